Context: an optimization exercise on an open-source flow, tuned for small area, a short achievable clock period and few clock cycles. The choices shown serve that exercise and are no tape-out recipe. Where RTL was checked, it was by simulation tests only, not by an equivalence proof against the original. Runs are listed by start time; runs that overlapped did not see each other's results, and the first one shown may already differ from the original design. The series may have gaps, and a smaller design here may also do less where the tests do not look. For runs 4, 5, 8 to 10, 16, 17, 29, 31 and 36, only the layout was checked, not whether the RTL still works.

$ cat run.sh
#!/bin/bash
# synth_recipe.tcl (not shown) runs the flow's synth.tcl, then flattens the netlist and writes it again
# the make line also repeats each setting of config.mk as NAME=value (left out here)
make -C /OpenROAD-flow-scripts/flow DESIGN_CONFIG=/design/flow/config.mk WORK_HOME=/design/flow/orfs CLKGATE_MAP_FILE= SYNTH_SCRIPT=/design/flow/synth_recipe.tcl finish
$ cat config.mk
export PLATFORM = sky130hd
export DESIGN_NAME = triangle
export DESIGN_NICKNAME = triangle
export VERILOG_FILES = /design/flow/design.v
export SDC_FILE = /design/flow/constraint.sdc
export NUM_CORES = 4
export LEC_CHECK = 0
export CAP_MARGIN = 20
export CORE_MARGIN = 2
export CORE_UTILIZATION = 40
export SLEW_MARGIN = 20
$ cat constraint.sdc
create_clock -name core_clock -period 6.0 [get_ports {clk}]
set_input_delay 1.2000 -clock core_clock [delete_from_list [all_inputs] [get_ports {clk}]]
set_output_delay 1.2000 -clock core_clock [all_outputs]
set_load 0.01 [all_outputs]
$ cat design.v
module triangle (clk, reset, nt, xi, yi, busy, po, xo, yo);
   input clk, reset, nt;
   input [2:0] xi, yi;
   output reg busy, po;
   output reg[2:0] xo, yo;
reg [2:0] IMEMX [0:2];		 
reg [2:0] IMEMY [0:2];		 
reg [2:0] i_counter;
wire x2_direction;		 
reg [5:0] f_counter;		 
wire [2:0] x, y;		 
reg flag1, flag2, flag3;	
reg signed [3:0] x_diff_12, y_diff_12, x_diff_1, y_diff_1;
reg signed [7:0] m11, m12, m13;
reg signed [7:0] a1;
reg signed [3:0] x_diff_23, y_diff_23, x_diff_3, y_diff_3;
reg signed [7:0] m21, m22, m23;
reg signed [7:0] b1;
reg busy_flag;
integer i;
always @(posedge clk or posedge reset)begin
	if(reset)begin
		for(i=0; i<3; i=i+1)begin
			IMEMX[i] <= 'd0;
			IMEMY[i] <= 'd0;	
		end
	end
	else if(i_counter < 'd3)begin	 
		IMEMX[i_counter] <= xi;
		IMEMY[i_counter] <= yi;
	end
end
always @(posedge clk or posedge reset)begin
	if(reset)begin
		i_counter <= 'd0;
	end
	else if(nt)begin			 
		i_counter <= 'd1;
	end
	else if(f_counter == 'd63)begin		 
		i_counter <= 'd0;
	end
	else if(i_counter == 'd3)begin		 
		i_counter <= i_counter;
	end
	else begin				 
		i_counter <= i_counter + 'd1;
	end
end
assign x2_direction = (IMEMX[1] > IMEMX[0]) ? 'd1 : 'd0;
always @(posedge clk or posedge reset)begin
	if(reset)begin
		f_counter <= 'd63;		 
	end
	else if(nt)begin
		f_counter <= 'd0;		 
	end
	else if(i_counter == 'd3)begin		 
		if(f_counter == 'd63)begin	 
			f_counter <= f_counter;
		end
		else begin
			f_counter <= f_counter + 'd1;
		end
	end
end
assign x = f_counter[2:0];
assign y = f_counter[5:3];
always @(*)begin
	if(x2_direction)begin
		if(x >= IMEMX[0])begin
			flag1 = 'd1;
		end
		else begin
			flag1 = 'd0;
		end
	end
	else begin
		if(x <= IMEMX[0])begin
			flag1 = 'd1;
		end
		else begin
			flag1 = 'd0;
		end
	end
end
always @(*)begin
	x_diff_12 = $signed({1'd0, IMEMX[1]}) - $signed({1'd0, IMEMX[0]});
	y_diff_12 = $signed({1'd0, IMEMY[1]}) - $signed({1'd0, IMEMY[0]});
	x_diff_1 = $signed({1'd0, x}) - $signed({1'd0, IMEMX[0]});
	y_diff_1 = $signed({1'd0, y}) - $signed({1'd0, IMEMY[0]});
	m11 = x_diff_1*y_diff_12;
	m12 = y_diff_1*x_diff_12;
	a1 = m11 - m12;
end
always @(*)begin
	if(x2_direction)begin
		if(a1[7] == 'd0)begin
			flag2 = 'd0;
		end
		else begin
			flag2 = 'd1;
		end
	end
	else begin
		if(a1[7] == 'd0)begin
			flag2 = 'd1;
		end
		else begin
			flag2 = 'd0;
		end
	end
end
always @(*)begin
	x_diff_23 = $signed({1'd0, IMEMX[1]}) - $signed({1'd0, IMEMX[2]});
	y_diff_23 = $signed({1'd0, IMEMY[1]}) - $signed({1'd0, IMEMY[2]});
	x_diff_3 = $signed({1'd0, x}) - $signed({1'd0, IMEMX[2]});
	y_diff_3 = $signed({1'd0, y}) - $signed({1'd0, IMEMY[2]});
	m21 = x_diff_3*y_diff_23;
	m22 = y_diff_3*x_diff_23;
	m23 = y_diff_3*y_diff_23;
	b1 = m21 - m22;
end
always @(*)begin
	if(x2_direction)begin
		if(b1[7] == 'd0)begin
			flag3 = 'd1;
		end
		else begin
			flag3 = 'd0;
		end
	end
	else begin
		if(b1[7] == 'd0)begin
			flag3 = 'd0;
		end
		else begin
			flag3 = 'd1;
		end
	end
end
always @(posedge clk or posedge reset)begin
	if(reset)begin
		po <= 'd0;
	end
	else if(i_counter != 'd3)begin		 
		po <= 'd0;
	end
	else if(flag1 && (flag2 || (a1 == 'd0)) && (flag3 || (b1 == 'd0)))begin
		po <= 'd1;
	end
	else begin
		po <= 'd0;
	end
end
always @(posedge clk or posedge reset)begin
	if(reset)begin
		xo <= 'd0;
		yo <= 'd0;
	end
	else begin
		xo <= x;
		yo <= y;
	end
end
always @(posedge clk or posedge reset)begin
	if(reset)begin
		busy <= 'd0;
		busy_flag <= 'd0;
	end
	else if(nt || busy_flag)begin
		if(f_counter == 'd63 && busy_flag)begin
			busy <= 'd0;
			busy_flag <= 'd0;
		end
		else begin
			busy <= 'd1;
			busy_flag <= 'd1;
		end
	end
	else begin
		busy <= 'd0;
		busy_flag <= 'd0;
	end
end
endmodule
==> summary.txt, run 1 <==
Run status
The flow ran to the end and the layout has no timing, DRC or antenna violations.

Worst setup path
In this design, the critical path's most frequently occurring cell is sky130_fd_sc_hd__fa_1. By startpoint and endpoint, the worst setup path is classified as register to register. The most critical setup path has its startpoint at f_counter[0]$_DFFE_PP1P_. Broken down by cell family, the worst path's largest delay share belongs to adder cells. The number of cells on the worst reg-to-reg path is 18. The worst setup path is captured at a register. Following the worst setup path forward leads to its endpoint at po$_DFF_PP0_. The register-to-register path setup slack is 440 ps. The endpoint identified for the worst register-to-register timing path is po$_DFF_PP0_. At the worst endpoint, the required time is 6190 ps. The data arrival time at the worst-slack endpoint is 5750 ps. The largest single stage delay on the critical path is 570 ps.

Along the worst path, the maximum fanout reaches 5. The type of element launching the critical path is a register. In this run the number of cells on the critical path is 18. The launching point of the worst reg2reg path is f_counter[0]$_DFFE_PP1P_. Among all stages on the critical path, the largest delay is contributed by sky130_fd_sc_hd__dfstp_2.

Traced cell by cell, the critical path runs through inv_1 -> ha_1 -> inv_1 -> fa_1 -> fa_1 -> or2_2 -> fa_1 -> inv_1 -> fa_1 -> fa_1 -> fa_1 -> ha_1 -> ha_1 -> a21oi_1 -> o21ai_0 -> xor2_1 -> o21a_1 -> o32ai_2. The number of buffers and inverters on the critical path is 3.

Route
The total wire length after detailed routing is 9.39 mm. The post-detailed-route wirelength per cell is 14.8 um. The number of DRC violations after detailed routing is 0.

The average vias per placed instance is 4.92. In this run, the number of DRC markers left after iteration 0 of detailed routing was 142. The count of nets left with antenna violations once routing finished came out at 0. The detailed router placed 3116 vias in this run. For this run, the detailed router's first-pass iteration total came to 4.

Clocking
Clock-pin slew was measured on the worst setup and hold paths at 60 ps. In this run, post-CTS repair resized a total of 0 instances. TritonCTS built the clock tree. After clock tree synthesis, the flow added hold-fix buffers numbering 0. CTS saw 35 sinks.

The tree is rooted in a sky130_fd_sc_hd__clkbuf_16. The clock passes through at most 2 buffers. The maximum level of the CTS H-tree is 2. Clock latency on the worst-skew pair, taken at its later pin, is 280 ps. The post-CTS setup buffer count is 0. In this run, CTS created clock tree buffers numbering 5.

Finish
The share of layout cells above drive strength 1 is 8.57%. Counting the fill cells in the layout gives 1089. 0 antenna diodes ended up in the layout. The net count of the finished layout is 632.

The finished layout holds 633 standard cells, fillers aside. Across the whole layout, storage elements account for 883 um2. The area added between synthesis and finish is 10.1%. Summing all multi-input logic gate instances after layout gives 3480 um2.

STA
Measured against its own limit, the worst slew margin works out to 64.7%. The post-route clock period utilization is 92.7%. At the pin with the least slew margin, the transition time is 529 ps. Setup repair after global routing left no endpoint under its margin.

Derived from the worst setup path, the maximum achievable clock frequency is 180 MHz. The count of final max-slew check failures was 0. The number of hold-slack violations in the final timing report is 0.

The worst path in the final design needs a cycle of 5560 ps, including I/O delays and setup. In the final timing run, aggregate negative setup slack is 0 ps. The final worst clock skew is 6.94 ps. The total setup violations reported at the end of the flow is 0.

Yosys
Of all cell types, the one taking the most synthesized area is sky130_fd_sc_hd__fa_1. The synthesized design contains 35 register bits. The total of warnings raised by yosys is 3. The synthesized cell area is 4740 um2. The post-synthesis sequential area ratio is 18.6%. Counting flops with a built-in enable in the synthesized netlist gives 0. After technology mapping, the gate count stands at 467. After synthesis, the cell types taking the most area are sky130_fd_sc_hd__fa_1, sky130_fd_sc_hd__ha_1, sky130_fd_sc_hd__dfrtp_1. After synthesis, the largest area contributor takes up 27.0% of total cell area. The top flip-flop cell by instance count after synthesis is sky130_fd_sc_hd__dfrtp_1.

The netlist uses 36 different library cells. The share of flip-flops with an asynchronous set or reset after synthesis is 100%. The mean area per synthesized cell is 10.1 um2. Synthesis produced a netlist with a net count of 610. Among all cell types in the netlist, the one instantiated most often is sky130_fd_sc_hd__inv_1. Sorting the synthesized cells by how often they occur yields sky130_fd_sc_hd__inv_1, sky130_fd_sc_hd__ha_1, sky130_fd_sc_hd__fa_1, sky130_fd_sc_hd__dfrtp_1, sky130_fd_sc_hd__nor2_1.

Global route
The via count of the first global-routing pass came to 3337. The total grt overflow is 0. For this run, the total global-route usage over all layers was measured as 16.1%. The first global-routing pass estimated 16.3 mm of wire. Entering global routing, the biggest net connects 36 pins. The initial antenna violation count is 0.

Placement
After detailed placement, the design holds a cell count of 625. Routability-driven placement finished with a final weighted congestion of 0.898. The count of input and output buffers is 16. The detailed placer's ending HPWL is 8.24 mm.

Die
The chip height is 113 um. The count of boundary I/O pins is 17. Measured along the x axis, the die boundary spans 113 um. The number of rows created at floorplan is 39.

The effective utilization at floorplan is 41.3%. The die covers 12700 um2. In this run the standard cell core region covers 11500 um2.

Worst hold path
The path class of the tightest hold or removal check is register to register.

Job
Across the run, the number of max-cap violations was 0.
==> stage by stage <==
step	setup WS, ps	instance area (um2)	hold slack [ps]	utilization (%)
after floorplan	717	4740	411	-
after global placement	562	5080	421	44.3
after detailed placement	405	5080	420	44.3
after CTS	403	5220	427	45.5
after global routing	91.7	5220	441	45.5
final	438	5220	429	45.5
==> metal layers <==
metal  share of wire (%)  vias to the layer above  GRT usage, %
li1                    -                     1509             -
met3                 4.5                        7          1.98
met1                  46                     1552          22.9
met4                0.69                        0          2.44
met2                  48                       48          27.1
met5                   0                        -             0
==> cell type report <==
class / count / share of cell area, %
Multi-Input combinational cell: 333 / 66.7
Sequential cell: 35 / 16.9
Inverter: 97 / 6.98
Tap cell: 143 / 3.43
Timing Repair Buffer: 17 / 3.21
Clock buffer: 6 / 2.47
Clock inverter: 2 / 0.264
==> flip-flops by register name, indices dropped and copies added (netlist names) <==
name       flops
busy_flag      1
po             1
yo             3
i_counter      3
xo             3
IMEMX          9
f_counter      6
IMEMY          9
==> logic make-up (layout without fill, tap and decap cells) <==
kind of cell	count (synthesis)	count (layout)	synth area share, %
XOR/XNOR	37	37	6.84
multiplexers	20	20	4.70
buffers and inverters	99	122	7.87
AO/OA/AOI/OAI	46	46	6.55
flip-flops	35	35	18.6
adder cells (fa/ha/maj)	134	134	45.5
AND/OR/NAND/NOR	96	96	9.88
==> cells in the final DEF, fill, tap and decap left out, drive strengths merged <==
cell type and count:
a211o 1, a211oi 2, a21o 16, a21oi 13, a31oi 2, a41oi 1, and2 7, and3 1
buf 1, clkbuf 6, clkdlybuf4s50 16, clkinv 2, dfrtp 29, dfstp 6, fa 64, ha 70
inv 97, mux2 18, mux2i 2, nand2 25, nand2b 8, nand3 4, nand4 2, nor2 28
nor2b 9, nor3 2, nor4 2, o2111ai 1, o21a 1, o21ai 5, o21bai 3, o32ai 1
or2 7, or3 1, xnor2 21, xor2 16
==> worst min-delay path by stage <==
stage                             start         endpoint  cells after the start
3_3_place_gp   f_counter[3]$_DFFE_PP1P_  yo[0]$_DFF_PP0_                      0
6_report       f_counter[0]$_DFFE_PP1P_  xo[0]$_DFF_PP0_                      0
5_1_grt        f_counter[3]$_DFFE_PP1P_  yo[0]$_DFF_PP0_                      0
3_5_place_dp   f_counter[3]$_DFFE_PP1P_  yo[0]$_DFF_PP0_                      0
2_1_floorplan  f_counter[3]$_DFFE_PP1P_  yo[0]$_DFF_PP0_                      0
4_1_cts        f_counter[3]$_DFFE_PP1P_  yo[0]$_DFF_PP0_                      0
==> worst reg2reg max path: stages, from the launching register on <==
cell                      delay, ps
sky130_fd_sc_hd__dfstp_2        570
sky130_fd_sc_hd__inv_1           70
sky130_fd_sc_hd__ha_1           190
sky130_fd_sc_hd__inv_1           80
sky130_fd_sc_hd__fa_1           200
sky130_fd_sc_hd__fa_1           470
sky130_fd_sc_hd__or2_2          340
sky130_fd_sc_hd__fa_1           480
sky130_fd_sc_hd__inv_1           50
sky130_fd_sc_hd__fa_1           460
sky130_fd_sc_hd__fa_1           510
sky130_fd_sc_hd__fa_1           500
sky130_fd_sc_hd__ha_1           310
sky130_fd_sc_hd__ha_1           350
sky130_fd_sc_hd__a21oi_1        200
sky130_fd_sc_hd__o21ai_0        130
sky130_fd_sc_hd__xor2_1         160
sky130_fd_sc_hd__o21a_1         180
sky130_fd_sc_hd__o32ai_2        230
Testbench counts, summed over its fixed seeds: cycles 32,160.
Power of run 1 is not shown: default switching activity piles up to over one toggle a cycle in this logic, so the estimate is an artifact.
==> run 2, diff against run 1 <==
==> design.v (replaced) <==
module triangle (clk, reset, nt, xi, yi, busy, po, xo, yo);
   input clk, reset, nt;
   input [2:0] xi, yi;
   output reg busy, po;
   output reg [2:0] xo, yo;
reg [1:0] ld;            
reg [2:0] X1, Y1, Y2, Y3;
reg [2:0] W;             
reg       rt;            
reg [2:0] xe;            
reg [2:0] Q12, R12, B12, Q23, R23, B23;    
reg [2:0] ax, ae, cx, ce;                  
function [5:0] sdiv;
   input neg;
   input [2:0] w, b;
   begin
      case ({neg, w, b})
      7'd1: sdiv = 6'd0;
      7'd2: sdiv = 6'd0;
      7'd3: sdiv = 6'd0;
      7'd4: sdiv = 6'd0;
      7'd5: sdiv = 6'd0;
      7'd6: sdiv = 6'd0;
      7'd7: sdiv = 6'd0;
      7'd9: sdiv = 6'd8;
      7'd10: sdiv = 6'd1;
      7'd11: sdiv = 6'd1;
      7'd12: sdiv = 6'd1;
      7'd13: sdiv = 6'd1;
      7'd14: sdiv = 6'd1;
      7'd15: sdiv = 6'd1;
      7'd17: sdiv = 6'd16;
      7'd18: sdiv = 6'd8;
      7'd19: sdiv = 6'd2;
      7'd20: sdiv = 6'd2;
      7'd21: sdiv = 6'd2;
      7'd22: sdiv = 6'd2;
      7'd23: sdiv = 6'd2;
      7'd25: sdiv = 6'd24;
      7'd26: sdiv = 6'd9;
      7'd27: sdiv = 6'd8;
      7'd28: sdiv = 6'd3;
      7'd29: sdiv = 6'd3;
      7'd30: sdiv = 6'd3;
      7'd31: sdiv = 6'd3;
      7'd33: sdiv = 6'd32;
      7'd34: sdiv = 6'd16;
      7'd35: sdiv = 6'd9;
      7'd36: sdiv = 6'd8;
      7'd37: sdiv = 6'd4;
      7'd38: sdiv = 6'd4;
      7'd39: sdiv = 6'd4;
      7'd41: sdiv = 6'd40;
      7'd42: sdiv = 6'd17;
      7'd43: sdiv = 6'd10;
      7'd44: sdiv = 6'd9;
      7'd45: sdiv = 6'd8;
      7'd46: sdiv = 6'd5;
      7'd47: sdiv = 6'd5;
      7'd49: sdiv = 6'd48;
      7'd50: sdiv = 6'd24;
      7'd51: sdiv = 6'd16;
      7'd52: sdiv = 6'd10;
      7'd53: sdiv = 6'd9;
      7'd54: sdiv = 6'd8;
      7'd55: sdiv = 6'd6;
      7'd57: sdiv = 6'd56;
      7'd58: sdiv = 6'd25;
      7'd59: sdiv = 6'd17;
      7'd60: sdiv = 6'd11;
      7'd61: sdiv = 6'd10;
      7'd62: sdiv = 6'd9;
      7'd63: sdiv = 6'd8;
      7'd65: sdiv = 6'd0;
      7'd66: sdiv = 6'd0;
      7'd67: sdiv = 6'd0;
      7'd68: sdiv = 6'd0;
      7'd69: sdiv = 6'd0;
      7'd70: sdiv = 6'd0;
      7'd71: sdiv = 6'd0;
      7'd73: sdiv = 6'd56;
      7'd74: sdiv = 6'd57;
      7'd75: sdiv = 6'd58;
      7'd76: sdiv = 6'd59;
      7'd77: sdiv = 6'd60;
      7'd78: sdiv = 6'd61;
      7'd79: sdiv = 6'd62;
      7'd81: sdiv = 6'd48;
      7'd82: sdiv = 6'd56;
      7'd83: sdiv = 6'd57;
      7'd84: sdiv = 6'd58;
      7'd85: sdiv = 6'd59;
      7'd86: sdiv = 6'd60;
      7'd87: sdiv = 6'd61;
      7'd89: sdiv = 6'd40;
      7'd90: sdiv = 6'd49;
      7'd91: sdiv = 6'd56;
      7'd92: sdiv = 6'd57;
      7'd93: sdiv = 6'd58;
      7'd94: sdiv = 6'd59;
      7'd95: sdiv = 6'd60;
      7'd97: sdiv = 6'd32;
      7'd98: sdiv = 6'd48;
      7'd99: sdiv = 6'd50;
      7'd100: sdiv = 6'd56;
      7'd101: sdiv = 6'd57;
      7'd102: sdiv = 6'd58;
      7'd103: sdiv = 6'd59;
      7'd105: sdiv = 6'd24;
      7'd106: sdiv = 6'd41;
      7'd107: sdiv = 6'd49;
      7'd108: sdiv = 6'd51;
      7'd109: sdiv = 6'd56;
      7'd110: sdiv = 6'd57;
      7'd111: sdiv = 6'd58;
      7'd113: sdiv = 6'd16;
      7'd114: sdiv = 6'd40;
      7'd115: sdiv = 6'd48;
      7'd116: sdiv = 6'd50;
      7'd117: sdiv = 6'd52;
      7'd118: sdiv = 6'd56;
      7'd119: sdiv = 6'd57;
      7'd121: sdiv = 6'd8;
      7'd122: sdiv = 6'd33;
      7'd123: sdiv = 6'd42;
      7'd124: sdiv = 6'd49;
      7'd125: sdiv = 6'd51;
      7'd126: sdiv = 6'd53;
      7'd127: sdiv = 6'd56;
      default: sdiv = 6'bxxxxxx;
      endcase
   end
endfunction
function [5:0] step;
   input [2:0] x, e, q, r, b;
   reg [3:0] s;
   reg c;
   begin
      s = {1'b0, e} + {1'b0, r};
      c = s >= {1'b0, b};
      step = {x + q + {2'b0, c}, c ? s[2:0] - b : s[2:0]};
   end
endfunction
wire       l1   = ld == 2'd1;
wire [2:0] yref = l1 ? Y1 : Y2;
wire       yup  = yi > yref;
wire [2:0] dy   = yup ? yi - yref : yref - yi;
wire       xr   = xi > X1;
wire [2:0] dxa  = xr ? xi - X1 : X1 - xi;
wire [5:0] qr   = sdiv(l1 ? (yup ? !xr : xr) : (yup ? rt : !rt), l1 ? dxa : W, dy);
wire [2:0] ymax = (Y2 > Y3) ? Y2 : Y3;
wire [2:0] yn   = yo + 3'd1;
wire [5:0] an = step(ax, ae, Q12, R12, B12);
wire [5:0] cn = step(cx, ce, Q23, R23, B23);
wire       cgo = (yn > Y2) || (yn > Y3);            
wire [5:0] cs  = cgo ? cn : {cx, ce};
wire [5:0] on  = (yn <= Y2) ? an : cs;
wire [5:0] inn = (yn < Y1) ? an : (yn > Y3) ? cs : {X1, 3'd0};
wire [2:0] ofl = on[5:3],  oce = on[5:3]  + {2'b0, on[2:0]  != 3'd0};
wire [2:0] ifl = inn[5:3], ice = inn[5:3] + {2'b0, inn[2:0] != 3'd0};
wire [2:0] nlo = rt ? ice : oce;
wire [2:0] nhi = rt ? ofl : ifl;
always @(posedge clk or posedge reset) begin
   if (reset) begin
      busy <= 1'b0; po <= 1'b0; ld <= 2'd0;
   end else if (nt) begin
      busy <= 1'b1; po <= 1'b0; ld <= 2'd1;
   end else if (ld == 2'd1) begin
      ld <= 2'd2; po <= 1'b1;
   end else if (ld != 2'd0) begin
      if (ld == 2'd2) ld <= 2'd3;
      if (ld == 2'd2 && Y2 < Y1) begin
         po <= 1'b0;                  
      end else if (xo != xe) begin
         po <= 1'b1;
         if (xo + 3'd1 == xe && yo == ymax) begin
            busy <= 1'b0; ld <= 2'd0;
         end
      end else begin
         po <= nlo <= nhi;
         if (nlo == nhi && yn == ymax) begin
            busy <= 1'b0; ld <= 2'd0;
         end
      end
   end else begin
      po <= 1'b0;
   end
end
always @(posedge clk) begin
   if (nt) begin
      X1 <= xi; Y1 <= yi;
   end else if (ld == 2'd1) begin
      W <= dxa; rt <= xr;
      Y2 <= yi; Y3 <= 3'd7;
      {Q12, R12} <= qr; B12 <= dy;
      ax <= (yi < Y1) ? xi : X1; ae <= 3'd0;
      cx <= xi; ce <= 3'd0;
      if (yi < Y1) begin
         xo <= xi; xe <= xi; yo <= yi;
      end else if (yi == Y1) begin
         xo <= xr ? X1 : xi; xe <= xr ? xi : X1; yo <= yi;
      end else begin
         xo <= X1; xe <= X1; yo <= Y1;
      end
   end else if (ld != 2'd0) begin
      if (ld == 2'd2) begin
         Y3 <= yi; {Q23, R23} <= qr; B23 <= dy;
         if (yi < Y2) cx <= X1;       
      end
      if (ld == 2'd2 && Y2 < Y1) begin
      end else if (xo != xe) begin
         xo <= xo + 3'd1;
      end else begin
         yo <= yn;
         {ax, ae} <= an;
         if (ld != 2'd2) {cx, ce} <= cs;
         xe <= nhi;
         xo <= (nlo <= nhi) ? nlo : nhi;
      end
   end
end
endmodule
==> run 2 against run 1 <==
Still clean on timing, DRC and antenna. Fmax shrank 1.7%. Area after synthesis grew 17%. Routed wire length grew 55%. Critical endpoint is now xo[1]$_DFFE_PP_. Highest routed layer unchanged.
==> summary.txt, run 2 <==
Run status
The flow ran to the end and the layout has no timing, DRC or antenna violations.

Clocking
The number of clock buffers inserted by TritonCTS is 9. The CTS tree is done. The clock transition at the register clock pins on the worst setup and hold paths after CTS is 60 ps. Clock tree synthesis selected as its root buffer the cell sky130_fd_sc_hd__clkbuf_16.

For the worst-skew pair, the clock arrives at the later sink with an insertion delay of 330 ps. The number of clock sinks seen by CTS is 59. After clock tree synthesis, the flow added hold-fix buffers numbering 0. The H-tree was split into 3 levels. The maximum number of buffers from clock root to sink is 2.

STA
The worst slew margin relative to its limit is 31.5%. Adding up every negative setup slack in the final design gives 0 ps. The highest attainable clock frequency is 177 MHz. Setup violations remaining at the end of the flow were counted as 0. Setup repair after global routing left no endpoint under its margin. The final hold slack is 553 ps.

The count of final max-slew check failures came to 0. The number of hold-slack violations in the final timing report is 0. For the pin with the worst max-slew slack, the measured transition is 1020 ps. The post-route clock period utilization is 94.4%. The final worst clock skew is 7.63 ps.

The worst path needs 5660 ps of the cycle, external delays included.

Global route
The first global-routing pass estimated 23.5 mm of wire. After global routing the overflow that remains totals 0. The layer flagged by global routing as most heavily used is met2.

The initial antenna violation count is 0. The global-route met1 utilization is 26.3%. The global routing met3 resource utilization is 2.67%.

The total routing usage reported by global routing is 20.3%. For this run, global-route usage on met2 was measured as 34.3%. The largest net degree at the start of global routing is 36. The via count of the first global-routing pass is 4552.

Route
The count of vias placed by the detailed router is 4612. In this run, the number of DRC markers left after iteration 0 of detailed routing was 411. The number of antenna-violating nets in the routed design is 0. The average vias per placed instance is 5.88. For this run, design rule violations remaining after detail routing come to 0. Summed over all layers, the routed wires come to 14.5 mm. Dividing the detail-routed wire length by the instance count gives 18.5 um. The first-pass detailed-route iteration total is 5.

Yosys
Synthesis inferred 59 register bits. The share of flip-flops with an asynchronous set or reset after synthesis is 6.78%. Sequential elements use 31.5% of the synthesized area.

Summed over its instances, the top area cell type makes up 29.7% of the synthesized netlist area. Among all flip-flop cells after synthesis, the most frequent one is sky130_fd_sc_hd__edfxtp_1. By area the synthesized netlist is led by sky130_fd_sc_hd__edfxtp_1, sky130_fd_sc_hd__ha_1, sky130_fd_sc_hd__inv_1. The top cell type by total area after synthesis is sky130_fd_sc_hd__edfxtp_1. The mean area per synthesized cell is 9.45 um2. The count of flip-flops with a built-in enable after synthesis is 55. Counting instances in the post-synthesis netlist gives the leading cell types as sky130_fd_sc_hd__inv_1, sky130_fd_sc_hd__ha_1, sky130_fd_sc_hd__edfxtp_1, sky130_fd_sc_hd__nor2_1. The number of different library cells in the post-synthesis netlist is 73. The library cell with the highest instance count after synthesis is sky130_fd_sc_hd__inv_1. For this run, the number of Yosys warnings is 1.

The synthesized cell area is 5560 um2. The cell count after synthesis is 588. The number of nets handed over by synthesis was 672.

Die
The die covers 14800 um2. The width of the die is 122 um. The number of rows created at floorplan is 43. In this run the vertical extent of the chip is 122 um.

The count of boundary I/O pins is 17. The floorplan core area is 13700 um2. For this configuration, the core starts out at a cell density of 40.5%.

Job
The count of maximum capacitance violations is 0.

Finish
The top cell types in the final layout, fill and taps aside, are sky130_fd_sc_hd__inv_1, sky130_fd_sc_hd__ha_1, sky130_fd_sc_hd__edfxtp_1. In the final layout, the share of cells above drive strength 1 is 6.95%. The leading cell type in the layout, fill and taps excluded is sky130_fd_sc_hd__inv_1.

Relative to the synthesized area, the layout overhead comes to 11.6%. The number of inserted diodes is 0. The net count reported at finish is 683.

Placement
The final weighted congestion of routability-driven global placement is 0.906. In this run the tool buffered the top-level ports with 16 buffer cells. The detailed placer's ending HPWL is 10.8 mm.

Worst setup path
The maximum fanout along the worst path is 6. In this run the register-to-register setup slack is 340 ps. The data arrival time at the worst-slack endpoint is 5740 ps. STA classifies the critical path startpoint as a register. For the worst setup path, the data required time is 6080 ps.

The critical path is of the register to register type. The capturing element type of the critical path is a register.

Worst hold path
The min-delay analysis places its worst path in the category register to register.
[run 2: cell types whose count changed in the layout (fill, tap and decap cells not counted), sizes merged, moves of 11 or more]
cell,previous run,this run
edfxtp,0,55
xnor2,21,7
nand2,25,38
a21oi,13,37
nor2,28,49
dfrtp,29,4
inv,97,67
o21a,1,13
fa,64,12
mux2,18,7
o21ai,5,28
o211ai,0,12
mux2i,2,20
[run 2: final cells by class]
cell class	count	area [um2]
Clock buffer	9	225
Clock inverter	7	92.6
Fill cell	1297	7520
Inverter	68	258
Multi-Input combinational cell	442	3470
Sequential cell	59	1750
Tap cell	180	225
Timing Repair Buffer	19	183
[run 2: logic make-up (layout without fill, tap and decap cells)]
kind of cell               Yosys count  count (layout)  share of synthesized area (%)
AOI/OAI and AO/OA                  168             168                           20.9
and+or+nand+nor                    146             146                           12.9
buffers and inverters               87             103                           6.19
adders and majority gates           76              76                           18.7
DFF                                 59              59                           31.5
muxes                               28              28                           5.49
xor gates and xnor gates            24              24                           4.28
[run 2: path summary, 6_finish.rpt]
| check | startpoint | end | depth (start not counted) |
|---|---|---|---|
| setup reg to reg | ce[0]$_SDFFCE_PP0P_ | xo[1]$_DFFE_PP_ | 20 |
| max in group asynchronous | reset | ld[0]$_DFFE_PP0P_ | 2 |
| hold reg to reg | busy$_DFFE_PP0P_ | busy$_DFFE_PP0P_ | 2 |
| hold / removal | busy$_DFFE_PP0P_ | busy$_DFFE_PP0P_ | 2 |
| setup / recovery | ce[0]$_SDFFCE_PP0P_ | xo[1]$_DFFE_PP_ | 20 |
| min in group asynchronous | reset | po$_DFF_PP0_ | 2 |
[run 2: timing repair]
item | CTS | global route
endpoints found under the setup margin | 0 | 3
gates resized for setup | 0 | 1
endpoints found under the hold margin | 0 | 0
setup buffers | 0 | 0
[run 2: per-stage QoR]
stage	instances	cell area [um2]	setup slack (ps)	util [%]
after CTS	784	6200	238	45.2
after floorplan	588	5560	544	-
after global placement	768	5880	559	42.8
after detailed placement	768	5880	373	42.9
after global routing	784	6200	16.4	45.2
final	784	6200	339	45.2
[run 2: worst max-delay path: stages (launching register included)]
cell                        delay, ps
sky130_fd_sc_hd__edfxtp_1         440
sky130_fd_sc_hd__ha_1             230
sky130_fd_sc_hd__fa_1             510
sky130_fd_sc_hd__fa_1             450
sky130_fd_sc_hd__a21oi_1          130
sky130_fd_sc_hd__nor2b_1           70
sky130_fd_sc_hd__a2111oi_2        470
sky130_fd_sc_hd__buf_4            230
sky130_fd_sc_hd__mux2i_1          220
sky130_fd_sc_hd__o21a_1           160
sky130_fd_sc_hd__o21a_1           150
sky130_fd_sc_hd__o22ai_1           80
sky130_fd_sc_hd__ha_1             230
sky130_fd_sc_hd__ha_1             190
sky130_fd_sc_hd__or4_1            520
sky130_fd_sc_hd__and3_1           190
sky130_fd_sc_hd__ha_1             320
sky130_fd_sc_hd__and3_1           200
sky130_fd_sc_hd__a21oi_2          230
sky130_fd_sc_hd__a21oi_1          110
sky130_fd_sc_hd__a311o_1          280
[run 2: routing by layer]
layer | vias to the layer above | wire, um
met1 | 2247 | 6530
met4 | 0 | 405
met3 | 30 | 670
li1 | 2195 | -
met2 | 140 | 6940
met5 | - | 0
Testbench counts for the RTL of run 2, summed over its fixed seeds: cycles 4,845.
Power of run 2 is left out for the same reason.
==> run 3, diff against run 2 <==
--- a/config.mk
+++ b/config.mk
@@ -5,6 +5,7 @@
 export SDC_FILE = /design/flow/constraint.sdc
 export NUM_CORES = 4
 export LEC_CHECK = 0
+export ABC_AREA = 1
 export CAP_MARGIN = 20
 export CORE_MARGIN = 2
 export CORE_UTILIZATION = 40
==> run 3 against run 2 <==
Count of clock-buffer cells in the layout did not move. Cell count rose by 15%. Area after synthesis fell by 1.7%. Utilization increased by 0.41 points. Via count rose by 4.3%. Fmax is 9.7% higher. Clock skew grew 2.5 ps. Synthesized cell count increased by 20%. Largest cell class unchanged. Highest routed layer unchanged.
==> summary.txt, run 3 <==
Placement
The count of input and output buffers is 16. The cell count after placement is 889. Once placement finished, the instance area stood at 5780 um2. The final weighted congestion of routability-driven global placement is 0.905. The detailed placer's ending HPWL is 11.2 mm.

STA
The number of hold-slack violations in the final timing report is 0. The highest attainable clock frequency is 194 MHz. The count of final max-slew check failures is 0.

The worst pin sits at a relative slew slack of 30.0%. Setup violations remaining at the end of the flow were counted as 0. The total negative slack is 0 ps. The final critical-path required period is 5160 ps. Clock skew on the completed layout was measured at 10.2 ps.

Setup repair after global routing left no endpoint under its margin. The final hold slack is 516 ps. The post-route clock period utilization is 86.0%. The pin slew with the least headroom to its limit is 1050 ps.

Yosys
The cell count after synthesis is 708. The total of warnings raised by yosys is 1. The post-synthesis sequential area ratio is 32.1%. The mean area per synthesized cell is 7.71 um2.

After synthesis, the share of flip-flops with an asynchronous set or reset is 6.78%. The top cell type by total area after synthesis is sky130_fd_sc_hd__edfxtp_1. The library cell with the highest instance count after synthesis is sky130_fd_sc_hd__nand2_1. The commonest cells after synthesis are sky130_fd_sc_hd__nand2_1, sky130_fd_sc_hd__inv_1, sky130_fd_sc_hd__nand3_1, sky130_fd_sc_hd__ha_1, sky130_fd_sc_hd__edfxtp_1.

The count of flip-flops with a built-in enable after synthesis is 55. The number of flip-flops and latches in the synthesized netlist is 59. The number of different library cells in the post-synthesis netlist is 38.

Of the post-synthesis cell area, the dominant cell type holds 30.2%. The synthesized cell area is 5460 um2. The net count of the mapped netlist is 792. After synthesis, the cell types taking the most area are sky130_fd_sc_hd__edfxtp_1, sky130_fd_sc_hd__ha_1, sky130_fd_sc_hd__nand2_1.

The most used flip-flop cell after synthesis is sky130_fd_sc_hd__edfxtp_1.

Clocking
In this run the post-CTS setup repair buffer count came out at 0. The number of clock sinks seen by CTS is 59. In this run, post-CTS repair resized a total of 0 instances.

The CTS tree is done. The number of buffers inserted by hold repair at cts is 0. The clock insertion delay at the later pin of the skew report is 330 ps. The maximum level of the CTS H-tree is 3. After clock tree synthesis, the clock-pin slew on the worst setup and hold paths is 60 ps. The number of clock buffers inserted by TritonCTS is 9. The maximum number of buffers from clock root to sink is 2.

The root buffer cell is sky130_fd_sc_hd__clkbuf_16.

Finish
The leading cell type in the layout, fill and taps excluded is sky130_fd_sc_hd__nand2_1. The top cell types in the final layout, fill and taps aside, are sky130_fd_sc_hd__nand2_1, sky130_fd_sc_hd__inv_1, sky130_fd_sc_hd__nand3_1. The number of inserted diodes is 0. Relative to the synthesized area, the layout overhead comes to 11.1%. Once layout is done, the placed cells without fillers occupy 6060 um2.

The net count reported at finish is 808. The layout has 1292 filler cells. The share of layout cells above drive strength 1 is 5.77%.

The non-filler instance count after layout is 904.

Route
The number of DRC violations after detailed routing is 0. The pre-antenna-repair detailed-routing pass consisted of 5 iterations. The initial detailed-routing violation count is 445. The final layout contains routed wiring with a total length of 14.2 mm. The post-detailed-route wirelength per cell is 15.7 um. The routed layout has 4811 vias. After detailed routing, the number of vias per cell comes to 5.32. Once detail routing completed, the nets flagged for antenna violations numbered 0.

Global route
The via count of the first global-routing pass came to 4567. The global-route met1 utilization is 28.1%. Summed over all layers, the global routing overflow is 0. For this run, global-route usage on met2 was measured as 32.2%. The first global-routing pass estimated 23.0 mm of wire. The total routing usage reported by global routing is 20.0%.

Global routing consumed, on the met3 layer, 3.16% of the routing resources. The initial antenna violation count is 0. After global routing, the most crowded layer is met2. The largest net degree at the start of global routing is 25.

Job
The count of maximum capacitance violations is 0.

Worst hold path
The worst hold path passes through 2 cells. The path class of the tightest hold or removal check is register to register.

Die
The floorplan core area is 13300 um2. The die covers 14600 um2. The chip height is 121 um. For this configuration, the core starts out at a cell density of 41.1%. The count of boundary I/O pins is 17.

The number of rows created at floorplan is 42. The floorplan step set the die width to 121 um.

Worst setup path
The critical path is of the register to register type. The data required time of the critical path is 6090 ps. The type of element launching the critical path is a register. The capturing element type of the critical path is a register. Data arrives at the worst endpoint at 5250 ps. The worst-case reg-to-reg path depth is 25.

Of all nets on the critical path, the largest fanout is 11.

Run status
The run finished with no timing, DRC or antenna violations.
[run 3: final timing paths]
| path | from | endpoint | slack, ps |
|---|---|---|---|
| hold reg to reg | busy$_DFFE_PP0P_ | busy$_DFFE_PP0P_ | 520 |
| setup / recovery | yo[0]$_DFFE_PP_ | xo[2]$_DFFE_PP_ | 840 |
| max in group asynchronous | reset | ld[0]$_DFFE_PP0P_ | 4790 |
| setup reg to reg | yo[0]$_DFFE_PP_ | xo[2]$_DFFE_PP_ | 840 |
| hold / removal | busy$_DFFE_PP0P_ | busy$_DFFE_PP0P_ | 520 |
| min in group asynchronous | reset | ld[1]$_DFFE_PP0P_ | 1060 |
[run 3: metal layers]
layer	vias to the layer above	part of all wire [%]
met5	-	0
met4	0	1.2
met3	15	7.4
met2	192	45
met1	2225	46
li1	2379	-
[run 3: critical path, cell delays in order, from the launching register on]
cell                       delay [ps]
sky130_fd_sc_hd__edfxtp_1         550
sky130_fd_sc_hd__ha_1             280
sky130_fd_sc_hd__xor2_1           420
sky130_fd_sc_hd__ha_1             340
sky130_fd_sc_hd__a21oi_1          150
sky130_fd_sc_hd__o21a_1           140
sky130_fd_sc_hd__nand2b_1         230
sky130_fd_sc_hd__nand2_1          260
sky130_fd_sc_hd__o21ai_0          300
sky130_fd_sc_hd__nand3_1          150
sky130_fd_sc_hd__o21a_1           200
sky130_fd_sc_hd__ha_1             190
sky130_fd_sc_hd__ha_1             180
sky130_fd_sc_hd__or2_2            290
sky130_fd_sc_hd__nand3_1          110
sky130_fd_sc_hd__nand2_1           70
sky130_fd_sc_hd__ha_1             310
sky130_fd_sc_hd__nand2_1           50
sky130_fd_sc_hd__nor2_1            90
sky130_fd_sc_hd__a211oi_1          50
sky130_fd_sc_hd__nor2_1           230
sky130_fd_sc_hd__nand3_1          120
sky130_fd_sc_hd__nand2_1           70
sky130_fd_sc_hd__inv_1             40
sky130_fd_sc_hd__nand2_1           50
sky130_fd_sc_hd__nand2_1           40
[run 3: area by class of cell]
| type | count | area, um2 | share of cell area [%] |
|---|---|---|---|
| inverter | 105 | 394 | 6.50 |
| clock buffer | 9 | 225 | 3.71 |
| multi-input combinational | 531 | 3240 | 53.4 |
| sequential | 59 | 1750 | 28.9 |
| tap | 176 | 220 | 3.63 |
| timing repair buffer | 18 | 175 | 2.89 |
| clock inverter | 6 | 57.6 | 0.949 |
[run 3: logic make-up (layout without fill, tap and decap cells)]
family	after synthesis	in the layout	synth area share [%]
buf+inv	118	138	8.62
flops	59	59	32.1
fa+ha+maj	75	75	18.8
simple gates	321	321	25.4
xor+xnor	17	17	2.73
compound gates	114	114	11.6
mux	4	4	0.733
[run 3: per-stage QoR]
stage | worst slack [ps] | util, %
2_1_floorplan | 1380 | -
3_5_place_dp | 878 | 43.5
3_3_place_gp | 1030 | 43.5
6_report | 840 | 45.6
5_1_grt | 328 | 45.6
4_1_cts | 874 | 45.6
Power of run 3 is left out for the same reason.
==> run 4, diff against run 3 <==
==> design.v (replaced) <==
module triangle (clk, reset, nt, xi, yi, busy, po, xo, yo);
   input clk, reset, nt;
   input [2:0] xi, yi;
   output reg busy, po;
   output reg [2:0] xo, yo;
reg [1:0] ld;            
reg [2:0] Y1, X2, Y2, Y3;
reg [2:0] W;             
reg       rt;            
reg [2:0] xe;            
function [2:0] fdiv;
   input [2:0] w, n, d;
   begin
      case ({w, n, d})
      9'd1: fdiv = 3'd0;
      9'd2: fdiv = 3'd0;
      9'd3: fdiv = 3'd0;
      9'd4: fdiv = 3'd0;
      9'd5: fdiv = 3'd0;
      9'd6: fdiv = 3'd0;
      9'd7: fdiv = 3'd0;
      9'd9: fdiv = 3'd0;
      9'd10: fdiv = 3'd0;
      9'd11: fdiv = 3'd0;
      9'd12: fdiv = 3'd0;
      9'd13: fdiv = 3'd0;
      9'd14: fdiv = 3'd0;
      9'd15: fdiv = 3'd0;
      9'd18: fdiv = 3'd0;
      9'd19: fdiv = 3'd0;
      9'd20: fdiv = 3'd0;
      9'd21: fdiv = 3'd0;
      9'd22: fdiv = 3'd0;
      9'd23: fdiv = 3'd0;
      9'd27: fdiv = 3'd0;
      9'd28: fdiv = 3'd0;
      9'd29: fdiv = 3'd0;
      9'd30: fdiv = 3'd0;
      9'd31: fdiv = 3'd0;
      9'd36: fdiv = 3'd0;
      9'd37: fdiv = 3'd0;
      9'd38: fdiv = 3'd0;
      9'd39: fdiv = 3'd0;
      9'd45: fdiv = 3'd0;
      9'd46: fdiv = 3'd0;
      9'd47: fdiv = 3'd0;
      9'd54: fdiv = 3'd0;
      9'd55: fdiv = 3'd0;
      9'd63: fdiv = 3'd0;
      9'd65: fdiv = 3'd0;
      9'd66: fdiv = 3'd0;
      9'd67: fdiv = 3'd0;
      9'd68: fdiv = 3'd0;
      9'd69: fdiv = 3'd0;
      9'd70: fdiv = 3'd0;
      9'd71: fdiv = 3'd0;
      9'd73: fdiv = 3'd1;
      9'd74: fdiv = 3'd0;
      9'd75: fdiv = 3'd0;
      9'd76: fdiv = 3'd0;
      9'd77: fdiv = 3'd0;
      9'd78: fdiv = 3'd0;
      9'd79: fdiv = 3'd0;
      9'd82: fdiv = 3'd1;
      9'd83: fdiv = 3'd0;
      9'd84: fdiv = 3'd0;
      9'd85: fdiv = 3'd0;
      9'd86: fdiv = 3'd0;
      9'd87: fdiv = 3'd0;
      9'd91: fdiv = 3'd1;
      9'd92: fdiv = 3'd0;
      9'd93: fdiv = 3'd0;
      9'd94: fdiv = 3'd0;
      9'd95: fdiv = 3'd0;
      9'd100: fdiv = 3'd1;
      9'd101: fdiv = 3'd0;
      9'd102: fdiv = 3'd0;
      9'd103: fdiv = 3'd0;
      9'd109: fdiv = 3'd1;
      9'd110: fdiv = 3'd0;
      9'd111: fdiv = 3'd0;
      9'd118: fdiv = 3'd1;
      9'd119: fdiv = 3'd0;
      9'd127: fdiv = 3'd1;
      9'd129: fdiv = 3'd0;
      9'd130: fdiv = 3'd0;
      9'd131: fdiv = 3'd0;
      9'd132: fdiv = 3'd0;
      9'd133: fdiv = 3'd0;
      9'd134: fdiv = 3'd0;
      9'd135: fdiv = 3'd0;
      9'd137: fdiv = 3'd2;
      9'd138: fdiv = 3'd1;
      9'd139: fdiv = 3'd0;
      9'd140: fdiv = 3'd0;
      9'd141: fdiv = 3'd0;
      9'd142: fdiv = 3'd0;
      9'd143: fdiv = 3'd0;
      9'd146: fdiv = 3'd2;
      9'd147: fdiv = 3'd1;
      9'd148: fdiv = 3'd1;
      9'd149: fdiv = 3'd0;
      9'd150: fdiv = 3'd0;
      9'd151: fdiv = 3'd0;
      9'd155: fdiv = 3'd2;
      9'd156: fdiv = 3'd1;
      9'd157: fdiv = 3'd1;
      9'd158: fdiv = 3'd1;
      9'd159: fdiv = 3'd0;
      9'd164: fdiv = 3'd2;
      9'd165: fdiv = 3'd1;
      9'd166: fdiv = 3'd1;
      9'd167: fdiv = 3'd1;
      9'd173: fdiv = 3'd2;
      9'd174: fdiv = 3'd1;
      9'd175: fdiv = 3'd1;
      9'd182: fdiv = 3'd2;
      9'd183: fdiv = 3'd1;
      9'd191: fdiv = 3'd2;
      9'd193: fdiv = 3'd0;
      9'd194: fdiv = 3'd0;
      9'd195: fdiv = 3'd0;
      9'd196: fdiv = 3'd0;
      9'd197: fdiv = 3'd0;
      9'd198: fdiv = 3'd0;
      9'd199: fdiv = 3'd0;
      9'd201: fdiv = 3'd3;
      9'd202: fdiv = 3'd1;
      9'd203: fdiv = 3'd1;
      9'd204: fdiv = 3'd0;
      9'd205: fdiv = 3'd0;
      9'd206: fdiv = 3'd0;
      9'd207: fdiv = 3'd0;
      9'd210: fdiv = 3'd3;
      9'd211: fdiv = 3'd2;
      9'd212: fdiv = 3'd1;
      9'd213: fdiv = 3'd1;
      9'd214: fdiv = 3'd1;
      9'd215: fdiv = 3'd0;
      9'd219: fdiv = 3'd3;
      9'd220: fdiv = 3'd2;
      9'd221: fdiv = 3'd1;
      9'd222: fdiv = 3'd1;
      9'd223: fdiv = 3'd1;
      9'd228: fdiv = 3'd3;
      9'd229: fdiv = 3'd2;
      9'd230: fdiv = 3'd2;
      9'd231: fdiv = 3'd1;
      9'd237: fdiv = 3'd3;
      9'd238: fdiv = 3'd2;
      9'd239: fdiv = 3'd2;
      9'd246: fdiv = 3'd3;
      9'd247: fdiv = 3'd2;
      9'd255: fdiv = 3'd3;
      9'd257: fdiv = 3'd0;
      9'd258: fdiv = 3'd0;
      9'd259: fdiv = 3'd0;
      9'd260: fdiv = 3'd0;
      9'd261: fdiv = 3'd0;
      9'd262: fdiv = 3'd0;
      9'd263: fdiv = 3'd0;
      9'd265: fdiv = 3'd4;
      9'd266: fdiv = 3'd2;
      9'd267: fdiv = 3'd1;
      9'd268: fdiv = 3'd1;
      9'd269: fdiv = 3'd0;
      9'd270: fdiv = 3'd0;
      9'd271: fdiv = 3'd0;
      9'd274: fdiv = 3'd4;
      9'd275: fdiv = 3'd2;
      9'd276: fdiv = 3'd2;
      9'd277: fdiv = 3'd1;
      9'd278: fdiv = 3'd1;
      9'd279: fdiv = 3'd1;
      9'd283: fdiv = 3'd4;
      9'd284: fdiv = 3'd3;
      9'd285: fdiv = 3'd2;
      9'd286: fdiv = 3'd2;
      9'd287: fdiv = 3'd1;
      9'd292: fdiv = 3'd4;
      9'd293: fdiv = 3'd3;
      9'd294: fdiv = 3'd2;
      9'd295: fdiv = 3'd2;
      9'd301: fdiv = 3'd4;
      9'd302: fdiv = 3'd3;
      9'd303: fdiv = 3'd2;
      9'd310: fdiv = 3'd4;
      9'd311: fdiv = 3'd3;
      9'd319: fdiv = 3'd4;
      9'd321: fdiv = 3'd0;
      9'd322: fdiv = 3'd0;
      9'd323: fdiv = 3'd0;
      9'd324: fdiv = 3'd0;
      9'd325: fdiv = 3'd0;
      9'd326: fdiv = 3'd0;
      9'd327: fdiv = 3'd0;
      9'd329: fdiv = 3'd5;
      9'd330: fdiv = 3'd2;
      9'd331: fdiv = 3'd1;
      9'd332: fdiv = 3'd1;
      9'd333: fdiv = 3'd1;
      9'd334: fdiv = 3'd0;
      9'd335: fdiv = 3'd0;
      9'd338: fdiv = 3'd5;
      9'd339: fdiv = 3'd3;
      9'd340: fdiv = 3'd2;
      9'd341: fdiv = 3'd2;
      9'd342: fdiv = 3'd1;
      9'd343: fdiv = 3'd1;
      9'd347: fdiv = 3'd5;
      9'd348: fdiv = 3'd3;
      9'd349: fdiv = 3'd3;
      9'd350: fdiv = 3'd2;
      9'd351: fdiv = 3'd2;
      9'd356: fdiv = 3'd5;
      9'd357: fdiv = 3'd4;
      9'd358: fdiv = 3'd3;
      9'd359: fdiv = 3'd2;
      9'd365: fdiv = 3'd5;
      9'd366: fdiv = 3'd4;
      9'd367: fdiv = 3'd3;
      9'd374: fdiv = 3'd5;
      9'd375: fdiv = 3'd4;
      9'd383: fdiv = 3'd5;
      9'd385: fdiv = 3'd0;
      9'd386: fdiv = 3'd0;
      9'd387: fdiv = 3'd0;
      9'd388: fdiv = 3'd0;
      9'd389: fdiv = 3'd0;
      9'd390: fdiv = 3'd0;
      9'd391: fdiv = 3'd0;
      9'd393: fdiv = 3'd6;
      9'd394: fdiv = 3'd3;
      9'd395: fdiv = 3'd2;
      9'd396: fdiv = 3'd1;
      9'd397: fdiv = 3'd1;
      9'd398: fdiv = 3'd1;
      9'd399: fdiv = 3'd0;
      9'd402: fdiv = 3'd6;
      9'd403: fdiv = 3'd4;
      9'd404: fdiv = 3'd3;
      9'd405: fdiv = 3'd2;
      9'd406: fdiv = 3'd2;
      9'd407: fdiv = 3'd1;
      9'd411: fdiv = 3'd6;
      9'd412: fdiv = 3'd4;
      9'd413: fdiv = 3'd3;
      9'd414: fdiv = 3'd3;
      9'd415: fdiv = 3'd2;
      9'd420: fdiv = 3'd6;
      9'd421: fdiv = 3'd4;
      9'd422: fdiv = 3'd4;
      9'd423: fdiv = 3'd3;
      9'd429: fdiv = 3'd6;
      9'd430: fdiv = 3'd5;
      9'd431: fdiv = 3'd4;
      9'd438: fdiv = 3'd6;
      9'd439: fdiv = 3'd5;
      9'd447: fdiv = 3'd6;
      9'd449: fdiv = 3'd0;
      9'd450: fdiv = 3'd0;
      9'd451: fdiv = 3'd0;
      9'd452: fdiv = 3'd0;
      9'd453: fdiv = 3'd0;
      9'd454: fdiv = 3'd0;
      9'd455: fdiv = 3'd0;
      9'd457: fdiv = 3'd7;
      9'd458: fdiv = 3'd3;
      9'd459: fdiv = 3'd2;
      9'd460: fdiv = 3'd1;
      9'd461: fdiv = 3'd1;
      9'd462: fdiv = 3'd1;
      9'd463: fdiv = 3'd1;
      9'd466: fdiv = 3'd7;
      9'd467: fdiv = 3'd4;
      9'd468: fdiv = 3'd3;
      9'd469: fdiv = 3'd2;
      9'd470: fdiv = 3'd2;
      9'd471: fdiv = 3'd2;
      9'd475: fdiv = 3'd7;
      9'd476: fdiv = 3'd5;
      9'd477: fdiv = 3'd4;
      9'd478: fdiv = 3'd3;
      9'd479: fdiv = 3'd3;
      9'd484: fdiv = 3'd7;
      9'd485: fdiv = 3'd5;
      9'd486: fdiv = 3'd4;
      9'd487: fdiv = 3'd4;
      9'd493: fdiv = 3'd7;
      9'd494: fdiv = 3'd5;
      9'd495: fdiv = 3'd5;
      9'd502: fdiv = 3'd7;
      9'd503: fdiv = 3'd6;
      9'd511: fdiv = 3'd7;
      default: fdiv = 3'bxxx;
      endcase
   end
endfunction
function [2:0] cdiv;
   input [2:0] w, n, d;
   begin
      case ({w, n, d})
      9'd1: cdiv = 3'd0;
      9'd2: cdiv = 3'd0;
      9'd3: cdiv = 3'd0;
      9'd4: cdiv = 3'd0;
      9'd5: cdiv = 3'd0;
      9'd6: cdiv = 3'd0;
      9'd7: cdiv = 3'd0;
      9'd9: cdiv = 3'd0;
      9'd10: cdiv = 3'd0;
      9'd11: cdiv = 3'd0;
      9'd12: cdiv = 3'd0;
      9'd13: cdiv = 3'd0;
      9'd14: cdiv = 3'd0;
      9'd15: cdiv = 3'd0;
      9'd18: cdiv = 3'd0;
      9'd19: cdiv = 3'd0;
      9'd20: cdiv = 3'd0;
      9'd21: cdiv = 3'd0;
      9'd22: cdiv = 3'd0;
      9'd23: cdiv = 3'd0;
      9'd27: cdiv = 3'd0;
      9'd28: cdiv = 3'd0;
      9'd29: cdiv = 3'd0;
      9'd30: cdiv = 3'd0;
      9'd31: cdiv = 3'd0;
      9'd36: cdiv = 3'd0;
      9'd37: cdiv = 3'd0;
      9'd38: cdiv = 3'd0;
      9'd39: cdiv = 3'd0;
      9'd45: cdiv = 3'd0;
      9'd46: cdiv = 3'd0;
      9'd47: cdiv = 3'd0;
      9'd54: cdiv = 3'd0;
      9'd55: cdiv = 3'd0;
      9'd63: cdiv = 3'd0;
      9'd65: cdiv = 3'd0;
      9'd66: cdiv = 3'd0;
      9'd67: cdiv = 3'd0;
      9'd68: cdiv = 3'd0;
      9'd69: cdiv = 3'd0;
      9'd70: cdiv = 3'd0;
      9'd71: cdiv = 3'd0;
      9'd73: cdiv = 3'd1;
      9'd74: cdiv = 3'd1;
      9'd75: cdiv = 3'd1;
      9'd76: cdiv = 3'd1;
      9'd77: cdiv = 3'd1;
      9'd78: cdiv = 3'd1;
      9'd79: cdiv = 3'd1;
      9'd82: cdiv = 3'd1;
      9'd83: cdiv = 3'd1;
      9'd84: cdiv = 3'd1;
      9'd85: cdiv = 3'd1;
      9'd86: cdiv = 3'd1;
      9'd87: cdiv = 3'd1;
      9'd91: cdiv = 3'd1;
      9'd92: cdiv = 3'd1;
      9'd93: cdiv = 3'd1;
      9'd94: cdiv = 3'd1;
      9'd95: cdiv = 3'd1;
      9'd100: cdiv = 3'd1;
      9'd101: cdiv = 3'd1;
      9'd102: cdiv = 3'd1;
      9'd103: cdiv = 3'd1;
      9'd109: cdiv = 3'd1;
      9'd110: cdiv = 3'd1;
      9'd111: cdiv = 3'd1;
      9'd118: cdiv = 3'd1;
      9'd119: cdiv = 3'd1;
      9'd127: cdiv = 3'd1;
      9'd129: cdiv = 3'd0;
      9'd130: cdiv = 3'd0;
      9'd131: cdiv = 3'd0;
      9'd132: cdiv = 3'd0;
      9'd133: cdiv = 3'd0;
      9'd134: cdiv = 3'd0;
      9'd135: cdiv = 3'd0;
      9'd137: cdiv = 3'd2;
      9'd138: cdiv = 3'd1;
      9'd139: cdiv = 3'd1;
      9'd140: cdiv = 3'd1;
      9'd141: cdiv = 3'd1;
      9'd142: cdiv = 3'd1;
      9'd143: cdiv = 3'd1;
      9'd146: cdiv = 3'd2;
      9'd147: cdiv = 3'd2;
      9'd148: cdiv = 3'd1;
      9'd149: cdiv = 3'd1;
      9'd150: cdiv = 3'd1;
      9'd151: cdiv = 3'd1;
      9'd155: cdiv = 3'd2;
      9'd156: cdiv = 3'd2;
      9'd157: cdiv = 3'd2;
      9'd158: cdiv = 3'd1;
      9'd159: cdiv = 3'd1;
      9'd164: cdiv = 3'd2;
      9'd165: cdiv = 3'd2;
      9'd166: cdiv = 3'd2;
      9'd167: cdiv = 3'd2;
      9'd173: cdiv = 3'd2;
      9'd174: cdiv = 3'd2;
      9'd175: cdiv = 3'd2;
      9'd182: cdiv = 3'd2;
      9'd183: cdiv = 3'd2;
      9'd191: cdiv = 3'd2;
      9'd193: cdiv = 3'd0;
      9'd194: cdiv = 3'd0;
      9'd195: cdiv = 3'd0;
      9'd196: cdiv = 3'd0;
      9'd197: cdiv = 3'd0;
      9'd198: cdiv = 3'd0;
      9'd199: cdiv = 3'd0;
      9'd201: cdiv = 3'd3;
      9'd202: cdiv = 3'd2;
      9'd203: cdiv = 3'd1;
      9'd204: cdiv = 3'd1;
      9'd205: cdiv = 3'd1;
      9'd206: cdiv = 3'd1;
      9'd207: cdiv = 3'd1;
      9'd210: cdiv = 3'd3;
      9'd211: cdiv = 3'd2;
      9'd212: cdiv = 3'd2;
      9'd213: cdiv = 3'd2;
      9'd214: cdiv = 3'd1;
      9'd215: cdiv = 3'd1;
      9'd219: cdiv = 3'd3;
      9'd220: cdiv = 3'd3;
      9'd221: cdiv = 3'd2;
      9'd222: cdiv = 3'd2;
      9'd223: cdiv = 3'd2;
      9'd228: cdiv = 3'd3;
      9'd229: cdiv = 3'd3;
      9'd230: cdiv = 3'd2;
      9'd231: cdiv = 3'd2;
      9'd237: cdiv = 3'd3;
      9'd238: cdiv = 3'd3;
      9'd239: cdiv = 3'd3;
      9'd246: cdiv = 3'd3;
      9'd247: cdiv = 3'd3;
      9'd255: cdiv = 3'd3;
      9'd257: cdiv = 3'd0;
      9'd258: cdiv = 3'd0;
      9'd259: cdiv = 3'd0;
      9'd260: cdiv = 3'd0;
      9'd261: cdiv = 3'd0;
      9'd262: cdiv = 3'd0;
      9'd263: cdiv = 3'd0;
      9'd265: cdiv = 3'd4;
      9'd266: cdiv = 3'd2;
      9'd267: cdiv = 3'd2;
      9'd268: cdiv = 3'd1;
      9'd269: cdiv = 3'd1;
      9'd270: cdiv = 3'd1;
      9'd271: cdiv = 3'd1;
      9'd274: cdiv = 3'd4;
      9'd275: cdiv = 3'd3;
      9'd276: cdiv = 3'd2;
      9'd277: cdiv = 3'd2;
      9'd278: cdiv = 3'd2;
      9'd279: cdiv = 3'd2;
      9'd283: cdiv = 3'd4;
      9'd284: cdiv = 3'd3;
      9'd285: cdiv = 3'd3;
      9'd286: cdiv = 3'd2;
      9'd287: cdiv = 3'd2;
      9'd292: cdiv = 3'd4;
      9'd293: cdiv = 3'd4;
      9'd294: cdiv = 3'd3;
      9'd295: cdiv = 3'd3;
      9'd301: cdiv = 3'd4;
      9'd302: cdiv = 3'd4;
      9'd303: cdiv = 3'd3;
      9'd310: cdiv = 3'd4;
      9'd311: cdiv = 3'd4;
      9'd319: cdiv = 3'd4;
      9'd321: cdiv = 3'd0;
      9'd322: cdiv = 3'd0;
      9'd323: cdiv = 3'd0;
      9'd324: cdiv = 3'd0;
      9'd325: cdiv = 3'd0;
      9'd326: cdiv = 3'd0;
      9'd327: cdiv = 3'd0;
      9'd329: cdiv = 3'd5;
      9'd330: cdiv = 3'd3;
      9'd331: cdiv = 3'd2;
      9'd332: cdiv = 3'd2;
      9'd333: cdiv = 3'd1;
      9'd334: cdiv = 3'd1;
      9'd335: cdiv = 3'd1;
      9'd338: cdiv = 3'd5;
      9'd339: cdiv = 3'd4;
      9'd340: cdiv = 3'd3;
      9'd341: cdiv = 3'd2;
      9'd342: cdiv = 3'd2;
      9'd343: cdiv = 3'd2;
      9'd347: cdiv = 3'd5;
      9'd348: cdiv = 3'd4;
      9'd349: cdiv = 3'd3;
      9'd350: cdiv = 3'd3;
      9'd351: cdiv = 3'd3;
      9'd356: cdiv = 3'd5;
      9'd357: cdiv = 3'd4;
      9'd358: cdiv = 3'd4;
      9'd359: cdiv = 3'd3;
      9'd365: cdiv = 3'd5;
      9'd366: cdiv = 3'd5;
      9'd367: cdiv = 3'd4;
      9'd374: cdiv = 3'd5;
      9'd375: cdiv = 3'd5;
      9'd383: cdiv = 3'd5;
      9'd385: cdiv = 3'd0;
      9'd386: cdiv = 3'd0;
      9'd387: cdiv = 3'd0;
      9'd388: cdiv = 3'd0;
      9'd389: cdiv = 3'd0;
      9'd390: cdiv = 3'd0;
      9'd391: cdiv = 3'd0;
      9'd393: cdiv = 3'd6;
      9'd394: cdiv = 3'd3;
      9'd395: cdiv = 3'd2;
      9'd396: cdiv = 3'd2;
      9'd397: cdiv = 3'd2;
      9'd398: cdiv = 3'd1;
      9'd399: cdiv = 3'd1;
      9'd402: cdiv = 3'd6;
      9'd403: cdiv = 3'd4;
      9'd404: cdiv = 3'd3;
      9'd405: cdiv = 3'd3;
      9'd406: cdiv = 3'd2;
      9'd407: cdiv = 3'd2;
      9'd411: cdiv = 3'd6;
      9'd412: cdiv = 3'd5;
      9'd413: cdiv = 3'd4;
      9'd414: cdiv = 3'd3;
      9'd415: cdiv = 3'd3;
      9'd420: cdiv = 3'd6;
      9'd421: cdiv = 3'd5;
      9'd422: cdiv = 3'd4;
      9'd423: cdiv = 3'd4;
      9'd429: cdiv = 3'd6;
      9'd430: cdiv = 3'd5;
      9'd431: cdiv = 3'd5;
      9'd438: cdiv = 3'd6;
      9'd439: cdiv = 3'd6;
      9'd447: cdiv = 3'd6;
      9'd449: cdiv = 3'd0;
      9'd450: cdiv = 3'd0;
      9'd451: cdiv = 3'd0;
      9'd452: cdiv = 3'd0;
      9'd453: cdiv = 3'd0;
      9'd454: cdiv = 3'd0;
      9'd455: cdiv = 3'd0;
      9'd457: cdiv = 3'd7;
      9'd458: cdiv = 3'd4;
      9'd459: cdiv = 3'd3;
      9'd460: cdiv = 3'd2;
      9'd461: cdiv = 3'd2;
      9'd462: cdiv = 3'd2;
      9'd463: cdiv = 3'd1;
      9'd466: cdiv = 3'd7;
      9'd467: cdiv = 3'd5;
      9'd468: cdiv = 3'd4;
      9'd469: cdiv = 3'd3;
      9'd470: cdiv = 3'd3;
      9'd471: cdiv = 3'd2;
      9'd475: cdiv = 3'd7;
      9'd476: cdiv = 3'd6;
      9'd477: cdiv = 3'd5;
      9'd478: cdiv = 3'd4;
      9'd479: cdiv = 3'd3;
      9'd484: cdiv = 3'd7;
      9'd485: cdiv = 3'd6;
      9'd486: cdiv = 3'd5;
      9'd487: cdiv = 3'd4;
      9'd493: cdiv = 3'd7;
      9'd494: cdiv = 3'd6;
      9'd495: cdiv = 3'd5;
      9'd502: cdiv = 3'd7;
      9'd503: cdiv = 3'd6;
      9'd511: cdiv = 3'd7;
      default: cdiv = 3'bxxx;
      endcase
   end
endfunction
wire [2:0] ymax = (Y2 > Y3) ? Y2 : Y3;
wire [2:0] yn   = yo + 3'd1;
wire       up   = yn > Y2;
wire [2:0] n    = up ? yn - Y2 : Y2 - yn;
wire [2:0] dou  = up ? Y3 - Y2 : Y2 - Y1;
wire [2:0] din  = up ? Y1 - Y2 : Y2 - Y3;
wire       tip  = (yn < Y1) || (yn > Y3);
wire [2:0] vlo  = cdiv(W, n, dou);
wire [2:0] vhi  = tip ? fdiv(W, n, din) : W;
wire       empty = vlo > vhi;
wire [2:0] nlo  = rt ? X2 - vhi : X2 + vlo;
wire [2:0] nhi  = rt ? X2 - vlo : X2 + vhi;
always @(posedge clk or posedge reset) begin
   if (reset) begin
      busy <= 1'b0; po <= 1'b0; ld <= 2'd0;
   end else if (nt) begin
      busy <= 1'b1; po <= 1'b0; ld <= 2'd1;
   end else if (ld == 2'd1) begin
      ld <= 2'd2; po <= 1'b1;
   end else if (ld != 2'd0) begin
      if (ld == 2'd2) ld <= 2'd3;
      if (ld == 2'd2 && Y2 < Y1) begin
         po <= 1'b0;                  
      end else if (xo != xe) begin
         po <= 1'b1;
         if (xo + 3'd1 == xe && yo == ymax) begin
            busy <= 1'b0; ld <= 2'd0;
         end
      end else begin
         po <= !empty;
         if (vlo == vhi && yn == ymax) begin
            busy <= 1'b0; ld <= 2'd0;
         end
      end
   end else begin
      po <= 1'b0;
   end
end
always @(posedge clk) begin
   if (nt) begin
      xo <= xi; Y1 <= yi;             
   end else if (ld == 2'd1) begin
      W  <= (xi > xo) ? xi - xo : xo - xi;
      rt <= xi > xo;
      X2 <= xi; Y2 <= yi; Y3 <= 3'd7;
      if (yi < Y1) begin
         xo <= xi; xe <= xi; yo <= yi;
      end else if (yi == Y1) begin
         xo <= (xi > xo) ? xo : xi; xe <= (xi > xo) ? xi : xo; yo <= yi;
      end else begin
         xe <= xo; yo <= Y1;
      end
   end else if (ld != 2'd0) begin
      if (ld == 2'd2) Y3 <= yi;
      if (ld == 2'd2 && Y2 < Y1) begin
      end else if (xo != xe) begin
         xo <= xo + 3'd1;
      end else begin
         yo <= yn;
         xe <= nhi;
         xo <= empty ? nhi : nlo;
      end
   end
end
endmodule
--- a/config.mk
+++ b/config.mk
@@ -5,7 +5,6 @@
 export SDC_FILE = /design/flow/constraint.sdc
 export NUM_CORES = 4
 export LEC_CHECK = 0
-export ABC_AREA = 1
 export CAP_MARGIN = 20
 export CORE_MARGIN = 2
 export CORE_UTILIZATION = 40
==> run 4 against run 3 <==
Register-to-register slack worse by 570 ps. Die area down 14%. Non-clock buffer count up 25. Critical path depth down 1. Global-route usage up 0.24 points. Worst hold slack better by 3.3 ps. Setup slack worse by 570 ps. Cell count down 19%. Largest cell class unchanged. Sequential share of layout area down 13 points. First-iteration DRC count down 6.5%.
==> summary.txt, run 4 <==
Die
Row generation in the floorplan step produced 39 rows. The count of boundary I/O pins is 17. The full die area is 12600 um2. The total area inside the core boundary comes to 11400 um2. The floorplan step set the die height to 112 um. In this run the horizontal extent of the chip is 112 um.

The initial utilization of the core area, before any placement, comes to 41.1%.

STA
The worst slew margin relative to its limit is 29.1%. Timing would allow up to 175 MHz. Clock skew on the completed layout was measured at 1.85 ps.

Setup total negative slack on the finished layout was measured at 0 ps. The number of hold-slack violations in the final timing report is 0. The post-route clock period utilization is 95.5%. Setup violations remaining at the end of the flow were counted as 0.

Setup repair after global routing could not meet its margin everywhere. The count of final max-slew check failures is 0. Hold is met by 519 ps.

After layout, the minimum clock period comes to 5730 ps. For the pin with the worst max-slew slack, the measured transition is 1050 ps. The worst setup slack after layout is 270 ps.

Worst setup path
The worst register-to-register path ends at xo[2]$_DFFE_PP_. The critical path in this run is classified as register to register. The register-to-register path setup slack is 270 ps. The worst setup path endpoint is xo[2]$_DFFE_PP_. The maximum fanout along the worst path is 9. Data on the critical path is required at its endpoint by 6020 ps.

The worst register-to-register path begins at yo[1]$_DFFE_PP_. The type of element launching the critical path is a register. At the worst endpoint, the arrival time is 5750 ps. The worst-case reg-to-reg path depth is 24. The worst setup path startpoint is yo[1]$_DFFE_PP_. The capturing element type of the critical path is a register.

Yosys
The number of different library cells in the post-synthesis netlist is 81. In the post-synthesis netlist, the biggest area contributors are sky130_fd_sc_hd__edfxtp_1, sky130_fd_sc_hd__ha_1, sky130_fd_sc_hd__mux2i_1. Yosys instantiated no cell more often than sky130_fd_sc_hd__ha_1. The post-synthesis sequential area ratio is 18.1%. For this run, the number of Yosys warnings is 1. For this run, the leading register cell type out of synthesis is sky130_fd_sc_hd__edfxtp_1. The number of flip-flops and latches in the synthesized netlist is 29.

The synthesized design contains 25 enable-type register cells. The share of flip-flops with an asynchronous set or reset after synthesis is 13.8%. The synthesized cell area is 4690 um2. Ranked by instance count, the synthesized netlist is headed by sky130_fd_sc_hd__ha_1, sky130_fd_sc_hd__inv_1, sky130_fd_sc_hd__nor2_1, sky130_fd_sc_hd__o21ai_0. The area share of the largest cell type after synthesis is 16.0%. The mean area per synthesized cell is 8.22 um2. Counting every net in the synthesized netlist gives 643. The cell count after synthesis came out at 571. The biggest area contributor in the post-synthesis netlist is sky130_fd_sc_hd__edfxtp_1.

Clocking
Clock-pin slew was measured on the worst setup and hold paths at 50 ps. The clock insertion delay at the later pin of the skew report is 270 ps. The maximum number of buffers from clock root to sink is 2. The number of clock sinks seen by CTS is 29. The maximum level of the CTS H-tree is 2. The number of clock buffers inserted by TritonCTS is 5. The number of buffers inserted by hold repair at cts is 0. The quantity of gates resized following cts is 0. The cell sitting at the root of the clock tree is a sky130_fd_sc_hd__clkbuf_16.

The CTS tree is done. The post-CTS setup buffer count is 0.

Global route
The met2 capacity usage during global routing is 33.3%. Entering global routing, the biggest net connects 49 pins. The initial antenna violation count is 0. The via count of the first global-routing pass is 4106. The wire length of the first global-routing pass is 21.1 mm. The global-route met1 utilization is 28.2%. The total grt overflow is 0.

The global routing met3 resource utilization is 2.27%. The total routing usage reported by global routing is 20.2%. In this run the most used layer during global routing was met2.

Route
The post-detailed-route wirelength per cell is 17.9 um. The number of antenna-violating nets in the routed design is 0. Before antenna repair, the detailed router went through 5 iterations. The initial detailed-routing violation count is 416. The total wire length after detailed routing is 13.1 mm. The number of DRC violations after detailed routing is 0. The count of vias placed by the detailed router is 4440. In the routed layout, each cell is associated on average with a via count of 6.07.

Placement
OpenSTA, run right after detailed placement, puts the worst setup slack at 209 ps. Routability-driven placement finished with a final weighted congestion of 0.968. The detailed placer's ending HPWL is 10.0 mm. Port buffering added 16 buffers.

Run status
The run finished with no timing, DRC or antenna violations.

Finish
The top cell types in the final layout, fill and taps aside, are sky130_fd_sc_hd__ha_1, sky130_fd_sc_hd__inv_1, sky130_fd_sc_hd__nor2_1. The share of layout cells above drive strength 1 is 12.6%. The number of inserted diodes is 0.

The net count reported at finish is 660. The leading cell type in the layout, fill and taps excluded is sky130_fd_sc_hd__ha_1. Compared with the post-synthesis result, the final layout area differs by 12.7%.

Worst hold path
The worst hold path belongs to the class register to register.

Job
The count of maximum capacitance violations is 0.
## run 4: per-layer routing
metal,routed length [um],vias to the layer above,share of wire (%)
met2,6130,175,47
met3,679,30,5.2
li1,-,2139,-
met4,312,0,2.4
met1,5960,2096,46
met5,0,-,0
## run 4: area by class of cell
type	count	area, um2
Tap cell	143	179
Clock inverter	1	30.0
Timing Repair Buffer	43	363
Multi-Input combinational cell	457	3530
Sequential cell	29	851
Clock buffer	7	143
Inverter	52	195
Fill cell	1141	6130
## run 4: logic make-up (layout without fill, tap and decap cells)
group | Yosys count | count (layout) | synth area share, %
AOI/OAI and AO/OA | 191 | 191 | 28.7
adders and majority gates | 63 | 63 | 18.4
and+or+nand+nor | 148 | 148 | 15.4
xor gates and xnor gates | 24 | 24 | 4.48
muxes | 31 | 31 | 6.91
buffers and inverters | 85 | 103 | 7.95
DFF | 29 | 29 | 18.1
## run 4: stage by stage
stage          cell area, um2  instances  util, %
6_report                 5290        732     46.3
5_1_grt                  5290        732     46.3
4_1_cts                  5230        732     45.8
3_5_place_dp             5060        724     44.3
3_3_place_gp             5060        724     44.3
2_1_floorplan            4690        571        -
## run 4: critical path, stage by stage (launching register included)
cell and delay (ps):
sky130_fd_sc_hd__edfxtp_1 430, sky130_fd_sc_hd__ha_1 400, sky130_fd_sc_hd__inv_1 80, sky130_fd_sc_hd__fa_1 680
sky130_fd_sc_hd__mux2_4 220, sky130_fd_sc_hd__o32ai_2 80, sky130_fd_sc_hd__a21o_2 250, sky130_fd_sc_hd__nor3_2 570
sky130_fd_sc_hd__o21ai_0 230, sky130_fd_sc_hd__o32ai_1 170, sky130_fd_sc_hd__nand2_1 80, sky130_fd_sc_hd__o211ai_1 130
sky130_fd_sc_hd__nand3b_1 100, sky130_fd_sc_hd__o211ai_1 170, sky130_fd_sc_hd__inv_1 80, sky130_fd_sc_hd__ha_1 270
sky130_fd_sc_hd__nor2_1 40, sky130_fd_sc_hd__a21o_1 170, sky130_fd_sc_hd__fa_1 420, sky130_fd_sc_hd__xor2_2 180
sky130_fd_sc_hd__xnor2_1 180, sky130_fd_sc_hd__xnor2_1 150, sky130_fd_sc_hd__nor3_1 70, sky130_fd_sc_hd__o31ai_1 250
sky130_fd_sc_hd__nand2_1 70
## run 4: worst min-delay path by stage
stage / start / to / slack, ps / cells after the start
finish: busy$_DFFE_PP0P_ / busy$_DFFE_PP0P_ / 520 / 2
global route: busy$_DFFE_PP0P_ / busy$_DFFE_PP0P_ / 560 / 2
CTS: busy$_DFFE_PP0P_ / busy$_DFFE_PP0P_ / 520 / 2
detailed placement: busy$_DFFE_PP0P_ / busy$_DFFE_PP0P_ / 500 / 2
global placement: busy$_DFFE_PP0P_ / busy$_DFFE_PP0P_ / 490 / 2
floorplan: ld[0]$_DFFE_PP0N_ / po$_DFF_PP0_ / 510 / 2
Power of run 4 is left out for the same reason.
==> run 5, diff against run 4 <==
--- a/config.mk
+++ b/config.mk
@@ -5,6 +5,7 @@
 export SDC_FILE = /design/flow/constraint.sdc
 export NUM_CORES = 4
 export LEC_CHECK = 0
+export ABC_AREA = 1
 export CAP_MARGIN = 20
 export CORE_MARGIN = 2
 export CORE_UTILIZATION = 40
==> run 5 against run 4 <==
Highest routed layer unchanged. Count of clock-buffer cells in the layout shrank 1. Via count shrank 3.3%. Flip-flop and latch count unchanged. Utilization decreased by 2.5 points. Routed wire length fell by 12%. Clock skew is 7.4 ps higher. Cell count increased by 6.7%. Still clean. Critical path type unchanged. Fmax increased by 4.5%.
==> summary.txt, run 5 <==
Yosys
The count of flip-flops with a built-in enable after synthesis is 25. The share of synthesized area in the top cell type comes to 17.2%. After synthesis, the cell types taking the most area are sky130_fd_sc_hd__edfxtp_1, sky130_fd_sc_hd__ha_1, sky130_fd_sc_hd__nand2_1. The top cell type by total area after synthesis is sky130_fd_sc_hd__edfxtp_1. The number of flip-flops and latches in the synthesized netlist is 29. Among all flip-flop cells after synthesis, the most frequent one is sky130_fd_sc_hd__edfxtp_1. In the synthesized netlist, the cells that appear most often are sky130_fd_sc_hd__nand2_1, sky130_fd_sc_hd__inv_1, sky130_fd_sc_hd__nand3_1, sky130_fd_sc_hd__ha_1, sky130_fd_sc_hd__o21ai_0. The mean area per synthesized cell is 6.88 um2. For this run, the number of Yosys warnings is 1. In this run, distinct cell masters in the synthesized netlist total 46. The library cell with the highest instance count after synthesis is sky130_fd_sc_hd__nand2_1. The cell count after synthesis is 634. The post-synthesis sequential area ratio is 19.5%. The synthesized cell area is 4360 um2. The share of flip-flops with an asynchronous set or reset after synthesis is 13.8%.

Counting every net in the synthesized netlist gives 706.

Clocking
CTS placed an instance of sky130_fd_sc_hd__clkbuf_8 at the clock tree root. The maximum level of the CTS H-tree is 2. Counting every sink on the clock net gives 29. The CTS tree is done. The number of buffers inserted by hold repair at cts is 0. The number of clock buffers inserted by TritonCTS is 5. Clock-pin slew was measured on the worst setup and hold paths at 60 ps. For the worst-skew pair, the clock arrives at the later sink with an insertion delay of 280 ps.

The maximum number of buffers from clock root to sink is 2.

Worst setup path
The register-to-register path setup slack is 520 ps. At the worst endpoint, the required time is 6030 ps. The worst setup path endpoint is xo[2]$_DFFE_PP_.

On the worst path, the slowest cell contributes a delay of 480 ps. The capturing element type of the critical path is a register. STA classifies the critical path startpoint as a register.

The startpoint identified for the worst register-to-register timing path is yo[0]$_DFFE_PP_. The cell with the largest stage delay on the worst path is sky130_fd_sc_hd__edfxtp_1. The worst register-to-register path ends at xo[2]$_DFFE_PP_. The worst-case reg-to-reg path depth is 29. The worst setup path startpoint is yo[0]$_DFFE_PP_. The data arrival time at the worst-slack endpoint is 5520 ps. Counting stages on the worst path, the most repeated cell is sky130_fd_sc_hd__nand2_1. The maximum fanout along the worst path is 14.

The start-to-end type of the worst setup path is register to register.

Placement
Port buffering added 16 buffers. At the end of routability-driven placement, the weighted congestion stood at 0.956. The detailed placer's ending HPWL is 8.91 mm.

Route
The routed layout has 4295 vias. The average vias per placed instance is 5.50. The post-detailed-route wirelength per cell is 14.7 um. For this block, the routed nets add up to 11.5 mm of wire. The number of DRC violations after detailed routing is 0. The number of antenna-violating nets in the routed design is 0.

The first-pass detailed-route iteration total is 5. The initial detailed-routing violation count is 336.

Finish
Summing all flip-flop and latch instances after layout gives 851 um2. In the final design database the tool counted 712 nets. The fill cell total of the finished layout is 1140. The area of combinational cells with multiple inputs is 3060 um2. The area added between synthesis and finish is 7.98%. The top cell types in the final layout, fill and taps aside, are sky130_fd_sc_hd__nand2_1, sky130_fd_sc_hd__inv_1, sky130_fd_sc_hd__nand3_1. The post-route netlist has 6.24% of its cells at a drive strength greater than 1. The number of inserted diodes is 0. Leaving out fill and tap cells, the most frequent cell in the layout is sky130_fd_sc_hd__nand2_1.

STA
The clock period could shrink to 5480 ps. The total setup violations reported at the end of the flow is 0. The count of final max-slew check failures is 0. The final worst clock skew is 9.21 ps. The highest attainable clock frequency is 182 MHz. The total negative slack is 0 ps. The worst slew margin relative to its limit is 30.7%. The post-route clock period utilization is 91.4%. The pin slew with the least headroom to its limit is 1040 ps. The number of hold-slack violations in the final timing report is 0. Setup repair after global routing left no endpoint under its margin.

Die
The total area inside the core boundary comes to 10700 um2. For this design the top-level I/O count stands at 17. The effective utilization at floorplan is 40.6%. The floorplan has 38 rows.

The width of the die is 108 um. The die covers 11800 um2. From bottom edge to top edge, the die measures 108 um.

Global route
The global routing met3 resource utilization is 2.29%. met2 is the most crowded layer. Global routing used 27.2% of the available met1 tracks. The wire length of the first global-routing pass is 19.6 mm. The met2 capacity usage during global routing is 34.4%. The via count of the first global-routing pass is 4122. Entering global routing, the biggest net connects 31 pins. The initial antenna violation count is 0.

The total routing usage reported by global routing is 20.3%. The total grt overflow is 0.

Worst hold path
The worst min-delay path class is register to register.

Run status
The flow ran to the end and the layout has no timing, DRC or antenna violations.

Job
Max-cap violations in this run came to 0.
## run 5: changes by cell type in the layout (fill, tap and decap cells not counted), moves of 11 or more
cell	previous run	this run
sky130_fd_sc_hd__nand2_1	37	146
sky130_fd_sc_hd__nand3_1	13	64
sky130_fd_sc_hd__inv_1	49	87
sky130_fd_sc_hd__mux2i_1	26	2
sky130_fd_sc_hd__buf_4	27	5
sky130_fd_sc_hd__nor2_1	43	32
## run 5: how the worst min path moves through the flow
| stage | from | slack, ps | cells past startpoint | to |
|---|---|---|---|---|
| 3_3_place_gp | busy$_DFFE_PP0P_ | 490 | 2 | busy$_DFFE_PP0P_ |
| 5_1_grt | busy$_DFFE_PP0P_ | 550 | 2 | busy$_DFFE_PP0P_ |
| 3_5_place_dp | busy$_DFFE_PP0P_ | 480 | 2 | busy$_DFFE_PP0P_ |
| 6_report | ld[1]$_DFFE_PP0N_ | 510 | 1 | po$_DFF_PP0_ |
| 2_1_floorplan | ld[1]$_DFFE_PP0N_ | 450 | 1 | po$_DFF_PP0_ |
| 4_1_cts | ld[1]$_DFFE_PP0N_ | 510 | 1 | po$_DFF_PP0_ |
## run 5: logic make-up after synthesis
| group | count (synthesis) | share of synthesized area, % |
|---|---|---|
| AO/OA/AOI/OAI | 129 | 16.8 |
| XOR/XNOR | 20 | 4.02 |
| adder cells (fa/ha/maj) | 63 | 19.8 |
| buffers and inverters | 114 | 10.5 |
| flip-flops | 29 | 19.5 |
| multiplexers | 2 | 0.459 |
| AND/OR/NAND/NOR | 277 | 28.9 |
## run 5: layer usage
| layer | share of wire, % | wire length, um |
|---|---|---|
| met5 | 0 | 0 |
| met4 | 1.8 | 212 |
| met3 | 6.1 | 703 |
| met2 | 46 | 5320 |
| met1 | 46 | 5260 |
## run 5: cell type report
type | count | share of cell area (%)
clock buffer | 6 | 1.54
sequential | 29 | 18.1
timing repair buffer | 21 | 4.20
multi-input combinational | 491 | 64.9
clock inverter | 2 | 0.213
tap | 140 | 3.72
inverter | 92 | 7.33
## run 5: per-stage QoR
stage	area [um2]	std cells	hold WS [ps]	setup slack, ps	util (%)
final	4710	781	509	517	43.8
after floorplan	4360	634	455	1230	-
after detailed placement	4600	770	485	414	42.8
after CTS	4680	778	506	404	43.6
after global routing	4710	781	550	56.1	43.8
after global placement	4600	770	492	514	42.8
## run 5: timing repair
item	4_1_cts	5_1_grt
gates resized for setup	0	2
setup buffers	0	3
setup endpoints to repair	0	3
## run 5: critical path, delay by kind of cell, from the launching register on
kind	cells	cell delay, ps
flops	1	480
simple gates	15	1740
compound gates	5	680
buf+inv	2	330
xor+xnor	2	380
fa+ha+maj	5	1630
Power of run 5 is left out for the same reason.
==> run 6, diff against run 5 <==
--- a/design.v
+++ b/design.v
@@ -8,6 +8,8 @@
 reg [2:0] W;             
 reg       rt;            
 reg [2:0] xe;            
+reg [2:0] svl, svh;      
+reg       fresh;         
 function [2:0] fdiv;
    input [2:0] w, n, d;
    begin
@@ -585,17 +587,19 @@
    end
 endfunction
 wire [2:0] ymax = (Y2 > Y3) ? Y2 : Y3;
-wire [2:0] yn   = yo + 3'd1;
-wire       up   = yn > Y2;
-wire [2:0] n    = up ? yn - Y2 : Y2 - yn;
+wire       run  = ld == 2'd3;
+wire       adv  = run && !fresh && xo == xe;    
+wire       sem  = svl > svh;                    
+wire [2:0] slo  = rt ? X2 - svh : X2 + svl;
+wire [2:0] shi  = rt ? X2 - svl : X2 + svh;
+wire [2:0] rq   = yo + (fresh ? 3'd1 : 3'd2);
+wire       up   = rq > Y2;
+wire [2:0] n    = up ? rq - Y2 : Y2 - rq;
 wire [2:0] dou  = up ? Y3 - Y2 : Y2 - Y1;
 wire [2:0] din  = up ? Y1 - Y2 : Y2 - Y3;
-wire       tip  = (yn < Y1) || (yn > Y3);
+wire       tip  = (rq < Y1) || (rq > Y3);
 wire [2:0] vlo  = cdiv(W, n, dou);
 wire [2:0] vhi  = tip ? fdiv(W, n, din) : W;
-wire       empty = vlo > vhi;
-wire [2:0] nlo  = rt ? X2 - vhi : X2 + vlo;
-wire [2:0] nhi  = rt ? X2 - vlo : X2 + vhi;
 always @(posedge clk or posedge reset) begin
    if (reset) begin
       busy <= 1'b0; po <= 1'b0; ld <= 2'd0;
@@ -603,18 +607,20 @@
       busy <= 1'b1; po <= 1'b0; ld <= 2'd1;
    end else if (ld == 2'd1) begin
       ld <= 2'd2; po <= 1'b1;
-   end else if (ld != 2'd0) begin
-      if (ld == 2'd2) ld <= 2'd3;
-      if (ld == 2'd2 && Y2 < Y1) begin
-         po <= 1'b0;                  
-      end else if (xo != xe) begin
+   end else if (ld == 2'd2) begin
+      ld <= 2'd3;
+      po <= Y2 == Y1;                 
+   end else if (ld == 2'd3) begin
+      if (xo != xe) begin
          po <= 1'b1;
          if (xo + 3'd1 == xe && yo == ymax) begin
             busy <= 1'b0; ld <= 2'd0;
          end
+      end else if (fresh) begin
+         po <= 1'b0;
       end else begin
-         po <= !empty;
-         if (vlo == vhi && yn == ymax) begin
+         po <= !sem;
+         if (!sem && svl == svh && yo + 3'd1 == ymax) begin
             busy <= 1'b0; ld <= 2'd0;
          end
       end
@@ -623,12 +629,16 @@
    end
 end
 always @(posedge clk) begin
+   if (fresh || adv) begin
+      svl <= vlo; svh <= vhi;
+   end
    if (nt) begin
       xo <= xi; Y1 <= yi;             
    end else if (ld == 2'd1) begin
       W  <= (xi > xo) ? xi - xo : xo - xi;
       rt <= xi > xo;
       X2 <= xi; Y2 <= yi; Y3 <= 3'd7;
+      fresh <= 1'b1;
       if (yi < Y1) begin
          xo <= xi; xe <= xi; yo <= yi;
       end else if (yi == Y1) begin
@@ -636,15 +646,18 @@
       end else begin
          xe <= xo; yo <= Y1;
       end
-   end else if (ld != 2'd0) begin
-      if (ld == 2'd2) Y3 <= yi;
-      if (ld == 2'd2 && Y2 < Y1) begin
-      end else if (xo != xe) begin
+   end else if (ld == 2'd2) begin
+      Y3 <= yi;
+      fresh <= Y2 <= Y1;
+      if (Y2 == Y1) xo <= xo + 3'd1;
+   end else if (ld == 2'd3) begin
+      fresh <= 1'b0;
+      if (xo != xe) begin
          xo <= xo + 3'd1;
-      end else begin
-         yo <= yn;
-         xe <= nhi;
-         xo <= empty ? nhi : nlo;
+      end else if (!fresh) begin
+         yo <= yo + 3'd1;
+         xe <= shi;
+         xo <= sem ? shi : slo;
       end
    end
 end
==> run 6 against run 5 <==
Cell count grew 1.3%. Critical path type unchanged. Routed wire length is 5.0% higher. Still clean. Flip-flop and latch count increased by 7. Area after synthesis grew 3.7%. Final area is 4.5% higher. Worst hold slack improved by 27 ps. Fmax grew 26%. First-iteration DRC count is 20% lower. Setup slack improved by 1100 ps. Critical endpoint is now svh[0]$_DFFE_PP_. Die area is 3.6% higher.
==> summary.txt, run 6 <==
Clocking
The post-CTS setup buffer count is 0. The maximum level of the CTS H-tree is 2. Post-CTS repair changed the size of 0 cells. The CTS tree is done. The number of clock buffers inserted by TritonCTS is 5. The clock transition at the register clock pins on the worst setup and hold paths after CTS is 60 ps. For the worst-skew pair, the clock arrives at the later sink with an insertion delay of 280 ps.

Clock tree synthesis found a total of 36 sinks. The number of buffers inserted by hold repair at cts is 0. The cell sitting at the root of the clock tree is a sky130_fd_sc_hd__clkbuf_16.

In this run the deepest clock path goes through 2 buffers.

STA
The final critical-path required period is 4340 ps. Setup repair after global routing left no endpoint under its margin. The number of hold-slack violations in the final timing report is 0.

Across the routed clock network, the largest skew measured is 9.85 ps. The pin slew with the least headroom to its limit is 1050 ps. The total setup violations reported at the end of the flow is 0. The post-route clock period utilization is 72.3%.

The total negative slack is 0 ps. The count of final max-slew check failures is 0. The worst pin sits at a relative slew slack of 29.9%. Timing would allow up to 231 MHz.

Route
The number of antenna-violating nets in the routed design is 0. For this run, design rule violations remaining after detail routing come to 0. The average vias per placed instance is 5.40.

The initial detailed-routing violation count is 270. Summing over every cut layer, the via total after detailed routing is 4270. The first-pass detailed-route iteration total is 5.

The post-detailed-route wirelength per cell is 15.3 um. The final layout contains routed wiring with a total length of 12.1 mm.

Worst hold path
The path class of the tightest hold or removal check is register to register.

Yosys
The number of flip-flops and latches in the synthesized netlist is 36. The top cell type by total area after synthesis is sky130_fd_sc_hd__edfxtp_1. By area the synthesized netlist is led by sky130_fd_sc_hd__edfxtp_1, sky130_fd_sc_hd__ha_1, sky130_fd_sc_hd__nand2_1. In the synthesized netlist the dominant register cell turns out to be sky130_fd_sc_hd__edfxtp_1. For this run, the number of Yosys warnings is 1. The area share of the largest cell type after synthesis is 21.2%.

The net count of the mapped netlist is 718. The mapped netlist covers 4520 um2. Dividing the synthesized area by the synthesized cell count gives 7.02 um2.

The count of flip-flops with a built-in enable after synthesis is 32. The post-synthesis sequential area ratio is 23.5%. The cell count after synthesis is 644.

The share of flip-flops with an asynchronous set or reset after synthesis is 11.1%. The number of different library cells in the post-synthesis netlist is 42. By count the netlist is led by sky130_fd_sc_hd__nand2_1, sky130_fd_sc_hd__inv_1, sky130_fd_sc_hd__nand3_1, sky130_fd_sc_hd__ha_1, sky130_fd_sc_hd__o21ai_0.

sky130_fd_sc_hd__nand2_1 is the most common cell in the netlist.

Die
The count of boundary I/O pins is 17. The chip height is 110 um. For this configuration, the core starts out at a cell density of 41.4%. The floorplan core area is 10900 um2. The number of rows created at floorplan is 38.

In this run the horizontal extent of the chip is 110 um. The full die area is 12200 um2.

Global route
Entering global routing, the biggest net connects 27 pins. The initial antenna violation count is 0. The via count of the first global-routing pass is 4234. The total routing usage reported by global routing is 21.2%. The wire length of the first global-routing pass is 20.3 mm.

Summed over all layers, the global routing overflow is 0.

Worst setup path
The cell with the largest stage delay on the worst path is sky130_fd_sc_hd__nand2_1. Of all nets on the critical path, the largest fanout is 21. The type of element launching the critical path is a register. The dominant delay contributor by cell family on the critical path is simple AND/OR/NAND/NOR gates. The delay of the slowest critical-path stage is 570 ps. The cell occurring most often along the worst timing path is sky130_fd_sc_hd__nand2_1.

Data on the critical path arrives at its endpoint at 4370 ps. The start-to-end type of the worst setup path is register to register. The data required time of the critical path is 6030 ps. The critical path contains buffers and inverters numbering 2 combined. The capturing element type of the critical path is a register.

Traced cell by cell, the critical path runs through ha_1 -> inv_1 -> fa_1 -> xnor2_1 -> ha_1 -> a21oi_1 -> nand2_2 -> nand2_2 -> nand2_1 -> nand2_1 -> nor2_1 -> nand2_1 -> nand3_1 -> nand2_1 -> nand2_1 -> nor2_1 -> nand2_1 -> nand3_1 -> nand3_1 -> nand2_1 -> inv_1.

Finish
After filler insertion, the fill cell instance count of the layout stands at 1130. The finished layout holds 791 standard cells, fillers aside. The leading cell type in the layout, fill and taps excluded is sky130_fd_sc_hd__nand2_1. The net count reported at finish is 724. From synthesis to final layout, the design area changed by 8.82%. The number of inserted diodes is 0.

The top cell types in the final layout, fill and taps aside, are sky130_fd_sc_hd__nand2_1, sky130_fd_sc_hd__inv_1, sky130_fd_sc_hd__nand3_1. Of the cells placed in the final design, the portion with a size suffix greater than 1 is 4.61%.

Placement
Counting tap cells, the placed design contains a total of 783 instances. The final weighted congestion of routability-driven global placement is 0.886. Detailed placement ended at an HPWL of 9.52 mm. During placement, the flow inserted port buffers numbering 16.

Run status
The run finished with no timing, DRC or antenna violations.

Job
The tool flagged a number of max-cap violations equal to 0.
run 6: cell count changes after synthesis, sizes merged, moves of 4 or more:
cell,before,now
nor2,35,47
nand2,157,166
edfxtp,25,32
a21oi,40,34
xnor2,7,13
nand3,69,65
nand4,7,3
run 6: layout make-up:
cell class,instances,area [um2],share of cell area [%]
Timing Repair Buffer,17,168,3.41
Clock inverter,1,7.51,0.153
Sequential cell,36,1060,21.6
Clock buffer,7,143,2.90
Multi-Input combinational cell,498,3020,61.4
Inverter,92,345,7.02
Tap cell,140,175,3.56
run 6: metal layers:
layer  part of all wire [%]  GRT usage [%]
met4                    2.3           6.70
met3                    4.9           2.41
met1                     44           27.2
met5                      0              0
met2                     49           37.2
run 6: final timing paths:
kind                              startpoint           endpoint  slack [ps]  cells past startpoint
max                          yo[0]$_DFFE_PP_   svh[0]$_DFFE_PP_        1660                     21
min                        ld[1]$_DFFE_PP0P_  ld[1]$_DFFE_PP0P_         540                      2
max reg2reg                  yo[0]$_DFFE_PP_   svh[0]$_DFFE_PP_        1660                     21
min reg2reg                ld[1]$_DFFE_PP0P_  ld[1]$_DFFE_PP0P_         540                      2
max in group asynchronous              reset       po$_DFF_PP0_        4760                      2
min in group asynchronous              reset   busy$_DFFE_PP0P_        1090                      2
run 6: worst register-to-register path: stages, from the launching register on:
cell	delay [ps]
sky130_fd_sc_hd__edfxtp_1	440
sky130_fd_sc_hd__ha_1	170
sky130_fd_sc_hd__inv_1	40
sky130_fd_sc_hd__fa_1	370
sky130_fd_sc_hd__xnor2_1	300
sky130_fd_sc_hd__ha_1	370
sky130_fd_sc_hd__a21oi_1	190
sky130_fd_sc_hd__nand2_2	130
sky130_fd_sc_hd__nand2_2	270
sky130_fd_sc_hd__nand2_1	80
sky130_fd_sc_hd__nand2_1	570
sky130_fd_sc_hd__nor2_1	360
sky130_fd_sc_hd__nand2_1	170
sky130_fd_sc_hd__nand3_1	100
sky130_fd_sc_hd__nand2_1	80
sky130_fd_sc_hd__nand2_1	50
sky130_fd_sc_hd__nor2_1	100
sky130_fd_sc_hd__nand2_1	60
sky130_fd_sc_hd__nand3_1	70
sky130_fd_sc_hd__nand3_1	80
sky130_fd_sc_hd__nand2_1	60
sky130_fd_sc_hd__inv_1	30
run 6: kinds of logic after synthesis:
group | after synthesis | share of synthesized area, %
adder cells (fa/ha/maj) | 65 | 19.8
buffers and inverters | 110 | 9.71
multiplexers | 2 | 0.443
AO/OA/AOI/OAI | 119 | 15.1
flip-flops | 36 | 23.5
AND/OR/NAND/NOR | 288 | 26.9
XOR/XNOR | 24 | 4.65
run 6: metrics by stage:
step	hold slack (ps)	setup WS, ps	area (um2)	util (%)
after detailed placement	525	1770	4770	43.6
after global placement	520	1800	4770	43.6
after CTS	538	1740	4920	45.0
after floorplan	490	2380	4520	-
after global routing	562	1270	4920	45.0
final	536	1660	4920	45.0
Testbench counts for the RTL of run 6, summed over its fixed seeds: cycles 5,273.
Power of run 6 is left out for the same reason.
==> run 7, diff against run 6 <==
--- a/config.mk
+++ b/config.mk
@@ -9,4 +9,5 @@
 export CAP_MARGIN = 20
 export CORE_MARGIN = 2
 export CORE_UTILIZATION = 40
+export SETUP_SLACK_MARGIN = 2.2
 export SLEW_MARGIN = 20
==> run 7 against run 6 <==
Fmax rose by 18%. Area after synthesis unchanged. Non-clock buffer count increased by 12. Via count increased by 2.1%. Synthesized cell count unchanged. Global-route usage is 0.18 points higher. Critical path depth shrank 1.
==> summary.txt, run 7 <==
Route
The initial detailed-routing violation count is 358. Summing over every cut layer, the via total after detailed routing is 4358. For this run, design rule violations remaining after detail routing come to 0. After detailed routing, the average wire length per cell comes to 15.6 um.

The number of antenna-violating nets in the routed design is 0. The average vias per placed instance is 5.43. The routed design has 12.5 mm of wire. For this run, the detailed router's first-pass iteration total came to 5.

STA
Hold is met by 536 ps. The worst setup slack after layout is 2330 ps. The pin slew with the least headroom to its limit is 1040 ps. The final critical-path required period is 3670 ps. The clock arrives with 10.2 ps of skew. The worst slew margin relative to its limit is 30.1%.

Setup violations remaining at the end of the flow were counted as 0. The number of hold-slack violations in the final timing report is 0. Setup total negative slack on the finished layout was measured at 0 ps. After layout, the worst path uses 61.2% of the clock period. The count of final max-slew check failures is 0. Setup repair after global routing could not meet its margin everywhere. Based on the critical path, the design can be clocked at up to 272 MHz.

Clocking
CTS placed an instance of sky130_fd_sc_hd__clkbuf_16 at the clock tree root. The CTS tree is done. The longest clock path from root to sink contains 2 buffers.

For the worst-skew pair, the clock arrives at the later sink with an insertion delay of 280 ps. The clock transition at the register clock pins on the worst setup and hold paths after CTS is 60 ps. In this run the number of H-tree levels came out at 2. The number of clock buffers added by TritonCTS is 5. For this design, the sink count on the clock tree is 36.

Yosys
The total of warnings raised by yosys is 1. The number of flip-flops and latches in the synthesized netlist is 36. In the synthesized netlist the async set-or-reset flop fraction comes to 11.1%. The average instance in the mapped netlist occupies 7.02 um2. The top cell type by total area after synthesis is sky130_fd_sc_hd__edfxtp_1.

After technology mapping, the gate count stands at 644. After synthesis the cells add up to 4520 um2. The number of nets handed over by synthesis was 718. Yosys mapped a number of flops with a built-in enable equal to 32.

The area share of the largest cell type after synthesis is 21.2%. The top flip-flop cell by instance count after synthesis is sky130_fd_sc_hd__edfxtp_1. The library cell with the highest instance count after synthesis is sky130_fd_sc_hd__nand2_1. The number of different library cells in the post-synthesis netlist is 42. Sorting the synthesized cells by area gives the leading types as sky130_fd_sc_hd__edfxtp_1, sky130_fd_sc_hd__ha_1, sky130_fd_sc_hd__nand2_1. The share of the Yosys chip area taken by registers is 23.5%. Ranked by instance count, the synthesized netlist is headed by sky130_fd_sc_hd__nand2_1, sky130_fd_sc_hd__inv_1, sky130_fd_sc_hd__nand3_1, sky130_fd_sc_hd__ha_1, sky130_fd_sc_hd__o21ai_0.

Worst setup path
The largest single stage delay on the critical path is 560 ps. The cell with the largest stage delay on the worst path is sky130_fd_sc_hd__fa_2. The count of buffer and inverter cells on the critical path is 5.

The dominant delay contributor by cell family on the critical path is adder cells. The start-to-end type of the worst setup path is register to register. The register-to-register path setup slack is 2330 ps.

The data arrival time at the worst-slack endpoint is 3700 ps. The type of element launching the critical path is a register. Of all nets on the critical path, the largest fanout is 8. The capturing element type of the critical path is a register. Walking the worst path, the cells encountered are ha_1 -> inv_1 -> fa_2 -> inv_2 -> ha_4 -> nand3_2 -> nand2_4 -> nand2_8 -> clkbuf_4 -> o21ai_4 -> ha_4 -> nor2_4 -> inv_1 -> o211ai_1 -> nor2_2 -> inv_1 -> nand3_1 -> nand3_1 -> nand3_1 -> nand2_1. For the worst setup path, the data required time is 6030 ps.

Finish
0 antenna diodes ended up in the layout. At the end of the flow, the number of nets in the layout was 736. The filler cells instantiated in the layout total 1116. Leaving out filler cells and counting taps, the final layout contains 803. In the layout the commonest cells are sky130_fd_sc_hd__nand2_1, sky130_fd_sc_hd__inv_1, sky130_fd_sc_hd__nand3_1. The area added between synthesis and finish is 14.4%.

The post-route netlist has 9.05% of its cells at a drive strength greater than 1. The library cell used most frequently in the layout, excluding fill and tap cells, is sky130_fd_sc_hd__nand2_1.

Die
The effective utilization at floorplan is 41.4%. The number of rows created at floorplan is 38. In this run the horizontal extent of the chip is 110 um. The core region is 10900 um2.

The die is 110 um tall. The count of boundary I/O pins is 17. The full die area is 12200 um2.

Global route
The total grt overflow is 0. Entering global routing, the biggest net connects 27 pins. The via count of the first global-routing pass came to 4257.

The first global-routing pass estimated 20.5 mm of wire. Global routing used 21.4% of the available tracks. The initial antenna violation count is 0.

Placement
The count of input and output buffers is 16. The final weighted congestion of routability-driven global placement is 0.886. The detailed placer's ending HPWL is 9.52 mm.

The number of placed instances, taps included, is 783. Prior to clock tree synthesis, the placed netlist has a worst setup slack of 1770 ps.

Job
The count of maximum capacitance violations is 0.

Worst hold path
The worst min-delay path class is register to register.

Run status
The run finished with no timing, DRC or antenna violations.
-- run 7: worst paths after layout --
path,end,from,depth (start not counted)
setup / recovery,svl[1]$_DFFE_PP_,fresh$_SDFFCE_PP1P_,20
hold / removal,ld[1]$_DFFE_PP0P_,ld[1]$_DFFE_PP0P_,2
setup reg to reg,svl[1]$_DFFE_PP_,fresh$_SDFFCE_PP1P_,20
hold reg to reg,ld[1]$_DFFE_PP0P_,ld[1]$_DFFE_PP0P_,2
max in group asynchronous,po$_DFF_PP0_,reset,2
min in group asynchronous,busy$_DFFE_PP0P_,reset,2
-- run 7: layout make-up --
cell class,instances,area (um2),area share (%)
flip-flops and latches,36,1060,20.5
clock buffers,7,143,2.76
well taps,140,175,3.39
repair buffers,29,262,5.05
multi-input cells,498,3180,61.4
inverters,92,350,6.77
clock inverters,1,7.51,0.145
-- run 7: worst register-to-register path, delay by kind of cell (launching register included) --
kind,cells,cell delay [ps]
AO/OA/AOI/OAI,2,430
adder cells (fa/ha/maj),4,1240
buffers and inverters,5,480
flip-flops,1,400
AND/OR/NAND/NOR,9,870
-- run 7: cells by family (layout without fill, tap and decap cells) --
| kind of cell | Yosys count | count (layout) | share of synthesized area [%] |
|---|---|---|---|
| adder cells (fa/ha/maj) | 65 | 65 | 19.8 |
| flip-flops | 36 | 36 | 23.5 |
| buffers and inverters | 110 | 129 | 9.71 |
| XOR/XNOR | 24 | 24 | 4.65 |
| multiplexers | 2 | 2 | 0.443 |
| AO/OA/AOI/OAI | 119 | 119 | 15.1 |
| AND/OR/NAND/NOR | 288 | 288 | 26.9 |
-- run 7: per-layer routing --
layer,part of all wire [%],vias up,track usage (%),wire [um]
met5,0,-,0,0
met4,2.5,0,6.79,309
met3,4.5,24,2.47,566
met2,50,127,37.6,6200
met1,43,2052,27.4,5440
li1,-,2155,-,-
-- run 7: metrics by stage --
stage	cell area [um2]	util (%)
after floorplan	4520	-
after global placement	4770	43.6
after detailed placement	4770	43.6
after CTS	4970	45.5
after global routing	5170	47.3
final	5170	47.3
-- run 7: what timing repair did --
item / CTS / global route
cloned: 0 / 0
hold buffers: 0 / 0
pin swaps: 1 / 8
setup endpoints to repair: 6 / 6
buffers inserted: 2 / 10
resized for setup: 7 / 29
Power of run 7 is left out for the same reason.
==> run 8, diff against run 7 <==
--- a/design.v
+++ b/design.v
@@ -4,12 +4,14 @@
    output reg busy, po;
    output reg [2:0] xo, yo;
 reg [1:0] ld;            
-reg [2:0] Y1, X2, Y2, Y3;
+reg [2:0] X2, Y2, Y3;
 reg [2:0] W;             
 reg       rt;            
 reg [2:0] xe;            
 reg [2:0] svl, svh;      
 reg       fresh;         
+reg [2:0] n, dou, din;
+reg       up;
 function [2:0] fdiv;
    input [2:0] w, n, d;
    begin
@@ -592,14 +594,12 @@
 wire       sem  = svl > svh;                    
 wire [2:0] slo  = rt ? X2 - svh : X2 + svl;
 wire [2:0] shi  = rt ? X2 - svl : X2 + svh;
-wire [2:0] rq   = yo + (fresh ? 3'd1 : 3'd2);
-wire       up   = rq > Y2;
-wire [2:0] n    = up ? rq - Y2 : Y2 - rq;
-wire [2:0] dou  = up ? Y3 - Y2 : Y2 - Y1;
-wire [2:0] din  = up ? Y1 - Y2 : Y2 - Y3;
-wire       tip  = (rq < Y1) || (rq > Y3);
+wire       tip  = n < din;                      
 wire [2:0] vlo  = cdiv(W, n, dou);
 wire [2:0] vhi  = tip ? fdiv(W, n, din) : W;
+wire       nz   = n == 3'd0;
+wire       eq12 = up && din == 3'd0;            
+wire       take = adv || (fresh && (run || (ld == 2'd2 && !up)));
 always @(posedge clk or posedge reset) begin
    if (reset) begin
       busy <= 1'b0; po <= 1'b0; ld <= 2'd0;
@@ -609,7 +609,7 @@
       ld <= 2'd2; po <= 1'b1;
    end else if (ld == 2'd2) begin
       ld <= 2'd3;
-      po <= Y2 == Y1;                 
+      po <= eq12;                     
    end else if (ld == 2'd3) begin
       if (xo != xe) begin
          po <= 1'b1;
@@ -632,24 +632,38 @@
    if (fresh || adv) begin
       svl <= vlo; svh <= vhi;
    end
+   if (take) begin
+      n  <= (up || nz) ? n + 3'd1 : n - 3'd1;
+      up <= up || nz;
+      if (!up && nz) begin            
+         dou <= ((ld == 2'd2) ? yi : Y3) - Y2; din <= 3'd0;
+      end
+   end
    if (nt) begin
-      xo <= xi; Y1 <= yi;             
+      xo <= xi; yo <= yi;             
    end else if (ld == 2'd1) begin
       W  <= (xi > xo) ? xi - xo : xo - xi;
       rt <= xi > xo;
       X2 <= xi; Y2 <= yi; Y3 <= 3'd7;
       fresh <= 1'b1;
-      if (yi < Y1) begin
+      if (yi > yo) begin              
+         up <= 1'b0; n <= yi - yo - 3'd1; dou <= yi - yo; din <= 3'd0;
+      end else begin                  
+         up <= 1'b1; n <= 3'd1; din <= yo - yi;
+      end
+      if (yi < yo) begin
          xo <= xi; xe <= xi; yo <= yi;
-      end else if (yi == Y1) begin
-         xo <= (xi > xo) ? xo : xi; xe <= (xi > xo) ? xi : xo; yo <= yi;
+      end else if (yi == yo) begin
+         xo <= (xi > xo) ? xo : xi; xe <= (xi > xo) ? xi : xo;
       end else begin
-         xe <= xo; yo <= Y1;
+         xe <= xo;
       end
    end else if (ld == 2'd2) begin
       Y3 <= yi;
-      fresh <= Y2 <= Y1;
-      if (Y2 == Y1) xo <= xo + 3'd1;
+      if (up) dou <= yi - Y2;
+      else din <= (Y2 > yi) ? Y2 - yi : 3'd0;
+      fresh <= up;
+      if (eq12) xo <= xo + 3'd1;
    end else if (ld == 2'd3) begin
       fresh <= 1'b0;
       if (xo != xe) begin
--- a/config.mk
+++ b/config.mk
@@ -9,5 +9,5 @@
 export CAP_MARGIN = 20
 export CORE_MARGIN = 2
 export CORE_UTILIZATION = 40
-export SETUP_SLACK_MARGIN = 2.2
+export SETUP_SLACK_MARGIN = 3.0
 export SLEW_MARGIN = 20
==> run 8 against run 7 <==
Routed wire length increased by 7.0%. Flip-flop and latch count increased by 7. Still clean. Utilization decreased by 1.6 points. Highest routed layer unchanged.
==> summary.txt, run 8 <==
Run status
The run finished with no timing, DRC or antenna violations.

Die
From bottom edge to top edge, the die measures 112 um. In this run the standard cell core region covers 11400 um2. The count of boundary I/O pins is 17. The floorplan has 39 rows. From left edge to right edge, the die measures 112 um.

The floorplan step defined a die boundary enclosing 12600 um2. Once the floorplan was initialized, standard cells occupied 41.1% of the core.

Worst setup path
The start-to-end type of the worst setup path is input port to register. The dominant delay contributor by cell family on the critical path is buffers and inverters. The worst setup path is launched from an input port.

The largest single stage delay on the critical path is 590 ps. The maximum fanout along the worst path is 5. Across all register-to-register paths, the minimum setup slack is 3250 ps. At the worst endpoint, the required time is 6210 ps. The cell with the largest stage delay on the worst path is sky130_fd_sc_hd__clkdlybuf4s50_1. The data arrival time at the worst-slack endpoint is 3150 ps. The endpoint identified for the worst register-to-register timing path is dou[2]$_DFF_P_.

STA classifies the critical path endpoint as a register. The critical path ends at din[1]$_DFF_P_. Tracing the worst setup path back leads to its startpoint at yi[2]. Counting stages on the worst path, the most repeated cell is sky130_fd_sc_hd__o21ai_0.

The count of buffer and inverter cells on the critical path is 2. The launching point of the worst reg2reg path is ld[0]$_DFFE_PP0P_. Traced cell by cell, the critical path runs through clkdlybuf4s50_1 -> inv_1 -> ha_4 -> nand2_1 -> o21ai_0 -> o21ai_0 -> nor4_1 -> o21ai_0 -> o211ai_1. The critical path crosses 9 cells after its start point. The worst-case reg-to-reg path depth is 13.

Clocking
The clock transition at the register clock pins on the worst setup and hold paths after CTS is 60 ps. The longest clock path from root to sink contains 2 buffers. The H-tree was split into 2 levels. The later pin in the worst-skew pair is clocked with a latency of 290 ps. The post-CTS setup buffer count is 0. The clock drives 43 sinks. The number of clock buffers inserted by TritonCTS is 5. The CTS tree is done. For this design, the CTS-stage hold fixing added 0 buffers. The tree is rooted in a sky130_fd_sc_hd__clkbuf_16.

Job
Max-cap violations in this run came to 0.

STA
Setup violations remaining at the end of the flow were counted as 0. At the pin with the least slew margin, the transition time is 720 ps. Setup repair after global routing could not meet its margin everywhere. The worst slew margin relative to its limit is 52.0%. The highest attainable clock frequency is 340 MHz. For the final database, setup skew stands at 6.40 ps. The routed design could run at a clock period as short as 2940 ps. The count of final max-slew check failures is 0. The worst path uses 49.0% of the clock period. The total negative slack is 0 ps. The number of hold-slack violations in the final timing report is 0.

Global route
The global routing met3 resource utilization is 2.21%. The largest net degree at the start of global routing is 22. In the global route stage, met2 resource usage came out at 35.4%. The first global-routing pass estimated 22.0 mm of wire. The global-route met1 utilization is 30.6%. The total routing usage reported by global routing is 21.5%.

The via count of the first global-routing pass is 4438. The initial antenna violation count is 0. The layer flagged by global routing as most heavily used is met2.

The total overflow left after global routing is 0.

Finish
The area growth from synthesis to layout is 11.3%. The number of inserted diodes is 0. In the layout the commonest cells are sky130_fd_sc_hd__nand2_1, sky130_fd_sc_hd__inv_1, sky130_fd_sc_hd__nand3_1. The leading cell type in the layout, fill and taps excluded is sky130_fd_sc_hd__nand2_1. The post-layout utilization of the core is 45.8%. The share of layout cells above drive strength 1 is 7.70%. After routing the design area is 5230 um2. After the flow finishes, the layout carries non-filler instances totaling 831.

After the last flow step, the layout net total stands at 752.

Placement
The count of input and output buffers is 16. The final weighted congestion of routability-driven global placement is 0.891. Detailed placement ended at an HPWL of 10.3 mm. After detailed placement, the design holds a cell count of 823. The placed instances occupy a cell area of 4950 um2.

Yosys
The net count of the mapped netlist is 746. The number of flip-flops and latches in the synthesized netlist is 43. The synthesized netlist occupies a cell area of 4690 um2.

After synthesis, the mean cell area works out to 6.89 um2. The total of warnings raised by yosys is 1. Ranked by total cell area, the synthesized netlist is headed by sky130_fd_sc_hd__edfxtp_1, sky130_fd_sc_hd__nand2_1, sky130_fd_sc_hd__ha_1. The library cell with the highest instance count after synthesis is sky130_fd_sc_hd__nand2_1. The share of flip-flops with an asynchronous set or reset after synthesis is 9.30%. The number of different library cells in the post-synthesis netlist is 48. The top flip-flop cell by instance count after synthesis is sky130_fd_sc_hd__edfxtp_1.

In this run the biggest area consumer among cell types represents 18.6% of the synthesized area. By count the netlist is led by sky130_fd_sc_hd__nand2_1, sky130_fd_sc_hd__inv_1, sky130_fd_sc_hd__nand3_1, sky130_fd_sc_hd__nor2_1, sky130_fd_sc_hd__o21ai_0. The count of flip-flops with a built-in enable after synthesis is 29. The biggest area contributor in the post-synthesis netlist is sky130_fd_sc_hd__edfxtp_1. The cell count after synthesis is 681. The post-synthesis sequential area ratio is 24.9%.

Route
The post-detailed-route wirelength per cell is 16.1 um. After the first detailed-routing iteration, the DRC count stood at 332. The average vias per placed instance is 5.54. For this block, the routed nets add up to 13.4 mm of wire. The number of antenna-violating nets in the routed design is 0. The number of DRC violations after detailed routing is 0.

The first detailed-routing pass took 5 iterations. The count of vias placed by the detailed router is 4603.

Worst hold path
The worst min-delay path class is register to register.
[run 8: changes by cell type in the layout (fill, tap and decap cells not counted), moves of 8 or more]
cell / delta
sky130_fd_sc_hd__buf_4: -8
sky130_fd_sc_hd__dfxtp_1: +10
sky130_fd_sc_hd__ha_1: -9
sky130_fd_sc_hd__nor2_1: +14
sky130_fd_sc_hd__o21ai_0: +9
[run 8: through the flow]
step | hold WS, ps | setup WS (ps)
4_1_cts | 482 | 3010
3_3_place_gp | 461 | 2240
2_1_floorplan | 490 | 3180
3_5_place_dp | 468 | 2160
5_1_grt | 512 | 2950
6_report | 474 | 3060
[run 8: worst min-delay path by stage]
stage	cells past startpoint	slack, ps	end	startpoint
2_1_floorplan	2	490	ld[1]$_DFFE_PP0P_	ld[1]$_DFFE_PP0P_
3_3_place_gp	2	460	busy$_DFFE_PP0P_	busy$_DFFE_PP0P_
3_5_place_dp	2	470	busy$_DFFE_PP0P_	busy$_DFFE_PP0P_
4_1_cts	2	480	busy$_DFFE_PP0P_	busy$_DFFE_PP0P_
5_1_grt	2	510	busy$_DFFE_PP0P_	busy$_DFFE_PP0P_
6_report	2	470	busy$_DFFE_PP0P_	busy$_DFFE_PP0P_
[run 8: cell type report]
| class | count | area [um2] |
|---|---|---|
| Inverter | 91 | 342 |
| Clock inverter | 2 | 60.1 |
| Sequential cell | 43 | 1170 |
| Clock buffer | 6 | 129 |
| Multi-Input combinational cell | 527 | 3160 |
| Fill cell | 1186 | 6190 |
| Tap cell | 143 | 179 |
| Timing Repair Buffer | 19 | 181 |
[run 8: logic make-up (layout without fill, tap and decap cells)]
family	count (synthesis)	in the layout	synth area share, %
simple gates	310	310	28.3
mux	1	1	0.213
flops	43	43	24.9
buf+inv	111	118	9.51
xor+xnor	18	18	3.36
fa+ha+maj	56	56	16.5
compound gates	142	142	17.2
[run 8: timing repair]
| action | CTS | global route |
|---|---|---|
| hold endpoints to repair | 0 | 0 |
| endpoints found under the setup margin | 23 | 14 |
| gates resized for setup | 17 | 14 |
| gates cloned | 0 | 0 |
| pin swaps | 2 | 4 |
[run 8: worst reg2reg max path: cells and delay by family (launching register included)]
family / cells / cell delay, ps
XOR/XNOR: 2 / 370
buffers and inverters: 2 / 150
adder cells (fa/ha/maj): 3 / 1000
AO/OA/AOI/OAI: 2 / 200
flip-flops: 1 / 440
AND/OR/NAND/NOR: 4 / 490
[run 8: routing by layer]
| layer | wire length, um | share of wire (%) |
|---|---|---|
| met1 | 6320 | 47 |
| met2 | 6160 | 46 |
| met3 | 778 | 5.8 |
| met4 | 129 | 0.96 |
| met5 | 0 | 0 |
Power of run 8 is not shown: the default activity estimate is doubtful for this run.
==> run 9, diff against run 8 <==
--- a/design.v
+++ b/design.v
@@ -588,13 +588,43 @@
       endcase
    end
 endfunction
-wire [2:0] ymax = (Y2 > Y3) ? Y2 : Y3;
+function [2:0] add3;
+   input [2:0] a, b;
+   begin
+      add3 = a + b;
+   end
+endfunction
+function [2:0] sub3;
+   input [2:0] a, b;
+   begin
+      sub3 = a - b;
+   end
+endfunction
+function gt3;
+   input [2:0] a, b;
+   begin
+      gt3 = (a[2] & ~b[2]) | (~(a[2] ^ b[2]) & ((a[1] & ~b[1]) | (~(a[1] ^ b[1]) & a[0] & ~b[0])));
+   end
+endfunction
+function [2:0] absd3;
+   input [2:0] a, b;
+   begin
+      absd3 = (a > b) ? a - b : b - a;
+   end
+endfunction
+function [2:0] subp3;
+   input [2:0] a, b;
+   begin
+      subp3 = (a > b) ? a - b : 3'd0;
+   end
+endfunction
+wire [2:0] ymax = gt3(Y2, Y3) ? Y2 : Y3;
 wire       run  = ld == 2'd3;
 wire       adv  = run && !fresh && xo == xe;    
-wire       sem  = svl > svh;                    
-wire [2:0] slo  = rt ? X2 - svh : X2 + svl;
-wire [2:0] shi  = rt ? X2 - svl : X2 + svh;
-wire       tip  = n < din;                      
+wire       sem  = gt3(svl, svh);                    
+wire [2:0] slo  = rt ? sub3(X2, svh) : add3(X2, svl);
+wire [2:0] shi  = rt ? sub3(X2, svl) : add3(X2, svh);
+wire       tip  = gt3(din, n);                      
 wire [2:0] vlo  = cdiv(W, n, dou);
 wire [2:0] vhi  = tip ? fdiv(W, n, din) : W;
 wire       nz   = n == 3'd0;
@@ -613,14 +643,14 @@
    end else if (ld == 2'd3) begin
       if (xo != xe) begin
          po <= 1'b1;
-         if (xo + 3'd1 == xe && yo == ymax) begin
+         if (add3(xo, 3'd1) == xe && yo == ymax) begin
             busy <= 1'b0; ld <= 2'd0;
          end
       end else if (fresh) begin
          po <= 1'b0;
       end else begin
          po <= !sem;
-         if (!sem && svl == svh && yo + 3'd1 == ymax) begin
+         if (!sem && svl == svh && add3(yo, 3'd1) == ymax) begin
             busy <= 1'b0; ld <= 2'd0;
          end
       end
@@ -633,43 +663,43 @@
       svl <= vlo; svh <= vhi;
    end
    if (take) begin
-      n  <= (up || nz) ? n + 3'd1 : n - 3'd1;
+      n  <= (up || nz) ? add3(n, 3'd1) : sub3(n, 3'd1);
       up <= up || nz;
       if (!up && nz) begin            
-         dou <= ((ld == 2'd2) ? yi : Y3) - Y2; din <= 3'd0;
+         dou <= sub3((ld == 2'd2) ? yi : Y3, Y2); din <= 3'd0;
       end
    end
    if (nt) begin
       xo <= xi; yo <= yi;             
    end else if (ld == 2'd1) begin
-      W  <= (xi > xo) ? xi - xo : xo - xi;
-      rt <= xi > xo;
+      W  <= absd3(xi, xo);
+      rt <= gt3(xi, xo);
       X2 <= xi; Y2 <= yi; Y3 <= 3'd7;
       fresh <= 1'b1;
-      if (yi > yo) begin              
-         up <= 1'b0; n <= yi - yo - 3'd1; dou <= yi - yo; din <= 3'd0;
+      if (gt3(yi, yo)) begin              
+         up <= 1'b0; n <= sub3(sub3(yi, yo), 3'd1); dou <= sub3(yi, yo); din <= 3'd0;
       end else begin                  
-         up <= 1'b1; n <= 3'd1; din <= yo - yi;
+         up <= 1'b1; n <= 3'd1; din <= sub3(yo, yi);
       end
-      if (yi < yo) begin
+      if (gt3(yo, yi)) begin
          xo <= xi; xe <= xi; yo <= yi;
       end else if (yi == yo) begin
-         xo <= (xi > xo) ? xo : xi; xe <= (xi > xo) ? xi : xo;
+         xo <= gt3(xi, xo) ? xo : xi; xe <= gt3(xi, xo) ? xi : xo;
       end else begin
          xe <= xo;
       end
    end else if (ld == 2'd2) begin
       Y3 <= yi;
-      if (up) dou <= yi - Y2;
-      else din <= (Y2 > yi) ? Y2 - yi : 3'd0;
+      if (up) dou <= sub3(yi, Y2);
+      else din <= subp3(Y2, yi);
       fresh <= up;
-      if (eq12) xo <= xo + 3'd1;
+      if (eq12) xo <= add3(xo, 3'd1);
    end else if (ld == 2'd3) begin
       fresh <= 1'b0;
       if (xo != xe) begin
-         xo <= xo + 3'd1;
+         xo <= add3(xo, 3'd1);
       end else if (!fresh) begin
-         yo <= yo + 3'd1;
+         yo <= add3(yo, 3'd1);
          xe <= shi;
          xo <= sem ? shi : slo;
       end
--- a/config.mk
+++ b/config.mk
@@ -9,5 +9,5 @@
 export CAP_MARGIN = 20
 export CORE_MARGIN = 2
 export CORE_UTILIZATION = 40
-export SETUP_SLACK_MARGIN = 3.0
+export SETUP_SLACK_MARGIN = 3.6
 export SLEW_MARGIN = 20
==> run 9 against run 8 <==
First-iteration DRC count up 49%. Count of clock-buffer cells in the layout down 1. Via count up 7.1%. Sequential share of layout area down 2.3 points. Cell count up 5.2%. Critical path depth up 5. Synthesized cell count up 0.73%. Final area up 11%. Critical endpoint is now dou[2]$_DFF_P_.
==> summary.txt, run 9 <==
Global route
The first global-routing pass estimated 23.2 mm of wire. The largest net degree at the start of global routing is 28. The via count of the first global-routing pass is 4733.

The initial antenna violation count came to 0. In the global route stage, overall resource usage came out at 22.1%. The total grt overflow is 0.

Finish
In the final layout, the share of cells above drive strength 1 is 18.5%. The number of inserted diodes is 0. Compared with the post-synthesis result, the final layout area differs by 21.6%. The leading cell type in the layout, fill and taps excluded is sky130_fd_sc_hd__nand2_1.

In the layout the commonest cells are sky130_fd_sc_hd__nand2_1, sky130_fd_sc_hd__inv_1, sky130_fd_sc_hd__nand3_1. The net count reported at finish is 797. The fill cell total of the finished layout is 1096.

Route
For this block, the via count after detailed routing is 4929. The final layout contains routed wiring with a total length of 14.2 mm. The number of DRC violations after detailed routing is 0. The post-detailed-route wirelength per cell is 16.2 um. Using the TritonRoute via totals, the vias-per-cell ratio works out to 5.64. The highest metal layer with signal wires is met4. The first-pass detailed-route iteration total is 6. The count of nets left with antenna violations once routing finished came out at 0. In the detailed route, the total length drawn on met2 is 6.85 mm.

The length of routed wiring on met1 is 6.36 mm. The routed design uses 775 um of met3 wire. The initial detailed-routing violation count is 494.

Job
Max-cap violations in this run came to 0.

Die
The die is 113 um wide. In this run the vertical extent of the chip is 113 um. The number of rows created at floorplan is 39. The core region is 11600 um2.

The effective utilization at floorplan is 41.4%. The floorplan step defined a die boundary enclosing 12900 um2. During I/O placement, the number of pins put on the boundary was 17.

STA
The worst setup slack after layout is 3370 ps. For the pin with the worst max-slew slack, the measured transition is 565 ps. Counting I/O delays and the setup requirement, the final critical path takes 2630 ps. The count of final max-slew check failures is 0. Setup violations remaining at the end of the flow were counted as 0.

Setup repair after global routing could not meet its margin everywhere. The number of hold-slack violations in the final timing report is 0. The total negative slack is 0 ps.

The final worst clock skew is 4.24 ps. The post-route clock period utilization is 43.8%. The highest attainable clock frequency is 381 MHz. The worst slew margin relative to its limit is 62.3%.

Yosys
In this run the cell area of the synthesized design comes to 4790 um2. The cell count after synthesis is 686. In the post-synthesis netlist, the cell with the most instances is sky130_fd_sc_hd__nand2_1. The area share of the largest cell type after synthesis is 18.2%. By area the synthesized netlist is led by sky130_fd_sc_hd__edfxtp_1, sky130_fd_sc_hd__ha_1, sky130_fd_sc_hd__nand2_1. The number of flip-flops and latches in the synthesized netlist is 43.

The number of different library cells in the post-synthesis netlist is 46. The post-synthesis sequential area ratio is 24.5%. The share of flip-flops with an asynchronous set or reset after synthesis is 9.30%. The top cell type by total area after synthesis is sky130_fd_sc_hd__edfxtp_1. Synthesis produced a netlist with a net count of 753. In the synthesized netlist, the cells that appear most often are sky130_fd_sc_hd__nand2_1, sky130_fd_sc_hd__inv_1, sky130_fd_sc_hd__nand3_1, sky130_fd_sc_hd__nor2_1, sky130_fd_sc_hd__ha_1. Each instance of the synthesized netlist takes up on average 6.98 um2.

The count of flip-flops with a built-in enable after synthesis is 29. The top flip-flop cell by instance count after synthesis is sky130_fd_sc_hd__edfxtp_1. For this run, the number of Yosys warnings is 1.

Clocking
The clock tree synthesis step divided the H-tree into 2 levels. The maximum number of buffers from clock root to sink is 2. The clock transition at the register clock pins on the worst setup and hold paths after CTS is 60 ps. In this run, CTS created clock tree buffers numbering 5. The tree is rooted in a sky130_fd_sc_hd__clkbuf_16. At the later pin of the worst-skew pair, clock insertion delay measures 290 ps.

TritonCTS built the clock tree. For this design, the CTS-stage hold fixing added 0 buffers. The clock drives 43 sinks.

Placement
The worst setup slack before clock tree synthesis is 2400 ps. The count of input and output buffers is 16. Routability-driven placement finished with a final weighted congestion of 0.947. The HPWL after detailed placement is 10.4 mm.

Worst setup path
For the worst setup path, the data required time is 6170 ps. STA classifies the critical path endpoint as a register. The maximum fanout along the worst path is 5.

The type of element launching the critical path is an input port. The setup path with the least slack is of type input port to register. The data arrival time at the worst-slack endpoint is 2800 ps.

Worst hold path
The path class of the tightest hold or removal check is register to register.

Run status
The flow ran to the end and the layout has no timing, DRC or antenna violations.
[run 9: worst paths after layout]
path,start,endpoint,slack [ps],depth (start not counted)
max,yi[0],dou[2]$_DFF_P_,3370,14
min,busy$_DFFE_PP0P_,busy$_DFFE_PP0P_,480,2
max reg2reg,ld[0]$_DFFE_PP0P_,dou[2]$_DFF_P_,3430,14
min reg2reg,busy$_DFFE_PP0P_,busy$_DFFE_PP0P_,480,2
max in group asynchronous,reset,ld[1]$_DFFE_PP0P_,4740,2
min in group asynchronous,reset,po$_DFF_PP0_,1100,2
[run 9: cell families after synthesis]
family                   share of synthesized area (%)
flip-flops                                        24.5
AND/OR/NAND/NOR                                   26.9
multiplexers                                     0.627
buffers and inverters                             9.69
adder cells (fa/ha/maj)                           16.7
AO/OA/AOI/OAI                                     17.3
XOR/XNOR                                          4.36
[run 9: metrics by stage]
step / hold WS [ps] / cells / utilization (%) / area [um2]
after floorplan: 495 / 686 / - / 4900
after global placement: 465 / 829 / 44.8 / 5180
after detailed placement: 468 / 829 / 44.8 / 5180
after CTS: 484 / 862 / 48.7 / 5630
after global routing: 534 / 874 / 50.4 / 5820
final: 476 / 874 / 50.4 / 5820
[run 9: repair_timing]
item | in CTS | in global routing
gates resized for setup | 57 | 43
endpoints found under the setup margin | 54 | 34
endpoints found under the hold margin | 0 | 0
cloned | 0 | 0
pin swaps | 19 | 20
buffers inserted | 25 | 12
[run 9: worst max-delay path, cell delays in order]
cell and delay [ps]:
sky130_fd_sc_hd__buf_12 110, sky130_fd_sc_hd__inv_16 50, sky130_fd_sc_hd__nand2_4 40, sky130_fd_sc_hd__o21ai_4 60, sky130_fd_sc_hd__ha_2 190, sky130_fd_sc_hd__inv_2 40, sky130_fd_sc_hd__fa_2 340, sky130_fd_sc_hd__xnor2_2 140
sky130_fd_sc_hd__xnor2_1 150, sky130_fd_sc_hd__o21ai_1 80, sky130_fd_sc_hd__nand2_1 80, sky130_fd_sc_hd__nand2_1 80, sky130_fd_sc_hd__o21ai_1 140, sky130_fd_sc_hd__nand3_1 80
[run 9: layer usage]
| metal | vias to the layer above | GRT usage (%) |
|---|---|---|
| met5 | - | 0 |
| met4 | 0 | 6.02 |
| met3 | 28 | 2.44 |
| met2 | 205 | 37.4 |
| met1 | 2307 | 30.2 |
| li1 | 2389 | - |
[run 9: cell type report]
class	count	area, um2	area share, %
Tap cell	143	179	3.07
Timing Repair Buffer	57	492	8.44
Inverter	99	410	7.05
Multi-Input combinational cell	524	3410	58.5
Clock buffer	5	125	2.15
Sequential cell	43	1170	20.1
Clock inverter	3	38.8	0.666
Power of run 9 is not shown: the default activity estimate is doubtful for this run.
==> run 10, diff against run 9 <==
--- a/config.mk
+++ b/config.mk
@@ -9,5 +9,5 @@
 export CAP_MARGIN = 20
 export CORE_MARGIN = 2
 export CORE_UTILIZATION = 40
-export SETUP_SLACK_MARGIN = 3.6
+export SETUP_SLACK_MARGIN = 4.0
 export SLEW_MARGIN = 20
==> run 10 against run 9 <==
Non-clock buffer count is 25 higher. Area after synthesis did not move. Global-route usage up 1.4 points. Die area did not move. Setup slack got worse by 25 ps. Final area increased by 11%. Routed wire length up 13%.
==> summary.txt, run 10 <==
STA
Clock skew on the completed layout was measured at 4.37 ps. The number of hold-slack violations in the final timing report is 0. The clock period could shrink to 2650 ps.

The count of final max-slew check failures is 0. The total setup violations reported at the end of the flow is 0. Setup repair after global routing could not meet its margin everywhere. The total negative slack is 0 ps. The pin slew with the least headroom to its limit is 617 ps.

The worst slew margin relative to its limit is 58.8%. Timing would allow up to 377 MHz. Of the available clock period, the critical path in the final layout requires 44.2%.

Worst setup path
For this run, the slowest stage of the critical path takes 510 ps. The cell with the largest stage delay on the worst path is sky130_fd_sc_hd__fa_1. The worst setup path is captured at a register.

The critical path goes through buf_12 -> inv_16 -> buf_4 -> buf_8 -> ha_4 -> fa_1 -> nand2_2 -> a21oi_2 -> nand2_1 -> o211ai_1 -> o211ai_1. The start-to-end type of the worst setup path is input port to register. The data arrival time at the worst-slack endpoint is 2790 ps. For the worst flop-to-flop path, the logic depth is 14. The worst setup path is launched from an input port. The maximum fanout along the worst path is 4. By instance count, the cell type seen most on the critical path is sky130_fd_sc_hd__o211ai_1. For flop-to-flop paths, the worst setup slack is 3460 ps. The data required time of the critical path is 6140 ps.

Clocking
The H-tree was split into 2 levels. The maximum number of buffers from clock root to sink is 2. Clock tree synthesis inserted a total of 5 buffers.

The later pin in the worst-skew pair is clocked with a latency of 290 ps. The clock transition at the register clock pins on the worst setup and hold paths after CTS is 70 ps. In this run the clock root is driven by a sky130_fd_sc_hd__clkbuf_16. The number of clock sinks seen by CTS is 43.

For this design, the CTS-stage hold fixing added 0 buffers. TritonCTS built the clock tree.

Yosys
The net count of the mapped netlist is 753. Summing the areas of all compound-gate instances in the mapped netlist gives 17.3% of the synthesized area. For this run, the number of Yosys warnings is 1. The largest family of logic cells by synthesized area is simple AND/OR/NAND/NOR gates. Yosys mapped a number of flops with a built-in enable equal to 29. Summing the areas of all xor and xnor instances in the mapped netlist gives 4.36% of the synthesized area. The multiplexer share of the synthesized area is 0.627%. Yosys attributes the largest share of cell area to sky130_fd_sc_hd__edfxtp_1, sky130_fd_sc_hd__ha_1, sky130_fd_sc_hd__nand2_1. The number of different library cells in the post-synthesis netlist is 46. The top cell type by area accounts for 18.2% of the synthesized area. The library cell with the highest instance count after synthesis is sky130_fd_sc_hd__nand2_1. The share of synthesized cell area in and, or, nand and nor gates is 26.9%. The top cell type by total area after synthesis is sky130_fd_sc_hd__edfxtp_1. Counting every instance in the synthesized netlist gives 686.

The post-synthesis sequential area ratio is 24.5%. For this run, asynchronously set or reset flops after synthesis account for 9.30%. After synthesis the netlist holds a flip-flop and latch count of 43. After synthesis the cells add up to 4790 um2. In this run the mean area of a mapped cell was 6.98 um2.

The top flip-flop cell by instance count after synthesis is sky130_fd_sc_hd__edfxtp_1. The synthesized netlist devotes 16.7% of its cell area to adder and majority cells. After synthesis, the most frequently instantiated cells are sky130_fd_sc_hd__nand2_1, sky130_fd_sc_hd__inv_1, sky130_fd_sc_hd__nand3_1, sky130_fd_sc_hd__nor2_1, sky130_fd_sc_hd__ha_1.

Placement
Detailed placement finished with a half-perimeter wire length of 10.6 mm. The final weighted congestion of routability-driven global placement is 0.916. The count of input and output buffers is 16.

The cell count after placement is 827.

Route
The average vias per placed instance is 5.73. In the routed design, unresolved DRC markers number 0. The total wire length after detailed routing is 16.0 mm. The first-pass detailed-route iteration total is 5.

The count of vias placed by the detailed router is 5149. After detailed routing, the average wire length per cell comes to 17.8 um. The initial detailed-routing violation count is 459. The detail route stage leaves a number of antenna-violating nets equal to 0.

Die
The effective utilization at floorplan is 41.4%. The full die area is 12900 um2. The chip height is 113 um. The floorplan core area is 11600 um2.

The count of boundary I/O pins is 17. The number of rows created at floorplan is 39. The die is 113 um wide.

Finish
Fill cells in the final layout number 1046. The number of inserted diodes is 0. Cells with a size suffix above 1 make up 30.8% of the layout. The finished layout holds 899 standard cells, fillers aside. The area growth from synthesis to layout is 35.0%. The leading cell type in the layout, fill and taps excluded is sky130_fd_sc_hd__nand2_1. In the layout the commonest cells are sky130_fd_sc_hd__nand2_1, sky130_fd_sc_hd__inv_1, sky130_fd_sc_hd__nand3_1.

The net count reported at finish is 822.

Global route
The via count of the first global-routing pass is 4892. The total grt overflow is 0. The largest net degree at the start of global routing is 28.

The wire length of the first global-routing pass is 24.3 mm. Global routing used 23.5% of the available tracks. The initial antenna violation count came to 0.

Worst hold path
Along the worst hold path, the cell count comes to 2. The worst min-delay path class is register to register.

Job
The tool flagged a number of max-cap violations equal to 0.

Run status
The run finished with no timing, DRC or antenna violations.
-- run 10: final cells by class --
class                   count  area, um2  share of cell area (%)
clock buffers               5        125                    1.93
clock inverters             3       43.8                   0.677
inverters                  99        452                    6.99
multi-input cells         524       3750                    58.0
flip-flops and latches     43       1190                    18.4
well taps                 143        179                    2.77
repair buffers             82        726                    11.2
-- run 10: path summary, 6_finish.rpt --
| kind | end | startpoint |
|---|---|---|
| setup / recovery | dou[1]$_DFF_P_ | yi[0] |
| hold / removal | busy$_DFFE_PP0P_ | busy$_DFFE_PP0P_ |
| setup reg to reg | dou[2]$_DFF_P_ | ld[0]$_DFFE_PP0P_ |
| hold reg to reg | busy$_DFFE_PP0P_ | busy$_DFFE_PP0P_ |
| max in group asynchronous | po$_DFF_PP0_ | reset |
| min in group asynchronous | ld[0]$_DFFE_PP0P_ | reset |
-- run 10: routing by layer --
metal	GRT usage (%)	part of all wire, %
met2	40.2	50
met4	8.21	3.0
met3	2.66	5.6
met5	0	0
met1	30.9	42
-- run 10: critical path, delay by kind of cell --
family / cells / cell delay (ps)
adder cells (fa/ha/maj): 2 / 660
buffers and inverters: 4 / 380
AO/OA/AOI/OAI: 3 / 380
AND/OR/NAND/NOR: 2 / 160
-- run 10: kinds of logic after synthesis --
logic type                 count (synthesis)
and+or+nand+nor                          297
AOI/OAI and AO/OA                        143
buffers and inverters                    119
adders and majority gates                 58
DFF                                       43
xor gates and xnor gates                  23
muxes                                      3
-- run 10: timing repair --
action	CTS	global route
cloned	0	1
pin swaps	26	40
buffers inserted	37	26
gates resized for setup	150	74
endpoints found under the setup margin	74	61
hold endpoints to repair	0	0
-- run 10: metrics by stage --
stage | hold WS [ps] | worst slack [ps] | utilization, % | area [um2]
after floorplan | 495 | 3350 | - | 5030
after global placement | 464 | 2460 | 45.5 | 5260
after detailed placement | 464 | 2380 | 45.5 | 5260
after CTS | 479 | 3410 | 51.3 | 5930
after global routing | 525 | 3260 | 55.9 | 6470
final | 480 | 3350 | 55.9 | 6470
Power of run 10 is not shown: the default activity estimate is doubtful for this run.
==> run 11, diff against run 10 <==
--- a/design.v
+++ b/design.v
@@ -4,7 +4,8 @@
    output reg busy, po;
    output reg [2:0] xo, yo;
 reg [1:0] ld;            
-reg [2:0] X2, Y2, Y3;
+reg [2:0] X2, Y2;
+reg [2:0] YM;            
 reg [2:0] W;             
 reg       rt;            
 reg [2:0] xe;            
@@ -618,44 +619,48 @@
       subp3 = (a > b) ? a - b : 3'd0;
    end
 endfunction
-wire [2:0] ymax = gt3(Y2, Y3) ? Y2 : Y3;
 wire       run  = ld == 2'd3;
 wire       adv  = run && !fresh && xo == xe;    
-wire       sem  = gt3(svl, svh);                    
+wire       sem  = gt3(svl, svh);                
 wire [2:0] slo  = rt ? sub3(X2, svh) : add3(X2, svl);
 wire [2:0] shi  = rt ? sub3(X2, svl) : add3(X2, svh);
-wire       tip  = gt3(din, n);                      
+wire       tip  = gt3(din, n);                  
 wire [2:0] vlo  = cdiv(W, n, dou);
 wire [2:0] vhi  = tip ? fdiv(W, n, din) : W;
 wire       nz   = n == 3'd0;
 wire       eq12 = up && din == 3'd0;            
 wire       take = adv || (fresh && (run || (ld == 2'd2 && !up)));
+wire [2:0] ybas = (ld == 2'd1) ? yo : Y2;
+wire [2:0] dyu  = sub3(yi, ybas);
+wire [2:0] dyd  = sub3(ybas, yi);
+wire       yigt = gt3(yi, ybas);
 always @(posedge clk or posedge reset) begin
    if (reset) begin
       busy <= 1'b0; po <= 1'b0; ld <= 2'd0;
-   end else if (nt) begin
-      busy <= 1'b1; po <= 1'b0; ld <= 2'd1;
+   end else if (ld == 2'd0) begin
+      po <= 1'b0;
+      if (nt) begin
+         busy <= 1'b1; ld <= 2'd1;
+      end
    end else if (ld == 2'd1) begin
       ld <= 2'd2; po <= 1'b1;
    end else if (ld == 2'd2) begin
       ld <= 2'd3;
       po <= eq12;                     
-   end else if (ld == 2'd3) begin
+   end else begin
       if (xo != xe) begin
          po <= 1'b1;
-         if (add3(xo, 3'd1) == xe && yo == ymax) begin
+         if (add3(xo, 3'd1) == xe && yo == YM) begin
             busy <= 1'b0; ld <= 2'd0;
          end
       end else if (fresh) begin
          po <= 1'b0;
       end else begin
          po <= !sem;
-         if (!sem && svl == svh && add3(yo, 3'd1) == ymax) begin
+         if (!sem && svl == svh && add3(yo, 3'd1) == YM) begin
             busy <= 1'b0; ld <= 2'd0;
          end
       end
-   end else begin
-      po <= 1'b0;
    end
 end
 always @(posedge clk) begin
@@ -665,21 +670,18 @@
    if (take) begin
       n  <= (up || nz) ? add3(n, 3'd1) : sub3(n, 3'd1);
       up <= up || nz;
-      if (!up && nz) begin            
-         dou <= sub3((ld == 2'd2) ? yi : Y3, Y2); din <= 3'd0;
-      end
    end
-   if (nt) begin
+   if (ld == 2'd0) begin
       xo <= xi; yo <= yi;             
    end else if (ld == 2'd1) begin
       W  <= absd3(xi, xo);
       rt <= gt3(xi, xo);
-      X2 <= xi; Y2 <= yi; Y3 <= 3'd7;
+      X2 <= xi; Y2 <= yi; YM <= 3'd7;
       fresh <= 1'b1;
-      if (gt3(yi, yo)) begin              
-         up <= 1'b0; n <= sub3(sub3(yi, yo), 3'd1); dou <= sub3(yi, yo); din <= 3'd0;
+      if (yigt) begin                 
+         up <= 1'b0; n <= add3(yi, ~yo); dou <= dyu; din <= 3'd0;
       end else begin                  
-         up <= 1'b1; n <= 3'd1; din <= sub3(yo, yi);
+         up <= 1'b1; n <= 3'd1; din <= dyd;
       end
       if (gt3(yo, yi)) begin
          xo <= xi; xe <= xi; yo <= yi;
@@ -689,12 +691,17 @@
          xe <= xo;
       end
    end else if (ld == 2'd2) begin
-      Y3 <= yi;
-      if (up) dou <= sub3(yi, Y2);
-      else din <= subp3(Y2, yi);
+      YM <= yigt ? yi : Y2;
+      if (up || nz) dou <= dyu;
+      if (up) begin
+      end else if (nz) din <= 3'd0;   
+      else din <= yigt ? 3'd0 : dyd;
       fresh <= up;
       if (eq12) xo <= add3(xo, 3'd1);
-   end else if (ld == 2'd3) begin
+   end else begin
+      if (take && !up && nz) begin    
+         dou <= sub3(YM, Y2); din <= 3'd0;
+      end
       fresh <= 1'b0;
       if (xo != xe) begin
          xo <= add3(xo, 3'd1);
--- a/config.mk
+++ b/config.mk
@@ -9,5 +9,5 @@
 export CAP_MARGIN = 20
 export CORE_MARGIN = 2
 export CORE_UTILIZATION = 40
-export SETUP_SLACK_MARGIN = 4.0
+export SETUP_SLACK_MARGIN = 3.0
 export SLEW_MARGIN = 20
==> run 11 against run 10 <==
Worst hold slack worse by 8.8 ps. Clock skew is 2.5 ps higher. Global-route usage down 3.2 points. Die area down 3.5%. Utilization down 11 points. Non-clock buffer count decreased by 63. Sequential share of layout area grew 6.0 points. Count of clock-buffer cells in the layout grew 1. Critical path depth decreased by 3. Cell count shrank 11%. Area after synthesis decreased by 3.7%. First-iteration DRC count down 6.8%.
==> summary.txt, run 11 <==
Worst setup path
The startpoint identified for the worst register-to-register timing path is ld[1]$_DFFE_PP0P_. The data arrival time at the worst-slack endpoint is 2870 ps. The maximum fanout along the worst path is 4. The register-to-register path setup slack is 3310 ps. The type of element launching the critical path is an input port. The start-to-end type of the worst setup path is input port to register. The worst-case reg-to-reg path depth is 12. In this run the worst setup path terminates at xe[0]$_DFFE_PP_. The worst setup path startpoint is yi[2]. The capture point of the worst reg-to-reg path is din[0]$_DFFE_PP_. STA classifies the critical path endpoint as a register. STA puts the critical path data required time at 6030 ps.

STA
Setup repair after global routing left no endpoint under its margin. For the finished layout, the period the worst path requires is 2840 ps. The total setup violations reported at the end of the flow is 0. Headroom to the max-slew limit came out at 48.5%. The number of hold-slack violations in the final timing report was 0.

The highest attainable clock frequency is 352 MHz. Between clock sinks in the finished design, the worst skew comes to 6.91 ps. The count of final max-slew check failures is 0.

The total negative slack is 0 ps. The pin slew with the least headroom to its limit is 772 ps. The post-route clock period utilization is 47.3%.

Finish
Relative to the synthesized area, the layout overhead comes to 9.49%. The final layout contains 719 nets. The number of inserted diodes is 0. The leading cell type in the layout, fill and taps excluded is sky130_fd_sc_hd__nand2_1. The share of layout cells above drive strength 1 is 5.63%.

The library cells used most frequently in the layout, excluding fill and tap cells, are sky130_fd_sc_hd__nand2_1, sky130_fd_sc_hd__inv_1, sky130_fd_sc_hd__nand3_1.

Yosys
When the netlist entered floorplanning its net count stood at 712. The library cell with the highest instance count after synthesis is sky130_fd_sc_hd__nand2_1. The cell count after synthesis came out at 649. The number of different library cells in the post-synthesis netlist is 41. The mean area per synthesized cell is 7.11 um2. The count of flip-flops with a built-in enable after synthesis is 35. For this run, the number of Yosys warnings is 1. Sorting the synthesized cells by how often they occur yields sky130_fd_sc_hd__nand2_1, sky130_fd_sc_hd__inv_1, sky130_fd_sc_hd__nand3_1, sky130_fd_sc_hd__o21ai_0, sky130_fd_sc_hd__ha_1. The number of flip-flops and latches in the synthesized netlist is 43. The area share of the largest cell type after synthesis is 22.8%.

Yosys attributes the largest share of cell area to sky130_fd_sc_hd__edfxtp_1, sky130_fd_sc_hd__nand2_1, sky130_fd_sc_hd__ha_1. The top cell type by total area after synthesis is sky130_fd_sc_hd__edfxtp_1. For this run, asynchronously set or reset flops after synthesis account for 9.30%. Of the synthesized area, sequential elements account for 26.7%. The top flip-flop cell by instance count after synthesis is sky130_fd_sc_hd__edfxtp_1. The synthesized netlist occupies a cell area of 4610 um2.

Route
The first routing iteration left 428 violations. The number of antenna-violating nets in the routed design is 0. The average vias per placed instance is 5.46. The number of DRC violations after detailed routing is 0. Dividing the detail-routed wire length by the instance count gives 15.4 um. The count of vias placed by the detailed router is 4369.

The total wire length after detailed routing is 12.3 mm. The first-pass detailed-route iteration total is 5.

Clocking
The number of clock buffers inserted by TritonCTS is 5. For this design, the CTS-stage hold fixing added 0 buffers. The clock insertion delay at the later pin of the skew report is 290 ps. No sink is reached through more buffers than the 2 on the longest clock path.

Clock-pin slew was measured on the worst setup and hold paths at 60 ps. The root buffer cell is sky130_fd_sc_hd__clkbuf_16. The tree built by TritonCTS fans out to 43 sinks. TritonCTS built the clock tree. The maximum level of the CTS H-tree is 2.

Die
The chip height is 111 um. The full die area is 12400 um2. The floorplan step set the die width to 111 um.

Once the floorplan was initialized, standard cells occupied 40.8% of the core. The number of rows created at floorplan is 39. For this design the top-level I/O count stands at 17. The floorplan core area is 11300 um2.

Global route
The total routing usage reported by global routing is 20.3%. The via count of the first global-routing pass is 4209. The largest net degree at the start of global routing is 24.

Global routing finished with a remaining overflow of 0. The first global-routing pass estimated 20.9 mm of wire. The initial antenna violation count is 0.

Job
The tool flagged a number of max-cap violations equal to 0.

Placement
The count of input and output buffers is 16. The final weighted congestion of routability-driven global placement is 0.913. Detailed placement finished with a half-perimeter wire length of 9.45 mm.

Run status
The run finished with no timing, DRC or antenna violations.

Worst hold path
The min-delay analysis places its worst path in the category register to register.
run 11: cell count changes in the layout (fill, tap and decap cells not counted), sizes merged, moves of 4 or more:
| cell | change |
|---|---|
| nand2 | +18 |
| buf | -78 |
| nor2 | -11 |
| dfxtp | -6 |
| o221ai | -5 |
| edfxtp | +6 |
| clkinvlp | -4 |
| clkdlybuf4s50 | +12 |
| o21ai | -14 |
run 11: critical path: stages:
cell and delay [ps]:
sky130_fd_sc_hd__clkdlybuf4s50_1 530, sky130_fd_sc_hd__inv_1 80, sky130_fd_sc_hd__ha_1 360, sky130_fd_sc_hd__nand3_1 200, sky130_fd_sc_hd__o21ai_2 260, sky130_fd_sc_hd__inv_1 90
sky130_fd_sc_hd__nand2_1 70, sky130_fd_sc_hd__a21oi_1 80
run 11: worst min-delay path by stage:
stage                      from  slack (ps)  cells after the start               end
3_5_place_dp   busy$_DFFE_PP0P_         460                      2  busy$_DFFE_PP0P_
3_3_place_gp   busy$_DFFE_PP0P_         450                      2  busy$_DFFE_PP0P_
6_report       busy$_DFFE_PP0P_         470                      2  busy$_DFFE_PP0P_
2_1_floorplan  busy$_DFFE_PP0P_         500                      2  busy$_DFFE_PP0P_
4_1_cts        busy$_DFFE_PP0P_         470                      2  busy$_DFFE_PP0P_
5_1_grt        busy$_DFFE_PP0P_         490                      2  busy$_DFFE_PP0P_
run 11: stage by stage:
stage	hold WS [ps]	util (%)	area, um2	setup slack (ps)	instances
after floorplan	504	-	4610	3390	649
after global placement	454	42.8	4850	2420	791
after detailed placement	459	42.8	4850	2350	791
after CTS	472	44.6	5050	3030	799
after global routing	491	44.6	5050	3000	800
final	471	44.6	5050	3160	800
run 11: area by class of cell:
cell class	instances	area, um2
Timing Repair Buffer	19	173
Tap cell	143	179
Multi-Input combinational cell	497	2960
Inverter	90	340
Sequential cell	43	1230
Clock inverter	2	35.0
Fill cell	1177	6270
Clock buffer	6	139
run 11: what timing repair did:
item / in CTS / in global routing
setup buffers: 0 / 1
gates resized for setup: 8 / 8
setup endpoints to repair: 16 / 22
pin swaps: 0 / 1
run 11: layer usage:
layer  up-vias  routed length [um]  GRT usage (%)
met4         0                 187           4.53
met1      2022                5470           27.8
met2       170                5840           33.5
li1       2158                   -              -
met3        19                 810           3.92
met5         -                   0              0
run 11: kinds of logic after synthesis:
| family | Yosys count | synth area share, % |
|---|---|---|
| buf+inv | 109 | 9.92 |
| mux | 4 | 0.868 |
| compound gates | 119 | 14.6 |
| fa+ha+maj | 54 | 16.1 |
| simple gates | 296 | 27.2 |
| flops | 43 | 26.7 |
| xor+xnor | 24 | 4.56 |
Testbench counts for the RTL of run 11, summed over its fixed seeds: cycles 5,273.
Power of run 11 is not shown: the default activity estimate is doubtful for this run.
==> run 12, diff against run 11 <==
--- a/config.mk
+++ b/config.mk
@@ -9,5 +9,5 @@
 export CAP_MARGIN = 20
 export CORE_MARGIN = 2
 export CORE_UTILIZATION = 40
-export SETUP_SLACK_MARGIN = 3.0
+export SETUP_SLACK_MARGIN = 3.4
 export SLEW_MARGIN = 20
==> run 12 against run 11 <==
Still clean. Area after synthesis stayed put. Final area increased by 2.9%. Synthesized cell count unchanged. Register-to-register slack gained 270 ps. Via count is 1.6% higher. Critical path depth down 7. Sequential share of layout area fell by 0.66 points. Critical path type is now register to output port.
==> summary.txt, run 12 <==
Run status
The flow ran to the end and the layout has no timing, DRC or antenna violations.

Yosys
In this run, synthesis inferred 35 flip-flops with an integrated enable. The net count of the mapped netlist is 712. The number of flip-flops and latches in the synthesized netlist is 43. The total of warnings raised by yosys is 1.

By area the synthesized netlist is led by sky130_fd_sc_hd__edfxtp_1, sky130_fd_sc_hd__nand2_1, sky130_fd_sc_hd__ha_1. The post-synthesis sequential area ratio is 26.7%. The share of flip-flops with an asynchronous set or reset after synthesis is 9.30%.

Yosys instantiated no cell more often than sky130_fd_sc_hd__nand2_1. The top flip-flop cell by instance count after synthesis is sky130_fd_sc_hd__edfxtp_1. The number of different library cells in the post-synthesis netlist is 41.

The synthesized cell area is 4610 um2. The mean area per synthesized cell is 7.11 um2. The area share of the largest cell type after synthesis is 22.8%. The commonest cells after synthesis are sky130_fd_sc_hd__nand2_1, sky130_fd_sc_hd__inv_1, sky130_fd_sc_hd__nand3_1, sky130_fd_sc_hd__o21ai_0, sky130_fd_sc_hd__ha_1. The cell count after synthesis is 649. Summed over all instances, the cell type with the most area after synthesis is sky130_fd_sc_hd__edfxtp_1.

Worst setup path
The endpoint identified for the worst register-to-register timing path is svh[0]$_DFFE_PP_. STA classifies the critical path endpoint as an output port. In this run the worst setup path terminates at yo[0]. The slowest stage of the critical path is the sky130_fd_sc_hd__clkdlybuf4s50_1 cell. The critical path depth in cells is 1. Data arrives at the worst endpoint at 1380 ps. The dominant delay contributor by cell family on the critical path is buffers and inverters.

The launching point of the worst reg2reg path is n[2]$_DFF_P_. STA classifies the critical path startpoint as a register. Counting both buffers and inverters, the worst setup path holds a total of 1. The most critical setup path has its startpoint at yo[0]$_DFFE_PP_. The data required time of the critical path is 4800 ps. The register-to-register path setup slack is 3580 ps. The delay of the slowest critical-path stage is 600 ps. For the worst flop-to-flop path, the logic depth is 10. Walking the worst path, the cells encountered are clkdlybuf4s50_1. The maximum fanout along the worst path is 6.

The start-to-end type of the worst setup path is register to output port.

STA
The pin slew with the least headroom to its limit is 760 ps. Based on the critical path, the design can be clocked at up to 388 MHz. The number of hold-slack violations in the final timing report came to 0. The final critical path takes up 43.0% of the cycle.

The routed design could run at a clock period as short as 2580 ps. The total negative slack is 0 ps. Setup repair after global routing left no endpoint under its margin. The count of final max-slew check failures is 0. In this run the tightest slew margin relative to its limit is 49.3%. The total setup violations reported at the end of the flow is 0. The final worst clock skew is 8.35 ps.

Global route
Global routing consumed, over all layers together, 20.4% of the routing resources. The via count of the first global-routing pass is 4362. The wire length of the first global-routing pass is 20.9 mm.

The initial antenna violation count is 0. Entering global routing, the biggest net connects 24 pins. The total grt overflow is 0.

Clocking
The clock transition at the register clock pins on the worst setup and hold paths after CTS is 60 ps. The root buffer cell is sky130_fd_sc_hd__clkbuf_16. The clock reaches the later pin of the worst-skew pair after 290 ps. The maximum number of buffers from clock root to sink is 2. Hold repair after CTS inserted 0 buffers.

The maximum level of the CTS H-tree is 2. In this run, CTS created clock tree buffers numbering 5. The tree built by TritonCTS fans out to 43 sinks. TritonCTS built the clock tree.

Die
The width of the die is 111 um. The core region is 11300 um2. In this run the vertical extent of the chip is 111 um. Once the floorplan was initialized, standard cells occupied 40.8% of the core. The full die area is 12400 um2. The initialized floorplan defines 39 standard-cell rows.

During I/O placement, the number of pins put on the boundary was 17.

Placement
The detailed placer's ending HPWL is 9.48 mm. The count of input and output buffers is 16. Routability-driven placement finished with a final weighted congestion of 0.926.

Worst hold path
The worst min-delay path class is register to register. In this run the most critical hold path is launched from busy$_DFFE_PP0P_.

Finish
The fill cell total of the finished layout is 1137. Summing all multi-input logic gate instances after layout gives 3040 um2. The repair_antennas step left the layout with diodes totalling 0. The net count reported at finish is 733. Summing all flip-flop and latch instances after layout gives 1230 um2. The area added between synthesis and finish is 12.6%. The leading cell type in the layout, fill and taps excluded is sky130_fd_sc_hd__nand2_1. The top cell types in the final layout, fill and taps aside, are sky130_fd_sc_hd__nand2_1, sky130_fd_sc_hd__inv_1, sky130_fd_sc_hd__nand3_1. The post-route netlist has 9.84% of its cells at a drive strength greater than 1.

Route
The detail route stage leaves a number of antenna-violating nets equal to 0. Wires add up to 12.8 mm. In the final routed layout, each cell accounts on average for 15.7 um. Using the TritonRoute via totals, the vias-per-cell ratio works out to 5.45. The first-pass detailed-route iteration total is 5. The number of DRC violations after detailed routing is 0.

The count of vias placed by the detailed router is 4439. The initial detailed-routing violation count is 404.

Job
Max-cap violations in this run came to 0.
-- run 12: worst min path at each step --
stage,to,slack (ps),cells after the start
2_1_floorplan,busy$_DFFE_PP0P_,500,2
5_1_grt,busy$_DFFE_PP0P_,520,2
3_3_place_gp,busy$_DFFE_PP0P_,460,2
3_5_place_dp,busy$_DFFE_PP0P_,470,2
6_report,busy$_DFFE_PP0P_,480,2
4_1_cts,busy$_DFFE_PP0P_,490,2
-- run 12: worst min-delay path, cell delays in order (launching register included) --
cell and delay [ps]:
sky130_fd_sc_hd__dfrtp_1 340, sky130_fd_sc_hd__nand2_1 50, sky130_fd_sc_hd__nand2_1 50
-- run 12: cell type report --
| type | instances | area share, % |
|---|---|---|
| inverters | 90 | 6.62 |
| multi-input cells | 497 | 58.4 |
| well taps | 143 | 3.44 |
| clock inverters | 2 | 0.144 |
| repair buffers | 33 | 5.20 |
| flip-flops and latches | 43 | 23.7 |
| clock buffers | 6 | 2.48 |
-- run 12: timing repair --
action | in CTS | in global routing
resized for setup | 32 | 17
setup endpoints to repair | 27 | 31
pin swaps | 3 | 3
gates cloned | 0 | 0
setup buffers | 3 | 12
-- run 12: kinds of logic (layout without fill, tap and decap cells) --
kind of cell	Yosys count	in the layout	synth area share, %
simple gates	296	296	27.2
mux	4	4	0.868
buf+inv	109	131	9.92
xor+xnor	24	24	4.56
flops	43	43	26.7
fa+ha+maj	54	54	16.1
compound gates	119	119	14.6
-- run 12: per-stage QoR --
step / hold slack (ps) / utilization (%) / std cells / setup slack [ps] / area (um2)
after global routing: 522 / 45.9 / 814 / 3390 / 5200
final: 482 / 45.9 / 814 / 3420 / 5200
after detailed placement: 474 / 42.9 / 791 / 2420 / 4860
after CTS: 489 / 44.8 / 802 / 3370 / 5070
after global placement: 455 / 42.9 / 791 / 2490 / 4860
after floorplan: 504 / - / 649 / 3410 / 4620
-- run 12: routing by layer --
metal  vias up  track usage [%]  share of wire [%]
met4         0             6.42                1.8
met3        31             2.34                6.4
met2       178             34.3                 48
met5         -                0                  0
li1       2188                -                  -
met1      2042             27.7                 44
Power of run 12 is not shown: the default activity estimate is doubtful for this run.
==> run 13, diff against run 12 <==
==> flow/run.sh (new file) <==
#!/bin/bash
# The standard layout (standard.sh), with one synthesis change: no adder cell
# mapping (ADDER_MAP_FILE empty), so yosys leaves adders and comparators as
# plain gates for abc to optimise. Registers are mapped exactly as standard.
set -euo pipefail
bash standard.sh ADDER_MAP_FILE= finish > standard_flow.log 2>&1
==> standard.sh (new file) <==
#!/bin/bash
# synth_recipe.tcl (not shown) runs the flow's synth.tcl, then flattens the netlist and writes it again
# the make line also repeats each setting of config.mk as NAME=value (left out here)
make -C /OpenROAD-flow-scripts/flow DESIGN_CONFIG=/design/flow/config.mk WORK_HOME=/design/flow/orfs CLKGATE_MAP_FILE= SYNTH_SCRIPT=/design/flow/synth_recipe.tcl "${@:-finish}"
removed: run.sh
==> run 13 against run 12 <==
Still clean on timing, DRC and antenna. Sequential share of layout area rose by 3.2 points. Critical path depth did not move. Count of clock-buffer cells in the layout shrank 1. Clock skew rose by 3.4 ps. Final area shrank 12%. Critical endpoint is now yo[1].
==> summary.txt, run 13 <==
Route
In this run, the number of DRC markers left after iteration 0 of detailed routing was 329. The average vias per placed instance is 5.36. The number of DRC violations after detailed routing is 0. The final layout contains routed wiring with a total length of 11.8 mm.

The post-detailed-route wirelength per cell is 14.4 um. In this run the remaining antenna-violating nets after routing total 0. The first-pass detailed-route iteration total is 5.

The count of vias placed by the detailed router is 4412.

Finish
The leading cell type in the layout, fill and taps excluded is sky130_fd_sc_hd__nand2_1. The net count of the finished layout is 695. Relative to the synthesized area, the layout overhead comes to 9.55%. The area of combinational cells with multiple inputs is 2550 um2. The final design area excluding fillers is 4580 um2.

The fill cell total of the finished layout is 1071. Leaving out fill and tap cells, the most frequent cells in the layout are sky130_fd_sc_hd__nand2_1, sky130_fd_sc_hd__inv_1, sky130_fd_sc_hd__nand3_1. The number of inserted diodes is 0. Cells with a size suffix above 1 make up 5.68% of the layout. The post-layout utilization of the core is 44.8%. The sequential cell area is 1230 um2.

STA
The smallest clock period supported by the final layout is computed as 2520 ps. The highest attainable clock frequency is 397 MHz. The count of final max-slew check failures was 0. The post-route clock period utilization is 42.0%.

In the final timing run, aggregate negative setup slack is 0 ps. The worst slew margin relative to its limit is 48.2%. The number of hold-slack violations in the final timing report came to 0. The total setup violations reported at the end of the flow is 0. The pin slew with the least headroom to its limit is 776 ps. On the final layout, the worst clock skew is 11.7 ps. Setup repair after global routing left no endpoint under its margin.

Worst setup path
The worst setup path startpoint is yo[1]$_DFFE_PP_. The worst setup path is of the register to output port kind. In this design, the stage delay of the slowest critical-path cell is 570 ps. Traced cell by cell, the critical path runs through clkdlybuf4s50_1. The register-to-register path setup slack is 3690 ps. The dominant delay contributor by cell family on the critical path is buffers and inverters. In this run the critical register-to-register path is captured at svh[0]$_DFFE_PP_. The worst-case reg-to-reg path depth is 9. STA classifies the critical path startpoint as a register. The capturing element type of the critical path is an output port.

The maximum fanout along the worst path is 6. Following the worst setup path forward leads to its endpoint at yo[1]. The data arrival time at the worst-slack endpoint is 1320 ps. The launching point of the worst reg2reg path is n[2]$_DFF_P_. For the worst setup path, the data required time is 4800 ps. The critical path depth in cells is 1. The count of buffer and inverter cells on the critical path is 1. The slowest stage of the critical path belongs to the cell sky130_fd_sc_hd__clkdlybuf4s50_1.

Clocking
The clock reaches the later pin of the worst-skew pair after 300 ps. The number of clock sinks seen by CTS is 43. The CTS tree is done. The maximum level of the CTS H-tree is 2. Clock-pin slew was measured on the worst setup and hold paths at 90 ps. The maximum number of buffers from clock root to sink is 2.

The number of clock buffers inserted by TritonCTS is 5. The root buffer cell is sky130_fd_sc_hd__clkbuf_8.

Yosys
Counting flops with an async set or reset pin after synthesis yields a share of 9.30%. The number of flip-flops and latches in the synthesized netlist is 43. The count of flip-flops with a built-in enable after synthesis is 35. The mapped netlist covers 4180 um2. In the synthesized netlist, the cells that appear most often are sky130_fd_sc_hd__nand2_1, sky130_fd_sc_hd__inv_1, sky130_fd_sc_hd__nand3_1, sky130_fd_sc_hd__nor2_1, sky130_fd_sc_hd__o21ai_0. The area share of the largest cell type after synthesis is 25.1%.

The cell count after synthesis is 681. The mean area per synthesized cell is 6.14 um2. The biggest area contributor in the post-synthesis netlist is sky130_fd_sc_hd__edfxtp_1.

After synthesis, the cell types taking the most area are sky130_fd_sc_hd__edfxtp_1, sky130_fd_sc_hd__nand2_1, sky130_fd_sc_hd__nand3_1. The post-synthesis sequential area ratio is 29.5%. The number of different library cells in the post-synthesis netlist is 40. By instance count, the leading cell after synthesis is sky130_fd_sc_hd__nand2_1. Counting every net in the synthesized netlist gives 690.

For this run, the number of Yosys warnings is 1. In the synthesized netlist the dominant register cell turns out to be sky130_fd_sc_hd__edfxtp_1.

Global route
The total routing usage reported by global routing is 21.3%. The first global-routing pass estimated 19.6 mm of wire. The via count of the first global-routing pass is 4167.

In the global route stage, met1 resource usage came out at 29.3%. Global routing finished with a remaining overflow of 0. In the global route stage, met2 resource usage came out at 35.9%. The global routing's busiest layer is met2. The initial antenna violation count is 0.

The global routing met3 resource utilization is 1.72%. Entering global routing, the biggest net connects 29 pins.

Die
The initial utilization of the core area, before any placement, comes to 40.9%. Row generation in the floorplan step produced 37 rows. In this run the horizontal extent of the chip is 106 um. The count of boundary I/O pins is 17. The die covers 11300 um2. The chip height is 106 um.

In this run the standard cell core region covers 10200 um2.

Placement
The detailed placer's ending HPWL is 9.01 mm. The instance area after placement is 4410 um2. The final weighted congestion of routability-driven global placement is 0.870.

Buffers placed on the I/O ports in this run total 16.

Worst hold path
The startpoint identified for the worst hold timing path is busy$_DFFE_PP0P_. The min-delay analysis places its worst path in the category register to register. The hold path depth is 2.

Run status
The flow ran to the end and the layout has no timing, DRC or antenna violations.

Job
The tool flagged a number of max-cap violations equal to 0.
run 13: repair_timing:
| item | CTS | global route |
|---|---|---|
| endpoints found under the setup margin | 17 | 8 |
| resized for setup | 13 | 3 |
| pin swaps | 2 | 1 |
| buffers inserted | 3 | 0 |
| hold buffers | 0 | 0 |
| cloned | 0 | 0 |
run 13: final cells by class:
cell class | count | share of cell area (%)
clock buffer | 5 | 1.50
clock inverter | 3 | 0.956
inverter | 82 | 6.89
multi-input combinational | 533 | 55.8
sequential | 43 | 26.9
tap | 136 | 3.72
timing repair buffer | 21 | 4.23
run 13: stage by stage:
| step | cells | setup WS (ps) | hold WS [ps] |
|---|---|---|---|
| global placement | 812 | 2780 | 480 |
| global route | 823 | 3400 | 531 |
| finish | 823 | 3480 | 510 |
| detailed placement | 812 | 2720 | 487 |
| CTS | 823 | 3460 | 513 |
| floorplan | 681 | 3530 | 518 |
run 13: cell families after synthesis:
kind of cell	share of synthesized area [%]
buf+inv	10.3
simple gates	40.0
compound gates	16.3
xor+xnor	3.95
flops	29.5
run 13: per-layer routing:
metal,up-vias,share of wire [%]
met5,-,0
met4,0,1.4
met3,14,4.0
met2,108,47
met1,2034,48
li1,2256,-
run 13: how the worst min path moves through the flow:
stage          slack, ps               end
2_1_floorplan        520  busy$_DFFE_PP0P_
3_3_place_gp         480  busy$_DFFE_PP0P_
3_5_place_dp         490  busy$_DFFE_PP0P_
4_1_cts              510  busy$_DFFE_PP0P_
5_1_grt              530  busy$_DFFE_PP0P_
6_report             510  busy$_DFFE_PP0P_
Power of run 13 is not shown: the default activity estimate is doubtful for this run.
==> run 14, diff against run 13 <==
--- a/config.mk
+++ b/config.mk
@@ -8,6 +8,6 @@
 export ABC_AREA = 1
 export CAP_MARGIN = 20
 export CORE_MARGIN = 2
-export CORE_UTILIZATION = 40
+export CORE_UTILIZATION = 65
 export SETUP_SLACK_MARGIN = 3.4
 export SLEW_MARGIN = 20
==> run 14 against run 13 <==
Clock skew shrank 5.9 ps. Synthesized cell count is the same. Cell count shrank 7.3%. Sequential share of layout area grew 0.71 points. Area after synthesis is the same. Via count grew 4.9%. Critical path depth is the same. Utilization grew 26 points. Critical path type unchanged.
==> summary.txt, run 14 <==
Yosys
The net count of the mapped netlist is 690. The synthesized cell area is 4180 um2. The cell count after synthesis is 681.

After synthesis the netlist holds a flip-flop and latch count of 43. The netlist uses 40 different library cells. In the synthesized netlist the dominant register cell turns out to be sky130_fd_sc_hd__edfxtp_1. By instance count, the leading cell after synthesis is sky130_fd_sc_hd__nand2_1. Of the post-synthesis cell area, the dominant cell type holds 25.1%. Counting instances in the post-synthesis netlist gives the leading cell types as sky130_fd_sc_hd__nand2_1, sky130_fd_sc_hd__inv_1, sky130_fd_sc_hd__nand3_1, sky130_fd_sc_hd__nor2_1, sky130_fd_sc_hd__o21ai_0. By area the synthesized netlist is led by sky130_fd_sc_hd__edfxtp_1, sky130_fd_sc_hd__nand2_1, sky130_fd_sc_hd__nand3_1.

Summing the sequential cell areas from Yosys gives 29.5% of the chip area. sky130_fd_sc_hd__edfxtp_1 takes more of the synthesized area than any other cell. The count of flip-flops with a built-in enable after synthesis is 35. The total of warnings raised by yosys is 1. The share of flip-flops with an asynchronous set or reset after synthesis is 9.30%. Each instance of the synthesized netlist takes up on average 6.14 um2.

Worst setup path
The register-to-register path setup slack is 3620 ps. The maximum fanout along the worst path is 5. The data arrival time at the worst-slack endpoint is 1350 ps. The capture point of the worst reg-to-reg path is svh[0]$_DFFE_PP_. The critical path goes through clkdlybuf4s50_1. The delay of the slowest critical-path stage is 580 ps. In this run the number of cells on the critical path is 1. The type of element launching the critical path is a register. The worst register-to-register path has a depth of 9. The count of buffer and inverter cells on the critical path is 1. In this run the critical register-to-register path is launched from n[2]$_DFF_P_. Tracing the worst setup path back leads to its startpoint at xo[1]$_DFFE_PP_. The most critical setup path has its endpoint at xo[1]. The dominant delay contributor by cell family on the critical path is buffers and inverters. The critical path is of the register to output port type. The slowest stage of the critical path belongs to the cell sky130_fd_sc_hd__clkdlybuf4s50_1. The capturing element type of the critical path is an output port. The data required time of the critical path is 4800 ps.

Global route
In the global route stage, overall resource usage came out at 34.4%. The global routing met3 resource utilization is 5.01%. The global routing's busiest layer is met2. The initial antenna violation count is 0. The wire length of the first global-routing pass is 20.1 mm. The via count of the first global-routing pass was 4365.

For met1 alone, demand over resource in global routing was 46.0%. The total grt overflow is 0. The largest net degree at the start of global routing is 29.

The met2 capacity usage during global routing is 58.1%.

Clocking
The clock insertion delay at the later pin of the skew report is 300 ps. No sink is reached through more buffers than the 2 on the longest clock path. The clock transition at the register clock pins on the worst setup and hold paths after CTS is 80 ps. The number of clock sinks seen by CTS is 43. The number of clock buffers inserted by TritonCTS is 5. In this run the clock root is driven by a sky130_fd_sc_hd__clkbuf_8. TritonCTS built the clock tree. The maximum level of the CTS H-tree is 2.

Route
For this block, the initial DRC count from the detailed router was 549. Dividing the detail-routed via count by the number of cells gives 6.07. The total wire length after detailed routing is 11.8 mm. In the routed design, unresolved DRC markers number 0.

The first TritonRoute pass finished after 6 iterations. The routed layout has 4628 vias. The detail route stage leaves a number of antenna-violating nets equal to 0. The post-detailed-route wirelength per cell is 15.5 um.

STA
Across all hold checks on the routed design, the worst slack comes to 509 ps. The total negative slack is 0 ps. Timing would allow up to 393 MHz.

In this run the tightest slew margin relative to its limit is 42.8%. Setup repair after global routing could not meet its margin everywhere. The number of hold-slack violations in the final timing report is 0.

Subtracting the final worst setup slack from the clock period gives 2550 ps. Dividing the final minimum period by the clock period gives 42.4%. For the final database, setup skew stands at 5.81 ps. The pin slew with the least headroom to its limit is 857 ps. The count of final max-slew check failures is 0. Setup violations remaining at the end of the flow were counted as 0.

Finish
The non-filler instance count after layout is 763. The share of layout cells above drive strength 1 is 5.54%. The area growth from synthesis to layout is 6.85%. In the layout the commonest cells are sky130_fd_sc_hd__nand2_1, sky130_fd_sc_hd__inv_1, sky130_fd_sc_hd__nand3_1. The leading cell type in the layout, fill and taps excluded is sky130_fd_sc_hd__nand2_1. The net count of the finished layout is 694.

The fill cell total of the finished layout is 556. 0 antenna diodes ended up in the layout.

Placement
The final weighted congestion of routability-driven global placement is 0.947. The detailed placer's ending HPWL is 8.68 mm. Counting tap cells, the placed design contains a total of 752 instances.

The count of input and output buffers is 16.

Die
The full die area is 7090 um2. The count of boundary I/O pins is 17. Measured along the y axis, the die boundary spans 84.2 um. The initial utilization of the core area, before any placement, comes to 66.6%.

The floorplan core area is 6280 um2. The width of the die is 84.2 um. The number of rows created at floorplan is 29.

Worst hold path
The tightest min-delay check is of the register to register type.

Job
Max-cap violations in this run came to 0.

Run status
The flow ran to the end and the layout has no timing, DRC or antenna violations.
## run 14: worst min path at each step
stage                     cells after the start             start               end  slack, ps
after CTS                                     2  busy$_DFFE_PP0P_  busy$_DFFE_PP0P_        520
after detailed placement                      2  busy$_DFFE_PP0P_  busy$_DFFE_PP0P_        490
after global routing                          2  busy$_DFFE_PP0P_  busy$_DFFE_PP0P_        550
after floorplan                               2  busy$_DFFE_PP0P_  busy$_DFFE_PP0P_        520
final                                         2  busy$_DFFE_PP0P_  busy$_DFFE_PP0P_        510
after global placement                        2  busy$_DFFE_PP0P_  busy$_DFFE_PP0P_        480
## run 14: cells by family (layout without fill, tap and decap cells)
| family | after synthesis | count (layout) | synth area share [%] |
|---|---|---|---|
| AND/OR/NAND/NOR | 396 | 396 | 40.0 |
| AO/OA/AOI/OAI | 119 | 119 | 16.3 |
| buffers and inverters | 105 | 110 | 10.3 |
| flip-flops | 43 | 43 | 29.5 |
| XOR/XNOR | 18 | 18 | 3.95 |
## run 14: layer usage
metal / routed length, um / vias up
met3: 1090 / 38
li1: - / 2256
met5: 0 / -
met4: 285 / 0
met2: 5660 / 275
met1: 4770 / 2059
## run 14: cell type report
| type | count | area (um2) | area share (%) |
|---|---|---|---|
| sequential | 43 | 1230 | 27.6 |
| inverter | 82 | 315 | 7.06 |
| multi-input combinational | 533 | 2550 | 57.0 |
| timing repair buffer | 20 | 189 | 4.23 |
| clock inverter | 2 | 12.5 | 0.280 |
| tap | 77 | 96.3 | 2.16 |
| clock buffer | 6 | 72.6 | 1.62 |
## run 14: metrics by stage
stage	instance area [um2]	utilization (%)	worst slack (ps)
after floorplan	4180	-	3530
after global placement	4330	69.0	2830
after detailed placement	4330	69.0	2760
after CTS	4440	70.8	3450
after global routing	4470	71.2	3360
final	4470	71.2	3450
## run 14: timing repair
action,4_1_cts,5_1_grt
pin swaps,3,1
gates resized for setup,10,8
cloned,0,0
endpoints found under the setup margin,16,12
hold buffers,0,0
setup buffers,3,0
Power of run 14 is not shown: the default activity estimate is doubtful for this run.
==> run 15, diff against run 14 <==
--- a/config.mk
+++ b/config.mk
@@ -8,6 +8,6 @@
 export ABC_AREA = 1
 export CAP_MARGIN = 20
 export CORE_MARGIN = 2
-export CORE_UTILIZATION = 65
+export CORE_UTILIZATION = 80
 export SETUP_SLACK_MARGIN = 3.4
 export SLEW_MARGIN = 20
==> run 15 against run 14 <==
Synthesized cell count unchanged. The run now fails in global placement (3_3_place_gp). Area after synthesis unchanged.
==> summary.txt, run 15 <==
Yosys
In this run the cell area of the synthesized design comes to 4180 um2. The count of flip-flops with a built-in enable after synthesis is 35. Of the post-synthesis cell area, the dominant cell type holds 25.1%. Synthesis produced a netlist with a net count of 690. In the synthesized netlist the dominant register cell turns out to be sky130_fd_sc_hd__edfxtp_1.

The library cell with the highest instance count after synthesis is sky130_fd_sc_hd__nand2_1. By area the synthesized netlist is led by sky130_fd_sc_hd__edfxtp_1, sky130_fd_sc_hd__nand2_1, sky130_fd_sc_hd__nand3_1. sky130_fd_sc_hd__edfxtp_1 takes more of the synthesized area than any other cell.

Synthesis inferred 43 register bits. The mean area per synthesized cell is 6.14 um2. After synthesis, flip-flops and latches occupy 29.5% of the total area.

After synthesis, the share of flip-flops with an asynchronous set or reset is 9.30%. Counting instances in the post-synthesis netlist gives the leading cell types as sky130_fd_sc_hd__nand2_1, sky130_fd_sc_hd__inv_1, sky130_fd_sc_hd__nand3_1, sky130_fd_sc_hd__nor2_1, sky130_fd_sc_hd__o21ai_0. The total of warnings raised by yosys is 1. The cell count after synthesis is 681. The number of different library cells in the post-synthesis netlist is 40.

Die
The count of boundary I/O pins is 17. The floorplan step set the die height to 76.3 um. After floorplanning, the core was divided into 26 placement rows. The floorplan step set the die width to 76.3 um. For this configuration, the core starts out at a cell density of 82.4%.

Placement
In this run the tool buffered the top-level ports with 16 buffer cells.

Run status
The run ended at global placement (3_3_place_gp). The flow did not finish. The first error in the log reads "[ERROR GPL-0301] Utilization 100.338 % exceeds 100%".
-- run 15: cell counts after synthesis --
No cell type changed its count.
-- run 15: cell families after synthesis --
| kind of cell | synth area share [%] |
|---|---|
| buf+inv | 10.3 |
| compound gates | 16.3 |
| xor+xnor | 3.95 |
| flops | 29.5 |
| simple gates | 40.0 |
==> run 16, diff against run 15 <==
--- a/design.v
+++ b/design.v
@@ -4,8 +4,10 @@
    output reg busy, po;
    output reg [2:0] xo, yo;
 reg [1:0] ld;            
-reg [2:0] X2, Y2;
+reg [2:0] Y2;
 reg [2:0] YM;            
+reg       lr;            
+reg [2:0] XB;            
 reg [2:0] W;             
 reg       rt;            
 reg [2:0] xe;            
@@ -622,8 +624,8 @@
 wire       run  = ld == 2'd3;
 wire       adv  = run && !fresh && xo == xe;    
 wire       sem  = gt3(svl, svh);                
-wire [2:0] slo  = rt ? sub3(X2, svh) : add3(X2, svl);
-wire [2:0] shi  = rt ? sub3(X2, svl) : add3(X2, svh);
+wire [2:0] slo  = add3(XB, rt ? svh : svl) ^ {3{rt}};
+wire [2:0] shi  = add3(XB, rt ? svl : svh) ^ {3{rt}};
 wire       tip  = gt3(din, n);                  
 wire [2:0] vlo  = cdiv(W, n, dou);
 wire [2:0] vhi  = tip ? fdiv(W, n, din) : W;
@@ -650,14 +652,14 @@
    end else begin
       if (xo != xe) begin
          po <= 1'b1;
-         if (add3(xo, 3'd1) == xe && yo == YM) begin
+         if (lr && add3(xo, 3'd1) == xe) begin
             busy <= 1'b0; ld <= 2'd0;
          end
       end else if (fresh) begin
          po <= 1'b0;
       end else begin
          po <= !sem;
-         if (!sem && svl == svh && add3(yo, 3'd1) == YM) begin
+         if (!sem && svl == svh && yo == YM) begin
             busy <= 1'b0; ld <= 2'd0;
          end
       end
@@ -676,7 +678,7 @@
    end else if (ld == 2'd1) begin
       W  <= absd3(xi, xo);
       rt <= gt3(xi, xo);
-      X2 <= xi; Y2 <= yi; YM <= 3'd7;
+      XB <= gt3(xi, xo) ? ~xi : xi; Y2 <= yi; YM <= 3'd7; lr <= 1'b0;
       fresh <= 1'b1;
       if (yigt) begin                 
          up <= 1'b0; n <= add3(yi, ~yo); dou <= dyu; din <= 3'd0;
@@ -691,7 +693,7 @@
          xe <= xo;
       end
    end else if (ld == 2'd2) begin
-      YM <= yigt ? yi : Y2;
+      YM <= sub3(yigt ? yi : Y2, 3'd1);
       if (up || nz) dou <= dyu;
       if (up) begin
       end else if (nz) din <= 3'd0;   
@@ -700,13 +702,14 @@
       if (eq12) xo <= add3(xo, 3'd1);
    end else begin
       if (take && !up && nz) begin    
-         dou <= sub3(YM, Y2); din <= 3'd0;
+         dou <= sub3(add3(YM, 3'd1), Y2); din <= 3'd0;
       end
       fresh <= 1'b0;
       if (xo != xe) begin
          xo <= add3(xo, 3'd1);
       end else if (!fresh) begin
          yo <= add3(yo, 3'd1);
+         lr <= yo == YM;
          xe <= shi;
          xo <= sem ? shi : slo;
       end
--- a/config.mk
+++ b/config.mk
@@ -8,6 +8,6 @@
 export ABC_AREA = 1
 export CAP_MARGIN = 20
 export CORE_MARGIN = 2
-export CORE_UTILIZATION = 80
+export CORE_UTILIZATION = 65
 export SETUP_SLACK_MARGIN = 3.4
 export SLEW_MARGIN = 20
==> run 16 against run 15 <==
Now clean on timing, DRC and antenna. Synthesized cell count shrank 0.29%. Area after synthesis shrank 0.39%.
==> summary.txt, run 16 <==
Finish
The area of combinational cells with multiple inputs is 2560 um2. In the final layout, the share of cells above drive strength 1 is 7.25%. Leaving out fill and tap cells, the most frequent cell in the layout is sky130_fd_sc_hd__nand2_1. In the layout the commonest cells are sky130_fd_sc_hd__nand2_1, sky130_fd_sc_hd__nand3_1, sky130_fd_sc_hd__nor2_1. The sequential cells in the finished layout cover a total of 1270 um2. The area added between synthesis and finish is 9.68%. The non-filler instance count after layout is 767. 0 antenna diodes ended up in the layout.

The fill cell total of the finished layout is 533. The finished cells cover 4570 um2. The net count reported at finish is 698.

Route
Once detail routing completed, the nets flagged for antenna violations numbered 0. For this run, the detailed router's first-pass iteration total came to 6. The initial detailed-routing violation count is 555.

The count of vias placed by the detailed router is 4630. The post-detailed-route wirelength per cell is 15.2 um. The number of DRC violations after detailed routing is 0. Dividing the detail-routed via count by the number of cells gives 6.04. Summed over all layers, the routed wires come to 11.7 mm.

Die
The initial utilization of the core area, before any placement, comes to 66.3%. The full die area is 7060 um2. The floorplan step defined a core boundary enclosing 6280 um2.

17 I/O pins were placed. The chip height is 84.0 um. In this run the core area contains 29 standard-cell rows. The floorplan step set the die width to 84.0 um.

Worst setup path
The worst setup path startpoint is yo[2]$_DFFE_PP_. Counting both buffers and inverters, the worst setup path holds a total of 1. The data arrival time at the worst-slack endpoint is 1360 ps. The start-to-end type of the worst setup path is register to output port. The cell with the largest stage delay on the worst path is sky130_fd_sc_hd__clkdlybuf4s50_1.

The cell family contributing the most delay on the critical path is buffers and inverters. The type of element launching the critical path is a register. The critical path depth in cells is 1.

STA classifies the critical path endpoint as an output port. The worst register-to-register path has a depth of 12. For flop-to-flop paths, the worst setup slack is 3640 ps. The data required time of the critical path is 4800 ps. The delay of the slowest critical-path stage is 580 ps.

In this run the critical register-to-register path is launched from ld[1]$_DFFE_PP0P_. The signal on the critical path passes through clkdlybuf4s50_1. The capture point of the worst reg-to-reg path is YM[2]$_SDFFCE_PP1P_. The maximum fanout along the worst path is 5. The worst setup path endpoint is yo[2].

STA
The post-route clock period utilization is 42.6%. The worst slew margin relative to its limit is 50.5%. At the pin with the least slew margin, the transition time is 735 ps. The number of hold-slack violations in the final timing report is 0. Setup violations remaining at the end of the flow were counted as 0. The highest attainable clock frequency is 391 MHz.

Final hold analysis gives a worst-case slack of 507 ps. The count of final max-slew check failures was 0. Setup repair after global routing left no endpoint under its margin. The final critical-path required period is 2560 ps.

The final worst clock skew is 9.62 ps. The total negative slack is 0 ps.

Global route
The met2 capacity usage during global routing is 56.7%. Global routing finished with a remaining overflow of 0. The via count of the first global-routing pass came to 4363. The wire length of the first global-routing pass is 19.7 mm. For met1 alone, demand over resource in global routing was 44.4%. The initial antenna violation count is 0. The global routing met3 resource utilization is 3.96%. The global routing's busiest layer is met2.

The largest net degree at the start of global routing is 26. Global routing used 33.7% of the available tracks across all layers.

Job
The count of maximum capacitance violations is 0.

Yosys
In the post-synthesis netlist, the biggest area contributors are sky130_fd_sc_hd__edfxtp_1, sky130_fd_sc_hd__nand2_1, sky130_fd_sc_hd__nand3_1. The cell count after synthesis is 679. Of the synthesized area, sequential elements account for 30.3%. Among all flip-flop cells after synthesis, the most frequent one is sky130_fd_sc_hd__edfxtp_1.

The share of synthesized area in the top cell type comes to 26.0%. In the synthesized netlist, the cells that appear most often are sky130_fd_sc_hd__nand2_1, sky130_fd_sc_hd__nand3_1, sky130_fd_sc_hd__nor2_1, sky130_fd_sc_hd__inv_1, sky130_fd_sc_hd__o21ai_0. The count of flip-flops with a built-in enable after synthesis is 36.

The total of warnings raised by yosys is 1. The mean area per synthesized cell is 6.13 um2. The library cell with the highest instance count after synthesis is sky130_fd_sc_hd__nand2_1. Counting every net in the synthesized netlist gives 688.

The number of flip-flops and latches in the synthesized netlist is 44. The top cell type by total area after synthesis is sky130_fd_sc_hd__edfxtp_1. The number of different library cells in the post-synthesis netlist is 42. The synthesized cell area is 4160 um2. The share of flip-flops with an asynchronous set or reset after synthesis is 9.09%.

Clocking
The H-tree was split into 2 levels. The clock reaches the later pin of the worst-skew pair after 310 ps. The number of clock buffers inserted by TritonCTS is 5.

The CTS tree is done. The maximum number of buffers from clock root to sink is 2. CTS placed an instance of sky130_fd_sc_hd__clkbuf_8 at the clock tree root. The clock transition at the register clock pins on the worst setup and hold paths after CTS is 90 ps.

The number of clock sinks seen by CTS is 44. The number of hold buffers added after CTS was 0.

Placement
The placed instances occupy a cell area of 4300 um2. Input and output buffers added on the ports amount to 16. Detailed placement ended at an HPWL of 8.32 mm. Routability-driven placement finished with a final weighted congestion of 1.00. Counting tap cells, the placed design contains a total of 748 instances.

Run status
The flow ran to the end and the layout has no timing, DRC or antenna violations.

Worst hold path
The worst min-delay path class is register to register.
==> run 16: area by class of cell <==
type,count,area share [%]
inverters,74,6.30
well taps,77,2.11
repair buffers,26,5.15
repair inverters,1,0.110
clock buffers,5,1.51
clock inverters,3,1.01
multi-input cells,537,56.1
flip-flops and latches,44,27.7
==> run 16: logic make-up (layout without fill, tap and decap cells) <==
kind of cell | after synthesis | count (layout) | synth area share (%)
flops | 44 | 44 | 30.3
compound gates | 101 | 101 | 13.5
buf+inv | 98 | 109 | 9.53
xor+xnor | 22 | 22 | 4.63
simple gates | 414 | 414 | 42.0
==> run 16: how the worst min path moves through the flow <==
stage | startpoint | endpoint | cells after the start
4_1_cts | busy$_DFFE_PP0P_ | busy$_DFFE_PP0P_ | 2
6_report | busy$_DFFE_PP0P_ | busy$_DFFE_PP0P_ | 2
2_1_floorplan | busy$_DFFE_PP0P_ | busy$_DFFE_PP0P_ | 2
3_5_place_dp | busy$_DFFE_PP0P_ | busy$_DFFE_PP0P_ | 2
5_1_grt | busy$_DFFE_PP0P_ | busy$_DFFE_PP0P_ | 2
3_3_place_gp | busy$_DFFE_PP0P_ | busy$_DFFE_PP0P_ | 2
==> run 16: metal layers <==
metal / wire length [um] / share of wire [%] / up-vias
li1: - / - / 2250
met1: 4780 / 41 / 2092
met2: 5630 / 48 / 246
met3: 886 / 7.6 / 42
met4: 389 / 3.3 / 0
met5: 0 / 0 / -
==> run 16: per-stage QoR <==
stage	utilization (%)	worst slack [ps]
after floorplan	-	3620
after global placement	68.6	2910
after detailed placement	68.6	2810
after CTS	71.3	3410
after global routing	72.8	3410
final	72.8	3440
==> run 16: repair_timing <==
item                                    in CTS  in global routing
setup buffers                                2                  8
cloned                                       1                  0
endpoints found under the setup margin      21                 20
pin swaps                                    3                  1
gates resized for setup                     14                 11
Power of run 16 is not shown: the default activity estimate is doubtful for this run.
==> run 17, diff against run 16 <==
--- a/config.mk
+++ b/config.mk
@@ -9,5 +9,5 @@
 export CAP_MARGIN = 20
 export CORE_MARGIN = 2
 export CORE_UTILIZATION = 65
-export SETUP_SLACK_MARGIN = 3.4
+export SETUP_SLACK_MARGIN = 3.7
 export SLEW_MARGIN = 20
==> run 17 against run 16 <==
Via count rose by 3.4%. Routed wire length is 9.1% higher. First-iteration DRC count up 8.8%. Sequential share of layout area fell by 0.98 points.
==> summary.txt, run 17 <==
Finish
The area added between synthesis and finish is 14.0%. The final layout contains 712 nets. The sequential cell area is 1270 um2. In the final layout, the share of cells above drive strength 1 is 12.8%.

The library cell used most frequently in the layout, excluding fill and tap cells, is sky130_fd_sc_hd__nand2_1. Excluding fillers, the count of instances in the completed layout stands at 781. The layout has 497 filler cells. The area of combinational cells with multiple inputs is 2660 um2. Leaving out fill and tap cells, the most frequent cells in the layout are sky130_fd_sc_hd__nand2_1, sky130_fd_sc_hd__nand3_1, sky130_fd_sc_hd__nor2_1. The number of inserted diodes is 0.

Yosys
The number of flip-flops and latches in the synthesized netlist is 44. The number of different library cells in the post-synthesis netlist is 42. The total of warnings raised by yosys is 1. The cell count after synthesis is 679. The share of flip-flops with an asynchronous set or reset after synthesis is 9.09%.

The number of nets in the synthesized netlist is 688. The most used flip-flop cell after synthesis is sky130_fd_sc_hd__edfxtp_1. By count the netlist is led by sky130_fd_sc_hd__nand2_1, sky130_fd_sc_hd__nand3_1, sky130_fd_sc_hd__nor2_1, sky130_fd_sc_hd__inv_1, sky130_fd_sc_hd__o21ai_0.

The share of the Yosys chip area taken by registers is 30.3%. The synthesized cell area is 4160 um2. Summed over all instances, the cell type with the most area after synthesis is sky130_fd_sc_hd__edfxtp_1.

The mean area per synthesized cell is 6.13 um2. By area the synthesized netlist is led by sky130_fd_sc_hd__edfxtp_1, sky130_fd_sc_hd__nand2_1, sky130_fd_sc_hd__nand3_1. Yosys instantiated no cell more often than sky130_fd_sc_hd__nand2_1. The area share of the largest cell type after synthesis is 26.0%.

The count of flip-flops with a built-in enable after synthesis is 36.

STA
The total negative slack is 0 ps. At the pin with the least slew margin, the transition time is 655 ps. The post-route clock period utilization is 37.8%. The number of hold-slack violations in the final timing report is 0. For this run, the top clock speed supported by timing is 441 MHz. In the post-route analysis, the smallest setup slack over all paths is 3730 ps.

Subtracting the final worst setup slack from the clock period gives 2270 ps. The clock arrives with 12.0 ps of skew. Setup repair after global routing could not meet its margin everywhere.

The worst slew margin relative to its limit is 55.9%. Setup violations remaining at the end of the flow were counted as 0. The count of final max-slew check failures was 0.

Worst setup path
The maximum fanout along the worst path is 5. Data on the critical path arrives at its endpoint at 2280 ps. The data required time of the critical path is 6010 ps. STA classifies the critical path startpoint as a register. The worst setup path is of the register to register kind.

The capturing element type of the critical path is a register.

Die
In this run the standard cell core region covers 6280 um2. In this run the core area contains 29 standard-cell rows. The count of boundary I/O pins is 17. The width of the die is 84.0 um.

For this configuration, the core starts out at a cell density of 66.3%. The die is 84.0 um tall. The floorplan step defined a die boundary enclosing 7060 um2.

Global route
Global routing used 34.5% of the available tracks. The via count of the first global-routing pass is 4352. The initial antenna violation count is 0. The first global-routing pass estimated 19.9 mm of wire. The total grt overflow is 0. The largest net degree at the start of global routing is 26.

Run status
The run finished with no timing, DRC or antenna violations.

Route
The average vias per placed instance is 6.13. The final layout contains routed wiring with a total length of 12.7 mm. The first-pass detailed-route iteration total is 6. Dividing the detail-routed wire length by the instance count gives 16.3 um. Summing over every cut layer, the via total after detailed routing is 4789. In the routed design, unresolved DRC markers number 0.

Once detail routing completed, the nets flagged for antenna violations numbered 0. In this run, the number of DRC markers left after iteration 0 of detailed routing was 604.

Clocking
The root buffer cell is sky130_fd_sc_hd__clkbuf_8. The CTS tree is done. The number of buffers inserted by hold repair at cts is 0. Buffers inserted during clock tree synthesis total 5. The maximum number of buffers from clock root to sink is 2. After clock tree synthesis, the clock-pin slew on the worst setup and hold paths is 100 ps. The clock net in this run drives a total of 44 sinks. The H-tree was split into 2 levels. For the worst-skew pair, the clock arrives at the later sink with an insertion delay of 310 ps.

Job
Across the run, the number of max-cap violations was 0.

Placement
The count of input and output buffers is 16. At the end of routability-driven placement, the weighted congestion stood at 0.994. The detailed placer's ending HPWL is 8.40 mm. Prior to clock tree synthesis, the placed netlist has a worst setup slack of 2860 ps. The number of placed instances, taps included, is 749.

Worst hold path
The worst hold path belongs to the class register to register.
==> run 17: cell types whose count changed in the layout (fill, tap and decap cells not counted), moves of 3 or more <==
| cell | previous run | this run |
|---|---|---|
| sky130_fd_sc_hd__nand2_2 | 6 | 15 |
| sky130_fd_sc_hd__buf_2 | 0 | 4 |
| sky130_fd_sc_hd__nor2_1 | 72 | 69 |
| sky130_fd_sc_hd__buf_4 | 10 | 23 |
| sky130_fd_sc_hd__dlygate4sd2_1 | 4 | 8 |
| sky130_fd_sc_hd__clkdlybuf4s50_1 | 10 | 2 |
| sky130_fd_sc_hd__nand2_1 | 226 | 216 |
==> run 17: cells by family (layout without fill, tap and decap cells) <==
family	Yosys count	in the layout	synth area share (%)
flip-flops	44	44	30.3
AND/OR/NAND/NOR	414	414	42.0
AO/OA/AOI/OAI	101	101	13.5
buffers and inverters	98	123	9.53
XOR/XNOR	22	22	4.63
==> run 17: per-layer routing <==
| metal | part of all wire (%) | global-route usage [%] |
|---|---|---|
| met2 | 48 | 59.8 |
| met5 | 0 | 0 |
| met4 | 4.7 | 13.8 |
| met1 | 39 | 43.9 |
| met3 | 8.0 | 3.76 |
==> run 17: what timing repair did <==
| item | CTS | global route |
|---|---|---|
| gates resized for setup | 52 | 26 |
| cloned | 1 | 0 |
| pin swaps | 6 | 10 |
| buffers inserted | 12 | 11 |
| endpoints found under the setup margin | 40 | 28 |
==> run 17: area by class of cell <==
| type | instances | area share (%) |
|---|---|---|
| Sequential cell | 44 | 26.7 |
| Tap cell | 77 | 2.03 |
| Timing Repair Buffer | 40 | 6.72 |
| Multi-Input combinational cell | 537 | 55.9 |
| Timing Repair inverter | 1 | 0.105 |
| Inverter | 74 | 6.06 |
| Clock buffer | 5 | 1.45 |
| Clock inverter | 3 | 0.975 |
==> run 17: metrics by stage <==
step,utilization [%],hold slack [ps],cell area (um2)
after global routing,75.6,559,4750
after global placement,68.8,477,4320
after CTS,73.3,534,4600
final,75.6,545,4750
after detailed placement,68.8,514,4320
after floorplan,-,515,4170
==> run 17: critical path: stages (launching register included) <==
cell and delay, ps:
sky130_fd_sc_hd__edfxtp_1 430, sky130_fd_sc_hd__buf_4 170, sky130_fd_sc_hd__xnor2_2 230, sky130_fd_sc_hd__nand3_1 170, sky130_fd_sc_hd__nor3_2 200, sky130_fd_sc_hd__nand2_1 200
sky130_fd_sc_hd__nand2_2 150, sky130_fd_sc_hd__nand3_1 80, sky130_fd_sc_hd__nand2_1 80, sky130_fd_sc_hd__inv_1 70, sky130_fd_sc_hd__nor2_2 180
==> run 17: final timing paths <==
kind,startpoint,endpoint,slack [ps],cells past startpoint
worst max-delay path,xo[1]$_DFFE_PP_,dou[0]$_DFFE_PP_,3730,10
worst min-delay path,busy$_DFFE_PP0P_,busy$_DFFE_PP0P_,540,2
worst max register to register,xo[1]$_DFFE_PP_,dou[0]$_DFFE_PP_,3730,10
worst min register to register,busy$_DFFE_PP0P_,busy$_DFFE_PP0P_,540,2
max in group asynchronous,reset,ld[1]$_DFFE_PP0P_,4780,2
min in group asynchronous,reset,ld[1]$_DFFE_PP0P_,1060,2
Power of run 17 is not shown: the default activity estimate is doubtful for this run.
==> run 18, diff against run 17 <==
--- a/design.v
+++ b/design.v
@@ -4,10 +4,8 @@
    output reg busy, po;
    output reg [2:0] xo, yo;
 reg [1:0] ld;            
-reg [2:0] Y2;
+reg [2:0] X2, Y2;
 reg [2:0] YM;            
-reg       lr;            
-reg [2:0] XB;            
 reg [2:0] W;             
 reg       rt;            
 reg [2:0] xe;            
@@ -624,8 +622,8 @@
 wire       run  = ld == 2'd3;
 wire       adv  = run && !fresh && xo == xe;    
 wire       sem  = gt3(svl, svh);                
-wire [2:0] slo  = add3(XB, rt ? svh : svl) ^ {3{rt}};
-wire [2:0] shi  = add3(XB, rt ? svl : svh) ^ {3{rt}};
+wire [2:0] slo  = rt ? sub3(X2, svh) : add3(X2, svl);
+wire [2:0] shi  = rt ? sub3(X2, svl) : add3(X2, svh);
 wire       tip  = gt3(din, n);                  
 wire [2:0] vlo  = cdiv(W, n, dou);
 wire [2:0] vhi  = tip ? fdiv(W, n, din) : W;
@@ -652,14 +650,14 @@
    end else begin
       if (xo != xe) begin
          po <= 1'b1;
-         if (lr && add3(xo, 3'd1) == xe) begin
+         if (add3(xo, 3'd1) == xe && yo == YM) begin
             busy <= 1'b0; ld <= 2'd0;
          end
       end else if (fresh) begin
          po <= 1'b0;
       end else begin
          po <= !sem;
-         if (!sem && svl == svh && yo == YM) begin
+         if (!sem && svl == svh && add3(yo, 3'd1) == YM) begin
             busy <= 1'b0; ld <= 2'd0;
          end
       end
@@ -678,7 +676,7 @@
    end else if (ld == 2'd1) begin
       W  <= absd3(xi, xo);
       rt <= gt3(xi, xo);
-      XB <= gt3(xi, xo) ? ~xi : xi; Y2 <= yi; YM <= 3'd7; lr <= 1'b0;
+      X2 <= xi; Y2 <= yi; YM <= 3'd7;
       fresh <= 1'b1;
       if (yigt) begin                 
          up <= 1'b0; n <= add3(yi, ~yo); dou <= dyu; din <= 3'd0;
@@ -693,7 +691,7 @@
          xe <= xo;
       end
    end else if (ld == 2'd2) begin
-      YM <= sub3(yigt ? yi : Y2, 3'd1);
+      YM <= yigt ? yi : Y2;
       if (up || nz) dou <= dyu;
       if (up) begin
       end else if (nz) din <= 3'd0;   
@@ -702,14 +700,13 @@
       if (eq12) xo <= add3(xo, 3'd1);
    end else begin
       if (take && !up && nz) begin    
-         dou <= sub3(add3(YM, 3'd1), Y2); din <= 3'd0;
+         dou <= sub3(YM, Y2); din <= 3'd0;
       end
       fresh <= 1'b0;
       if (xo != xe) begin
          xo <= add3(xo, 3'd1);
       end else if (!fresh) begin
          yo <= add3(yo, 3'd1);
-         lr <= yo == YM;
          xe <= shi;
          xo <= sem ? shi : slo;
       end
--- a/config.mk
+++ b/config.mk
@@ -9,5 +9,5 @@
 export CAP_MARGIN = 20
 export CORE_MARGIN = 2
 export CORE_UTILIZATION = 65
-export SETUP_SLACK_MARGIN = 3.7
+export SETUP_SLACK_MARGIN = 4.0
 export SLEW_MARGIN = 20
==> run 18 against run 17 <==
Still clean. Flip-flop and latch count shrank 1. Fmax shrank 0.69%. Final area grew 8.1%. Critical path depth grew 1. Worst hold slack lost 29 ps. Synthesized cell count grew 0.29%. Register-to-register slack gained 270 ps. Utilization grew 6.1 points. Count of clock-buffer cells in the layout is the same. Global-route usage grew 2.4 points. Via count grew 12%. Critical endpoint is now xe[1]$_DFFE_PP_.
==> summary.txt, run 18 <==
Yosys
The commonest cells after synthesis are sky130_fd_sc_hd__nand2_1, sky130_fd_sc_hd__inv_1, sky130_fd_sc_hd__nand3_1, sky130_fd_sc_hd__nor2_1, sky130_fd_sc_hd__o21ai_0. The cell count after synthesis is 681. Among all flip-flop cells after synthesis, the most frequent one is sky130_fd_sc_hd__edfxtp_1. The mean area per synthesized cell is 6.14 um2. The number of flip-flops and latches in the synthesized netlist is 43.

The total of warnings raised by yosys is 1. The net count of the mapped netlist is 690. The number of different library cells in the post-synthesis netlist is 40. After synthesis, the share of flip-flops with an asynchronous set or reset is 9.30%. The synthesized cell area is 4180 um2. The synthesized design contains 35 enable-type register cells. The post-synthesis sequential area ratio is 29.5%. Sorting the synthesized cells by area gives the leading types as sky130_fd_sc_hd__edfxtp_1, sky130_fd_sc_hd__nand2_1, sky130_fd_sc_hd__nand3_1. The area share of the largest cell type after synthesis is 25.1%. The most common cell in the synthesized netlist is sky130_fd_sc_hd__nand2_1. sky130_fd_sc_hd__edfxtp_1 takes more of the synthesized area than any other cell.

Placement
Counting tap cells, the placed design contains a total of 752 instances. Once placement finished, the instance area stood at 4410 um2. At the end of routability-driven placement, the weighted congestion stood at 0.977. The count of buffers added on input and output ports is 16. Detailed placement ended at an HPWL of 8.79 mm.

Job
The count of maximum capacitance violations is 0.

Die
For this design the top-level I/O count stands at 17. From bottom edge to top edge, the die measures 84.2 um. The floorplan step set the die width to 84.2 um.

The effective utilization at floorplan is 66.6%. The full die area is 7090 um2. The floorplan core area is 6280 um2. The number of rows created at floorplan is 29.

Global route
The initial antenna violation count is 0. The total grt overflow is 0. Entering global routing, the biggest net connects 29 pins. The total routing usage reported by global routing is 37.0%. The via count of the first global-routing pass came to 4607. The wire length of the first global-routing pass is 21.3 mm.

Clocking
The clock net in this run drives a total of 43 sinks. The number of clock buffers inserted by TritonCTS is 5. In this run the number of H-tree levels came out at 2. The number of buffers inserted by hold repair at cts is 0. The clock insertion delay at the later pin of the skew report is 320 ps. The clock transition at the register clock pins on the worst setup and hold paths after CTS is 90 ps. The CTS tree is done. No sink is reached through more buffers than the 2 on the longest clock path. CTS placed an instance of sky130_fd_sc_hd__clkbuf_8 at the clock tree root.

STA
For the pin with the worst max-slew slack, the measured transition is 714 ps. The highest attainable clock frequency is 438 MHz. The count of final max-slew check failures is 0. Measured against its own limit, the worst slew margin works out to 52.1%.

Setup repair after global routing could not meet its margin everywhere. The final critical path takes up 38.0% of the cycle. For the final database, setup skew stands at 12.2 ps. The number of hold-slack violations in the final timing report is 0. After routing, the total negative slack on setup checks comes to 0 ps. The final critical-path required period is 2280 ps. Setup violations remaining at the end of the flow were counted as 0.

Finish
The number of inserted diodes is 0. The final design area excluding fillers is 5130 um2. The area of combinational cells with multiple inputs is 2850 um2. The library cell used most frequently in the layout, excluding fill and tap cells, is sky130_fd_sc_hd__nand2_1. In the layout the commonest cells are sky130_fd_sc_hd__nand2_1, sky130_fd_sc_hd__nand3_1, sky130_fd_sc_hd__inv_1.

In the final layout, flip-flops and latches occupy 1240 um2. Leaving out filler cells and counting taps, the final layout contains 803. The net count reported at finish is 734. The share of layout cells above drive strength 1 is 20.7%. The area growth from synthesis to layout is 22.8%. The fill cell total of the finished layout is 395.

Worst setup path
The type of element launching the critical path is an input port. For the worst flop-to-flop path, the logic depth is 11. The maximum fanout along the worst path is 4. For flop-to-flop paths, the worst setup slack is 4000 ps. The cell occurring most often along the worst timing path is sky130_fd_sc_hd__nand2_2.

The delay of the slowest critical-path stage is 200 ps. The data arrival time at the worst-slack endpoint is 2340 ps. The critical path goes through buf_4 -> inv_2 -> nand2_2 -> nand2_2 -> o21ai_4 -> nand2_2 -> nand2_2 -> a21oi_4 -> a21oi_1 -> o21ai_1 -> nand2_1. The count of buffer and inverter cells on the critical path is 2.

STA puts the critical path data required time at 6060 ps. Among cell families on the critical path, the largest total delay comes from simple AND/OR/NAND/NOR gates. The cell with the largest stage delay on the worst path is sky130_fd_sc_hd__a21oi_4. The launching point of the worst reg2reg path is xo[1]$_DFFE_PP_. The critical path depth in cells is 11.

The capturing element type of the critical path is a register. The worst setup path is of the input port to register kind. The capture point of the worst reg-to-reg path is xe[1]$_DFFE_PP_.

Worst hold path
The worst hold path belongs to the class register to register. The startpoint identified for the worst hold timing path is busy$_DFFE_PP0P_. The worst hold path was traced through 2 stages.

The path with the worst hold slack has its endpoint at busy$_DFFE_PP0P_.

Route
The number of DRC violations after detailed routing is 0. The initial detailed-routing violation count is 920. In the routed layout, each cell is associated on average with a via count of 6.65. For this block, the via count after detailed routing is 5342.

The number of antenna-violating nets in the routed design is 0. The first-pass detailed-route iteration total is 7. In the final routed layout, each cell accounts on average for 19.6 um. The total wire length after detailed routing is 15.7 mm.

Run status
The run finished with no timing, DRC or antenna violations.
==> run 18: cell types whose count changed after synthesis, sizes merged, moves of 3 or more <==
cell    change
nand3      -13
inv        +10
nor2        -8
o211ai      +4
o21ai       +4
a22oi       +3
and2        -3
nor3        +3
==> run 18: metrics by stage <==
| stage | setup WS [ps] | hold WS, ps | util, % |
|---|---|---|---|
| 2_1_floorplan | 3680 | 518 | - |
| 5_1_grt | 3710 | 528 | 81.8 |
| 4_1_cts | 3840 | 501 | 75.1 |
| 3_5_place_dp | 2800 | 481 | 70.2 |
| 6_report | 3720 | 516 | 81.8 |
| 3_3_place_gp | 2890 | 486 | 70.2 |
==> run 18: what timing repair did <==
action                                 CTS  global route
resized for setup                      109            50
gates cloned                             0             1
setup endpoints to repair               46            42
pin swaps                               14            20
endpoints found under the hold margin    0             0
setup buffers                           13            29
==> run 18: worst max path at each step <==
stage	to	from
3_3_place_gp	xe[1]$_DFFE_PP_	yi[2]
3_5_place_dp	xe[1]$_DFFE_PP_	yi[2]
4_1_cts	xe[1]$_DFFE_PP_	xi[1]
2_1_floorplan	xo[0]$_DFFE_PP_	yi[2]
6_report	xe[1]$_DFFE_PP_	xi[1]
5_1_grt	xe[0]$_DFFE_PP_	xi[1]
==> run 18: logic make-up after synthesis <==
group | Yosys count | synth area share (%)
compound gates | 119 | 16.3
xor+xnor | 18 | 3.95
buf+inv | 105 | 10.3
flops | 43 | 29.5
simple gates | 396 | 40.0
==> run 18: layer usage <==
layer	wire length [um]	part of all wire, %	up-vias	global-route usage [%]
met2	7170	46	508	60.7
li1	-	-	2335	-
met5	0	0	-	0
met3	1800	11	136	6.19
met4	1110	7.0	0	17.2
met1	5630	36	2363	47.9
==> run 18: worst reg2reg max path: cells and delay by family, from the launching register on <==
| kind | cells | cell delay, ps |
|---|---|---|
| AO/OA/AOI/OAI | 4 | 470 |
| buffers and inverters | 2 | 330 |
| AND/OR/NAND/NOR | 5 | 510 |
| flip-flops | 1 | 430 |
==> run 18: area by class of cell <==
type	instances	share of cell area, %
clock buffer	5	1.34
clock inverter	3	0.853
inverter	82	6.78
multi-input combinational	534	55.6
sequential	43	24.1
tap	77	1.88
timing repair buffer	59	9.43
Testbench counts for the RTL of run 18, summed over its fixed seeds: cycles 5,273.
Power of run 18 is not shown: the default activity estimate is doubtful for this run.
==> run 19, diff against run 18 <==
--- a/config.mk
+++ b/config.mk
@@ -8,6 +8,6 @@
 export ABC_AREA = 1
 export CAP_MARGIN = 20
 export CORE_MARGIN = 2
-export CORE_UTILIZATION = 65
-export SETUP_SLACK_MARGIN = 4.0
+export CORE_UTILIZATION = 70
+export SETUP_SLACK_MARGIN = 3.7
 export SLEW_MARGIN = 20
==> run 19 against run 18 <==
Sequential share of layout area grew 2.7 points. Routed wire length shrank 17%. Flip-flop and latch count is the same. Critical path depth shrank 10. Clock skew grew 7.8 ps. First-iteration DRC count shrank 26%. Still clean. Setup slack lost 15 ps. Worst hold slack is essentially flat.
==> summary.txt, run 19 <==
Worst setup path
The dominant delay contributor by cell family on the critical path is flip-flops. STA puts the critical path data required time at 4800 ps. The count of buffer and inverter cells on the critical path is 1. The startpoint identified for the worst register-to-register timing path is ld[1]$_DFFE_PP0P_.

In this run the worst path has a maximum fanout of 2. The start-to-end type of the worst setup path is register to output port. The worst setup path is launched from a register. The capturing element type of the critical path is an output port. The worst-case reg-to-reg path depth is 11. The cell with the largest stage delay on the worst path is sky130_fd_sc_hd__edfxtp_1. Data on the critical path arrives at its endpoint at 1100 ps. The delay of the slowest critical-path stage is 460 ps. Across all register-to-register paths, the minimum setup slack is 3750 ps. The capture point of the worst reg-to-reg path is dou[2]$_DFFE_PP_. Traced cell by cell, the critical path runs through dlygate4sd2_1.

Finish
The layout has 408 filler cells. The sequential cell area is 1230 um2. Leaving out fill and tap cells, the most frequent cell in the layout is sky130_fd_sc_hd__nand2_1.

For this run, the post-layout net count is 700. The post-route netlist has 10.8% of its cells at a drive strength greater than 1. The number of inserted diodes is 0. The area added between synthesis and finish is 10.1%. The area of combinational cells with multiple inputs is 2620 um2. In the layout the commonest cells are sky130_fd_sc_hd__nand2_1, sky130_fd_sc_hd__inv_1, sky130_fd_sc_hd__nand3_1.

STA
The number of hold-slack violations in the final timing report is 0. Measured against its own limit, the worst slew margin works out to 62.4%. Setup violations remaining at the end of the flow were counted as 0. The clock period could shrink to 2300 ps.

The total negative slack is 0 ps. The count of final max-slew check failures is 0. The final worst clock skew is 20.0 ps. Static timing analysis puts the maximum clock frequency at 435 MHz. The pin slew with the least headroom to its limit is 562 ps. Setup repair after global routing could not meet its margin everywhere. The post-route clock period utilization is 38.3%.

Route
Dividing the detail-routed wire length by the instance count gives 17.0 um. The number of antenna-violating nets in the routed design is 0. The first-pass detailed-route iteration total is 5. The routed layout has 4867 vias. The routed design has 13.1 mm of wire.

The detailed router finished its first iteration with 682 violations. After detailed routing, the number of vias per cell comes to 6.35. The number of DRC violations after detailed routing is 0.

Clocking
The clock insertion delay at the later pin of the skew report is 320 ps. No sink is reached through more buffers than the 2 on the longest clock path. The number of clock buffers inserted by TritonCTS is 5.

The maximum level of the CTS H-tree is 2. The root buffer cell is sky130_fd_sc_hd__clkbuf_8. The clock transition at the register clock pins on the worst setup and hold paths after CTS is 100 ps. TritonCTS built the clock tree.

The clock net in this run drives a total of 43 sinks. The number of buffers inserted by hold repair at cts is 0.

Yosys
The synthesized cell area is 4180 um2. By area the synthesized netlist is led by sky130_fd_sc_hd__edfxtp_1, sky130_fd_sc_hd__nand2_1, sky130_fd_sc_hd__nand3_1. The synthesized design contains 35 enable-type register cells. The cell count after synthesis is 681. The library cell with the highest instance count after synthesis is sky130_fd_sc_hd__nand2_1. The top flip-flop cell by instance count after synthesis is sky130_fd_sc_hd__edfxtp_1. In the synthesized netlist the async set-or-reset flop fraction comes to 9.30%. Averaged over all synthesized cells, the footprint is 6.14 um2.

The number of nets in the synthesized netlist is 690. Summed over its instances, the top area cell type makes up 25.1% of the synthesized netlist area. In this run, synthesis produced a sequential element count of 43. The top cell type by total area after synthesis is sky130_fd_sc_hd__edfxtp_1. Sequential elements use 29.5% of the synthesized area.

Yosys mapped the design onto 40 distinct sky130hd cell types. By count the netlist is led by sky130_fd_sc_hd__nand2_1, sky130_fd_sc_hd__inv_1, sky130_fd_sc_hd__nand3_1, sky130_fd_sc_hd__nor2_1, sky130_fd_sc_hd__o21ai_0. For this run, the number of Yosys warnings is 1.

Worst hold path
The hold-critical path endpoint is busy$_DFFE_PP0P_. The origin of the worst min-delay path is busy$_DFFE_PP0P_. The min-delay analysis places its worst path in the category register to register. The hold path depth is 2.

Die
The die is 81.3 um wide. In this run the vertical extent of the chip is 81.3 um. The count of boundary I/O pins is 17. For this configuration, the core starts out at a cell density of 71.4%. The floorplan step defined a core boundary enclosing 5850 um2. The floorplan step defined a die boundary enclosing 6610 um2. The number of rows created at floorplan is 28.

Job
Max-cap violations in this run came to 0.

Placement
At the end of routability-driven placement, the weighted congestion stood at 0.988. The detailed placer's ending HPWL is 8.75 mm. Buffers placed on the I/O ports in this run total 16.

Global route
In this run the most used layer during global routing was met2. The largest net degree at the start of global routing is 29. The initial antenna violation count came to 0. The met2 capacity usage during global routing is 67.6%. The global-route met1 utilization is 47.8%.

Global routing consumed, on the met3 layer, 7.44% of the routing resources. The wire length of the first global-routing pass is 19.9 mm. The via count of the first global-routing pass was 4327. The total grt overflow is 0. The total routing usage reported by global routing is 39.2%.

Run status
The run finished with no timing, DRC or antenna violations.
[run 19: cell counts after synthesis]
Identical to the previous run, type by type.
[run 19: what timing repair did]
| action | 4_1_cts | 5_1_grt |
|---|---|---|
| setup buffers | 8 | 1 |
| gates resized for setup | 49 | 18 |
| setup endpoints to repair | 34 | 22 |
| pin swaps | 6 | 4 |
[run 19: logic make-up after synthesis]
group,synth area share [%]
AO/OA/AOI/OAI,16.3
XOR/XNOR,3.95
flip-flops,29.5
buffers and inverters,10.3
AND/OR/NAND/NOR,40.0
[run 19: worst max-delay path by stage]
stage	start	to	slack [ps]	cells past startpoint
floorplan	yi[2]	xo[0]$_DFFE_PP_	3680	6
global placement	yi[2]	xo[2]$_DFFE_PP_	2900	7
detailed placement	yi[2]	xo[2]$_DFFE_PP_	2770	7
CTS	yi[1]	xo[0]$_DFFE_PP_	3710	7
global route	xi[2]	xe[0]$_DFFE_PP_	3630	10
finish	yo[1]$_DFFE_PP_	yo[1]	3700	1
[run 19: through the flow]
stage,worst slack (ps),std cells,instance area (um2),hold WS [ps],util [%]
floorplan,3680,681,4210,518,-
global placement,2900,750,4350,487,74.4
detailed placement,2770,750,4350,487,74.4
CTS,3710,766,4580,508,78.3
global route,3630,767,4600,525,78.7
finish,3700,767,4600,516,78.7
[run 19: area by class of cell]
type	instances	share of cell area (%)
Multi-Input combinational cell	533	57.0
Inverter	82	7.12
Tap cell	75	2.04
Clock inverter	3	0.951
Clock buffer	5	1.49
Sequential cell	43	26.8
Timing Repair Buffer	26	4.59
[run 19: routing by layer]
| layer | vias to the layer above | part of all wire, % |
|---|---|---|
| met4 | 0 | 4.4 |
| met1 | 2199 | 39 |
| li1 | 2271 | - |
| met5 | - | 0 |
| met2 | 327 | 47 |
| met3 | 70 | 9.7 |
Power of run 19 is not shown: the default activity estimate is doubtful for this run.
==> run 20, diff against run 19 <==
--- a/config.mk
+++ b/config.mk
@@ -8,6 +8,6 @@
 export ABC_AREA = 1
 export CAP_MARGIN = 20
 export CORE_MARGIN = 2
-export CORE_UTILIZATION = 70
-export SETUP_SLACK_MARGIN = 3.7
+export CORE_UTILIZATION = 65
+export SETUP_SLACK_MARGIN = 3.55
 export SLEW_MARGIN = 20
==> run 20 against run 19 <==
Still clean on timing, DRC and antenna. Fmax is 4.9% lower. Global-route usage down 5.1 points. Synthesized cell count did not move. Count of clock-buffer cells in the layout increased by 1. Cell count unchanged. Clock skew down 14 ps. Via count decreased by 5.0%. Utilization shrank 6.9 points. Setup slack got worse by 120 ps. Die area increased by 7.3%. Critical path type unchanged.
==> summary.txt, run 20 <==
Route
After detailed routing, the number of remaining DRC violations is 0. The total wire length after detailed routing is 11.8 mm. The post-detailed-route wirelength per cell is 15.4 um. The first-pass detailed-route iteration total is 6. The number of antenna-violating nets in the routed design is 0. The average vias per placed instance is 6.03.

The initial detailed-routing violation count is 514. The count of vias placed by the detailed router is 4626.

Yosys
The post-synthesis sequential area ratio is 29.5%. The number of flip-flops and latches in the synthesized netlist is 43. The cell count after synthesis came out at 681. Counting distinct cell types in the post-synthesis netlist gives 40. By count the netlist is led by sky130_fd_sc_hd__nand2_1, sky130_fd_sc_hd__inv_1, sky130_fd_sc_hd__nand3_1, sky130_fd_sc_hd__nor2_1, sky130_fd_sc_hd__o21ai_0. The count of flip-flops with a built-in enable after synthesis is 35. In the synthesized netlist the dominant register cell turns out to be sky130_fd_sc_hd__edfxtp_1. The synthesized design devotes to its leading area cell type 25.1% of total area.

The library cell with the highest instance count after synthesis is sky130_fd_sc_hd__nand2_1. The top cell type by total area after synthesis is sky130_fd_sc_hd__edfxtp_1. For this run, the number of Yosys warnings is 1. The number of nets handed over by synthesis was 690. The mapped netlist covers 4180 um2. Dividing the synthesized area by the synthesized cell count gives 6.14 um2.

The share of flip-flops with an asynchronous set or reset after synthesis is 9.30%. Yosys attributes the largest share of cell area to sky130_fd_sc_hd__edfxtp_1, sky130_fd_sc_hd__nand2_1, sky130_fd_sc_hd__nand3_1.

Die
The width of the die is 84.2 um. The die covers 7090 um2. The count of boundary I/O pins is 17. The number of rows created at floorplan is 29.

The chip height is 84.2 um. The floorplan core area is 6280 um2. The effective utilization at floorplan is 66.6%.

Clocking
TritonCTS built the clock tree. The root buffer cell is sky130_fd_sc_hd__clkbuf_8. The clock transition at the register clock pins on the worst setup and hold paths after CTS is 80 ps. The clock insertion delay at the later pin of the skew report is 300 ps.

The maximum level of the CTS H-tree is 2. For this design, the sink count on the clock tree is 43. The clock passes through at most 2 buffers.

The number of clock buffers added by TritonCTS is 5.

STA
Setup repair after global routing could not meet its margin everywhere. Between clock sinks in the finished design, the worst skew comes to 6.40 ps. Subtracting the final worst setup slack from the clock period gives 2410 ps. Setup violations remaining at the end of the flow were counted as 0.

The total negative slack is 0 ps. The worst slew margin relative to its limit is 47.5%. The pin slew with the least headroom to its limit is 787 ps.

On the final layout, the worst hold slack is 518 ps. The highest attainable clock frequency is 414 MHz. The post-route clock period utilization is 40.2%.

The count of final max-slew check failures was 0. The number of hold-slack violations in the final timing report is 0.

Global route
The initial antenna violation count is 0. After global routing the overflow that remains totals 0. The via count of the first global-routing pass was 4306. The first global-routing pass estimated 19.8 mm of wire. Entering global routing, the biggest net connects 29 pins. In the global route stage, overall resource usage came out at 34.1%.

Placement
The count of input and output buffers is 16. The detailed placer's ending HPWL is 8.63 mm. The final weighted congestion of routability-driven global placement is 0.964.

Finish
The sequential cell area is 1230 um2. The fill cell total of the finished layout is 543. Cells fill 71.8% of the core in the end.

Leaving out fill and tap cells, the most frequent cell in the layout is sky130_fd_sc_hd__nand2_1. The number of inserted diodes is 0. The top cell types in the final layout, fill and taps aside, are sky130_fd_sc_hd__nand2_1, sky130_fd_sc_hd__inv_1, sky130_fd_sc_hd__nand3_1. In the final layout, the share of cells above drive strength 1 is 6.96%. The net count reported at finish is 698.

The area of combinational cells with multiple inputs is 2560 um2. From synthesis to final layout, the design area changed by 7.84%.

Run status
The run finished with no timing, DRC or antenna violations.

Worst setup path
Traced cell by cell, the critical path runs through clkdlybuf4s50_1. The data arrival time at the worst-slack endpoint is 1210 ps. The dominant delay contributor by cell family on the critical path is buffers and inverters. The capturing element type of the critical path is an output port. The data required time of the critical path is 4800 ps. The critical path in this run is classified as register to output port. The maximum fanout along the worst path is 2. The type of element launching the critical path is a register. The number of buffers and inverters on the critical path is 1.

On the critical path, the stage with the largest delay is an instance of sky130_fd_sc_hd__clkdlybuf4s50_1. In this design, the stage delay of the slowest critical-path cell is 550 ps.

Worst hold path
The min-delay analysis places its worst path in the category register to register.

Job
The count of maximum capacitance violations is 0.
-- run 20: cell types whose count changed in the layout (fill, tap and decap cells not counted), moves of 4 or more --
| cell | change |
|---|---|
| sky130_fd_sc_hd__nand2_1 | +10 |
| sky130_fd_sc_hd__nand2_2 | -10 |
| sky130_fd_sc_hd__dlygate4sd2_1 | -7 |
| sky130_fd_sc_hd__clkdlybuf4s50_1 | +4 |
| sky130_fd_sc_hd__dlymetal6s2s_1 | +4 |
| sky130_fd_sc_hd__nor2_1 | +4 |
| sky130_fd_sc_hd__nor2_2 | -4 |
-- run 20: layout make-up --
class | instances | area share, %
inverters | 82 | 6.99
flip-flops and latches | 43 | 27.4
clock buffers | 6 | 1.61
clock inverters | 2 | 0.278
multi-input cells | 533 | 56.8
repair buffers | 24 | 4.86
well taps | 77 | 2.14
-- run 20: timing repair --
| item | 4_1_cts | 5_1_grt |
|---|---|---|
| cloned | 0 | 0 |
| hold buffers | 0 | 0 |
| buffers inserted | 6 | 1 |
| gates resized for setup | 15 | 16 |
| pin swaps | 2 | 4 |
| hold endpoints to repair | 0 | 0 |
| setup endpoints to repair | 22 | 23 |
-- run 20: layer usage --
layer | vias up | track usage, % | wire length (um)
li1 | 2261 | - | -
met1 | 2101 | 43.8 | 4930
met2 | 230 | 57.3 | 5590
met3 | 34 | 5.90 | 928
met4 | 0 | 13.5 | 343
met5 | - | 0 | 0
-- run 20: logic make-up after synthesis --
family | share of synthesized area [%]
xor+xnor | 3.95
simple gates | 40.0
buf+inv | 10.3
compound gates | 16.3
flops | 29.5
-- run 20: final timing paths --
kind,from,endpoint,cells after the start,slack (ps)
worst max-delay path,yo[2]$_DFFE_PP_,yo[2],1,3590
worst min-delay path,busy$_DFFE_PP0P_,busy$_DFFE_PP0P_,2,520
worst max register to register,n[2]$_DFF_P_,svh[0]$_DFFE_PP_,9,3650
worst min register to register,busy$_DFFE_PP0P_,busy$_DFFE_PP0P_,2,520
max in group asynchronous,reset,ld[1]$_DFFE_PP0P_,2,4770
min in group asynchronous,reset,busy$_DFFE_PP0P_,2,1080
-- run 20: per-stage QoR --
step,cell area (um2),setup WS (ps),cells
CTS,4480,3550,766
detailed placement,4330,2900,752
floorplan,4190,3630,681
finish,4510,3590,767
global route,4510,3490,767
global placement,4330,2930,752
Power of run 20 is not shown: the default activity estimate is doubtful for this run.
==> run 21, diff against run 20 <==
--- a/config.mk
+++ b/config.mk
@@ -9,5 +9,5 @@
 export CAP_MARGIN = 20
 export CORE_MARGIN = 2
 export CORE_UTILIZATION = 65
-export SETUP_SLACK_MARGIN = 3.55
+export SETUP_SLACK_MARGIN = 3.7
 export SLEW_MARGIN = 20
==> run 21 against run 20 <==
Critical path depth up 9. Cell count stayed put. Register-to-register slack gained 160 ps. Fmax rose by 4.4%. Clock skew decreased by 0.62 ps. Setup slack improved by 100 ps. Utilization rose by 1.0 points. Non-clock buffer count did not move. Critical path type is now input port to register. Critical endpoint is now xe[1]$_DFFE_PP_.
==> summary.txt, run 21 <==
Run status
The flow ran to the end and the layout has no timing, DRC or antenna violations.

Finish
In the layout the commonest cells are sky130_fd_sc_hd__nand2_1, sky130_fd_sc_hd__inv_1, sky130_fd_sc_hd__nand3_1. The net count reported at finish is 698. The number of inserted diodes is 0. Relative to the synthesized area, the layout overhead comes to 9.37%. The non-filler instance count after layout is 767. Of the cells placed in the final design, the portion with a size suffix greater than 1 is 9.57%. The library cell used most frequently in the layout, excluding fill and tap cells, is sky130_fd_sc_hd__nand2_1.

Worst setup path
In this run the worst path has a maximum fanout of 5. The register-to-register path setup slack is 3810 ps. The type of element launching the critical path is an input port. The worst-case reg-to-reg path depth is 10. The capture point of the worst reg-to-reg path is din[0]$_DFFE_PP_. STA classifies the critical path endpoint as a register. STA puts the critical path data arrival time at 2380 ps. The startpoint identified for the worst register-to-register timing path is xo[2]$_DFFE_PP_. The setup path with the least slack is of type input port to register. For the worst setup path, the data required time is 6060 ps.

Job
The tool flagged a number of max-cap violations equal to 0.

STA
The worst path uses 38.5% of the clock period. Setup repair after global routing could not meet its margin everywhere. At the pin with the least slew margin, the transition time is 530 ps. The total negative slack is 0 ps. In this run the tightest slew margin relative to its limit is 64.5%.

Setup slack closes at 3690 ps. On the final layout, the worst clock skew is 5.78 ps. The number of hold-slack violations in the final timing report is 0.

Timing would allow up to 432 MHz. The count of final max-slew check failures is 0. Setup violations remaining at the end of the flow were counted as 0. The clock period could shrink to 2310 ps.

Placement
The worst setup slack before clock tree synthesis is 2820 ps. The final weighted congestion of routability-driven global placement is 1.01. In this run the tool buffered the top-level ports with 16 buffer cells. Detailed placement ended at an HPWL of 8.55 mm. The cell count after placement is 752.

Yosys
The area share of the largest cell type after synthesis is 25.1%. The number of different library cells in the post-synthesis netlist is 40. In the synthesized netlist, the number of instances is 681.

The mean area per synthesized cell is 6.14 um2. The library cell with the highest instance count after synthesis is sky130_fd_sc_hd__nand2_1. By area the synthesized netlist is led by sky130_fd_sc_hd__edfxtp_1, sky130_fd_sc_hd__nand2_1, sky130_fd_sc_hd__nand3_1. Summing every instance area after synthesis gives 4180 um2.

The net count of the mapped netlist is 690. The biggest area contributor in the post-synthesis netlist is sky130_fd_sc_hd__edfxtp_1. The post-synthesis sequential area ratio is 29.5%.

Counting flops with a built-in enable in the synthesized netlist gives 35. The number of flip-flops and latches in the synthesized netlist is 43. For this run, asynchronously set or reset flops after synthesis account for 9.30%. For this run, the number of Yosys warnings is 1. The commonest cells after synthesis are sky130_fd_sc_hd__nand2_1, sky130_fd_sc_hd__inv_1, sky130_fd_sc_hd__nand3_1, sky130_fd_sc_hd__nor2_1, sky130_fd_sc_hd__o21ai_0.

The top flip-flop cell by instance count after synthesis is sky130_fd_sc_hd__edfxtp_1.

Clocking
The tree built by TritonCTS fans out to 43 sinks. The clock insertion delay at the later pin of the skew report is 310 ps. In this run the deepest clock path goes through 2 buffers.

The root buffer cell is sky130_fd_sc_hd__clkbuf_8. The number of clock buffers inserted by TritonCTS is 5. TritonCTS built the clock tree. Clock-pin slew was measured on the worst setup and hold paths at 80 ps.

The maximum level of the CTS H-tree is 2. Hold repair after CTS inserted 0 buffers.

Die
The die is 84.2 um wide. In this run the count of I/O pins placed on the die edge is 17. The die covers 7090 um2. The number of rows created at floorplan is 29. The floorplan step defined a core boundary enclosing 6280 um2. The chip height is 84.2 um. The effective utilization at floorplan is 66.6%.

Global route
Entering global routing, the biggest net connects 29 pins. The initial antenna violation count is 0. After global routing the overflow that remains totals 0. Global routing used 33.9% of the available tracks across all layers. The via count of the first global-routing pass is 4261. The first global-routing pass estimated 19.6 mm of wire.

Worst hold path
The worst min-delay path class is register to register. The worst hold path begins at busy$_DFFE_PP0P_. The worst hold path terminates at busy$_DFFE_PP0P_. The hold path depth is 2.

Route
The count of vias placed by the detailed router is 4611. After detailed routing, the total wire length is 11.9 mm. For this run, design rule violations remaining after detail routing come to 0. The average vias per placed instance is 6.01. The detailed router finished its first iteration with 491 violations. In the final routed layout, each cell accounts on average for 15.6 um.

The pre-antenna-repair detailed-routing pass consisted of 6 iterations. The count of nets left with antenna violations once routing finished came out at 0.
[run 21: layout make-up]
class	instances	area, um2
fillers	517	1710
flip-flops and latches	43	1240
clock buffers	5	68.8
multi-input cells	533	2610
well taps	77	96.3
inverters	82	328
repair buffers	24	189
clock inverters	3	43.8
[run 21: routing by layer]
layer  vias to the layer above  GRT usage [%]  share of wire (%)  routed length [um]
met5                         -              0                  0                   0
met3                        39           4.42                8.5                1020
met2                       250           55.6                 47                5610
li1                       2256              -                  -                   -
met1                      2066           45.9                 42                4970
met4                         0           12.9                2.8                 337
[run 21: cells by family (layout without fill, tap and decap cells)]
group / Yosys count / after routing / synth area share, %
buf+inv: 105 / 114 / 10.3
simple gates: 396 / 396 / 40.0
flops: 43 / 43 / 29.5
xor+xnor: 18 / 18 / 3.95
compound gates: 119 / 119 / 16.3
[run 21: worst max path at each step]
stage	slack, ps	endpoint	start	cells past startpoint
global placement	2890	xo[2]$_DFFE_PP_	yi[2]	7
floorplan	3680	xo[0]$_DFFE_PP_	yi[2]	6
CTS	3690	xe[0]$_DFFE_PP_	xi[2]	10
finish	3690	xe[1]$_DFFE_PP_	yi[2]	10
global route	3650	xe[1]$_DFFE_PP_	yi[2]	10
detailed placement	2820	xe[0]$_DFFE_PP_	yi[2]	9
[run 21: repair_timing]
action,in CTS,in global routing
buffers inserted,6,1
gates resized for setup,41,23
endpoints found under the setup margin,34,21
pin swaps,3,5
[run 21: metrics by stage]
step                hold WS [ps]  utilization (%)  cell area (um2)
floorplan                    518                -             4210
global placement             488             69.4             4350
detailed placement           484             69.4             4350
CTS                          506             72.4             4550
global route                 548             72.8             4570
finish                       498             72.8             4570
[run 21: critical path, cell delays in order]
cell,delay [ps]
sky130_fd_sc_hd__buf_6,120
sky130_fd_sc_hd__inv_12,30
sky130_fd_sc_hd__or2_1,250
sky130_fd_sc_hd__nand2_2,100
sky130_fd_sc_hd__nor3_4,60
sky130_fd_sc_hd__buf_4,140
sky130_fd_sc_hd__a21oi_4,190
sky130_fd_sc_hd__a21oi_1,110
sky130_fd_sc_hd__o21ai_1,120
sky130_fd_sc_hd__nand2_1,70
Power of run 21 is not shown: the default activity estimate is doubtful for this run.
==> run 22, diff against run 21 <==
--- a/config.mk
+++ b/config.mk
@@ -9,5 +9,6 @@
 export CAP_MARGIN = 20
 export CORE_MARGIN = 2
 export CORE_UTILIZATION = 65
+export PLACE_DENSITY = 0.8
 export SETUP_SLACK_MARGIN = 3.7
 export SLEW_MARGIN = 20
==> run 22 against run 21 <==
Sequential share of layout area stayed put. Non-clock buffer count stayed put. Setup slack stayed put. Worst hold slack stayed put. Count of clock-buffer cells in the layout stayed put. Synthesized cell count stayed put. Global-route usage stayed put. Critical path depth stayed put. Cell count stayed put. Still clean on timing, DRC and antenna. Register-to-register slack hardly changed. Flip-flop and latch count stayed put. First-iteration DRC count stayed put.
==> summary.txt, run 22 <==
Global route
The total grt overflow is 0. The via count of the first global-routing pass is 4261. The wire length of the first global-routing pass is 19.6 mm. The total routing usage reported by global routing is 33.9%. The initial antenna violation count is 0. The largest net degree at the start of global routing is 29.

Worst setup path
Along the worst path, the maximum fanout reaches 5. At the worst endpoint, the required time is 6060 ps. The critical path is of the input port to register type.

The launching point of the worst reg2reg path is xo[2]$_DFFE_PP_. The worst setup path startpoint is yi[2]. The worst setup path is launched from an input port. The capturing element type of the critical path is a register.

The data arrival time at the worst-slack endpoint is 2380 ps.

STA
The post-route clock period utilization is 38.5%. The worst slew margin relative to its limit is 64.5%. Setup repair after global routing could not meet its margin everywhere. At the pin with the least slew margin, the transition time is 530 ps. Subtracting the final worst setup slack from the clock period gives 2310 ps. Static timing analysis puts the maximum clock frequency at 432 MHz. The number of hold-slack violations in the final timing report is 0. The total negative slack is 0 ps. The total setup violations reported at the end of the flow is 0. The count of final max-slew check failures is 0. The final worst clock skew is 5.78 ps.

Route
The count of vias placed by the detailed router is 4611. The number of antenna-violating nets in the routed design is 0. Dividing the detail-routed wire length by the instance count gives 15.6 um.

The first-pass detailed-route iteration total is 6. The average vias per placed instance is 6.01. The routed design has 11.9 mm of wire.

The number of DRC violations after detailed routing is 0. The initial detailed-routing violation count is 491.

Yosys
Synthesis produced a netlist with a net count of 690. Ranked by total cell area, the synthesized netlist is headed by sky130_fd_sc_hd__edfxtp_1, sky130_fd_sc_hd__nand2_1, sky130_fd_sc_hd__nand3_1. The area share of fa/ha/maj cells after synthesis is 0%.

After synthesis, the largest family of logic cells by area is simple AND/OR/NAND/NOR gates. Multiplexer cells account for 0% of the synthesized area. The post-synthesis sequential area ratio is 29.5%. Yosys mapped a number of flops with a built-in enable equal to 35. After synthesis the cells add up to 4180 um2. The cell count after synthesis is 681.

Counting instances in the post-synthesis netlist gives the leading cell types as sky130_fd_sc_hd__nand2_1, sky130_fd_sc_hd__inv_1, sky130_fd_sc_hd__nand3_1, sky130_fd_sc_hd__nor2_1, sky130_fd_sc_hd__o21ai_0. The area share of the largest cell type after synthesis is 25.1%. The synthesized-area fraction occupied by ao, oa, aoi and oai cells is 16.3%. The number of different library cells in the post-synthesis netlist is 40.

The synthesized netlist devotes 40.0% of its cell area to simple gates. The most used flip-flop cell after synthesis is sky130_fd_sc_hd__edfxtp_1. The library cell with the highest instance count after synthesis is sky130_fd_sc_hd__nand2_1. The share of flip-flops with an asynchronous set or reset after synthesis is 9.30%.

After Yosys synthesis, XOR and XNOR cells account for 3.95% of the synthesized area. Synthesis inferred 43 register bits. For this run, the number of Yosys warnings is 1. The top cell type by total area after synthesis is sky130_fd_sc_hd__edfxtp_1. A synthesized cell averages 6.14 um2.

Clocking
The H-tree was split into 2 levels. The clock insertion delay at the later pin of the skew report is 310 ps. The maximum number of buffers from clock root to sink is 2.

The root buffer cell is sky130_fd_sc_hd__clkbuf_8. After clock tree synthesis, the flow added hold-fix buffers numbering 0. TritonCTS built the clock tree. The clock transition at the register clock pins on the worst setup and hold paths after CTS is 80 ps. Clock tree synthesis inserted a total of 5 buffers. The number of clock sinks seen by CTS is 43.

Finish
The leading cell type in the layout, fill and taps excluded is sky130_fd_sc_hd__nand2_1. Once layout is complete, the utilization of the core stands at 72.8%. Of the cells placed in the final design, the portion with a size suffix greater than 1 is 9.57%. The net count reported at finish is 698.

The library cells used most frequently in the layout, excluding fill and tap cells, are sky130_fd_sc_hd__nand2_1, sky130_fd_sc_hd__inv_1, sky130_fd_sc_hd__nand3_1. The area growth from synthesis to layout is 9.37%. The repair_antennas step left the layout with diodes totalling 0.

Worst hold path
The worst hold path belongs to the class register to register. The origin of the worst min-delay path is busy$_DFFE_PP0P_.

Placement
The count of input and output buffers is 16. The final weighted congestion of routability-driven global placement is 1.01. Detailed placement ended at an HPWL of 8.55 mm.

Job
Across the run, the number of max-cap violations was 0.

Die
The floorplan core area is 6280 um2. The count of boundary I/O pins is 17. The die covers 7090 um2.

Row generation in the floorplan step produced 29 rows. In this run the vertical extent of the chip is 84.2 um. The die is 84.2 um wide. For this configuration, the core starts out at a cell density of 66.6%.

Run status
The flow ran to the end and the layout has no timing, DRC or antenna violations.
[run 22: cell counts after synthesis]
Identical to the previous run, type by type.
[run 22: final timing paths]
path	endpoint	slack [ps]	cells after the start
setup / recovery	xe[1]$_DFFE_PP_	3690	10
hold reg to reg	busy$_DFFE_PP0P_	500	2
hold / removal	busy$_DFFE_PP0P_	500	2
setup reg to reg	din[0]$_DFFE_PP_	3810	10
min in group asynchronous	po$_DFF_PP0_	1060	2
max in group asynchronous	ld[1]$_DFFE_PP0P_	4780	2
[run 22: per-stage QoR]
stage / setup slack (ps) / std cells / hold slack, ps / area, um2
after detailed placement: 2820 / 752 / 484 / 4350
after global routing: 3650 / 767 / 548 / 4570
after global placement: 2890 / 752 / 488 / 4350
final: 3690 / 767 / 498 / 4570
after CTS: 3690 / 766 / 506 / 4550
after floorplan: 3680 / 681 / 518 / 4210
[run 22: what timing repair did]
item,CTS,global route
gates cloned,0,0
setup endpoints to repair,34,21
resized for setup,41,23
endpoints found under the hold margin,0,0
pin swaps,3,5
setup buffers,6,1
[run 22: logic make-up (layout without fill, tap and decap cells)]
kind of cell,after synthesis,in the layout
AO/OA/AOI/OAI,119,119
XOR/XNOR,18,18
buffers and inverters,105,114
flip-flops,43,43
AND/OR/NAND/NOR,396,396
[run 22: area by class of cell]
type / instances / area [um2]
repair buffers: 24 / 189
flip-flops and latches: 43 / 1240
fillers: 517 / 1710
multi-input cells: 533 / 2610
clock inverters: 3 / 43.8
inverters: 82 / 328
well taps: 77 / 96.3
clock buffers: 5 / 68.8
[run 22: per-layer routing]
metal	vias up	global-route usage, %	routed length [um]
met5	-	0	0
li1	2256	-	-
met2	250	55.6	5610
met1	2066	45.9	4970
met3	39	4.42	1020
met4	0	12.9	337
[run 22: worst max-delay path, stage by stage]
cell and delay [ps]:
sky130_fd_sc_hd__buf_6 120, sky130_fd_sc_hd__inv_12 30, sky130_fd_sc_hd__or2_1 250, sky130_fd_sc_hd__nand2_2 100, sky130_fd_sc_hd__nor3_4 60, sky130_fd_sc_hd__buf_4 140
sky130_fd_sc_hd__a21oi_4 190, sky130_fd_sc_hd__a21oi_1 110, sky130_fd_sc_hd__o21ai_1 120, sky130_fd_sc_hd__nand2_1 70
Power of run 22 is not shown: the default activity estimate is doubtful for this run.
==> run 23, diff against run 22 <==
--- a/config.mk
+++ b/config.mk
@@ -6,9 +6,8 @@
 export NUM_CORES = 4
 export LEC_CHECK = 0
 export ABC_AREA = 1
-export CAP_MARGIN = 20
+export CAP_MARGIN = 0
 export CORE_MARGIN = 2
 export CORE_UTILIZATION = 65
-export PLACE_DENSITY = 0.8
 export SETUP_SLACK_MARGIN = 3.7
-export SLEW_MARGIN = 20
+export SLEW_MARGIN = 0
==> run 23 against run 22 <==
Still clean. Die area is the same. Synthesized cell count unchanged. Flip-flop and latch count unchanged. Clock skew unchanged. Critical path depth stayed put. Sequential share of layout area unchanged. Largest cell class unchanged. Highest routed layer unchanged.
==> summary.txt, run 23 <==
Job
The count of maximum capacitance violations is 0.

Worst setup path
For the worst setup path, the data arrival time is 2380 ps. The maximum fanout along the worst path is 5. The type of element launching the critical path is an input port. On the worst path, the slowest cell contributes a delay of 250 ps. The cell with the largest stage delay on the worst path is sky130_fd_sc_hd__or2_1. The start-to-end type of the worst setup path is input port to register. The data required time of the critical path is 6060 ps. The critical path contains buffers and inverters numbering 3 combined. The dominant delay contributor by cell family on the critical path is simple AND/OR/NAND/NOR gates.

The capturing element type of the critical path is a register. The critical path runs through a total of 10 cells. Walking the worst path, the cells encountered are buf_6 -> inv_12 -> or2_1 -> nand2_2 -> nor3_4 -> buf_4 -> a21oi_4 -> a21oi_1 -> o21ai_1 -> nand2_1. The worst-case reg-to-reg path depth is 10.

Placement
At the end of routability-driven placement, the weighted congestion stood at 1.01. During placement, the flow inserted port buffers numbering 16. After legalization and detailed placement, the total HPWL measured 8.55 mm.

Global route
The total grt overflow is 0. The initial antenna violation count is 0. The via count of the first global-routing pass came to 4261. The wire length of the first global-routing pass is 19.6 mm. The largest net degree at the start of global routing is 29. The total routing usage reported by global routing is 33.9%.

Finish
The fill cell total of the finished layout is 517. Summing all multi-input logic gate instances after layout gives 2610 um2. The sequential cell area is 1240 um2. The leading cell type in the layout, fill and taps excluded is sky130_fd_sc_hd__nand2_1. The number of inserted diodes is 0.

The library cells used most frequently in the layout, excluding fill and tap cells, are sky130_fd_sc_hd__nand2_1, sky130_fd_sc_hd__inv_1, sky130_fd_sc_hd__nand3_1. Compared with the post-synthesis result, the final layout area differs by 9.37%. In the final design database the tool counted 698 nets. The share of layout cells above drive strength 1 is 9.57%.

Route
The total wire length after detailed routing is 11.9 mm. The initial detailed-routing violation count is 491. Dividing the detail-routed via count by the number of cells gives 6.01. The number of DRC violations after detailed routing is 0.

The routed layout has 4611 vias. The number of antenna-violating nets in the routed design is 0. The first-pass detailed-route iteration total is 6. After detailed routing, the average wire length per cell comes to 15.6 um.

Yosys
Counting instances in the post-synthesis netlist gives the leading cell types as sky130_fd_sc_hd__nand2_1, sky130_fd_sc_hd__inv_1, sky130_fd_sc_hd__nand3_1, sky130_fd_sc_hd__nor2_1, sky130_fd_sc_hd__o21ai_0. The synthesized netlist occupies a cell area of 4180 um2. Synthesis handed over a netlist of 681 instances. In the synthesized netlist the async set-or-reset flop fraction comes to 9.30%. The synthesized design contains 35 enable-type register cells.

Of the synthesized area, sequential elements account for 29.5%. The top cell type by total area after synthesis is sky130_fd_sc_hd__edfxtp_1. Sorting the synthesized cells by area gives the leading types as sky130_fd_sc_hd__edfxtp_1, sky130_fd_sc_hd__nand2_1, sky130_fd_sc_hd__nand3_1. The net count of the mapped netlist is 690. The total of warnings raised by yosys is 1. After synthesis, the largest area contributor takes up 25.1% of total cell area.

In the synthesized netlist the dominant register cell turns out to be sky130_fd_sc_hd__edfxtp_1. In this run the mean area of a mapped cell was 6.14 um2. The synthesized design contains 43 register bits. After synthesis, the netlist uses 40 different library cells. By instance count, the leading cell after synthesis is sky130_fd_sc_hd__nand2_1.

Clocking
The maximum level of the CTS H-tree is 2. The number of clock buffers inserted by TritonCTS is 5. Clock tree synthesis found a total of 43 sinks.

The maximum number of buffers from clock root to sink is 2. The clock insertion delay at the later pin of the skew report is 310 ps. The clock transition at the register clock pins on the worst setup and hold paths after CTS is 80 ps. The root buffer cell is sky130_fd_sc_hd__clkbuf_8. The number of buffers inserted by hold repair at cts is 0.

The CTS tree is done.

Die
The count of boundary I/O pins is 17. The full die area is 7090 um2. The effective utilization at floorplan is 66.6%.

Measured along the y axis, the die boundary spans 84.2 um. After floorplanning, the core was divided into 29 placement rows. The width of the die is 84.2 um. The floorplan core area is 6280 um2.

STA
For the pin with the worst max-slew slack, the measured transition is 530 ps. Headroom to the max-slew limit came out at 64.5%. Summed over all failing endpoints, the final setup total negative slack is 0 ps. Counting I/O delays and the setup requirement, the final critical path takes 2310 ps. The count of final max-slew check failures is 0. In the finished design, the share of the clock period the worst path needs comes to 38.5%.

The final worst clock skew is 5.78 ps. Timing would allow up to 432 MHz. The number of hold-slack violations in the final timing report came to 0. The total setup violations reported at the end of the flow is 0. Setup repair after global routing could not meet its margin everywhere.

Run status
The flow ran to the end and the layout has no timing, DRC or antenna violations.

Worst hold path
The hold path depth is 2. The worst min-delay path class is register to register.
## run 23: cell counts after synthesis
No cell type changed its count.
## run 23: layout make-up
type	instances	share of cell area (%)
well taps	77	2.11
clock buffers	5	1.51
clock inverters	3	0.958
repair buffers	24	4.13
inverters	82	7.17
multi-input cells	533	57.1
flip-flops and latches	43	27.1
## run 23: cell families (layout without fill, tap and decap cells)
| family | count (synthesis) | count (layout) | synth area share, % |
|---|---|---|---|
| AND/OR/NAND/NOR | 396 | 396 | 40.0 |
| AO/OA/AOI/OAI | 119 | 119 | 16.3 |
| buffers and inverters | 105 | 114 | 10.3 |
| flip-flops | 43 | 43 | 29.5 |
| XOR/XNOR | 18 | 18 | 3.95 |
## run 23: repair_timing
action,4_1_cts,5_1_grt
endpoints found under the hold margin,0,0
buffers inserted,6,1
gates resized for setup,41,23
endpoints found under the setup margin,34,21
pin swaps,3,5
## run 23: metal layers
layer	routed length [um]	GRT usage [%]
met1	4970	45.9
met2	5610	55.6
met3	1020	4.42
met4	337	12.9
met5	0	0
## run 23: through the flow
stage               worst slack (ps)  std cells  util (%)  hold WS (ps)  cell area [um2]
floorplan                       3680        681         -           518             4210
global placement                2890        752      69.4           488             4350
detailed placement              2820        752      69.4           484             4350
CTS                             3690        766      72.4           506             4550
global route                    3650        767      72.8           548             4570
finish                          3690        767      72.8           498             4570
## run 23: worst reg2reg max path, delay by kind of cell (launching register included)
kind	cells	cell delay, ps
compound gates	1	320
xor+xnor	1	220
buf+inv	2	240
flops	1	390
simple gates	6	700
## run 23: final timing paths
kind | start | endpoint | slack (ps)
worst min register to register | busy$_DFFE_PP0P_ | busy$_DFFE_PP0P_ | 500
max in group asynchronous | reset | ld[1]$_DFFE_PP0P_ | 4780
worst max-delay path | yi[2] | xe[1]$_DFFE_PP_ | 3690
worst max register to register | xo[2]$_DFFE_PP_ | din[0]$_DFFE_PP_ | 3810
min in group asynchronous | reset | po$_DFF_PP0_ | 1060
worst min-delay path | busy$_DFFE_PP0P_ | busy$_DFFE_PP0P_ | 500
Power of run 23 is not shown: the default activity estimate is doubtful for this run.
==> run 24, diff against run 23 <==
--- a/config.mk
+++ b/config.mk
@@ -6,8 +6,9 @@
 export NUM_CORES = 4
 export LEC_CHECK = 0
 export ABC_AREA = 1
-export CAP_MARGIN = 0
+export CAP_MARGIN = 20
 export CORE_MARGIN = 2
 export CORE_UTILIZATION = 65
 export SETUP_SLACK_MARGIN = 3.7
-export SLEW_MARGIN = 0
+export SLEW_MARGIN = 20
+export TNS_END_PERCENT = 100
==> run 24 against run 23 <==
Still clean on timing, DRC and antenna. Critical path depth stayed put. Routed wire length stayed put. Synthesized cell count stayed put. Cell count stayed put. Clock skew stayed put. Fmax stayed put. Register-to-register slack hardly changed. First-iteration DRC count stayed put. Final area stayed put. Utilization stayed put. Critical path type unchanged. Critical endpoint unchanged. Highest routed layer unchanged.
==> summary.txt, run 24 <==
Yosys
Sorting the synthesized cells by how often they occur yields sky130_fd_sc_hd__nand2_1, sky130_fd_sc_hd__inv_1, sky130_fd_sc_hd__nand3_1, sky130_fd_sc_hd__nor2_1, sky130_fd_sc_hd__o21ai_0. For this run, the leading register cell type out of synthesis is sky130_fd_sc_hd__edfxtp_1. The cell count after synthesis is 681.

The number of flip-flops and latches in the synthesized netlist is 43. In the post-synthesis netlist, the cell with the most instances is sky130_fd_sc_hd__nand2_1. The share of flip-flops with an asynchronous set or reset after synthesis is 9.30%.

When the netlist entered floorplanning its net count stood at 690. The synthesized cell area is 4180 um2. After synthesis, flip-flops and latches occupy 29.5% of the total area. The area share of the largest cell type after synthesis is 25.1%. The synthesized design contains 35 enable-type register cells.

The mean area per synthesized cell is 6.14 um2. The top cell type by total area after synthesis is sky130_fd_sc_hd__edfxtp_1. The total of warnings raised by yosys is 1. The number of different library cells in the post-synthesis netlist is 40. Sorting the synthesized cells by area gives the leading types as sky130_fd_sc_hd__edfxtp_1, sky130_fd_sc_hd__nand2_1, sky130_fd_sc_hd__nand3_1.

Clocking
After clock tree synthesis, the clock-pin slew on the worst setup and hold paths is 80 ps. TritonCTS built the clock tree. The clock insertion delay at the later pin of the skew report is 310 ps.

The H-tree was split into 2 levels. The number of clock buffers inserted by TritonCTS is 5. Buffers inserted to repair hold after CTS numbered 0. CTS placed an instance of sky130_fd_sc_hd__clkbuf_8 at the clock tree root. Counting along the longest clock path gives a buffer depth of 2. The number of clock sinks seen by CTS is 43.

Global route
The total grt overflow is 0. Entering global routing, the biggest net connects 29 pins. The total routing usage reported by global routing is 33.9%. The wire length of the first global-routing pass is 19.6 mm. The via count of the first global-routing pass is 4261. The initial antenna violation count came to 0.

STA
The final critical-path required period is 2310 ps. The final worst clock skew is 5.78 ps. The post-route clock period utilization is 38.5%. Setup violations remaining at the end of the flow were counted as 0. The number of hold-slack violations in the final timing report is 0. The worst slew margin relative to its limit is 64.5%. The pin slew with the least headroom to its limit is 530 ps. The count of final max-slew check failures came to 0. The highest attainable clock frequency is 432 MHz. Setup repair after global routing could not meet its margin everywhere. The total negative slack is 0 ps.

Worst setup path
The type of element launching the critical path is an input port. The launching point of the worst reg2reg path is xo[2]$_DFFE_PP_. The worst setup path endpoint is xe[1]$_DFFE_PP_.

The worst setup path startpoint is yi[2]. The critical path is of the input port to register type. The data arrival time at the worst-slack endpoint is 2380 ps. The capture point of the worst reg-to-reg path is din[0]$_DFFE_PP_. The register-to-register path setup slack is 3810 ps. For the worst setup path, the data required time is 6060 ps. The worst register-to-register path has a depth of 10. STA classifies the critical path endpoint as a register. Along the worst path, the maximum fanout reaches 5.

Finish
For this run, the post-layout net count is 698. The number of inserted diodes is 0. The library cells used most frequently in the layout, excluding fill and tap cells, are sky130_fd_sc_hd__nand2_1, sky130_fd_sc_hd__inv_1, sky130_fd_sc_hd__nand3_1.

The leading cell type in the layout, fill and taps excluded is sky130_fd_sc_hd__nand2_1. The area added between synthesis and finish is 9.37%. The post-layout utilization of the core is 72.8%.

With fillers left out, the area of the finished cells amounts to 4570 um2. Of the cells placed in the final design, the portion with a size suffix greater than 1 is 9.57%.

Route
After detailed routing, the number of remaining DRC violations is 0. The pre-antenna-repair detailed-routing pass consisted of 6 iterations. The post-detailed-route wirelength per cell is 15.6 um. For this block, the initial DRC count from the detailed router was 491. After detailed routing, the number of vias per cell comes to 6.01.

For this block, the via count after detailed routing is 4611. The number of antenna-violating nets in the routed design is 0. The total wire length after detailed routing is 11.9 mm.

Die
The width of the die is 84.2 um. The floorplan step defined a die boundary enclosing 7090 um2. The floorplan core area is 6280 um2. The chip height is 84.2 um. For this configuration, the core starts out at a cell density of 66.6%.

During I/O placement, the number of pins put on the boundary was 17. The number of rows created at floorplan is 29.

Run status
The flow ran to the end and the layout has no timing, DRC or antenna violations.

Placement
The instance area after placement is 4350 um2. After legalization and detailed placement, the total HPWL measured 8.55 mm. At the end of routability-driven placement, the weighted congestion stood at 1.01.

The count of buffers added on input and output ports is 16.

Job
The tool flagged a number of max-cap violations equal to 0.

Worst hold path
The worst min-delay path class is register to register.
[run 24: cell counts after synthesis]
No cell type changed its count.
[run 24: critical path, cell delays in order]
cell                      delay (ps)
sky130_fd_sc_hd__buf_6           120
sky130_fd_sc_hd__inv_12           30
sky130_fd_sc_hd__or2_1           250
sky130_fd_sc_hd__nand2_2         100
sky130_fd_sc_hd__nor3_4           60
sky130_fd_sc_hd__buf_4           140
sky130_fd_sc_hd__a21oi_4         190
sky130_fd_sc_hd__a21oi_1         110
sky130_fd_sc_hd__o21ai_1         120
sky130_fd_sc_hd__nand2_1          70
[run 24: cells by family after synthesis]
| group | count (synthesis) | share of synthesized area [%] |
|---|---|---|
| simple gates | 396 | 40.0 |
| xor+xnor | 18 | 3.95 |
| buf+inv | 105 | 10.3 |
| compound gates | 119 | 16.3 |
| flops | 43 | 29.5 |
[run 24: cell type report]
class	instances	area, um2
Clock inverter	3	43.8
Inverter	82	328
Timing Repair Buffer	24	189
Clock buffer	5	68.8
Multi-Input combinational cell	533	2610
Tap cell	77	96.3
Fill cell	517	1710
Sequential cell	43	1240
[run 24: repair_timing]
action / 4_1_cts / 5_1_grt
endpoints found under the setup margin: 34 / 21
pin swaps: 3 / 5
setup buffers: 6 / 1
gates resized for setup: 41 / 23
endpoints found under the hold margin: 0 / 0
[run 24: worst min path at each step]
stage,endpoint,depth (start not counted),startpoint
3_3_place_gp,busy$_DFFE_PP0P_,2,busy$_DFFE_PP0P_
6_report,busy$_DFFE_PP0P_,2,busy$_DFFE_PP0P_
4_1_cts,busy$_DFFE_PP0P_,2,busy$_DFFE_PP0P_
2_1_floorplan,busy$_DFFE_PP0P_,2,busy$_DFFE_PP0P_
5_1_grt,busy$_DFFE_PP0P_,2,busy$_DFFE_PP0P_
3_5_place_dp,busy$_DFFE_PP0P_,2,busy$_DFFE_PP0P_
[run 24: metal layers]
layer	up-vias	global-route usage, %	share of wire [%]
li1	2256	-	-
met2	250	55.6	47
met5	-	0	0
met3	39	4.42	8.5
met1	2066	45.9	42
met4	0	12.9	2.8
[run 24: metrics by stage]
step	setup slack [ps]	std cells	hold slack [ps]
3_3_place_gp	2890	752	488
6_report	3690	767	498
2_1_floorplan	3680	681	518
5_1_grt	3650	767	548
4_1_cts	3690	766	506
3_5_place_dp	2820	752	484
Power of run 24 is not shown: the default activity estimate is doubtful for this run.
==> run 25, diff against run 24 <==
==> flow/run.sh (replaced) <==
#!/bin/bash
# The standard layout (standard.sh) with two synthesis changes, neither of
# which touches a register:
#  1. no adder cell mapping (ADDER_MAP_FILE empty);
#  2. after the standard synthesis, the combinational cells are mapped again by
#     abc with an area script (flow/resynth.tcl); every flip-flop instance is
#     kept as it is, with its name and cell type.
set -euo pipefail
B=$PWD/orfs/results/sky130hd/triangle/base
bash standard.sh ADDER_MAP_FILE= $B/1_2_yosys.v > standard_synth.log 2>&1
cp $B/1_2_yosys.v yosys_standard.v
DONT_USE="$(grep -o -- '-dont_use [^ ]*' orfs/logs/sky130hd/triangle/base/1_2_yosys.log | sort -u | tr '\n' ' ')" \
  IN=$PWD/yosys_standard.v OUT=$PWD/yosys_resynth.v \
  yosys -c flow/resynth.tcl > resynth.log 2>&1
cp yosys_resynth.v $B/1_2_yosys.v
touch $B/1_2_yosys.v
bash standard.sh ADDER_MAP_FILE= finish > standard_flow.log 2>&1
==> flow/resynth.tcl (new file) <==
# Map the combinational logic of the synthesized netlist again with abc.
# Flip-flops are black boxes here, so they keep their instance names and cells.
set lib $::env(FLOW_HOME)/platforms/sky130hd/lib/sky130_fd_sc_hd__tt_025C_1v80.lib
yosys read_liberty -ignore_miss_func $lib
yosys read_verilog $::env(IN)
yosys hierarchy -top triangle
foreach c [list dfrtp_1 dfxtp_1 edfxtp_1 dfstp_2 dfrtp_2 dfxtp_2 dfxtp_4 dfrtp_4 dfstp_1 dfstp_4 dfsbp_1 dfrbp_1 dfxbp_1 edfxbp_1] {
  yosys setattr -mod -set blackbox 1 sky130_fd_sc_hd__$c
}
yosys flatten
yosys opt_clean -purge
yosys delete t:\$scopeinfo
yosys abc -liberty $lib {*}$::env(DONT_USE) -script "+strash;dch -f;map -a;topo"
yosys opt_clean -purge
yosys stat -liberty $lib
yosys hierarchy -top triangle
yosys write_verilog -noattr -nohex -nodec $::env(OUT)
--- a/config.mk
+++ b/config.mk
@@ -11,4 +11,3 @@
 export CORE_UTILIZATION = 65
 export SETUP_SLACK_MARGIN = 3.7
 export SLEW_MARGIN = 20
-export TNS_END_PERCENT = 100
==> run 25 against run 24 <==
Count of clock-buffer cells in the layout up 1. Synthesized cell count down 20%. Cell count fell by 11%. Routed wire length increased by 22%. Sequential share of layout area fell by 0.61 points. Final area is 2.7% higher. Clock skew rose by 6.8 ps. Die area down 11%. Largest cell class unchanged. Critical path type unchanged.
==> summary.txt, run 25 <==
Finish
After the last flow step, the layout net total stands at 620. Cells with a size suffix above 1 make up 23.2% of the layout. The area added between synthesis and finish is 27.6%. The number of antenna diodes in the final layout is 0.

Counting the fill cells in the layout gives 323. Leaving out fill and tap cells, the most frequent cell in the layout is sky130_fd_sc_hd__nor2_1. In the layout the commonest cells are sky130_fd_sc_hd__nor2_1, sky130_fd_sc_hd__clkinv_1, sky130_fd_sc_hd__nand2_1, sky130_fd_sc_hd__o21ai_0, sky130_fd_sc_hd__a21oi_1.

Die
The core region is 5470 um2. In this run the core area contains 27 standard-cell rows. The chip height is 79.2 um.

The die covers 6280 um2. The initial utilization of the core area, before any placement, comes to 67.2%. The count of boundary I/O pins is 17. The floorplan step set the die width to 79.2 um.

Worst setup path
The worst setup path endpoint is xe[1]$_DFFE_PP_. The worst register-to-register path has a depth of 10. The launching point of the worst reg2reg path is xo[1]$_DFFE_PP_. The data required time of the critical path is 6120 ps. The capturing element type of the critical path is a register. STA classifies the critical path startpoint as an input port.

The setup check on the worst reg-to-reg path leaves a slack of 3580 ps. The worst setup path is of the input port to register kind. The capture point of the worst reg-to-reg path is n[2]$_DFF_P_. The worst setup path startpoint is xi[2].

Along the worst path, the maximum fanout reaches 4. STA puts the critical path data arrival time at 2710 ps.

Worst hold path
Along the worst hold path, the cell count comes to 2. The worst min-delay path class is register to register.

Clocking
TritonCTS built the clock tree. The root buffer cell is sky130_fd_sc_hd__clkbuf_8. The clock insertion delay at the later pin of the skew report is 320 ps. The number of clock sinks seen by CTS is 43. Counting the buffers created by CTS gives 5. The clock tree synthesis step divided the H-tree into 2 levels. The clock transition at the register clock pins on the worst setup and hold paths after CTS is 80 ps.

In this run the deepest clock path goes through 2 buffers. For this design, the CTS-stage hold fixing added 0 buffers.

Yosys
The synthesized cell area is 3680 um2. The number of nets handed over by synthesis was 553. For this run, the number of Yosys warnings is 1.

The mean area per synthesized cell is 6.76 um2. The cell count after synthesis came out at 544.

Route
The first-pass detailed-route iteration total is 22. The post-detailed-route wirelength per cell is 21.3 um. The total wire length after detailed routing is 14.6 mm.

The detail route stage leaves a number of antenna-violating nets equal to 0. The count of vias placed by the detailed router is 4949. After the first detailed-routing iteration, the DRC count stood at 1122. The number of DRC violations after detailed routing is 0. The average vias per placed instance is 7.24.

STA
Setup violations remaining at the end of the flow were counted as 0. The worst setup slack after layout is 3410 ps. The number of hold-slack violations in the final timing report is 0. The post-route clock period utilization is 43.1%.

The final critical-path required period is 2590 ps. Setup repair after global routing could not meet its margin everywhere. At the pin with the least slew margin, the transition time is 778 ps. The total negative slack is 0 ps.

The worst pin sits at a relative slew slack of 48.0%. The count of final max-slew check failures came to 0. The highest attainable clock frequency is 387 MHz. Across the routed clock network, the largest skew measured is 12.6 ps.

Global route
The largest net degree at the start of global routing is 23. The initial antenna violation count is 0. The wire length of the first global-routing pass is 20.1 mm. For this run, the total global-route usage over all layers was measured as 41.6%. The total grt overflow is 0.

The via count of the first global-routing pass was 4265.

Placement
Timing analysis after detailed placement gives a worst setup slack of 2760 ps. Routability-driven placement finished with a final weighted congestion of 1.04. Input and output buffers added on the ports amount to 16. The detailed placer's ending HPWL is 8.10 mm.

Run status
The run finished with no timing, DRC or antenna violations.

Job
The count of maximum capacitance violations is 0.
## run 25: cell types whose count changed in the layout (fill, tap and decap cells not counted), moves of 15 or more
cell	change
sky130_fd_sc_hd__clkinv_1	+64
sky130_fd_sc_hd__nand2_2	-16
sky130_fd_sc_hd__nor2_2	+15
sky130_fd_sc_hd__o21ai_0	+18
sky130_fd_sc_hd__a21oi_1	+16
sky130_fd_sc_hd__inv_1	-75
sky130_fd_sc_hd__nand2_1	-158
sky130_fd_sc_hd__buf_4	+36
sky130_fd_sc_hd__nand3_1	-53
## run 25: final cells by class
type	instances	area, um2	area share (%)
flip-flops and latches	43	1240	26.5
clock inverters	2	12.5	0.266
well taps	72	90.1	1.92
inverters	88	390	8.31
multi-input cells	414	2410	51.4
clock buffers	6	72.6	1.55
repair buffers	59	473	10.1
## run 25: worst min-delay path by stage
stage | slack, ps | start | end
2_1_floorplan | 530 | ld[0]$_DFFE_PP0P_ | ld[0]$_DFFE_PP0P_
3_3_place_gp | 530 | busy$_DFFE_PP0P_ | busy$_DFFE_PP0P_
3_5_place_dp | 540 | busy$_DFFE_PP0P_ | busy$_DFFE_PP0P_
4_1_cts | 560 | busy$_DFFE_PP0P_ | busy$_DFFE_PP0P_
5_1_grt | 600 | busy$_DFFE_PP0P_ | busy$_DFFE_PP0P_
6_report | 570 | busy$_DFFE_PP0P_ | busy$_DFFE_PP0P_
## run 25: repair_timing
action	4_1_cts	5_1_grt
setup buffers	24	19
cloned	1	0
endpoints found under the hold margin	0	0
endpoints found under the setup margin	48	33
resized for setup	68	55
pin swaps	12	14
## run 25: metal layers
metal / GRT usage (%) / part of all wire, %
met1: 50.8 / 33
met2: 65.7 / 45
met3: 10.5 / 13
met4: 26.2 / 8.7
met5: 0 / 0.20
## run 25: stage by stage
stage / util [%] / cells / area, um2 / hold slack, ps
after floorplan: - / 544 / 3820 / 531
after global placement: 74.3 / 632 / 4070 / 535
after detailed placement: 74.3 / 632 / 4070 / 542
after CTS: 80.1 / 665 / 4380 / 561
after global routing: 85.8 / 684 / 4700 / 597
final: 85.8 / 684 / 4700 / 570
## run 25: worst max-delay path, stage by stage
cell and delay (ps):
sky130_fd_sc_hd__clkdlybuf4s15_1 250, sky130_fd_sc_hd__nor2_2 200, sky130_fd_sc_hd__clkinv_2 120, sky130_fd_sc_hd__a21oi_4 200, sky130_fd_sc_hd__inv_4 50, sky130_fd_sc_hd__a21oi_4 180, sky130_fd_sc_hd__nor2_1 60, sky130_fd_sc_hd__a21oi_1 150
sky130_fd_sc_hd__nor2_1 60, sky130_fd_sc_hd__a21oi_1 230
Power of run 25 is not shown: the default activity estimate is doubtful for this run.
==> run 26, diff against run 25 <==
--- a/flow/resynth.tcl
+++ b/flow/resynth.tcl
@@ -10,7 +10,7 @@
 yosys flatten
 yosys opt_clean -purge
 yosys delete t:\$scopeinfo
-yosys abc -liberty $lib {*}$::env(DONT_USE) -script "+strash;dch -f;map -a;topo"
+yosys abc -liberty $lib {*}$::env(DONT_USE) -script "+strash;dch -f;map -a;topo;stime -c;buffer -c;upsize -c;dnsize -c" -D 2300
 yosys opt_clean -purge
 yosys stat -liberty $lib
 yosys hierarchy -top triangle
==> run 26 against run 25 <==
Setup slack better by 230 ps. Sequential share of layout area up 0.46 points. Area after synthesis up 5.5%. Clock skew down 2.8 ps. Via count down 10%. Cell count down 1.2%.
==> summary.txt, run 26 <==
Placement
The detailed placer's ending HPWL is 8.21 mm. At the placement stage, the worst setup path has a slack of 2870 ps. The final weighted congestion of routability-driven global placement is 1.02. Buffers placed on the I/O ports in this run total 16. The instance area after placement is 4140 um2.

Worst hold path
The origin of the worst min-delay path is busy$_DFFE_PP0P_. The worst min-delay path class is register to register.

Route
The count of vias placed by the detailed router is 4446. The number of antenna-violating nets in the routed design is 0. In the routed layout, each cell is associated on average with a via count of 6.58. The total wire length after detailed routing is 12.2 mm. The number of DRC violations after detailed routing is 0. The post-detailed-route wirelength per cell is 18.0 um. The first-pass detailed-route iteration total is 5. The initial detailed-routing violation count is 574.

Global route
The initial antenna violation count is 0. The largest net degree at the start of global routing is 28. The first global-routing pass estimated 18.3 mm of wire. The total grt overflow is 0. The total routing usage reported by global routing is 35.5%. The via count of the first global-routing pass is 3987.

Worst setup path
Counting stages on the worst path, the most repeated cell is sky130_fd_sc_hd__inv_2. The largest single stage delay on the critical path is 290 ps. Walking the worst path, the cells encountered are buf_8 -> nor2_4 -> inv_2 -> a21oi_2 -> inv_2 -> a21oi_4 -> buf_4 -> nand2_2 -> a221oi_4. The worst setup path is launched from an input port. By startpoint and endpoint, the worst setup path is classified as input port to register.

The data required time of the critical path is 5990 ps. The largest individual stage delay along the critical path comes from the cell sky130_fd_sc_hd__a221oi_4. In this run the critical register-to-register path is launched from din[1]$_DFFE_PP_. In this run the worst setup path begins at xi[1]. Data on the critical path arrives at its endpoint at 2340 ps.

STA classifies the critical path endpoint as a register. In this run the worst path has a maximum fanout of 4.

STA
The pin slew with the least headroom to its limit is 506 ps. The final critical-path required period is 2350 ps. The worst slew margin relative to its limit is 65.9%. The highest attainable clock frequency is 425 MHz. Setup repair after global routing could not meet its margin everywhere. Setup violations remaining at the end of the flow were counted as 0. Setup slack on the critical path of the routed design comes to 3650 ps. The final worst clock skew is 9.74 ps. The count of final max-slew check failures is 0.

The number of hold-slack violations in the final timing report is 0. Dividing the final minimum period by the clock period gives 39.2%. Summed over all failing endpoints, the final setup total negative slack is 0 ps.

Finish
In the final layout, the share of cells above drive strength 1 is 24.1%. The leading cell type in the layout, fill and taps excluded is sky130_fd_sc_hd__nor2_1. The fill cell total of the finished layout is 428. The number of inserted diodes is 0.

The library cells used most frequently in the layout, excluding fill and tap cells, are sky130_fd_sc_hd__nor2_1, sky130_fd_sc_hd__nand2_1, sky130_fd_sc_hd__o21ai_0. The final design area excluding fillers is 4620 um2. The area added between synthesis and finish is 19.1%. At the end of the flow, the number of nets in the layout was 609. The area of combinational cells with multiple inputs is 2440 um2. The sequential cells in the finished layout cover a total of 1240 um2.

Die
The number of rows created at floorplan is 28. The count of boundary I/O pins is 17. After floorplanning, the core was sized to cover 5850 um2. The width of the die is 81.3 um. The effective utilization at floorplan is 66.4%. The floorplan step set the die height to 81.3 um.

The die covers 6610 um2.

Clocking
The clock transition at the register clock pins on the worst setup and hold paths after CTS is 90 ps. The number of clock sinks seen by CTS is 43. TritonCTS built the clock tree. For the worst-skew pair, the clock arrives at the later sink with an insertion delay of 310 ps. In this run the deepest clock path goes through 2 buffers.

The tree is rooted in a sky130_fd_sc_hd__clkbuf_8. The number of buffers inserted by hold repair at cts is 0. The H-tree was split into 2 levels. The number of clock buffers inserted by TritonCTS is 5.

Yosys
The net count of the mapped netlist is 559. The mean area per synthesized cell is 7.06 um2. The cell count after synthesis is 550. The total of warnings raised by yosys is 1. The synthesized cell area is 3880 um2.

Run status
The flow ran to the end and the layout has no timing, DRC or antenna violations.

Job
Across the run, the number of max-cap violations was 0.
-- run 26: what timing repair did --
action	4_1_cts	5_1_grt
buffers inserted	15	17
cloned	0	1
gates resized for setup	47	34
pin swaps	12	13
hold endpoints to repair	0	0
endpoints found under the setup margin	41	28
-- run 26: through the flow --
step | util, % | hold WS, ps | instances
6_report | 79.0 | 579 | 676
3_3_place_gp | 70.8 | 530 | 635
3_5_place_dp | 70.8 | 555 | 635
4_1_cts | 74.8 | 586 | 658
2_1_floorplan | - | 530 | 550
5_1_grt | 79.0 | 614 | 676
-- run 26: layout make-up --
cell class / count / share of cell area, %
clock buffer: 5 / 1.49
tap: 75 / 2.03
timing repair buffer: 48 / 8.14
clock inverter: 3 / 0.947
sequential: 43 / 26.9
multi-input combinational: 414 / 52.7
inverter: 88 / 7.74
-- run 26: worst paths after layout --
path,endpoint,slack [ps],cells after the start
max,xo[2]$_DFFE_PP_,3650,9
min,busy$_DFFE_PP0P_,580,2
max reg2reg,svh[1]$_DFFE_PP_,3750,9
min reg2reg,busy$_DFFE_PP0P_,580,2
max in group asynchronous,ld[1]$_DFFE_PP0P_,4760,2
min in group asynchronous,ld[1]$_DFFE_PP0P_,1070,2
-- run 26: layer usage --
layer | share of wire (%) | up-vias | wire (um) | track usage, %
met5 | 0 | - | 0 | 0
met4 | 3.9 | 0 | 478 | 14.4
met3 | 9.1 | 59 | 1110 | 6.11
met2 | 48 | 308 | 5830 | 61.1
met1 | 39 | 2046 | 4770 | 44.0
li1 | - | 2033 | - | -
-- run 26: worst max-delay path: cells and delay by family --
family / cells / cell delay [ps]
buffers and inverters: 4 / 360
AOI/OAI and AO/OA: 3 / 610
and+or+nand+nor: 2 / 170
Power of run 26 is not shown: the default activity estimate is doubtful for this run.
==> run 27, diff against run 26 <==
--- a/flow/resynth.tcl
+++ b/flow/resynth.tcl
@@ -10,7 +10,7 @@
 yosys flatten
 yosys opt_clean -purge
 yosys delete t:\$scopeinfo
-yosys abc -liberty $lib {*}$::env(DONT_USE) -script "+strash;dch -f;map -a;topo;stime -c;buffer -c;upsize -c;dnsize -c" -D 2300
+yosys abc -liberty $lib {*}$::env(DONT_USE) -script "+strash;&get -n;&deepsyn -T 30;&put;dch -f;map -a;topo;stime -c;buffer -c;upsize -c;dnsize -c" -D 2300
 yosys opt_clean -purge
 yosys stat -liberty $lib
 yosys hierarchy -top triangle
==> run 27 against run 26 <==
Routed wire length is 17% lower. Area after synthesis is 16% lower. Worst hold slack worse by 35 ps. Utilization is 7.3 points higher. Highest routed layer unchanged. Fmax is 6.6% lower. Global-route usage is 1.0 points lower. Still clean on timing, DRC and antenna. Non-clock buffer count is 1 higher. Sequential share of layout area is 3.1 points higher. Clock skew is 3.4 ps lower.
==> summary.txt, run 27 <==
Run status
The flow ran to the end and the layout has no timing, DRC or antenna violations.

Finish
Leaving out fill and tap cells, the most frequent cells in the layout are sky130_fd_sc_hd__nor2_1, sky130_fd_sc_hd__nand2_1, sky130_fd_sc_hd__inv_1. The area added between synthesis and finish is 25.9%. The net count reported at finish is 509. After filler insertion, the fill cell instance count of the layout stands at 268. The share of layout cells above drive strength 1 is 24.4%.

The number of antenna diodes in the final layout is 0.

STA
The number of hold-slack violations in the final timing report was 0. Setup repair after global routing could not meet its margin everywhere. The total setup violations reported at the end of the flow is 0. The count of final max-slew check failures is 0.

The final critical-path required period is 2520 ps. The pin slew with the least headroom to its limit is 633 ps. Headroom to the max-slew limit came out at 57.7%. Of the available clock period, the critical path in the final layout requires 41.9%. The highest attainable clock frequency is 397 MHz. The clock arrives with 6.34 ps of skew. The total negative slack is 0 ps.

Route
In the final routed layout, each cell accounts on average for 17.8 um. The final layout contains routed wiring with a total length of 10.1 mm. In this run the remaining antenna-violating nets after routing total 0.

The first-pass detailed-route iteration total is 8. Across all layers, the routed design uses 3567 vias. After detailed routing, the number of vias per cell comes to 6.28. After detailed routing, the number of remaining DRC violations is 0. The first routing iteration left 617 violations.

Global route
The initial antenna violation count is 0. The wire length of the first global-routing pass is 14.6 mm. The largest net degree at the start of global routing is 15. Global routing finished with a remaining overflow of 0.

The total routing usage reported by global routing is 34.5%. The via count of the first global-routing pass is 3098.

Clocking
The CTS tree is done. The clock transition at the register clock pins on the worst setup and hold paths after CTS is 90 ps. The number of clock sinks seen by CTS is 43. Clock tree synthesis selected as its root buffer the cell sky130_fd_sc_hd__clkbuf_8. The clock tree synthesis step divided the H-tree into 2 levels. The clock passes through at most 2 buffers.

The number of clock buffers inserted by TritonCTS is 5. Clock latency on the worst-skew pair, taken at its later pin, is 310 ps. The number of buffers inserted by hold repair at cts is 0.

Die
The width of the die is 75.0 um. The die covers 5630 um2. The floorplan core area is 4790 um2.

The chip height is 75.0 um. For this configuration, the core starts out at a cell density of 68.5%. In this run the core area contains 25 standard-cell rows. 17 I/O pins were placed.

Worst setup path
STA classifies the critical path endpoint as a register. The worst setup path endpoint is din[1]$_DFFE_PP_. The worst register-to-register path begins at ld[1]$_DFFE_PP0P_. Counting cells, the worst reg-to-reg path comes to 9. The worst setup path is launched from a register.

Of all nets on the critical path, the largest fanout is 14. Walking the worst path, the cells encountered are nor2_4 -> clkinvlp_4 -> o21ai_4 -> inv_4 -> nor2_4 -> a21oi_4 -> a21oi_4 -> nand2_2 -> nor3_2. The data arrival time at the worst-slack endpoint is 2670 ps. The dominant delay contributor by cell family on the critical path is simple AND/OR/NAND/NOR gates. The data required time of the critical path is 6150 ps. The count of buffer and inverter cells on the critical path is 2. On the critical path, the stage with the largest delay is an instance of sky130_fd_sc_hd__dfrtp_4. The most critical setup path has its startpoint at ld[1]$_DFFE_PP0P_. On the worst path, the slowest cell contributes a delay of 600 ps. The register-to-register path setup slack is 3480 ps.

By startpoint and endpoint, the worst setup path is classified as register to register. The critical path depth in cells is 9. In this run the critical register-to-register path is captured at din[1]$_DFFE_PP_.

Placement
At the end of routability-driven placement, the weighted congestion stood at 0.986. The count of input and output buffers is 16. The detailed placer's ending HPWL is 6.24 mm.

Job
Across the run, the number of max-cap violations was 0.

Yosys
The total of warnings raised by yosys is 1. The cell area that synthesis handed to floorplanning was 3280 um2. Synthesis produced a netlist whose cell count is 445. The average instance in the mapped netlist occupies 7.37 um2.

The net count of the mapped netlist is 454.

Worst hold path
The worst min-delay path class is register to register.
-- run 27: cell types whose count changed in the layout (fill, tap and decap cells not counted), moves of 4 or more --
cell,change
sky130_fd_sc_hd__nor3_1,-9
sky130_fd_sc_hd__nand3_1,-6
sky130_fd_sc_hd__nor2_2,-9
sky130_fd_sc_hd__a21oi_1,-32
sky130_fd_sc_hd__xnor2_1,-4
sky130_fd_sc_hd__inv_2,-16
sky130_fd_sc_hd__o21ai_0,-22
sky130_fd_sc_hd__nand2_1,+8
sky130_fd_sc_hd__a31oi_1,-6
sky130_fd_sc_hd__o211ai_1,-4
-- run 27: repair_timing --
item / 4_1_cts / 5_1_grt
buffers inserted: 16 / 17
endpoints found under the setup margin: 37 / 26
endpoints found under the hold margin: 0 / 0
pin swaps: 9 / 20
cloned: 1 / 0
gates resized for setup: 59 / 51
-- run 27: per-layer routing --
layer / wire (um) / vias up / track usage, %
met3: 1020 / 53 / 5.49
met2: 4880 / 253 / 56.9
met4: 384 / 0 / 12.3
li1: - / 1626 / -
met1: 3840 / 1635 / 46.2
met5: 0 / - / 0
-- run 27: per-stage QoR --
stage                     setup slack (ps)  hold slack (ps)  instance area [um2]  instances  util (%)
after global routing                  3400              578                 4130        568      86.3
after CTS                             3520              555                 3870        551      80.9
after floorplan                       3520              500                 3290        445         -
after detailed placement              2460              540                 3530        526      73.8
after global placement                2530              538                 3530        526      73.8
final                                 3480              543                 4130        568      86.3
-- run 27: cell type report --
type / instances / area (um2) / share of cell area (%)
Clock inverter: 3 / 43.8 / 1.06
Clock buffer: 5 / 68.8 / 1.67
Tap cell: 67 / 83.8 / 2.03
Sequential cell: 43 / 1240 / 30.0
Timing Repair Buffer: 49 / 417 / 10.1
Inverter: 72 / 323 / 7.82
Multi-Input combinational cell: 329 / 1950 / 47.3
-- run 27: worst min path at each step --
stage / endpoint / cells after the start / start / slack [ps]
3_3_place_gp: busy$_DFFE_PP0P_ / 2 / busy$_DFFE_PP0P_ / 540
2_1_floorplan: up$_DFF_P_ / 2 / up$_DFF_P_ / 500
4_1_cts: busy$_DFFE_PP0P_ / 2 / busy$_DFFE_PP0P_ / 560
6_report: busy$_DFFE_PP0P_ / 2 / busy$_DFFE_PP0P_ / 540
5_1_grt: busy$_DFFE_PP0P_ / 2 / busy$_DFFE_PP0P_ / 580
3_5_place_dp: up$_DFF_P_ / 2 / up$_DFF_P_ / 540
-- run 27: worst reg2reg max path, delay by kind of cell, from the launching register on --
family | cells | cell delay [ps]
buffers and inverters | 2 | 420
AND/OR/NAND/NOR | 4 | 810
flip-flops | 1 | 600
AO/OA/AOI/OAI | 3 | 540
Power of run 27 is not shown: the default activity estimate is doubtful for this run.
==> run 28, diff against run 27 <==
--- a/flow/resynth.tcl
+++ b/flow/resynth.tcl
@@ -10,7 +10,7 @@
 yosys flatten
 yosys opt_clean -purge
 yosys delete t:\$scopeinfo
-yosys abc -liberty $lib {*}$::env(DONT_USE) -script "+strash;&get -n;&deepsyn -T 30;&put;dch -f;map -a;topo;stime -c;buffer -c;upsize -c;dnsize -c" -D 2300
+yosys abc -liberty $lib {*}$::env(DONT_USE) -script "+strash;&get -n;&deepsyn -T 30;&put;dch -f;map -B 0.9;topo;stime -c;buffer -c;upsize -c;dnsize -c" -D 2300
 yosys opt_clean -purge
 yosys stat -liberty $lib
 yosys hierarchy -top triangle
==> run 28 against run 27 <==
Still clean on timing, DRC and antenna. Fmax is 10% higher. Flip-flop and latch count did not move. Count of clock-buffer cells in the layout increased by 1. Setup slack improved by 230 ps. Die area increased by 2.0%. Register-to-register slack better by 340 ps. Sequential share of layout area increased by 2.0 points. Area after synthesis rose by 2.1%. Via count is 3.1% lower. Synthesized cell count rose by 8.8%.
==> summary.txt, run 28 <==
Global route
The via count of the first global-routing pass is 3128. Entering global routing, the biggest net connects 16 pins. The wire length of the first global-routing pass is 14.0 mm. For this run the aggregate overflow at the end of global routing stands at 0. The total routing usage reported by global routing is 32.3%. The initial antenna violation count was 0.

Route
The total wire length after detailed routing is 8.76 mm. The initial detailed-routing violation count is 411. The number of DRC violations after detailed routing is 0. The number of antenna-violating nets in the routed design is 0. The first-pass detailed-route iteration total is 7. The count of vias placed by the detailed router is 3458. In the final routed layout, each cell accounts on average for 14.9 um. Using the TritonRoute via totals, the vias-per-cell ratio works out to 5.88.

Finish
The area added between synthesis and finish is 15.1%. The final layout contains 526 nets. The sequential cell area is 1230 um2. Leaving out fill and tap cells, the most frequent cells in the layout are sky130_fd_sc_hd__nand2_1, sky130_fd_sc_hd__inv_1, sky130_fd_sc_hd__nor2_1. The area of combinational cells with multiple inputs is 1910 um2. The fill cell total of the finished layout is 402. The number of inserted diodes is 0.

The library cell used most frequently in the layout, excluding fill and tap cells, is sky130_fd_sc_hd__nand2_1. Of the cells placed in the final design, the portion with a size suffix greater than 1 is 14.9%.

Clocking
The number of buffers inserted by hold repair at cts is 0. TritonCTS built the clock tree. In this run, CTS created clock tree buffers numbering 5. CTS saw 43 sinks.

The later pin in the worst-skew pair is clocked with a latency of 300 ps. The maximum level of the CTS H-tree is 2. The clock transition at the register clock pins on the worst setup and hold paths after CTS is 90 ps. The root buffer cell is sky130_fd_sc_hd__clkbuf_8. In this run the deepest clock path goes through 2 buffers.

STA
After routing, the total negative slack on setup checks comes to 0 ps. Setup violations remaining at the end of the flow were counted as 0. The highest attainable clock frequency is 438 MHz. The clock arrives with 5.60 ps of skew. Subtracting the final worst setup slack from the clock period gives 2280 ps.

For the pin with the worst max-slew slack, the measured transition is 659 ps. Setup repair after global routing could not meet its margin everywhere. The number of hold-slack violations in the final timing report is 0.

The count of final max-slew check failures is 0. The post-route clock period utilization is 38.1%. The worst slew margin relative to its limit is 56.0%.

Placement
The detailed placer's ending HPWL is 6.40 mm. The congestion estimate from routability-driven global placement came to 0.975. Buffers placed on the I/O ports in this run total 16.

Die
The number of rows created at floorplan is 26. The floorplan core area is 5040 um2. The die covers 5740 um2.

The effective utilization at floorplan is 66.4%. In this run the count of I/O pins placed on the die edge is 17. From left edge to right edge, the die measures 75.8 um. The die is 75.8 um tall.

Worst setup path
STA puts the critical path data required time at 6040 ps. STA classifies the critical path endpoint as a register. The worst setup path is launched from an input port. The worst setup path is of the input port to register kind.

The data arrival time at the worst-slack endpoint is 2330 ps. The maximum fanout along the worst path is 4.

Yosys
The total of warnings raised by yosys is 1. The synthesized cell area is 3350 um2. The net count of the mapped netlist is 493. The cell count after synthesis is 484.

The mean area per synthesized cell is 6.92 um2.

Job
The count of maximum capacitance violations is 0.

Run status
The flow ran to the end and the layout has no timing, DRC or antenna violations.

Worst hold path
The worst min-delay path class is register to register.
==> run 28: cell count changes in the layout (fill, tap and decap cells not counted), moves of 9 or more <==
cell,delta
sky130_fd_sc_hd__nand2_1,+68
sky130_fd_sc_hd__nand3_1,+17
sky130_fd_sc_hd__nor2_1,-23
sky130_fd_sc_hd__inv_1,+10
sky130_fd_sc_hd__nand4_1,+9
sky130_fd_sc_hd__buf_4,-20
==> run 28: worst paths after layout <==
path | to | slack, ps | startpoint | cells past startpoint
max | xe[1]$_DFFE_PP_ | 3720 | xi[2] | 11
min | busy$_DFFE_PP0P_ | 480 | busy$_DFFE_PP0P_ | 2
max reg2reg | dou[2]$_DFFE_PP_ | 3820 | xo[2]$_DFFE_PP_ | 13
min reg2reg | busy$_DFFE_PP0P_ | 480 | busy$_DFFE_PP0P_ | 2
max in group asynchronous | ld[1]$_DFFE_PP0P_ | 4760 | reset | 2
min in group asynchronous | po$_DFF_PP0_ | 1070 | reset | 2
==> run 28: critical path, stage by stage <==
cell                            delay [ps]
sky130_fd_sc_hd__dlygate4sd2_1         290
sky130_fd_sc_hd__inv_1                 100
sky130_fd_sc_hd__nand2_1               100
sky130_fd_sc_hd__nand2_1                90
sky130_fd_sc_hd__nand2_2                70
sky130_fd_sc_hd__inv_2                 100
sky130_fd_sc_hd__nand2_1                70
sky130_fd_sc_hd__nand2_2               110
sky130_fd_sc_hd__nand2_1                50
sky130_fd_sc_hd__o21ai_0                60
sky130_fd_sc_hd__o21ai_0                90
==> run 28: timing repair <==
item,CTS,global route
resized for setup,35,20
buffers inserted,6,5
cloned,1,0
pin swaps,3,12
endpoints found under the setup margin,36,23
==> run 28: cell type report <==
type / instances / share of cell area (%)
multi-input cells: 367 / 49.6
flip-flops and latches: 43 / 32.0
inverters: 73 / 7.95
repair buffers: 27 / 5.91
well taps: 70 / 2.27
clock buffers: 6 / 1.88
clock inverters: 2 / 0.325
==> run 28: per-stage QoR <==
stage / setup slack, ps / utilization (%) / hold slack (ps) / instances / area, um2
global route: 3620 / 76.4 / 535 / 588 / 3850
floorplan: 3710 / - / 495 / 484 / 3390
finish: 3720 / 76.4 / 484 / 588 / 3850
global placement: 2810 / 71.9 / 461 / 568 / 3620
detailed placement: 2740 / 71.9 / 464 / 568 / 3620
CTS: 3710 / 74.6 / 483 / 583 / 3760
==> run 28: metal layers <==
layer	routed length [um]	track usage (%)	share of wire, %	vias to the layer above
li1	-	-	-	1683
met1	3590	42.5	41	1571
met2	4330	54.3	49	181
met3	640	5.56	7.3	23
met4	202	9.94	2.3	0
met5	0	0	0	-
Power of run 28 is not shown: the default activity estimate is doubtful for this run.
==> run 29, diff against run 28 <==
--- a/design.v
+++ b/design.v
@@ -589,6 +589,70 @@
       endcase
    end
 endfunction
+function [2:0] qdiv;
+   input [2:0] w, d;
+   begin
+      case ({w, d})
+      6'd1: qdiv = 3'd0;
+      6'd2: qdiv = 3'd0;
+      6'd3: qdiv = 3'd0;
+      6'd4: qdiv = 3'd0;
+      6'd5: qdiv = 3'd0;
+      6'd6: qdiv = 3'd0;
+      6'd7: qdiv = 3'd0;
+      6'd9: qdiv = 3'd1;
+      6'd10: qdiv = 3'd0;
+      6'd11: qdiv = 3'd0;
+      6'd12: qdiv = 3'd0;
+      6'd13: qdiv = 3'd0;
+      6'd14: qdiv = 3'd0;
+      6'd15: qdiv = 3'd0;
+      6'd17: qdiv = 3'd2;
+      6'd18: qdiv = 3'd1;
+      6'd19: qdiv = 3'd0;
+      6'd20: qdiv = 3'd0;
+      6'd21: qdiv = 3'd0;
+      6'd22: qdiv = 3'd0;
+      6'd23: qdiv = 3'd0;
+      6'd25: qdiv = 3'd3;
+      6'd26: qdiv = 3'd1;
+      6'd27: qdiv = 3'd1;
+      6'd28: qdiv = 3'd0;
+      6'd29: qdiv = 3'd0;
+      6'd30: qdiv = 3'd0;
+      6'd31: qdiv = 3'd0;
+      6'd33: qdiv = 3'd4;
+      6'd34: qdiv = 3'd2;
+      6'd35: qdiv = 3'd1;
+      6'd36: qdiv = 3'd1;
+      6'd37: qdiv = 3'd0;
+      6'd38: qdiv = 3'd0;
+      6'd39: qdiv = 3'd0;
+      6'd41: qdiv = 3'd5;
+      6'd42: qdiv = 3'd2;
+      6'd43: qdiv = 3'd1;
+      6'd44: qdiv = 3'd1;
+      6'd45: qdiv = 3'd1;
+      6'd46: qdiv = 3'd0;
+      6'd47: qdiv = 3'd0;
+      6'd49: qdiv = 3'd6;
+      6'd50: qdiv = 3'd3;
+      6'd51: qdiv = 3'd2;
+      6'd52: qdiv = 3'd1;
+      6'd53: qdiv = 3'd1;
+      6'd54: qdiv = 3'd1;
+      6'd55: qdiv = 3'd0;
+      6'd57: qdiv = 3'd7;
+      6'd58: qdiv = 3'd3;
+      6'd59: qdiv = 3'd2;
+      6'd60: qdiv = 3'd1;
+      6'd61: qdiv = 3'd1;
+      6'd62: qdiv = 3'd1;
+      6'd63: qdiv = 3'd1;
+      default: qdiv = 3'bxxx;
+      endcase
+   end
+endfunction
 function [2:0] add3;
    input [2:0] a, b;
    begin
@@ -628,8 +692,11 @@
 wire [2:0] vlo  = cdiv(W, n, dou);
 wire [2:0] vhi  = tip ? fdiv(W, n, din) : W;
 wire       nz   = n == 3'd0;
-wire       eq12 = up && din == 3'd0;            
-wire       take = adv || (fresh && (run || (ld == 2'd2 && !up)));
+wire       at2  = yo == Y2;                     
+wire       eq12 = at2 && din == 3'd0;           
+wire [2:0] q1   = qdiv(W, dou);
+wire       y3lo = !at2 && yi == add3(yo, 3'd1);
+wire       take = adv || (fresh && (run || (ld == 2'd2 && !up && !y3lo)));
 wire [2:0] ybas = (ld == 2'd1) ? yo : Y2;
 wire [2:0] dyu  = sub3(yi, ybas);
 wire [2:0] dyd  = sub3(ybas, yi);
@@ -646,7 +713,7 @@
       ld <= 2'd2; po <= 1'b1;
    end else if (ld == 2'd2) begin
       ld <= 2'd3;
-      po <= eq12;                     
+      po <= !at2 || eq12;             
    end else begin
       if (xo != xe) begin
          po <= 1'b1;
@@ -679,7 +746,9 @@
       X2 <= xi; Y2 <= yi; YM <= 3'd7;
       fresh <= 1'b1;
       if (yigt) begin                 
-         up <= 1'b0; n <= add3(yi, ~yo); dou <= dyu; din <= 3'd0;
+         dou <= dyu; din <= 3'd0;
+         if (yi == add3(yo, 3'd1)) begin up <= 1'b1; n <= 3'd1; end
+         else begin up <= 1'b0; n <= sub3(dyu, 3'd2); end
       end else begin                  
          up <= 1'b1; n <= 3'd1; din <= dyd;
       end
@@ -692,12 +761,17 @@
       end
    end else if (ld == 2'd2) begin
       YM <= yigt ? yi : Y2;
-      if (up || nz) dou <= dyu;
+      if (up || (nz && take)) dou <= dyu;
       if (up) begin
-      end else if (nz) din <= 3'd0;   
+      end else if (nz && take) din <= 3'd0;   
       else din <= yigt ? 3'd0 : dyd;
-      fresh <= up;
+      fresh <= up || y3lo;
       if (eq12) xo <= add3(xo, 3'd1);
+      else if (!at2) begin
+         yo <= add3(yo, 3'd1);
+         xo <= rt ? xo : sub3(xo, q1);
+         xe <= rt ? add3(xo, q1) : xo;
+      end
    end else begin
       if (take && !up && nz) begin    
          dou <= sub3(YM, Y2); din <= 3'd0;
==> run 29 against run 28 <==
Die area increased by 17%. Global-route usage up 2.9 points. Still clean. Via count up 21%. Routed wire length increased by 26%.
==> summary.txt, run 29 <==
Die
In this run the standard cell core region covers 5890 um2. The effective utilization at floorplan is 67.0%. The die covers 6710 um2.

The floorplan has 28 rows. The floorplan step set the die width to 81.9 um. During I/O placement, the number of pins put on the boundary was 17. The die is 81.9 um tall.

Worst setup path
The kind of cell with the highest combined delay along the critical path is flip-flops. The worst register-to-register path begins at ld[1]$_DFFE_PP0P_. The capturing element type of the critical path is an output port. The number of buffers and inverters on the critical path is 1. The start-to-end type of the worst setup path is register to output port. In this run the number of cells on the critical path is 1. The maximum fanout along the worst path is 2. At the worst endpoint, the required time is 4800 ps. The cell with the largest stage delay on the worst path is sky130_fd_sc_hd__edfxtp_1. Walking the worst path, the cells encountered are dlygate4sd2_1.

Data arrives at the worst endpoint at 1050 ps. The type of element launching the critical path is a register. The capture point of the worst reg-to-reg path is dou[0]$_DFFE_PP_. The delay of the slowest critical-path stage is 430 ps. The register-to-register path setup slack is 3800 ps. The number of cells on the worst reg-to-reg path is 10. Tracing the worst setup path back leads to its startpoint at yo[0]$_DFFE_PP_.

Placement
The instance area after placement is 4180 um2. At the placement stage, the worst setup path has a slack of 2740 ps. The count of input and output buffers is 16. The final weighted congestion of routability-driven global placement is 0.963. The HPWL after detailed placement is 8.13 mm.

The cell count after placement is 668.

Clocking
Clock tree synthesis found a total of 43 sinks. The maximum level of the CTS H-tree is 2. At the later pin of the worst-skew pair, clock insertion delay measures 310 ps. The maximum number of buffers from clock root to sink is 2. The number of clock buffers inserted by TritonCTS is 5. The clock transition at the register clock pins on the worst setup and hold paths after CTS is 90 ps.

TritonCTS built the clock tree. The root buffer cell is sky130_fd_sc_hd__clkbuf_8.

Finish
In the final design database the tool counted 623 nets. The leading cell type in the layout, fill and taps excluded is sky130_fd_sc_hd__nand2_1. Leaving out fill and tap cells, the most frequent cells in the layout are sky130_fd_sc_hd__nand2_1, sky130_fd_sc_hd__nor2_1, sky130_fd_sc_hd__inv_1. For this run, the number of standard cells in the final layout without fillers is 690. After routing the design area is 4430 um2.

The share of layout cells above drive strength 1 is 18.7%. 0 antenna diodes ended up in the layout. The area added between synthesis and finish is 12.4%.

Global route
Global routing used 35.2% of the available tracks across all layers. The total grt overflow is 0. The via count of the first global-routing pass came to 3838. The initial antenna violation count is 0. The first global-routing pass estimated 17.8 mm of wire. Entering global routing, the biggest net connects 21 pins.

Worst hold path
The hold-critical path endpoint is busy$_DFFE_PP0P_. The worst min-delay path class is register to register. The origin of the worst min-delay path is busy$_DFFE_PP0P_.

Counting instances, the worst hold path has a depth of 2.

STA
Headroom to the max-slew limit came out at 60.5%. The pin slew with the least headroom to its limit is 588 ps. Across all setup checks in the final design, the least slack found is 3750 ps. The highest attainable clock frequency is 444 MHz. In the finished design, the share of the clock period the worst path needs comes to 37.6%.

The number of hold-slack violations in the final timing report is 0. The final worst clock skew is 11.1 ps. The final critical-path required period is 2250 ps. The total setup violations reported at the end of the flow is 0. Adding up every negative setup slack in the final design gives 0 ps. Setup repair after global routing could not meet its margin everywhere. The count of final max-slew check failures was 0.

Route
The pre-antenna-repair detailed-routing pass consisted of 6 iterations. The number of antenna-violating nets in the routed design is 0. Detailed routing inserted a total of 4186 vias.

After detailed routing, the total wire length is 11.0 mm. The initial detailed-routing violation count is 646. The number of DRC violations after detailed routing is 0. Using the TritonRoute via totals, the vias-per-cell ratio works out to 6.07. After detailed routing, the average wire length per cell comes to 16.0 um.

Yosys
The cell count after synthesis is 580. The synthesized cell area is 3940 um2. The net count of the mapped netlist is 589. The mean area per synthesized cell is 6.80 um2.

The total of warnings raised by yosys is 1.

Run status
The flow ran to the end and the layout has no timing, DRC or antenna violations.

Job
Max-cap violations in this run came to 0.
## run 29: worst min-delay path, stage by stage, from the launching register on
cell and delay (ps):
sky130_fd_sc_hd__dfrtp_1 350, sky130_fd_sc_hd__o22ai_1 110, sky130_fd_sc_hd__inv_1 80
## run 29: repair_timing
item                                    4_1_cts  5_1_grt
buffers inserted                             12        2
hold buffers                                  0        0
gates resized for setup                      41       20
endpoints found under the setup margin       37       31
pin swaps                                     7        7
## run 29: layout make-up
type / instances / area, um2
Multi-Input combinational cell: 447 / 2390
Clock buffer: 7 / 76.3
Sequential cell: 43 / 1240
Fill cell: 475 / 1450
Tap cell: 75 / 93.8
Timing Repair Buffer: 30 / 250
Inverter: 87 / 378
Clock inverter: 1 / 7.51
## run 29: worst max path at each step
stage,end,slack [ps]
final,yo[0],3750
after CTS,din[2]$_DFFE_PP_,3700
after detailed placement,din[0]$_DFFE_PP_,2740
after global routing,din[2]$_DFFE_PP_,3680
after global placement,din[0]$_DFFE_PP_,2850
after floorplan,din[0]$_DFFE_PP_,3580
## run 29: per-stage QoR
stage | hold slack, ps | utilization [%]
after floorplan | 537 | -
after global placement | 488 | 71.0
after detailed placement | 494 | 71.0
after CTS | 511 | 74.4
after global routing | 611 | 75.3
final | 577 | 75.3
## run 29: metal layers
layer / up-vias / track usage [%] / wire, um
met5: - / 0 / 0
met4: 0 / 15.2 / 411
met3: 50 / 5.05 / 904
met2: 233 / 59.9 / 5290
met1: 1905 / 44.5 / 4410
li1: 1998 / - / -
Power of run 29 is not shown: the default activity estimate is doubtful for this run.
==> run 30, diff against run 29 <==
==> design.v: back to that of run 11 <==
--- a/config.mk
+++ b/config.mk
@@ -9,5 +9,5 @@
 export CAP_MARGIN = 20
 export CORE_MARGIN = 2
 export CORE_UTILIZATION = 65
-export SETUP_SLACK_MARGIN = 3.7
+export SETUP_SLACK_MARGIN = 3.9
 export SLEW_MARGIN = 20
==> run 30 against run 29 <==
Non-clock buffer count up 22. Sequential share of layout area increased by 1.3 points. Register-to-register slack lost 140 ps. Die area is 14% lower. Count of clock-buffer cells in the layout is 2 lower. Fmax down 3.8%. Global-route usage down 0.72 points. First-iteration DRC count is 18% lower. Flip-flop and latch count is the same. Area after synthesis down 15%. Still clean on timing, DRC and antenna. Cell count is 11% lower.
==> summary.txt, run 30 <==
Run status
The run finished with no timing, DRC or antenna violations.

Finish
The number of inserted diodes is 0. The fill cell total of the finished layout is 308. Cells fill 84.2% of the core in the end. The share of layout cells above drive strength 1 is 26.7%. The sequential cell area is 1240 um2.

The multi-input combinational cells in the finished layout cover a total of 2090 um2. The area added between synthesis and finish is 26.8%. The leading cell type in the layout, fill and taps excluded is sky130_fd_sc_hd__nand2_1. The final design area excluding fillers is 4250 um2.

The top cell types in the final layout, fill and taps aside, are sky130_fd_sc_hd__nand2_1, sky130_fd_sc_hd__inv_1, sky130_fd_sc_hd__nor2_1. At the end of the flow, the number of nets in the layout was 551.

Worst setup path
The critical path in this run is classified as register to register. The type of element launching the critical path is a register. Along the worst path, the maximum fanout reaches 11. The capturing element type of the critical path is a register. For the worst setup path, the data arrival time is 2370 ps. For the worst setup path, the data required time is 6020 ps.

STA
The highest attainable clock frequency is 427 MHz. The final worst clock skew is 12.3 ps. In this run the tightest slew margin relative to its limit is 54.3%. The count of final max-slew check failures is 0. The total setup violations reported at the end of the flow is 0. At the pin with the least slew margin, the transition time is 685 ps.

The post-route clock period utilization is 39.0%. Summed over all failing endpoints, the final setup total negative slack is 0 ps. Setup repair after global routing could not meet its margin everywhere. For the finished layout, the period the worst path requires is 2340 ps. The number of hold-slack violations in the final timing report is 0.

Route
The average vias per placed instance is 6.40. The number of antenna-violating nets in the routed design is 0. Summed over all layers, the routed wires come to 11.3 mm. The first-pass detailed-route iteration total is 8. Dividing the detail-routed wire length by the instance count gives 18.4 um. The detailed router placed 3926 vias in this run. After the first detailed-routing iteration, the DRC count stood at 530. The number of DRC violations after detailed routing is 0.

Die
The full die area is 5740 um2. The core region is 5040 um2. Row generation in the floorplan step produced 26 rows.

The die is 75.8 um tall. For this configuration, the core starts out at a cell density of 66.4%. The width of the die is 75.8 um. 17 I/O pins were placed.

Job
The count of maximum capacitance violations is 0.

Yosys
The cell count after synthesis came out at 484. For this run, the number of Yosys warnings is 1. The number of nets in the synthesized netlist is 493.

The synthesized cell area is 3350 um2. Averaged over all synthesized cells, the footprint is 6.92 um2.

Clocking
The number of clock buffers inserted by TritonCTS is 5. The H-tree was split into 2 levels. The number of clock sinks seen by CTS is 43.

CTS placed an instance of sky130_fd_sc_hd__clkbuf_8 at the clock tree root. The CTS tree is done. The clock insertion delay at the later pin of the skew report is 310 ps. The maximum number of buffers from clock root to sink is 2. After clock tree synthesis, the clock-pin slew on the worst setup and hold paths is 100 ps.

Placement
The final weighted congestion of routability-driven global placement is 0.985. The detailed placer's ending HPWL is 6.47 mm. The instance area after placement is 3660 um2. In this run the tool buffered the top-level ports with 16 buffer cells.

Worst hold path
The worst hold path belongs to the class register to register.

Global route
The total grt overflow is 0. The first global-routing pass estimated 14.9 mm of wire. The largest net degree at the start of global routing is 16. The via count of the first global-routing pass is 3271.

The total routing usage reported by global routing is 34.5%. The initial antenna violation count is 0.
==> run 30: worst max-delay path, cell delays in order, from the launching register on <==
cell and delay (ps):
sky130_fd_sc_hd__dfrtp_2 600, sky130_fd_sc_hd__clkinv_2 280, sky130_fd_sc_hd__nor2_1 250, sky130_fd_sc_hd__inv_1 150, sky130_fd_sc_hd__nor2_1 350, sky130_fd_sc_hd__inv_1 150
sky130_fd_sc_hd__nand2_1 110, sky130_fd_sc_hd__inv_1 60, sky130_fd_sc_hd__nand2_2 90
==> run 30: path summary, 6_finish.rpt <==
check	start	endpoint	slack (ps)	cells after the start
min in group asynchronous	reset	po$_DFF_PP0_	1080	2
worst min register to register	busy$_DFFE_PP0P_	busy$_DFFE_PP0P_	610	3
worst max register to register	ld[1]$_DFFE_PP0P_	dou[0]$_DFFE_PP_	3660	8
worst max-delay path	ld[1]$_DFFE_PP0P_	dou[0]$_DFFE_PP_	3660	8
worst min-delay path	busy$_DFFE_PP0P_	busy$_DFFE_PP0P_	610	3
max in group asynchronous	reset	ld[1]$_DFFE_PP0P_	4760	2
==> run 30: cell type report <==
class	count	share of cell area, %
Timing Repair Buffer	52	9.37
Clock inverter	3	1.03
Multi-Input combinational cell	367	49.3
Clock buffer	5	1.62
Tap cell	70	2.06
Sequential cell	43	29.2
Inverter	73	7.40
==> run 30: repair_timing <==
action / CTS / global route
pin swaps: 16 / 19
setup buffers: 21 / 15
gates resized for setup: 86 / 52
hold buffers: 0 / 0
cloned: 1 / 0
setup endpoints to repair: 40 / 36
==> run 30: metrics by stage <==
step | instances | hold WS (ps) | worst slack (ps)
3_5_place_dp | 568 | 465 | 2720
6_report | 613 | 606 | 3660
5_1_grt | 613 | 623 | 3650
2_1_floorplan | 484 | 495 | 3710
3_3_place_gp | 568 | 457 | 2780
4_1_cts | 598 | 555 | 3870
==> run 30: metal layers <==
metal  vias to the layer above  GRT usage (%)  wire (um)
met1                      1777           42.1       4030
met4                         0           14.2        754
met3                        99           7.14       1130
met2                       311           59.2       5390
met5                         -              0          0
li1                       1739              -          -
Testbench counts for the RTL of run 30, summed over its fixed seeds: cycles 5,273.
Power of run 30 is not shown: the default activity estimate is doubtful for this run.
==> run 31, diff against run 30 <==
--- a/design.v
+++ b/design.v
@@ -4,8 +4,10 @@
    output reg busy, po;
    output reg [2:0] xo, yo;
 reg [1:0] ld;            
-reg [2:0] X2, Y2;
+reg [2:0] Y2;
 reg [2:0] YM;            
+reg       lr;            
+reg [2:0] XB;            
 reg [2:0] W;             
 reg       rt;            
 reg [2:0] xe;            
@@ -622,8 +624,8 @@
 wire       run  = ld == 2'd3;
 wire       adv  = run && !fresh && xo == xe;    
 wire       sem  = gt3(svl, svh);                
-wire [2:0] slo  = rt ? sub3(X2, svh) : add3(X2, svl);
-wire [2:0] shi  = rt ? sub3(X2, svl) : add3(X2, svh);
+wire [2:0] slo  = add3(XB, rt ? svh : svl) ^ {3{rt}};
+wire [2:0] shi  = add3(XB, rt ? svl : svh) ^ {3{rt}};
 wire       tip  = gt3(din, n);                  
 wire [2:0] vlo  = cdiv(W, n, dou);
 wire [2:0] vhi  = tip ? fdiv(W, n, din) : W;
@@ -650,14 +652,14 @@
    end else begin
       if (xo != xe) begin
          po <= 1'b1;
-         if (add3(xo, 3'd1) == xe && yo == YM) begin
+         if (lr && add3(xo, 3'd1) == xe) begin
             busy <= 1'b0; ld <= 2'd0;
          end
       end else if (fresh) begin
          po <= 1'b0;
       end else begin
          po <= !sem;
-         if (!sem && svl == svh && add3(yo, 3'd1) == YM) begin
+         if (!sem && svl == svh && yo == YM) begin
             busy <= 1'b0; ld <= 2'd0;
          end
       end
@@ -676,7 +678,7 @@
    end else if (ld == 2'd1) begin
       W  <= absd3(xi, xo);
       rt <= gt3(xi, xo);
-      X2 <= xi; Y2 <= yi; YM <= 3'd7;
+      XB <= gt3(xi, xo) ? ~xi : xi; Y2 <= yi; YM <= 3'd7; lr <= 1'b0;
       fresh <= 1'b1;
       if (yigt) begin                 
          up <= 1'b0; n <= add3(yi, ~yo); dou <= dyu; din <= 3'd0;
@@ -691,7 +693,7 @@
          xe <= xo;
       end
    end else if (ld == 2'd2) begin
-      YM <= yigt ? yi : Y2;
+      YM <= sub3(yigt ? yi : Y2, 3'd1);
       if (up || nz) dou <= dyu;
       if (up) begin
       end else if (nz) din <= 3'd0;   
@@ -700,13 +702,14 @@
       if (eq12) xo <= add3(xo, 3'd1);
    end else begin
       if (take && !up && nz) begin    
-         dou <= sub3(YM, Y2); din <= 3'd0;
+         dou <= sub3(add3(YM, 3'd1), Y2); din <= 3'd0;
       end
       fresh <= 1'b0;
       if (xo != xe) begin
          xo <= add3(xo, 3'd1);
       end else if (!fresh) begin
          yo <= add3(yo, 3'd1);
+         lr <= yo == YM;
          xe <= shi;
          xo <= sem ? shi : slo;
       end
--- a/config.mk
+++ b/config.mk
@@ -9,5 +9,5 @@
 export CAP_MARGIN = 20
 export CORE_MARGIN = 2
 export CORE_UTILIZATION = 65
-export SETUP_SLACK_MARGIN = 3.9
+export SETUP_SLACK_MARGIN = 3.7
 export SLEW_MARGIN = 20
==> run 31 against run 30 <==
Still clean on timing, DRC and antenna. Sequential share of layout area rose by 1.5 points. Final area fell by 3.1%. Clock skew fell by 5.0 ps. Count of clock-buffer cells in the layout rose by 1. Area after synthesis rose by 6.4%. Routed wire length fell by 17%. Critical path depth rose by 4. Setup slack improved by 110 ps. Synthesized cell count rose by 5.8%.
==> summary.txt, run 31 <==
Clocking
The clock passes through at most 2 buffers. TritonCTS created 5 clock buffers. The clock tree synthesis step divided the H-tree into 2 levels. The clock insertion delay at the later pin of the skew report is 300 ps. TritonCTS built the clock tree. The clock transition at the register clock pins on the worst setup and hold paths after CTS is 80 ps. The number of clock sinks seen by CTS is 44. For this design, the CTS-stage hold fixing added 0 buffers. Clock tree synthesis selected as its root buffer the cell sky130_fd_sc_hd__clkbuf_8.

Yosys
For this run, the number of Yosys warnings is 1. Averaged over all synthesized cells, the footprint is 6.96 um2. The number of nets handed over by synthesis was 521. After synthesis the cells add up to 3560 um2. Synthesis handed over a netlist of 512 instances.

Global route
The via count of the first global-routing pass came to 3255. The initial antenna violation count was 0. The wire length of the first global-routing pass is 14.9 mm. In the global route stage, overall resource usage came out at 30.5%. The total grt overflow is 0. The largest net degree at the start of global routing is 25.

Worst setup path
The startpoint identified for the worst register-to-register timing path is xo[0]$_DFFE_PP_. In this run the critical register-to-register path is captured at din[1]$_DFFE_PP_. Data arrives at the worst endpoint at 2230 ps.

The critical path goes through buf_4 -> inv_4 -> nor2_4 -> inv_1 -> nand2_1 -> nand2_1 -> nand2_1 -> nor2_1 -> inv_1 -> nand2_1 -> inv_1 -> o21ai_2. In this run the worst setup path begins at yi[0]. The worst register-to-register path has a depth of 8. For this design, the slowest cell found on the critical path is sky130_fd_sc_hd__o21ai_2. The worst setup path endpoint is yo[0]$_DFFE_PP_. The critical path depth in cells is 12. For flop-to-flop paths, the worst setup slack is 3840 ps. The dominant delay contributor by cell family on the critical path is simple AND/OR/NAND/NOR gates.

The critical path is of the input port to register type. The delay of the slowest critical-path stage is 200 ps. Of all nets on the critical path, the largest fanout is 6. The data required time of the critical path is 5990 ps.

The count of buffer and inverter cells on the critical path is 5. The cell occurring most often along the worst timing path is sky130_fd_sc_hd__nand2_1. The capturing element type of the critical path is a register. The type of element launching the critical path is an input port.

Die
The chip height is 78.0 um. Once the floorplan was initialized, standard cells occupied 68.5% of the core. The floorplan step defined a core boundary enclosing 5200 um2.

The width of the die is 78.0 um. The number of rows created at floorplan is 26. The full die area is 6090 um2.

The count of boundary I/O pins is 17.

Route
The total wire length after detailed routing is 9.33 mm. For this block, the via count after detailed routing is 3642. The number of antenna-violating nets in the routed design is 0. The initial detailed-routing violation count is 404. In the final routed layout, each cell accounts on average for 15.0 um. The first-pass detailed-route iteration total is 9.

After detailed routing, the number of remaining DRC violations is 0. The average vias per placed instance is 5.86.

STA
The total setup violations reported at the end of the flow is 0. The routed design could run at a clock period as short as 2240 ps. At the pin with the least slew margin, the transition time is 657 ps. Setup repair after global routing could not meet its margin everywhere. Of the available clock period, the critical path in the final layout requires 37.3%. The total negative slack is 0 ps. The number of hold-slack violations in the final timing report was 0.

The highest attainable clock frequency is 447 MHz. The final worst clock skew is 7.33 ps. The count of final max-slew check failures is 0. The worst setup slack after layout is 3760 ps. Measured against its own limit, the worst slew margin works out to 56.1%.

Finish
The repair_antennas step left the layout with diodes totalling 0. The leading cell type in the layout, fill and taps excluded is sky130_fd_sc_hd__nand2_1. The top cell types in the final layout, fill and taps aside, are sky130_fd_sc_hd__nand2_1, sky130_fd_sc_hd__inv_1, sky130_fd_sc_hd__nor2_1. In the final design database the tool counted 560 nets. Compared with the post-synthesis result, the final layout area differs by 15.5%.

The fill cell total of the finished layout is 383. The share of layout cells above drive strength 1 is 17.0%.

Placement
The congestion estimate from routability-driven global placement came to 0.980. Buffers placed on the I/O ports in this run total 16. The wire-length estimate of the detail-placed layout is 6.62 mm. The worst setup slack before clock tree synthesis is 2880 ps.

Run status
The run finished with no timing, DRC or antenna violations.

Job
Max-cap violations in this run came to 0.

Worst hold path
In this run the worst hold path is classified as register to register.
## run 31: cell types whose count changed in the layout (fill, tap and decap cells not counted), sizes merged, moves of 2 or more
cell         delta
nand2          +22
dlygate4sd2     +8
o21a            -2
xor2            +2
o211ai          +2
buf            -27
o21ai          -10
nor2            +2
inv             +5
nand3           +6
## run 31: worst reg2reg max path: stages (launching register included)
cell	delay [ps]
sky130_fd_sc_hd__edfxtp_1	410
sky130_fd_sc_hd__buf_4	180
sky130_fd_sc_hd__inv_2	90
sky130_fd_sc_hd__nor2_1	40
sky130_fd_sc_hd__nor2_1	180
sky130_fd_sc_hd__nand4_4	210
sky130_fd_sc_hd__nand2_2	290
sky130_fd_sc_hd__nand3_1	160
sky130_fd_sc_hd__a21oi_1	290
## run 31: metrics by stage
step,hold WS (ps),util [%],area (um2),std cells
2_1_floorplan,534,-,3570,512
3_3_place_gp,500,73.1,3810,596
3_5_place_dp,504,73.1,3810,596
4_1_cts,523,76.8,4000,618
5_1_grt,551,79.1,4120,622
6_report,523,79.1,4120,622
## run 31: cell type report
| cell class | instances | area, um2 | area share, % |
|---|---|---|---|
| clock buffers | 6 | 72.6 | 1.76 |
| clock inverters | 2 | 12.5 | 0.304 |
| inverters | 78 | 340 | 8.27 |
| multi-input cells | 388 | 2060 | 50.1 |
| flip-flops and latches | 44 | 1260 | 30.7 |
| well taps | 70 | 87.6 | 2.13 |
| repair buffers | 34 | 278 | 6.75 |
## run 31: repair_timing
action	CTS	global route
endpoints found under the setup margin	39	20
setup buffers	14	4
gates cloned	0	0
gates resized for setup	36	36
endpoints found under the hold margin	0	0
pin swaps	8	13
## run 31: layer usage
layer,global-route usage (%),vias to the layer above,share of wire [%]
met5,0,-,0
met4,10.4,0,3.0
met3,4.14,34,8.4
met2,51.9,205,48
met1,40.4,1627,40
li1,-,1776,-
## run 31: worst min-delay path by stage
stage	to	slack (ps)	from	cells after the start
2_1_floorplan	busy$_DFFE_PP0P_	530	busy$_DFFE_PP0P_	2
3_3_place_gp	busy$_DFFE_PP0P_	500	busy$_DFFE_PP0P_	2
3_5_place_dp	busy$_DFFE_PP0P_	500	busy$_DFFE_PP0P_	2
4_1_cts	busy$_DFFE_PP0P_	520	busy$_DFFE_PP0P_	2
5_1_grt	busy$_DFFE_PP0P_	550	busy$_DFFE_PP0P_	2
6_report	busy$_DFFE_PP0P_	520	busy$_DFFE_PP0P_	2
Power of run 31 is not shown: the default activity estimate is doubtful for this run.
==> run 32, diff against run 31 <==
--- a/design.v
+++ b/design.v
@@ -4,10 +4,8 @@
    output reg busy, po;
    output reg [2:0] xo, yo;
 reg [1:0] ld;            
-reg [2:0] Y2;
+reg [2:0] X2, Y2;
 reg [2:0] YM;            
-reg       lr;            
-reg [2:0] XB;            
 reg [2:0] W;             
 reg       rt;            
 reg [2:0] xe;            
@@ -624,8 +622,8 @@
 wire       run  = ld == 2'd3;
 wire       adv  = run && !fresh && xo == xe;    
 wire       sem  = gt3(svl, svh);                
-wire [2:0] slo  = add3(XB, rt ? svh : svl) ^ {3{rt}};
-wire [2:0] shi  = add3(XB, rt ? svl : svh) ^ {3{rt}};
+wire [2:0] slo  = rt ? sub3(X2, svh) : add3(X2, svl);
+wire [2:0] shi  = rt ? sub3(X2, svl) : add3(X2, svh);
 wire       tip  = gt3(din, n);                  
 wire [2:0] vlo  = cdiv(W, n, dou);
 wire [2:0] vhi  = tip ? fdiv(W, n, din) : W;
@@ -652,14 +650,14 @@
    end else begin
       if (xo != xe) begin
          po <= 1'b1;
-         if (lr && add3(xo, 3'd1) == xe) begin
+         if (add3(xo, 3'd1) == xe && yo == YM) begin
             busy <= 1'b0; ld <= 2'd0;
          end
       end else if (fresh) begin
          po <= 1'b0;
       end else begin
          po <= !sem;
-         if (!sem && svl == svh && yo == YM) begin
+         if (!sem && svl == svh && add3(yo, 3'd1) == YM) begin
             busy <= 1'b0; ld <= 2'd0;
          end
       end
@@ -678,7 +676,7 @@
    end else if (ld == 2'd1) begin
       W  <= absd3(xi, xo);
       rt <= gt3(xi, xo);
-      XB <= gt3(xi, xo) ? ~xi : xi; Y2 <= yi; YM <= 3'd7; lr <= 1'b0;
+      X2 <= xi; Y2 <= yi; YM <= 3'd7;
       fresh <= 1'b1;
       if (yigt) begin                 
          up <= 1'b0; n <= add3(yi, ~yo); dou <= dyu; din <= 3'd0;
@@ -693,7 +691,7 @@
          xe <= xo;
       end
    end else if (ld == 2'd2) begin
-      YM <= sub3(yigt ? yi : Y2, 3'd1);
+      YM <= yigt ? yi : Y2;
       if (up || nz) dou <= dyu;
       if (up) begin
       end else if (nz) din <= 3'd0;   
@@ -702,14 +700,13 @@
       if (eq12) xo <= add3(xo, 3'd1);
    end else begin
       if (take && !up && nz) begin    
-         dou <= sub3(add3(YM, 3'd1), Y2); din <= 3'd0;
+         dou <= sub3(YM, Y2); din <= 3'd0;
       end
       fresh <= 1'b0;
       if (xo != xe) begin
          xo <= add3(xo, 3'd1);
       end else if (!fresh) begin
          yo <= add3(yo, 3'd1);
-         lr <= yo == YM;
          xe <= shi;
          xo <= sem ? shi : slo;
       end
--- a/config.mk
+++ b/config.mk
@@ -9,5 +9,5 @@
 export CAP_MARGIN = 20
 export CORE_MARGIN = 2
 export CORE_UTILIZATION = 65
-export SETUP_SLACK_MARGIN = 3.7
+export SETUP_SLACK_MARGIN = 3.6
 export SLEW_MARGIN = 20
==> run 32 against run 31 <==
Clock skew hardly changed. Highest routed layer unchanged. Synthesized cell count fell by 5.5%. First-iteration DRC count is 18% higher. Global-route usage grew 0.87 points. Register-to-register slack worse by 80 ps. Critical path depth fell by 2. Count of clock-buffer cells in the layout is the same. Routed wire length shrank 4.3%. Area after synthesis down 6.0%. Worst hold slack lost 44 ps. Setup slack lost 160 ps.
==> summary.txt, run 32 <==
Run status
The flow ran to the end and the layout has no timing, DRC or antenna violations.

Die
Once the floorplan was initialized, standard cells occupied 66.4% of the core. The chip height is 75.8 um. After floorplanning, the core was sized to cover 5040 um2. The width of the die is 75.8 um.

The full die area is 5740 um2. 17 I/O pins were placed. The initialized floorplan defines 26 standard-cell rows.

Global route
The via count of the first global-routing pass is 3023. The total overflow left after global routing is 0. The largest net degree at the start of global routing is 16. Global routing used 31.4% of the available tracks. The initial antenna violation count came to 0. The wire length of the first global-routing pass is 13.6 mm.

Worst setup path
The start-to-end type of the worst setup path is input port to register. The maximum fanout along the worst path is 7. The delay of the slowest critical-path stage is 250 ps. The cell with the largest stage delay on the worst path is sky130_fd_sc_hd__clkdlybuf4s15_2.

Counting stages on the worst path, the most repeated cell is sky130_fd_sc_hd__nand2_2. STA puts the critical path data required time at 5990 ps. The data arrival time at the worst-slack endpoint is 2390 ps.

STA classifies the critical path endpoint as a register. On the critical path the largest part of the delay comes from simple AND/OR/NAND/NOR gates. The type of element launching the critical path is an input port. The critical path contains buffers and inverters numbering 2 combined. The critical path goes through clkdlybuf4s15_2 -> nand2_1 -> inv_1 -> nand2_2 -> nand2_2 -> nor2_2 -> nor2_2 -> nand2_2 -> o21ai_1 -> nor2_1.

STA
The total negative slack is 0 ps. The number of hold-slack violations in the final timing report is 0. At the pin with the least slew margin, the transition time is 671 ps. The final critical-path required period is 2390 ps. For this run, the top clock speed supported by timing is 418 MHz. The count of final max-slew check failures is 0.

After layout, the worst path uses 39.9% of the clock period. Setup violations remaining at the end of the flow were counted as 0. Between clock sinks in the finished design, the worst skew comes to 7.79 ps. Setup repair after global routing left no endpoint under its margin.

In this run the tightest slew margin relative to its limit is 55.2%.

Finish
The library cell used most frequently in the layout, excluding fill and tap cells, is sky130_fd_sc_hd__nand2_1. Relative to the synthesized area, the layout overhead comes to 13.9%. The share of layout cells above drive strength 1 is 14.1%.

The number of inserted diodes is 0. In the layout the commonest cells are sky130_fd_sc_hd__nand2_1, sky130_fd_sc_hd__inv_1, sky130_fd_sc_hd__nor2_1. At the end of the flow, the number of nets in the layout was 527.

Placement
The wire-length estimate of the detail-placed layout is 6.25 mm. The count of input and output buffers is 16. At the end of routability-driven placement, the weighted congestion stood at 0.960.

Route
In this run, the number of DRC markers left after iteration 0 of detailed routing was 478. After detailed routing, the number of remaining DRC violations is 0. The detailed router placed 3489 vias in this run. Summed over all layers, the routed wires come to 8.93 mm. Dividing the detail-routed wire length by the instance count gives 15.2 um. The number of antenna-violating nets in the routed design is 0. The first detailed-routing pass ran for 7 iterations. The average vias per placed instance is 5.92.

Yosys
The net count of the mapped netlist is 493. Summing every instance area after synthesis gives 3350 um2. A synthesized cell averages 6.92 um2.

In the synthesized netlist, the number of instances is 484. The total of warnings raised by yosys is 1.

Clocking
The root buffer cell is sky130_fd_sc_hd__clkbuf_8. The clock passes through at most 2 buffers. TritonCTS built the clock tree. For this design, the CTS-stage hold fixing added 0 buffers. The number of clock sinks seen by CTS is 43. The clock transition at the register clock pins on the worst setup and hold paths after CTS is 90 ps. The clock insertion delay at the later pin of the skew report is 300 ps. The number of clock buffers inserted by TritonCTS is 5. The H-tree generated during clock tree synthesis spans 2 levels.

Worst hold path
The worst min-delay path class is register to register.

Job
The tool flagged a number of max-cap violations equal to 0.
run 32: timing repair:
item / 4_1_cts / 5_1_grt
hold endpoints to repair: 0 / 0
gates cloned: 1 / 0
pin swaps: 3 / 5
setup endpoints to repair: 33 / 24
setup buffers: 8 / 4
gates resized for setup: 25 / 22
run 32: path summary, 6_finish.rpt:
path	end	cells past startpoint	from	slack, ps
min in group asynchronous	ld[0]$_DFFE_PP0P_	2	reset	1070
setup / recovery	xo[0]$_DFFE_PP_	10	yi[0]	3610
hold reg to reg	busy$_DFFE_PP0P_	2	busy$_DFFE_PP0P_	480
hold / removal	busy$_DFFE_PP0P_	2	busy$_DFFE_PP0P_	480
setup reg to reg	svl[1]$_DFFE_PP_	13	n[1]$_DFF_P_	3760
max in group asynchronous	ld[1]$_DFFE_PP0P_	2	reset	4780
run 32: metrics by stage:
step	area, um2	util, %	worst slack [ps]	hold slack (ps)	cells
global placement	3590	71.2	2990	459	568
floorplan	3350	-	3630	495	484
detailed placement	3590	71.2	2950	462	568
global route	3810	75.7	3530	505	589
finish	3810	75.7	3610	478	589
CTS	3760	74.6	3600	483	585
run 32: final cells by class:
cell class	instances	area, um2
fill	369	1230
tap	70	87.6
multi-input combinational	367	1890
clock buffer	6	72.6
sequential	43	1230
clock inverter	2	12.5
timing repair buffer	28	231
inverter	73	292
run 32: metal layers:
metal  vias up  wire length [um]  global-route usage [%]
met2       213              4290                    53.1
met1      1551              3580                    40.5
li1       1690                 -                       -
met3        35               779                    6.88
met4         0               266                    9.16
met5         -                 0                       0
run 32: worst reg2reg max path: cells and delay by family, from the launching register on:
kind / cells / cell delay (ps)
AO/OA/AOI/OAI: 2 / 140
AND/OR/NAND/NOR: 9 / 880
buffers and inverters: 2 / 360
flip-flops: 1 / 600
Testbench counts for the RTL of run 32, summed over its fixed seeds: cycles 5,273.
Power of run 32 is not shown: the default activity estimate is doubtful for this run.
==> run 33, diff against run 32 <==
==> flow/run.sh (replaced) <==
#!/bin/bash
# The standard layout (standard.sh) with two synthesis changes, neither of
# which touches a register:
#  1. no adder cell mapping (ADDER_MAP_FILE empty);
#  2. after the standard synthesis, the combinational cells are mapped again by
#     abc with an area script (flow/resynth.tcl), twice; every flip-flop instance is
#     kept as it is, with its name and cell type.
set -euo pipefail
B=$PWD/orfs/results/sky130hd/triangle/base
bash standard.sh ADDER_MAP_FILE= $B/1_2_yosys.v > standard_synth.log 2>&1
cp $B/1_2_yosys.v yosys_standard.v
DONT_USE="$(grep -o -- '-dont_use [^ ]*' orfs/logs/sky130hd/triangle/base/1_2_yosys.log | sort -u | tr '\n' ' ')" \
  IN=$PWD/yosys_standard.v OUT=$PWD/yosys_resynth.v \
  yosys -c flow/resynth.tcl > resynth.log 2>&1
DONT_USE="$(grep -o -- '-dont_use [^ ]*' orfs/logs/sky130hd/triangle/base/1_2_yosys.log | sort -u | tr '\n' ' ')" \
  IN=$PWD/yosys_resynth.v OUT=$PWD/yosys_resynth2.v \
  yosys -c flow/resynth.tcl > resynth2.log 2>&1
cp yosys_resynth2.v $B/1_2_yosys.v
touch $B/1_2_yosys.v
bash standard.sh ADDER_MAP_FILE= finish > standard_flow.log 2>&1
--- a/config.mk
+++ b/config.mk
@@ -9,5 +9,5 @@
 export CAP_MARGIN = 20
 export CORE_MARGIN = 2
 export CORE_UTILIZATION = 65
-export SETUP_SLACK_MARGIN = 3.6
+export SETUP_SLACK_MARGIN = 3.8
 export SLEW_MARGIN = 20
==> run 33 against run 32 <==
Fmax grew 7.1%. Routed wire length shrank 1.3%. Flip-flop and latch count is the same. Clock skew grew 3.1 ps. Sequential share of layout area shrank 0.88 points. Die area grew 2.8%. Synthesized cell count grew 3.7%. Register-to-register slack gained 150 ps. Via count grew 1.4%. Count of clock-buffer cells in the layout is the same. Critical path type unchanged. Cell count grew 2.4%. Worst hold slack gained 15 ps.
==> summary.txt, run 33 <==
Global route
The first global-routing pass estimated 14.3 mm of wire. The initial antenna violation count is 0. Entering global routing, the biggest net connects 21 pins. The total routing usage reported by global routing is 30.0%. The via count of the first global-routing pass is 3189.

The total grt overflow is 0.

STA
The final worst clock skew is 10.8 ps. The pin slew with the least headroom to its limit is 460 ps. The total negative slack is 0 ps. The highest attainable clock frequency is 447 MHz. The worst slew margin relative to its limit is 69.3%. Setup repair after global routing could not meet its margin everywhere. The total setup violations reported at the end of the flow is 0.

The count of final max-slew check failures is 0. The number of hold-slack violations in the final timing report is 0. The smallest clock period supported by the final layout is computed as 2230 ps. The post-route clock period utilization is 37.2%.

Clocking
After clock tree synthesis, the clock-pin slew on the worst setup and hold paths is 90 ps. The tree built by TritonCTS fans out to 43 sinks. The clock insertion delay at the later pin of the skew report is 300 ps. The H-tree was split into 2 levels. The maximum number of buffers from clock root to sink is 2. The root buffer cell is sky130_fd_sc_hd__clkbuf_8. The number of buffers inserted by hold repair at cts is 0. The number of clock buffers inserted by TritonCTS is 5.

TritonCTS built the clock tree.

Finish
The net count of the finished layout is 541. 0 antenna diodes ended up in the layout. In the layout the commonest cells are sky130_fd_sc_hd__nand2_1, sky130_fd_sc_hd__nor2_1, sky130_fd_sc_hd__inv_1. The share of layout cells above drive strength 1 is 18.8%. The leading cell type in the layout, fill and taps excluded is sky130_fd_sc_hd__nand2_1. The area growth from synthesis to layout is 14.0%.

Worst setup path
The capturing element type of the critical path is a register. The data required time of the critical path is 6070 ps. The start-to-end type of the worst setup path is input port to register. In this run the worst path has a maximum fanout of 4. STA classifies the critical path startpoint as an input port. At the worst endpoint, the arrival time is 2310 ps.

Placement
The final weighted congestion of routability-driven global placement is 0.946. The detailed placer's ending HPWL is 6.40 mm. Port buffering added 16 buffers.

Yosys
The net count of the mapped netlist is 511. The synthesized cell area is 3450 um2. The cell count after synthesis is 502.

The mean area per synthesized cell is 6.87 um2. The total of warnings raised by yosys is 1.

Job
The tool flagged a number of max-cap violations equal to 0.

Route
Dividing the detail-routed wire length by the instance count gives 14.6 um. The initial detailed-routing violation count is 245. The count of vias placed by the detailed router is 3539. For this block, the routed nets add up to 8.81 mm of wire. The first detailed-routing pass took 6 iterations. The average vias per placed instance is 5.87.

The count of nets left with antenna violations once routing finished came out at 0. In the routed design, unresolved DRC markers number 0.

Die
The effective utilization at floorplan is 67.5%. The region available for standard cell placement spans 5110 um2. After floorplanning, the core was divided into 26 placement rows.

In this run the horizontal extent of the chip is 76.8 um. The count of boundary I/O pins is 17. The chip height is 76.8 um. The die covers 5900 um2.

Run status
The run finished with no timing, DRC or antenna violations.

Worst hold path
The worst min-delay path class is register to register.
## run 33: timing repair
item,CTS,global route
resized for setup,50,22
setup endpoints to repair,34,24
pin swaps,2,3
buffers inserted,5,5
## run 33: metrics by stage
step	instances	setup WS [ps]	util (%)	hold slack, ps	cell area, um2
finish	603	3770	76.9	494	3930
global route	603	3690	76.9	519	3930
CTS	598	3600	75.7	484	3870
detailed placement	585	2870	73.4	466	3750
global placement	585	2950	73.4	463	3750
floorplan	502	3780	-	504	3530
## run 33: layout make-up
| cell class | count | area (um2) |
|---|---|---|
| tap | 70 | 87.6 |
| clock buffer | 6 | 72.6 |
| multi-input combinational | 383 | 1970 |
| fill | 376 | 1180 |
| timing repair buffer | 26 | 214 |
| inverter | 73 | 335 |
| clock inverter | 2 | 12.5 |
| sequential | 43 | 1230 |
## run 33: worst max-delay path: stages
cell                              delay, ps
sky130_fd_sc_hd__clkdlybuf4s15_2        230
sky130_fd_sc_hd__inv_2                   70
sky130_fd_sc_hd__nand2_1                 90
sky130_fd_sc_hd__nand3_1                 90
sky130_fd_sc_hd__nand2_2                110
sky130_fd_sc_hd__inv_2                   50
sky130_fd_sc_hd__nand2_1                 60
sky130_fd_sc_hd__nand2_2                 70
sky130_fd_sc_hd__a21oi_1                120
sky130_fd_sc_hd__o21ai_1                 90
sky130_fd_sc_hd__nand2_1                 80
sky130_fd_sc_hd__inv_1                   40
## run 33: path summary, 6_finish.rpt
kind	from	to	slack [ps]	cells after the start
setup / recovery	xi[2]	xe[0]$_DFFE_PP_	3770	12
hold / removal	busy$_DFFE_PP0P_	busy$_DFFE_PP0P_	490	2
setup reg to reg	xo[1]$_DFFE_PP_	dou[2]$_DFFE_PP_	3910	11
hold reg to reg	busy$_DFFE_PP0P_	busy$_DFFE_PP0P_	490	2
max in group asynchronous	reset	ld[1]$_DFFE_PP0P_	4770	2
min in group asynchronous	reset	ld[0]$_DFFE_PP0P_	1070	2
## run 33: layer usage
metal | track usage [%] | share of wire, %
met4 | 11.3 | 2.2
met3 | 6.47 | 8.3
met5 | 0 | 0
met2 | 51.0 | 49
met1 | 37.5 | 40
Power of run 33 is not shown: the default activity estimate is doubtful for this run.
==> run 34, diff against run 33 <==
--- a/config.mk
+++ b/config.mk
@@ -9,5 +9,5 @@
 export CAP_MARGIN = 20
 export CORE_MARGIN = 2
 export CORE_UTILIZATION = 65
-export SETUP_SLACK_MARGIN = 3.8
+export SETUP_SLACK_MARGIN = 4.0
 export SLEW_MARGIN = 20
==> run 34 against run 33 <==
First-iteration DRC count increased by 150%. Via count increased by 15%. Count of clock-buffer cells in the layout unchanged. Largest cell class unchanged.
==> summary.txt, run 34 <==
Worst setup path
The capturing element type of the critical path is a register. Grouping stages by cell kind, the critical path spends the most delay in simple AND/OR/NAND/NOR gates. The start-to-end type of the worst setup path is register to register. The worst register-to-register path has a depth of 10. In this run the register-to-register setup slack is 3650 ps. The delay of the slowest critical-path stage is 400 ps. The worst register-to-register path ends at dou[2]$_DFFE_PP_. The startpoint identified for the worst register-to-register timing path is xo[0]$_DFFE_PP_. STA classifies the critical path startpoint as a register. The signal on the critical path passes through buf_4 -> inv_4 -> or2_1 -> nand2_2 -> nand4_4 -> a21oi_2 -> nand4_1 -> nand3_1 -> nand2_1 -> nand2_4. The data required time of the critical path is 6040 ps. The maximum fanout along the worst path is 8. The slowest stage of the critical path belongs to the cell sky130_fd_sc_hd__edfxtp_1. For the worst setup path, the data arrival time is 2390 ps. The count of buffer and inverter cells on the critical path is 2.

Placement
The count of input and output buffers is 16. The congestion estimate from routability-driven global placement came to 0.936. The detailed placer's ending HPWL is 6.47 mm.

Global route
Global routing used 33.8% of the available tracks. The via count of the first global-routing pass came to 3470. The first global-routing pass estimated 15.9 mm of wire. For this run the aggregate overflow at the end of global routing stands at 0. The largest net degree at the start of global routing is 21.

The initial antenna violation count is 0.

Yosys
In the synthesized netlist, the number of instances is 502. The number of nets in the synthesized netlist is 511. The synthesized cell area is 3450 um2. The total of warnings raised by yosys is 1. The mean area per synthesized cell is 6.87 um2.

STA
The total negative slack is 0 ps. The number of hold-slack violations in the final timing report is 0. The highest attainable clock frequency is 425 MHz.

For the final database, setup skew stands at 10.8 ps. Dividing the final minimum period by the clock period gives 39.2%. Setup repair after global routing could not meet its margin everywhere.

The total setup violations reported at the end of the flow is 0. Headroom to the max-slew limit came out at 71.7%. The pin slew with the least headroom to its limit is 420 ps.

The routed design could run at a clock period as short as 2350 ps. The count of final max-slew check failures is 0.

Clocking
At the later pin of the worst-skew pair, clock insertion delay measures 320 ps. The clock drives 43 sinks. After clock tree synthesis, the clock-pin slew on the worst setup and hold paths is 90 ps. In this run, CTS created clock tree buffers numbering 5.

Clock tree synthesis selected as its root buffer the cell sky130_fd_sc_hd__clkbuf_8. In this run the number of H-tree levels came out at 2. The clock passes through at most 2 buffers. TritonCTS built the clock tree.

Finish
The share of layout cells above drive strength 1 is 27.9%. The number of inserted diodes is 0. The top cell types in the final layout, fill and taps aside, are sky130_fd_sc_hd__nand2_1, sky130_fd_sc_hd__nor2_1, sky130_fd_sc_hd__inv_1. Compared with the post-synthesis result, the final layout area differs by 24.9%. For this run, the post-layout net count is 567.

The leading cell type in the layout, fill and taps excluded is sky130_fd_sc_hd__nand2_1.

Die
17 I/O pins were placed. The die is 76.8 um tall. The full die area is 5900 um2.

The effective utilization at floorplan is 67.5%. The number of rows created at floorplan is 26. The floorplan step set the die width to 76.8 um.

The total area inside the core boundary comes to 5110 um2.

Route
The post-detailed-route wirelength per cell is 19.5 um. The number of DRC violations after detailed routing is 0. For this run, the detailed router's first-pass iteration total came to 6. The count of vias placed by the detailed router is 4061. The total wire length after detailed routing is 12.3 mm. The number of antenna-violating nets in the routed design is 0.

The first routing iteration left 602 violations. The average vias per placed instance is 6.46.

Worst hold path
Counting instances, the worst hold path has a depth of 2. The hold-critical path endpoint is busy$_DFFE_PP0P_. The worst hold path begins at busy$_DFFE_PP0P_.

The tightest min-delay check is of the register to register type.

Job
Max-cap violations in this run came to 0.

Run status
The run finished with no timing, DRC or antenna violations.
## run 34: cell count changes in the layout (fill, tap and decap cells not counted), moves of 3 or more
cell,before,now
sky130_fd_sc_hd__nand2_8,0,3
sky130_fd_sc_hd__buf_2,2,10
sky130_fd_sc_hd__clkbuf_2,3,0
sky130_fd_sc_hd__o21ai_2,4,8
sky130_fd_sc_hd__buf_4,11,34
sky130_fd_sc_hd__nand2_2,10,13
sky130_fd_sc_hd__nand2_1,150,139
sky130_fd_sc_hd__inv_1,48,45
sky130_fd_sc_hd__nand2_4,3,8
sky130_fd_sc_hd__buf_12,0,3
## run 34: tightest hold or removal path, stage by stage (launching register included)
cell and delay [ps]:
sky130_fd_sc_hd__dfrtp_1 380, sky130_fd_sc_hd__nand2_1 90, sky130_fd_sc_hd__nand2_1 60
## run 34: worst max-delay path by stage
stage,start,end,depth (start not counted)
after CTS,xi[0],xe[0]$_DFFE_PP_,14
final,xo[0]$_DFFE_PP_,dou[2]$_DFFE_PP_,10
after global routing,xo[0]$_DFFE_PP_,dou[2]$_DFFE_PP_,10
after floorplan,xi[0],xe[0]$_DFFE_PP_,13
after global placement,yi[0],dou[1]$_DFFE_PP_,13
after detailed placement,yi[0],xe[1]$_DFFE_PP_,8
## run 34: metrics by stage
step | hold slack (ps) | cell area, um2 | util (%) | std cells | setup slack [ps]
after floorplan | 504 | 3540 | - | 502 | 3780
after global placement | 470 | 3760 | 73.6 | 585 | 2900
after detailed placement | 476 | 3760 | 73.6 | 585 | 2800
after CTS | 496 | 4040 | 79.2 | 615 | 3900
after global routing | 569 | 4310 | 84.3 | 629 | 3580
final | 554 | 4310 | 84.3 | 629 | 3650
## run 34: repair_timing
item                                    4_1_cts  5_1_grt
gates resized for setup                      93       43
pin swaps                                    14       21
buffers inserted                             22       14
gates cloned                                  0        0
endpoints found under the setup margin       46       39
hold buffers                                  0        0
## run 34: layer usage
layer / wire, um / vias up / track usage (%)
met4: 958 / 0 / 19.3
met2: 5840 / 392 / 56.1
met5: 0 / - / 0
met3: 1390 / 112 / 6.71
met1: 4070 / 1798 / 41.0
li1: - / 1759 / -
## run 34: cell type report
type                            instances  area, um2
Clock buffer                            6       72.6
Clock inverter                          2       12.5
Fill cell                             313        801
Inverter                               73        354
Multi-Input combinational cell        383       2120
Sequential cell                        43       1240
Tap cell                               70       87.6
Timing Repair Buffer                   52        419
Power of run 34 is not shown: the default activity estimate is doubtful for this run.
==> run 35, diff against run 34 <==
--- a/config.mk
+++ b/config.mk
@@ -9,5 +9,5 @@
 export CAP_MARGIN = 20
 export CORE_MARGIN = 2
 export CORE_UTILIZATION = 65
-export SETUP_SLACK_MARGIN = 4.0
+export SETUP_SLACK_MARGIN = 3.7
 export SLEW_MARGIN = 20
==> run 35 against run 34 <==
Non-clock buffer count shrank 29. Critical endpoint is now yo[0]. Still clean on timing, DRC and antenna. Utilization shrank 9.0 points. Flip-flop and latch count is the same. Synthesized cell count is the same. Largest cell class unchanged.
==> summary.txt, run 35 <==
STA
On the final layout, the worst clock skew is 11.5 ps. Setup repair after global routing could not meet its margin everywhere. The highest attainable clock frequency is 443 MHz.

After layout, the worst path uses 37.6% of the clock period. Setup violations remaining at the end of the flow were counted as 0. At the pin with the least slew margin, the transition time is 458 ps.

The final critical-path required period is 2260 ps. In the final timing run, aggregate negative setup slack is 0 ps. Headroom to the max-slew limit came out at 69.4%. The count of final max-slew check failures came to 0. The number of hold-slack violations in the final timing report is 0.

Worst setup path
Data arrives at the worst endpoint at 1060 ps. In this design, the stage delay of the slowest critical-path cell is 480 ps. The count of buffer and inverter cells on the critical path is 1.

The dominant delay contributor by cell family on the critical path is flip-flops. STA classifies the critical path endpoint as an output port. The type of element launching the critical path is a register. The start-to-end type of the worst setup path is register to output port. Data on the critical path is required at its endpoint by 4800 ps. The maximum fanout along the worst path is 5. The signal on the critical path passes through clkdlybuf4s15_1. On the critical path, the stage with the largest delay is an instance of sky130_fd_sc_hd__edfxtp_1.

Placement
The count of input and output buffers is 16. Once placement finished, the instance area stood at 3670 um2. The congestion estimate from routability-driven global placement came to 0.971. The wire-length estimate of the detail-placed layout is 6.35 mm.

Route
Wires add up to 8.62 mm. The post-detailed-route wirelength per cell is 14.4 um. In the routed layout, each cell is associated on average with a via count of 5.76.

The detailed router finished its first iteration with 354 violations. The first TritonRoute pass finished after 5 iterations. Across all layers, the routed design uses 3458 vias.

The number of antenna-violating nets in the routed design is 0. The number of DRC violations after detailed routing is 0.

Clocking
The number of clock sinks seen by CTS is 43. The clock insertion delay at the later pin of the skew report is 310 ps. The H-tree was split into 2 levels.

The CTS tree is done. After clock tree synthesis, the clock-pin slew on the worst setup and hold paths is 80 ps. TritonCTS created 5 clock buffers.

In this run the deepest clock path goes through 2 buffers. The root buffer cell is sky130_fd_sc_hd__clkbuf_8.

Finish
The post-route netlist has 17.2% of its cells at a drive strength greater than 1. The net count reported at finish is 538. The area growth from synthesis to layout is 11.5%.

In the layout the commonest cells are sky130_fd_sc_hd__nand2_1, sky130_fd_sc_hd__nor2_1, sky130_fd_sc_hd__inv_1. The leading cell type in the layout, fill and taps excluded is sky130_fd_sc_hd__nand2_1. The number of inserted diodes is 0. The final design area excluding fillers is 3850 um2. The fill cell total of the finished layout is 419.

Global route
The via count of the first global-routing pass is 3141. Summed over all layers, the global routing overflow is 0. The wire length of the first global-routing pass is 14.3 mm. The initial antenna violation count is 0. Global routing used 29.9% of the available tracks. Entering global routing, the biggest net connects 21 pins.

Die
The count of boundary I/O pins is 17. The effective utilization at floorplan is 67.5%. Measured along the y axis, the die boundary spans 76.8 um. The floorplan step defined a core boundary enclosing 5110 um2. The number of rows created at floorplan is 26. The width of the die is 76.8 um. The full die area is 5900 um2.

Yosys
In this run the mean area of a mapped cell was 6.87 um2. The total of warnings raised by yosys is 1. The cell count after synthesis is 502. The synthesized netlist occupies a cell area of 3450 um2. The net count of the mapped netlist is 511.

Job
The count of maximum capacitance violations is 0.

Worst hold path
The worst min-delay path class is register to register.

Run status
The flow ran to the end and the layout has no timing, DRC or antenna violations.
==> run 35: area by class of cell <==
| cell class | instances | area, um2 | share of cell area, % |
|---|---|---|---|
| timing repair buffer | 23 | 180 | 4.68 |
| tap | 70 | 87.6 | 2.28 |
| inverter | 73 | 303 | 7.87 |
| clock buffer | 5 | 68.8 | 1.79 |
| clock inverter | 3 | 25.0 | 0.651 |
| sequential | 43 | 1230 | 32.0 |
| multi-input combinational | 383 | 1950 | 50.7 |
==> run 35: per-layer routing <==
layer	routed length [um]	global-route usage [%]	up-vias
li1	-	-	1704
met1	3530	38.7	1557
met2	4180	51.2	168
met3	681	4.59	29
met4	228	9.82	0
met5	0	0	-
==> run 35: per-stage QoR <==
stage,cells,utilization (%),setup slack [ps],hold slack [ps]
global placement,585,71.9,3040,465
CTS,599,74.9,3570,482
global route,600,75.3,3680,501
detailed placement,585,71.9,2990,462
floorplan,502,-,3700,504
finish,600,75.3,3740,482
==> run 35: what timing repair did <==
action / in CTS / in global routing
buffers inserted: 6 / 1
endpoints found under the setup margin: 29 / 17
resized for setup: 32 / 23
pin swaps: 2 / 7
hold endpoints to repair: 0 / 0
hold buffers: 0 / 0
==> run 35: path summary, 6_finish.rpt <==
check                             startpoint                   to  slack [ps]  cells past startpoint
setup / recovery             yo[0]$_DFFE_PP_                yo[0]        3740                      1
hold / removal              busy$_DFFE_PP0P_     busy$_DFFE_PP0P_         480                      2
setup reg to reg           ld[1]$_DFFE_PP0P_  YM[0]$_SDFFCE_PN1P_        3790                     10
hold reg to reg             busy$_DFFE_PP0P_     busy$_DFFE_PP0P_         480                      2
max in group asynchronous              reset    ld[1]$_DFFE_PP0P_        4750                      2
min in group asynchronous              reset     busy$_DFFE_PP0P_        1090                      2
Power of run 35 is not shown: the default activity estimate is doubtful for this run.
==> run 36, diff against run 35 <==
--- a/design.v
+++ b/design.v
@@ -9,7 +9,7 @@
 reg [2:0] W;             
 reg       rt;            
 reg [2:0] xe;            
-reg [2:0] svl, svh;      
+reg [2:0] slo, shi;      
 reg       fresh;         
 reg [2:0] n, dou, din;
 reg       up;
@@ -621,9 +621,7 @@
 endfunction
 wire       run  = ld == 2'd3;
 wire       adv  = run && !fresh && xo == xe;    
-wire       sem  = gt3(svl, svh);                
-wire [2:0] slo  = rt ? sub3(X2, svh) : add3(X2, svl);
-wire [2:0] shi  = rt ? sub3(X2, svl) : add3(X2, svh);
+wire       sem  = gt3(slo, shi);                
 wire       tip  = gt3(din, n);                  
 wire [2:0] vlo  = cdiv(W, n, dou);
 wire [2:0] vhi  = tip ? fdiv(W, n, din) : W;
@@ -657,7 +655,7 @@
          po <= 1'b0;
       end else begin
          po <= !sem;
-         if (!sem && svl == svh && add3(yo, 3'd1) == YM) begin
+         if (!sem && slo == shi && add3(yo, 3'd1) == YM) begin
             busy <= 1'b0; ld <= 2'd0;
          end
       end
@@ -665,7 +663,8 @@
 end
 always @(posedge clk) begin
    if (fresh || adv) begin
-      svl <= vlo; svh <= vhi;
+      slo <= rt ? sub3(X2, vhi) : add3(X2, vlo);
+      shi <= rt ? sub3(X2, vlo) : add3(X2, vhi);
    end
    if (take) begin
       n  <= (up || nz) ? add3(n, 3'd1) : sub3(n, 3'd1);
==> run 36 against run 35 <==
Still clean on timing, DRC and antenna. Worst hold slack better by 60 ps. Clock skew is 5.9 ps higher. Register-to-register slack worse by 480 ps. First-iteration DRC count is 140% higher. Final area is 26% higher. Critical path type is now input port to register. Critical endpoint is now din[0]$_DFFE_PP_. Largest cell class unchanged.
==> summary.txt, run 36 <==
Run status
The flow ran to the end and the layout has no timing, DRC or antenna violations.

Route
Once detail routing completed, the nets flagged for antenna violations numbered 0. For this block, the routed nets add up to 14.6 mm of wire. The number of DRC violations after detailed routing is 0. Dividing the detail-routed wire length by the instance count gives 22.1 um. In the routed layout, each cell is associated on average with a via count of 6.87. The count of vias placed by the detailed router is 4550. For this run, the detailed router's first-pass iteration total came to 6. For this block, the initial DRC count from the detailed router was 845.

Yosys
The synthesized cell area is 3630 um2. The mean area per synthesized cell is 7.12 um2. The cell count after synthesis is 510. The number of nets in the synthesized netlist is 519. For this run, the number of Yosys warnings is 1.

Die
In this run the vertical extent of the chip is 78.8 um. The floorplan core area is 5440 um2. The effective utilization at floorplan is 66.8%.

Row generation in the floorplan step produced 27 rows. During I/O placement, the number of pins put on the boundary was 17. Measured along the x axis, the die boundary spans 78.8 um. The full die area is 6200 um2.

Worst hold path
The hold path depth is 2. The worst min-delay path class is register to register.

Finish
The library cell used most frequently in the layout, excluding fill and tap cells, is sky130_fd_sc_hd__nand2_1. The net count reported at finish is 598. The repair_antennas step left the layout with diodes totalling 0. The area added between synthesis and finish is 33.8%.

The library cells used most frequently in the layout, excluding fill and tap cells, are sky130_fd_sc_hd__nand2_1, sky130_fd_sc_hd__inv_1, sky130_fd_sc_hd__buf_4. In the final layout, the share of cells above drive strength 1 is 36.4%.

Global route
The via count of the first global-routing pass is 3776. The first global-routing pass estimated 17.7 mm of wire. The initial antenna violation count is 0.

The total routing usage reported by global routing is 36.2%. The largest net degree at the start of global routing is 30. The total grt overflow is 0.

Clocking
For this design, the sink count on the clock tree is 43. The maximum level of the CTS H-tree is 2. The number of clock buffers inserted by TritonCTS is 5.

Clock-pin slew was measured on the worst setup and hold paths at 100 ps. Counting along the longest clock path gives a buffer depth of 2. Hold repair after CTS inserted 0 buffers. The root buffer cell is sky130_fd_sc_hd__clkbuf_8. TritonCTS built the clock tree. The clock insertion delay at the later pin of the skew report is 310 ps.

Worst setup path
The worst setup path is captured at a register. The signal on the critical path passes through buf_8 -> clkinvlp_4 -> nor2_2 -> nor2_2 -> inv_1 -> nand2_1 -> nand2_2 -> inv_2 -> nor2_2 -> a31oi_2 -> o21ai_1 -> o21ai_2 -> a32oi_2 -> nor2_1. The data arrival time at the worst-slack endpoint is 2790 ps.

Along the worst path, the maximum fanout reaches 4. The type of element launching the critical path is an input port. Data on the critical path is required at its endpoint by 6040 ps.

The most numerous cell type found on the critical path is sky130_fd_sc_hd__nor2_2. On the worst path, the slowest cell contributes a delay of 280 ps. Among all stages on the critical path, the largest delay is contributed by sky130_fd_sc_hd__a32oi_2. The worst-case reg-to-reg path depth is 14. The start-to-end type of the worst setup path is input port to register.

STA
The number of hold-slack violations in the final timing report is 0. The post-route clock period utilization is 45.9%. The worst slew margin relative to its limit is 61.7%.

The clock period could shrink to 2750 ps. The count of final max-slew check failures was 0. In the final timing run, aggregate negative setup slack is 0 ps.

The total setup violations reported at the end of the flow is 0. The pin slew with the least headroom to its limit is 569 ps. Across the routed clock network, the largest skew measured is 17.4 ps.

Setup repair after global routing could not meet its margin everywhere. The highest attainable clock frequency is 363 MHz.

Job
The count of maximum capacitance violations is 0.

Placement
The count of buffers added on input and output ports is 16. Summed over all nets, the half-perimeter wirelength after detailed placement is 7.12 mm. The final weighted congestion of routability-driven global placement is 0.928.
run 36: routing by layer:
metal	part of all wire, %	track usage (%)	up-vias
met1	32	46.1	1987
met4	8.5	16.3	0
li1	-	-	1866
met5	0	0	-
met2	46	61.2	538
met3	13	5.23	159
run 36: final timing paths:
kind	from	end	slack [ps]
setup / recovery	yi[1]	din[0]$_DFFE_PP_	3250
hold / removal	busy$_DFFE_PP0P_	busy$_DFFE_PP0P_	540
setup reg to reg	din[0]$_DFFE_PP_	shi[2]$_DFFE_PP_	3310
hold reg to reg	busy$_DFFE_PP0P_	busy$_DFFE_PP0P_	540
max in group asynchronous	reset	ld[1]$_DFFE_PP0P_	4780
min in group asynchronous	reset	ld[0]$_DFFE_PP0P_	1060
run 36: critical path, delay by kind of cell:
| kind | cells | cell delay [ps] |
|---|---|---|
| buf+inv | 4 | 380 |
| simple gates | 6 | 640 |
| compound gates | 4 | 570 |
run 36: per-stage QoR:
stage	util (%)	hold slack, ps	std cells	area, um2	worst slack, ps
3_3_place_gp	72.4	532	597	3940	2700
6_report	89.3	542	662	4860	3250
3_5_place_dp	72.4	542	597	3940	2600
2_1_floorplan	-	517	510	3690	3460
5_1_grt	89.3	561	662	4860	3150
4_1_cts	83.5	537	648	4540	3490
run 36: timing repair:
item,4_1_cts,5_1_grt
resized for setup,86,62
setup endpoints to repair,45,40
buffers inserted,43,14
pin swaps,24,26
cloned,0,0
run 36: final cells by class:
class                   instances  area [um2]
well taps                      72        90.1
flip-flops and latches         43        1240
fillers                       251         581
clock inverters                 2        60.1
clock buffers                   6        72.6
repair buffers                 74         607
multi-input cells             381        2420
inverters                      84         372
Power of run 36 is not shown: the default activity estimate is doubtful for this run.
==> run 37, diff against run 36 <==
--- a/design.v
+++ b/design.v
@@ -9,7 +9,7 @@
 reg [2:0] W;             
 reg       rt;            
 reg [2:0] xe;            
-reg [2:0] slo, shi;      
+reg [2:0] svl, svh;      
 reg       fresh;         
 reg [2:0] n, dou, din;
 reg       up;
@@ -621,7 +621,9 @@
 endfunction
 wire       run  = ld == 2'd3;
 wire       adv  = run && !fresh && xo == xe;    
-wire       sem  = gt3(slo, shi);                
+wire       sem  = gt3(svl, svh);                
+wire [2:0] slo  = rt ? sub3(X2, svh) : add3(X2, svl);
+wire [2:0] shi  = rt ? sub3(X2, svl) : add3(X2, svh);
 wire       tip  = gt3(din, n);                  
 wire [2:0] vlo  = cdiv(W, n, dou);
 wire [2:0] vhi  = tip ? fdiv(W, n, din) : W;
@@ -655,7 +657,7 @@
          po <= 1'b0;
       end else begin
          po <= !sem;
-         if (!sem && slo == shi && add3(yo, 3'd1) == YM) begin
+         if (!sem && svl == svh && add3(yo, 3'd1) == YM) begin
             busy <= 1'b0; ld <= 2'd0;
          end
       end
@@ -663,8 +665,7 @@
 end
 always @(posedge clk) begin
    if (fresh || adv) begin
-      slo <= rt ? sub3(X2, vhi) : add3(X2, vlo);
-      shi <= rt ? sub3(X2, vlo) : add3(X2, vhi);
+      svl <= vlo; svh <= vhi;
    end
    if (take) begin
       n  <= (up || nz) ? add3(n, 3'd1) : sub3(n, 3'd1);
--- a/config.mk
+++ b/config.mk
@@ -8,6 +8,6 @@
 export ABC_AREA = 1
 export CAP_MARGIN = 20
 export CORE_MARGIN = 2
-export CORE_UTILIZATION = 65
+export CORE_UTILIZATION = 55
 export SETUP_SLACK_MARGIN = 3.7
 export SLEW_MARGIN = 20
==> run 37 against run 36 <==
Still clean on timing, DRC and antenna. Area after synthesis shrank 5.1%. Count of clock-buffer cells in the layout is 1 lower. Register-to-register slack better by 520 ps. Die area grew 12%. Sequential share of layout area increased by 6.3 points. Critical path depth is 5 lower. Highest routed layer unchanged.
==> summary.txt, run 37 <==
Run status
The flow ran to the end and the layout has no timing, DRC or antenna violations.

Clocking
The maximum number of buffers from clock root to sink is 2. The tree is rooted in a sky130_fd_sc_hd__clkbuf_8. The maximum level of the CTS H-tree is 2. The clock transition at the register clock pins on the worst setup and hold paths after CTS is 90 ps. The clock insertion delay at the later pin of the skew report is 310 ps.

The number of buffers inserted by hold repair at cts is 0. The number of clock buffers inserted by TritonCTS is 5. TritonCTS built the clock tree. The number of clock sinks seen by CTS is 43.

Route
The first detailed-routing pass ran for 4 iterations. In the final routed layout, each cell accounts on average for 13.9 um. After detailed routing, the total wire length is 8.44 mm. Dividing the detail-routed via count by the number of cells gives 5.49. In the routed design, unresolved DRC markers number 0. The number of antenna-violating nets in the routed design is 0. The initial detailed-routing violation count is 302. Across all layers, the routed design uses 3346 vias.

Finish
The leading cell type in the layout, fill and taps excluded is sky130_fd_sc_hd__nand2_1. The area of combinational cells with multiple inputs is 1950 um2. 0 antenna diodes ended up in the layout. The final layout contains 542 nets. The sequential cell area is 1230 um2. The area added between synthesis and finish is 12.6%. Cells with a size suffix above 1 make up 17.2% of the layout. The filler cells instantiated in the layout total 553. In the layout the commonest cells are sky130_fd_sc_hd__nand2_1, sky130_fd_sc_hd__inv_1, sky130_fd_sc_hd__nor2_1.

Worst setup path
The data required time of the critical path is 6030 ps. The start-to-end type of the worst setup path is input port to register. The maximum fanout along the worst path is 7. The capturing element type of the critical path is a register. Data on the critical path arrives at its endpoint at 2260 ps. The type of element launching the critical path is an input port.

Worst hold path
The worst min-delay path class is register to register.

Die
The floorplan core area is 5990 um2. The chip height is 83.2 um. The full die area is 6920 um2.

The floorplan has 28 rows. The count of boundary I/O pins is 17. The initial utilization of the core area, before any placement, comes to 57.6%. The width of the die is 83.2 um.

Placement
Once detailed placement completed, the half-perimeter wirelength came to 6.42 mm. Routability-driven placement finished with a final weighted congestion of 0.889. Port buffering added 16 buffers.

Yosys
The cell area that synthesis handed to floorplanning was 3450 um2. The cell count after synthesis is 502. When the netlist entered floorplanning its net count stood at 511.

A synthesized cell averages 6.87 um2. The total of warnings raised by yosys is 1.

STA
Setup repair after global routing could not meet its margin everywhere. The worst slew margin relative to its limit is 68.3%. The total setup violations reported at the end of the flow is 0. Based on the critical path, the design can be clocked at up to 450 MHz. Counting I/O delays and the setup requirement, the final critical path takes 2220 ps. The number of hold-slack violations in the final timing report is 0. The final worst clock skew is 15.0 ps. The total negative slack is 0 ps. The post-route clock period utilization is 37.1%.

The count of final max-slew check failures is 0. The pin slew with the least headroom to its limit is 475 ps.

Global route
The initial antenna violation count is 0. After global routing the overflow that remains totals 0. The via count of the first global-routing pass is 3013. The largest net degree at the start of global routing is 21. The first global-routing pass estimated 13.8 mm of wire. Global routing consumed, over all layers together, 24.5% of the routing resources.

Job
Max-cap violations in this run came to 0.
run 37: layer usage:
| metal | part of all wire, % | track usage [%] | up-vias |
|---|---|---|---|
| met3 | 4.5 | 3.28 | 10 |
| met1 | 46 | 33.4 | 1549 |
| met5 | 0 | 0 | - |
| met4 | 1.4 | 6.41 | 0 |
| met2 | 48 | 41.2 | 79 |
| li1 | - | - | 1708 |
run 37: final cells by class:
cell class	count	share of cell area, %
Inverter	73	7.67
Clock inverter	3	0.612
Timing Repair Buffer	27	5.54
Sequential cell	43	31.8
Multi-Input combinational cell	383	50.2
Clock buffer	5	1.77
Tap cell	75	2.42
run 37: what timing repair did:
| item | in CTS | in global routing |
|---|---|---|
| endpoints found under the setup margin | 29 | 19 |
| gates resized for setup | 28 | 19 |
| buffers inserted | 7 | 4 |
| pin swaps | 1 | 4 |
run 37: critical path, cell delays in order:
cell and delay [ps]:
sky130_fd_sc_hd__clkdlybuf4s15_2 250, sky130_fd_sc_hd__nor2_2 170, sky130_fd_sc_hd__inv_1 50, sky130_fd_sc_hd__nand2_1 60, sky130_fd_sc_hd__nand2_2 70, sky130_fd_sc_hd__inv_2 90
sky130_fd_sc_hd__nand2_2 80, sky130_fd_sc_hd__o211ai_1 150, sky130_fd_sc_hd__o21ai_0 110
run 37: per-stage QoR:
stage          utilization (%)  instances  setup slack (ps)  area, um2  hold slack [ps]
2_1_floorplan                -        502              3700       3450              504
3_3_place_gp              61.4        590              3030       3680              465
3_5_place_dp              61.4        590              2970       3680              476
4_1_cts                   64.0        605              3570       3830              495
5_1_grt                   64.8        609              3680       3880              540
6_report                  64.8        609              3780       3880              491
run 37: path summary, 6_finish.rpt:
path,startpoint,end,slack (ps),depth (start not counted)
max,yi[2],xe[1]$_DFFE_PP_,3780,9
min,busy$_DFFE_PP0P_,busy$_DFFE_PP0P_,490,2
max reg2reg,ld[1]$_DFFE_PP0P_,YM[0]$_SDFFCE_PN1P_,3830,9
min reg2reg,busy$_DFFE_PP0P_,busy$_DFFE_PP0P_,490,2
max in group asynchronous,reset,ld[1]$_DFFE_PP0P_,4780,2
min in group asynchronous,reset,ld[1]$_DFFE_PP0P_,1060,2
Testbench counts for the RTL of run 37, summed over its fixed seeds: cycles 5,273.
Power of run 37 is not shown: the default activity estimate is doubtful for this run.
==> run 38, diff against run 37 <==
--- a/config.mk
+++ b/config.mk
@@ -8,6 +8,6 @@
 export ABC_AREA = 1
 export CAP_MARGIN = 20
 export CORE_MARGIN = 2
-export CORE_UTILIZATION = 55
+export CORE_UTILIZATION = 72
 export SETUP_SLACK_MARGIN = 3.7
 export SLEW_MARGIN = 20
==> run 38 against run 37 <==
Setup slack worse by 30 ps. Synthesized cell count did not move. Cell count shrank 3.1%. Flip-flop and latch count is the same. Fmax shrank 1.3%. Worst hold slack better by 14 ps. Die area fell by 23%. Critical path depth shrank 8. Highest routed layer unchanged.
==> summary.txt, run 38 <==
Run status
The flow ran to the end and the layout has no timing, DRC or antenna violations.

Worst setup path
The critical path is of the register to output port type. The data required time of the critical path is 4800 ps. The worst setup path endpoint is yo[2]. The worst register-to-register path has a setup slack of 3870 ps. The count of buffer and inverter cells on the critical path is 1. Along the worst path, the maximum fanout reaches 2. The type of element launching the critical path is a register.

The largest individual stage delay along the critical path comes from the cell sky130_fd_sc_hd__edfxtp_1. For this run, the slowest stage of the critical path takes 440 ps. In this run the number of cells on the critical path is 1. The capturing element type of the critical path is an output port. The capture point of the worst reg-to-reg path is dou[2]$_DFFE_PP_. The dominant delay contributor by cell family on the critical path is flip-flops. The most critical setup path has its startpoint at yo[2]$_DFFE_PP_. The worst-case reg-to-reg path depth is 9. The data arrival time at the worst-slack endpoint is 1050 ps. The launching point of the worst reg2reg path is ld[1]$_DFFE_PP0P_. The signal on the critical path passes through dlygate4sd2_1.

Route
The detail route stage leaves a number of antenna-violating nets equal to 0. Dividing the detail-routed wire length by the instance count gives 15.1 um. The initial detailed-routing violation count is 403. Across all layers, the routed design uses 3534 vias. Summed over all layers, the routed wires come to 8.90 mm. After detailed routing, the number of vias per cell comes to 5.99. Before antenna repair, the detailed router went through 5 iterations.

After detailed routing, the number of remaining DRC violations is 0.

Clocking
TritonCTS built the clock tree. For the worst-skew pair, the clock arrives at the later sink with an insertion delay of 310 ps. The number of hold buffers added after CTS was 0. Counting every sink on the clock net gives 43. The maximum number of buffers from clock root to sink is 2. The root buffer cell is sky130_fd_sc_hd__clkbuf_8. The maximum level of the CTS H-tree is 2. After clock tree synthesis, the clock-pin slew on the worst setup and hold paths is 90 ps. In this run, CTS created clock tree buffers numbering 5.

Die
The width of the die is 73.2 um. The total area inside the core boundary comes to 4660 um2. The full die area is 5360 um2. The chip height is 73.2 um. The floorplan has 25 rows. The count of boundary I/O pins is 17. For this configuration, the core starts out at a cell density of 74.0%.

Global route
Entering global routing, the biggest net connects 21 pins. The via count of the first global-routing pass is 3125. Summed over all layers, the global routing overflow is 0.

Across every metal layer, demand over resource in global routing totals 34.2%. The initial antenna violation count was 0. The wire length of the first global-routing pass is 14.1 mm.

Yosys
The net count of the mapped netlist is 511. The synthesized cell area is 3450 um2. The average instance in the mapped netlist occupies 6.87 um2. The total of warnings raised by yosys is 1. Counting every instance in the synthesized netlist gives 502.

Finish
Leaving out fill and tap cells, the most frequent cells in the layout are sky130_fd_sc_hd__nand2_1, sky130_fd_sc_hd__nor2_1, sky130_fd_sc_hd__inv_1. The number of antenna diodes in the final layout is 0. In the final layout, the share of cells above drive strength 1 is 18.7%. The net count reported at finish is 544. The leading cell type in the layout, fill and taps excluded is sky130_fd_sc_hd__nand2_1. The area added between synthesis and finish is 12.6%. Cells fill 83.3% of the core in the end.

Placement
The count of input and output buffers is 16. The detailed placer's ending HPWL is 6.28 mm. The worst setup slack before clock tree synthesis is 2980 ps. The final weighted congestion of routability-driven global placement is 0.976.

STA
In this run the tightest slew margin relative to its limit is 69.1%. The final critical-path required period is 2250 ps. After layout, the worst setup slack is 3750 ps. The count of final max-slew check failures was 0. The pin slew with the least headroom to its limit is 462 ps. The final worst clock skew is 12.6 ps. The total setup violations reported at the end of the flow is 0. Adding up every negative setup slack in the final design gives 0 ps. Setup repair after global routing left no endpoint under its margin.

The highest attainable clock frequency is 444 MHz. The number of hold-slack violations in the final timing report is 0. The post-route clock period utilization is 37.6%.

Job
The count of maximum capacitance violations is 0.

Worst hold path
In this run the worst hold path is classified as register to register.
run 38: cell types whose count changed in the layout (fill, tap and decap cells not counted), sizes merged:
cell / previous run / this run
buf: 12 / 15
clkdlybuf4s15: 1 / 0
inv: 73 / 72
clkinv: 1 / 2
run 38: routing by layer:
metal / global-route usage, % / vias up / wire length, um
li1: - / 1714 / -
met1: 44.6 / 1584 / 3420
met2: 56.1 / 201 / 4440
met3: 6.49 / 35 / 768
met4: 13.6 / 0 / 276
met5: 0 / - / 0
run 38: what timing repair did:
action                     4_1_cts  5_1_grt
setup buffers                    9        4
pin swaps                        3        5
resized for setup               30       30
setup endpoints to repair       31       21
run 38: per-stage QoR:
step	hold WS, ps	instance area (um2)	cells
floorplan	504	3450	502
global placement	466	3650	569
detailed placement	477	3650	569
CTS	497	3820	586
global route	524	3880	590
finish	504	3880	590
run 38: cell type report:
type                    instances  area (um2)
multi-input cells             383        1960
flip-flops and latches         43        1230
fillers                       324         778
inverters                      73         305
repair buffers                 29         224
clock buffers                   5        68.8
well taps                      54        67.6
clock inverters                 3        20.0
run 38: worst min path at each step:
stage / start / end / depth (start not counted)
final: busy$_DFFE_PP0P_ / busy$_DFFE_PP0P_ / 2
after CTS: busy$_DFFE_PP0P_ / busy$_DFFE_PP0P_ / 2
after detailed placement: busy$_DFFE_PP0P_ / busy$_DFFE_PP0P_ / 2
after global routing: busy$_DFFE_PP0P_ / busy$_DFFE_PP0P_ / 2
after floorplan: busy$_DFFE_PP0P_ / busy$_DFFE_PP0P_ / 2
after global placement: busy$_DFFE_PP0P_ / busy$_DFFE_PP0P_ / 2
Power of run 38 is not shown: the default activity estimate is doubtful for this run.

## afterwards: timing with drivers on the ports
Ports are ideal in the flow. The routed layouts listed here were re-timed in OpenROAD. Step 1 assumes that a clkbuf_16 drives the clock port and a buf_2 every other input. Step 2, shift: input delay + t, output delay - t, t = (earliest + latest rising clock arrival at the registers) / 2. This alone moves slack from input paths to output paths. a / b / c = ideal / step 1 / step 2; a / b = the first two.
| run | t, ns | slack for setup (ns) | worst setup path after step 2 | clock arrival spread, ns | pins driven straight from the clock port |
|---|---|---|---|---|---|
| run 1 | 0.314 | 0.438 / 0.438 / 0.438 | register to register | 0.007 / 0.007 | 1 |
| run 2 | 0.369 | 0.339 / 0.339 / 0.339 | register to register | 0.007 / 0.007 | 1 |
| run 3 | 0.359 | 0.840 / 0.840 / 0.840 | register to register | 0.010 / 0.010 | 1 |
| run 4 | 0.302 | 0.270 / 0.270 / 0.270 | register to register | 0.002 / 0.002 | 1 |
| run 5 | 0.304 | 0.517 / 0.517 / 0.517 | register to register | 0.009 / 0.010 | 1 |
| run 6 | 0.314 | 1.662 / 1.662 / 1.662 | register to register | 0.010 / 0.010 | 1 |
| run 7 | 0.314 | 2.330 / 2.330 / 2.160 | input to register | 0.010 / 0.010 | 1 |
| run 8 | 0.320 | 3.060 / 3.076 / 2.756 | input to register | 0.006 / 0.007 | 1 |
| run 9 | 0.323 | 3.374 / 3.368 / 3.046 | input to register | 0.004 / 0.005 | 1 |
| run 10 | 0.326 | 3.350 / 3.329 / 3.003 | input to register | 0.005 / 0.005 | 1 |
| run 11 | 0.318 | 3.162 / 3.175 / 2.857 | input to register | 0.007 / 0.007 | 1 |
| run 12 | 0.318 | 3.421 / 3.385 / 3.177 | input to register | 0.008 / 0.008 | 1 |
| run 13 | 0.322 | 3.480 / 3.449 / 3.171 | input to register | 0.012 / 0.012 | 1 |
| run 14 | 0.336 | 3.455 / 3.421 / 3.196 | input to register | 0.006 / 0.006 | 1 |
| run 16 | 0.334 | 3.442 / 3.411 / 3.124 | input to register | 0.010 / 0.010 | 1 |
| run 17 | 0.343 | 3.735 / 3.702 / 3.404 | input to register | 0.012 / 0.012 | 1 |
| run 18 | 0.348 | 3.719 / 3.722 / 3.374 | input to register | 0.013 / 0.013 | 1 |
| run 19 | 0.347 | 3.704 / 3.671 / 3.357 | input to register | 0.020 / 0.020 | 1 |
| run 20 | 0.322 | 3.586 / 3.555 / 3.327 | input to register | 0.008 / 0.008 | 1 |
| run 21 | 0.334 | 3.687 / 3.683 / 3.349 | input to register | 0.006 / 0.006 | 1 |
| run 22 | 0.334 | 3.687 / 3.683 / 3.349 | input to register | 0.006 / 0.006 | 1 |
| run 23 | 0.334 | 3.687 / 3.683 / 3.349 | input to register | 0.006 / 0.006 | 1 |
| run 24 | 0.334 | 3.687 / 3.683 / 3.349 | input to register | 0.006 / 0.006 | 1 |
| run 25 | 0.351 | 3.415 / 3.421 / 3.069 | input to register | 0.012 / 0.013 | 1 |
| run 26 | 0.337 | 3.649 / 3.640 / 3.303 | input to register | 0.010 / 0.010 | 1 |
| run 27 | 0.338 | 3.483 / 3.465 / 3.127 | input to register | 0.007 / 0.006 | 1 |
| run 28 | 0.321 | 3.715 / 3.725 / 3.404 | input to register | 0.005 / 0.006 | 1 |
| run 29 | 0.334 | 3.746 / 3.714 / 3.413 | input to register | 0.011 / 0.011 | 1 |
| run 30 | 0.333 | 3.657 / 3.657 / 3.372 | input to register | 0.012 / 0.012 | 1 |
| run 31 | 0.326 | 3.764 / 3.741 / 3.429 | input to register | 0.008 / 0.007 | 1 |
| run 32 | 0.323 | 3.606 / 3.616 / 3.293 | input to register | 0.008 / 0.008 | 1 |
| run 33 | 0.326 | 3.765 / 3.767 / 3.441 | input to register | 0.011 / 0.011 | 1 |
| run 34 | 0.343 | 3.647 / 3.647 / 3.321 | input to register | 0.011 / 0.011 | 1 |
| run 35 | 0.335 | 3.742 / 3.714 / 3.447 | input to register | 0.011 / 0.012 | 1 |
| run 36 | 0.337 | 3.247 / 3.227 / 2.890 | input to register | 0.018 / 0.018 | 1 |
| run 37 | 0.333 | 3.775 / 3.756 / 3.452 | input to register | 0.015 / 0.015 | 1 |
| run 38 | 0.337 | 3.746 / 3.715 / 3.451 | input to register | 0.013 / 0.012 | 1 |
After both steps setup and hold are still met in every run listed. The setup slack of run 36, which loses most, moves by -0.020 ns with the drivers and by -0.357 ns with both steps.
